From an optimization exercise on the open Yosys and OpenROAD flow, aimed at small area, a short achievable clock period and few clock cycles; shortcuts taken in it are not production practice. RTL that was checked went through simulation tests only; none was proved equivalent to the original. The runs stand in the order in which they began. Some may have run side by side, so a run need not build on the results above it, and the first need not be the original design. The series may have gaps, and a smaller design here may also do less where the tests do not look. For runs 10, 22, 23 and 28 to 32, only the layout was checked, not whether the RTL still works. The flow treats the clock pin as an ideal source, which a real chip does not have. Power figures rest on the tool's default switching activity, not on a simulated workload.

$ cat flow/config.mk
export PLATFORM = sky130hd
export DESIGN_NAME = top
export DESIGN_NICKNAME = top
export VERILOG_FILES = /design/flow/design.v
export SDC_FILE = /design/flow/constraint.sdc
export NUM_CORES = 4
export LEC_CHECK = 0
export CAP_MARGIN = 20
export CORE_MARGIN = 2
export CORE_UTILIZATION = 40
export SLEW_MARGIN = 20
$ cat flow/constraint.sdc
create_clock -name core_clock -period 100.0 [get_ports {clk}]
set_input_delay 20.0000 -clock core_clock [delete_from_list [all_inputs] [get_ports {clk}]]
set_output_delay 20.0000 -clock core_clock [all_outputs]
set_load 0.01 [all_outputs]
$ cat flow/design.v
        module sqrt(
            input clk,
            input rst,
            input [31:0] in_data,
            input en,
            output out_valid,
            output [11:0] out_data
        );
reg [11:0] out_data_true;
reg [11:0] out_data_true_next;
reg out_valid_true;
reg out_valid_true_next;
reg [7:0] integer_parts;
reg [7:0] integer_parts_next;
reg [3:0] fraction_parts;
reg [3:0] fraction_parts_next;
reg integer_trigger;
reg [7:0] temp1;
reg [15:0] temp2;
reg [31:0] temp_result;
reg [31:0] difference;
reg [31:0] last_temp_result;
reg [7:0] last_integer_parts;
reg [3:0] last_fraction_parts;
always @(posedge clk or posedge rst)
begin
    if (rst)
    begin
        out_valid_true <= 0;
    end
    else if(en)
        out_valid_true <= out_valid_true_next;
    else
        out_valid_true <= 0;
end
always @(posedge clk or posedge rst)
begin
    if (rst)
    begin
        out_data_true <= 0;
    end
    else if(en)
        out_data_true <= out_data_true_next;
    else
        out_data_true <= 0;
end
always @(posedge clk or posedge rst)
begin
    if(rst)
        fraction_parts <= 0;
    else if(en)
        fraction_parts <= fraction_parts_next;
    else
        fraction_parts <= 0;
end
always @(*)
begin  
    if (fraction_parts < 15)
    begin
        fraction_parts_next = fraction_parts + 1;
        integer_trigger = 0;
    end
    else
    begin
        fraction_parts_next = 0;
        integer_trigger = 1;
    end
end
always @(posedge clk or posedge rst)
begin
    if(rst)
        integer_parts <= 0;
    else if(en == 1 && integer_trigger == 1)
        integer_parts <= integer_parts_next;
    else if(en == 1 && integer_trigger != 1)
        integer_parts <= integer_parts;
    else
        integer_parts <= 0;
end
always @(*)
begin  
    if (integer_parts < 256)
        integer_parts_next = integer_parts + 1;
    else
        integer_parts_next = 0;
end
always @(posedge clk) begin
    last_temp_result <= temp_result;
    last_fraction_parts <= fraction_parts;
    last_integer_parts  <= integer_parts;
end
always @(*) begin
    difference = in_data - last_temp_result;
end
always @(*)
begin
    temp1 = fraction_parts * fraction_parts;
    temp2 = integer_parts * integer_parts;
    temp_result = {temp2,8'b0} + temp1 +2*{integer_parts,4'b0}*fraction_parts;
    if (in_data == temp_result)
    begin
        out_data_true_next = {integer_parts,fraction_parts};
        out_valid_true_next = 1;
    end
    else if (in_data > temp_result )
    begin
        out_data_true_next = {integer_parts,fraction_parts};
        out_valid_true_next = 0;
    end
    else
    begin
        if(difference > temp_result - in_data)
        begin
            out_data_true_next = {integer_parts,fraction_parts};
            out_valid_true_next = 1;
        end
        else begin
            out_data_true_next = {last_integer_parts,last_fraction_parts};
            out_valid_true_next = 1;
        end
    end
end
assign out_data = out_data_true;    
assign out_valid = out_valid_true;
endmodule
module top(
           input clk,
           input rst,
           input [7:0] in_data,
           input in_valid,
           input storage_reset,
           output [11:0] out_data,
           output out_valid,
           output in_rdy,
           output [1:0] err_data,
           output err_valid
       );
reg [2:0] current_state,next_state;
reg [7:0] rdy_data;
reg [24:0] square_result;
reg [24:0] square_result_next;
reg [8:0] count;
reg [8:0] count_next;
reg [11:0] out_data_reg;
reg in_rdy_reg;
wire [31:0] divide_result;
reg [31:0] divide_result_reg;
wire [11:0] ROOT;
wire en;
wire out_valid_reg1;
reg out_valid_reg;
reg  en_reg;
reg  en_add_reg;
sqrt U0(.clk(clk),.rst(rst),.in_data(divide_result),.en(en),.out_valid(out_valid_reg1),.out_data(ROOT));
parameter RESET=0,READY=1, INPUT=2,CALCULATE=3,OUTPUT=4;
always@(posedge clk or posedge rst)
begin
    if(rst)
        current_state <= RESET;
    else
        current_state <= next_state;
end
always@(*)
begin
    case(current_state)
        RESET :
            next_state = (rst == 0)?READY:RESET;
        READY :
            next_state = (in_valid == 0)?READY:INPUT;
        INPUT :
            next_state = (in_valid == 1)?INPUT:CALCULATE;
        CALCULATE:
            next_state = (out_valid_reg1 == 1)?OUTPUT:CALCULATE;
        OUTPUT:
            next_state = READY;
        default:
            next_state = READY;
    endcase
end
always@(*)
begin
    case(current_state)
        RESET:
        begin
            in_rdy_reg = 0;
            en_add_reg = 0;
            out_valid_reg = 0;
            en_reg = 0;
        end
        READY:
        begin
            in_rdy_reg = 1;
            en_add_reg = 0;
            out_valid_reg = 0;
            en_reg = 0;
        end
        INPUT:
        begin
            in_rdy_reg = 0;
            out_valid_reg = 0;
            en_add_reg = 1;
            en_reg = 0;
        end
        CALCULATE:
        begin
            in_rdy_reg = 0;
            en_add_reg = 0;
            out_valid_reg = 0;
            en_reg = 1;
        end
        OUTPUT:
        begin
            in_rdy_reg = 0;
            en_add_reg = 0;
            out_valid_reg = 1;
            en_reg = 0;
        end
        default:
        begin
            in_rdy_reg = 0;
            en_add_reg = 0;
            out_valid_reg = 0;
            en_reg = 0;
        end
    endcase
end
always @(posedge clk or posedge rst)
begin
    if(rst)
        square_result <= 0;
    else if (storage_reset == 1)
        square_result <= (next_state == INPUT) ? rdy_data * rdy_data : 25'd0;
    else if(next_state == INPUT)
        square_result <= square_result_next;
    else
        square_result <= square_result;
end
always @(*)
begin  
    rdy_data = in_data;
    square_result_next = square_result + rdy_data * rdy_data;
end
always @(posedge clk or posedge rst)
begin
    if(rst)
        count <= 0;
    else if (storage_reset == 1)
        count <= (next_state == INPUT) ? 9'd1 : 9'd0;
    else if(next_state == INPUT)
        count <= count_next;
    else
        count <= count;
end
always @(*)
begin  
    count_next = count + 1;
end
always @(*)
begin
    divide_result_reg = ({square_result, 8'b0}) / count;
end
always @(posedge clk)
begin
    out_data_reg <= ROOT;
end
assign divide_result = divide_result_reg;
assign en = en_reg;
assign out_valid = out_valid_reg;
assign out_data = out_data_reg;
assign in_rdy = in_rdy_reg;
assign err_data = 0;
assign err_valid = 0;
endmodule
$ cat flow/run.sh
#!/bin/bash
# synth_recipe.tcl (not shown) runs the flow's synth.tcl, then flattens the netlist and writes it again
# the make line also repeats each setting of config.mk as NAME=value (left out here)
make -C /OpenROAD-flow-scripts/flow DESIGN_CONFIG=/design/flow/config.mk WORK_HOME=/design/flow/orfs CLKGATE_MAP_FILE= SYNTH_SCRIPT=/design/flow/synth_recipe.tcl finish
==> out/results.tsv, run 1 <==
stage	metric	value	unit
global_route	antenna_found_initial	0	
detailed_routing	wire_per_inst	18.24	um
detailed_routing	vias	33730	
clocking	cts_root_buf	clkbuf_16	
clocking	cts_tree	yes	
detailed_routing	drc	0	
logic_synthesis	yosysSeqAreaShare	7.418	%
global_route	grt_first_pass_wirelength	165400	um
worst_setup_path	crit_path_max_fanout	23	
timing	maxSlewHeadroom	27.20	%
final_layout	drive_above_1_share	8.128	%
global_route	track_usage	23.15	%
global_route	grt_max_degree	50	
timing	drv_slew	0	
final_layout	synthToLayoutAreaGrowth	6.912	%
clocking	clockBufferDepth	2	
final_layout	utilization	43.06	%
timing	period_share	92.81	%
logic_synthesis	syn_area	33600	um^2
detailed_routing	first_iter_violations	2568	
logic_synthesis	synth_cell_types	129	
detailed_routing	routed_wl	103200	um
logic_synthesis	yosysWarningCount	2	
worst_setup_path	crit_required	100.27	ns
worst_setup_path	cp_slowest_cell	or4_1	
global_route	grt-ovfl-total	0	
timing	max_freq	10.77	MHz
logic_synthesis	synth_async_sr_flop_share	56.88	%
worst_setup_path	critPathArrivalTime	93.08	ns
placed_design	place_congestion	0.9384	
final_layout	nFillCells	8604	
final_layout	largest_reg_flops	25	
floorplan	rows	106	
final_layout	final_cells	5659	
placed_design	portBuffers	25	
logic_synthesis	synthCells	4597	
placed_design	place_hpwl	82350	um
timing	hold_viol_final	0	
flow_run	cap_viol_max_count	0	
clocking	path_clk_slew	0.09	ns
detailed_routing	drt-pass1-iter-count	7	
worst_setup_path	timing.critical_path.mode_cell	o21a_1	
final_layout	regMostFlops	square_result	
logic_synthesis	avgSynthCellArea	7.309	um^2
logic_synthesis	ys_dominant_reg_cell	dfrtp_1	
timing	skew	0.01542	ns
timing	tightest_slew	1.064	ns
floorplan	initial_core_util	40.28	%
clocking	cts.sinks	109	
floorplan	num_io_pins	29	
logic_synthesis	ys_seq_elements	109	
clocking	htreeDepth	3	
min_path	hp-class	reg -> reg	
detailed_routing	vias_per_cell	5.961	
placed_design	place_inst	5595	
worst_setup_path	worst_setup_path_start_kind	register	
global_route	grt_pass1_vias	31360	
clocking	numCtsBuffers	9	
timing	period_needed	92.81	ns
logic_synthesis	synth-edff-count	0	
final_layout	top_regs	square_result x25, U0.last_temp_result x23	
placed_design	dpl_cell_area	34860	um^2
final_layout	layout.nets	5103	
run_status	outcome	finished clean	
clocking	clkLatencyLatePin	0.40	ns
worst_setup_path	worst_path_largest_cell_delay	0.64	ns
detailed_routing	antenna_left	0	
floorplan	core	83420	um^2
timing	setup_viol	0	
floorplan	die-width	293.8	um
floorplan	die_area	86330	um^2
worst_setup_path	crit_type	reg -> reg	
final_layout	fin_area	35920	um^2
timing	setup_tns	0	ns
floorplan	die_h	293.8	um
worst_setup_path	crit_path_end_kind	register	
==> cells by family (layout without fill, tap and decap cells) <==
group | count (synthesis) | count (layout) | synth area share [%]
simple gates | 1682 | 1682 | 25.65
compound gates | 1382 | 1382 | 28.17
fa+ha+maj | 521 | 521 | 20.84
buf+inv | 439 | 416 | 5.180
xor+xnor | 346 | 346 | 9.042
mux | 116 | 116 | 3.679
flops | 109 | 109 | 7.418
other cells | 2 | 7 | 0.02235
==> layout make-up <==
| class | count | area [um^2] | share of cell area [%] |
|---|---|---|---|
| clock buffers | 10 | 229.0 | 0.6374 |
| repair inverters | 1 | 5.005 | 0.01393 |
| diodes | 2 | 5.005 | 0.01393 |
| clock inverters | 6 | 56.30 | 0.1567 |
| flip-flops and latches | 109 | 2492 | 6.938 |
| multi-input cells | 4052 | 29770 | 82.88 |
| inverters | 294 | 1151 | 3.204 |
| well taps | 1080 | 1351 | 3.762 |
| repair buffers | 105 | 859.6 | 2.393 |
==> Yosys cell counts, drive strengths merged (71+ instances only) <==
| cell | instances | area share [%] |
|---|---|---|
| and2 | 97 | 1.8 |
| inv | 292 | 3.3 |
| xnor2 | 226 | 5.9 |
| nor2 | 418 | 4.7 |
| a21oi | 339 | 5.1 |
| nor3 | 199 | 3.1 |
| o21a | 147 | 3.3 |
| xor2 | 120 | 3.1 |
| o21ai | 228 | 3.4 |
| clkbuf | 89 | 0.99 |
| a21o | 136 | 3.0 |
| nand4 | 71 | 1.3 |
| o31ai | 90 | 2.1 |
| nand3 | 140 | 2.1 |
| nand2 | 365 | 4.1 |
| ha | 454 | 17 |
==> what timing repair did <==
item	CTS	global route
resized for setup	14	100
gates cloned	0	2
hold buffers	0	0
setup buffers	1	43
pin swaps	2	14
setup endpoints to repair	12	13
==> worst max-delay path, delay by kind of cell (launching register included) <==
| kind | cells | cell delay, ns |
|---|---|---|
| flops | 1 | 0.47 |
| mux | 6 | 1.69 |
| simple gates | 138 | 24.71 |
| buf+inv | 41 | 5.96 |
| fa+ha+maj | 35 | 10.23 |
| compound gates | 259 | 49.24 |
| xor+xnor | 1 | 0.14 |
==> metal layers <==
metal	GRT usage (%)	wire, um	part of all wire (%)	vias to the layer above
li1	-	-	-	16870
met1	33.05	50380	49	15880
met2	37.99	46710	45	864
met3	2.085	4583	4.4	110
met4	4.256	1552	1.5	0
met5	0	0	0	-
==> per-stage QoR <==
| step | worst slack (ns) | hold WS [ns] |
|---|---|---|
| after floorplan | 7.499 | 0.3242 |
| after global placement | 0.5733 | 0.3250 |
| after detailed placement | -1.730 | 0.3294 |
| after CTS | 0.02629 | 0.3398 |
| after global routing | -0.3196 | 0.3453 |
| final | 7.189 | 0.3392 |
==> worst paths after layout <==
kind | cells after the start | end | startpoint | slack [ns]
setup / recovery | 480 | U0.out_data_true[9] | count[8] | 7.19
hold / removal | 0 | out_data_reg[9] | U0.out_data_true[9] | 0.34
setup reg to reg | 480 | U0.out_data_true[9] | count[8] | 7.19
hold reg to reg | 0 | out_data_reg[9] | U0.out_data_true[9] | 0.34
max in group asynchronous | 3 | square_result[23] | rst | 78.99
min in group asynchronous | 2 | count[0] | rst | 19.94
==> layout by cell type, fill, tap and decap left out, drive strengths merged, types with 81 or more instances in the layout <==
| cell type | instances |
|---|---|
| nor2 | 418 |
| buf | 81 |
| and2 | 97 |
| ha | 454 |
| nand2 | 365 |
| nor3 | 199 |
| o31ai | 90 |
| o21ai | 228 |
| a21oi | 339 |
| xor2 | 120 |
| a21o | 136 |
| inv | 285 |
| xnor2 | 226 |
| nand3 | 140 |
| o21a | 147 |
Testbench counts, summed over its fixed seeds: cycles 359,509.
Power of run 1 is left out: the tool's default activity adds up to more than one toggle a clock period on the data nets, which glitch-free logic cannot reach.
==> inputs of run 2 (changes only) <==
==> flow/design.v (replaced) <==
module rsub #(parameter W = 8) (
    input  [W-1:0] a,
    input  [W-1:0] b,
    output [W-1:0] d,
    output         ge
);
wire [W:0] c;
assign c[0] = 1'b1;
genvar i;
generate
    for (i = 0; i < W; i = i + 1) begin : bit_
        wire nb = ~b[i];
        assign d[i]   = a[i] ^ nb ^ c[i];
        assign c[i+1] = (a[i] & nb) | (a[i] & c[i]) | (nb & c[i]);
    end
endgenerate
assign ge = c[W];
endmodule
module sqrt(
    input  [8:0]  rd_in,     
    input  [1:0]  yb,        
    input  [8:0]  divisor,   
    input         zero_q,    
    input  [12:0] rs_in,     
    input  [11:0] f_in,      
    output [8:0]  rd_out,
    output [12:0] rs_out,
    output        b          
);
wire [9:0] t1 = {rd_in, yb[1]};
wire [9:0] d1;
wire       q1;
rsub #(10) s1(.a(t1), .b({1'b0, divisor}), .d(d1), .ge(q1));
wire [8:0] r1 = q1 ? d1[8:0] : t1[8:0];
wire [9:0] t2 = {r1, yb[0]};
wire [9:0] d2;
wire       q2;
rsub #(10) s2(.a(t2), .b({1'b0, divisor}), .d(d2), .ge(q2));
assign rd_out = q2 ? d2[8:0] : t2[8:0];
wire [14:0] ts = {rs_in, q1 & ~zero_q, q2 & ~zero_q};
wire [14:0] ds;
rsub #(15) s3(.a(ts), .b({1'b0, f_in, 2'b01}), .d(ds), .ge(b));
assign rs_out = b ? ds[12:0] : ts[12:0];
endmodule
module top(
    input clk,
    input rst,
    input [7:0] in_data,
    input in_valid,
    input storage_reset,
    output [11:0] out_data,
    output out_valid,
    output in_rdy,
    output [1:0] err_data,
    output err_valid
);
reg  [7:0]  xq;
reg         vq, srq;
reg  [24:0] S;
reg  [8:0]  N;
reg  [3:0]  st;         
reg         ov, rdy;
reg  [8:0]  Rd;
reg  [12:0] Rs;
reg  [11:0] F;
always @(posedge clk)
    xq <= in_data;
wire [24:0] Sn;
sqacc U1(.s(srq ? 25'd0 : S), .x(vq ? xq : 8'd0), .sn(Sn));
wire [8:0]  Nn = (srq ? 9'd0 : N) + {8'd0, vq};
wire idle  = (st == 4'd0);
wire rnd   = (st == 4'd13);
wire start = idle & vq & ~in_valid;
wire [3:0] st_next = idle ? {3'd0, start} : (rnd ? 4'd0 : st + 4'd1);
always @(posedge clk or posedge rst) begin
    if (rst) begin
        vq  <= 1'b0;
        srq <= 1'b0;
        S   <= 25'd0;
        N   <= 9'd0;
        st  <= 4'd0;
        ov  <= 1'b0;
        rdy <= 1'b1;
    end else begin
        vq  <= in_valid;
        srq <= storage_reset;
        S   <= Sn;
        N   <= Nn;
        st  <= st_next;
        ov  <= rnd;
        rdy <= (st_next == 4'd0) & ~in_valid;
    end
end
reg [1:0] yb;
always @(*) begin
    case (st)
        4'd1: yb = S[15:14];
        4'd2: yb = S[13:12];
        4'd3: yb = S[11:10];
        4'd4: yb = S[9:8];
        4'd5: yb = S[7:6];
        4'd6: yb = S[5:4];
        4'd7: yb = S[3:2];
        4'd8: yb = S[1:0];
        default: yb = 2'b00;
    endcase
end
wire [8:0]  rd_out;
wire [12:0] rs_out;
wire        b;
sqrt U0(
    .rd_in  (Rd),
    .yb     (yb),
    .divisor(N),
    .zero_q (rnd),
    .rs_in  (Rs),
    .f_in   (F),
    .rd_out (rd_out),
    .rs_out (rs_out),
    .b      (b)
);
always @(posedge clk) begin
    Rd <= idle ? Sn[24:16] : rd_out;
    Rs <= idle ? 13'd0 : rs_out;
    F  <= idle ? 12'd0 : (rnd ? F + {11'd0, b} : {F[10:0], b});
end
assign out_data  = F;
assign out_valid = ov;
assign in_rdy    = rdy;
assign err_data  = 2'b00;
assign err_valid = 1'b0;
endmodule
module sqacc(input [24:0] s, input [7:0] x, output [24:0] sn);
wire p1 = x[0] & x[1];
wire p2 = x[0] & x[2];
wire p3 = x[0] & x[3];
wire p4 = x[0] & x[4];
wire p5 = x[0] & x[5];
wire p6 = x[0] & x[6];
wire p7 = x[0] & x[7];
wire p8 = x[1] & x[2];
wire p9 = x[1] & x[3];
wire p10 = x[1] & x[4];
wire p11 = x[1] & x[5];
wire p12 = x[1] & x[6];
wire p13 = x[1] & x[7];
wire p14 = x[2] & x[3];
wire p15 = x[2] & x[4];
wire p16 = x[2] & x[5];
wire p17 = x[2] & x[6];
wire p18 = x[2] & x[7];
wire p19 = x[3] & x[4];
wire p20 = x[3] & x[5];
wire p21 = x[3] & x[6];
wire p22 = x[3] & x[7];
wire p23 = x[4] & x[5];
wire p24 = x[4] & x[6];
wire p25 = x[4] & x[7];
wire p26 = x[5] & x[6];
wire p27 = x[5] & x[7];
wire p28 = x[6] & x[7];
wire s29 = s[0] ^ x[0];
wire c30 = s[0] & x[0];
wire s31 = s[1] ^ c30;
wire c32 = s[1] & c30;
wire s33 = s[2] ^ x[1] ^ p1;
wire c34 = (s[2] & x[1]) | (s[2] & p1) | (x[1] & p1);
wire s35 = c32 ^ s33;
wire c36 = c32 & s33;
wire s37 = s[3] ^ p2 ^ c34;
wire c38 = (s[3] & p2) | (s[3] & c34) | (p2 & c34);
wire s39 = c36 ^ s37;
wire c40 = c36 & s37;
wire s41 = s[4] ^ x[2] ^ p3;
wire c42 = (s[4] & x[2]) | (s[4] & p3) | (x[2] & p3);
wire s43 = p8 ^ s41 ^ c38;
wire c44 = (p8 & s41) | (p8 & c38) | (s41 & c38);
wire s45 = c40 ^ s43;
wire c46 = c40 & s43;
wire s47 = s[5] ^ p4 ^ p9;
wire c48 = (s[5] & p4) | (s[5] & p9) | (p4 & p9);
wire s49 = c42 ^ s47 ^ c44;
wire c50 = (c42 & s47) | (c42 & c44) | (s47 & c44);
wire s51 = c46 ^ s49;
wire c52 = c46 & s49;
wire s53 = s[6] ^ x[3] ^ p5;
wire c54 = (s[6] & x[3]) | (s[6] & p5) | (x[3] & p5);
wire s55 = p10 ^ p14 ^ c48;
wire c56 = (p10 & p14) | (p10 & c48) | (p14 & c48);
wire s57 = s53 ^ s55 ^ c50;
wire c58 = (s53 & s55) | (s53 & c50) | (s55 & c50);
wire s59 = c52 ^ s57;
wire c60 = c52 & s57;
wire s61 = s[7] ^ p6 ^ p11;
wire c62 = (s[7] & p6) | (s[7] & p11) | (p6 & p11);
wire s63 = p15 ^ c54 ^ s61;
wire c64 = (p15 & c54) | (p15 & s61) | (c54 & s61);
wire s65 = c56 ^ s63 ^ c58;
wire c66 = (c56 & s63) | (c56 & c58) | (s63 & c58);
wire s67 = c60 ^ s65;
wire c68 = c60 & s65;
wire s69 = s[8] ^ x[4] ^ p7;
wire c70 = (s[8] & x[4]) | (s[8] & p7) | (x[4] & p7);
wire s71 = p12 ^ p16 ^ p19;
wire c72 = (p12 & p16) | (p12 & p19) | (p16 & p19);
wire s73 = c62 ^ s69 ^ s71;
wire c74 = (c62 & s69) | (c62 & s71) | (s69 & s71);
wire s75 = c64 ^ s73 ^ c66;
wire c76 = (c64 & s73) | (c64 & c66) | (s73 & c66);
wire s77 = c68 ^ s75;
wire c78 = c68 & s75;
wire s79 = s[9] ^ p13 ^ p17;
wire c80 = (s[9] & p13) | (s[9] & p17) | (p13 & p17);
wire s81 = p20 ^ c70 ^ c72;
wire c82 = (p20 & c70) | (p20 & c72) | (c70 & c72);
wire s83 = s79 ^ c74 ^ s81;
wire c84 = (s79 & c74) | (s79 & s81) | (c74 & s81);
wire s85 = s83 ^ c76 ^ c78;
wire c86 = (s83 & c76) | (s83 & c78) | (c76 & c78);
wire s87 = s[10] ^ x[5] ^ p18;
wire c88 = (s[10] & x[5]) | (s[10] & p18) | (x[5] & p18);
wire s89 = p21 ^ p23 ^ c80;
wire c90 = (p21 & p23) | (p21 & c80) | (p23 & c80);
wire s91 = s87 ^ c82 ^ s89;
wire c92 = (s87 & c82) | (s87 & s89) | (c82 & s89);
wire s93 = c84 ^ s91 ^ c86;
wire c94 = (c84 & s91) | (c84 & c86) | (s91 & c86);
wire s95 = s[11] ^ p22 ^ p24;
wire c96 = (s[11] & p22) | (s[11] & p24) | (p22 & p24);
wire s97 = c88 ^ s95 ^ c90;
wire c98 = (c88 & s95) | (c88 & c90) | (s95 & c90);
wire s99 = c92 ^ s97 ^ c94;
wire c100 = (c92 & s97) | (c92 & c94) | (s97 & c94);
wire s101 = s[12] ^ x[6] ^ p25;
wire c102 = (s[12] & x[6]) | (s[12] & p25) | (x[6] & p25);
wire s103 = p26 ^ c96 ^ s101;
wire c104 = (p26 & c96) | (p26 & s101) | (c96 & s101);
wire s105 = s103 ^ c98 ^ c100;
wire c106 = (s103 & c98) | (s103 & c100) | (c98 & c100);
wire s107 = s[13] ^ p27 ^ c102;
wire c108 = (s[13] & p27) | (s[13] & c102) | (p27 & c102);
wire s109 = c104 ^ s107 ^ c106;
wire c110 = (c104 & s107) | (c104 & c106) | (s107 & c106);
wire s111 = s[14] ^ x[7] ^ p28;
wire c112 = (s[14] & x[7]) | (s[14] & p28) | (x[7] & p28);
wire s113 = s111 ^ c108 ^ c110;
wire c114 = (s111 & c108) | (s111 & c110) | (c108 & c110);
wire s115 = s[15] ^ c112 ^ c114;
wire c116 = (s[15] & c112) | (s[15] & c114) | (c112 & c114);
wire s117 = s[16] ^ c116;
wire c118 = s[16] & c116;
wire s119 = s[17] ^ c118;
wire c120 = s[17] & c118;
wire s121 = s[18] ^ c120;
wire c122 = s[18] & c120;
wire s123 = s[19] ^ c122;
wire c124 = s[19] & c122;
wire s125 = s[20] ^ c124;
wire c126 = s[20] & c124;
wire s127 = s[21] ^ c126;
wire c128 = s[21] & c126;
wire s129 = s[22] ^ c128;
wire c130 = s[22] & c128;
wire s131 = s[23] ^ c130;
wire c132 = s[23] & c130;
wire s133 = s[24] ^ c132;
wire c134 = s[24] & c132;
assign sn[0] = s29;
assign sn[1] = s31;
assign sn[2] = s35;
assign sn[3] = s39;
assign sn[4] = s45;
assign sn[5] = s51;
assign sn[6] = s59;
assign sn[7] = s67;
assign sn[8] = s77;
assign sn[9] = s85;
assign sn[10] = s93;
assign sn[11] = s99;
assign sn[12] = s105;
assign sn[13] = s109;
assign sn[14] = s113;
assign sn[15] = s115;
assign sn[16] = s117;
assign sn[17] = s119;
assign sn[18] = s121;
assign sn[19] = s123;
assign sn[20] = s125;
assign sn[21] = s127;
assign sn[22] = s129;
assign sn[23] = s131;
assign sn[24] = s133;
endmodule
==> run 2 against run 1 <==
Against the previous run: final area shrank 83%; critical path depth shrank 479; core utilization grew 2.7 points; non-clock buffer count shrank 76; sequential share of layout area grew 24 points; routed wire length shrank 90%; synthesized cell count shrank 88%; via count shrank 89%; area after synthesis shrank 84%; sequential cell count shrank 25; register-to-register slack gained 78 ns.
==> out/results.tsv, run 2 <==
stage	metric	value	unit	change
clocking	ctsResizeCount	0		-14
min_path	min-delay-start	Rs[9]		
clocking	clockBufferDepth	2		unchanged
global_route	grt_max_degree	45		-10%
logic_synthesis	post_synth_xor_area_fraction	2.265	%	-6.8 points
final_layout	layout.nets	651		-87%
final_layout	utilization	45.79	%	+2.7 points
timing	setup_tns	0	ns	unchanged
logic_synthesis	synth_area_leaders	fa_1, dfrtp_1, dfxtp_1		
final_layout	final_cells	734		-87%
logic_synthesis	avgSynthCellArea	10.06	um^2	+38%
worst_setup_path	crit_path_end_kind	output port		
timing	maxSlewHeadroom	38.52	%	+11 points
logic_synthesis	synth_common_cells	inv_1, fa_1, nand2_1, dfxtp_1, dfrtp_1		
logic_synthesis	synth.top_cell.area_share	21.82	%	+4.9 points
worst_setup_path	crit_type	reg -> out		
timing	drv_slew	0		unchanged
worst_setup_path	reg2reg_from	st[0]		
final_layout	nFillCells	1295		-85%
flow_run	cap_viol_max_count	0		unchanged
timing	period_share	21.43	%	-71 points
worst_setup_path	cp_slowest_cell	clkdlybuf4s50_1		
clocking	cts_tree	yes		
placed_design	place_inst	718		-87%
detailed_routing	routed_wl	10220	um	-90%
clocking	numCtsBuffers	9		unchanged
logic_synthesis	synth_cell_types	49		-62%
placed_design	dpl_cell_area	5784	um^2	-83%
logic_synthesis	ys_seq_elements	84		-23%
logic_synthesis	synth-edff-count	0		unchanged
logic_synthesis	synth-compound-area-share	7.189	%	-21 points
floorplan	core	13240	um^2	-84%
final_layout	synthToLayoutAreaGrowth	12.02	%	
logic_synthesis	synthCells	538		-88%
floorplan	rows	42		-60%
floorplan	die_h	120.3	um	-59%
timing	max_freq	46.67	MHz	+330%
placed_design	place_hpwl	7673	um	-91%
floorplan	die_area	14480	um^2	-83%
final_layout	multi_input_area	3166	um^2	-89%
detailed_routing	vias	3642		-89%
worst_setup_path	critical_path.top_delay_family	buffers and inverters		
final_layout	largest_reg_flops	25		unchanged
final_layout	final_cell_mix	inv_1, fa_1, nand2_1, dfxtp_1, dfrtp_1		
worst_setup_path	worst_path_largest_cell_delay	0.60	ns	-0.04 ns
worst_setup_path	crit_required	80.00	ns	-20.27 ns
logic_synthesis	yosys.cell_count.top_type	inv_1		
global_route	grt_pass1_vias	3698		-88%
detailed_routing	vias_per_cell	4.962		-17%
final_layout	diodes	0		-2
logic_synthesis	synth-simple-area-share	18.89	%	-6.8 points
logic_synthesis	ys_dominant_reg_cell	dfxtp_1		
clocking	postCtsSetupRepairBufs	0		-1
global_route	grt-ovfl-total	0		unchanged
final_layout	seq_area	1893	um^2	-24%
global_route	track_usage	15.72	%	-7.4 points
logic_synthesis	yosysWarningCount	1		-1
run_status	outcome	finished clean		
logic_synthesis	muxShareOfSynthArea	1.872	%	-1.8 points
detailed_routing	antenna_left	0		unchanged
timing	skew	0.005571	ns	-0.009852 ns
power_and_ir_drop	power.density	27.43	nW/um^2	
min_path	hp-class	reg -> reg		
worst_setup_path	worst_setup_path_start_kind	register		
detailed_routing	first_iter_violations	156		-94%
clocking	clkLatencyLatePin	0.35	ns	-0.05 ns
final_layout	fin_area	6063	um^2	-83%
final_layout	top_regs	S x25, Rs x13, F x12		
timing	setup_viol	0		unchanged
timing	period_needed	21.43	ns	-71.38 ns
logic_synthesis	synth_async_sr_flop_share	50.00	%	-6.9 points
worst_setup_path	crit_path_max_fanout	8		-65%
floorplan	initial_core_util	40.87	%	+0.60 points
placed_design	portBuffers	25		unchanged
logic_synthesis	synth_fa_ha_area_share	28.06	%	+7.2 points
worst_setup_path	path_buf_inv	1		-98%
worst_setup_path	critPathLaunch	F[3]		
floorplan	die-width	120.3	um	-59%
timing	hold_ws	0.4966	ns	+0.1575 ns
logic_synthesis	syn_area	5413	um^2	-84%
timing	tightest_slew	0.9222	ns	-0.1423 ns
clocking	path_clk_slew	0.06	ns	-0.03 ns
clocking	cts_root_buf	clkbuf_16		
timing	hold_viol_final	0		unchanged
placed_design	place_congestion	0.7948		-15%
worst_setup_path	cp_cell_sequence	clkdlybuf4s50_1		
logic_synthesis	synth_top_family_by_area	adder cells		
detailed_routing	drt-pass1-iter-count	5		-2
clocking	cts.sinks	84		-23%
timing	rsz0062_at_grt	false		
global_route	antenna_found_initial	0		unchanged
global_route	grt_first_pass_wirelength	17860	um	-89%
logic_synthesis	yosysSeqAreaShare	34.97	%	+28 points
detailed_routing	drc	0		unchanged
worst_setup_path	critPathArrivalTime	1.43	ns	-91.65 ns
clocking	ctsHoldBuffers	0		unchanged
power_and_ir_drop	peakVddDrop	0.000009254	V	
clocking	htreeDepth	3		unchanged
final_layout	regMostFlops	S		
power_and_ir_drop	p_leak	2.809	nW	
detailed_routing	wire_per_inst	13.92	um	-24%
floorplan	num_io_pins	29		unchanged
final_layout	drive_above_1_share	4.839	%	-3.3 points
logic_synthesis	synth_top_area_cell	fa_1		
run 2: per-stage QoR:
step,total power [W],worst slack [ns]
finish,0.0001663,78.57
global route,0.0001835,78.50
CTS,0.0001692,78.56
detailed placement,0.0001372,78.70
global placement,0.0001344,78.78
floorplan,0.0001158,79.03
run 2: area by class of cell:
cell class              instances  area share (%)
flip-flops and latches         84           31.22
well taps                     176           3.632
inverters                      60           3.714
repair buffers                 29           4.622
clock buffers                  11           4.003
multi-input cells             369           52.21
clock inverters                 5          0.5984
run 2: cell families (layout without fill, tap and decap cells):
kind of cell	count (synthesis)	in the layout
and+or+nand+nor	193	193
buffers and inverters	87	105
adders and majority gates	86	86
DFF	84	84
AOI/OAI and AO/OA	63	63
xor gates and xnor gates	14	14
muxes	10	10
other	1	3
run 2: power breakdown:
group	switching, W	total (W)	internal, W
clock network	0.0000138	0.0000313	0.0000175
registers	0.0000133	0.0000595	0.0000461
logic	0.0000393	0.0000755	0.0000362
total	0.0000664	0.000166	0.0000999
run 2: final timing paths:
| check | to | slack, ns | cells past startpoint |
|---|---|---|---|
| max | out_data[3] | 78.57 | 1 |
| max in group asynchronous | rdy | 79.52 | 3 |
| min | Rs[11] | 0.50 | 2 |
| min in group asynchronous | srq | 20.10 | 3 |
| min reg2reg | Rs[11] | 0.50 | 2 |
| max reg2reg | F[11] | 84.74 | 50 |
run 2: metal layers:
| metal | routed length, um | GRT usage, % |
|---|---|---|
| met1 | 4500 | 19.99 |
| met3 | 284 | 3.255 |
| met5 | 0 | 0 |
| met4 | 132 | 5.669 |
| met2 | 5299 | 26.60 |
Testbench counts for the RTL of run 2, summed over its fixed seeds: cycles 9,702.
==> inputs of run 3 (changes only) <==
--- a/flow/config.mk
+++ b/flow/config.mk
@@ -8,4 +8,7 @@
 export CAP_MARGIN = 20
 export CORE_MARGIN = 2
 export CORE_UTILIZATION = 40
+export CTS_BUF_LIST = sky130_fd_sc_hd__clkbuf_8
+export CTS_CLUSTER_DIAMETER = 200
+export CTS_CLUSTER_SIZE = 50
 export SLEW_MARGIN = 20
==> run 3 against run 2 <==
Against the previous run: still clean on timing, DRC and antenna; die area unchanged; area after synthesis is the same; clock skew increased by 0.0065 ns; routed wire length is 0.31% lower; core utilization is 0.77 points lower; via count rose by 0.11%; cell count stayed put; worst setup slack got worse by 0.051 ns; largest cell class unchanged.
==> out/results.tsv, run 3 <==
stage	metric	value	unit	change
run_status	outcome	finished clean		
timing	period_needed	21.48	ns	+0.05080 ns
worst_setup_path	worst_path_largest_cell_delay	0.60	ns	about the same
placed_design	place_hpwl	7673	um	unchanged
worst_setup_path	critPathArrivalTime	1.48	ns	+0.05 ns
clocking	postCtsSetupRepairBufs	0		unchanged
power_and_ir_drop	peakVddDrop	0.000007790	V	-16%
final_layout	largest_reg_flops	25		unchanged
clocking	cts_tree	yes		
min_path	min-delay-start	Rs[8]		
clocking	ctsHoldBuffers	0		unchanged
logic_synthesis	synth.top_cell.area_share	21.82	%	unchanged
logic_synthesis	yosys.cell_count.top_type	inv_1		
worst_setup_path	critical_path.top_delay_family	buffers and inverters		
global_route	grt_max_degree	45		unchanged
final_layout	nFillCells	1307		+0.93%
logic_synthesis	synth_cell_types	49		unchanged
final_layout	final_cell_mix	inv_1, fa_1, nand2_1, dfxtp_1, dfrtp_1		
floorplan	num_io_pins	29		unchanged
logic_synthesis	yosysWarningCount	1		unchanged
floorplan	die-width	120.3	um	unchanged
logic_synthesis	synth_async_sr_flop_share	50.00	%	unchanged
worst_setup_path	reg2reg_from	st[0]		
detailed_routing	wire_per_inst	13.88	um	-0.31%
clocking	cts.sinks	84		unchanged
detailed_routing	routed_wl	10190	um	-0.31%
final_layout	multi_input_area	3166	um^2	unchanged
global_route	track_usage	15.67	%	-0.054 points
worst_setup_path	cp_cell_sequence	clkdlybuf4s50_1		
detailed_routing	drt-pass1-iter-count	4		-1
final_layout	regMostFlops	S		
floorplan	rows	42		unchanged
worst_setup_path	crit_path_max_fanout	8		unchanged
placed_design	place_congestion	0.7948		unchanged
timing	hold_viol_final	0		unchanged
flow_run	cap_viol_max_count	0		unchanged
final_layout	diodes	0		unchanged
timing	maxSlewHeadroom	38.29	%	-0.23 points
final_layout	drive_above_1_share	4.839	%	unchanged
min_path	hold_depth	2		unchanged
logic_synthesis	synth_common_cells	inv_1, fa_1, nand2_1, dfxtp_1, dfrtp_1		
clocking	htreeDepth	3		unchanged
timing	max_freq	46.56	MHz	-0.24%
global_route	grt-ovfl-total	0		unchanged
worst_setup_path	crit_type	reg -> out		
logic_synthesis	ys_seq_elements	84		unchanged
power_and_ir_drop	p_leak	2.767	nW	-1.5%
worst_setup_path	ff2ff_path_depth	50		unchanged
clocking	path_clk_slew	0.09	ns	+0.03 ns
detailed_routing	vias	3646		+0.11%
worst_setup_path	reg2reg_to	F[11]		
floorplan	die_h	120.3	um	unchanged
timing	rsz0062_at_grt	false		
final_layout	final_common_cell	inv_1		
final_layout	synthToLayoutAreaGrowth	10.15	%	
global_route	grt_first_pass_wirelength	17850	um	about the same
timing	tightest_slew	0.9256	ns	+0.003391 ns
logic_synthesis	synth_area_leaders	fa_1, dfrtp_1, dfxtp_1		
worst_setup_path	worst_setup_path_start_kind	register		
timing	drv_slew	0		unchanged
global_route	grt_pass1_vias	3708		+0.27%
worst_setup_path	cp_slowest_cell	clkdlybuf4s50_1		
timing	setup_viol	0		unchanged
worst_setup_path	path_buf_inv	1		unchanged
worst_setup_path	ff2ff_setup_slack	84.72	ns	-0.02 ns
detailed_routing	drc	0		unchanged
logic_synthesis	synthCells	538		unchanged
global_route	antenna_found_initial	0		unchanged
clocking	clkLatencyLatePin	0.38	ns	+0.03 ns
worst_setup_path	crit_path_end_kind	output port		
floorplan	initial_core_util	40.87	%	unchanged
floorplan	core	13240	um^2	unchanged
placed_design	portBuffers	25		unchanged
logic_synthesis	avgSynthCellArea	10.06	um^2	unchanged
detailed_routing	vias_per_cell	4.967		+0.11%
final_layout	layout.nets	651		unchanged
min_path	min_to	Rs[10]		
detailed_routing	antenna_left	0		unchanged
logic_synthesis	synth-edff-count	0		unchanged
final_layout	top_regs	S x25, Rs x13, F x12		
clocking	ctsResizeCount	0		unchanged
final_layout	seq_area	1893	um^2	unchanged
detailed_routing	first_iter_violations	145		-7.1%
timing	hold_ws	0.5006	ns	+0.003929 ns
clocking	clockBufferDepth	2		unchanged
logic_synthesis	ys_dominant_reg_cell	dfxtp_1		
worst_setup_path	crit_required	80.00	ns	about the same
timing	period_share	21.48	%	+0.051 points
floorplan	die_area	14480	um^2	unchanged
timing	skew	0.01208	ns	+0.006509 ns
logic_synthesis	syn_area	5413	um^2	unchanged
clocking	cts_root_buf	clkbuf_8		
min_path	hp-class	reg -> reg		
logic_synthesis	synth_top_area_cell	fa_1		
clocking	numCtsBuffers	9		unchanged
power_and_ir_drop	power.density	26.42	nW/um^2	-3.7%
logic_synthesis	yosysSeqAreaShare	34.97	%	unchanged
timing	setup_tns	0	ns	unchanged
run 3: cell counts after synthesis:
Identical to the previous run, type by type.
run 3: worst max-delay path by stage:
stage | from | to | slack [ns] | depth (start not counted)
6_report | F[3] | out_data[3] | 78.52 | 1
2_1_floorplan | rst | N[0] | 79.03 | 1
5_1_grt | F[3] | out_data[3] | 78.46 | 1
3_3_place_gp | in_valid | rdy | 78.78 | 5
4_1_cts | F[3] | out_data[3] | 78.51 | 1
3_5_place_dp | in_valid | rdy | 78.70 | 5
run 3: cells by family after synthesis:
family	count (synthesis)	synth area share [%]
other	1	0.06928
muxes	10	1.872
AOI/OAI and AO/OA	63	7.190
and+or+nand+nor	193	18.89
buffers and inverters	87	6.681
xor gates and xnor gates	14	2.265
DFF	84	34.97
adders and majority gates	86	28.06
run 3: area by class of cell:
type | count | share of cell area, %
Tap cell | 176 | 3.694
Inverter | 60 | 3.778
Timing Repair Buffer | 29 | 4.701
Multi-Input combinational cell | 369 | 53.10
Clock buffer | 10 | 2.308
Clock inverter | 6 | 0.6716
Sequential cell | 84 | 31.75
run 3: per-stage QoR:
| stage | total power, W | instances | area, um^2 | utilization (%) | setup slack, ns |
|---|---|---|---|---|---|
| floorplan | 0.0001158 | 540 | 5420 | - | 79.03 |
| global placement | 0.0001344 | 718 | 5784 | 43.68 | 78.78 |
| detailed placement | 0.0001372 | 718 | 5784 | 43.68 | 78.70 |
| CTS | 0.0001602 | 734 | 5962 | 45.02 | 78.51 |
| global route | 0.0001743 | 734 | 5962 | 45.02 | 78.46 |
| finish | 0.0001575 | 734 | 5962 | 45.02 | 78.52 |
run 3: report_power, final:
part	total [W]	switching (W)	internal, W
Sequential	0.0000594	0.0000134	0.0000460
Combinational	0.0000755	0.0000393	0.0000362
Clock	0.0000226	0.0000129	0.00000964
run 3: routing by layer:
metal | part of all wire, % | GRT usage [%]
met1 | 45 | 19.89
met2 | 51 | 26.63
met3 | 2.3 | 2.547
met4 | 1.9 | 6.541
met5 | 0 | 0
==> inputs of run 4 (changes only) <==
==> flow/flow/run.sh (new file) <==
#!/bin/bash
# Standard layout, with plain buffers (buf_1) on the ports.
bash standard.sh BUFFER_PORTS_ARGS="-buffer_cell sky130_fd_sc_hd__buf_1" finish > standard.log 2>&1
==> flow/standard.sh (new file) <==
#!/bin/bash
# synth_recipe.tcl (not shown) runs the flow's synth.tcl, then flattens the netlist and writes it again
# the make line also repeats each setting of config.mk as NAME=value (left out here)
make -C /OpenROAD-flow-scripts/flow DESIGN_CONFIG=/design/flow/config.mk WORK_HOME=/design/flow/orfs CLKGATE_MAP_FILE= SYNTH_SCRIPT=/design/flow/synth_recipe.tcl "${@:-finish}"
removed: flow/run.sh
==> run 4 against run 3 <==
Against the previous run: critical path type unchanged; total power increased by 0.61%; still clean on timing, DRC and antenna; area after synthesis stayed put; final area is 2.0% lower.
==> out/results.tsv, run 4 <==
stage	metric	value	unit	change
logic_synthesis	synth-compound-area-share	7.189	%	unchanged
detailed_routing	vias	3622		-0.66%
worst_setup_path	reg2reg_from	st[0]		
final_layout	final_common_cell	inv_1		
floorplan	num_io_pins	29		unchanged
clocking	clkLatencyLatePin	0.38	ns	about the same
worst_setup_path	critical_path_depth	1		unchanged
placed_design	place_congestion	0.8142		+2.4%
logic_synthesis	synth_top_area_cell	fa_1		
detailed_routing	drt-pass1-iter-count	4		unchanged
logic_synthesis	ys_seq_elements	84		unchanged
clocking	numCtsBuffers	9		unchanged
timing	setup_ws	78.91	ns	+0.3906 ns
clocking	htreeDepth	3		unchanged
timing	period_needed	21.09	ns	-0.3906 ns
logic_synthesis	muxShareOfSynthArea	1.872	%	unchanged
logic_synthesis	synth_async_sr_flop_share	50.00	%	unchanged
timing	hold_viol_final	0		unchanged
worst_setup_path	path_buf_inv	1		unchanged
floorplan	initial_core_util	40.87	%	unchanged
global_route	grt_pass1_vias	3827		+3.2%
final_layout	final_cells	734		unchanged
clocking	clockBufferDepth	2		unchanged
worst_setup_path	worst_setup_path_start_kind	register		
detailed_routing	first_iter_violations	140		-3.4%
final_layout	nFillCells	1304		-0.23%
timing	skew	0.01414	ns	+0.002056 ns
placed_design	dp_slack	79.09	ns	+0.3893 ns
timing	drv_slew	0		unchanged
logic_synthesis	synthCells	538		unchanged
logic_synthesis	synth_area_leaders	fa_1, dfrtp_1, dfxtp_1		
final_layout	largest_reg_flops	25		unchanged
final_layout	synthToLayoutAreaGrowth	7.975	%	
detailed_routing	routed_wl	10160	um	-0.21%
clocking	cts_root_buf	clkbuf_8		
logic_synthesis	synth-simple-area-share	18.89	%	unchanged
power_and_ir_drop	peakVddDrop	0.000009031	V	+16%
floorplan	rows	42		unchanged
logic_synthesis	synth_cell_types	49		unchanged
detailed_routing	wire_per_inst	13.85	um	-0.21%
logic_synthesis	avgSynthCellArea	10.06	um^2	unchanged
final_layout	final_cell_mix	inv_1, fa_1, nand2_1, dfxtp_1, dfrtp_1		
timing	setup_tns	0	ns	unchanged
worst_setup_path	crit_required	80.00	ns	about the same
min_path	min-delay-start	Rs[4]		
logic_synthesis	yosysSeqAreaShare	34.97	%	unchanged
logic_synthesis	ys_dominant_reg_cell	dfxtp_1		
worst_setup_path	ff2ff_path_depth	50		unchanged
worst_setup_path	worst_path_largest_cell_delay	0.50	ns	-0.10 ns
logic_synthesis	syn_area	5413	um^2	unchanged
worst_setup_path	crit_path_end_kind	output port		
power_and_ir_drop	p_leak	2.727	nW	-1.4%
placed_design	dpl_cell_area	5628	um^2	-2.7%
global_route	grt-ovfl-total	0		unchanged
clocking	postCtsSetupRepairBufs	0		unchanged
clocking	cts.sinks	84		unchanged
logic_synthesis	synth_top_family_by_area	adder cells		
timing	rsz0062_at_grt	false		
detailed_routing	antenna_left	0		unchanged
global_route	track_usage	15.78	%	+0.11 points
run_status	outcome	finished clean		
timing	tightest_slew	0.9216	ns	-0.003944 ns
power_and_ir_drop	power.density	27.11	nW/um^2	+2.6%
floorplan	die_h	120.3	um	unchanged
logic_synthesis	synth_common_cells	inv_1, fa_1, nand2_1, dfxtp_1, dfrtp_1		
worst_setup_path	critical_path.top_delay_family	flip-flops		
detailed_routing	vias_per_cell	4.935		-0.66%
floorplan	die-width	120.3	um	unchanged
worst_setup_path	cp_slowest_cell	dfxtp_1		
clocking	ctsResizeCount	0		unchanged
logic_synthesis	yosys.cell_count.top_type	inv_1		
timing	max_freq	47.42	MHz	+1.9%
logic_synthesis	synth_fa_ha_area_share	28.06	%	unchanged
placed_design	portBuffers	25		unchanged
power_and_ir_drop	power	0.0001584	W	+0.61%
logic_synthesis	post_synth_xor_area_fraction	2.265	%	unchanged
logic_synthesis	yosysWarningCount	1		unchanged
final_layout	layout.nets	651		unchanged
final_layout	drive_above_1_share	4.659	%	-0.18 points
final_layout	top_regs	S x25, Rs x13, F x12		
floorplan	core	13240	um^2	unchanged
placed_design	place_hpwl	7588	um	-1.1%
worst_setup_path	critPathArrivalTime	1.09	ns	-0.39 ns
clocking	path_clk_slew	0.09	ns	about the same
worst_setup_path	crit_path_max_fanout	8		unchanged
clocking	ctsHoldBuffers	0		unchanged
global_route	grt_first_pass_wirelength	18140	um	+1.6%
final_layout	diodes	0		unchanged
final_layout	fin_area	5844	um^2	-2.0%
logic_synthesis	synth-edff-count	0		unchanged
timing	maxSlewHeadroom	38.56	%	+0.26 points
clocking	cts_tree	yes		
worst_setup_path	cp_cell_sequence	buf_1		
worst_setup_path	critPathLaunch	F[9]		
timing	period_share	21.09	%	-0.39 points
detailed_routing	drc	0		unchanged
min_path	hp-class	reg -> reg		
logic_synthesis	synth.top_cell.area_share	21.82	%	unchanged
global_route	grt_max_degree	45		unchanged
placed_design	place_inst	718		unchanged
flow_run	cap_viol_max_count	0		unchanged
global_route	antenna_found_initial	0		unchanged
final_layout	regMostFlops	S		
min_path	hold_depth	2		unchanged
timing	setup_viol	0		unchanged
worst_setup_path	crit_type	reg -> out		
floorplan	die_area	14480	um^2	unchanged
==> run 4: report_power, final <==
| group | internal (W) | switching [W] |
|---|---|---|
| sequential | 0.0000460 | 0.0000133 |
| clock | 0.0000140 | 0.0000131 |
| combinational | 0.0000328 | 0.0000392 |
==> run 4: final timing paths <==
check,end,slack [ns]
hold / removal,Rs[6],0.50
setup reg to reg,F[11],84.71
min in group asynchronous,srq,19.72
hold reg to reg,Rs[6],0.50
setup / recovery,out_data[9],78.91
max in group asynchronous,N[7],79.89
==> run 4: through the flow <==
step	util, %	hold WS [ns]
floorplan	-	0.4714
global placement	42.50	0.4841
detailed placement	42.50	0.4888
CTS	44.13	0.5057
global route	44.13	0.5216
finish	44.13	0.5048
==> run 4: layer usage <==
layer / global-route usage [%] / part of all wire (%) / vias up
met1: 20.46 / 46 / 1790
met2: 26.49 / 50 / 40
met4: 6.177 / 1.8 / 0
met3: 2.642 / 2.3 / 14
li1: - / - / 1778
met5: 0 / 0 / -
==> run 4: logic make-up after synthesis <==
kind of cell	Yosys count
AOI/OAI and AO/OA	63
xor gates and xnor gates	14
adders and majority gates	86
buffers and inverters	87
DFF	84
muxes	10
other	1
and+or+nand+nor	193
==> run 4: area by class of cell <==
cell class	count	area, um^2	area share (%)
clock inverters	7	92.59	1.584
inverters	60	225.2	3.854
multi-input cells	369	3166	54.16
well taps	176	220.2	3.768
repair buffers	29	123.9	2.119
flip-flops and latches	84	1893	32.39
clock buffers	9	123.9	2.119
==> inputs of run 5 (changes only) <==
==> flow/flow/run.sh (replaced) <==
#!/bin/bash
# Standard layout, with plain buffers (buf_2) on the ports.
bash standard.sh BUFFER_PORTS_ARGS="-buffer_cell sky130_fd_sc_hd__buf_2" finish > standard.log 2>&1
==> run 5 against run 4 <==
Against the previous run: global-route usage decreased by 0.48 points; sequential share of layout area decreased by 0.097 points; clock skew rose by 0.0023 ns; area after synthesis is the same; still clean; core utilization is 0.13 points higher; critical path depth unchanged; total power down 0.83%; largest cell class unchanged; sequential power is essentially flat; worst setup slack better by 0.016 ns.
==> out/results.tsv, run 5 <==
stage	metric	value	unit	change
final_layout	largest_reg_flops	25		unchanged
worst_setup_path	critPathArrivalTime	1.07	ns	-0.02 ns
clocking	ctsHoldBuffers	0		unchanged
final_layout	final_cell_mix	inv_1, fa_1, nand2_1, dfxtp_1, dfrtp_1		
timing	max_freq	47.46	MHz	about the same
detailed_routing	vias_per_cell	4.921		-0.28%
timing	tightest_slew	0.9112	ns	-0.01042 ns
final_layout	drive_above_1_share	9.319	%	+4.7 points
worst_setup_path	crit_type	reg -> out		
clocking	postCtsSetupRepairBufs	0		unchanged
logic_synthesis	yosysSeqAreaShare	34.97	%	unchanged
global_route	grt_max_degree	45		unchanged
flow_run	cap_viol_max_count	0		unchanged
global_route	grt_pass1_vias	3779		-1.3%
logic_synthesis	synth_cell_types	49		unchanged
global_route	track_usage	15.30	%	-0.48 points
timing	drv_slew	0		unchanged
timing	rsz0062_at_grt	false		
timing	period_share	21.07	%	about the same
worst_setup_path	worst_path_largest_cell_delay	0.50	ns	about the same
worst_setup_path	crit_path_max_fanout	8		unchanged
run_status	outcome	finished clean		
detailed_routing	drt-pass1-iter-count	4		unchanged
logic_synthesis	synth.top_cell.area_share	21.82	%	unchanged
timing	setup_tns	0	ns	unchanged
clocking	cts_root_buf	clkbuf_8		
logic_synthesis	synth-edff-count	0		unchanged
final_layout	final_common_cell	inv_1		
final_layout	layout.nets	651		unchanged
worst_setup_path	cp_slowest_cell	dfxtp_1		
placed_design	place_congestion	0.7876		-3.3%
floorplan	die_area	14480	um^2	unchanged
logic_synthesis	avgSynthCellArea	10.06	um^2	unchanged
worst_setup_path	crit_required	80.00	ns	about the same
logic_synthesis	ys_seq_elements	84		unchanged
timing	hold_viol_final	0		unchanged
clocking	path_clk_slew	0.09	ns	about the same
detailed_routing	drc	0		unchanged
final_layout	synthToLayoutAreaGrowth	8.299	%	
worst_setup_path	cp_cell_sequence	buf_2		
timing	period_needed	21.07	ns	-0.01550 ns
floorplan	die_h	120.3	um	unchanged
clocking	numCtsBuffers	9		unchanged
final_layout	nFillCells	1320		+1.2%
power_and_ir_drop	power	0.0001571	W	-0.83%
detailed_routing	first_iter_violations	97		-31%
floorplan	core	13240	um^2	unchanged
global_route	grt_first_pass_wirelength	17600	um	-3.0%
detailed_routing	wire_per_inst	13.73	um	-0.83%
timing	skew	0.01639	ns	+0.002258 ns
detailed_routing	antenna_left	0		unchanged
clocking	clkLatencyLatePin	0.38	ns	about the same
logic_synthesis	synthCells	538		unchanged
power_and_ir_drop	peakVddDrop	0.000009736	V	+7.8%
clocking	cts_tree	yes		
timing	maxSlewHeadroom	39.25	%	+0.69 points
worst_setup_path	path_buf_inv	1		unchanged
placed_design	portBuffers	25		unchanged
logic_synthesis	synth_common_cells	inv_1, fa_1, nand2_1, dfxtp_1, dfrtp_1		
clocking	htreeDepth	3		unchanged
worst_setup_path	critical_path_depth	1		unchanged
clocking	clockBufferDepth	2		unchanged
clocking	cts.sinks	84		unchanged
floorplan	num_io_pins	29		unchanged
detailed_routing	vias	3612		-0.28%
final_layout	top_regs	S x25, Rs x13, F x12		
logic_synthesis	yosys.cell_count.top_type	inv_1		
floorplan	die-width	120.3	um	unchanged
logic_synthesis	synth_async_sr_flop_share	50.00	%	unchanged
floorplan	initial_core_util	40.87	%	unchanged
worst_setup_path	critical_path.top_delay_family	flip-flops		
power_and_ir_drop	p_leak	2.798	nW	+2.6%
final_layout	regMostFlops	S		
clocking	ctsResizeCount	0		unchanged
logic_synthesis	ys_dominant_reg_cell	dfxtp_1		
min_path	hold_depth	2		unchanged
global_route	antenna_found_initial	0		unchanged
min_path	hp-class	reg -> reg		
placed_design	place_hpwl	7638	um	+0.65%
worst_setup_path	worst_setup_path_start_kind	register		
logic_synthesis	synth_top_area_cell	fa_1		
detailed_routing	routed_wl	10080	um	-0.83%
global_route	grt-ovfl-total	0		unchanged
timing	setup_viol	0		unchanged
worst_setup_path	crit_path_end_kind	output port		
floorplan	rows	42		unchanged
final_layout	diodes	0		unchanged
worst_setup_path	ff2ff_path_depth	50		unchanged
logic_synthesis	synth_area_leaders	fa_1, dfrtp_1, dfxtp_1		
logic_synthesis	yosysWarningCount	1		unchanged
logic_synthesis	syn_area	5413	um^2	unchanged
power_and_ir_drop	power.density	26.81	nW/um^2	-1.1%
[run 5: cell counts after synthesis]
Identical to the previous run, type by type.
[run 5: layout make-up]
cell class | instances | area (um^2) | share of cell area, %
clock inverters | 6 | 65.06 | 1.110
clock buffers | 10 | 137.6 | 2.348
inverters | 60 | 225.2 | 3.842
multi-input cells | 369 | 3166 | 54.00
well taps | 176 | 220.2 | 3.757
repair buffers | 29 | 155.1 | 2.647
flip-flops and latches | 84 | 1893 | 32.29
[run 5: routing by layer]
| layer | wire (um) | vias up | track usage [%] |
|---|---|---|---|
| li1 | - | 1771 | - |
| met1 | 4520 | 1792 | 19.15 |
| met2 | 5157 | 37 | 26.53 |
| met3 | 219 | 12 | 2.406 |
| met4 | 183 | 0 | 6.105 |
| met5 | 0 | - | 0 |
[run 5: worst paths after layout]
path	startpoint	to	slack, ns
setup / recovery	F[3]	out_data[3]	78.93
hold / removal	Rs[9]	Rs[11]	0.50
setup reg to reg	st[0]	F[11]	84.74
hold reg to reg	Rs[9]	Rs[11]	0.50
max in group asynchronous	rst	rdy	79.88
min in group asynchronous	rst	S[4]	19.74
[run 5: logic make-up after synthesis]
| kind of cell | after synthesis | synth area share [%] |
|---|---|---|
| AO/OA/AOI/OAI | 63 | 7.190 |
| XOR/XNOR | 14 | 2.265 |
| adder cells (fa/ha/maj) | 86 | 28.06 |
| buffers and inverters | 87 | 6.681 |
| flip-flops | 84 | 34.97 |
| multiplexers | 10 | 1.872 |
| other | 1 | 0.06928 |
| AND/OR/NAND/NOR | 193 | 18.89 |
[run 5: stage by stage]
| stage | setup slack [ns] | util [%] | instance area, um^2 | cells | hold slack (ns) |
|---|---|---|---|---|---|
| after floorplan | 79.03 | - | 5420 | 540 | 0.4714 |
| after global placement | 79.18 | 42.73 | 5659 | 718 | 0.4875 |
| after detailed placement | 79.14 | 42.73 | 5659 | 718 | 0.4867 |
| after CTS | 78.91 | 44.26 | 5862 | 734 | 0.5076 |
| after global routing | 78.88 | 44.26 | 5862 | 734 | 0.5285 |
| final | 78.93 | 44.26 | 5862 | 734 | 0.5033 |
[run 5: where the power goes]
| part | internal [W] | switching, W |
|---|---|---|
| registers | 0.0000460 | 0.0000131 |
| clock network | 0.0000122 | 0.0000130 |
| logic | 0.0000336 | 0.0000392 |
==> inputs of run 6 (changes only) <==
==> flow/flow/run.sh (replaced) <==
#!/bin/bash
# Standard layout with plain port buffers and a small clock tree without dummy loads.
bash standard.sh BUFFER_PORTS_ARGS="-buffer_cell sky130_fd_sc_hd__buf_1" \
  CTS_ARGS="-sink_clustering_enable -repair_clock_nets -dont_use_dummy_load -sink_clustering_size 100 -sink_clustering_max_diameter 1000 -buf_list sky130_fd_sc_hd__clkbuf_16 -root_buf sky130_fd_sc_hd__clkbuf_16" \
  finish > standard.log 2>&1
--- a/flow/config.mk
+++ b/flow/config.mk
@@ -8,7 +8,4 @@
 export CAP_MARGIN = 20
 export CORE_MARGIN = 2
 export CORE_UTILIZATION = 40
-export CTS_BUF_LIST = sky130_fd_sc_hd__clkbuf_8
-export CTS_CLUSTER_DIAMETER = 200
-export CTS_CLUSTER_SIZE = 50
 export SLEW_MARGIN = 20
==> run 6 against run 5 <==
Against the previous run: clock power increased by 11%; cell count decreased by 0.95%; clock skew about the same; die area unchanged; clock-buffer cell count decreased by 1; still clean; critical endpoint unchanged; sequential power increased by 0.7%; critical path type unchanged; core utilization decreased by 0.066 points.
==> out/results.tsv, run 6 <==
stage	metric	value	unit	change
timing	max_freq	47.55	MHz	+0.19%
clocking	path_clk_slew	0.06	ns	-0.03 ns
final_layout	nFillCells	1293		-2.0%
final_layout	regMostFlops	S		
worst_setup_path	crit_type	reg -> out		
logic_synthesis	yosysSeqAreaShare	34.97	%	unchanged
floorplan	rows	42		unchanged
worst_setup_path	critPathLaunch	F[3]		
placed_design	dp_slack	79.09	ns	-0.04990 ns
clocking	cts_tree	yes		
min_path	hp-class	reg -> reg		
logic_synthesis	synth_top_area_cell	fa_1		
timing	setup_tns	0	ns	unchanged
power_and_ir_drop	peakVddDrop	0.00001078	V	+11%
worst_setup_path	critPathArrivalTime	1.03	ns	-0.04 ns
worst_setup_path	critical_path_depth	1		unchanged
clocking	cts_root_buf	clkbuf_16		
logic_synthesis	yosys.cell_count.top_type	inv_1		
logic_synthesis	synth_async_sr_flop_share	50.00	%	unchanged
placed_design	place_congestion	0.8142		+3.4%
detailed_routing	routed_wl	10190	um	+1.0%
final_layout	layout.nets	651		unchanged
worst_setup_path	crit_required	80.00	ns	about the same
logic_synthesis	yosysWarningCount	1		unchanged
logic_synthesis	ys_dominant_reg_cell	dfxtp_1		
final_layout	top_regs	S x25, Rs x13, F x12		
logic_synthesis	synth-edff-count	0		unchanged
worst_setup_path	reg2reg_from	st[0]		
clocking	postCtsSetupRepairBufs	0		unchanged
floorplan	die_area	14480	um^2	unchanged
clocking	htreeDepth	3		unchanged
floorplan	initial_core_util	40.87	%	unchanged
global_route	grt_max_degree	45		unchanged
timing	period_needed	21.03	ns	-0.04030 ns
timing	hold_viol_final	0		unchanged
clocking	clkLatencyLatePin	0.34	ns	-0.04 ns
detailed_routing	drc	0		unchanged
logic_synthesis	synthCells	538		unchanged
logic_synthesis	synth.top_cell.area_share	21.82	%	unchanged
timing	setup_viol	0		unchanged
clocking	numCtsBuffers	9		unchanged
final_layout	drive_above_1_share	3.811	%	-5.5 points
floorplan	num_io_pins	29		unchanged
timing	tightest_slew	0.9158	ns	+0.004617 ns
worst_setup_path	cp_cell_sequence	buf_1		
worst_setup_path	worst_path_largest_cell_delay	0.49	ns	about the same
timing	skew	0.01642	ns	+0.00002970 ns
worst_setup_path	crit_path_max_fanout	8		unchanged
logic_synthesis	avgSynthCellArea	10.06	um^2	unchanged
global_route	grt-ovfl-total	0		unchanged
run_status	outcome	finished clean		
global_route	grt_first_pass_wirelength	18220	um	+3.5%
final_layout	diodes	0		unchanged
placed_design	portBuffers	25		unchanged
floorplan	die_h	120.3	um	unchanged
global_route	grt_pass1_vias	3844		+1.7%
logic_synthesis	synth_area_leaders	fa_1, dfrtp_1, dfxtp_1		
final_layout	final_cell_mix	inv_1, fa_1, nand2_1, dfxtp_1, dfrtp_1		
flow_run	cap_viol_max_count	0		unchanged
final_layout	multi_input_area	3166	um^2	unchanged
clocking	clockBufferDepth	2		unchanged
worst_setup_path	crit_path_end_kind	output port		
detailed_routing	antenna_left	0		unchanged
final_layout	seq_area	1893	um^2	unchanged
final_layout	synthToLayoutAreaGrowth	8.137	%	
floorplan	die-width	120.3	um	unchanged
power_and_ir_drop	p_leak	2.726	nW	-2.6%
clocking	ctsResizeCount	0		unchanged
worst_setup_path	cp_slowest_cell	dfxtp_1		
logic_synthesis	syn_area	5413	um^2	unchanged
floorplan	core	13240	um^2	unchanged
detailed_routing	vias	3633		+0.58%
final_layout	largest_reg_flops	25		unchanged
timing	period_share	21.03	%	-0.040 points
worst_setup_path	worst_setup_path_start_kind	register		
detailed_routing	vias_per_cell	4.997		+1.5%
global_route	track_usage	15.79	%	+0.49 points
timing	setup_ws	78.97	ns	+0.04030 ns
detailed_routing	drt-pass1-iter-count	4		unchanged
timing	drv_slew	0		unchanged
detailed_routing	wire_per_inst	14.01	um	+2.0%
clocking	cts.sinks	84		unchanged
logic_synthesis	synth_cell_types	49		unchanged
logic_synthesis	ys_seq_elements	84		unchanged
power_and_ir_drop	power.density	27.24	nW/um^2	+1.6%
clocking	ctsHoldBuffers	0		unchanged
min_path	hold_depth	2		unchanged
min_path	min-delay-start	Rs[9]		
timing	rsz0062_at_grt	false		
worst_setup_path	path_buf_inv	1		unchanged
worst_setup_path	ff2ff_path_depth	50		unchanged
logic_synthesis	synth_common_cells	inv_1, fa_1, nand2_1, dfxtp_1, dfrtp_1		
global_route	antenna_found_initial	0		unchanged
timing	maxSlewHeadroom	38.94	%	-0.31 points
detailed_routing	first_iter_violations	139		+43%
worst_setup_path	critical_path.top_delay_family	flip-flops		
placed_design	place_hpwl	7588	um	-0.65%
-- run 6: cell counts after synthesis --
No cell type changed its count.
-- run 6: cell families (layout without fill, tap and decap cells) --
kind of cell	count (synthesis)	after routing	synth area share, %
multiplexers	10	10	1.872
buffers and inverters	87	98	6.681
adder cells (fa/ha/maj)	86	86	28.06
other	1	3	0.06928
XOR/XNOR	14	14	2.265
AND/OR/NAND/NOR	193	193	18.89
flip-flops	84	84	34.97
AO/OA/AOI/OAI	63	63	7.190
-- run 6: layout make-up --
class / count / share of cell area, %
well taps: 176 / 3.762
multi-input cells: 369 / 54.08
repair buffers: 29 / 2.116
clock buffers: 9 / 3.848
flip-flops and latches: 84 / 32.34
inverters: 60 / 3.848
-- run 6: power breakdown --
| part | internal, W | total (W) | switching [W] |
|---|---|---|---|
| combinational | 0.0000328 | 0.0000720 | 0.0000392 |
| clock | 0.0000158 | 0.0000280 | 0.0000122 |
| sequential | 0.0000461 | 0.0000595 | 0.0000133 |
| total | 0.0000948 | 0.000159 | 0.0000647 |
-- run 6: per-stage QoR --
stage | utilization, % | hold WS, ns | power, W | cell area (um^2) | instances
4_1_cts | 44.20 | 0.4946 | 0.0001624 | 5853 | 727
2_1_floorplan | - | 0.4714 | 0.0001158 | 5420 | 540
3_3_place_gp | 42.50 | 0.4841 | 0.0001311 | 5628 | 718
6_report | 44.20 | 0.4907 | 0.0001594 | 5853 | 727
3_5_place_dp | 42.50 | 0.4888 | 0.0001342 | 5628 | 718
5_1_grt | 44.20 | 0.5140 | 0.0001767 | 5853 | 727
-- run 6: path summary, 6_finish.rpt --
check	to	slack [ns]
max	out_data[3]	78.97
min	Rs[11]	0.49
max reg2reg	F[11]	84.75
min reg2reg	Rs[11]	0.49
max in group asynchronous	N[7]	79.84
min in group asynchronous	srq	19.76
-- run 6: metal layers --
layer  vias to the layer above  global-route usage (%)  part of all wire, %
met1                      1798                   20.40                   45
met4                         0                   4.433                  1.4
met3                        14                   3.491                  3.1
met2                        52                   26.81                   50
met5                         -                       0                    0
li1                       1769                       -                    -
==> inputs of run 7 (changes only) <==
==> flow/flow/run.sh (replaced) <==
#!/bin/bash
# Standard layout with plain port buffers and a small clock tree without dummy loads.
bash standard.sh BUFFER_PORTS_ARGS="-buffer_cell sky130_fd_sc_hd__buf_1" \
  CTS_ARGS="-sink_clustering_enable -repair_clock_nets -dont_use_dummy_load -sink_clustering_size 100 -sink_clustering_max_diameter 1000 -buf_list sky130_fd_sc_hd__clkbuf_8 -root_buf sky130_fd_sc_hd__clkbuf_16" \
  finish > standard.log 2>&1
==> run 7 against run 6 <==
Against the previous run: final area is the same; total power unchanged; die area is the same; worst setup slack stayed put; via count stayed put; sequential cell count unchanged; combinational power about the same; core utilization did not move; clock-buffer cell count stayed put; fmax unchanged; cell count did not move; clock skew unchanged.
==> out/results.tsv, run 7 <==
stage	metric	value	unit	change
timing	hold_viol_final	0		unchanged
final_layout	synthToLayoutAreaGrowth	8.137	%	unchanged
power_and_ir_drop	peakVddDrop	0.00001078	V	unchanged
final_layout	seq_area	1893	um^2	unchanged
clocking	clkLatencyLatePin	0.34	ns	about the same
placed_design	place_hpwl	7588	um	unchanged
clocking	cts_root_buf	clkbuf_16		
clocking	clockBufferDepth	2		unchanged
detailed_routing	drc	0		unchanged
worst_setup_path	critPathArrivalTime	1.03	ns	about the same
worst_setup_path	worst_path_largest_cell_delay	0.49	ns	about the same
run_status	outcome	finished clean		
timing	setup_viol	0		unchanged
placed_design	place_inst	718		unchanged
logic_synthesis	yosysWarningCount	1		unchanged
logic_synthesis	synth_top_area_cell	fa_1		
timing	period_share	21.03	%	unchanged
clocking	postCtsSetupRepairBufs	0		unchanged
worst_setup_path	worst_setup_path_start_kind	register		
floorplan	initial_core_util	40.87	%	unchanged
floorplan	die-width	120.3	um	unchanged
timing	tightest_slew	0.9158	ns	unchanged
detailed_routing	antenna_left	0		unchanged
placed_design	place_congestion	0.8142		unchanged
logic_synthesis	synthCells	538		unchanged
final_layout	final_cell_mix	inv_1, fa_1, nand2_1, dfxtp_1, dfrtp_1		
detailed_routing	first_iter_violations	139		unchanged
detailed_routing	wire_per_inst	14.01	um	unchanged
worst_setup_path	critical_path.top_delay_family	flip-flops		
final_layout	final_cells	727		unchanged
logic_synthesis	synth_cell_types	49		unchanged
logic_synthesis	synth_common_cells	inv_1, fa_1, nand2_1, dfxtp_1, dfrtp_1		
global_route	grt_first_pass_wirelength	18220	um	unchanged
detailed_routing	routed_wl	10190	um	unchanged
timing	drv_slew	0		unchanged
power_and_ir_drop	power.density	27.24	nW/um^2	unchanged
power_and_ir_drop	internal_power	0.00009475	W	unchanged
final_layout	regMostFlops	S		
timing	hold_ws	0.4907	ns	unchanged
final_layout	utilization	44.20	%	unchanged
timing	maxSlewHeadroom	38.94	%	unchanged
global_route	grt-ovfl-total	0		unchanged
floorplan	die_area	14480	um^2	unchanged
power_and_ir_drop	p_leak	2.726	nW	unchanged
final_layout	multi_input_area	3166	um^2	unchanged
floorplan	rows	42		unchanged
logic_synthesis	syn_area	5413	um^2	unchanged
logic_synthesis	ys_seq_elements	84		unchanged
power_and_ir_drop	p_seq_share	37.3	%	about the same
clocking	cts_tree	yes		
clocking	numCtsBuffers	9		unchanged
power_and_ir_drop	p_comb_share	45.2	%	about the same
logic_synthesis	synth_area_leaders	fa_1, dfrtp_1, dfxtp_1		
power_and_ir_drop	p_sw_share	40.57	%	unchanged
floorplan	core	13240	um^2	unchanged
placed_design	dpl_cell_area	5628	um^2	unchanged
final_layout	nFillCells	1293		unchanged
power_and_ir_drop	clockPowerShare	17.6	%	about the same
global_route	antenna_found_initial	0		unchanged
detailed_routing	vias	3633		unchanged
worst_setup_path	path_buf_inv	1		unchanged
timing	max_freq	47.55	MHz	unchanged
logic_synthesis	synth-edff-count	0		unchanged
timing	period_needed	21.03	ns	unchanged
worst_setup_path	cp_slowest_cell	dfxtp_1		
clocking	htreeDepth	3		unchanged
logic_synthesis	yosys.cell_count.top_type	inv_1		
logic_synthesis	synth_async_sr_flop_share	50.00	%	unchanged
logic_synthesis	avgSynthCellArea	10.06	um^2	unchanged
flow_run	cap_viol_max_count	0		unchanged
global_route	grt_max_degree	45		unchanged
global_route	track_usage	15.79	%	unchanged
clocking	ctsResizeCount	0		unchanged
final_layout	fin_area	5853	um^2	unchanged
worst_setup_path	crit_path_max_fanout	8		unchanged
timing	setup_tns	0	ns	unchanged
final_layout	layout.nets	651		unchanged
final_layout	drive_above_1_share	3.811	%	unchanged
min_path	hp-class	reg -> reg		
logic_synthesis	yosysSeqAreaShare	34.97	%	unchanged
detailed_routing	drt-pass1-iter-count	4		unchanged
worst_setup_path	crit_required	80.00	ns	about the same
worst_setup_path	crit_path_end_kind	output port		
final_layout	diodes	0		unchanged
logic_synthesis	ys_dominant_reg_cell	dfxtp_1		
global_route	grt_pass1_vias	3844		unchanged
final_layout	top_regs	S x25, Rs x13, F x12		
timing	skew	0.01642	ns	unchanged
clocking	path_clk_slew	0.06	ns	about the same
detailed_routing	vias_per_cell	4.997		unchanged
floorplan	die_h	120.3	um	unchanged
clocking	ctsHoldBuffers	0		unchanged
placed_design	portBuffers	25		unchanged
floorplan	num_io_pins	29		unchanged
power_and_ir_drop	power_switching	0.00006468	W	unchanged
worst_setup_path	cp_cell_sequence	buf_1		
timing	rsz0062_at_grt	false		
logic_synthesis	synth.top_cell.area_share	21.82	%	unchanged
worst_setup_path	crit_type	reg -> out		
clocking	cts.sinks	84		unchanged
final_layout	largest_reg_flops	25		unchanged
## run 7: metrics by stage
stage | setup WS, ns | total power (W)
final | 78.97 | 0.0001594
after floorplan | 79.03 | 0.0001158
after detailed placement | 79.09 | 0.0001342
after global routing | 78.91 | 0.0001767
after CTS | 78.96 | 0.0001624
after global placement | 79.16 | 0.0001311
## run 7: power by group through the flow
stage | logic, W | registers (W) | clock network (W)
6_report | 0.0000720 | 0.0000595 | 0.0000280
4_1_cts | 0.0000739 | 0.0000596 | 0.0000289
2_1_floorplan | 0.0000603 | 0.0000554 | 0
5_1_grt | 0.0000849 | 0.0000617 | 0.0000301
3_3_place_gp | 0.0000715 | 0.0000595 | 0
3_5_place_dp | 0.0000741 | 0.0000601 | 0
## run 7: cells by family after synthesis
| kind of cell | after synthesis | synth area share, % |
|---|---|---|
| AOI/OAI and AO/OA | 63 | 7.190 |
| adders and majority gates | 86 | 28.06 |
| muxes | 10 | 1.872 |
| DFF | 84 | 34.97 |
| xor gates and xnor gates | 14 | 2.265 |
| buffers and inverters | 87 | 6.681 |
| other | 1 | 0.06928 |
| and+or+nand+nor | 193 | 18.89 |
## run 7: final timing paths
check,start,endpoint,slack (ns),cells past startpoint
max,F[3],out_data[3],78.97,1
min,Rs[9],Rs[11],0.49,2
max reg2reg,st[0],F[11],84.75,50
min reg2reg,Rs[9],Rs[11],0.49,2
max in group asynchronous,rst,N[7],79.84,3
min in group asynchronous,rst,srq,19.76,3
## run 7: cell type report
cell class	instances	share of cell area [%]
inverters	60	3.848
flip-flops and latches	84	32.34
repair buffers	29	2.116
well taps	176	3.762
multi-input cells	369	54.08
clock buffers	9	3.848
## run 7: per-layer routing
metal / wire length [um] / global-route usage, % / up-vias
met5: 0 / 0 / -
met4: 144 / 4.433 / 0
met3: 312 / 3.491 / 14
met2: 5099 / 26.81 / 52
met1: 4627 / 20.40 / 1798
li1: - / - / 1769
## run 7: worst min-delay path: stages (launching register included)
cell      delay (ns)
dfxtp_1         0.31
nor2_1          0.10
a211oi_1        0.05
==> inputs of run 8 (changes only) <==
==> flow/flow/run.sh (replaced) <==
#!/bin/bash
# The standard layout (standard.sh, standard synthesis) with two
# changes: plain buf_1 cells as the port buffers, and a one-level clock tree
# built by flow/clock_tree.tcl before CTS (2 clkbuf_16 driving the
# flip-flops) instead of TritonCTS's H-tree.
export FLOW_CLK_BUFS=2
export FLOW_CLK_CELL=sky130_fd_sc_hd__clkbuf_16
bash standard.sh BUFFER_PORTS_ARGS="-buffer_cell sky130_fd_sc_hd__buf_1" \
  PRE_CTS_TCL="$PWD/flow/clock_tree.tcl" finish > standard.log 2>&1
==> flow/flow/clock_tree.tcl (new file) <==
# PRE_CTS hook: a one-level clock tree. The clock port drives a few clock
# buffers, each driving the flip-flops of one cluster (k-means on the
# flip-flop positions). TritonCTS then finds the clock net already buffered
# and leaves it alone.
proc my_clock_tree {nbuf cell} {
  set net [$block findNet clk]
  set pts {}
  foreach it [$net getITerms] {
    set b [[$it getInst] getBBox]
    lappend pts [list $it [expr {([$b xMin]+[$b xMax])/2.0}] [expr {([$b yMin]+[$b yMax])/2.0}]]
  }
  set pts [lsort -real -index 1 $pts]
  set n [llength $pts]
  # initial centres spread along x
  set cs {}
  for {set k 0} {$k < $nbuf} {incr k} {
    set p [lindex $pts [expr {int(($k + 0.5) * $n / $nbuf)}]]
    lappend cs [list [lindex $p 1] [lindex $p 2]]
  }
  for {set iter 0} {$iter < 30} {incr iter} {
    set groups {}
    for {set k 0} {$k < $nbuf} {incr k} { lappend groups {} }
    foreach p $pts {
      set best 0; set bd 1e30
      for {set k 0} {$k < $nbuf} {incr k} {
        set c [lindex $cs $k]
        set d [expr {abs([lindex $p 1]-[lindex $c 0]) + abs([lindex $p 2]-[lindex $c 1])}]
        if {$d < $bd} { set bd $d; set best $k }
      }
      lset groups $best [concat [lindex $groups $best] [list $p]]
    }
    set cs {}
    foreach g $groups {
      set sx 0; set sy 0
      foreach p $g { set sx [expr {$sx + [lindex $p 1]}]; set sy [expr {$sy + [lindex $p 2]}] }
      set m [expr {max(1, [llength $g])}]
      lappend cs [list [expr {$sx / $m}] [expr {$sy / $m}]]
    }
  }
  set dbu [$block getDbUnitsPerMicron]
  for {set k 0} {$k < $nbuf} {incr k} {
    set g [lindex $groups $k]
    if {[llength $g] == 0} continue
    set pins {}
    foreach p $g {
      set it [lindex $p 0]
      lappend pins [get_pins "[[$it getInst] getName]/[[$it getMTerm] getName]"]
    }
    set c [lindex $cs $k]
    insert_buffer -buffer_cell $cell -net clk -load_pins $pins \
      -location [list [expr {[lindex $c 0] / $dbu}] [expr {[lindex $c 1] / $dbu}]]
    puts "clock buffer $k: [llength $g] flip-flops"
  }
}
my_clock_tree $::env(FLOW_CLK_BUFS) $::env(FLOW_CLK_CELL)
==> run 8 against run 7 <==
Against the previous run: the run now fails in clock tree synthesis; synthesized cell count is the same; area after synthesis unchanged.
==> out/results.tsv, run 8 <==
stage	metric	value	unit	change
floorplan	num_io_pins	29		unchanged
floorplan	die_h	120.3	um	unchanged
logic_synthesis	synth.top_cell.area_share	21.82	%	unchanged
placed_design	place_congestion	0.8142		unchanged
logic_synthesis	yosys.cell_count.top_type	inv_1		
run_status	error_line	"Error: cts.tcl, 6 can't read ""block"": no such variable"		
logic_synthesis	ys_seq_elements	84		unchanged
logic_synthesis	yosysWarningCount	1		unchanged
run_status	outcome	aborted with a tool error		
floorplan	rows	42		unchanged
floorplan	initial_core_util	40.87	%	unchanged
logic_synthesis	synth_common_cells	inv_1, fa_1, nand2_1, dfxtp_1, dfrtp_1		
floorplan	die-width	120.3	um	unchanged
logic_synthesis	ys_dominant_reg_cell	dfxtp_1		
logic_synthesis	synth_cell_types	49		unchanged
logic_synthesis	synth_async_sr_flop_share	50.00	%	unchanged
logic_synthesis	synthCells	538		unchanged
logic_synthesis	syn_area	5413	um^2	unchanged
placed_design	portBuffers	25		unchanged
run_status	haltStage	clock tree synthesis		
logic_synthesis	synth_top_area_cell	fa_1		
logic_synthesis	synth_area_leaders	fa_1, dfrtp_1, dfxtp_1		
logic_synthesis	avgSynthCellArea	10.06	um^2	unchanged
logic_synthesis	yosysSeqAreaShare	34.97	%	unchanged
placed_design	place_hpwl	7588	um	unchanged
logic_synthesis	synth-edff-count	0		unchanged
## run 8: cell counts after synthesis
No cell type changed its count.
## run 8: kinds of logic after synthesis
kind of cell,share of synthesized area [%]
buf+inv,6.681
other cells,0.06928
mux,1.872
flops,34.97
compound gates,7.190
xor+xnor,2.265
fa+ha+maj,28.06
simple gates,18.89
## run 8: worst max path at each step
stage                end  slack [ns]  depth (start not counted)  startpoint
floorplan           N[0]       79.03                          1         rst
global placement     rdy       79.16                          5    in_valid
detailed placement   rdy       79.09                          5    in_valid
## run 8: through the flow
| stage | instances | cell area (um^2) | setup WS (ns) | util, % | hold WS (ns) |
|---|---|---|---|---|---|
| 3_5_place_dp | 718 | 5628 | 79.09 | 42.50 | 0.4888 |
| 3_3_place_gp | 718 | 5628 | 79.16 | 42.50 | 0.4841 |
| 2_1_floorplan | 540 | 5420 | 79.03 | - | 0.4714 |
==> inputs of run 9 (changes only) <==
==> flow/flow/run.sh (replaced) <==
#!/bin/bash
# The standard layout (standard.sh, standard synthesis) with two
# changes: plain buf_1 cells as the port buffers, and a one-level clock tree
# built by flow/clock_tree.tcl before CTS (4 clkbuf_16 driving the
# flip-flops) instead of TritonCTS's H-tree.
export FLOW_CLK_BUFS=4
export FLOW_CLK_CELL=sky130_fd_sc_hd__clkbuf_16
bash standard.sh BUFFER_PORTS_ARGS="-buffer_cell sky130_fd_sc_hd__buf_1" \
  PRE_CTS_TCL="$PWD/flow/clock_tree.tcl" finish > standard.log 2>&1
--- a/flow/flow/clock_tree.tcl
+++ b/flow/flow/clock_tree.tcl
@@ -3,6 +3,7 @@
 # flip-flop positions). TritonCTS then finds the clock net already buffered
 # and leaves it alone.
 proc my_clock_tree {nbuf cell} {
+  set block [ord::get_db_block]
   set net [$block findNet clk]
   set pts {}
   foreach it [$net getITerms] {
==> run 9 against run 8 <==
Against the previous run: now clean on timing, DRC and antenna; area after synthesis unchanged; synthesized cell count unchanged.
==> out/results.tsv, run 9 <==
stage	metric	value	unit	change
global_route	gr-usage-met1	20.28	%	
detailed_routing	drt-pass1-iter-count	6		
power_and_ir_drop	power_switching	0.00006129	W	
global_route	antenna_found_initial	0		
detailed_routing	routed_wl	10010	um	
final_layout	synthToLayoutAreaGrowth	5.825	%	
global_route	grtUsageMet3	0.9434	%	
logic_synthesis	synth_cell_types	49		unchanged
power_and_ir_drop	p_comb_share	48.9	%	
global_route	grt_max_degree	45		
global_route	grt_first_pass_wirelength	17930	um	
logic_synthesis	synthCells	538		unchanged
timing	period_needed	20.87	ns	
floorplan	die_h	120.3	um	unchanged
final_layout	fin_area	5728	um^2	
worst_setup_path	crit_path_end_kind	output port		
detailed_routing	vias	3586		
power_and_ir_drop	p_leak	2.664	nW	
logic_synthesis	ys_dominant_reg_cell	dfxtp_1		
detailed_routing	vias_per_cell	4.967		
final_layout	regMostFlops	S		
flow_run	cap_viol_max_count	0		
logic_synthesis	syn_area	5413	um^2	unchanged
clocking	clkLatencyLatePin	0.17	ns	
power_and_ir_drop	clockPowerShare	10.8	%	
min_path	hold_depth	2		
logic_synthesis	yosys.cell_count.top_type	inv_1		
run_status	outcome	finished clean		
worst_setup_path	worst_setup_path_start_kind	register		
placed_design	place_hpwl	7588	um	unchanged
power_and_ir_drop	power.density	25.74	nW/um^2	
final_layout	utilization	43.25	%	
timing	hold_ws	0.4985	ns	
final_layout	largest_reg_flops	25		
floorplan	num_io_pins	29		unchanged
detailed_routing	wire_per_inst	13.87	um	
logic_synthesis	yosysWarningCount	1		unchanged
logic_synthesis	synth_area_leaders	fa_1, dfrtp_1, dfxtp_1		
placed_design	portBuffers	25		unchanged
worst_setup_path	path_buf_inv	1		
timing	hold_viol_final	0		
logic_synthesis	synth_async_sr_flop_share	50.00	%	unchanged
min_path	min-delay-start	Rs[8]		
logic_synthesis	yosysSeqAreaShare	34.97	%	unchanged
power_and_ir_drop	p_sw_share	41.56	%	
global_route	grt-ovfl-total	0		
global_route	grt.busiest_layer	met2		
floorplan	die_area	14480	um^2	
global_route	grt_pass1_vias	3787		
timing	setup_tns	0	ns	
logic_synthesis	avgSynthCellArea	10.06	um^2	unchanged
worst_setup_path	cp_cell_sequence	buf_1		
floorplan	die-width	120.3	um	unchanged
power_and_ir_drop	internal_power	0.00008616	W	
clocking	ctsHoldBuffers	0		
power_and_ir_drop	power	0.0001475	W	
final_layout	layout.nets	646		
worst_setup_path	reg2reg_from	st[0]		
min_path	hp-class	reg -> reg		
detailed_routing	antenna_left	0		
logic_synthesis	synth.top_cell.area_share	21.82	%	unchanged
clocking	ctsResizeCount	0		
clocking	path_clk_slew	0.11	ns	
timing	max_freq	47.91	MHz	
clocking	postCtsSetupRepairBufs	0		
final_layout	diodes	0		
placed_design	place_congestion	0.8142		unchanged
floorplan	rows	42		unchanged
detailed_routing	drc	0		
timing	setup_viol	0		
global_route	use_met2	26.46	%	
worst_setup_path	cp_slowest_cell	dfxtp_1		
final_layout	final_cell_mix	inv_1, fa_1, nand2_1, dfxtp_1, dfrtp_1		
logic_synthesis	ys_seq_elements	84		unchanged
logic_synthesis	synth_common_cells	inv_1, fa_1, nand2_1, dfxtp_1, dfrtp_1		
worst_setup_path	critical_path.top_delay_family	flip-flops		
final_layout	drive_above_1_share	2.930	%	
logic_synthesis	synth-edff-count	0		unchanged
detailed_routing	first_iter_violations	131		
placed_design	dpl_cell_area	5628	um^2	unchanged
min_path	min_to	Rs[10]		
power_and_ir_drop	peakVddDrop	0.00001127	V	
final_layout	top_regs	S x25, Rs x13, F x12		
worst_setup_path	crit_path_max_fanout	8		
global_route	track_usage	14.67	%	
floorplan	core	13240	um^2	
worst_setup_path	ff2ff_path_depth	50		
worst_setup_path	reg2reg_to	F[11]		
power_and_ir_drop	p_seq_share	40.2	%	
worst_setup_path	crit_required	80.00	ns	
timing	drv_slew	0		
worst_setup_path	ff2ff_setup_slack	84.73	ns	
timing	maxSlewHeadroom	37.50	%	
timing	skew	0.03699	ns	
timing	rsz0062_at_grt	false		
logic_synthesis	synth_top_area_cell	fa_1		
timing	period_share	20.87	%	
worst_setup_path	worst_path_largest_cell_delay	0.51	ns	
floorplan	initial_core_util	40.87	%	unchanged
worst_setup_path	critPathArrivalTime	0.87	ns	
timing	tightest_slew	0.9374	ns	
worst_setup_path	crit_type	reg -> out		
[run 9: cell counts after synthesis]
Identical to the previous run, type by type.
[run 9: cells by family (layout without fill, tap and decap cells)]
kind of cell / Yosys count / in the layout / share of synthesized area [%]
simple gates: 193 / 193 / 18.89
buf+inv: 87 / 93 / 6.681
fa+ha+maj: 86 / 86 / 28.06
flops: 84 / 84 / 34.97
compound gates: 63 / 63 / 7.190
xor+xnor: 14 / 14 / 2.265
mux: 10 / 10 / 1.872
other cells: 1 / 3 / 0.06928
[run 9: worst max path at each step]
stage | startpoint | endpoint | slack [ns] | cells after the start
final | F[3] | out_data[3] | 79.13 | 1
after global placement | in_valid | rdy | 79.16 | 5
after global routing | F[2] | out_data[2] | 79.07 | 1
after floorplan | rst | N[0] | 79.03 | 1
after detailed placement | in_valid | rdy | 79.09 | 5
after CTS | in_valid | rdy | 79.09 | 5
[run 9: power groups by stage]
stage | clock network [W] | logic, W | registers [W]
global route | 0.0000179 | 0.0000848 | 0.0000616
detailed placement | 0 | 0.0000741 | 0.0000601
CTS | 0.0000122 | 0.0000738 | 0.0000603
finish | 0.0000160 | 0.0000721 | 0.0000593
global placement | 0 | 0.0000715 | 0.0000595
floorplan | 0 | 0.0000603 | 0.0000554
[run 9: routing by layer]
layer  up-vias  share of wire, %
met3         7               2.0
met1      1780                46
li1       1765                 -
met5         -                 0
met4         0              0.85
met2        34                52
[run 9: area by class of cell, without the clock buffers]
| class | instances | area (um^2) |
|---|---|---|
| tap | 176 | 220.2 |
| fill | 1305 | 7515 |
| inverter | 60 | 225.2 |
| timing repair buffer | 29 | 123.9 |
| multi-input combinational | 369 | 3166 |
| sequential | 84 | 1893 |
[run 9: per-stage QoR]
step	worst slack (ns)	std cells
after floorplan	79.03	540
after global placement	79.16	718
after detailed placement	79.09	718
after CTS	79.09	722
after global routing	79.07	722
final	79.13	722
==> inputs of run 10 (changes only) <==
--- a/flow/design.v
+++ b/flow/design.v
@@ -54,28 +54,26 @@
     output [1:0] err_data,
     output err_valid
 );
-reg  [7:0]  xq;
-reg         vq, srq;
+reg  [7:0]  xq;         
+reg         vq;
 reg  [24:0] S;
 reg  [8:0]  N;
 reg  [3:0]  st;         
 reg         ov, rdy;
 reg  [8:0]  Rd;
 reg  [12:0] Rs;
-reg  [11:0] F;
-always @(posedge clk)
-    xq <= in_data;
-wire [24:0] Sn;
-sqacc U1(.s(srq ? 25'd0 : S), .x(vq ? xq : 8'd0), .sn(Sn));
-wire [8:0]  Nn = (srq ? 9'd0 : N) + {8'd0, vq};
+reg  [3:0]  Fh;         
 wire idle  = (st == 4'd0);
+wire first = (st == 4'd1);
 wire rnd   = (st == 4'd13);
 wire start = idle & vq & ~in_valid;
 wire [3:0] st_next = idle ? {3'd0, start} : (rnd ? 4'd0 : st + 4'd1);
+wire [24:0] Sn;
+sqacc U1(.s(S), .x(vq ? xq : 8'd0), .sn(Sn));
+wire [8:0]  Nn = N + {8'd0, vq};
 always @(posedge clk or posedge rst) begin
     if (rst) begin
         vq  <= 1'b0;
-        srq <= 1'b0;
         S   <= 25'd0;
         N   <= 9'd0;
         st  <= 4'd0;
@@ -83,9 +81,8 @@
         rdy <= 1'b1;
     end else begin
         vq  <= in_valid;
-        srq <= storage_reset;
-        S   <= Sn;
-        N   <= Nn;
+        S   <= storage_reset ? 25'd0 : Sn;
+        N   <= storage_reset ? 9'd0 : Nn;
         st  <= st_next;
         ov  <= rnd;
         rdy <= (st_next == 4'd0) & ~in_valid;
@@ -105,6 +102,7 @@
         default: yb = 2'b00;
     endcase
 end
+wire [11:0] F = {Fh, first ? 8'd0 : xq};
 wire [8:0]  rd_out;
 wire [12:0] rs_out;
 wire        b;
@@ -119,12 +117,14 @@
     .rs_out (rs_out),
     .b      (b)
 );
+wire [11:0] f_next = rnd ? F + {11'd0, b} : {F[10:0], b};
 always @(posedge clk) begin
+    xq <= idle ? in_data : f_next[7:0];
+    Fh <= idle ? 4'd0 : f_next[11:8];
     Rd <= idle ? Sn[24:16] : rd_out;
     Rs <= idle ? 13'd0 : rs_out;
-    F  <= idle ? 12'd0 : (rnd ? F + {11'd0, b} : {F[10:0], b});
 end
-assign out_data  = F;
+assign out_data  = {Fh, xq};
 assign out_valid = ov;
 assign in_rdy    = rdy;
 assign err_data  = 2'b00;
==> run 10 against run 9 <==
Against the previous run: routed wire length rose by 11%; combinational power up 43%; sequential cell count shrank 9; worst setup slack worse by 0.18 ns; core utilization decreased by 0.20 points; via count rose by 3.2%; critical path type unchanged; largest power group unchanged; highest routed layer unchanged.
==> out/results.tsv, run 10 <==
stage	metric	value	unit	change
run_status	outcome	finished clean		
timing	setup_tns	0	ns	unchanged
timing	period_share	21.06	%	+0.18 points
timing	setup_ws	78.94	ns	-0.1843 ns
power_and_ir_drop	peakVddDrop	0.000009616	V	-15%
power_and_ir_drop	power.density	30.72	nW/um^2	+19%
clocking	ctsResizeCount	0		unchanged
power_and_ir_drop	p_comb_share	58.6	%	+9.7 points
worst_setup_path	reg2reg_from	st[1]		
power_and_ir_drop	p_seq_share	32.8	%	-7.4 points
timing	setup_viol	0		unchanged
final_layout	drive_above_1_share	4.052	%	+1.1 points
worst_setup_path	crit_type	reg -> out		
timing	skew	0.02914	ns	-0.007853 ns
worst_setup_path	worst_path_largest_cell_delay	0.69	ns	+0.18 ns
final_layout	largest_reg_flops	25		unchanged
floorplan	core	13240	um^2	unchanged
final_layout	nFillCells	1296		-0.69%
logic_synthesis	synth_cell_types	51		+4.1%
worst_setup_path	critPathLaunch	xq[3]		
worst_setup_path	ff2ff_setup_slack	84.36	ns	-0.37 ns
worst_setup_path	worst_setup_path_start_kind	register		
logic_synthesis	yosys.cell_count.top_type	inv_1		
logic_synthesis	synth_area_leaders	fa_1, dfrtp_1, dfxtp_1		
power_and_ir_drop	clockPowerShare	8.6	%	-2.2 points
worst_setup_path	path_buf_inv	1		unchanged
min_path	min-delay-start	Rs[0]		
logic_synthesis	synth_common_cells	inv_1, fa_1, dfrtp_1, nand2_1, nor2_1		
flow_run	cap_viol_max_count	0		unchanged
placed_design	place_congestion	0.8248		+1.3%
detailed_routing	vias	3701		+3.2%
clocking	path_clk_slew	0.09	ns	-0.02 ns
global_route	grt_first_pass_wirelength	19550	um	+9.0%
min_path	hold_depth	2		unchanged
worst_setup_path	crit_path_end_kind	output port		
detailed_routing	antenna_left	0		unchanged
timing	period_needed	21.06	ns	+0.1843 ns
logic_synthesis	synth-edff-count	0		unchanged
floorplan	num_io_pins	29		unchanged
logic_synthesis	synth_async_sr_flop_share	54.67	%	+4.7 points
logic_synthesis	yosysSeqAreaShare	31.43	%	-3.5 points
placed_design	dp_slack	79.16	ns	+0.07100 ns
global_route	grt_pass1_vias	3951		+4.3%
final_layout	regMostFlops	S		
floorplan	die_h	120.6	um	+0.19%
logic_synthesis	ys_dominant_reg_cell	dfrtp_1		
timing	max_freq	47.49	MHz	-0.88%
clocking	clkLatencyLatePin	0.16	ns	about the same
min_path	hp-class	reg -> reg		
worst_setup_path	crit_path_max_fanout	14		+6
final_layout	diodes	0		unchanged
global_route	grt_max_degree	46		+2.2%
global_route	track_usage	16.25	%	+1.6 points
final_layout	top_regs	S x25, Rs x13		
detailed_routing	vias_per_cell	5.147		+3.6%
floorplan	rows	42		unchanged
detailed_routing	drt-pass1-iter-count	4		-2
logic_synthesis	yosysWarningCount	1		unchanged
logic_synthesis	synthCells	542		+0.74%
worst_setup_path	crit_required	80.00	ns	about the same
clocking	ctsHoldBuffers	0		unchanged
timing	hold_viol_final	0		unchanged
min_path	min_to	Rs[2]		
timing	rsz0062_at_grt	false		
global_route	antenna_found_initial	0		unchanged
logic_synthesis	synth.top_cell.area_share	21.74	%	-0.085 points
clocking	postCtsSetupRepairBufs	0		unchanged
power_and_ir_drop	p_leak	2.650	nW	-0.52%
floorplan	die-width	120.6	um	+0.19%
timing	maxSlewHeadroom	33.88	%	-3.6 points
detailed_routing	first_iter_violations	247		+89%
logic_synthesis	syn_area	5434	um^2	+0.39%
logic_synthesis	ys_seq_elements	75		-11%
detailed_routing	routed_wl	11150	um	+11%
floorplan	die_area	14530	um^2	+0.38%
worst_setup_path	critPathArrivalTime	1.06	ns	+0.19 ns
placed_design	portBuffers	25		unchanged
worst_setup_path	ff2ff_path_depth	53		+6.0%
worst_setup_path	cp_slowest_cell	dfxtp_1		
final_layout	synthToLayoutAreaGrowth	4.927	%	
logic_synthesis	synth_top_area_cell	fa_1		
floorplan	initial_core_util	41.03	%	+0.16 points
final_layout	layout.nets	643		-0.46%
final_layout	final_cell_mix	inv_1, fa_1, dfrtp_1, nand2_1, nor2_1		
power_and_ir_drop	p_sw_share	44.58	%	+3.0 points
logic_synthesis	avgSynthCellArea	10.03	um^2	-0.35%
worst_setup_path	critical_path.top_delay_family	flip-flops		
worst_setup_path	reg2reg_to	xq[5]		
power_and_ir_drop	power_switching	0.00007809	W	+27%
detailed_routing	wire_per_inst	15.51	um	+12%
power_and_ir_drop	internal_power	0.00009707	W	+13%
detailed_routing	drc	0		unchanged
global_route	grt-ovfl-total	0		unchanged
placed_design	place_hpwl	8401	um	+11%
worst_setup_path	cp_cell_sequence	buf_1		
timing	tightest_slew	0.9918	ns	+0.05442 ns
timing	drv_slew	0		unchanged
run 10: cells by family after synthesis:
logic type | count (synthesis) | synth area share [%]
simple gates | 175 | 17.68
buf+inv | 93 | 7.391
fa+ha+maj | 86 | 27.95
compound gates | 77 | 9.142
flops | 75 | 31.43
mux | 22 | 4.237
xor+xnor | 13 | 2.095
other cells | 1 | 0.06901
run 10: final cells by class, without the clock buffers:
class	instances	area [um^2]	area share, %
inverter	60	225.2	3.950
sequential	75	1708	29.95
timing repair buffer	28	116.4	2.041
tap	176	220.2	3.862
multi-input combinational	376	3332	58.44
run 10: per-layer routing:
metal	part of all wire [%]	routed length, um	global-route usage, %
met1	46	5148	22.50
met5	0	0	0
met4	1.2	138	1.890
met2	50	5549	28.88
met3	2.8	317	1.132
run 10: worst max-delay path by stage:
stage	end	slack, ns	cells past startpoint
4_1_cts	out_data[1]	79.15	1
5_1_grt	out_data[1]	78.88	1
2_1_floorplan	N[0]	79.06	1
6_report	out_data[3]	78.94	1
3_3_place_gp	out_data[1]	79.18	1
3_5_place_dp	out_data[1]	79.16	1
run 10: metrics by stage:
step,hold slack (ns),cell area (um^2),cells,util (%),total power (W)
5_1_grt,0.5390,5702,719,43.06,0.0001956
3_3_place_gp,0.4919,5602,715,42.30,0.0001576
6_report,0.5044,5702,719,43.06,0.0001752
2_1_floorplan,0.4781,5441,544,-,0.0001364
4_1_cts,0.5000,5702,719,43.06,0.0001754
3_5_place_dp,0.4996,5602,715,42.30,0.0001625
run 10: power groups by stage:
| stage | Combinational (W) | Sequential, W | Clock, W |
|---|---|---|---|
| CTS | 0.000105 | 0.0000582 | 0.0000117 |
| global route | 0.000119 | 0.0000595 | 0.0000167 |
| floorplan | 0.0000869 | 0.0000495 | 0 |
| detailed placement | 0.000105 | 0.0000579 | 0 |
| global placement | 0.000100 | 0.0000574 | 0 |
| finish | 0.000103 | 0.0000574 | 0.0000151 |
==> inputs of run 11 (changes only) <==
--- a/flow/design.v
+++ b/flow/design.v
@@ -54,26 +54,28 @@
     output [1:0] err_data,
     output err_valid
 );
-reg  [7:0]  xq;         
-reg         vq;
+reg  [7:0]  xq;
+reg         vq, srq;
 reg  [24:0] S;
 reg  [8:0]  N;
 reg  [3:0]  st;         
 reg         ov, rdy;
 reg  [8:0]  Rd;
 reg  [12:0] Rs;
-reg  [3:0]  Fh;         
+reg  [11:0] F;
+always @(posedge clk)
+    xq <= in_data;
+wire [24:0] Sn;
+sqacc U1(.s(srq ? 25'd0 : S), .x(vq ? xq : 8'd0), .sn(Sn));
+wire [8:0]  Nn = (srq ? 9'd0 : N) + {8'd0, vq};
 wire idle  = (st == 4'd0);
-wire first = (st == 4'd1);
 wire rnd   = (st == 4'd13);
 wire start = idle & vq & ~in_valid;
 wire [3:0] st_next = idle ? {3'd0, start} : (rnd ? 4'd0 : st + 4'd1);
-wire [24:0] Sn;
-sqacc U1(.s(S), .x(vq ? xq : 8'd0), .sn(Sn));
-wire [8:0]  Nn = N + {8'd0, vq};
 always @(posedge clk or posedge rst) begin
     if (rst) begin
         vq  <= 1'b0;
+        srq <= 1'b0;
         S   <= 25'd0;
         N   <= 9'd0;
         st  <= 4'd0;
@@ -81,8 +83,9 @@
         rdy <= 1'b1;
     end else begin
         vq  <= in_valid;
-        S   <= storage_reset ? 25'd0 : Sn;
-        N   <= storage_reset ? 9'd0 : Nn;
+        srq <= storage_reset;
+        S   <= Sn;
+        N   <= Nn;
         st  <= st_next;
         ov  <= rnd;
         rdy <= (st_next == 4'd0) & ~in_valid;
@@ -102,7 +105,6 @@
         default: yb = 2'b00;
     endcase
 end
-wire [11:0] F = {Fh, first ? 8'd0 : xq};
 wire [8:0]  rd_out;
 wire [12:0] rs_out;
 wire        b;
@@ -117,14 +119,12 @@
     .rs_out (rs_out),
     .b      (b)
 );
-wire [11:0] f_next = rnd ? F + {11'd0, b} : {F[10:0], b};
 always @(posedge clk) begin
-    xq <= idle ? in_data : f_next[7:0];
-    Fh <= idle ? 4'd0 : f_next[11:8];
     Rd <= idle ? Sn[24:16] : rd_out;
     Rs <= idle ? 13'd0 : rs_out;
+    F  <= idle ? 12'd0 : (rnd ? F + {11'd0, b} : {F[10:0], b});
 end
-assign out_data  = {Fh, xq};
+assign out_data  = F;
 assign out_valid = ov;
 assign in_rdy    = rdy;
 assign err_data  = 2'b00;
==> flow/flow/run.sh (replaced) <==
#!/bin/bash
# The standard layout (standard.sh) with three changes:
#  1. after the standard synthesis, flow/fa_polarity.py flips full-adder
#     cells (all inputs and outputs complemented, same function) to remove
#     inverters; the result is used only if Yosys proves it equivalent to
#     the standard netlist (flow/fa_equiv.ys);
#  2. plain buf_1 cells as the port buffers;
#  3. a one-level clock tree built by flow/clock_tree.tcl before CTS
#     (4 clkbuf_16 driving the flip-flops) instead of TritonCTS's H-tree.
# Each tool's output goes to its own log file in this folder.
set -u
export FLOW_CLK_BUFS=4
export FLOW_CLK_CELL=sky130_fd_sc_hd__clkbuf_16
RES=orfs/results/sky130hd/top/base
bash standard.sh synth > synth.log 2>&1 || exit 1
cp $RES/1_2_yosys.v 1_2_yosys.std.v
if python3 flow/fa_polarity.py 1_2_yosys.std.v 1_2_yosys.fa.v > fa_polarity.log 2>&1 &&
   yosys -l fa_equiv.log -q flow/fa_equiv.ys > /dev/null 2>&1 &&
   grep -q "Equivalence successfully proven" fa_equiv.log; then
  echo "using the full-adder polarity netlist" >> fa_polarity.log
  cp 1_2_yosys.fa.v $RES/1_2_yosys.v
  rm -f $RES/1_synth.odb $RES/1_synth.sdc
else
  echo "keeping the standard netlist" >> fa_polarity.log
fi
bash standard.sh BUFFER_PORTS_ARGS="-buffer_cell sky130_fd_sc_hd__buf_1" \
  PRE_CTS_TCL="$PWD/flow/clock_tree.tcl" finish > standard.log 2>&1
==> flow/flow/fa_equiv.ys (new file) <==
# Prove the full-adder polarity netlist equivalent to the standard netlist.
read_liberty -ignore_miss_func /OpenROAD-flow-scripts/flow/platforms/sky130hd/lib/sky130_fd_sc_hd__tt_025C_1v80.lib
read_verilog 1_2_yosys.std.v
rename top gold
read_verilog 1_2_yosys.fa.v
rename top gate
flatten
async2sync
rename -hide w:*.*
opt_clean -purge
equiv_make gold gate eq
hierarchy -top eq
equiv_simple -seq 2
equiv_induct
equiv_status -assert
==> flow/flow/fa_polarity.py (new file) <==
#!/usr/bin/env python3
"""Remove inverters around full-adder cells in a flat gate-level netlist.

A full adder is self-dual: FA(~a,~b,~c) = (~sum, ~cout). Each fa cell may so
be "flipped" (all its inputs and outputs complemented) without changing the
circuit's function. This script chooses flips that minimise the number of
inverters needed and rewrites the netlist. Only inv_1/clkinv_1 cells whose
nets are internal are rebuilt; every other cell keeps its function.

usage: fa_polarity.py IN.v OUT.v
"""
import re, sys, random

OUTPINS = {"X", "Y", "Q", "Q_N", "SUM", "COUT", "HI", "LO"}
INV = {"sky130_fd_sc_hd__inv_1", "sky130_fd_sc_hd__clkinv_1"}
FA = {"sky130_fd_sc_hd__fa_1", "sky130_fd_sc_hd__fa_2", "sky130_fd_sc_hd__fa_4"}

src = open(sys.argv[1]).read()
inst_re = re.compile(r"^(\s*)(sky130_fd_sc_hd__\w+)\s+(\S+)\s*\((.*?)\);\n", re.S | re.M)
pin_re = re.compile(r"\.(\w+)\(\s*(.*?)\s*\)\s*(?:,|$)", re.S)

insts = []
for m in inst_re.finditer(src):
    pins = [(p, n.strip()) for p, n in pin_re.findall(m.group(4))]
    insts.append({"span": m.span(), "ind": m.group(1), "type": m.group(2),
                  "name": m.group(3), "pins": pins})

hdr = re.search(r"module\s+\w+\s*\((.*?)\);", src, re.S).group(1)
special = set()
for d in re.findall(r"^\s*(?:input|output|inout)\b([^;]*);", src, re.M):
    d = re.sub(r"\[[^\]]*\]", " ", d)
    for t in d.replace(",", " ").split():
        special.add(t)
assign_txt = " ".join(re.findall(r"^\s*assign\s+(.*?);", src, re.M | re.S))

def base(n):
    return re.sub(r"\s*\[\d+\]$", "", n.lstrip("\\").strip())

def is_special(n):
    b = base(n)
    return b in special or (n.strip() in assign_txt) or b in assign_txt

driver = {}
for i, c in enumerate(insts):
    for p, n in c["pins"]:
        if p in OUTPINS:
            driver[n] = (i, p)

# inverters we may rebuild
rebuild = set()
for i, c in enumerate(insts):
    if c["type"] in INV:
        d = dict(c["pins"])
        if not is_special(d["Y"]) and not is_special(d["A"]):
            rebuild.add(i)

def root(n):
    pol = 0
    seen = 0
    while n in driver and driver[n][0] in rebuild and seen < 100:
        i = driver[n][0]
        n = dict(insts[i]["pins"])["A"]
        pol ^= 1
        seen += 1
    return n, pol

fas = [i for i, c in enumerate(insts) if c["type"] in FA]
fa_index = {i: k for k, i in enumerate(fas)}

# consumers: (root, needed polarity, fa index or None)
cons = {}   # root -> list of (pol, fa or None)
for i, c in enumerate(insts):
    if i in rebuild:
        continue
    for p, n in c["pins"]:
        if p in OUTPINS:
            continue
        r, pol = root(n)
        cons.setdefault(r, []).append((pol, fa_index.get(i)))
# nets referenced by ports / assigns with rebuilt-inverter drivers
for n in list(driver):
    if is_special(n) and driver[n][0] in rebuild:
        r, pol = root(n)
        cons.setdefault(r, []).append((pol, None))

# source of each root: fa output?
src_fa = {}
for i in fas:
    for p, n in insts[i]["pins"]:
        if p in ("SUM", "COUT"):
            src_fa[n] = fa_index[i]

def cost(flip):
    tot = 0
    for r, lst in cons.items():
        sp = flip[src_fa[r]] if r in src_fa else 0
        need = set(pol ^ (flip[f] if f is not None else 0) for pol, f in lst)
        if any(q != sp for q in need):
            tot += 1
    return tot

# roots touched by each fa
touch = {k: set() for k in range(len(fas))}
for r, lst in cons.items():
    for pol, f in lst:
        if f is not None:
            touch[f].add(r)
for r, f in src_fa.items():
    touch[f].add(r)

def local_cost(flip, roots):
    tot = 0
    for r in roots:
        lst = cons.get(r, [])
        sp = flip[src_fa[r]] if r in src_fa else 0
        if any((pol ^ (flip[f] if f is not None else 0)) != sp for pol, f in lst):
            tot += 1
    return tot

best = [0] * len(fas)
bestc = cost(best)
start_cost = bestc
rng = random.Random(1)
for restart in range(30):
    flip = best[:] if restart == 0 else [rng.randint(0, 1) for _ in fas]
    improved = True
    while improved:
        improved = False
        for k in range(len(fas)):
            before = local_cost(flip, touch[k])
            flip[k] ^= 1
            after = local_cost(flip, touch[k])
            if after < before:
                improved = True
            else:
                flip[k] ^= 1
    c = cost(flip)
    if c < bestc:
        best, bestc = flip, c
print(f"fa cells {len(fas)}, rebuildable inverters {len(rebuild)}, "
      f"inverters needed: before {start_cost}, after {bestc}", file=sys.stderr)

# rebuild netlist
flip = best
newwires = []
newinsts = []
cnt = [0]
def fmt(n):
    return n + " " if n.startswith("\\") else n

def fresh(prefix):
    cnt[0] += 1
    return f"{prefix}{cnt[0]}_"

pol_net = {}  # (root, pol) -> net name
for r in cons:
    sp = flip[src_fa[r]] if r in src_fa else 0
    pol_net[(r, sp)] = r if sp == 0 else None  # filled below for flipped fa
for r, f in src_fa.items():
    if flip[f]:
        n = fresh("fapn_")
        newwires.append(n)
        pol_net[(r, 1)] = n
        pol_net[(r, 0)] = None

def net_for(r, pol):
    k = (r, pol)
    if pol_net.get(k):
        return pol_net[k]
    other = pol_net.get((r, pol ^ 1))
    if other is None:
        other = r
        pol_net[(r, pol ^ 1)] = r
    if pol == 0 and r in src_fa and flip[src_fa[r]]:
        n = r   # keep the original name for the true polarity
    else:
        n = fresh("fapi_")
        newwires.append(n)
    newinsts.append(("sky130_fd_sc_hd__inv_1", fresh("fapinv_"), [("A", other), ("Y", n)]))
    pol_net[k] = n
    return n

out = []
last = 0
for i, c in enumerate(insts):
    s, e = c["span"]
    out.append(src[last:s])
    last = e
    if i in rebuild:
        d = dict(c["pins"])
        if is_special(d["Y"]):
            r, pol = root(d["Y"])
            out.append(f"{c['ind']}{c['type']} {c['name']} (\n    .A({fmt(net_for(r, pol ^ 1))}),\n    .Y({fmt(d['Y'])})\n  );\n")
            # note: keeps the port-facing inverter, input rebuilt
        continue
    f = fa_index.get(i)
    fl = flip[f] if f is not None else 0
    pins = []
    for p, n in c["pins"]:
        if p in OUTPINS:
            if fl and p in ("SUM", "COUT"):
                n = pol_net[(n, 1)]
            pins.append((p, n))
        else:
            r, pol = root(n)
            pins.append((p, net_for(r, pol ^ fl)))
    body = ",\n".join(f"    .{p}({fmt(n)})" for p, n in pins)
    out.append(f"{c['ind']}{c['type']} {c['name']} (\n{body}\n  );\n")
out.append(src[last:])
txt = "".join(out)
decl = "".join(f"  wire {w};\n" for w in newwires)
body = "".join(f"  {t} {nm} (\n" + ",\n".join(f"    .{p}({fmt(n)})" for p, n in pins) + "\n  );\n"
               for t, nm, pins in newinsts)
k = txt.rfind("endmodule")
txt = txt[:k] + decl + body + txt[k:]
open(sys.argv[2], "w").write(txt)
==> run 11 against run 10 <==
Against the previous run: routed wire length is 11% lower; sequential cell count is 9 higher; total power is 16% lower; combinational power is about 30% lower; critical endpoint is now out_data[2]; clock power is 7% higher; still clean on timing, DRC and antenna; die area is 1.5% lower; final area is 0.79% lower; hold slack worse by 0.020 ns; register-to-register slack better by 0.45 ns; area after synthesis is 1.6% lower.
==> out/results.tsv, run 11 <==
stage	metric	value	unit	change
timing	skew	0.02666	ns	-0.002480 ns
clocking	path_clk_slew	0.10	ns	about the same
detailed_routing	vias_per_cell	4.977		-3.3%
final_layout	largest_reg_flops	25		unchanged
detailed_routing	drc	0		unchanged
power_and_ir_drop	p_leak	2.644	nW	-0.22%
floorplan	initial_core_util	40.71	%	-0.32 points
final_layout	final_common_cell	fa_1		
final_layout	nFillCells	1307		+0.85%
timing	maxSlewHeadroom	39.23	%	+5.4 points
worst_setup_path	crit_type	reg -> out		
worst_setup_path	crit_path_max_fanout	7		-7
global_route	grt_max_degree	45		-2.2%
final_layout	regMostFlops	S		
global_route	grt_pass1_vias	3655		-7.5%
logic_synthesis	syn_area	5349	um^2	-1.6%
timing	hold_viol_final	0		unchanged
floorplan	die_h	119.6	um	-0.76%
worst_setup_path	crit_path_end_kind	output port		
floorplan	rows	42		unchanged
clocking	ctsHoldBuffers	0		unchanged
timing	setup_tns	0	ns	unchanged
final_layout	top_regs	S x25, Rs x13, F x12		
worst_setup_path	critPathArrivalTime	0.86	ns	-0.20 ns
detailed_routing	antenna_left	0		unchanged
detailed_routing	first_iter_violations	112		-55%
timing	period_needed	20.86	ns	-0.2027 ns
global_route	grt_first_pass_wirelength	17530	um	-10%
worst_setup_path	path_buf_inv	1		unchanged
placed_design	place_hpwl	7564	um	-10%
floorplan	die-width	119.6	um	-0.76%
timing	drv_slew	0		unchanged
worst_setup_path	critical_path.top_delay_family	flip-flops		
worst_setup_path	cp_cell_sequence	buf_1		
floorplan	die_area	14310	um^2	-1.5%
detailed_routing	vias	3504		-5.3%
timing	setup_viol	0		unchanged
detailed_routing	routed_wl	9926	um	-11%
run_status	outcome	finished clean		
timing	rsz0062_at_grt	false		
clocking	postCtsSetupRepairBufs	0		unchanged
global_route	track_usage	14.45	%	-1.8 points
global_route	antenna_found_initial	0		unchanged
final_layout	drive_above_1_share	3.030	%	-1.0 points
flow_run	cap_viol_max_count	0		unchanged
logic_synthesis	synthCells	521		-3.9%
final_layout	utilization	43.06	%	about the same
global_route	grt-ovfl-total	0		unchanged
clocking	ctsResizeCount	0		unchanged
worst_setup_path	cp_slowest_cell	dfxtp_1		
placed_design	place_congestion	0.7961		-3.5%
worst_setup_path	crit_required	80.00	ns	about the same
detailed_routing	wire_per_inst	14.10	um	-9.1%
final_layout	diodes	0		unchanged
final_layout	multi_input_area	3166	um^2	-5.0%
worst_setup_path	worst_setup_path_start_kind	register		
timing	period_share	20.86	%	-0.20 points
final_layout	final_cell_mix	fa_1, nand2_1, dfxtp_1, inv_1, dfrtp_1		
power_and_ir_drop	power.density	26.08	nW/um^2	-15%
min_path	hp-class	reg -> reg		
power_and_ir_drop	peakVddDrop	0.000008976	V	-6.7%
logic_synthesis	avgSynthCellArea	10.27	um^2	+2.4%
final_layout	layout.nets	628		-2.3%
detailed_routing	drt-pass1-iter-count	4		unchanged
worst_setup_path	worst_path_largest_cell_delay	0.48	ns	-0.21 ns
final_layout	synthToLayoutAreaGrowth	5.754	%	
timing	max_freq	47.95	MHz	+0.97%
floorplan	num_io_pins	29		unchanged
final_layout	seq_area	1893	um^2	+11%
timing	tightest_slew	0.9102	ns	-0.08164 ns
floorplan	core	13140	um^2	-0.79%
logic_synthesis	yosysWarningCount	1		unchanged
placed_design	portBuffers	25		unchanged
clocking	clkLatencyLatePin	0.17	ns	about the same
==> run 11: layout make-up, without the clock buffers <==
| class | count | area share (%) |
|---|---|---|
| Timing Repair Buffer | 28 | 2.057 |
| Inverter | 43 | 2.853 |
| Multi-Input combinational cell | 369 | 55.96 |
| Tap cell | 176 | 3.893 |
| Sequential cell | 84 | 33.47 |
==> run 11: final timing paths <==
path                        from     endpoint  slack, ns  depth (start not counted)
max reg2reg                st[0]        F[11]      84.81                         50
max in group asynchronous    rst         S[9]      79.40                          2
max                         F[2]  out_data[2]      79.14                          1
min                        Rs[5]        Rs[7]       0.48                          2
min reg2reg                Rs[5]        Rs[7]       0.48                          2
min in group asynchronous    rst        S[20]      20.01                          2
==> run 11: metal layers <==
metal / vias to the layer above / track usage (%) / routed length [um]
met1: 1733 / 19.37 / 4394
met4: 0 / 1.471 / 123
met2: 33 / 26.93 / 5199
met3: 8 / 0.5703 / 208
li1: 1730 / - / -
met5: - / 0 / 0
==> run 11: per-stage QoR <==
step	instance area [um^2]	hold slack, ns	worst slack, ns	instances	power [W]
final	5657	0.4839	79.14	704	0.0001475
after CTS	5657	0.4901	79.09	704	0.0001461
after global routing	5657	0.5109	79.09	704	0.0001644
after global placement	5557	0.4833	79.16	700	0.0001309
after detailed placement	5557	0.4878	79.09	700	0.0001336
after floorplan	5356	0.4714	79.03	523	0.0001155
==> run 11: power breakdown <==
group	switching [W]	total [W]	internal, W
clock network	0.00000878	0.0000161	0.00000731
registers	0.0000129	0.0000590	0.0000460
logic	0.0000394	0.0000725	0.0000330
Testbench counts for the RTL of run 11, summed over its fixed seeds: cycles 9,702.
==> inputs of run 12 (changes only) <==
--- a/flow/design.v
+++ b/flow/design.v
@@ -55,7 +55,7 @@
     output err_valid
 );
 reg  [7:0]  xq;
-reg         vq, srq;
+reg         vq;
 reg  [24:0] S;
 reg  [8:0]  N;
 reg  [3:0]  st;         
@@ -66,8 +66,8 @@
 always @(posedge clk)
     xq <= in_data;
 wire [24:0] Sn;
-sqacc U1(.s(srq ? 25'd0 : S), .x(vq ? xq : 8'd0), .sn(Sn));
-wire [8:0]  Nn = (srq ? 9'd0 : N) + {8'd0, vq};
+sqacc U1(.s(S), .x(vq ? xq : 8'd0), .sn(Sn));
+wire [8:0]  Nn = N + {8'd0, vq};
 wire idle  = (st == 4'd0);
 wire rnd   = (st == 4'd13);
 wire start = idle & vq & ~in_valid;
@@ -75,20 +75,18 @@
 always @(posedge clk or posedge rst) begin
     if (rst) begin
         vq  <= 1'b0;
-        srq <= 1'b0;
         S   <= 25'd0;
         N   <= 9'd0;
         st  <= 4'd0;
         ov  <= 1'b0;
-        rdy <= 1'b1;
+        rdy <= 1'b0;
     end else begin
         vq  <= in_valid;
-        srq <= storage_reset;
-        S   <= Sn;
-        N   <= Nn;
+        S   <= storage_reset ? 25'd0 : Sn;
+        N   <= storage_reset ? 9'd0 : Nn;
         st  <= st_next;
         ov  <= rnd;
-        rdy <= (st_next == 4'd0) & ~in_valid;
+        rdy <= ~in_valid & (idle ? ~vq : rnd);    
     end
 end
 reg [1:0] yb;
==> run 12 against run 11 <==
Against the previous run: still clean; routed wire length is 3.9% lower; total power fell by 5.3%; die area decreased by 1.5%; cell count is 4.1% lower; final area down 1.4%; highest routed layer unchanged.
==> out/results.tsv, run 12 <==
stage	metric	value	unit	change
global_route	grt_first_pass_wirelength	17050	um	-2.7%
worst_setup_path	path_buf_inv	1		unchanged
placed_design	dpl_cell_area	5478	um^2	-1.4%
placed_design	place_congestion	0.8116		+1.9%
detailed_routing	met1Wirelength	4668	um	+6.2%
final_layout	largest_reg_flops	25		unchanged
clocking	ctsHoldBuffers	0		unchanged
detailed_routing	drt-pass1-iter-count	4		unchanged
power_and_ir_drop	power.density	25.04	nW/um^2	-4.0%
final_layout	diodes	0		unchanged
placed_design	dp_slack	79.20	ns	+0.1055 ns
timing	skew	0.05381	ns	+0.02716 ns
worst_setup_path	worst_setup_path_start_kind	register		
floorplan	rows	41		-2.4%
clocking	ctsResizeCount	0		unchanged
final_layout	layout.nets	603		-4.0%
logic_synthesis	avgSynthCellArea	10.68	um^2	+4.0%
flow_run	cap_viol_max_count	0		unchanged
final_layout	regMostFlops	S		
final_layout	top_regs	S x25, Rs x13, F x12		
detailed_routing	drc	0		unchanged
placed_design	place_hpwl	7326	um	-3.2%
worst_setup_path	crit_path_end_kind	output port		
power_and_ir_drop	power	0.0001397	W	-5.3%
worst_setup_path	crit_type	reg -> out		
timing	hold_viol_final	0		unchanged
placed_design	portBuffers	25		unchanged
clocking	path_clk_slew	0.12	ns	+0.02 ns
floorplan	die_h	118.7	um	-0.75%
worst_setup_path	cp_slowest_cell	dfxtp_1		
timing	setup_ws	79.13	ns	-0.01200 ns
timing	maxSlewHeadroom	37.64	%	-1.6 points
worst_setup_path	critPathArrivalTime	0.87	ns	about the same
timing	drv_slew	0		unchanged
logic_synthesis	yosysWarningCount	1		unchanged
floorplan	num_io_pins	29		unchanged
floorplan	core	12720	um^2	-3.2%
global_route	grt_max_degree	42		-6.7%
detailed_routing	wire_per_inst	14.13	um	+0.25%
floorplan	initial_core_util	41.39	%	+0.68 points
detailed_routing	top_layer	met4		
floorplan	die-width	118.7	um	-0.75%
timing	hold_ws	0.5053	ns	+0.02131 ns
global_route	antenna_found_initial	0		unchanged
logic_synthesis	syn_area	5266	um^2	-1.5%
global_route	track_usage	14.26	%	-0.19 points
floorplan	die_area	14100	um^2	-1.5%
timing	setup_viol	0		unchanged
logic_synthesis	synthCells	493		-5.4%
min_path	hp-class	reg -> reg		
worst_setup_path	critical_path.top_delay_family	flip-flops		
detailed_routing	antenna_left	0		unchanged
timing	period_share	20.87	%	about the same
worst_setup_path	crit_path_max_fanout	8		+1
detailed_routing	first_iter_violations	177		+58%
final_layout	final_common_cell	fa_1		
worst_setup_path	worst_path_largest_cell_delay	0.50	ns	+0.02 ns
detailed_routing	vias_per_cell	4.982		about the same
clocking	postCtsSetupRepairBufs	0		unchanged
timing	period_needed	20.87	ns	+0.01200 ns
detailed_routing	dr_wl_met2	4593	um	-12%
detailed_routing	wl_met3	173	um	-17%
timing	tightest_slew	0.9355	ns	+0.02526 ns
worst_setup_path	crit_required	80.00	ns	about the same
detailed_routing	routed_wl	9541	um	-3.9%
timing	setup_tns	0	ns	unchanged
final_layout	drive_above_1_share	4.374	%	+1.3 points
power_and_ir_drop	peakVddDrop	0.00001381	V	+54%
power_and_ir_drop	p_leak	2.586	nW	-2.2%
run_status	outcome	finished clean		
global_route	grt-ovfl-total	0		unchanged
timing	max_freq	47.92	MHz	about the same
clocking	clkLatencyLatePin	0.18	ns	about the same
final_layout	synthToLayoutAreaGrowth	5.916	%	
global_route	grt_pass1_vias	3427		-6.2%
timing	rsz0062_at_grt	false		
worst_setup_path	cp_cell_sequence	buf_1		
detailed_routing	vias	3363		-4.0%
final_layout	fin_area	5578	um^2	-1.4%
final_layout	final_cell_mix	fa_1, dfxtp_1, nand2_1, dfrtp_1, inv_1		
[run 12: cell type report, without the clock buffers]
type | count | area, um^2
Sequential cell | 83 | 1867
Tap cell | 172 | 215.2
Fill cell | 1284 | 7144
Timing Repair Buffer | 27 | 108.9
Inverter | 39 | 146.4
Multi-Input combinational cell | 350 | 3141
[run 12: where the power goes]
group          switching [W]  internal [W]
Clock             0.00000843    0.00000729
Sequential         0.0000122     0.0000442
Combinational      0.0000353     0.0000323
[run 12: final timing paths]
check	slack [ns]	depth (start not counted)	end	from
setup / recovery	79.13	1	out_data[2]	F[2]
hold / removal	0.51	2	Rs[6]	Rs[4]
setup reg to reg	84.71	49	F[11]	st[0]
hold reg to reg	0.51	2	Rs[6]	Rs[4]
max in group asynchronous	79.43	2	S[5]	rst
min in group asynchronous	19.98	2	rdy	rst
[run 12: per-stage QoR]
| stage | std cells | util (%) |
|---|---|---|
| 2_1_floorplan | 495 | - |
| 3_3_place_gp | 671 | 43.06 |
| 3_5_place_dp | 671 | 43.06 |
| 4_1_cts | 675 | 43.84 |
| 5_1_grt | 675 | 43.84 |
| 6_report | 675 | 43.84 |
[run 12: routing by layer]
metal,GRT usage (%),vias to the layer above
li1,-,1652
met4,1.190,0
met5,0,-
met3,0.4826,6
met2,23.67,28
met1,21.68,1677
Testbench counts for the RTL of run 12, summed over its fixed seeds: cycles 9,702.
==> inputs of run 13 (changes only) <==
--- a/flow/flow/run.sh
+++ b/flow/flow/run.sh
@@ -6,10 +6,10 @@
 #     the standard netlist (flow/fa_equiv.ys);
 #  2. plain buf_1 cells as the port buffers;
 #  3. a one-level clock tree built by flow/clock_tree.tcl before CTS
-#     (4 clkbuf_16 driving the flip-flops) instead of TritonCTS's H-tree.
+#     (4 clkbuf_16, each driving a quarter of the flip-flops) instead of TritonCTS's H-tree.
 # Each tool's output goes to its own log file in this folder.
 set -u
-export FLOW_CLK_BUFS=4
+
 export FLOW_CLK_CELL=sky130_fd_sc_hd__clkbuf_16
 RES=orfs/results/sky130hd/top/base
 bash standard.sh synth > synth.log 2>&1 || exit 1
==> flow/flow/clock_tree.tcl (replaced) <==
# PRE_CTS hook: a one-level clock tree. The clock port drives four clock
# buffers; each drives one quarter of the flip-flops (split at the median x,
# then each half at its median y), placed at the quarter's centre. TritonCTS
# then finds the clock net already buffered and leaves it alone.
proc my_clock_tree {cell} {
  set block [ord::get_db_block]
  set net [$block findNet clk]
  set pts {}
  foreach it [$net getITerms] {
    set b [[$it getInst] getBBox]
    lappend pts [list $it [expr {([$b xMin]+[$b xMax])/2.0}] [expr {([$b yMin]+[$b yMax])/2.0}]]
  }
  set pts [lsort -real -index 1 $pts]
  set h [expr {[llength $pts] / 2}]
  set groups {}
  foreach half [list [lrange $pts 0 [expr {$h - 1}]] [lrange $pts $h end]] {
    set half [lsort -real -index 2 $half]
    set q [expr {[llength $half] / 2}]
    lappend groups [lrange $half 0 [expr {$q - 1}]] [lrange $half $q end]
  }
  set dbu [$block getDbUnitsPerMicron]
  set k 0
  foreach g $groups {
    set pins {}
    set sx 0; set sy 0
    foreach p $g {
      set it [lindex $p 0]
      lappend pins [get_pins "[[$it getInst] getName]/[[$it getMTerm] getName]"]
      set sx [expr {$sx + [lindex $p 1]}]; set sy [expr {$sy + [lindex $p 2]}]
    }
    set n [llength $g]
    insert_buffer -buffer_cell $cell -net clk -load_pins $pins \
      -location [list [expr {$sx / $n / $dbu}] [expr {$sy / $n / $dbu}]]
    puts "clock buffer $k: $n flip-flops"
    incr k
  }
}
my_clock_tree $::env(FLOW_CLK_CELL)
==> run 13 against run 12 <==
Against the previous run: routed wire length barely moved; global-route usage increased by 0.15 points; total power hardly changed; die area unchanged; final area is the same; core utilization stayed put; sequential share of layout area unchanged; sequential cell count unchanged; fmax up 0.18%; sequential power is essentially flat; critical path type unchanged.
==> out/results.tsv, run 13 <==
stage	metric	value	unit	change
timing	rsz0062_at_grt	false		
worst_setup_path	crit_required	80.00	ns	about the same
logic_synthesis	syn_area	5266	um^2	unchanged
detailed_routing	antenna_left	0		unchanged
detailed_routing	vias	3352		-0.33%
worst_setup_path	critPathArrivalTime	0.83	ns	-0.04 ns
worst_setup_path	critical_path.top_delay_family	flip-flops		
floorplan	die_area	14100	um^2	unchanged
run_status	outcome	finished clean		
final_layout	largest_reg_flops	25		unchanged
worst_setup_path	crit_path_max_fanout	8		unchanged
worst_setup_path	crit_type	reg -> out		
power_and_ir_drop	p_leak	2.586	nW	unchanged
detailed_routing	drc	0		unchanged
global_route	grt-ovfl-total	0		unchanged
clocking	postCtsSetupRepairBufs	0		unchanged
worst_setup_path	path_buf_inv	1		unchanged
worst_setup_path	ff2ff_setup_slack	84.74	ns	+0.03 ns
final_layout	utilization	43.84	%	unchanged
final_layout	top_regs	S x25, Rs x13, F x12		
global_route	track_usage	14.42	%	+0.15 points
worst_setup_path	worst_setup_path_start_kind	register		
timing	skew	0.01028	ns	-0.04353 ns
timing	drv_slew	0		unchanged
final_layout	synthToLayoutAreaGrowth	5.916	%	unchanged
worst_setup_path	cp_cell_sequence	buf_1		
flow_run	cap_viol_max_count	0		unchanged
placed_design	portBuffers	25		unchanged
floorplan	die_h	118.7	um	unchanged
placed_design	place_congestion	0.8116		unchanged
final_layout	diodes	0		unchanged
timing	max_freq	48.01	MHz	+0.18%
final_layout	final_cells	675		unchanged
detailed_routing	routed_wl	9549	um	about the same
timing	setup_tns	0	ns	unchanged
timing	setup_viol	0		unchanged
global_route	grt_first_pass_wirelength	17170	um	+0.69%
clocking	ctsResizeCount	0		unchanged
floorplan	core	12720	um^2	unchanged
global_route	grt_pass1_vias	3443		+0.47%
detailed_routing	first_iter_violations	190		+7.3%
power_and_ir_drop	power	0.0001397	W	about the same
final_layout	regMostFlops	S		
clocking	clkLatencyLatePin	0.15	ns	-0.03 ns
final_layout	layout.nets	603		unchanged
clocking	path_clk_slew	0.08	ns	-0.04 ns
detailed_routing	vias_per_cell	4.966		-0.33%
logic_synthesis	yosysWarningCount	1		unchanged
timing	maxSlewHeadroom	37.65	%	about the same
min_path	hp-class	reg -> reg		
timing	hold_viol_final	0		unchanged
worst_setup_path	worst_path_largest_cell_delay	0.49	ns	about the same
worst_setup_path	cp_slowest_cell	dfxtp_1		
global_route	antenna_found_initial	0		unchanged
floorplan	initial_core_util	41.39	%	unchanged
placed_design	place_inst	671		unchanged
clocking	ctsHoldBuffers	0		unchanged
global_route	grt_max_degree	42		unchanged
logic_synthesis	avgSynthCellArea	10.68	um^2	unchanged
floorplan	num_io_pins	29		unchanged
detailed_routing	wire_per_inst	14.15	um	about the same
power_and_ir_drop	peakVddDrop	0.00001339	V	-3.0%
power_and_ir_drop	power.density	25.05	nW/um^2	about the same
timing	period_needed	20.83	ns	-0.03660 ns
final_layout	fin_area	5578	um^2	unchanged
timing	period_share	20.83	%	-0.037 points
placed_design	dpl_cell_area	5478	um^2	unchanged
floorplan	die-width	118.7	um	unchanged
final_layout	final_common_cell	fa_1		
floorplan	rows	41		unchanged
placed_design	place_hpwl	7326	um	unchanged
final_layout	final_cell_mix	fa_1, dfxtp_1, nand2_1, dfrtp_1, inv_1		
timing	tightest_slew	0.9352	ns	-0.0002435 ns
worst_setup_path	crit_path_end_kind	output port		
logic_synthesis	synthCells	493		unchanged
final_layout	drive_above_1_share	4.374	%	unchanged
detailed_routing	drt-pass1-iter-count	4		unchanged
[run 13: routing by layer]
layer | GRT usage, % | share of wire (%) | vias up
met5 | 0 | 0 | -
met4 | 1.339 | 1.2 | 0
met3 | 0.4344 | 1.5 | 5
met2 | 23.60 | 48 | 26
met1 | 22.17 | 49 | 1671
li1 | - | - | 1650
[run 13: stage by stage]
stage               hold slack (ns)  worst slack, ns
floorplan                    0.4714            79.05
finish                       0.5037            79.17
CTS                          0.4905            79.20
global placement             0.4792            79.22
global route                 0.5356            79.12
detailed placement           0.4884            79.20
[run 13: area by class of cell, without the clock buffers]
| type | count | area (um^2) |
|---|---|---|
| fillers | 1284 | 7144 |
| inverters | 39 | 146.4 |
| multi-input cells | 350 | 3141 |
| flip-flops and latches | 83 | 1867 |
| well taps | 172 | 215.2 |
| repair buffers | 27 | 108.9 |
[run 13: power breakdown]
group | leakage, nW | internal [W] | switching (W) | total [W]
clock | 0.0493 | 0.00000729 | 0.00000854 | 0.0000158
combinational | 1.64 | 0.0000323 | 0.0000353 | 0.0000676
sequential | 0.901 | 0.0000442 | 0.0000121 | 0.0000563
[run 13: path summary, 6_finish.rpt]
check	from	cells past startpoint	end
max	F[2]	1	out_data[2]
min	Rs[7]	2	Rs[9]
max reg2reg	st[1]	49	F[11]
min reg2reg	Rs[7]	2	Rs[9]
max in group asynchronous	rst	2	vq
min in group asynchronous	rst	2	N[3]
==> inputs of run 14 (changes only) <==
--- a/flow/config.mk
+++ b/flow/config.mk
@@ -7,5 +7,5 @@
 export LEC_CHECK = 0
 export CAP_MARGIN = 20
 export CORE_MARGIN = 2
-export CORE_UTILIZATION = 40
+export CORE_UTILIZATION = 65
 export SLEW_MARGIN = 20
==> run 14 against run 13 <==
Against the previous run: still clean on timing, DRC and antenna; sequential cell count stayed put; area after synthesis is the same; synthesized cell count stayed put; fmax is essentially flat; die area fell by 37%; register-to-register slack improved by 0.33 ns; sequential power hardly changed; worst setup slack got worse by 0.0013 ns; combinational power is 0.9% higher; clock skew down 0.0029 ns; routed wire length down 0.92%; largest power group unchanged.
==> out/results.tsv, run 14 <==
stage	metric	value	unit	change
worst_setup_path	crit_path_max_fanout	8		unchanged
final_layout	regMostFlops	S		
floorplan	rows	32		-22%
logic_synthesis	avgSynthCellArea	10.68	um^2	unchanged
logic_synthesis	yosysWarningCount	1		unchanged
placed_design	place_inst	603		-10%
worst_setup_path	worst_path_largest_cell_delay	0.49	ns	about the same
power_and_ir_drop	internal_power	0.00008419	W	+0.47%
floorplan	die_h	94.01	um	-21%
final_layout	synthToLayoutAreaGrowth	4.538	%	
worst_setup_path	path_buf_inv	1		unchanged
floorplan	initial_core_util	67.45	%	+26 points
timing	setup_ws	79.17	ns	-0.001300 ns
timing	setup_tns	0	ns	unchanged
final_layout	seq_area	1867	um^2	unchanged
global_route	track_usage	22.75	%	+8.3 points
power_and_ir_drop	power_switching	0.00005635	W	+0.76%
detailed_routing	wire_per_inst	15.59	um	+10%
detailed_routing	antenna_left	0		unchanged
final_layout	largest_reg_flops	25		unchanged
clocking	postCtsSetupRepairBufs	0		unchanged
worst_setup_path	crit_path_end_kind	output port		
timing	hold_viol_final	0		unchanged
power_and_ir_drop	p_sw_share	40.10	%	+0.069 points
power_and_ir_drop	peakVddDrop	0.00001970	V	+47%
worst_setup_path	critical_path.top_delay_family	flip-flops		
global_route	grt_first_pass_wirelength	16100	um	-6.2%
timing	skew	0.007337	ns	-0.002944 ns
placed_design	place_congestion	0.8114		about the same
final_layout	nFillCells	616		-52%
final_layout	final_cell_mix	fa_1, dfxtp_1, nand2_1, dfrtp_1, inv_1		
worst_setup_path	crit_type	reg -> out		
flow_run	cap_viol_max_count	0		unchanged
final_layout	drive_above_1_share	4.554	%	+0.18 points
final_layout	diodes	0		unchanged
detailed_routing	vias_per_cell	5.619		+13%
worst_setup_path	cp_slowest_cell	dfxtp_1		
clocking	ctsHoldBuffers	0		unchanged
power_and_ir_drop	p_comb_share	48.5	%	about the same
worst_setup_path	crit_required	80.00	ns	about the same
power_and_ir_drop	power.density	25.53	nW/um^2	+1.9%
timing	rsz0062_at_grt	false		
floorplan	core	7807	um^2	-39%
clocking	path_clk_slew	0.09	ns	about the same
global_route	grt-ovfl-total	0		unchanged
logic_synthesis	syn_area	5266	um^2	unchanged
placed_design	portBuffers	25		unchanged
final_layout	multi_input_area	3141	um^2	unchanged
floorplan	die_area	8838	um^2	-37%
global_route	grt_pass1_vias	3342		-2.9%
power_and_ir_drop	p_seq_share	40.0	%	-0.3 points
clocking	clkLatencyLatePin	0.15	ns	about the same
global_route	antenna_found_initial	0		unchanged
timing	drv_slew	0		unchanged
global_route	grt_max_degree	42		unchanged
detailed_routing	routed_wl	9461	um	-0.92%
final_layout	top_regs	S x25, Rs x13, F x12		
placed_design	place_hpwl	7159	um	-2.3%
logic_synthesis	synthCells	493		unchanged
worst_setup_path	worst_setup_path_start_kind	register		
timing	max_freq	48.00	MHz	about the same
final_layout	final_common_cell	fa_1		
floorplan	die-width	94.01	um	-21%
placed_design	dp_slack	79.35	ns	+0.1509 ns
final_layout	final_cells	607		-10%
timing	period_needed	20.83	ns	+0.001300 ns
detailed_routing	first_iter_violations	93		-51%
run_status	outcome	finished clean		
timing	maxSlewHeadroom	51.16	%	+14 points
final_layout	utilization	70.51	%	+27 points
detailed_routing	drc	0		unchanged
worst_setup_path	critPathArrivalTime	0.83	ns	about the same
worst_setup_path	cp_cell_sequence	buf_1		
timing	period_share	20.83	%	about the same
power_and_ir_drop	p_leak	2.592	nW	+0.25%
detailed_routing	vias	3411		+1.8%
final_layout	layout.nets	605		+0.33%
timing	tightest_slew	0.7325	ns	-0.2027 ns
detailed_routing	drt-pass1-iter-count	6		+2
power_and_ir_drop	power	0.0001405	W	+0.59%
power_and_ir_drop	clockPowerShare	11.5	%	+0.2 points
min_path	hp-class	reg -> reg		
clocking	ctsResizeCount	0		unchanged
timing	setup_viol	0		unchanged
floorplan	num_io_pins	29		unchanged
[run 14: changes by cell type in the layout (fill, tap and decap cells not counted), sizes merged]
cell / delta
clkinv: +1
buf: +2
inv: -1
[run 14: final cells by class, without the clock buffers]
class | instances | share of cell area [%]
inverters | 39 | 2.659
multi-input cells | 350 | 57.05
flip-flops and latches | 83 | 33.91
well taps | 102 | 2.318
repair buffers | 29 | 2.250
[run 14: per-layer routing]
metal | vias to the layer above | track usage, % | share of wire, %
met5 | - | 0 | 0
met4 | 0 | 0.9662 | 0.66
met2 | 75 | 37.20 | 45
li1 | 1648 | - | -
met1 | 1683 | 34.95 | 49
met3 | 5 | 2.568 | 5.1
[run 14: through the flow]
stage	hold WS, ns	area [um^2]
after floorplan	0.4714	5274
after global placement	0.4858	5405
after detailed placement	0.4863	5405
after CTS	0.4905	5505
after global routing	0.5248	5505
final	0.4946	5505
[run 14: path summary, 6_finish.rpt]
| path | startpoint | endpoint | slack [ns] | cells after the start |
|---|---|---|---|---|
| max in group asynchronous | rst | S[20] | 79.72 | 3 |
| setup reg to reg | st[1] | F[10] | 85.07 | 51 |
| hold / removal | Rs[7] | Rs[9] | 0.49 | 2 |
| hold reg to reg | Rs[7] | Rs[9] | 0.49 | 2 |
| min in group asynchronous | rst | S[2] | 19.93 | 3 |
| setup / recovery | F[3] | out_data[3] | 79.17 | 1 |
[run 14: power by group through the flow]
stage               clock [W]  sequential [W]  combinational (W)
CTS                 0.0000122       0.0000570          0.0000694
floorplan                   0       0.0000531          0.0000565
global placement            0       0.0000566          0.0000662
global route        0.0000176       0.0000582          0.0000792
finish              0.0000161       0.0000562          0.0000682
detailed placement          0       0.0000569          0.0000690
==> inputs of run 15 (changes only) <==
--- a/flow/flow/run.sh
+++ b/flow/flow/run.sh
@@ -7,6 +7,7 @@
 #  2. plain buf_1 cells as the port buffers;
 #  3. a one-level clock tree built by flow/clock_tree.tcl before CTS
 #     (4 clkbuf_16, each driving a quarter of the flip-flops) instead of TritonCTS's H-tree.
+#  4. flip-flops that drive output ports get drive strength 2.
 # Each tool's output goes to its own log file in this folder.
 set -u
 
--- a/flow/flow/clock_tree.tcl
+++ b/flow/flow/clock_tree.tcl
@@ -1,7 +1,29 @@
-# PRE_CTS hook: a one-level clock tree. The clock port drives four clock
-# buffers; each drives one quarter of the flip-flops (split at the median x,
-# then each half at its median y), placed at the quarter's centre. TritonCTS
-# then finds the clock net already buffered and leaves it alone.
+# PRE_CTS hook.
+# 1. Flip-flops that drive an output port (through its port buffer) get the
+#    next drive strength (the output stage only; same cell function).
+# 2. A one-level clock tree: the clock port drives four clock buffers; each
+#    drives one quarter of the flip-flops (split at the median x, then each
+#    half at its median y), placed at the quarter's centre. TritonCTS then
+#    finds the clock net already buffered and leaves it alone.
+proc my_size_output_flops {} {
+  set block [ord::get_db_block]
+  foreach bt [$block getBTerms] {
+    if {[$bt getIoType] ne "OUTPUT"} continue
+    foreach it [[$bt getNet] getITerms] {
+      if {![$it isOutputSignal]} continue
+      set buf [$it getInst]
+      set a [$buf findITerm A]
+      if {$a eq "NULL" || [$a getNet] eq "NULL"} continue
+      foreach d [[$a getNet] getITerms] {
+        if {![$d isOutputSignal]} continue
+        set ff [$d getInst]
+        if {[regexp {^(sky130_fd_sc_hd__df[a-z]+)_1$} [[$ff getMaster] getName] -> base]} {
+          replace_cell [$ff getName] ${base}_2
+        }
+      }
+    }
+  }
+}
 proc my_clock_tree {cell} {
   set block [ord::get_db_block]
   set net [$block findNet clk]
@@ -35,4 +57,5 @@
     incr k
   }
 }
+my_size_output_flops
 my_clock_tree $::env(FLOW_CLK_CELL)
--- a/flow/config.mk
+++ b/flow/config.mk
@@ -7,5 +7,5 @@
 export LEC_CHECK = 0
 export CAP_MARGIN = 20
 export CORE_MARGIN = 2
-export CORE_UTILIZATION = 65
+export CORE_UTILIZATION = 40
 export SLEW_MARGIN = 20
==> run 15 against run 14 <==
Against the previous run: still clean; sequential share of layout area fell by 0.23 points; combinational power fell by 0.9%; synthesized cell count did not move; global-route usage fell by 8.4 points; clock skew rose by 0.0015 ns; worst setup slack improved by 0.092 ns; die area rose by 60%; critical endpoint is now out_data[2].
==> out/results.tsv, run 15 <==
stage	metric	value	unit	change
worst_setup_path	path_buf_inv	1		unchanged
detailed_routing	drc	0		unchanged
final_layout	top_regs	S x25, Rs x13, F x12		
floorplan	num_io_pins	29		unchanged
placed_design	portBuffers	25		unchanged
floorplan	initial_core_util	41.39	%	-26 points
final_layout	drive_above_1_share	7.157	%	+2.6 points
timing	setup_tns	0	ns	unchanged
worst_setup_path	critPathArrivalTime	0.74	ns	-0.09 ns
global_route	grt_first_pass_wirelength	17150	um	+6.5%
final_layout	final_cell_mix	fa_1, nand2_1, dfrtp_1, inv_1		
floorplan	die_area	14100	um^2	+60%
logic_synthesis	avgSynthCellArea	10.68	um^2	unchanged
detailed_routing	first_iter_violations	195		+110%
timing	max_freq	48.22	MHz	+0.45%
clocking	path_clk_slew	0.08	ns	about the same
final_layout	largest_reg_flops	25		unchanged
worst_setup_path	crit_path_max_fanout	8		unchanged
floorplan	die_h	118.7	um	+26%
floorplan	die-width	118.7	um	+26%
power_and_ir_drop	peakVddDrop	0.00001351	V	-31%
detailed_routing	wire_per_inst	14.19	um	-9.0%
global_route	antenna_found_initial	0		unchanged
logic_synthesis	synthCells	493		unchanged
timing	setup_viol	0		unchanged
timing	hold_viol_final	0		unchanged
timing	period_needed	20.74	ns	-0.09240 ns
run_status	outcome	finished clean		
placed_design	place_congestion	0.8116		about the same
clocking	postCtsSetupRepairBufs	0		unchanged
timing	period_share	20.74	%	-0.092 points
global_route	grt_pass1_vias	3438		+2.9%
detailed_routing	antenna_left	0		unchanged
floorplan	core	12720	um^2	+63%
timing	tightest_slew	0.9359	ns	+0.2033 ns
final_layout	seq_area	1884	um^2	+0.94%
flow_run	cap_viol_max_count	0		unchanged
floorplan	rows	41		+28%
worst_setup_path	cp_slowest_cell	dfxtp_2		
power_and_ir_drop	p_leak	2.584	nW	-0.29%
detailed_routing	routed_wl	9578	um	+1.2%
global_route	grt-ovfl-total	0		unchanged
timing	maxSlewHeadroom	37.61	%	-14 points
logic_synthesis	syn_area	5266	um^2	unchanged
global_route	track_usage	14.40	%	-8.4 points
worst_setup_path	critical_path.top_delay_family	flip-flops		
clocking	clkLatencyLatePin	0.15	ns	about the same
final_layout	nFillCells	1284		+110%
clocking	ctsResizeCount	0		unchanged
detailed_routing	vias_per_cell	4.960		-12%
detailed_routing	vias	3348		-1.8%
final_layout	synthToLayoutAreaGrowth	6.249	%	
placed_design	place_inst	671		+11%
worst_setup_path	crit_path_end_kind	output port		
global_route	grt_max_degree	42		unchanged
logic_synthesis	yosysWarningCount	1		unchanged
final_layout	regMostFlops	S		
final_layout	utilization	43.98	%	-27 points
power_and_ir_drop	power	0.0001404	W	-0.12%
final_layout	layout.nets	603		-0.33%
worst_setup_path	cp_cell_sequence	buf_1		
final_layout	final_cells	675		+11%
final_layout	final_common_cell	fa_1		
worst_setup_path	crit_type	reg -> out		
power_and_ir_drop	power.density	25.09	nW/um^2	-1.7%
timing	drv_slew	0		unchanged
timing	rsz0062_at_grt	false		
timing	skew	0.008825	ns	+0.001487 ns
detailed_routing	drt-pass1-iter-count	4		-2
clocking	ctsHoldBuffers	0		unchanged
worst_setup_path	worst_path_largest_cell_delay	0.42	ns	-0.07 ns
worst_setup_path	worst_setup_path_start_kind	register		
min_path	hp-class	reg -> reg		
worst_setup_path	crit_required	80.00	ns	about the same
final_layout	diodes	0		unchanged
placed_design	place_hpwl	7326	um	+2.3%
final_layout	multi_input_area	3141	um^2	unchanged
-- run 15: cell types whose count changed in the layout (fill, tap and decap cells not counted) --
cell	change
buf_4	-2
clkinv_1	-1
dfrtp_1	-2
dfrtp_2	+2
dfxtp_1	-12
dfxtp_2	+12
inv_2	+1
-- run 15: layout make-up, without the clock buffers --
type	count	area share [%]
multi-input cells	350	56.13
flip-flops and latches	83	33.68
well taps	172	3.846
inverters	39	2.616
repair buffers	27	1.945
-- run 15: path summary, 6_finish.rpt --
check,from,to,slack [ns],cells after the start
min in group asynchronous,rst,N[3],20.00,2
setup reg to reg,st[1],F[11],84.76,49
hold / removal,Rs[7],Rs[9],0.50,2
hold reg to reg,Rs[7],Rs[9],0.50,2
setup / recovery,F[2],out_data[2],79.26,1
max in group asynchronous,rst,rdy,79.40,2
-- run 15: worst register-to-register path: cells and delay by family, from the launching register on --
family / cells / cell delay (ns)
flops: 1 / 0.70
simple gates: 10 / 2.68
fa+ha+maj: 30 / 10.56
compound gates: 6 / 1.01
buf+inv: 3 / 0.20
-- run 15: metal layers --
| layer | track usage [%] | wire, um | vias to the layer above |
|---|---|---|---|
| met5 | 0 | 0 | - |
| li1 | - | - | 1649 |
| met4 | 1.339 | 117 | 0 |
| met3 | 0.4344 | 185 | 5 |
| met1 | 22.14 | 4710 | 1667 |
| met2 | 23.56 | 4565 | 27 |
-- run 15: per-stage QoR --
stage	hold slack [ns]	cell area, um^2	setup WS (ns)
floorplan	0.4714	5274	79.05
global placement	0.4792	5478	79.22
detailed placement	0.4884	5478	79.20
CTS	0.4905	5595	79.13
global route	0.5356	5595	79.19
finish	0.5033	5595	79.26
-- run 15: power by group --
group,total [W],switching [W],internal (W),leakage [nW]
Clock,0.0000159,0.00000863,0.00000730,0.0493
Sequential,0.0000569,0.0000121,0.0000447,0.900
Combinational,0.0000676,0.0000352,0.0000323,1.64
Total,0.000140,0.0000560,0.0000844,2.58
==> inputs of run 16 (changes only) <==
--- a/flow/design.v
+++ b/flow/design.v
@@ -75,19 +75,19 @@
 always @(posedge clk or posedge rst) begin
     if (rst) begin
         vq  <= 1'b0;
-        S   <= 25'd0;
-        N   <= 9'd0;
         st  <= 4'd0;
         ov  <= 1'b0;
         rdy <= 1'b0;
     end else begin
         vq  <= in_valid;
-        S   <= storage_reset ? 25'd0 : Sn;
-        N   <= storage_reset ? 9'd0 : Nn;
         st  <= st_next;
         ov  <= rnd;
         rdy <= ~in_valid & (idle ? ~vq : rnd);    
     end
+end
+always @(posedge clk) begin
+    S <= (rst | storage_reset) ? 25'd0 : Sn;
+    N <= (rst | storage_reset) ? 9'd0 : Nn;
 end
 reg [1:0] yb;
 always @(*) begin
--- a/flow/flow/run.sh
+++ b/flow/flow/run.sh
@@ -7,7 +7,6 @@
 #  2. plain buf_1 cells as the port buffers;
 #  3. a one-level clock tree built by flow/clock_tree.tcl before CTS
 #     (4 clkbuf_16, each driving a quarter of the flip-flops) instead of TritonCTS's H-tree.
-#  4. flip-flops that drive output ports get drive strength 2.
 # Each tool's output goes to its own log file in this folder.
 set -u
 
==> flow/flow/clock_tree.tcl (replaced) <==
# PRE_CTS hook: a one-level clock tree. The clock port drives four clock
# buffers; each drives one quarter of the flip-flops (split at the median x,
# then each half at its median y), placed at the quarter's centre. TritonCTS
# then finds the clock net already buffered and leaves it alone.
proc my_clock_tree {cell} {
  set block [ord::get_db_block]
  set net [$block findNet clk]
  set pts {}
  foreach it [$net getITerms] {
    set b [[$it getInst] getBBox]
    lappend pts [list $it [expr {([$b xMin]+[$b xMax])/2.0}] [expr {([$b yMin]+[$b yMax])/2.0}]]
  }
  set pts [lsort -real -index 1 $pts]
  set h [expr {[llength $pts] / 2}]
  set groups {}
  foreach half [list [lrange $pts 0 [expr {$h - 1}]] [lrange $pts $h end]] {
    set half [lsort -real -index 2 $half]
    set q [expr {[llength $half] / 2}]
    lappend groups [lrange $half 0 [expr {$q - 1}]] [lrange $half $q end]
  }
  set dbu [$block getDbUnitsPerMicron]
  set k 0
  foreach g $groups {
    set pins {}
    set sx 0; set sy 0
    foreach p $g {
      set it [lindex $p 0]
      lappend pins [get_pins "[[$it getInst] getName]/[[$it getMTerm] getName]"]
      set sx [expr {$sx + [lindex $p 1]}]; set sy [expr {$sy + [lindex $p 2]}]
    }
    set n [llength $g]
    insert_buffer -buffer_cell $cell -net clk -load_pins $pins \
      -location [list [expr {$sx / $n / $dbu}] [expr {$sy / $n / $dbu}]]
    puts "clock buffer $k: $n flip-flops"
    incr k
  }
}
my_clock_tree $::env(FLOW_CLK_CELL)
==> run 16 against run 15 <==
Against the previous run: largest power group unchanged; still clean on timing, DRC and antenna; sequential power decreased by 4.4%; synthesized cell count up 7.1%; hold slack worse by 0.0073 ns; fmax down 0.47%; cell count increased by 4.9%; sequential cell count stayed put; worst setup slack got worse by 0.099 ns; sequential share of layout area decreased by 2.8 points.
==> out/results.tsv, run 16 <==
stage	metric	value	unit	change
run_status	outcome	finished clean		
clocking	ctsHoldBuffers	0		unchanged
logic_synthesis	avgSynthCellArea	9.832	um^2	-8.0%
power_and_ir_drop	clockPowerShare	12.5	%	+1.1 points
min_path	min-delay-start	N[7]		
final_layout	multi_input_area	3197	um^2	+1.8%
global_route	antenna_found_initial	0		unchanged
logic_synthesis	synthCells	528		+7.1%
placed_design	place_congestion	0.7824		-3.6%
final_layout	diodes	0		unchanged
worst_setup_path	cp_cell_sequence	buf_1		
logic_synthesis	yosysWarningCount	1		unchanged
detailed_routing	antenna_left	0		unchanged
worst_setup_path	path_buf_inv	1		unchanged
min_path	hp-class	reg -> reg		
worst_setup_path	crit_required	80.00	ns	about the same
timing	setup_viol	0		unchanged
power_and_ir_drop	power	0.0001259	W	-10%
worst_setup_path	reg2reg_from	st[1]		
detailed_routing	drt-pass1-iter-count	4		unchanged
worst_setup_path	crit_path_max_fanout	9		+1
global_route	grt-ovfl-total	0		unchanged
floorplan	die_area	13910	um^2	-1.4%
final_layout	top_regs	S x25, Rs x13, F x12		
clocking	postCtsSetupRepairBufs	0		unchanged
power_and_ir_drop	p_comb_share	44.3	%	-3.8 points
flow_run	cap_viol_max_count	0		unchanged
final_layout	drive_above_1_share	3.358	%	-3.8 points
power_and_ir_drop	p_leak	2.528	nW	-2.2%
global_route	track_usage	14.75	%	+0.36 points
logic_synthesis	syn_area	5191	um^2	-1.4%
final_layout	nFillCells	1261		-1.8%
timing	tightest_slew	0.7429	ns	-0.1930 ns
floorplan	num_io_pins	29		unchanged
global_route	grt_pass1_vias	3622		+5.4%
placed_design	place_hpwl	7796	um	+6.4%
timing	skew	0.01022	ns	+0.001393 ns
clocking	path_clk_slew	0.08	ns	about the same
floorplan	core	12670	um^2	-0.40%
power_and_ir_drop	peakVddDrop	0.000009519	V	-30%
placed_design	portBuffers	25		unchanged
power_and_ir_drop	power_switching	0.00005052	W	-9.8%
final_layout	largest_reg_flops	25		unchanged
detailed_routing	first_iter_violations	111		-43%
power_and_ir_drop	internal_power	0.00007535	W	-11%
timing	setup_tns	0	ns	unchanged
worst_setup_path	cp_slowest_cell	dfxtp_1		
timing	period_needed	20.84	ns	+0.09870 ns
detailed_routing	vias	3521		+5.2%
clocking	clkLatencyLatePin	0.15	ns	about the same
worst_setup_path	critPathArrivalTime	0.84	ns	+0.10 ns
final_layout	final_cell_mix	dfxtp_1, nand2_1, fa_1, inv_1, nor2_1		
timing	hold_viol_final	0		unchanged
global_route	grt_first_pass_wirelength	17310	um	+0.93%
detailed_routing	routed_wl	10020	um	+4.6%
clocking	ctsResizeCount	0		unchanged
floorplan	rows	41		unchanged
worst_setup_path	crit_path_end_kind	output port		
global_route	grt_max_degree	34		-19%
final_layout	layout.nets	636		+5.5%
power_and_ir_drop	power.density	22.88	nW/um^2	-8.8%
worst_setup_path	worst_setup_path_start_kind	register		
worst_setup_path	crit_type	reg -> out		
power_and_ir_drop	p_seq_share	43.2	%	+2.7 points
worst_setup_path	critPathLaunch	F[8]		
detailed_routing	drc	0		unchanged
detailed_routing	vias_per_cell	4.973		+0.27%
timing	rsz0062_at_grt	false		
timing	drv_slew	0		unchanged
floorplan	die_h	117.9	um	-0.69%
timing	period_share	20.84	%	+0.099 points
worst_setup_path	critical_path.top_delay_family	flip-flops		
power_and_ir_drop	p_sw_share	40.13	%	+0.24 points
final_layout	regMostFlops	S		
final_layout	synthToLayoutAreaGrowth	5.977	%	
detailed_routing	wire_per_inst	14.16	um	-0.23%
worst_setup_path	worst_path_largest_cell_delay	0.50	ns	+0.08 ns
final_layout	final_common_cell	dfxtp_1		
final_layout	seq_area	1697	um^2	-10%
timing	maxSlewHeadroom	50.47	%	+13 points
timing	max_freq	47.99	MHz	-0.47%
floorplan	initial_core_util	40.97	%	-0.42 points
floorplan	die-width	117.9	um	-0.69%
## run 16: through the flow
step	hold WS [ns]	cell area, um^2	utilization, %	setup WS (ns)	cells
after global placement	0.4736	5401	42.63	79.33	704
after detailed placement	0.4889	5401	42.63	79.30	704
after floorplan	0.4581	5199	-	79.38	530
final	0.4960	5502	43.42	79.16	708
after CTS	0.4889	5502	43.42	79.30	708
after global routing	0.5246	5502	43.42	79.09	708
## run 16: worst paths after layout
path                            cells past startpoint  slack (ns)     endpoint
worst max-delay path                                1       79.16  out_data[8]
max in group asynchronous                           2       79.96           ov
worst min-delay path                                2        0.50         N[7]
worst max register to register                     55       85.38        F[10]
min in group asynchronous                           2       19.79        st[2]
worst min register to register                      2        0.50         N[7]
## run 16: layer usage
metal	GRT usage [%]	vias up	wire, um
met2	25.98	43	4782
met3	0.6783	12	215
met4	2.033	0	159
li1	-	1743	-
met5	0	-	0
met1	20.64	1723	4866
## run 16: layout make-up, without the clock buffers
type / instances / share of cell area, %
Tap cell: 172 / 3.912
Sequential cell: 83 / 30.84
Inverter: 43 / 2.934
Timing Repair Buffer: 30 / 2.388
Multi-Input combinational cell: 376 / 58.11
## run 16: worst min-delay path, stage by stage (launching register included)
cell,delay [ns]
dfxtp_1,0.32
o21ai_0,0.07
a21oi_1,0.06
## run 16: power groups by stage
stage | combinational [W] | clock [W] | sequential [W]
2_1_floorplan | 0.0000464 | 0 | 0.0000509
3_3_place_gp | 0.0000547 | 0 | 0.0000547
3_5_place_dp | 0.0000556 | 0 | 0.0000553
4_1_cts | 0.0000567 | 0.0000122 | 0.0000554
5_1_grt | 0.0000653 | 0.0000174 | 0.0000563
6_report | 0.0000558 | 0.0000157 | 0.0000544
Testbench counts for the RTL of run 16, summed over its fixed seeds: cycles 9,702.
==> inputs of run 17 (changes only) <==
==> flow/flow/run.sh (replaced) <==
#!/bin/bash
# The standard layout (standard.sh) with these changes:
#  1. after the standard synthesis, flow/fa_polarity.py flips full-adder
#     cells (all inputs and outputs complemented, same function) to remove
#     inverters, and flow/remap.tcl re-maps the remaining combinational
#     logic for area with ABC's area mapper (flip-flops and adders kept).
#     A netlist is used only if Yosys proves it equivalent to the standard
#     netlist (flow/equiv.ys); otherwise the previous one is kept;
#  2. plain buf_1 cells as the port buffers;
#  3. a one-level clock tree built by flow/clock_tree.tcl before CTS
#     (4 clkbuf_16, each driving a quarter of the flip-flops) instead of
#     TritonCTS's H-tree.
# Each tool's output goes to its own log file in this folder.
set -u
export FLOW_CLK_CELL=sky130_fd_sc_hd__clkbuf_16
RES=orfs/results/sky130hd/top/base
bash standard.sh synth > synth.log 2>&1 || exit 1
cp $RES/1_2_yosys.v 1_2_yosys.std.v
use=1_2_yosys.std.v
proven() {  # proven NETLIST LOG
  cp "$1" gate.v
  yosys -l "$2" -q flow/equiv.ys > /dev/null 2>&1 && grep -q "Equivalence successfully proven" "$2"
}
if python3 flow/fa_polarity.py 1_2_yosys.std.v 1_2_yosys.fa.v > fa_polarity.log 2>&1 &&
   proven 1_2_yosys.fa.v equiv_fa.log; then
  use=1_2_yosys.fa.v
  if yosys -l remap.log -q -c flow/remap.tcl > /dev/null 2>&1 &&
     proven 1_2_yosys.remap.v equiv_remap.log; then
    use=1_2_yosys.remap.v
  fi
fi
echo "netlist used: $use" > netlist_used.log
if [ "$use" != 1_2_yosys.std.v ]; then
  cp $use $RES/1_2_yosys.v
  rm -f $RES/1_synth.odb $RES/1_synth.sdc
fi
bash standard.sh BUFFER_PORTS_ARGS="-buffer_cell sky130_fd_sc_hd__buf_1" \
  PRE_CTS_TCL="$PWD/flow/clock_tree.tcl" finish > standard.log 2>&1
==> flow/flow/equiv.ys (new file) <==
# Prove the netlist in gate.v equivalent to the standard netlist 1_2_yosys.std.v
# (registers paired by name).
read_liberty -ignore_miss_func /OpenROAD-flow-scripts/flow/platforms/sky130hd/lib/sky130_fd_sc_hd__tt_025C_1v80.lib
read_verilog 1_2_yosys.std.v
rename top gold
read_verilog gate.v
rename top gate
hierarchy -check
check -assert gate
flatten
async2sync
setundef -undriven -anyseq
rename -hide w:*.*
opt_clean -purge
equiv_make gold gate eq
hierarchy -top eq
equiv_simple -seq 2
equiv_induct
equiv_status -assert
==> flow/flow/remap.tcl (new file) <==
# Yosys: re-map the combinational logic of the (full-adder polarity) netlist
# 1_2_yosys.fa.v for area with ABC's area mapper. Flip-flops, full and half
# adders stay as they are (same instances and names); every other cell is
# expanded to its function and mapped again. Writes 1_2_yosys.remap.v.
set lib $::env(FLOW_HOME)/platforms/sky130hd/lib/sky130_fd_sc_hd__tt_025C_1v80.lib
set dont_use {}
set f [open $lib r]
set txt [read $f]
close $f
foreach {m c} [regexp -all -inline {cell\s*\(\s*"?(sky130_fd_sc_hd__\w+)"?\s*\)} $txt] {
  if {[string match *lpflow* $c] || [string match *probe* $c] ||
      [string match sky130_fd_sc_hd__clk* $c] || [string match sky130_fd_sc_hd__dly* $c]} {
    lappend dont_use -dont_use $c
  }
}
yosys read_liberty -ignore_miss_func $lib
yosys read_verilog 1_2_yosys.fa.v
yosys hierarchy -top top
yosys setattr -mod -set keep_hierarchy 1 sky130_fd_sc_hd__fa_1 sky130_fd_sc_hd__ha_1 sky130_fd_sc_hd__df*
yosys flatten
yosys rename -hide w:*.*
yosys opt_clean -purge
yosys abc -liberty $lib {*}$dont_use -script "+strash;dc2;dch,-f;amap;topo"
yosys opt_clean -purge
yosys hilomap -hicell sky130_fd_sc_hd__conb_1 HI -locell sky130_fd_sc_hd__conb_1 LO
yosys splitnets
yosys opt_clean -purge
yosys stat -liberty $lib
yosys select top
yosys write_verilog -noattr -noexpr -nohex -nodec -selected 1_2_yosys.remap.v
removed: flow/flow/fa_equiv.ys
==> run 17 against run 16 <==
Against the previous run: sequential power fell by 7.5%; combinational power rose by 3%; hold slack improved by 0.0065 ns; die area fell by 8.6%; global-route usage rose by 0.51 points; total power fell by 1.5%; register-to-register slack got worse by 0.50 ns; sequential cell count did not move; critical path depth rose by 2; critical endpoint is now N[7]; largest cell class unchanged.
==> out/results.tsv, run 17 <==
stage	metric	value	unit	change
floorplan	num_io_pins	29		unchanged
logic_synthesis	syn_area	4730	um^2	-8.9%
final_layout	utilization	44.63	%	+1.2 points
final_layout	layout.nets	600		-5.7%
clocking	postCtsSetupRepairBufs	0		unchanged
placed_design	dpl_cell_area	5017	um^2	-7.1%
placed_design	portBuffers	25		unchanged
timing	hold_viol_final	0		unchanged
final_layout	largest_reg_flops	25		unchanged
global_route	grt-ovfl-total	0		unchanged
detailed_routing	vias	3337		-5.2%
floorplan	initial_core_util	41.24	%	+0.27 points
floorplan	die-width	112.7	um	-4.4%
global_route	grt_pass1_vias	3430		-5.3%
power_and_ir_drop	power.density	24.23	nW/um^2	+5.9%
logic_synthesis	yosysWarningCount	1		unchanged
clocking	ctsHoldBuffers	0		unchanged
timing	setup_viol	0		unchanged
global_route	grt_first_pass_wirelength	16310	um	-5.7%
floorplan	die_area	12710	um^2	-8.6%
timing	maxSlewHeadroom	34.83	%	-16 points
timing	setup_tns	0	ns	unchanged
timing	tightest_slew	0.9764	ns	+0.2335 ns
worst_setup_path	crit_path_end_kind	register		
flow_run	cap_viol_max_count	0		unchanged
power_and_ir_drop	internal_power	0.00007529	W	about the same
floorplan	die_h	112.7	um	-4.4%
timing	period_needed	20.91	ns	+0.07450 ns
detailed_routing	antenna_left	0		unchanged
final_layout	final_common_cell	nor2_1		
worst_setup_path	worst_setup_path_start_kind	input pin		
final_layout	drive_above_1_share	1.400	%	-2.0 points
worst_setup_path	crit_required	100.06	ns	+20.06 ns
final_layout	diodes	0		unchanged
power_and_ir_drop	p_leak	2.271	nW	-10%
worst_setup_path	cp_slowest_cell	or2_2		
power_and_ir_drop	clockPowerShare	13.0	%	+0.5 points
run_status	outcome	finished clean		
detailed_routing	routed_wl	9505	um	-5.2%
clocking	clkLatencyLatePin	0.15	ns	about the same
final_layout	synthToLayoutAreaGrowth	8.201	%	
min_path	hp-class	reg -> reg		
logic_synthesis	avgSynthCellArea	10.08	um^2	+2.6%
detailed_routing	drt-pass1-iter-count	4		unchanged
timing	max_freq	47.82	MHz	-0.36%
floorplan	rows	39		-4.9%
worst_setup_path	crit_type	in -> reg		
final_layout	nFillCells	1111		-12%
global_route	grt_max_degree	35		+2.9%
worst_setup_path	crit_path_max_fanout	34		+25
power_and_ir_drop	p_comb_share	46.4	%	+2.1 points
global_route	antenna_found_initial	0		unchanged
worst_setup_path	cp_cell_sequence	buf_1 > or2_2 > a311oi_1		
timing	period_share	20.91	%	+0.074 points
timing	drv_slew	0		unchanged
power_and_ir_drop	p_sw_share	39.28	%	-0.85 points
timing	skew	0.005114	ns	-0.005104 ns
power_and_ir_drop	peakVddDrop	0.00001922	V	+100%
timing	hold_ws	0.5025	ns	+0.006496 ns
logic_synthesis	synthCells	469		-11%
worst_setup_path	worst_path_largest_cell_delay	0.55	ns	+0.05 ns
worst_setup_path	critPathArrivalTime	20.97	ns	+20.13 ns
timing	rsz0062_at_grt	false		
power_and_ir_drop	power	0.0001240	W	-1.5%
final_layout	top_regs	S x25, Rs x13, F x12		
final_layout	fin_area	5117	um^2	-7.0%
detailed_routing	drc	0		unchanged
global_route	track_usage	15.27	%	+0.51 points
placed_design	place_congestion	0.7996		+2.2%
power_and_ir_drop	p_seq_share	40.6	%	-2.6 points
detailed_routing	vias_per_cell	5.190		+4.4%
final_layout	regMostFlops	S		
clocking	ctsResizeCount	0		unchanged
detailed_routing	wire_per_inst	14.78	um	+4.4%
detailed_routing	first_iter_violations	153		+38%
power_and_ir_drop	power_switching	0.00004871	W	-3.6%
final_layout	final_cell_mix	nor2_1, dfxtp_1, inv_1, fa_1, ha_1		
placed_design	place_hpwl	7307	um	-6.3%
clocking	path_clk_slew	0.08	ns	about the same
floorplan	core	11470	um^2	-9.5%
[run 17: path summary, 6_finish.rpt]
path,startpoint,end,slack [ns],cells after the start
hold reg to reg,N[7],N[7],0.50,1
setup reg to reg,st[1],F[11],84.88,61
setup / recovery,rst,N[7],79.09,3
min in group asynchronous,rst,vq,19.75,2
hold / removal,N[7],N[7],0.50,1
max in group asynchronous,rst,st[3],80.02,2
[run 17: stage by stage]
step / setup WS (ns) / cells
detailed placement: 78.91 / 639
CTS: 78.90 / 643
global route: 79.03 / 643
finish: 79.09 / 643
global placement: 78.72 / 639
floorplan: 78.79 / 469
[run 17: area by class of cell, without the clock buffers]
class / count / area (um^2) / share of cell area [%]
sequential: 83 / 1697 / 33.15
timing repair buffer: 27 / 108.9 / 2.127
inverter: 69 / 259.0 / 5.061
multi-input combinational: 317 / 2774 / 54.21
tap: 143 / 178.9 / 3.496
[run 17: power by group through the flow]
stage          Sequential [W]  Combinational, W   Clock, W
2_1_floorplan       0.0000502         0.0000425          0
3_3_place_gp        0.0000509         0.0000553          0
3_5_place_dp        0.0000513         0.0000576          0
4_1_cts             0.0000514         0.0000579  0.0000122
5_1_grt             0.0000519         0.0000670  0.0000174
6_report            0.0000503         0.0000576  0.0000161
[run 17: routing by layer]
metal  track usage, %  wire, um
met5                0         0
met3            1.071       308
met1            21.63      4581
met2            27.03      4559
met4            1.138        55
[run 17: worst max-delay path: cells and delay by family]
family                 cells  cell delay, ns
AOI/OAI and AO/OA          1            0.34
buffers and inverters      1            0.08
and+or+nand+nor            1            0.55
==> inputs of run 18 (changes only) <==
--- a/flow/design.v
+++ b/flow/design.v
@@ -75,19 +75,19 @@
 always @(posedge clk or posedge rst) begin
     if (rst) begin
         vq  <= 1'b0;
+        S   <= 25'd0;
+        N   <= 9'd0;
         st  <= 4'd0;
         ov  <= 1'b0;
         rdy <= 1'b0;
     end else begin
         vq  <= in_valid;
+        S   <= storage_reset ? 25'd0 : Sn;
+        N   <= storage_reset ? 9'd0 : Nn;
         st  <= st_next;
         ov  <= rnd;
         rdy <= ~in_valid & (idle ? ~vq : rnd);    
     end
-end
-always @(posedge clk) begin
-    S <= (rst | storage_reset) ? 25'd0 : Sn;
-    N <= (rst | storage_reset) ? 9'd0 : Nn;
 end
 reg [1:0] yb;
 always @(*) begin
==> run 18 against run 17 <==
Against the previous run: clock skew increased by 0.0019 ns; via count up 1.5%; sequential share of layout area up 2.0 points; first-iteration DRC count fell by 0.65%; cell count rose by 0.31%; combinational power up about 20%; critical path depth fell by 2; routed wire length rose by 1.7%; core utilization decreased by 0.25 points; fmax grew 0.53%.
==> out/results.tsv, run 18 <==
stage	metric	value	unit	change
run_status	outcome	finished clean		
worst_setup_path	crit_type	reg -> out		
final_layout	top_regs	S x25, Rs x13, F x12		
final_layout	drive_above_1_share	1.807	%	+0.41 points
power_and_ir_drop	power	0.0001388	W	+12%
floorplan	rows	40		+2.6%
final_layout	diodes	0		unchanged
worst_setup_path	crit_path_max_fanout	7		-79%
detailed_routing	top_layer	met4		
floorplan	core	11960	um^2	+4.3%
global_route	track_usage	15.75	%	+0.48 points
detailed_routing	first_iter_violations	152		-0.65%
placed_design	dp_slack	79.17	ns	+0.2582 ns
placed_design	place_hpwl	7373	um	+0.90%
final_layout	layout.nets	598		-0.33%
global_route	grt_first_pass_wirelength	17040	um	+4.4%
power_and_ir_drop	peakVddDrop	0.000008844	V	-54%
timing	setup_tns	0	ns	unchanged
floorplan	num_io_pins	29		unchanged
detailed_routing	met1Wirelength	4748	um	+3.6%
detailed_routing	drc	0		unchanged
timing	setup_ws	79.20	ns	+0.1097 ns
timing	hold_viol_final	0		unchanged
timing	period_share	20.80	%	-0.11 points
timing	tightest_slew	0.7318	ns	-0.2446 ns
timing	drv_slew	0		unchanged
worst_setup_path	critical_path.top_delay_family	flip-flops		
detailed_routing	drt-pass1-iter-count	4		unchanged
worst_setup_path	worst_setup_path_start_kind	register		
detailed_routing	vias_per_cell	5.250		+1.2%
placed_design	place_congestion	0.8320		+4.1%
detailed_routing	vias	3386		+1.5%
clocking	ctsResizeCount	0		unchanged
placed_design	place_inst	641		+0.31%
global_route	grt-ovfl-total	0		unchanged
detailed_routing	routed_wl	9664	um	+1.7%
worst_setup_path	path_buf_inv	1		unchanged
clocking	postCtsSetupRepairBufs	0		unchanged
global_route	grt_max_degree	41		+17%
timing	max_freq	48.07	MHz	+0.53%
global_route	antenna_found_initial	0		unchanged
flow_run	cap_viol_max_count	0		unchanged
timing	setup_viol	0		unchanged
worst_setup_path	worst_path_largest_cell_delay	0.47	ns	-0.08 ns
timing	skew	0.007059	ns	+0.001945 ns
logic_synthesis	avgSynthCellArea	10.54	um^2	+4.6%
clocking	path_clk_slew	0.09	ns	about the same
logic_synthesis	synthCells	464		-1.1%
detailed_routing	antenna_left	0		unchanged
floorplan	die-width	114.6	um	+1.6%
floorplan	die_area	13130	um^2	+3.3%
detailed_routing	wire_per_inst	14.98	um	+1.4%
final_layout	regMostFlops	S		
floorplan	die_h	114.6	um	+1.6%
floorplan	initial_core_util	40.90	%	-0.34 points
detailed_routing	dr_wl_met2	4569	um	+0.22%
worst_setup_path	critPathArrivalTime	0.80	ns	-20.17 ns
global_route	grt_pass1_vias	3481		+1.5%
power_and_ir_drop	power.density	26.15	nW/um^2	+7.9%
final_layout	final_cell_mix	inv_1, nor2_1, fa_1, dfxtp_1, dfrtp_1		
timing	rsz0062_at_grt	false		
clocking	clkLatencyLatePin	0.15	ns	about the same
worst_setup_path	crit_path_end_kind	output port		
final_layout	final_common_cell	inv_1		
final_layout	largest_reg_flops	25		unchanged
timing	maxSlewHeadroom	51.11	%	+16 points
worst_setup_path	cp_cell_sequence	buf_1		
min_path	hp-class	reg -> reg		
timing	period_needed	20.80	ns	-0.1097 ns
clocking	ctsHoldBuffers	0		unchanged
logic_synthesis	yosysWarningCount	1		unchanged
final_layout	synthToLayoutAreaGrowth	8.491	%	
power_and_ir_drop	p_leak	2.467	nW	+8.6%
worst_setup_path	crit_required	80.00	ns	-20.06 ns
final_layout	final_cells	645		+0.31%
worst_setup_path	cp_slowest_cell	dfxtp_1		
logic_synthesis	syn_area	4892	um^2	+3.4%
detailed_routing	wl_met3	243	um	-21%
placed_design	portBuffers	25		unchanged
==> run 18: final cells by class, without the clock buffers <==
cell class	count	area, um^2
Fill cell	1163	6654
Multi-Input combinational cell	310	2759
Sequential cell	83	1867
Inverter	71	266.5
Tap cell	147	183.9
Timing Repair Buffer	30	131.4
==> run 18: path summary, 6_finish.rpt <==
path,endpoint,startpoint,depth (start not counted),slack (ns)
max,out_data[9],F[9],1,79.20
min,N[8],N[7],1,0.49
max reg2reg,F[11],st[1],59,84.36
min reg2reg,N[8],N[7],1,0.49
max in group asynchronous,S[10],rst,3,79.64
min in group asynchronous,ov,rst,2,19.65
==> run 18: report_power, final <==
| part | switching [W] | internal (W) | total [W] |
|---|---|---|---|
| sequential | 0.00000889 | 0.0000444 | 0.0000533 |
| clock | 0.00000880 | 0.00000730 | 0.0000161 |
| combinational | 0.0000376 | 0.0000318 | 0.0000694 |
==> run 18: per-stage QoR <==
step           hold slack [ns]  utilization [%]  cell area (um^2)
6_report                0.4925            44.37              5308
5_1_grt                 0.5313            44.37              5308
4_1_cts                 0.4830            44.37              5308
3_5_place_dp            0.4838            43.54              5207
3_3_place_gp            0.4640            43.54              5207
2_1_floorplan           0.4557                -              4892
==> run 18: layer usage <==
layer | vias up | track usage, %
li1 | 1624 | -
met1 | 1702 | 23.80
met2 | 54 | 26.27
met3 | 6 | 0.6353
met4 | 0 | 1.463
met5 | - | 0
Testbench counts for the RTL of run 18, summed over its fixed seeds: cycles 9,702.
==> inputs of run 19 (changes only) <==
--- a/flow/flow/run.sh
+++ b/flow/flow/run.sh
@@ -3,7 +3,7 @@
 #  1. after the standard synthesis, flow/fa_polarity.py flips full-adder
 #     cells (all inputs and outputs complemented, same function) to remove
 #     inverters, and flow/remap.tcl re-maps the remaining combinational
-#     logic for area with ABC's area mapper (flip-flops and adders kept).
+#     logic for area with ABC's area mapper (flip-flops and full adders kept).
 #     A netlist is used only if Yosys proves it equivalent to the standard
 #     netlist (flow/equiv.ys); otherwise the previous one is kept;
 #  2. plain buf_1 cells as the port buffers;
@@ -21,7 +21,7 @@
   cp "$1" gate.v
   yosys -l "$2" -q flow/equiv.ys > /dev/null 2>&1 && grep -q "Equivalence successfully proven" "$2"
 }
-if python3 flow/fa_polarity.py 1_2_yosys.std.v 1_2_yosys.fa.v > fa_polarity.log 2>&1 &&
+if python3 flow/fa_polarity.py --free-logic 1_2_yosys.std.v 1_2_yosys.fa.v > fa_polarity.log 2>&1 &&
    proven 1_2_yosys.fa.v equiv_fa.log; then
   use=1_2_yosys.fa.v
   if yosys -l remap.log -q -c flow/remap.tcl > /dev/null 2>&1 &&
--- a/flow/flow/fa_polarity.py
+++ b/flow/flow/fa_polarity.py
@@ -7,7 +7,11 @@
 inverters needed and rewrites the netlist. Only inv_1/clkinv_1 cells whose
 nets are internal are rebuilt; every other cell keeps its function.
 
-usage: fa_polarity.py IN.v OUT.v
+With --free-logic, plain logic cells count as taking and giving either
+polarity (the netlist is re-mapped afterwards), so only the polarities at
+full adders, flip-flops, half adders and ports are costed.
+
+usage: fa_polarity.py [--free-logic] IN.v OUT.v
 """
 import re, sys, random
 
@@ -15,6 +19,9 @@
 INV = {"sky130_fd_sc_hd__inv_1", "sky130_fd_sc_hd__clkinv_1"}
 FA = {"sky130_fd_sc_hd__fa_1", "sky130_fd_sc_hd__fa_2", "sky130_fd_sc_hd__fa_4"}
 
+FREE = "--free-logic" in sys.argv
+args = [a for a in sys.argv[1:] if not a.startswith("--")]
+sys.argv = [sys.argv[0]] + args
 src = open(sys.argv[1]).read()
 inst_re = re.compile(r"^(\s*)(sky130_fd_sc_hd__\w+)\s+(\S+)\s*\((.*?)\);\n", re.S | re.M)
 pin_re = re.compile(r"\.(\w+)\(\s*(.*?)\s*\)\s*(?:,|$)", re.S)
@@ -69,6 +76,7 @@
 
 # consumers: (root, needed polarity, fa index or None)
 cons = {}   # root -> list of (pol, fa or None)
+free_cons = {}
 for i, c in enumerate(insts):
     if i in rebuild:
         continue
@@ -76,6 +84,10 @@
         if p in OUTPINS:
             continue
         r, pol = root(n)
+        t = c["type"]
+        if FREE and i not in fa_index and not t.startswith("sky130_fd_sc_hd__df") and not t.startswith("sky130_fd_sc_hd__ha"):
+            free_cons[(r, pol)] = True
+            continue
         cons.setdefault(r, []).append((pol, fa_index.get(i)))
 # nets referenced by ports / assigns with rebuilt-inverter drivers
 for n in list(driver):
@@ -90,14 +102,14 @@
         if p in ("SUM", "COUT"):
             src_fa[n] = fa_index[i]
 
+def is_free_src(r):
+    return FREE and r in driver and driver[r][0] not in rebuild and insts[driver[r][0]]["type"] not in FA \
+        and not insts[driver[r][0]]["type"].startswith("sky130_fd_sc_hd__df") \
+        and not insts[driver[r][0]]["type"].startswith("sky130_fd_sc_hd__ha") \
+        and not insts[driver[r][0]]["type"].startswith("sky130_fd_sc_hd__conb")
+
 def cost(flip):
-    tot = 0
-    for r, lst in cons.items():
-        sp = flip[src_fa[r]] if r in src_fa else 0
-        need = set(pol ^ (flip[f] if f is not None else 0) for pol, f in lst)
-        if any(q != sp for q in need):
-            tot += 1
-    return tot
+    return local_cost(flip, cons.keys())
 
 # roots touched by each fa
 touch = {k: set() for k in range(len(fas))}
@@ -113,6 +125,13 @@
     for r in roots:
         lst = cons.get(r, [])
         sp = flip[src_fa[r]] if r in src_fa else 0
+        if FREE:
+            lst = [(pol, f) for pol, f in lst if f is not None or not free_cons.get((r, pol), False)]
+            if is_free_src(r):
+                need = set(pol ^ (flip[f] if f is not None else 0) for pol, f in lst)
+                if len(need) > 1:
+                    tot += 1
+                continue
         if any((pol ^ (flip[f] if f is not None else 0)) != sp for pol, f in lst):
             tot += 1
     return tot
@@ -165,6 +184,8 @@
 
 def net_for(r, pol):
     k = (r, pol)
+    if (r, 0) not in pol_net and (r, 1) not in pol_net:
+        pol_net[(r, 0)] = r      # a root net carries its own (true) value
     if pol_net.get(k):
         return pol_net[k]
     other = pol_net.get((r, pol ^ 1))
--- a/flow/flow/remap.tcl
+++ b/flow/flow/remap.tcl
@@ -1,6 +1,6 @@
 # Yosys: re-map the combinational logic of the (full-adder polarity) netlist
-# 1_2_yosys.fa.v for area with ABC's area mapper. Flip-flops, full and half
-# adders stay as they are (same instances and names); every other cell is
+# 1_2_yosys.fa.v for area with ABC's area mapper. Flip-flops and full adders
+# stay as they are (same instances and names); every other cell is
 # expanded to its function and mapped again. Writes 1_2_yosys.remap.v.
 set lib $::env(FLOW_HOME)/platforms/sky130hd/lib/sky130_fd_sc_hd__tt_025C_1v80.lib
 set dont_use {}
@@ -16,7 +16,7 @@
 yosys read_liberty -ignore_miss_func $lib
 yosys read_verilog 1_2_yosys.fa.v
 yosys hierarchy -top top
-yosys setattr -mod -set keep_hierarchy 1 sky130_fd_sc_hd__fa_1 sky130_fd_sc_hd__ha_1 sky130_fd_sc_hd__df*
+yosys setattr -mod -set keep_hierarchy 1 sky130_fd_sc_hd__fa_1 sky130_fd_sc_hd__df*
 yosys flatten
 yosys rename -hide w:*.*
 yosys opt_clean -purge
==> run 19 against run 18 <==
Against the previous run: total power decreased by 3.1%; critical path type unchanged; fmax increased by 0.20%; still clean; highest routed layer unchanged; sequential cell count unchanged; final area decreased by 4.0%; sequential share of layout area increased by 1.5 points; sequential power decreased by 2%; core utilization increased by 0.24 points; hold slack got worse by 0.024 ns.
==> out/results.tsv, run 19 <==
stage	metric	value	unit	change
min_path	hold_depth	1		unchanged
power_and_ir_drop	p_leak	2.306	nW	-6.5%
clocking	ctsResizeCount	0		unchanged
timing	tightest_slew	0.9939	ns	+0.2621 ns
timing	setup_ws	79.24	ns	+0.04240 ns
global_route	track_usage	15.46	%	-0.29 points
placed_design	dp_slack	79.32	ns	+0.1491 ns
timing	period_needed	20.76	ns	-0.04240 ns
detailed_routing	vias	3389		+0.089%
power_and_ir_drop	p_seq_share	39.0	%	+0.6 points
detailed_routing	drt-pass1-iter-count	5		+1
min_path	hp-class	reg -> reg		
worst_setup_path	crit_type	reg -> out		
final_layout	nFillCells	1122		-3.5%
worst_setup_path	worst_setup_path_start_kind	register		
power_and_ir_drop	p_comb_share	49.0	%	-1.0 points
global_route	grt_max_degree	42		+2.4%
worst_setup_path	critPathArrivalTime	0.76	ns	-0.04 ns
detailed_routing	routed_wl	9224	um	-4.6%
worst_setup_path	reg2reg_from	st[1]		
final_layout	synthToLayoutAreaGrowth	8.763	%	
timing	drv_slew	0		unchanged
worst_setup_path	ff2ff_path_depth	57		-3.4%
power_and_ir_drop	peakVddDrop	0.00001917	V	+120%
worst_setup_path	crit_path_end_kind	output port		
placed_design	place_inst	647		+0.94%
logic_synthesis	yosysWarningCount	1		unchanged
final_layout	final_common_cell	nor2_1		
floorplan	die_h	112.2	um	-2.1%
clocking	postCtsSetupRepairBufs	0		unchanged
final_layout	largest_reg_flops	25		unchanged
final_layout	top_regs	S x25, Rs x13, F x12		
worst_setup_path	cp_slowest_cell	dfxtp_1		
timing	setup_viol	0		unchanged
floorplan	num_io_pins	29		unchanged
clocking	ctsHoldBuffers	0		unchanged
power_and_ir_drop	internal_power	0.00008113	W	-2.8%
global_route	antenna_found_initial	0		unchanged
final_layout	diodes	0		unchanged
final_layout	drive_above_1_share	1.772	%	-0.036 points
worst_setup_path	critPathLaunch	F[9]		
detailed_routing	vias_per_cell	5.206		-0.83%
global_route	grt-ovfl-total	0		unchanged
timing	maxSlewHeadroom	33.45	%	-18 points
worst_setup_path	critical_path.top_delay_family	flip-flops		
placed_design	place_hpwl	7142	um	-3.1%
final_layout	regMostFlops	S		
timing	rsz0062_at_grt	false		
detailed_routing	wire_per_inst	14.17	um	-5.4%
final_layout	utilization	44.61	%	+0.24 points
placed_design	portBuffers	25		unchanged
timing	setup_tns	0	ns	unchanged
logic_synthesis	syn_area	4683	um^2	-4.3%
final_layout	final_cells	651		+0.93%
global_route	grt_first_pass_wirelength	16530	um	-3.0%
detailed_routing	drc	0		unchanged
detailed_routing	antenna_left	0		unchanged
min_path	min-delay-start	N[8]		
logic_synthesis	synthCells	474		+2.2%
timing	period_share	20.76	%	-0.042 points
timing	max_freq	48.17	MHz	+0.20%
clocking	path_clk_slew	0.09	ns	about the same
final_layout	layout.nets	581		-2.8%
worst_setup_path	crit_required	80.00	ns	about the same
power_and_ir_drop	power_switching	0.00005340	W	-3.4%
floorplan	initial_core_util	41.01	%	+0.12 points
placed_design	place_congestion	0.8743		+5.1%
worst_setup_path	cp_cell_sequence	buf_1		
run_status	outcome	finished clean		
floorplan	rows	39		-2.5%
timing	hold_viol_final	0		unchanged
final_layout	final_cell_mix	nor2_1, inv_1, fa_1, dfxtp_1, dfrtp_1		
power_and_ir_drop	p_sw_share	39.69	%	-0.14 points
logic_synthesis	avgSynthCellArea	9.880	um^2	-6.3%
global_route	grt_pass1_vias	3527		+1.3%
worst_setup_path	critical_path_depth	1		unchanged
flow_run	cap_viol_max_count	0		unchanged
worst_setup_path	crit_path_max_fanout	5		-2
power_and_ir_drop	clockPowerShare	12.0	%	+0.4 points
floorplan	die-width	112.2	um	-2.1%
detailed_routing	first_iter_violations	182		+20%
floorplan	core	11420	um^2	-4.5%
power_and_ir_drop	power.density	26.41	nW/um^2	+1.0%
worst_setup_path	worst_path_largest_cell_delay	0.42	ns	-0.05 ns
floorplan	die_area	12590	um^2	-4.1%
worst_setup_path	path_buf_inv	1		unchanged
clocking	clkLatencyLatePin	0.15	ns	about the same
timing	skew	0.008248	ns	+0.001189 ns
==> run 19: path summary, 6_finish.rpt <==
| kind | end | slack [ns] |
|---|---|---|
| max | out_data[9] | 79.24 |
| min | N[8] | 0.47 |
| max reg2reg | F[10] | 83.28 |
| min reg2reg | N[8] | 0.47 |
| max in group asynchronous | S[0] | 79.70 |
| min in group asynchronous | S[22] | 19.92 |
==> run 19: area by class of cell, without the clock buffers <==
class / count / area, um^2 / area share [%]
tap: 143 / 178.9 / 3.513
inverter: 70 / 262.8 / 5.158
timing repair buffer: 30 / 131.4 / 2.579
multi-input combinational: 321 / 2554 / 50.14
sequential: 83 / 1867 / 36.65
==> run 19: metrics by stage <==
step                hold slack [ns]   power, W  instance area (um^2)
floorplan                    0.4277  0.0001030                  4683
global placement             0.4516  0.0001169                  4994
detailed placement           0.4633  0.0001197                  4994
CTS                          0.4634  0.0001323                  5094
global route                 0.5032  0.0001494                  5094
finish                       0.4688  0.0001345                  5094
==> run 19: layer usage <==
| metal | wire [um] | up-vias | part of all wire, % | global-route usage (%) |
|---|---|---|---|---|
| met4 | 177 | 0 | 1.9 | 2.358 |
| met2 | 4293 | 89 | 47 | 26.14 |
| li1 | - | 1662 | - | - |
| met1 | 4246 | 1620 | 46 | 22.10 |
| met5 | 0 | - | 0 | 0 |
| met3 | 505 | 18 | 5.5 | 1.836 |
==> run 19: power groups by stage <==
stage	clock (W)	sequential (W)	combinational [W]
global placement	0	0.0000532	0.0000637
finish	0.0000161	0.0000524	0.0000659
global route	0.0000176	0.0000540	0.0000777
CTS	0.0000122	0.0000534	0.0000667
floorplan	0	0.0000520	0.0000510
detailed placement	0	0.0000531	0.0000666
==> inputs of run 20 (changes only) <==
--- a/flow/design.v
+++ b/flow/design.v
@@ -75,19 +75,19 @@
 always @(posedge clk or posedge rst) begin
     if (rst) begin
         vq  <= 1'b0;
-        S   <= 25'd0;
-        N   <= 9'd0;
         st  <= 4'd0;
         ov  <= 1'b0;
         rdy <= 1'b0;
     end else begin
         vq  <= in_valid;
-        S   <= storage_reset ? 25'd0 : Sn;
-        N   <= storage_reset ? 9'd0 : Nn;
         st  <= st_next;
         ov  <= rnd;
         rdy <= ~in_valid & (idle ? ~vq : rnd);    
     end
+end
+always @(posedge clk) begin
+    S <= (rst | storage_reset) ? 25'd0 : Sn;
+    N <= (rst | storage_reset) ? 9'd0 : Nn;
 end
 reg [1:0] yb;
 always @(*) begin
==> run 20 against run 19 <==
Against the previous run: core utilization is 0.58 points higher; still clean; hold slack better by 0.0011 ns; worst setup slack worse by 0.34 ns; clock power hardly changed; routed wire length is 1.9% higher; via count is 2.2% lower; area after synthesis is 4.1% lower.
==> out/results.tsv, run 20 <==
stage	metric	value	unit	change
global_route	track_usage	16.68	%	+1.2 points
floorplan	core	10890	um^2	-4.6%
floorplan	num_io_pins	29		unchanged
worst_setup_path	worst_path_largest_cell_delay	0.33	ns	-0.09 ns
final_layout	utilization	45.18	%	+0.58 points
power_and_ir_drop	p_leak	2.132	nW	-7.6%
min_path	hp-class	reg -> reg		
detailed_routing	wire_per_inst	14.50	um	+2.3%
worst_setup_path	crit_type	in -> reg		
final_layout	diodes	0		unchanged
timing	period_needed	21.10	ns	+0.3439 ns
final_layout	final_cells	648		-0.46%
detailed_routing	routed_wl	9397	um	+1.9%
final_layout	regMostFlops	S		
global_route	grt_first_pass_wirelength	16250	um	-1.7%
placed_design	place_congestion	0.8122		-7.1%
detailed_routing	drc	0		unchanged
logic_synthesis	yosysWarningCount	1		unchanged
placed_design	place_hpwl	7241	um	+1.4%
clocking	clkLatencyLatePin	0.15	ns	about the same
timing	max_freq	47.38	MHz	-1.6%
logic_synthesis	syn_area	4491	um^2	-4.1%
clocking	ctsHoldBuffers	0		unchanged
worst_setup_path	crit_required	100.06	ns	+20.06 ns
final_layout	largest_reg_flops	25		unchanged
final_layout	layout.nets	581		unchanged
min_path	min_to	N[8]		
worst_setup_path	reg2reg_from	st[0]		
worst_setup_path	reg2reg_to	F[11]		
floorplan	die_area	12090	um^2	-4.0%
timing	setup_ws	78.90	ns	-0.3439 ns
run_status	outcome	finished clean		
worst_setup_path	crit_path_max_fanout	18		+13
worst_setup_path	ff2ff_path_depth	59		+3.5%
detailed_routing	drt-pass1-iter-count	4		-1
final_layout	synthToLayoutAreaGrowth	9.557	%	
worst_setup_path	critPathArrivalTime	21.17	ns	+20.41 ns
global_route	grt_pass1_vias	3452		-2.1%
power_and_ir_drop	power.density	24.82	nW/um^2	-6.0%
min_path	min-delay-start	N[8]		
flow_run	cap_viol_max_count	0		unchanged
placed_design	place_inst	643		-0.62%
floorplan	rows	38		-2.6%
timing	tightest_slew	0.5288	ns	-0.4651 ns
timing	skew	0.009192	ns	+0.0009436 ns
floorplan	die_h	110.0	um	-2.0%
final_layout	nFillCells	1068		-4.8%
timing	drv_slew	0		unchanged
timing	setup_viol	0		unchanged
worst_setup_path	cp_cell_sequence	buf_1 > nor2_1 > inv_1 > buf_16 > a221oi_1		
detailed_routing	antenna_left	0		unchanged
global_route	grt-ovfl-total	0		unchanged
worst_setup_path	path_buf_inv	3		+2
timing	rsz0062_at_grt	false		
clocking	ctsResizeCount	0		unchanged
logic_synthesis	avgSynthCellArea	9.474	um^2	-4.1%
final_layout	final_common_cell	nor2_1		
timing	maxSlewHeadroom	64.71	%	+31 points
worst_setup_path	cp_slowest_cell	inv_1		
global_route	grt_max_degree	33		-21%
final_layout	fin_area	4920	um^2	-3.4%
worst_setup_path	ff2ff_setup_slack	85.27	ns	+1.99 ns
placed_design	dpl_cell_area	4792	um^2	-4.0%
power_and_ir_drop	peakVddDrop	0.00001850	V	-3.5%
clocking	postCtsSetupRepairBufs	0		unchanged
min_path	hold_depth	1		unchanged
global_route	antenna_found_initial	0		unchanged
worst_setup_path	crit_path_end_kind	register		
logic_synthesis	synthCells	474		unchanged
worst_setup_path	worst_setup_path_start_kind	input pin		
detailed_routing	first_iter_violations	167		-8.2%
placed_design	dp_slack	78.59	ns	-0.7228 ns
timing	setup_tns	0	ns	unchanged
final_layout	drive_above_1_share	1.969	%	+0.20 points
clocking	path_clk_slew	0.09	ns	about the same
placed_design	portBuffers	25		unchanged
timing	period_share	21.10	%	+0.34 points
timing	hold_viol_final	0		unchanged
floorplan	initial_core_util	41.24	%	+0.23 points
detailed_routing	vias	3314		-2.2%
final_layout	top_regs	S x25, Rs x13, F x12		
final_layout	final_cell_mix	nor2_1, dfxtp_1, inv_1, fa_1, nand2_1		
worst_setup_path	critical_path.top_delay_family	buffers and inverters		
floorplan	die-width	110.0	um	-2.0%
detailed_routing	vias_per_cell	5.114		-1.8%
run 20: cell type report, without the clock buffers:
cell class	instances	area, um^2	share of cell area [%]
multi-input cells	319	2526	51.35
flip-flops and latches	83	1697	34.49
inverters	72	270.3	5.493
well taps	140	175.2	3.561
repair buffers	30	151.4	3.077
run 20: worst max path at each step:
| stage | from | endpoint | slack, ns | cells after the start |
|---|---|---|---|---|
| after floorplan | rst | N[8] | 79.16 | 3 |
| after global placement | rst | N[8] | 78.67 | 4 |
| after detailed placement | rst | N[8] | 78.59 | 4 |
| after CTS | rst | N[8] | 78.59 | 4 |
| after global routing | rst | N[8] | 78.76 | 5 |
| final | rst | N[8] | 78.90 | 5 |
run 20: worst reg2reg max path, delay by kind of cell (launching register included):
kind,cells,cell delay (ns)
DFF,1,0.44
adders and majority gates,26,9.15
and+or+nand+nor,16,2.46
buffers and inverters,10,1.55
AOI/OAI and AO/OA,7,1.01
run 20: metal layers:
| layer | track usage [%] | vias up | share of wire [%] |
|---|---|---|---|
| met2 | 27.83 | 51 | 46 |
| li1 | - | 1648 | - |
| met3 | 1.423 | 6 | 3.3 |
| met1 | 24.31 | 1609 | 50 |
| met4 | 1.989 | 0 | 1.3 |
| met5 | 0 | - | 0 |
run 20: stage by stage:
stage / hold WS [ns] / power, W
global route: 0.5041 / 0.0001340
finish: 0.4698 / 0.0001221
CTS: 0.4621 / 0.0001198
detailed placement: 0.4637 / 0.0001074
floorplan: 0.4290 / 0.00009164
global placement: 0.4394 / 0.0001043
run 20: power by group:
group	leakage (nW)	total, W	switching, W	internal [W]
Sequential	0.715	0.0000502	0.00000738	0.0000428
Combinational	1.37	0.0000560	0.0000314	0.0000246
Clock	0.0493	0.0000159	0.00000862	0.00000730
Testbench counts for the RTL of run 20, summed over its fixed seeds: cycles 9,702.
==> inputs of run 21 (changes only) <==
--- a/flow/design.v
+++ b/flow/design.v
@@ -1,46 +1,48 @@
-module rsub #(parameter W = 8) (
+module radd #(parameter W = 8) (
     input  [W-1:0] a,
     input  [W-1:0] b,
-    output [W-1:0] d,
-    output         ge
+    input          ci,
+    output [W-1:0] s,
+    output         co
 );
 wire [W:0] c;
-assign c[0] = 1'b1;
+assign c[0] = ci;
 genvar i;
 generate
     for (i = 0; i < W; i = i + 1) begin : bit_
-        wire nb = ~b[i];
-        assign d[i]   = a[i] ^ nb ^ c[i];
-        assign c[i+1] = (a[i] & nb) | (a[i] & c[i]) | (nb & c[i]);
+        assign s[i]   = a[i] ^ b[i] ^ c[i];
+        assign c[i+1] = (a[i] & b[i]) | (a[i] & c[i]) | (b[i] & c[i]);
     end
 endgenerate
-assign ge = c[W];
+assign co = c[W];
 endmodule
 module sqrt(
     input  [8:0]  rd_in,     
     input  [1:0]  yb,        
-    input  [8:0]  divisor,   
+    input  [8:0]  ndiv,      
     input         zero_q,    
-    input  [12:0] rs_in,     
+    input  [12:0] nrs_in,    
     input  [11:0] f_in,      
     output [8:0]  rd_out,
-    output [12:0] rs_out,
+    output [12:0] nrs_out,
     output        b          
 );
 wire [9:0] t1 = {rd_in, yb[1]};
 wire [9:0] d1;
 wire       q1;
-rsub #(10) s1(.a(t1), .b({1'b0, divisor}), .d(d1), .ge(q1));
+radd #(10) s1(.a(t1), .b({1'b1, ndiv}), .ci(1'b1), .s(d1), .co(q1));
 wire [8:0] r1 = q1 ? d1[8:0] : t1[8:0];
 wire [9:0] t2 = {r1, yb[0]};
 wire [9:0] d2;
 wire       q2;
-rsub #(10) s2(.a(t2), .b({1'b0, divisor}), .d(d2), .ge(q2));
+radd #(10) s2(.a(t2), .b({1'b1, ndiv}), .ci(1'b1), .s(d2), .co(q2));
 assign rd_out = q2 ? d2[8:0] : t2[8:0];
-wire [14:0] ts = {rs_in, q1 & ~zero_q, q2 & ~zero_q};
-wire [14:0] ds;
-rsub #(15) s3(.a(ts), .b({1'b0, f_in, 2'b01}), .d(ds), .ge(b));
-assign rs_out = b ? ds[12:0] : ts[12:0];
+wire [14:0] nts = {nrs_in, ~(q1 & ~zero_q), ~(q2 & ~zero_q)};
+wire [14:0] nds;
+wire        lt;
+radd #(15) s3(.a(nts), .b({1'b0, f_in, 2'b01}), .ci(1'b0), .s(nds), .co(lt));
+assign b = ~lt;
+assign nrs_out = lt ? nts[12:0] : nds[12:0];
 endmodule
 module top(
     input clk,
@@ -57,17 +59,17 @@
 reg  [7:0]  xq;
 reg         vq;
 reg  [24:0] S;
-reg  [8:0]  N;
+reg  [8:0]  Nb;        
 reg  [3:0]  st;         
 reg         ov, rdy;
 reg  [8:0]  Rd;
-reg  [12:0] Rs;
+reg  [12:0] Rsb;       
 reg  [11:0] F;
 always @(posedge clk)
     xq <= in_data;
 wire [24:0] Sn;
 sqacc U1(.s(S), .x(vq ? xq : 8'd0), .sn(Sn));
-wire [8:0]  Nn = N + {8'd0, vq};
+wire [8:0]  Nbn = Nb - {8'd0, vq};
 wire idle  = (st == 4'd0);
 wire rnd   = (st == 4'd13);
 wire start = idle & vq & ~in_valid;
@@ -75,19 +77,19 @@
 always @(posedge clk or posedge rst) begin
     if (rst) begin
         vq  <= 1'b0;
+        S   <= 25'd0;
+        Nb  <= 9'h1ff;
         st  <= 4'd0;
         ov  <= 1'b0;
         rdy <= 1'b0;
     end else begin
         vq  <= in_valid;
+        S   <= storage_reset ? 25'd0 : Sn;
+        Nb  <= storage_reset ? 9'h1ff : Nbn;
         st  <= st_next;
         ov  <= rnd;
         rdy <= ~in_valid & (idle ? ~vq : rnd);    
     end
-end
-always @(posedge clk) begin
-    S <= (rst | storage_reset) ? 25'd0 : Sn;
-    N <= (rst | storage_reset) ? 9'd0 : Nn;
 end
 reg [1:0] yb;
 always @(*) begin
@@ -104,22 +106,22 @@
     endcase
 end
 wire [8:0]  rd_out;
-wire [12:0] rs_out;
+wire [12:0] nrs_out;
 wire        b;
 sqrt U0(
     .rd_in  (Rd),
     .yb     (yb),
-    .divisor(N),
+    .ndiv   (Nb),
     .zero_q (rnd),
-    .rs_in  (Rs),
+    .nrs_in (Rsb),
     .f_in   (F),
     .rd_out (rd_out),
-    .rs_out (rs_out),
+    .nrs_out(nrs_out),
     .b      (b)
 );
 always @(posedge clk) begin
     Rd <= idle ? Sn[24:16] : rd_out;
-    Rs <= idle ? 13'd0 : rs_out;
+    Rsb <= idle ? 13'h1fff : nrs_out;
     F  <= idle ? 12'd0 : (rnd ? F + {11'd0, b} : {F[10:0], b});
 end
 assign out_data  = F;
--- a/flow/flow/run.sh
+++ b/flow/flow/run.sh
@@ -10,6 +10,7 @@
 #  3. a one-level clock tree built by flow/clock_tree.tcl before CTS
 #     (4 clkbuf_16, each driving a quarter of the flip-flops) instead of
 #     TritonCTS's H-tree.
+#  4. before CTS, drivers of nets with 12 or more loads get drive strength 4.
 # Each tool's output goes to its own log file in this folder.
 set -u
 export FLOW_CLK_CELL=sky130_fd_sc_hd__clkbuf_16
--- a/flow/flow/clock_tree.tcl
+++ b/flow/flow/clock_tree.tcl
@@ -1,7 +1,33 @@
-# PRE_CTS hook: a one-level clock tree. The clock port drives four clock
-# buffers; each drives one quarter of the flip-flops (split at the median x,
-# then each half at its median y), placed at the quarter's centre. TritonCTS
-# then finds the clock net already buffered and leaves it alone.
+# PRE_CTS hook.
+# 1. Nets with many loads get a stronger driver: a cell with drive strength
+#    0, 1 or 2 that drives 12 or more pins is swapped for the same function
+#    with drive strength 4 (clock nets and flip-flops left alone).
+# 2. A one-level clock tree: the clock port drives four clock buffers; each
+#    drives one quarter of the flip-flops (split at the median x, then each
+#    half at its median y), placed at the quarter's centre. TritonCTS then
+#    finds the clock net already buffered and leaves it alone.
+proc my_size_fanout_drivers {min_loads} {
+  set block [ord::get_db_block]
+  foreach net [$block getNets] {
+    if {[$net getSigType] ne "SIGNAL"} continue
+    set loads 0
+    set drv ""
+    foreach it [$net getITerms] {
+      if {[$it isOutputSignal]} { set drv $it } else { incr loads }
+    }
+    if {$drv eq "" || $loads < $min_loads} continue
+    set inst [$drv getInst]
+    set m [[$inst getMaster] getName]
+    if {[string match "sky130_fd_sc_hd__df*" $m] || [string match "sky130_fd_sc_hd__clk*" $m]} continue
+    if {[regexp {^(sky130_fd_sc_hd__\w+)_[012]$} $m -> base]} {
+      if {[get_lib_cells -quiet ${base}_4] ne ""} {
+        replace_cell [$inst getName] ${base}_4
+        puts "sized [$inst getName] $m -> ${base}_4 ($loads loads)"
+      }
+    }
+  }
+}
+my_size_fanout_drivers 12
 proc my_clock_tree {cell} {
   set block [ord::get_db_block]
   set net [$block findNet clk]
==> run 21 against run 20 <==
Against the previous run: critical path depth shrank 4; combinational power grew 26%; clock skew grew 0.0023 ns; final area rose by 3.0%; critical path type is now reg -> out.
==> out/results.tsv, run 21 <==
stage	metric	value	unit	change
run_status	outcome	finished clean		
worst_setup_path	worst_path_largest_cell_delay	0.43	ns	+0.10 ns
placed_design	portBuffers	25		unchanged
final_layout	synthToLayoutAreaGrowth	9.044	%	
timing	tightest_slew	0.7513	ns	+0.2225 ns
logic_synthesis	syn_area	4648	um^2	+3.5%
detailed_routing	antenna_left	0		unchanged
timing	setup_tns	0	ns	unchanged
floorplan	die-width	111.8	um	+1.7%
timing	hold_viol_final	0		unchanged
placed_design	place_congestion	0.8152		+0.37%
floorplan	initial_core_util	40.88	%	-0.36 points
floorplan	die_area	12500	um^2	+3.4%
final_layout	regMostFlops	S		
detailed_routing	vias	3392		+2.4%
timing	rsz0062_at_grt	false		
worst_setup_path	reg2reg_from	st[1]		
worst_setup_path	reg2reg_to	F[11]		
floorplan	num_io_pins	29		unchanged
logic_synthesis	avgSynthCellArea	9.911	um^2	+4.6%
final_layout	top_regs	S x25, Rsb x13, F x12		
global_route	grt_pass1_vias	3534		+2.4%
worst_setup_path	ff2ff_path_depth	57		-3.4%
final_layout	final_common_cell	nor2_1		
final_layout	layout.nets	576		-0.86%
clocking	path_clk_slew	0.09	ns	about the same
worst_setup_path	crit_type	reg -> out		
detailed_routing	drc	0		unchanged
final_layout	utilization	44.58	%	-0.60 points
detailed_routing	vias_per_cell	5.259		+2.8%
final_layout	diodes	0		unchanged
final_layout	largest_reg_flops	25		unchanged
timing	max_freq	48.17	MHz	+1.7%
clocking	ctsResizeCount	0		unchanged
min_path	min_to	st[0]		
worst_setup_path	critPathArrivalTime	0.76	ns	-20.41 ns
global_route	track_usage	16.37	%	-0.31 points
detailed_routing	routed_wl	9709	um	+3.3%
timing	setup_viol	0		unchanged
worst_setup_path	crit_path_end_kind	output port		
worst_setup_path	crit_path_max_fanout	5		-13
global_route	grt-ovfl-total	0		unchanged
timing	period_share	20.76	%	-0.35 points
floorplan	die_h	111.8	um	+1.7%
placed_design	place_hpwl	7369	um	+1.8%
placed_design	dp_slack	79.22	ns	+0.6263 ns
global_route	grt_max_degree	42		+27%
worst_setup_path	cp_slowest_cell	dfxtp_1		
detailed_routing	drt-pass1-iter-count	4		unchanged
logic_synthesis	yosysWarningCount	1		unchanged
detailed_routing	wire_per_inst	15.05	um	+3.8%
clocking	clkLatencyLatePin	0.16	ns	about the same
final_layout	final_cell_mix	nor2_1, fa_1, inv_1, dfxtp_1, nand2_1		
final_layout	nFillCells	1134		+6.2%
final_layout	drive_above_1_share	3.984	%	+2.0 points
worst_setup_path	cp_cell_sequence	buf_1		
timing	drv_slew	0		unchanged
flow_run	cap_viol_max_count	0		unchanged
worst_setup_path	crit_required	80.00	ns	-20.06 ns
global_route	antenna_found_initial	0		unchanged
logic_synthesis	synthCells	469		-1.1%
timing	period_needed	20.76	ns	-0.3462 ns
floorplan	core	11370	um^2	+4.4%
worst_setup_path	critical_path.top_delay_family	flip-flops		
power_and_ir_drop	p_leak	2.259	nW	+5.9%
worst_setup_path	path_buf_inv	1		-2
global_route	grt_first_pass_wirelength	17020	um	+4.8%
min_path	hold_depth	1		unchanged
detailed_routing	first_iter_violations	237		+42%
clocking	postCtsSetupRepairBufs	0		unchanged
floorplan	rows	39		+2.6%
timing	setup_ws	79.24	ns	+0.3462 ns
worst_setup_path	ff2ff_setup_slack	83.39	ns	-1.88 ns
power_and_ir_drop	peakVddDrop	0.00001954	V	+5.6%
worst_setup_path	worst_setup_path_start_kind	register		
min_path	hp-class	reg -> reg		
power_and_ir_drop	power.density	27.71	nW/um^2	+12%
timing	skew	0.01154	ns	+0.002345 ns
timing	maxSlewHeadroom	49.73	%	-15 points
clocking	ctsHoldBuffers	0		unchanged
min_path	min-delay-start	st[0]		
==> run 21: per-layer routing <==
| metal | global-route usage [%] | up-vias | wire (um) |
|---|---|---|---|
| met3 | 1.415 | 6 | 328 |
| met2 | 28.57 | 54 | 4797 |
| li1 | - | 1637 | - |
| met4 | 1.481 | 0 | 83 |
| met1 | 23.36 | 1695 | 4500 |
| met5 | 0 | - | 0 |
==> run 21: cell type report, without the clock buffers <==
type,instances,area [um^2],share of cell area (%)
well taps,143,178.9,3.530
inverters,54,207.7,4.098
flip-flops and latches,83,1878,37.05
multi-input cells,332,2580,50.90
repair buffers,29,123.9,2.444
==> run 21: report_power, final <==
part	switching [W]	internal, W
clock	0.00000875	0.00000730
combinational	0.0000391	0.0000315
sequential	0.00000920	0.0000446
total	0.0000570	0.0000834
==> run 21: how the worst max path moves through the flow <==
stage                              from           to  depth (start not counted)
after floorplan                     rst         S[0]                          1
after global placement    storage_reset        Nb[4]                          3
after detailed placement  storage_reset         S[2]                          3
after CTS                 storage_reset         S[2]                          3
after global routing               F[4]  out_data[4]                          1
final                              F[6]  out_data[6]                          1
==> run 21: through the flow <==
step	power, W	hold slack (ns)	instances	area, um^2
5_1_grt	0.0001561	0.5259	645	5069
2_1_floorplan	0.0001067	0.4456	469	4648
3_5_place_dp	0.0001251	0.4764	641	4951
3_3_place_gp	0.0001224	0.4714	641	4951
6_report	0.0001404	0.4846	645	5069
4_1_cts	0.0001389	0.4757	645	5069
Testbench counts for the RTL of run 21, summed over its fixed seeds: cycles 9,702.
==> inputs of run 22 (changes only) <==
--- a/flow/design.v
+++ b/flow/design.v
@@ -77,19 +77,19 @@
 always @(posedge clk or posedge rst) begin
     if (rst) begin
         vq  <= 1'b0;
-        S   <= 25'd0;
-        Nb  <= 9'h1ff;
         st  <= 4'd0;
         ov  <= 1'b0;
         rdy <= 1'b0;
     end else begin
         vq  <= in_valid;
-        S   <= storage_reset ? 25'd0 : Sn;
-        Nb  <= storage_reset ? 9'h1ff : Nbn;
         st  <= st_next;
         ov  <= rnd;
         rdy <= ~in_valid & (idle ? ~vq : rnd);    
     end
+end
+always @(posedge clk) begin
+    S <= (rst | storage_reset) ? 25'd0 : Sn;
+    Nb <= (rst | storage_reset) ? 9'h1ff : Nbn;
 end
 reg [1:0] yb;
 always @(*) begin
==> run 22 against run 21 <==
Against the previous run: still clean; register-to-register slack improved by 0.60 ns; clock power about the same; core utilization increased by 0.40 points; area after synthesis decreased by 4.3%; critical path depth increased by 3; cell count decreased by 1.9%; total power decreased by 9.9%; sequential share of layout area decreased by 2.3 points; synthesized cell count decreased by 1.5%; hold slack got worse by 0.0050 ns; sequential power decreased by 4.3%; routed wire length decreased by 10%; critical path type is now in -> reg.
==> out/results.tsv, run 22 <==
stage	metric	value	unit	change
worst_setup_path	crit_path_end_kind	register		
floorplan	core	10840	um^2	-4.7%
floorplan	initial_core_util	41.05	%	+0.17 points
placed_design	place_congestion	0.8225		+0.90%
final_layout	regMostFlops	S		
final_layout	final_common_cell	nor2_1		
worst_setup_path	reg2reg_to	F[11]		
logic_synthesis	yosysWarningCount	1		unchanged
floorplan	die_h	109.5	um	-2.1%
worst_setup_path	reg2reg_from	st[0]		
power_and_ir_drop	power.density	25.96	nW/um^2	-6.3%
final_layout	layout.nets	567		-1.6%
timing	maxSlewHeadroom	51.64	%	+1.9 points
detailed_routing	drc	0		unchanged
clocking	ctsHoldBuffers	0		unchanged
flow_run	cap_viol_max_count	0		unchanged
worst_setup_path	critPathArrivalTime	21.24	ns	+20.48 ns
global_route	grt-ovfl-total	0		unchanged
clocking	path_clk_slew	0.08	ns	about the same
logic_synthesis	syn_area	4451	um^2	-4.3%
worst_setup_path	ff2ff_path_depth	59		+3.5%
detailed_routing	vias_per_cell	5.177		-1.6%
logic_synthesis	avgSynthCellArea	9.633	um^2	-2.8%
min_path	hp-class	reg -> reg		
final_layout	drive_above_1_share	2.434	%	-1.5 points
timing	period_share	21.19	%	+0.44 points
detailed_routing	antenna_left	0		unchanged
worst_setup_path	crit_type	in -> reg		
worst_setup_path	cp_cell_sequence	buf_1 > nor2_1 > inv_4 > a211o_1		
detailed_routing	wire_per_inst	13.75	um	-8.6%
worst_setup_path	crit_required	100.05	ns	+20.05 ns
placed_design	place_hpwl	6800	um	-7.7%
global_route	antenna_found_initial	0		unchanged
detailed_routing	first_iter_violations	175		-26%
run_status	outcome	finished clean		
global_route	track_usage	15.35	%	-1.0 points
timing	skew	0.007078	ns	-0.004459 ns
placed_design	place_inst	629		-1.9%
detailed_routing	drt-pass1-iter-count	5		+1
power_and_ir_drop	p_leak	2.065	nW	-8.6%
floorplan	num_io_pins	29		unchanged
clocking	postCtsSetupRepairBufs	0		unchanged
global_route	grt_max_degree	28		-33%
clocking	clkLatencyLatePin	0.15	ns	about the same
timing	tightest_slew	0.7227	ns	-0.02860 ns
timing	rsz0062_at_grt	false		
final_layout	top_regs	S x25, Rsb x13, F x12		
timing	max_freq	47.18	MHz	-2.1%
final_layout	nFillCells	1039		-8.4%
floorplan	rows	38		-2.6%
timing	drv_slew	0		unchanged
worst_setup_path	cp_slowest_cell	nor2_1		
global_route	grt_pass1_vias	3391		-4.0%
power_and_ir_drop	peakVddDrop	0.00001615	V	-17%
detailed_routing	routed_wl	8706	um	-10%
floorplan	die-width	109.5	um	-2.1%
worst_setup_path	critPathLaunch	storage_reset		
worst_setup_path	ff2ff_setup_slack	83.99	ns	+0.60 ns
detailed_routing	vias	3277		-3.4%
timing	period_needed	21.19	ns	+0.4365 ns
final_layout	synthToLayoutAreaGrowth	9.559	%	
timing	setup_tns	0	ns	unchanged
worst_setup_path	crit_path_max_fanout	27		+22
global_route	grt_first_pass_wirelength	15010	um	-12%
final_layout	final_cells	633		-1.9%
logic_synthesis	synthCells	462		-1.5%
worst_setup_path	worst_setup_path_start_kind	input pin		
worst_setup_path	setup.worst_path.end	Nb[6]		
final_layout	diodes	0		unchanged
clocking	ctsResizeCount	0		unchanged
floorplan	die_area	11990	um^2	-4.1%
final_layout	largest_reg_flops	25		unchanged
timing	setup_viol	0		unchanged
final_layout	final_cell_mix	nor2_1, dfxtp_1, fa_1, inv_1, nand2_1		
timing	hold_viol_final	0		unchanged
placed_design	portBuffers	25		unchanged
worst_setup_path	worst_path_largest_cell_delay	0.56	ns	+0.13 ns
-- run 22: cell types whose count changed in the layout (fill, tap and decap cells not counted), moves of 3 or more --
cell	before	now
dfrtp_1	32	7
a222oi_1	3	0
and3_1	6	3
a21oi_1	19	12
o211ai_1	1	6
dfxtp_1	42	76
dfstp_2	9	0
nor3_1	12	9
nor2_1	92	87
o21ai_0	24	21
o22ai_1	20	25
-- run 22: power breakdown --
group / internal (W) / total [W] / switching (W)
registers: 0.0000427 / 0.0000515 / 0.00000878
clock network: 0.00000729 / 0.0000158 / 0.00000852
logic: 0.0000267 / 0.0000593 / 0.0000326
total: 0.0000767 / 0.000127 / 0.0000499
-- run 22: cell type report, without the clock buffers --
cell class	instances	area (um^2)	area share, %
Sequential cell	83	1697	34.80
Timing Repair Buffer	27	108.9	2.232
Multi-Input combinational cell	325	2585	53.02
Tap cell	140	175.2	3.593
Inverter	54	210.2	4.311
-- run 22: critical path: cells and delay by family --
kind                   cells  cell delay, ns
AND/OR/NAND/NOR            1            0.56
buffers and inverters      2            0.34
AO/OA/AOI/OAI              1            0.33
-- run 22: through the flow --
stage          setup WS, ns  utilization (%)  hold slack, ns  total power, W  instance area [um^2]
2_1_floorplan         78.91                -          0.4434      0.00009534                  4451
6_report              78.81            44.98          0.4796       0.0001266                  4876
4_1_cts               78.63            44.98          0.4754       0.0001249                  4876
3_5_place_dp          78.31            43.68          0.4647       0.0001102                  4735
5_1_grt               78.68            44.98          0.5288       0.0001402                  4876
3_3_place_gp          78.40            43.68          0.4620       0.0001086                  4735
-- run 22: worst min-delay path by stage --
stage               startpoint  endpoint  slack (ns)  depth (start not counted)
floorplan                 S[1]      S[1]        0.44                          1
global placement          S[1]      S[1]        0.46                          1
detailed placement        S[1]      S[1]        0.46                          1
CTS                       S[1]      S[1]        0.48                          1
global route              S[1]      S[1]        0.53                          1
finish                    S[1]      S[1]        0.48                          1
-- run 22: layer usage --
metal	vias to the layer above	track usage, %	wire (um)	part of all wire, %
li1	1610	-	-	-
met1	1615	20.31	4131	47
met2	46	28.35	4216	48
met3	6	1.541	289	3.3
met4	0	1.085	69	0.79
met5	-	0	0	0
==> inputs of run 23 (changes only) <==
--- a/flow/design.v
+++ b/flow/design.v
@@ -58,6 +58,7 @@
 );
 reg  [7:0]  xq;
 reg         vq;
+reg         clr;        
 reg  [24:0] S;
 reg  [8:0]  Nb;        
 reg  [3:0]  st;         
@@ -68,8 +69,8 @@
 always @(posedge clk)
     xq <= in_data;
 wire [24:0] Sn;
-sqacc U1(.s(S), .x(vq ? xq : 8'd0), .sn(Sn));
-wire [8:0]  Nbn = Nb - {8'd0, vq};
+sqacc U1(.s(clr ? 25'd0 : S), .x(vq ? xq : 8'd0), .sn(Sn));
+wire [8:0]  Nbn = (clr ? 9'h1ff : Nb) - {8'd0, vq};
 wire idle  = (st == 4'd0);
 wire rnd   = (st == 4'd13);
 wire start = idle & vq & ~in_valid;
@@ -88,8 +89,9 @@
     end
 end
 always @(posedge clk) begin
-    S <= (rst | storage_reset) ? 25'd0 : Sn;
-    Nb <= (rst | storage_reset) ? 9'h1ff : Nbn;
+    clr <= rst | storage_reset;
+    S   <= Sn;
+    Nb  <= Nbn;
 end
 reg [1:0] yb;
 always @(*) begin
--- a/flow/flow/run.sh
+++ b/flow/flow/run.sh
@@ -10,7 +10,6 @@
 #  3. a one-level clock tree built by flow/clock_tree.tcl before CTS
 #     (4 clkbuf_16, each driving a quarter of the flip-flops) instead of
 #     TritonCTS's H-tree.
-#  4. before CTS, drivers of nets with 12 or more loads get drive strength 4.
 # Each tool's output goes to its own log file in this folder.
 set -u
 export FLOW_CLK_CELL=sky130_fd_sc_hd__clkbuf_16
==> flow/flow/clock_tree.tcl (replaced) <==
# PRE_CTS hook: a one-level clock tree. The clock port drives four clock
# buffers; each drives one quarter of the flip-flops (split at the median x,
# then each half at its median y), placed at the quarter's centre. TritonCTS
# then finds the clock net already buffered and leaves it alone.
proc my_clock_tree {cell} {
  set block [ord::get_db_block]
  set net [$block findNet clk]
  set pts {}
  foreach it [$net getITerms] {
    set b [[$it getInst] getBBox]
    lappend pts [list $it [expr {([$b xMin]+[$b xMax])/2.0}] [expr {([$b yMin]+[$b yMax])/2.0}]]
  }
  set pts [lsort -real -index 1 $pts]
  set h [expr {[llength $pts] / 2}]
  set groups {}
  foreach half [list [lrange $pts 0 [expr {$h - 1}]] [lrange $pts $h end]] {
    set half [lsort -real -index 2 $half]
    set q [expr {[llength $half] / 2}]
    lappend groups [lrange $half 0 [expr {$q - 1}]] [lrange $half $q end]
  }
  set dbu [$block getDbUnitsPerMicron]
  set k 0
  foreach g $groups {
    set pins {}
    set sx 0; set sy 0
    foreach p $g {
      set it [lindex $p 0]
      lappend pins [get_pins "[[$it getInst] getName]/[[$it getMTerm] getName]"]
      set sx [expr {$sx + [lindex $p 1]}]; set sy [expr {$sy + [lindex $p 2]}]
    }
    set n [llength $g]
    insert_buffer -buffer_cell $cell -net clk -load_pins $pins \
      -location [list [expr {$sx / $n / $dbu}] [expr {$sy / $n / $dbu}]]
    puts "clock buffer $k: $n flip-flops"
    incr k
  }
}
my_clock_tree $::env(FLOW_CLK_CELL)
==> run 23 against run 22 <==
Against the previous run: via count up 3.6%; combinational power grew 14%; hold slack improved by 0.013 ns; sequential share of layout area shrank 0.41 points; clock power barely moved; critical path type is now reg -> out; critical endpoint is now out_data[1]; largest cell class unchanged.
==> out/results.tsv, run 23 <==
stage	metric	value	unit	change
global_route	grt_pass1_vias	3508		+3.5%
logic_synthesis	synthCells	485		+5.0%
detailed_routing	first_iter_violations	190		+8.6%
final_layout	fin_area	4992	um^2	+2.4%
global_route	grt_max_degree	32		+14%
final_layout	top_regs	S x25, Rsb x13, F x12		
timing	max_freq	48.18	MHz	+2.1%
floorplan	initial_core_util	40.47	%	-0.58 points
detailed_routing	wire_per_inst	13.99	um	+1.7%
detailed_routing	vias_per_cell	5.128		-0.94%
floorplan	die_area	12330	um^2	+2.8%
timing	rsz0062_at_grt	false		
global_route	antenna_found_initial	0		unchanged
timing	hold_viol_final	0		unchanged
power_and_ir_drop	peakVddDrop	0.00001673	V	+3.6%
detailed_routing	drt-pass1-iter-count	4		-1
detailed_routing	dr_wl_met2	4327	um	+2.6%
final_layout	drive_above_1_share	1.734	%	-0.70 points
timing	setup_tns	0	ns	unchanged
worst_setup_path	critPathArrivalTime	0.75	ns	-20.49 ns
global_route	grt-ovfl-total	0		unchanged
global_route	track_usage	15.66	%	+0.31 points
power_and_ir_drop	power	0.0001367	W	+8.0%
logic_synthesis	syn_area	4582	um^2	+3.0%
power_and_ir_drop	power.density	27.39	nW/um^2	+5.5%
final_layout	regMostFlops	S		
worst_setup_path	crit_type	reg -> out		
detailed_routing	routed_wl	9264	um	+6.4%
timing	setup_viol	0		unchanged
clocking	clkLatencyLatePin	0.15	ns	about the same
worst_setup_path	worst_path_largest_cell_delay	0.42	ns	-0.14 ns
placed_design	place_inst	658		+4.6%
floorplan	die_h	111.0	um	+1.4%
final_layout	final_cells	662		+4.6%
detailed_routing	vias	3395		+3.6%
min_path	hp-class	reg -> reg		
floorplan	core	11320	um^2	+4.4%
worst_setup_path	cp_slowest_cell	dfxtp_1		
final_layout	diodes	0		unchanged
worst_setup_path	crit_path_max_fanout	5		-81%
global_route	grt_first_pass_wirelength	16480	um	+9.7%
worst_setup_path	worst_setup_path_start_kind	register		
timing	period_share	20.75	%	-0.44 points
worst_setup_path	path_buf_inv	1		-1
timing	tightest_slew	1.000	ns	+0.2776 ns
final_layout	layout.nets	593		+4.6%
detailed_routing	drc	0		unchanged
final_layout	largest_reg_flops	25		unchanged
clocking	ctsResizeCount	0		unchanged
worst_setup_path	cp_cell_sequence	buf_1		
clocking	ctsHoldBuffers	0		unchanged
logic_synthesis	avgSynthCellArea	9.447	um^2	-1.9%
timing	skew	0.01170	ns	+0.004622 ns
floorplan	die-width	111.0	um	+1.4%
floorplan	num_io_pins	29		unchanged
floorplan	rows	39		+2.6%
detailed_routing	antenna_left	0		unchanged
timing	maxSlewHeadroom	33.02	%	-19 points
placed_design	place_hpwl	7179	um	+5.6%
timing	drv_slew	0		unchanged
flow_run	cap_viol_max_count	0		unchanged
final_layout	nFillCells	1145		+10%
run_status	outcome	finished clean		
clocking	path_clk_slew	0.08	ns	about the same
timing	period_needed	20.75	ns	-0.4414 ns
final_layout	final_common_cell	nor2_1		
worst_setup_path	critical_path.top_delay_family	flip-flops		
final_layout	final_cell_mix	nor2_1, dfxtp_1, fa_1, inv_1, nand2_1		
power_and_ir_drop	p_leak	2.110	nW	+2.2%
worst_setup_path	crit_required	80.00	ns	-20.05 ns
placed_design	dpl_cell_area	4892	um^2	+3.3%
logic_synthesis	yosysWarningCount	1		unchanged
clocking	postCtsSetupRepairBufs	0		unchanged
detailed_routing	met1Wirelength	4469	um	+8.2%
final_layout	synthToLayoutAreaGrowth	8.957	%	
detailed_routing	wl_met3	384	um	+33%
detailed_routing	top_layer	met4		
final_layout	utilization	44.10	%	-0.88 points
worst_setup_path	crit_path_end_kind	output port		
placed_design	place_congestion	0.8357		+1.6%
placed_design	portBuffers	25		unchanged
[run 23: report_power, final]
group / switching [W] / internal (W) / total, W
registers: 0.00000797 / 0.0000449 / 0.0000528
clock network: 0.00000881 / 0.00000731 / 0.0000161
logic: 0.0000370 / 0.0000308 / 0.0000678
total: 0.0000538 / 0.0000830 / 0.000137
[run 23: layout make-up, without the clock buffers]
cell class / instances / area [um^2] / share of cell area [%]
Timing Repair Buffer: 30 / 131.4 / 2.632
Inverter: 52 / 195.2 / 3.910
Sequential cell: 84 / 1717 / 34.39
Tap cell: 143 / 178.9 / 3.584
Multi-Input combinational cell: 349 / 2670 / 53.48
[run 23: worst paths after layout]
check / start / to / slack [ns] / cells past startpoint
worst min-delay path: S[24] / S[24] / 0.49 / 1
min in group asynchronous: rst / st[2] / 19.75 / 2
worst max-delay path: F[1] / out_data[1] / 79.25 / 1
worst min register to register: S[24] / S[24] / 0.49 / 1
worst max register to register: st[0] / F[11] / 83.86 / 54
max in group asynchronous: rst / ov / 80.03 / 2
[run 23: stage by stage]
step	setup slack (ns)	hold slack [ns]
detailed placement	79.42	0.4810
floorplan	79.58	0.4447
CTS	79.41	0.4836
global placement	79.42	0.4565
finish	79.25	0.4928
global route	79.19	0.5274
[run 23: routing by layer]
layer | GRT usage [%] | up-vias
li1 | - | 1685
met1 | 22.65 | 1652
met2 | 27.03 | 52
met3 | 1.422 | 6
met4 | 1.152 | 0
met5 | 0 | -
==> inputs of run 24 (changes only) <==
--- a/flow/design.v
+++ b/flow/design.v
@@ -58,7 +58,6 @@
 );
 reg  [7:0]  xq;
 reg         vq;
-reg         clr;        
 reg  [24:0] S;
 reg  [8:0]  Nb;        
 reg  [3:0]  st;         
@@ -69,8 +68,8 @@
 always @(posedge clk)
     xq <= in_data;
 wire [24:0] Sn;
-sqacc U1(.s(clr ? 25'd0 : S), .x(vq ? xq : 8'd0), .sn(Sn));
-wire [8:0]  Nbn = (clr ? 9'h1ff : Nb) - {8'd0, vq};
+sqacc U1(.s(S), .x(vq ? xq : 8'd0), .sn(Sn));
+wire [8:0]  Nbn = Nb - {8'd0, vq};
 wire idle  = (st == 4'd0);
 wire rnd   = (st == 4'd13);
 wire start = idle & vq & ~in_valid;
@@ -78,20 +77,19 @@
 always @(posedge clk or posedge rst) begin
     if (rst) begin
         vq  <= 1'b0;
+        S   <= 25'd0;
+        Nb  <= 9'h1ff;
         st  <= 4'd0;
         ov  <= 1'b0;
         rdy <= 1'b0;
     end else begin
         vq  <= in_valid;
+        S   <= storage_reset ? 25'd0 : Sn;
+        Nb  <= storage_reset ? 9'h1ff : Nbn;
         st  <= st_next;
         ov  <= rnd;
         rdy <= ~in_valid & (idle ? ~vq : rnd);    
     end
-end
-always @(posedge clk) begin
-    clr <= rst | storage_reset;
-    S   <= Sn;
-    Nb  <= Nbn;
 end
 reg [1:0] yb;
 always @(*) begin
==> run 24 against run 23 <==
Against the previous run: routed wire length grew 4.4%; final area is 1.2% higher; combinational power increased by 3%; first-iteration DRC count grew 27%; clock skew is essentially flat; register-to-register slack worse by 0.69 ns; highest routed layer unchanged.
==> out/results.tsv, run 24 <==
stage	metric	value	unit	change
run_status	outcome	finished clean		
timing	tightest_slew	0.8057	ns	-0.1946 ns
global_route	grt_first_pass_wirelength	17000	um	+3.2%
floorplan	rows	39		unchanged
floorplan	die_area	12500	um^2	+1.4%
placed_design	place_inst	641		-2.6%
power_and_ir_drop	peakVddDrop	0.00001955	V	+17%
worst_setup_path	critPathLaunch	F[6]		
placed_design	portBuffers	25		unchanged
worst_setup_path	setup.worst_path.end	out_data[6]		
global_route	track_usage	16.35	%	+0.69 points
worst_setup_path	critPathArrivalTime	0.76	ns	about the same
worst_setup_path	ff2ff_path_depth	57		+5.6%
detailed_routing	drc	0		unchanged
floorplan	initial_core_util	40.88	%	+0.41 points
global_route	grt_pass1_vias	3524		+0.46%
timing	maxSlewHeadroom	46.13	%	+13 points
power_and_ir_drop	power	0.0001396	W	+2.1%
worst_setup_path	crit_path_end_kind	output port		
placed_design	place_hpwl	7369	um	+2.6%
detailed_routing	antenna_left	0		unchanged
worst_setup_path	worst_path_largest_cell_delay	0.43	ns	about the same
logic_synthesis	synthCells	469		-3.3%
detailed_routing	first_iter_violations	241		+27%
placed_design	dpl_cell_area	4951	um^2	+1.2%
logic_synthesis	avgSynthCellArea	9.911	um^2	+4.9%
final_layout	diodes	0		unchanged
detailed_routing	vias_per_cell	5.223		+1.8%
timing	max_freq	48.17	MHz	about the same
worst_setup_path	reg2reg_to	F[11]		
final_layout	final_common_cell	nor2_1		
final_layout	largest_reg_flops	25		unchanged
clocking	postCtsSetupRepairBufs	0		unchanged
worst_setup_path	crit_path_max_fanout	5		unchanged
flow_run	cap_viol_max_count	0		unchanged
clocking	ctsHoldBuffers	0		unchanged
worst_setup_path	critical_path_depth	1		unchanged
final_layout	fin_area	5051	um^2	+1.2%
final_layout	drive_above_1_share	3.386	%	+1.7 points
worst_setup_path	crit_required	80.00	ns	about the same
power_and_ir_drop	p_leak	2.263	nW	+7.2%
worst_setup_path	crit_type	reg -> out		
timing	period_share	20.76	%	about the same
global_route	antenna_found_initial	0		unchanged
placed_design	dp_slack	79.22	ns	-0.1953 ns
floorplan	die_h	111.8	um	+0.70%
floorplan	die-width	111.8	um	+0.70%
timing	hold_viol_final	0		unchanged
logic_synthesis	syn_area	4648	um^2	+1.4%
detailed_routing	vias	3369		-0.77%
detailed_routing	routed_wl	9672	um	+4.4%
clocking	ctsResizeCount	0		unchanged
placed_design	place_congestion	0.8152		-2.5%
clocking	path_clk_slew	0.09	ns	about the same
timing	skew	0.01188	ns	+0.0001842 ns
worst_setup_path	worst_setup_path_start_kind	register		
final_layout	top_regs	S x25, Rsb x13, F x12		
worst_setup_path	cp_slowest_cell	dfxtp_1		
floorplan	num_io_pins	29		unchanged
worst_setup_path	critical_path.top_delay_family	flip-flops		
timing	rsz0062_at_grt	false		
timing	period_needed	20.76	ns	+0.004800 ns
clocking	clkLatencyLatePin	0.16	ns	about the same
timing	drv_slew	0		unchanged
final_layout	final_cell_mix	nor2_1, fa_1, inv_1, dfxtp_1, nand2_1		
worst_setup_path	cp_cell_sequence	buf_1		
detailed_routing	drt-pass1-iter-count	4		unchanged
worst_setup_path	path_buf_inv	1		unchanged
final_layout	layout.nets	576		-2.9%
floorplan	core	11370	um^2	+0.43%
global_route	grt_max_degree	42		+31%
power_and_ir_drop	power.density	27.63	nW/um^2	+0.89%
logic_synthesis	yosysWarningCount	1		unchanged
final_layout	final_cells	645		-2.6%
worst_setup_path	ff2ff_setup_slack	83.17	ns	-0.69 ns
timing	setup_ws	79.24	ns	-0.004800 ns
final_layout	regMostFlops	S		
worst_setup_path	reg2reg_from	st[1]		
detailed_routing	wire_per_inst	15.00	um	+7.2%
final_layout	synthToLayoutAreaGrowth	8.667	%	
global_route	grt-ovfl-total	0		unchanged
timing	setup_tns	0	ns	unchanged
min_path	hp-class	reg -> reg		
timing	setup_viol	0		unchanged
-- run 24: layer usage --
| metal | up-vias | track usage [%] | wire length, um |
|---|---|---|---|
| met5 | - | 0 | 0 |
| li1 | 1632 | - | - |
| met3 | 6 | 1.415 | 429 |
| met2 | 62 | 28.48 | 4737 |
| met1 | 1669 | 23.36 | 4422 |
| met4 | 0 | 1.481 | 83 |
-- run 24: final cells by class, without the clock buffers --
cell class	instances	area (um^2)
multi-input cells	332	2567
repair buffers	29	123.9
flip-flops and latches	83	1878
inverters	54	202.7
well taps	143	178.9
fillers	1135	6319
-- run 24: worst min-delay path by stage --
stage / start / endpoint / slack, ns / depth (start not counted)
after floorplan: st[0] / st[0] / 0.45 / 1
after global placement: st[0] / st[0] / 0.47 / 1
after detailed placement: st[0] / st[0] / 0.48 / 1
after CTS: st[0] / st[0] / 0.48 / 1
after global routing: st[0] / st[0] / 0.53 / 1
final: st[0] / st[0] / 0.48 / 1
-- run 24: power breakdown --
part           switching (W)  total [W]  internal [W]
clock network     0.00000877  0.0000161    0.00000730
logic              0.0000384  0.0000697     0.0000313
registers         0.00000920  0.0000538     0.0000446
total              0.0000563   0.000140     0.0000832
-- run 24: stage by stage --
step,util [%],hold WS (ns)
floorplan,-,0.4456
global placement,43.55,0.4714
detailed placement,43.55,0.4764
CTS,44.43,0.4757
global route,44.43,0.5259
finish,44.43,0.4846
Testbench counts for the RTL of run 24, summed over its fixed seeds: cycles 9,702.
==> inputs of run 25 (changes only) <==
--- a/flow/design.v
+++ b/flow/design.v
@@ -58,6 +58,7 @@
 );
 reg  [7:0]  xq;
 reg         vq;
+reg         W;          
 reg  [24:0] S;
 reg  [8:0]  Nb;        
 reg  [3:0]  st;         
@@ -68,8 +69,8 @@
 always @(posedge clk)
     xq <= in_data;
 wire [24:0] Sn;
-sqacc U1(.s(S), .x(vq ? xq : 8'd0), .sn(Sn));
-wire [8:0]  Nbn = Nb - {8'd0, vq};
+sqacc U1(.s(W ? S : 25'd0), .x(vq ? xq : 8'd0), .sn(Sn));
+wire [8:0]  Nbn = (W ? Nb : 9'h1ff) - {8'd0, vq};
 wire idle  = (st == 4'd0);
 wire rnd   = (st == 4'd13);
 wire start = idle & vq & ~in_valid;
@@ -77,15 +78,13 @@
 always @(posedge clk or posedge rst) begin
     if (rst) begin
         vq  <= 1'b0;
-        S   <= 25'd0;
-        Nb  <= 9'h1ff;
+        W   <= 1'b0;
         st  <= 4'd0;
         ov  <= 1'b0;
         rdy <= 1'b0;
     end else begin
         vq  <= in_valid;
-        S   <= storage_reset ? 25'd0 : Sn;
-        Nb  <= storage_reset ? 9'h1ff : Nbn;
+        W   <= ~storage_reset;
         st  <= st_next;
         ov  <= rnd;
         rdy <= ~in_valid & (idle ? ~vq : rnd);    
@@ -120,6 +119,8 @@
     .b      (b)
 );
 always @(posedge clk) begin
+    S  <= Sn;
+    Nb <= Nbn;
     Rd <= idle ? Sn[24:16] : rd_out;
     Rsb <= idle ? 13'h1fff : nrs_out;
     F  <= idle ? 12'd0 : (rnd ? F + {11'd0, b} : {F[10:0], b});
==> run 25 against run 24 <==
Against the previous run: fmax down 0.11%; cell count up 4.7%; highest routed layer unchanged; sequential share of layout area decreased by 2.8 points; clock power about the same.
==> out/results.tsv, run 25 <==
stage	metric	value	unit	change
run_status	outcome	finished clean		
global_route	grt_pass1_vias	3424		-2.8%
placed_design	dpl_cell_area	4906	um^2	-0.91%
floorplan	rows	39		unchanged
worst_setup_path	crit_required	80.00	ns	about the same
worst_setup_path	worst_path_largest_cell_delay	0.45	ns	+0.02 ns
worst_setup_path	ff2ff_path_depth	53		-7.0%
min_path	hp-class	reg -> reg		
final_layout	utilization	44.22	%	-0.21 points
power_and_ir_drop	p_sw_share	41.05	%	+0.68 points
final_layout	largest_reg_flops	25		unchanged
floorplan	die_area	12380	um^2	-0.94%
flow_run	cap_viol_max_count	0		unchanged
detailed_routing	drc	0		unchanged
timing	tightest_slew	0.8001	ns	-0.005629 ns
detailed_routing	first_iter_violations	213		-12%
worst_setup_path	reg2reg_to	F[11]		
placed_design	place_congestion	0.7897		-3.1%
timing	hold_ws	0.4759	ns	-0.008703 ns
detailed_routing	routed_wl	9175	um	-5.1%
final_layout	seq_area	1722	um^2	-8.3%
worst_setup_path	ff2ff_setup_slack	83.98	ns	+0.81 ns
final_layout	top_regs	S x25, Rsb x13, F x12		
global_route	grt.busiest_layer	met2		
worst_setup_path	crit_path_end_kind	output port		
global_route	gr-usage-met1	20.96	%	-2.4 points
timing	period_needed	20.78	ns	+0.02220 ns
final_layout	final_common_cell	nor2_1		
power_and_ir_drop	p_leak	2.138	nW	-5.5%
power_and_ir_drop	power_switching	0.00006088	W	+8.1%
logic_synthesis	avgSynthCellArea	9.225	um^2	-6.9%
worst_setup_path	crit_type	reg -> out		
min_path	min_to	S[24]		
placed_design	place_hpwl	7057	um	-4.2%
floorplan	initial_core_util	40.66	%	-0.22 points
clocking	ctsHoldBuffers	0		unchanged
global_route	grt_max_degree	31		-26%
timing	setup_tns	0	ns	unchanged
final_layout	drive_above_1_share	1.504	%	-1.9 points
floorplan	num_io_pins	29		unchanged
timing	skew	0.01102	ns	-0.0008664 ns
worst_setup_path	critical_path_depth	1		unchanged
timing	maxSlewHeadroom	46.46	%	+0.33 points
detailed_routing	vias	3380		+0.33%
detailed_routing	vias_per_cell	5.007		-4.1%
clocking	clkLatencyLatePin	0.16	ns	about the same
final_layout	nFillCells	1092		-3.8%
timing	drv_slew	0		unchanged
min_path	hold_depth	1		unchanged
global_route	antenna_found_initial	0		unchanged
clocking	postCtsSetupRepairBufs	0		unchanged
placed_design	portBuffers	25		unchanged
global_route	grt_first_pass_wirelength	15930	um	-6.3%
floorplan	die-width	111.3	um	-0.47%
global_route	use_met2	26.59	%	-1.9 points
power_and_ir_drop	power.density	29.63	nW/um^2	+7.2%
detailed_routing	wire_per_inst	13.59	um	-9.4%
final_layout	fin_area	5006	um^2	-0.89%
timing	max_freq	48.12	MHz	-0.11%
timing	rsz0062_at_grt	false		
worst_setup_path	critPathArrivalTime	0.78	ns	+0.02 ns
detailed_routing	drt-pass1-iter-count	6		+2
floorplan	die_h	111.3	um	-0.47%
power_and_ir_drop	internal_power	0.00008745	W	+5.1%
final_layout	regMostFlops	S		
global_route	grt-ovfl-total	0		unchanged
detailed_routing	antenna_left	0		unchanged
worst_setup_path	cp_cell_sequence	buf_1		
logic_synthesis	synthCells	499		+6.4%
global_route	grtUsageMet3	1.367	%	-0.048 points
timing	period_share	20.78	%	+0.022 points
final_layout	final_cell_mix	nor2_1, dfxtp_1, fa_1, inv_1, nand2_1		
clocking	ctsResizeCount	0		unchanged
logic_synthesis	yosysWarningCount	1		unchanged
power_and_ir_drop	p_comb_share	52.6	%	+2.7 points
final_layout	synthToLayoutAreaGrowth	8.752	%	about the same
worst_setup_path	cp_slowest_cell	dfxtp_1		
min_path	min-delay-start	S[24]		
global_route	track_usage	15.14	%	-1.2 points
clocking	path_clk_slew	0.09	ns	about the same
worst_setup_path	path_buf_inv	1		unchanged
logic_synthesis	syn_area	4603	um^2	-0.97%
power_and_ir_drop	clockPowerShare	10.8	%	-0.7 points
power_and_ir_drop	p_seq_share	36.6	%	-2.0 points
final_layout	layout.nets	606		+5.2%
worst_setup_path	critical_path.top_delay_family	flip-flops		
worst_setup_path	worst_setup_path_start_kind	register		
floorplan	core	11320	um^2	-0.43%
final_layout	diodes	0		unchanged
worst_setup_path	crit_path_max_fanout	7		+2
final_layout	multi_input_area	2679	um^2	+4.3%
worst_setup_path	reg2reg_from	st[1]		
timing	setup_viol	0		unchanged
timing	hold_viol_final	0		unchanged
power_and_ir_drop	peakVddDrop	0.00001450	V	-26%
==> run 25: final cells by class, without the clock buffers <==
type	count	area share [%]
timing repair buffer	29	2.474
tap	143	3.574
inverter	54	4.049
multi-input combinational	361	53.51
sequential	84	34.39
==> run 25: metal layers <==
metal,wire (um),part of all wire [%]
met1,4308,47
met4,111,1.2
met2,4354,47
met3,401,4.4
met5,0,0
==> run 25: worst max-delay path by stage <==
stage          startpoint     endpoint  slack (ns)
5_1_grt              F[7]  out_data[7]       79.15
2_1_floorplan        F[7]  out_data[7]       79.56
6_report             F[7]  out_data[7]       79.22
3_5_place_dp         F[7]  out_data[7]       79.39
3_3_place_gp         F[7]  out_data[7]       79.41
4_1_cts              F[7]  out_data[7]       79.39
==> run 25: metrics by stage <==
stage	worst slack (ns)	total power [W]	cells
2_1_floorplan	79.56	0.0001131	499
3_3_place_gp	79.41	0.0001316	671
3_5_place_dp	79.39	0.0001330	671
4_1_cts	79.39	0.0001464	675
5_1_grt	79.15	0.0001632	675
6_report	79.22	0.0001483	675
==> run 25: power by group through the flow <==
stage | combinational, W | sequential, W | clock (W)
4_1_cts | 0.0000788 | 0.0000553 | 0.0000122
3_5_place_dp | 0.0000779 | 0.0000551 | 0
3_3_place_gp | 0.0000770 | 0.0000546 | 0
6_report | 0.0000780 | 0.0000543 | 0.0000161
5_1_grt | 0.0000894 | 0.0000560 | 0.0000178
2_1_floorplan | 0.0000586 | 0.0000545 | 0
Testbench counts for the RTL of run 25, summed over its fixed seeds: cycles 9,702.
==> inputs of run 26 (changes only) <==
--- a/flow/flow/run.sh
+++ b/flow/flow/run.sh
@@ -8,7 +8,7 @@
 #     netlist (flow/equiv.ys); otherwise the previous one is kept;
 #  2. plain buf_1 cells as the port buffers;
 #  3. a one-level clock tree built by flow/clock_tree.tcl before CTS
-#     (4 clkbuf_16, each driving a quarter of the flip-flops) instead of
+#     (3 clkbuf_16, each driving a third of the flip-flops) instead of
 #     TritonCTS's H-tree.
 # Each tool's output goes to its own log file in this folder.
 set -u
==> flow/flow/clock_tree.tcl (replaced) <==
# PRE_CTS hook: a one-level clock tree. The clock port drives three clock
# buffers; each drives one third of the flip-flops (cut by x position),
# placed at the centre of its third. TritonCTS then finds the clock net
# already buffered and leaves it alone.
proc my_clock_tree {cell nbuf} {
  set block [ord::get_db_block]
  set net [$block findNet clk]
  set pts {}
  foreach it [$net getITerms] {
    set b [[$it getInst] getBBox]
    lappend pts [list $it [expr {([$b xMin]+[$b xMax])/2.0}] [expr {([$b yMin]+[$b yMax])/2.0}]]
  }
  set pts [lsort -real -index 1 $pts]
  set n [llength $pts]
  set dbu [$block getDbUnitsPerMicron]
  for {set k 0} {$k < $nbuf} {incr k} {
    set g [lrange $pts [expr {$k * $n / $nbuf}] [expr {($k + 1) * $n / $nbuf - 1}]]
    set pins {}
    set sx 0; set sy 0
    foreach p $g {
      set it [lindex $p 0]
      lappend pins [get_pins "[[$it getInst] getName]/[[$it getMTerm] getName]"]
      set sx [expr {$sx + [lindex $p 1]}]; set sy [expr {$sy + [lindex $p 2]}]
    }
    set m [llength $g]
    insert_buffer -buffer_cell $cell -net clk -load_pins $pins \
      -location [list [expr {$sx / $m / $dbu}] [expr {$sy / $m / $dbu}]]
    puts "clock buffer $k: $m flip-flops"
  }
}
my_clock_tree $::env(FLOW_CLK_CELL) 3
==> run 26 against run 25 <==
Against the previous run: sequential share of layout area grew 0.17 points; die area unchanged; highest routed layer unchanged; critical path depth unchanged; combinational power decreased by 0.8%; sequential cell count stayed put; still clean on timing, DRC and antenna.
==> out/results.tsv, run 26 <==
stage	metric	value	unit	change
placed_design	portBuffers	25		unchanged
logic_synthesis	yosysWarningCount	1		unchanged
floorplan	rows	39		unchanged
detailed_routing	vias	3374		-0.18%
power_and_ir_drop	peakVddDrop	0.00001885	V	+30%
final_layout	regMostFlops	S		
flow_run	cap_viol_max_count	0		unchanged
placed_design	dp_slack	79.39	ns	unchanged
floorplan	die-width	111.3	um	unchanged
clocking	path_clk_slew	0.11	ns	+0.02 ns
timing	skew	0.008081	ns	-0.002936 ns
detailed_routing	routed_wl	9034	um	-1.5%
floorplan	die_area	12380	um^2	unchanged
logic_synthesis	synthCells	499		unchanged
timing	hold_viol_final	0		unchanged
final_layout	final_cell_mix	nor2_1, dfxtp_1, fa_1, inv_1, nand2_1		
final_layout	synthToLayoutAreaGrowth	8.209	%	
worst_setup_path	ff2ff_setup_slack	84.01	ns	+0.03 ns
timing	rsz0062_at_grt	false		
global_route	grt_first_pass_wirelength	15730	um	-1.3%
worst_setup_path	crit_path_end_kind	output port		
detailed_routing	vias_per_cell	5.006		about the same
timing	drv_slew	0		unchanged
timing	tightest_slew	0.7832	ns	-0.01688 ns
timing	setup_viol	0		unchanged
worst_setup_path	cp_slowest_cell	dfxtp_1		
clocking	ctsResizeCount	0		unchanged
detailed_routing	drc	0		unchanged
timing	period_share	20.80	%	+0.023 points
global_route	antenna_found_initial	0		unchanged
floorplan	initial_core_util	40.66	%	unchanged
global_route	track_usage	14.87	%	-0.27 points
final_layout	top_regs	S x25, Rsb x13, F x12		
worst_setup_path	worst_setup_path_start_kind	register		
floorplan	num_io_pins	29		unchanged
worst_setup_path	worst_path_largest_cell_delay	0.46	ns	about the same
timing	max_freq	48.07	MHz	-0.11%
final_layout	final_common_cell	nor2_1		
final_layout	nFillCells	1097		+0.46%
placed_design	place_hpwl	7057	um	unchanged
clocking	postCtsSetupRepairBufs	0		unchanged
global_route	grt_pass1_vias	3395		-0.85%
worst_setup_path	cp_cell_sequence	buf_1		
power_and_ir_drop	power.density	29.29	nW/um^2	-1.1%
worst_setup_path	crit_type	reg -> out		
worst_setup_path	critPathArrivalTime	0.80	ns	+0.02 ns
logic_synthesis	avgSynthCellArea	9.225	um^2	unchanged
global_route	grt-ovfl-total	0		unchanged
final_layout	multi_input_area	2679	um^2	unchanged
floorplan	core	11320	um^2	unchanged
run_status	outcome	finished clean		
worst_setup_path	crit_path_max_fanout	7		unchanged
worst_setup_path	crit_required	80.00	ns	about the same
final_layout	largest_reg_flops	25		unchanged
logic_synthesis	syn_area	4603	um^2	unchanged
detailed_routing	drt-pass1-iter-count	4		-2
global_route	grt_max_degree	31		unchanged
timing	maxSlewHeadroom	47.59	%	+1.1 points
timing	setup_ws	79.20	ns	-0.02310 ns
detailed_routing	wire_per_inst	13.40	um	-1.4%
worst_setup_path	path_buf_inv	1		unchanged
detailed_routing	first_iter_violations	173		-19%
final_layout	diodes	0		unchanged
final_layout	drive_above_1_share	1.318	%	-0.19 points
power_and_ir_drop	p_leak	2.125	nW	-0.58%
worst_setup_path	critical_path.top_delay_family	flip-flops		
clocking	ctsHoldBuffers	0		unchanged
final_layout	layout.nets	605		-0.17%
min_path	hp-class	reg -> reg		
timing	period_needed	20.80	ns	+0.02310 ns
floorplan	die_h	111.3	um	unchanged
placed_design	place_congestion	0.7897		unchanged
clocking	clkLatencyLatePin	0.17	ns	about the same
final_layout	seq_area	1722	um^2	unchanged
timing	setup_tns	0	ns	unchanged
detailed_routing	antenna_left	0		unchanged
-- run 26: changes by cell type in the layout (fill, tap and decap cells not counted) --
cell / previous run / this run
clkbuf_16: 4 / 3
-- run 26: path summary, 6_finish.rpt --
check,start,end,cells past startpoint
worst min register to register,S[24],S[24],1
worst min-delay path,S[24],S[24],1
worst max register to register,st[1],F[11],53
min in group asynchronous,rst,W,2
max in group asynchronous,rst,rdy,2
worst max-delay path,F[7],out_data[7],1
-- run 26: through the flow --
stage               std cells  cell area, um^2  hold WS, ns  power [W]  utilization (%)
global route              674             4981       0.5252  0.0001609            44.00
global placement          671             4906       0.4630  0.0001316            43.34
floorplan                 499             4603       0.4441  0.0001131                -
finish                    674             4981       0.4792  0.0001459            44.00
detailed placement        671             4906       0.4624  0.0001330            43.34
CTS                       674             4981       0.4647  0.0001440            44.00
-- run 26: power by group --
part / leakage (nW) / internal, W / switching (W)
clock network: 0.0370 / 0.00000558 / 0.00000874
registers: 0.733 / 0.0000458 / 0.00000844
logic: 1.36 / 0.0000341 / 0.0000432
total: 2.13 / 0.0000855 / 0.0000604
-- run 26: layout make-up, without the clock buffers --
type	instances	area share, %
multi-input cells	361	53.78
well taps	143	3.592
flip-flops and latches	84	34.56
inverters	54	4.069
repair buffers	29	2.487
-- run 26: routing by layer --
layer  part of all wire (%)  GRT usage (%)  vias up
met5                      0              0        -
met4                    1.0          1.728        0
met3                    3.8          1.039       11
met2                     48          26.50       65
met1                     47          20.61     1607
li1                       -              -     1691
==> inputs of run 27 (changes only) <==
--- a/flow/config.mk
+++ b/flow/config.mk
@@ -7,5 +7,5 @@
 export LEC_CHECK = 0
 export CAP_MARGIN = 20
 export CORE_MARGIN = 2
-export CORE_UTILIZATION = 40
+export CORE_UTILIZATION = 55
 export SLEW_MARGIN = 20
==> run 27 against run 26 <==
Against the previous run: still clean on timing, DRC and antenna; final area shrank 0.95%; routed wire length hardly changed; clock skew shrank 0.0022 ns; fmax about the same; cell count is 5.6% lower; core utilization increased by 16 points; synthesized cell count unchanged; sequential cell count is the same; hold slack gained 0.0092 ns; sequential share of layout area increased by 0.33 points; clock power about the same; highest routed layer unchanged.
==> out/results.tsv, run 27 <==
stage	metric	value	unit	change
detailed_routing	wire_per_inst	14.20	um	+5.9%
global_route	antenna_found_initial	0		unchanged
detailed_routing	antenna_left	0		unchanged
floorplan	num_io_pins	29		unchanged
global_route	gr-usage-met1	31.92	%	+11 points
timing	drv_slew	0		unchanged
worst_setup_path	cp_cell_sequence	buf_1		
final_layout	synthToLayoutAreaGrowth	7.176	%	
final_layout	largest_reg_flops	25		unchanged
timing	hold_ws	0.4883	ns	+0.009165 ns
global_route	grt_first_pass_wirelength	15300	um	-2.7%
placed_design	place_inst	633		-5.7%
worst_setup_path	reg2reg_to	F[11]		
floorplan	die_area	9117	um^2	-26%
final_layout	final_cell_mix	nor2_1, dfxtp_1, fa_1, inv_1, nand2_1		
timing	skew	0.005861	ns	-0.002221 ns
worst_setup_path	critical_path_depth	1		unchanged
detailed_routing	drt-pass1-iter-count	4		unchanged
worst_setup_path	crit_required	80.00	ns	about the same
global_route	grt.busiest_layer	met2		
timing	max_freq	48.08	MHz	about the same
power_and_ir_drop	power.density	29.65	nW/um^2	+1.2%
placed_design	portBuffers	25		unchanged
power_and_ir_drop	peakVddDrop	0.00001493	V	-21%
global_route	use_met2	35.15	%	+8.6 points
timing	maxSlewHeadroom	45.44	%	-2.2 points
final_layout	regMostFlops	S		
timing	period_share	20.80	%	about the same
worst_setup_path	crit_type	reg -> out		
timing	setup_viol	0		unchanged
worst_setup_path	critPathLaunch	F[7]		
timing	rsz0062_at_grt	false		
logic_synthesis	yosysWarningCount	1		unchanged
final_layout	diodes	0		unchanged
logic_synthesis	syn_area	4603	um^2	unchanged
worst_setup_path	setup.worst_path.end	out_data[7]		
clocking	clkLatencyLatePin	0.17	ns	about the same
clocking	postCtsSetupRepairBufs	0		unchanged
clocking	path_clk_slew	0.11	ns	about the same
floorplan	die_h	95.49	um	-14%
detailed_routing	vias	3365		-0.27%
run_status	outcome	finished clean		
detailed_routing	routed_wl	9030	um	about the same
worst_setup_path	critPathArrivalTime	0.80	ns	about the same
clocking	ctsResizeCount	0		unchanged
timing	tightest_slew	0.8154	ns	+0.03216 ns
timing	hold_viol_final	0		unchanged
floorplan	initial_core_util	56.31	%	+16 points
clocking	ctsHoldBuffers	0		unchanged
global_route	grtUsageMet3	0.8696	%	-0.17 points
worst_setup_path	crit_path_end_kind	output port		
detailed_routing	drc	0		unchanged
placed_design	place_hpwl	6950	um	-1.5%
final_layout	drive_above_1_share	1.318	%	unchanged
floorplan	die-width	95.49	um	-14%
global_route	grt_pass1_vias	3271		-3.7%
worst_setup_path	cp_slowest_cell	dfxtp_1		
worst_setup_path	worst_setup_path_start_kind	register		
power_and_ir_drop	p_leak	2.125	nW	unchanged
timing	setup_tns	0	ns	unchanged
detailed_routing	vias_per_cell	5.291		+5.7%
global_route	track_usage	20.84	%	+6.0 points
final_layout	layout.nets	605		unchanged
timing	period_needed	20.80	ns	-0.005700 ns
floorplan	rows	33		-15%
worst_setup_path	path_buf_inv	1		unchanged
placed_design	place_congestion	0.7848		-0.62%
detailed_routing	first_iter_violations	182		+5.2%
final_layout	final_common_cell	nor2_1		
worst_setup_path	critical_path.top_delay_family	flip-flops		
logic_synthesis	synthCells	499		unchanged
worst_setup_path	crit_path_max_fanout	7		unchanged
final_layout	utilization	60.35	%	+16 points
final_layout	top_regs	S x25, Rsb x13, F x12		
worst_setup_path	ff2ff_setup_slack	84.15	ns	+0.14 ns
global_route	grt-ovfl-total	0		unchanged
min_path	hp-class	reg -> reg		
global_route	grt_max_degree	31		unchanged
flow_run	cap_viol_max_count	0		unchanged
worst_setup_path	ff2ff_path_depth	53		unchanged
worst_setup_path	reg2reg_from	st[1]		
floorplan	core	8175	um^2	-28%
logic_synthesis	avgSynthCellArea	9.225	um^2	unchanged
final_layout	final_cells	636		-5.6%
worst_setup_path	worst_path_largest_cell_delay	0.45	ns	about the same
==> run 27: per-stage QoR <==
| stage | cell area (um^2) | setup slack, ns | total power [W] |
|---|---|---|---|
| floorplan | 4603 | 79.56 | 0.0001131 |
| global placement | 4858 | 79.41 | 0.0001316 |
| detailed placement | 4858 | 79.40 | 0.0001322 |
| CTS | 4933 | 79.40 | 0.0001442 |
| global route | 4933 | 79.13 | 0.0001620 |
| finish | 4933 | 79.20 | 0.0001463 |
==> run 27: worst min path at each step <==
stage           from     to  slack (ns)  depth (start not counted)
3_5_place_dp   S[24]  S[24]        0.47                          1
3_3_place_gp   S[24]  S[24]        0.46                          1
4_1_cts        S[24]  S[24]        0.48                          1
5_1_grt        S[24]  S[24]        0.52                          1
6_report       S[24]  S[24]        0.49                          1
2_1_floorplan  S[24]  S[24]        0.44                          1
==> run 27: final cells by class, without the clock buffers <==
class / instances / area, um^2
repair buffers: 29 / 123.9
well taps: 105 / 131.4
fillers: 754 / 3242
flip-flops and latches: 84 / 1722
inverters: 54 / 202.7
multi-input cells: 361 / 2679
==> run 27: power breakdown <==
part,switching [W],total (W),internal [W]
logic,0.0000432,0.0000776,0.0000344
clock network,0.00000856,0.0000141,0.00000557
registers,0.00000871,0.0000545,0.0000458
total,0.0000605,0.000146,0.0000858
==> run 27: metal layers <==
layer / vias up / routed length (um)
met3: 4 / 324
met5: - / 0
li1: 1687 / -
met4: 0 / 44
met2: 56 / 4141
met1: 1618 / 4520
==> inputs of run 28 (changes only) <==
--- a/flow/design.v
+++ b/flow/design.v
@@ -25,6 +25,7 @@
     input  [11:0] f_in,      
     output [8:0]  rd_out,
     output [12:0] nrs_out,
+    output [1:0]  q,         
     output        b          
 );
 wire [9:0] t1 = {rd_in, yb[1]};
@@ -37,6 +38,7 @@
 wire       q2;
 radd #(10) s2(.a(t2), .b({1'b1, ndiv}), .ci(1'b1), .s(d2), .co(q2));
 assign rd_out = q2 ? d2[8:0] : t2[8:0];
+assign q = {q1, q2};
 wire [14:0] nts = {nrs_in, ~(q1 & ~zero_q), ~(q2 & ~zero_q)};
 wire [14:0] nds;
 wire        lt;
@@ -72,7 +74,7 @@
 sqacc U1(.s(W ? S : 25'd0), .x(vq ? xq : 8'd0), .sn(Sn));
 wire [8:0]  Nbn = (W ? Nb : 9'h1ff) - {8'd0, vq};
 wire idle  = (st == 4'd0);
-wire rnd   = (st == 4'd13);
+wire rnd   = (st == 4'd12);
 wire start = idle & vq & ~in_valid;
 wire [3:0] st_next = idle ? {3'd0, start} : (rnd ? 4'd0 : st + 4'd1);
 always @(posedge clk or posedge rst) begin
@@ -93,37 +95,41 @@
 reg [1:0] yb;
 always @(*) begin
     case (st)
-        4'd1: yb = S[15:14];
-        4'd2: yb = S[13:12];
-        4'd3: yb = S[11:10];
-        4'd4: yb = S[9:8];
-        4'd5: yb = S[7:6];
-        4'd6: yb = S[5:4];
-        4'd7: yb = S[3:2];
-        4'd8: yb = S[1:0];
+        4'd0: yb = Sn[15:14];
+        4'd1: yb = S[13:12];
+        4'd2: yb = S[11:10];
+        4'd3: yb = S[9:8];
+        4'd4: yb = S[7:6];
+        4'd5: yb = S[5:4];
+        4'd6: yb = S[3:2];
+        4'd7: yb = S[1:0];
         default: yb = 2'b00;
     endcase
 end
 wire [8:0]  rd_out;
 wire [12:0] nrs_out;
+wire [1:0]  q;
 wire        b;
 sqrt U0(
-    .rd_in  (Rd),
+    .rd_in  (idle ? Sn[24:16] : Rd),
     .yb     (yb),
-    .ndiv   (Nb),
+    .ndiv   (Nbn),       
     .zero_q (rnd),
     .nrs_in (Rsb),
     .f_in   (F),
     .rd_out (rd_out),
     .nrs_out(nrs_out),
+    .q      (q),
     .b      (b)
 );
+wire       b0  = q[1] | q[0];
+wire [1:0] rs0 = {q[1] & q[0], q[1] & ~q[0]};    
 always @(posedge clk) begin
     S  <= Sn;
     Nb <= Nbn;
-    Rd <= idle ? Sn[24:16] : rd_out;
-    Rsb <= idle ? 13'h1fff : nrs_out;
-    F  <= idle ? 12'd0 : (rnd ? F + {11'd0, b} : {F[10:0], b});
+    Rd <= rd_out;
+    Rsb <= idle ? {11'h7ff, ~rs0} : nrs_out;
+    F  <= idle ? {11'd0, b0} : (rnd ? F + {11'd0, b} : {F[10:0], b});
 end
 assign out_data  = F;
 assign out_valid = ov;
--- a/flow/flow/run.sh
+++ b/flow/flow/run.sh
@@ -8,7 +8,7 @@
 #     netlist (flow/equiv.ys); otherwise the previous one is kept;
 #  2. plain buf_1 cells as the port buffers;
 #  3. a one-level clock tree built by flow/clock_tree.tcl before CTS
-#     (3 clkbuf_16, each driving a third of the flip-flops) instead of
+#     (4 clkbuf_16, each driving a quarter of the flip-flops) instead of
 #     TritonCTS's H-tree.
 # Each tool's output goes to its own log file in this folder.
 set -u
==> flow/flow/clock_tree.tcl (replaced) <==
# PRE_CTS hook: a one-level clock tree. The clock port drives four clock
# buffers; each drives one quarter of the flip-flops (split at the median x,
# then each half at its median y), placed at the quarter's centre. TritonCTS
# then finds the clock net already buffered and leaves it alone.
proc my_clock_tree {cell} {
  set block [ord::get_db_block]
  set net [$block findNet clk]
  set pts {}
  foreach it [$net getITerms] {
    set b [[$it getInst] getBBox]
    lappend pts [list $it [expr {([$b xMin]+[$b xMax])/2.0}] [expr {([$b yMin]+[$b yMax])/2.0}]]
  }
  set pts [lsort -real -index 1 $pts]
  set h [expr {[llength $pts] / 2}]
  set groups {}
  foreach half [list [lrange $pts 0 [expr {$h - 1}]] [lrange $pts $h end]] {
    set half [lsort -real -index 2 $half]
    set q [expr {[llength $half] / 2}]
    lappend groups [lrange $half 0 [expr {$q - 1}]] [lrange $half $q end]
  }
  set dbu [$block getDbUnitsPerMicron]
  set k 0
  foreach g $groups {
    set pins {}
    set sx 0; set sy 0
    foreach p $g {
      set it [lindex $p 0]
      lappend pins [get_pins "[[$it getInst] getName]/[[$it getMTerm] getName]"]
      set sx [expr {$sx + [lindex $p 1]}]; set sy [expr {$sy + [lindex $p 2]}]
    }
    set n [llength $g]
    insert_buffer -buffer_cell $cell -net clk -load_pins $pins \
      -location [list [expr {$sx / $n / $dbu}] [expr {$sy / $n / $dbu}]]
    puts "clock buffer $k: $n flip-flops"
    incr k
  }
}
my_clock_tree $::env(FLOW_CLK_CELL)
--- a/flow/config.mk
+++ b/flow/config.mk
@@ -7,5 +7,5 @@
 export LEC_CHECK = 0
 export CAP_MARGIN = 20
 export CORE_MARGIN = 2
-export CORE_UTILIZATION = 55
+export CORE_UTILIZATION = 40
 export SLEW_MARGIN = 20
==> run 28 against run 27 <==
Against the previous run: still clean; routed wire length is 6.8% higher; worst setup slack improved by 0.034 ns; synthesized cell count down 2.4%; final area up 2.6%; core utilization decreased by 16 points; area after synthesis grew 0.98%; first-iteration DRC count down 23%; sequential cell count did not move; combinational power is 4.4% higher; via count rose by 1.2%; critical path type unchanged; largest cell class unchanged.
==> out/results.tsv, run 28 <==
stage	metric	value	unit	change
power_and_ir_drop	p_sw_share	40.15	%	-1.2 points
worst_setup_path	ff2ff_setup_slack	79.28	ns	-4.87 ns
final_layout	regMostFlops	S		
worst_setup_path	crit_path_end_kind	output port		
timing	rsz0062_at_grt	false		
power_and_ir_drop	peakVddDrop	0.00001989	V	+33%
logic_synthesis	avgSynthCellArea	9.545	um^2	+3.5%
timing	period_share	20.76	%	-0.034 points
final_layout	final_cell_mix	nor2_1, dfxtp_1, inv_1, fa_1, nand2_1		
detailed_routing	wire_per_inst	14.55	um	+2.5%
global_route	antenna_found_initial	0		unchanged
final_layout	drive_above_1_share	1.923	%	+0.60 points
global_route	track_usage	16.08	%	-4.8 points
global_route	grt-ovfl-total	0		unchanged
final_layout	final_common_cell	nor2_1		
placed_design	portBuffers	25		unchanged
detailed_routing	vias_per_cell	5.134		-3.0%
final_layout	nFillCells	1095		+45%
power_and_ir_drop	p_leak	2.175	nW	+2.3%
global_route	grt_first_pass_wirelength	17010	um	+11%
run_status	outcome	finished clean		
power_and_ir_drop	p_seq_share	35.5	%	-1.8 points
worst_setup_path	crit_required	80.00	ns	about the same
floorplan	die_area	12500	um^2	+37%
clocking	ctsResizeCount	0		unchanged
detailed_routing	drt-pass1-iter-count	4		unchanged
timing	setup_tns	0	ns	unchanged
worst_setup_path	worst_setup_path_start_kind	register		
floorplan	core	11370	um^2	+39%
final_layout	largest_reg_flops	25		unchanged
timing	drv_slew	0		unchanged
clocking	ctsHoldBuffers	0		unchanged
timing	skew	0.01006	ns	+0.004200 ns
timing	hold_viol_final	0		unchanged
worst_setup_path	crit_type	reg -> out		
logic_synthesis	yosysWarningCount	1		unchanged
floorplan	die_h	111.8	um	+17%
placed_design	place_congestion	0.7971		+1.6%
power_and_ir_drop	p_comb_share	53.7	%	+0.6 points
detailed_routing	routed_wl	9648	um	+6.8%
power_and_ir_drop	clockPowerShare	10.8	%	+1.1 points
clocking	clkLatencyLatePin	0.16	ns	about the same
worst_setup_path	path_buf_inv	1		unchanged
global_route	grt_max_degree	28		-9.7%
worst_setup_path	cp_slowest_cell	dfxtp_1		
placed_design	place_hpwl	7390	um	+6.3%
final_layout	synthToLayoutAreaGrowth	8.856	%	
timing	period_needed	20.76	ns	-0.03450 ns
worst_setup_path	cp_cell_sequence	buf_1		
floorplan	num_io_pins	29		unchanged
clocking	postCtsSetupRepairBufs	0		unchanged
floorplan	rows	39		+18%
detailed_routing	vias	3404		+1.2%
timing	maxSlewHeadroom	52.53	%	+7.1 points
worst_setup_path	critPathArrivalTime	0.76	ns	-0.04 ns
final_layout	layout.nets	593		-2.0%
flow_run	cap_viol_max_count	0		unchanged
timing	setup_viol	0		unchanged
detailed_routing	drc	0		unchanged
logic_synthesis	syn_area	4648	um^2	+0.98%
power_and_ir_drop	power_switching	0.00006063	W	+0.27%
power_and_ir_drop	power.density	29.85	nW/um^2	+0.66%
floorplan	initial_core_util	40.88	%	-15 points
detailed_routing	antenna_left	0		unchanged
final_layout	utilization	44.50	%	-16 points
clocking	path_clk_slew	0.09	ns	-0.02 ns
global_route	grt_pass1_vias	3586		+9.6%
final_layout	diodes	0		unchanged
timing	max_freq	48.16	MHz	+0.17%
floorplan	die-width	111.8	um	+17%
worst_setup_path	crit_path_max_fanout	5		-2
worst_setup_path	critical_path.top_delay_family	flip-flops		
worst_setup_path	worst_path_largest_cell_delay	0.42	ns	-0.03 ns
final_layout	seq_area	1722	um^2	unchanged
final_layout	multi_input_area	2699	um^2	+0.75%
min_path	hp-class	reg -> reg		
final_layout	top_regs	S x25, Rsb x13, F x12		
power_and_ir_drop	internal_power	0.00009039	W	+5.3%
timing	tightest_slew	0.7121	ns	-0.1033 ns
detailed_routing	first_iter_violations	141		-23%
logic_synthesis	synthCells	487		-2.4%
run 28: cell types whose count changed in the layout (fill, tap and decap cells not counted), sizes merged, moves of 3 or more:
cell / previous run / this run
a221o: 1 / 11
nand2: 38 / 32
o22ai: 16 / 5
a2111oi: 0 / 3
inv: 54 / 63
o21ai: 14 / 25
a211o: 0 / 3
nor3: 16 / 10
nor2: 124 / 101
o22a: 7 / 16
o32ai: 1 / 7
a21oi: 22 / 16
run 28: metal layers:
layer	vias up	part of all wire, %	track usage (%)
li1	1684	-	-
met1	1658	47	22.75
met2	58	49	28.12
met3	4	3.1	1.143
met4	0	0.83	1.893
met5	-	0	0
run 28: final timing paths:
| kind | from | to | cells past startpoint |
|---|---|---|---|
| worst max-delay path | F[8] | out_data[8] | 1 |
| worst min-delay path | S[24] | S[24] | 1 |
| worst max register to register | vq | F[11] | 70 |
| worst min register to register | S[24] | S[24] | 1 |
| max in group asynchronous | rst | ov | 2 |
| min in group asynchronous | rst | st[1] | 2 |
run 28: cell type report, without the clock buffers:
type	count	share of cell area (%)
sequential	84	34.03
multi-input combinational	340	53.34
timing repair buffer	29	2.448
tap	143	3.536
inverter	63	4.674
run 28: metrics by stage:
stage	total power (W)	setup slack, ns	std cells	instance area (um^2)	hold WS, ns
2_1_floorplan	0.0001150	79.58	487	4648	0.4229
3_3_place_gp	0.0001329	79.42	659	4956	0.4393
3_5_place_dp	0.0001354	79.32	659	4960	0.4536
4_1_cts	0.0001486	79.25	663	5060	0.4524
5_1_grt	0.0001678	78.04	663	5060	0.4984
6_report	0.0001510	79.24	663	5060	0.4605
run 28: power by group through the flow:
| stage | registers (W) | clock network, W | logic (W) |
|---|---|---|---|
| final | 0.0000536 | 0.0000164 | 0.0000810 |
| after global routing | 0.0000555 | 0.0000181 | 0.0000941 |
| after CTS | 0.0000546 | 0.0000122 | 0.0000818 |
| after detailed placement | 0.0000544 | 0 | 0.0000810 |
| after global placement | 0.0000541 | 0 | 0.0000788 |
| after floorplan | 0.0000537 | 0 | 0.0000613 |
==> inputs of run 29 (changes only) <==
--- a/flow/flow/run.sh
+++ b/flow/flow/run.sh
@@ -8,7 +8,7 @@
 #     netlist (flow/equiv.ys); otherwise the previous one is kept;
 #  2. plain buf_1 cells as the port buffers;
 #  3. a one-level clock tree built by flow/clock_tree.tcl before CTS
-#     (4 clkbuf_16, each driving a quarter of the flip-flops) instead of
+#     (3 clkbuf_16, each driving a third of the flip-flops) instead of
 #     TritonCTS's H-tree.
 # Each tool's output goes to its own log file in this folder.
 set -u
==> flow/flow/clock_tree.tcl (replaced) <==
# PRE_CTS hook: a one-level clock tree. The clock port drives three clock
# buffers; each drives one third of the flip-flops (cut by x position),
# placed at the centre of its third. TritonCTS then finds the clock net
# already buffered and leaves it alone.
proc my_clock_tree {cell nbuf} {
  set block [ord::get_db_block]
  set net [$block findNet clk]
  set pts {}
  foreach it [$net getITerms] {
    set b [[$it getInst] getBBox]
    lappend pts [list $it [expr {([$b xMin]+[$b xMax])/2.0}] [expr {([$b yMin]+[$b yMax])/2.0}]]
  }
  set pts [lsort -real -index 1 $pts]
  set n [llength $pts]
  set dbu [$block getDbUnitsPerMicron]
  for {set k 0} {$k < $nbuf} {incr k} {
    set g [lrange $pts [expr {$k * $n / $nbuf}] [expr {($k + 1) * $n / $nbuf - 1}]]
    set pins {}
    set sx 0; set sy 0
    foreach p $g {
      set it [lindex $p 0]
      lappend pins [get_pins "[[$it getInst] getName]/[[$it getMTerm] getName]"]
      set sx [expr {$sx + [lindex $p 1]}]; set sy [expr {$sy + [lindex $p 2]}]
    }
    set m [llength $g]
    insert_buffer -buffer_cell $cell -net clk -load_pins $pins \
      -location [list [expr {$sx / $m / $dbu}] [expr {$sy / $m / $dbu}]]
    puts "clock buffer $k: $m flip-flops"
  }
}
my_clock_tree $::env(FLOW_CLK_CELL) 3
==> run 29 against run 28 <==
Against the previous run: still clean on timing, DRC and antenna; fmax decreased by 0.13%; critical path depth unchanged; area after synthesis unchanged; hold slack improved by 0.0018 ns; sequential power about the same; sequential share of layout area increased by 0.17 points; core utilization decreased by 0.22 points; global-route usage decreased by 0.093 points; first-iteration DRC count increased by 12%; clock skew decreased by 0.0015 ns; routed wire length decreased by 0.97%; largest cell class unchanged.
==> out/results.tsv, run 29 <==
stage	metric	value	unit	change
placed_design	place_congestion	0.7971		unchanged
min_path	hold_depth	1		unchanged
global_route	grtUsageMet3	0.7621	%	-0.38 points
floorplan	core	11370	um^2	unchanged
global_route	grt_first_pass_wirelength	16970	um	-0.24%
global_route	grt_max_degree	29		+3.6%
final_layout	final_common_cell	nor2_1		
final_layout	regMostFlops	S		
detailed_routing	first_iter_violations	158		+12%
flow_run	cap_viol_max_count	0		unchanged
worst_setup_path	worst_path_largest_cell_delay	0.43	ns	about the same
final_layout	nFillCells	1097		+0.18%
final_layout	top_regs	S x25, Rsb x13, F x12		
timing	setup_ws	79.21	ns	-0.02660 ns
detailed_routing	vias	3374		-0.88%
final_layout	synthToLayoutAreaGrowth	8.318	%	
timing	maxSlewHeadroom	53.38	%	+0.85 points
placed_design	portBuffers	25		unchanged
timing	hold_viol_final	0		unchanged
worst_setup_path	cp_cell_sequence	buf_1		
clocking	ctsHoldBuffers	0		unchanged
worst_setup_path	reg2reg_from	vq		
final_layout	layout.nets	592		-0.17%
floorplan	die-width	111.8	um	unchanged
global_route	grt.busiest_layer	met2		
clocking	clkLatencyLatePin	0.17	ns	about the same
worst_setup_path	crit_path_end_kind	output port		
detailed_routing	drt-pass1-iter-count	4		unchanged
worst_setup_path	reg2reg_to	F[11]		
global_route	grt-ovfl-total	0		unchanged
worst_setup_path	cp_slowest_cell	dfxtp_1		
timing	hold_ws	0.4623	ns	+0.001824 ns
run_status	outcome	finished clean		
detailed_routing	wire_per_inst	14.43	um	-0.82%
logic_synthesis	synthCells	487		unchanged
logic_synthesis	syn_area	4648	um^2	unchanged
floorplan	num_io_pins	29		unchanged
floorplan	die_area	12500	um^2	unchanged
final_layout	final_cells	662		-0.15%
timing	setup_tns	0	ns	unchanged
power_and_ir_drop	p_leak	2.163	nW	-0.57%
power_and_ir_drop	power.density	29.55	nW/um^2	-0.99%
timing	period_share	20.79	%	+0.027 points
timing	skew	0.008540	ns	-0.001521 ns
floorplan	initial_core_util	40.88	%	unchanged
timing	period_needed	20.79	ns	+0.02660 ns
clocking	postCtsSetupRepairBufs	0		unchanged
detailed_routing	antenna_left	0		unchanged
worst_setup_path	critPathArrivalTime	0.79	ns	+0.03 ns
worst_setup_path	crit_required	80.00	ns	about the same
timing	tightest_slew	0.6994	ns	-0.01273 ns
logic_synthesis	avgSynthCellArea	9.545	um^2	unchanged
placed_design	place_inst	659		unchanged
global_route	antenna_found_initial	0		unchanged
worst_setup_path	worst_setup_path_start_kind	register		
floorplan	rows	39		unchanged
final_layout	diodes	0		unchanged
detailed_routing	vias_per_cell	5.097		-0.73%
worst_setup_path	crit_type	reg -> out		
worst_setup_path	path_buf_inv	1		unchanged
logic_synthesis	yosysWarningCount	1		unchanged
detailed_routing	drc	0		unchanged
worst_setup_path	critical_path.top_delay_family	flip-flops		
final_layout	fin_area	5035	um^2	-0.49%
placed_design	place_hpwl	7390	um	unchanged
worst_setup_path	ff2ff_path_depth	70		unchanged
final_layout	largest_reg_flops	25		unchanged
final_layout	drive_above_1_share	1.734	%	-0.19 points
worst_setup_path	crit_path_max_fanout	5		unchanged
placed_design	dp_slack	79.32	ns	unchanged
timing	drv_slew	0		unchanged
min_path	hp-class	reg -> reg		
global_route	track_usage	15.99	%	-0.093 points
worst_setup_path	ff2ff_setup_slack	79.25	ns	-0.03 ns
global_route	gr-usage-met1	22.36	%	-0.39 points
timing	rsz0062_at_grt	false		
floorplan	die_h	111.8	um	unchanged
clocking	path_clk_slew	0.11	ns	+0.02 ns
timing	setup_viol	0		unchanged
timing	max_freq	48.10	MHz	-0.13%
global_route	use_met2	28.65	%	+0.53 points
clocking	ctsResizeCount	0		unchanged
power_and_ir_drop	peakVddDrop	0.00001763	V	-11%
min_path	min-delay-start	S[24]		
global_route	grt_pass1_vias	3595		+0.25%
detailed_routing	routed_wl	9554	um	-0.97%
final_layout	final_cell_mix	nor2_1, dfxtp_1, inv_1, fa_1, nand2_1		
placed_design	dpl_cell_area	4960	um^2	unchanged
min_path	min_to	S[24]		
==> run 29: stage by stage <==
stage / util [%] / power [W]
after floorplan: - / 0.0001150
after global placement: 43.59 / 0.0001329
after detailed placement: 43.62 / 0.0001354
final: 44.28 / 0.0001488
after global routing: 44.28 / 0.0001658
after CTS: 44.28 / 0.0001469
==> run 29: routing by layer <==
metal / part of all wire, % / wire [um]
met1: 48 / 4570
met2: 49 / 4686
met3: 2.5 / 235
met4: 0.64 / 61
met5: 0 / 0
==> run 29: how the worst max path moves through the flow <==
stage	startpoint	end	slack, ns	depth (start not counted)
after floorplan	F[6]	out_data[6]	79.58	0
after global placement	F[8]	out_data[8]	79.42	1
after detailed placement	vq	F[11]	79.32	70
after CTS	vq	F[11]	79.25	70
after global routing	vq	F[11]	78.02	70
final	F[8]	out_data[8]	79.21	1
==> run 29: area by class of cell, without the clock buffers <==
| type | count | area [um^2] | share of cell area (%) |
|---|---|---|---|
| Inverter | 63 | 236.5 | 4.697 |
| Multi-Input combinational cell | 340 | 2699 | 53.60 |
| Sequential cell | 84 | 1722 | 34.19 |
| Tap cell | 143 | 178.9 | 3.554 |
| Timing Repair Buffer | 29 | 123.9 | 2.460 |
==> run 29: power breakdown <==
group	switching, W	total, W	internal (W)	leakage [nW]
combinational	0.0000436	0.0000809	0.0000373	1.39
sequential	0.00000785	0.0000536	0.0000457	0.733
clock	0.00000874	0.0000143	0.00000558	0.0370
==> inputs of run 30 (changes only) <==
--- a/flow/design.v
+++ b/flow/design.v
@@ -124,12 +124,20 @@
 );
 wire       b0  = q[1] | q[0];
 wire [1:0] rs0 = {q[1] & q[0], q[1] & ~q[0]};    
+wire [11:0] fones;
+assign fones[0] = 1'b1;
+genvar gi;
+generate
+    for (gi = 1; gi < 12; gi = gi + 1) begin : fo
+        assign fones[gi] = fones[gi-1] & F[gi-1];
+    end
+endgenerate
 always @(posedge clk) begin
     S  <= Sn;
     Nb <= Nbn;
     Rd <= rd_out;
     Rsb <= idle ? {11'h7ff, ~rs0} : nrs_out;
-    F  <= idle ? {11'd0, b0} : (rnd ? F + {11'd0, b} : {F[10:0], b});
+    F  <= idle ? {11'd0, b0} : (rnd ? F ^ ({12{b}} & fones) : {F[10:0], b});
 end
 assign out_data  = F;
 assign out_valid = ov;
==> run 30 against run 29 <==
Against the previous run: still clean; critical path depth unchanged; routed wire length grew 5.4%; clock power about the same; clock skew grew 0.0041 ns; combinational power rose by 4.7%; fmax is essentially flat; sequential power barely moved; sequential share of layout area is the same; worst setup slack lost 0.014 ns; global-route usage up 0.42 points; largest power group unchanged.
==> out/results.tsv, run 30 <==
stage	metric	value	unit	change
floorplan	num_io_pins	29		unchanged
final_layout	top_regs	S x25, Rsb x13, F x12		
worst_setup_path	reg2reg_from	vq		
worst_setup_path	worst_path_largest_cell_delay	0.46	ns	+0.03 ns
detailed_routing	drt-pass1-iter-count	4		unchanged
detailed_routing	first_iter_violations	268		+70%
final_layout	final_common_cell	nor2_1		
timing	maxSlewHeadroom	46.00	%	-7.4 points
power_and_ir_drop	power.density	30.38	nW/um^2	+2.8%
logic_synthesis	yosysWarningCount	1		unchanged
detailed_routing	routed_wl	10070	um	+5.4%
flow_run	cap_viol_max_count	0		unchanged
worst_setup_path	reg2reg_to	F[10]		
global_route	grt-ovfl-total	0		unchanged
floorplan	die_area	12460	um^2	-0.31%
timing	skew	0.01262	ns	+0.004083 ns
clocking	ctsHoldBuffers	0		unchanged
min_path	hold_depth	1		unchanged
detailed_routing	drc	0		unchanged
worst_setup_path	path_buf_inv	1		unchanged
worst_setup_path	crit_path_end_kind	output port		
worst_setup_path	critPathArrivalTime	0.80	ns	about the same
global_route	grt_pass1_vias	3635		+1.1%
global_route	grt_first_pass_wirelength	17420	um	+2.6%
timing	hold_viol_final	0		unchanged
final_layout	drive_above_1_share	2.079	%	+0.35 points
worst_setup_path	cp_cell_sequence	buf_1		
logic_synthesis	avgSynthCellArea	9.360	um^2	-1.9%
floorplan	rows	39		unchanged
timing	setup_tns	0	ns	unchanged
timing	setup_viol	0		unchanged
placed_design	place_hpwl	7739	um	+4.7%
global_route	grt_max_degree	29		unchanged
floorplan	die-width	111.6	um	-0.16%
logic_synthesis	synthCells	495		+1.6%
power_and_ir_drop	p_sw_share	42.21	%	+1.8 points
clocking	postCtsSetupRepairBufs	0		unchanged
worst_setup_path	worst_setup_path_start_kind	register		
clocking	path_clk_slew	0.11	ns	about the same
floorplan	initial_core_util	40.75	%	-0.13 points
final_layout	layout.nets	602		+1.7%
global_route	antenna_found_initial	0		unchanged
worst_setup_path	crit_path_max_fanout	6		+1
worst_setup_path	cp_slowest_cell	dfxtp_1		
power_and_ir_drop	p_leak	2.173	nW	+0.46%
floorplan	die_h	111.6	um	-0.16%
final_layout	regMostFlops	S		
final_layout	nFillCells	1132		+3.2%
detailed_routing	vias_per_cell	5.204		+2.1%
logic_synthesis	syn_area	4633	um^2	-0.32%
timing	period_needed	20.80	ns	+0.01390 ns
power_and_ir_drop	p_seq_share	35.2	%	-0.8 points
min_path	min_to	S[24]		
timing	hold_ws	0.4796	ns	+0.01733 ns
clocking	ctsResizeCount	0		unchanged
min_path	min-delay-start	S[24]		
worst_setup_path	crit_required	80.00	ns	about the same
worst_setup_path	ff2ff_path_depth	72		+2.9%
min_path	hp-class	reg -> reg		
timing	rsz0062_at_grt	false		
final_layout	synthToLayoutAreaGrowth	8.669	%	
timing	tightest_slew	0.8069	ns	+0.1076 ns
worst_setup_path	ff2ff_setup_slack	79.42	ns	+0.17 ns
run_status	outcome	finished clean		
power_and_ir_drop	p_comb_share	55.4	%	+1.0 points
worst_setup_path	crit_type	reg -> out		
timing	drv_slew	0		unchanged
timing	period_share	20.80	%	about the same
final_layout	final_cell_mix	nor2_1, dfxtp_1, inv_1, fa_1, nand2_1		
power_and_ir_drop	power_switching	0.00006455	W	+7.3%
power_and_ir_drop	clockPowerShare	9.4	%	-0.2 points
power_and_ir_drop	peakVddDrop	0.00002380	V	+35%
detailed_routing	wire_per_inst	14.98	um	+3.8%
floorplan	core	11370	um^2	unchanged
timing	max_freq	48.07	MHz	about the same
worst_setup_path	critical_path.top_delay_family	flip-flops		
power_and_ir_drop	internal_power	0.00008839	W	-0.26%
global_route	track_usage	16.41	%	+0.42 points
detailed_routing	antenna_left	0		unchanged
placed_design	place_congestion	0.8499		+6.6%
final_layout	diodes	0		unchanged
clocking	clkLatencyLatePin	0.17	ns	about the same
final_layout	largest_reg_flops	25		unchanged
placed_design	portBuffers	25		unchanged
detailed_routing	vias	3497		+3.6%
run 30: worst max-delay path by stage:
stage	start	end	slack [ns]	cells after the start
after floorplan	F[10]	out_data[10]	79.56	0
after global placement	F[10]	out_data[10]	79.41	1
after detailed placement	F[10]	out_data[10]	79.39	1
after CTS	vq	F[10]	79.39	72
after global routing	vq	F[11]	78.15	73
final	F[10]	out_data[10]	79.20	1
run 30: per-layer routing:
layer  global-route usage [%]  share of wire, %  vias to the layer above
met2                    29.62                51                       52
met5                        0                 0                        -
met1                    22.98                45                     1728
met4                   0.9053              0.65                        0
li1                         -                 -                     1712
met3                   0.9799               2.9                        5
run 30: metrics by stage:
stage / utilization [%] / area [um^2] / setup slack (ns) / instances / total power (W)
floorplan: - / 4633 / 79.56 / 495 / 0.0001162
global route: 44.28 / 5035 / 78.15 / 672 / 0.0001693
CTS: 44.28 / 5035 / 79.39 / 672 / 0.0001510
finish: 44.28 / 5035 / 79.20 / 672 / 0.0001529
detailed placement: 43.62 / 4960 / 79.39 / 669 / 0.0001398
global placement: 43.62 / 4960 / 79.41 / 669 / 0.0001364
run 30: area by class of cell, without the clock buffers:
| type | count | area (um^2) | share of cell area, % |
|---|---|---|---|
| inverter | 64 | 240.2 | 4.771 |
| sequential | 84 | 1722 | 34.19 |
| timing repair buffer | 32 | 146.4 | 2.908 |
| tap | 143 | 178.9 | 3.554 |
| multi-input combinational | 346 | 2673 | 53.08 |
run 30: power by group through the flow:
stage	clock network [W]	registers (W)	logic, W
floorplan	0	0.0000539	0.0000623
global placement	0	0.0000544	0.0000820
detailed placement	0	0.0000546	0.0000852
CTS	0.0000105	0.0000549	0.0000856
global route	0.0000162	0.0000555	0.0000976
finish	0.0000144	0.0000538	0.0000847
==> inputs of run 31 (changes only) <==
--- a/flow/design.v
+++ b/flow/design.v
@@ -69,9 +69,9 @@
 reg  [12:0] Rsb;       
 reg  [11:0] F;
 always @(posedge clk)
-    xq <= in_data;
+    xq <= in_valid ? in_data : 8'd0;
 wire [24:0] Sn;
-sqacc U1(.s(W ? S : 25'd0), .x(vq ? xq : 8'd0), .sn(Sn));
+sqacc U1(.s(W ? S : 25'd0), .x(xq), .sn(Sn));
 wire [8:0]  Nbn = (W ? Nb : 9'h1ff) - {8'd0, vq};
 wire idle  = (st == 4'd0);
 wire rnd   = (st == 4'd12);
==> run 31 against run 30 <==
Against the previous run: still clean; fmax about the same; combinational power decreased by 8.5%; die area increased by 0.73%; hold slack got worse by 0.0065 ns; clock skew decreased by 0.0068 ns; sequential share of layout area decreased by 0.10 points; first-iteration DRC count decreased by 26%; final area increased by 0.30%; cell count increased by 0.60%.
==> out/results.tsv, run 31 <==
stage	metric	value	unit	change
worst_setup_path	cp_slowest_cell	dfxtp_1		
floorplan	die_h	112.0	um	+0.36%
final_layout	largest_reg_flops	25		unchanged
final_layout	top_regs	S x25, Rsb x13, F x12		
worst_setup_path	crit_required	80.00	ns	about the same
global_route	use_met2	28.53	%	-1.1 points
placed_design	portBuffers	25		unchanged
detailed_routing	first_iter_violations	198		-26%
clocking	clkLatencyLatePin	0.17	ns	about the same
global_route	gr-usage-met1	23.41	%	+0.43 points
final_layout	drive_above_1_share	1.501	%	-0.58 points
worst_setup_path	worst_path_largest_cell_delay	0.45	ns	about the same
timing	max_freq	48.09	MHz	about the same
clocking	ctsHoldBuffers	0		unchanged
worst_setup_path	crit_path_max_fanout	5		-1
power_and_ir_drop	power.density	28.50	nW/um^2	-6.2%
final_layout	multi_input_area	2691	um^2	+0.70%
flow_run	cap_viol_max_count	0		unchanged
floorplan	die-width	112.0	um	+0.36%
power_and_ir_drop	p_leak	2.178	nW	+0.25%
detailed_routing	routed_wl	9646	um	-4.2%
clocking	path_clk_slew	0.11	ns	about the same
global_route	grt_first_pass_wirelength	17300	um	-0.67%
floorplan	rows	39		unchanged
timing	skew	0.005852	ns	-0.006770 ns
placed_design	place_congestion	0.7800		-8.2%
placed_design	dpl_cell_area	4975	um^2	+0.30%
global_route	grt.busiest_layer	met2		
detailed_routing	drt-pass1-iter-count	4		unchanged
final_layout	diodes	0		unchanged
placed_design	dp_slack	79.19	ns	-0.1988 ns
timing	setup_viol	0		unchanged
worst_setup_path	critical_path.top_delay_family	flip-flops		
logic_synthesis	synthCells	501		+1.2%
logic_synthesis	yosysWarningCount	1		unchanged
global_route	grtUsageMet3	0.9719	%	-0.0079 points
detailed_routing	vias	3521		+0.69%
global_route	grt_max_degree	29		unchanged
power_and_ir_drop	peakVddDrop	0.00002142	V	-10%
detailed_routing	wire_per_inst	14.27	um	-4.8%
worst_setup_path	cp_cell_sequence	buf_1		
final_layout	final_cell_mix	nor2_1, dfxtp_1, inv_1, fa_1, nand2_1		
min_path	hp-class	reg -> reg		
clocking	ctsResizeCount	0		unchanged
worst_setup_path	critical_path_depth	1		unchanged
clocking	postCtsSetupRepairBufs	0		unchanged
run_status	outcome	finished clean		
floorplan	die_area	12550	um^2	+0.73%
timing	setup_ws	79.21	ns	+0.01000 ns
placed_design	place_hpwl	7459	um	-3.6%
min_path	hold_depth	1		unchanged
final_layout	regMostFlops	S		
detailed_routing	drc	0		unchanged
logic_synthesis	syn_area	4668	um^2	+0.76%
worst_setup_path	worst_setup_path_start_kind	register		
timing	drv_slew	0		unchanged
timing	tightest_slew	1.045	ns	+0.2383 ns
worst_setup_path	path_buf_inv	1		unchanged
detailed_routing	vias_per_cell	5.209		about the same
timing	period_needed	20.79	ns	-0.01000 ns
worst_setup_path	critPathArrivalTime	0.79	ns	about the same
floorplan	core	11420	um^2	+0.43%
final_layout	layout.nets	606		+0.66%
worst_setup_path	ff2ff_path_depth	68		-5.6%
floorplan	initial_core_util	40.88	%	+0.13 points
final_layout	nFillCells	1135		+0.27%
final_layout	seq_area	1722	um^2	unchanged
final_layout	final_common_cell	nor2_1		
final_layout	synthToLayoutAreaGrowth	8.175	%	
timing	period_share	20.79	%	about the same
global_route	antenna_found_initial	0		unchanged
final_layout	fin_area	5050	um^2	+0.30%
worst_setup_path	crit_path_end_kind	output port		
global_route	grt_pass1_vias	3619		-0.44%
worst_setup_path	crit_type	reg -> out		
floorplan	num_io_pins	29		unchanged
logic_synthesis	avgSynthCellArea	9.318	um^2	-0.45%
detailed_routing	antenna_left	0		unchanged
global_route	grt-ovfl-total	0		unchanged
timing	setup_tns	0	ns	unchanged
global_route	track_usage	16.21	%	-0.19 points
timing	hold_viol_final	0		unchanged
timing	rsz0062_at_grt	false		
timing	maxSlewHeadroom	29.99	%	-16 points
[run 31: per-layer routing]
metal / wire length [um] / share of wire, %
met1: 4560 / 47
met2: 4704 / 49
met4: 66 / 0.68
met5: 0 / 0
met3: 314 / 3.3
[run 31: worst paths after layout]
check,startpoint,endpoint,slack (ns)
worst max-delay path,F[8],out_data[8],79.21
worst min-delay path,S[24],S[24],0.47
max in group asynchronous,rst,rdy,80.04
min in group asynchronous,rst,st[3],19.73
worst max register to register,W,F[11],79.63
worst min register to register,S[24],S[24],0.47
[run 31: area by class of cell, without the clock buffers]
| cell class | instances | area share, % |
|---|---|---|
| Multi-Input combinational cell | 349 | 53.30 |
| Sequential cell | 84 | 34.09 |
| Inverter | 67 | 4.980 |
| Tap cell | 143 | 3.543 |
| Timing Repair Buffer | 30 | 2.602 |
[run 31: power by group]
part | internal (W) | switching (W) | total, W
clock network | 0.00000557 | 0.00000871 | 0.0000143
registers | 0.0000450 | 0.00000706 | 0.0000521
logic | 0.0000339 | 0.0000436 | 0.0000775
[run 31: metrics by stage]
stage | total power [W] | utilization, % | hold WS, ns | std cells
after global routing | 0.0001598 | 44.23 | 0.5065 | 676
after floorplan | 0.0001113 | - | 0.4231 | 501
after global placement | 0.0001285 | 43.57 | 0.4525 | 673
after detailed placement | 0.0001311 | 43.57 | 0.4619 | 673
final | 0.0001439 | 44.23 | 0.4731 | 676
after CTS | 0.0001420 | 44.23 | 0.4611 | 676
==> inputs of run 32 (changes only) <==
--- a/flow/design.v
+++ b/flow/design.v
@@ -69,7 +69,7 @@
 reg  [12:0] Rsb;       
 reg  [11:0] F;
 always @(posedge clk)
-    xq <= in_valid ? in_data : 8'd0;
+    xq <= (in_valid & ~rst) ? in_data : 8'd0;
 wire [24:0] Sn;
 sqacc U1(.s(W ? S : 25'd0), .x(xq), .sn(Sn));
 wire [8:0]  Nbn = (W ? Nb : 9'h1ff) - {8'd0, vq};
==> run 32 against run 31 <==
Against the previous run: still clean; clock power about the same; sequential power decreased by 2%; cell count increased by 0.15%; worst setup slack got worse by 0.45 ns; via count decreased by 0.97%; global-route usage decreased by 0.73 points; sequential cell count unchanged; synthesized cell count increased by 0.20%; die area increased by 0.34%; largest power group unchanged.
==> out/results.tsv, run 32 <==
stage	metric	value	unit	change
final_layout	drive_above_1_share	1.685	%	+0.18 points
min_path	hp-class	reg -> reg		
final_layout	layout.nets	607		+0.17%
clocking	ctsHoldBuffers	0		unchanged
worst_setup_path	crit_path_end_kind	register		
worst_setup_path	crit_required	100.06	ns	+20.06 ns
worst_setup_path	crit_path_max_fanout	25		+20
power_and_ir_drop	power.density	25.78	nW/um^2	-9.5%
detailed_routing	wire_per_inst	14.00	um	-1.9%
power_and_ir_drop	p_leak	2.155	nW	-1.1%
clocking	path_clk_slew	0.11	ns	about the same
logic_synthesis	syn_area	4684	um^2	+0.35%
timing	setup_ws	78.76	ns	-0.4455 ns
global_route	grt_first_pass_wirelength	16560	um	-4.3%
floorplan	num_io_pins	29		unchanged
clocking	clkLatencyLatePin	0.17	ns	about the same
final_layout	regMostFlops	S		
global_route	grt-ovfl-total	0		unchanged
final_layout	top_regs	S x25, Rsb x13, F x12		
final_layout	diodes	0		unchanged
logic_synthesis	synthCells	502		+0.20%
final_layout	synthToLayoutAreaGrowth	8.253	%	about the same
flow_run	cap_viol_max_count	0		unchanged
final_layout	largest_reg_flops	25		unchanged
worst_setup_path	cp_slowest_cell	inv_1		
worst_setup_path	worst_setup_path_start_kind	register		
timing	setup_tns	0	ns	unchanged
clocking	ctsResizeCount	0		unchanged
placed_design	dp_slack	78.73	ns	-0.4603 ns
detailed_routing	drt-pass1-iter-count	4		unchanged
logic_synthesis	yosysWarningCount	1		unchanged
timing	max_freq	47.08	MHz	-2.1%
clocking	postCtsSetupRepairBufs	0		unchanged
final_layout	final_cell_mix	nor2_1, dfxtp_1, inv_1, fa_1, nand2_1		
timing	drv_slew	0		unchanged
timing	setup_viol	0		unchanged
global_route	track_usage	15.48	%	-0.73 points
timing	period_share	21.24	%	+0.45 points
timing	maxSlewHeadroom	48.74	%	+19 points
placed_design	portBuffers	25		unchanged
timing	rsz0062_at_grt	false		
floorplan	die-width	112.2	um	+0.17%
floorplan	initial_core_util	41.03	%	+0.14 points
detailed_routing	vias_per_cell	5.151		-1.1%
global_route	grt_max_degree	29		unchanged
floorplan	core	11420	um^2	unchanged
placed_design	place_hpwl	7683	um	+3.0%
worst_setup_path	worst_path_largest_cell_delay	0.58	ns	+0.13 ns
run_status	outcome	finished clean		
timing	tightest_slew	0.7680	ns	-0.2772 ns
final_layout	final_common_cell	nor2_1		
worst_setup_path	timing.critical_path.mode_cell	fa_1		
placed_design	place_congestion	0.8268		+6.0%
timing	hold_viol_final	0		unchanged
timing	skew	0.006048	ns	+0.0001952 ns
worst_setup_path	crit_type	reg -> reg		
detailed_routing	vias	3487		-0.97%
floorplan	die_area	12590	um^2	+0.34%
final_layout	nFillCells	1101		-3.0%
detailed_routing	drc	0		unchanged
power_and_ir_drop	power	0.0001307	W	-9.2%
detailed_routing	first_iter_violations	171		-14%
floorplan	rows	39		unchanged
placed_design	place_inst	674		+0.15%
logic_synthesis	avgSynthCellArea	9.332	um^2	+0.15%
worst_setup_path	critPathArrivalTime	21.30	ns	+20.51 ns
global_route	antenna_found_initial	0		unchanged
detailed_routing	routed_wl	9479	um	-1.7%
floorplan	die_h	112.2	um	+0.17%
detailed_routing	antenna_left	0		unchanged
power_and_ir_drop	peakVddDrop	0.00002516	V	+17%
final_layout	final_cells	677		+0.15%
timing	period_needed	21.24	ns	+0.4455 ns
global_route	grt_pass1_vias	3506		-3.1%
[run 32: worst paths after layout]
| path | startpoint | end | slack, ns | cells after the start |
|---|---|---|---|---|
| min in group asynchronous | rst | W | 19.75 | 2 |
| worst min-delay path | S[24] | S[24] | 0.46 | 1 |
| worst min register to register | S[24] | S[24] | 0.46 | 1 |
| worst max register to register | W | F[10] | 78.76 | 72 |
| worst max-delay path | W | F[10] | 78.76 | 72 |
| max in group asynchronous | rst | rdy | 79.99 | 2 |
[run 32: area by class of cell, without the clock buffers]
class                      count  area, um^2  share of cell area [%]
timing repair buffer          30       131.4                   2.591
multi-input combinational    343        2686                   52.97
sequential                    84        1722                   33.95
tap                          143       178.9                   3.528
inverter                      74       277.8                   5.477
[run 32: power by group]
group	switching, W	internal (W)	total [W]
registers	0.00000723	0.0000436	0.0000508
logic	0.0000357	0.0000300	0.0000657
clock network	0.00000861	0.00000557	0.0000142
total	0.0000516	0.0000791	0.000131
[run 32: per-stage QoR]
step | hold WS, ns | util [%] | cell area [um^2]
detailed placement | 0.4353 | 43.75 | 4996
floorplan | 0.4174 | - | 4684
global placement | 0.4323 | 43.75 | 4996
finish | 0.4575 | 44.41 | 5071
global route | 0.4888 | 44.41 | 5071
CTS | 0.4396 | 44.41 | 5071
[run 32: critical path, delay by kind of cell (launching register included)]
family | cells | cell delay (ns)
fa+ha+maj | 39 | 14.35
compound gates | 9 | 1.53
flops | 1 | 0.37
simple gates | 17 | 3.34
buf+inv | 7 | 1.55
[run 32: layer usage]
layer | part of all wire (%) | track usage (%)
met5 | 0 | 0
met2 | 47 | 26.63
met4 | 1.1 | 2.276
met1 | 48 | 22.29
met3 | 3.3 | 0.9179
==> inputs of run 33 (changes only) <==
==> flow/design.v: back to that of run 25 <==
--- a/flow/config.mk
+++ b/flow/config.mk
@@ -5,7 +5,7 @@
 export SDC_FILE = /design/flow/constraint.sdc
 export NUM_CORES = 4
 export LEC_CHECK = 0
-export CAP_MARGIN = 20
+export CAP_MARGIN = 0
 export CORE_MARGIN = 2
 export CORE_UTILIZATION = 40
-export SLEW_MARGIN = 20
+export SLEW_MARGIN = 0
==> run 33 against run 32 <==
Against the previous run: largest power group unchanged; fmax rose by 2.1%; final area fell by 1.8%; clock skew rose by 0.0020 ns; hold slack improved by 0.022 ns; die area fell by 1.7%; synthesized cell count fell by 0.60%; still clean; combinational power rose by 18%; worst setup slack improved by 0.44 ns; global-route usage fell by 0.61 points; cell count fell by 0.44%.
==> out/results.tsv, run 33 <==
stage	metric	value	unit	change
min_path	hold_depth	1		unchanged
final_layout	utilization	44.00	%	-0.41 points
logic_synthesis	synthCells	499		-0.60%
detailed_routing	drt-pass1-iter-count	4		unchanged
final_layout	largest_reg_flops	25		unchanged
timing	hold_viol_final	0		unchanged
min_path	min_to	S[24]		
floorplan	core	11320	um^2	-0.85%
floorplan	die_area	12380	um^2	-1.7%
global_route	grt_first_pass_wirelength	15730	um	-5.0%
placed_design	place_inst	671		-0.45%
power_and_ir_drop	clockPowerShare	9.8	%	-1.0 points
power_and_ir_drop	power.density	29.29	nW/um^2	+14%
timing	rsz0062_at_grt	false		
detailed_routing	antenna_left	0		unchanged
worst_setup_path	crit_required	80.00	ns	-20.06 ns
worst_setup_path	cp_cell_sequence	buf_1		
power_and_ir_drop	peakVddDrop	0.00001885	V	-25%
floorplan	num_io_pins	29		unchanged
placed_design	portBuffers	25		unchanged
run_status	outcome	finished clean		
clocking	clkLatencyLatePin	0.17	ns	about the same
worst_setup_path	path_buf_inv	1		-6
timing	setup_viol	0		unchanged
clocking	postCtsSetupRepairBufs	0		unchanged
global_route	antenna_found_initial	0		unchanged
timing	skew	0.008081	ns	+0.002034 ns
detailed_routing	drc	0		unchanged
logic_synthesis	avgSynthCellArea	9.225	um^2	-1.1%
detailed_routing	routed_wl	9034	um	-4.7%
power_and_ir_drop	p_comb_share	53.0	%	+2.7 points
worst_setup_path	reg2reg_to	F[11]		
logic_synthesis	yosysWarningCount	1		unchanged
detailed_routing	wire_per_inst	13.40	um	-4.3%
detailed_routing	vias	3374		-3.2%
final_layout	layout.nets	605		-0.33%
timing	hold_ws	0.4792	ns	+0.02163 ns
timing	period_share	20.80	%	-0.44 points
timing	tightest_slew	0.7832	ns	+0.01519 ns
power_and_ir_drop	p_sw_share	41.40	%	+1.9 points
final_layout	diodes	0		unchanged
placed_design	place_congestion	0.7897		-4.5%
worst_setup_path	ff2ff_path_depth	53		-26%
worst_setup_path	worst_setup_path_start_kind	register		
final_layout	synthToLayoutAreaGrowth	8.209	%	about the same
final_layout	final_cells	674		-0.44%
final_layout	final_common_cell	nor2_1		
logic_synthesis	syn_area	4603	um^2	-1.7%
global_route	track_usage	14.87	%	-0.61 points
power_and_ir_drop	internal_power	0.00008551	W	+8.0%
floorplan	initial_core_util	40.66	%	-0.36 points
worst_setup_path	crit_path_end_kind	output port		
worst_setup_path	crit_path_max_fanout	7		-72%
flow_run	cap_viol_max_count	0		unchanged
power_and_ir_drop	power_switching	0.00006040	W	+17%
timing	drv_slew	0		unchanged
floorplan	die-width	111.3	um	-0.84%
worst_setup_path	critical_path.top_delay_family	flip-flops		
worst_setup_path	reg2reg_from	st[1]		
placed_design	place_hpwl	7057	um	-8.1%
clocking	path_clk_slew	0.11	ns	about the same
timing	max_freq	48.07	MHz	+2.1%
global_route	grt_pass1_vias	3395		-3.2%
global_route	grt_max_degree	31		+6.9%
timing	setup_tns	0	ns	unchanged
worst_setup_path	worst_path_largest_cell_delay	0.46	ns	-0.12 ns
detailed_routing	vias_per_cell	5.006		-2.8%
clocking	ctsResizeCount	0		unchanged
worst_setup_path	critPathArrivalTime	0.80	ns	-20.50 ns
clocking	ctsHoldBuffers	0		unchanged
worst_setup_path	ff2ff_setup_slack	84.01	ns	+5.25 ns
power_and_ir_drop	p_seq_share	37.2	%	-1.7 points
final_layout	regMostFlops	S		
power_and_ir_drop	p_leak	2.125	nW	-1.4%
worst_setup_path	cp_slowest_cell	dfxtp_1		
timing	period_needed	20.80	ns	-0.4358 ns
final_layout	final_cell_mix	nor2_1, dfxtp_1, fa_1, inv_1, nand2_1		
final_layout	top_regs	S x25, Rsb x13, F x12		
floorplan	die_h	111.3	um	-0.84%
timing	maxSlewHeadroom	47.59	%	-1.1 points
worst_setup_path	crit_type	reg -> out		
min_path	min-delay-start	S[24]		
min_path	hp-class	reg -> reg		
detailed_routing	first_iter_violations	173		+1.2%
final_layout	drive_above_1_share	1.318	%	-0.37 points
global_route	grt-ovfl-total	0		unchanged
floorplan	rows	39		unchanged
run 33: worst max-delay path by stage:
| stage | to | slack (ns) | cells past startpoint | start |
|---|---|---|---|---|
| global placement | out_data[7] | 79.41 | 1 | F[7] |
| finish | out_data[7] | 79.20 | 1 | F[7] |
| detailed placement | out_data[7] | 79.39 | 1 | F[7] |
| global route | out_data[7] | 79.12 | 1 | F[7] |
| CTS | out_data[7] | 79.39 | 1 | F[7] |
| floorplan | out_data[7] | 79.56 | 0 | F[7] |
run 33: metal layers:
| layer | global-route usage, % | up-vias | share of wire (%) |
|---|---|---|---|
| met5 | 0 | - | 0 |
| met4 | 1.728 | 0 | 1.0 |
| met3 | 1.039 | 11 | 3.8 |
| met2 | 26.50 | 65 | 48 |
| met1 | 20.61 | 1607 | 47 |
| li1 | - | 1691 | - |
run 33: final cells by class, without the clock buffers:
cell class / count / area [um^2]
well taps: 143 / 178.9
repair buffers: 29 / 123.9
flip-flops and latches: 84 / 1722
multi-input cells: 361 / 2679
inverters: 54 / 202.7
fillers: 1097 / 6340
run 33: metrics by stage:
stage           power, W  worst slack (ns)  instance area (um^2)
2_1_floorplan  0.0001131             79.56                  4603
3_3_place_gp   0.0001316             79.41                  4906
3_5_place_dp   0.0001330             79.39                  4906
4_1_cts        0.0001440             79.39                  4981
5_1_grt        0.0001609             79.12                  4981
6_report       0.0001459             79.20                  4981
run 33: power groups by stage:
stage          logic [W]  clock network, W  registers [W]
2_1_floorplan  0.0000586                 0      0.0000545
3_3_place_gp   0.0000770                 0      0.0000546
3_5_place_dp   0.0000779                 0      0.0000551
4_1_cts        0.0000782         0.0000105      0.0000552
5_1_grt        0.0000890         0.0000160      0.0000559
6_report       0.0000774         0.0000143      0.0000542
Testbench counts for the RTL of run 33, summed over its fixed seeds: cycles 9,702.
==> inputs of run 34 (changes only) <==
--- a/flow/flow/remap.tcl
+++ b/flow/flow/remap.tcl
@@ -20,7 +20,7 @@
 yosys flatten
 yosys rename -hide w:*.*
 yosys opt_clean -purge
-yosys abc -liberty $lib {*}$dont_use -script "+strash;dc2;dch,-f;amap;topo"
+yosys abc -liberty $lib {*}$dont_use -script "+strash;dch,-f;amap,-m;topo"
 yosys opt_clean -purge
 yosys hilomap -hicell sky130_fd_sc_hd__conb_1 HI -locell sky130_fd_sc_hd__conb_1 LO
 yosys splitnets
--- a/flow/config.mk
+++ b/flow/config.mk
@@ -5,7 +5,7 @@
 export SDC_FILE = /design/flow/constraint.sdc
 export NUM_CORES = 4
 export LEC_CHECK = 0
-export CAP_MARGIN = 0
+export CAP_MARGIN = 20
 export CORE_MARGIN = 2
 export CORE_UTILIZATION = 40
-export SLEW_MARGIN = 0
+export SLEW_MARGIN = 20
==> run 34 against run 33 <==
Against the previous run: via count shrank 0.44%; area after synthesis shrank 0.22%; worst setup slack improved by 0.0056 ns; clock power about the same; cell count up 0.45%; sequential cell count unchanged; total power up 0.48%; hold slack improved by 0.0041 ns; synthesized cell count rose by 0.60%; die area decreased by 0.21%; largest cell class unchanged.
==> out/results.tsv, run 34 <==
stage	metric	value	unit	change
flow_run	cap_viol_max_count	0		unchanged
timing	period_share	20.80	%	about the same
final_layout	layout.nets	608		+0.50%
clocking	ctsHoldBuffers	0		unchanged
placed_design	dp_slack	79.40	ns	+0.008900 ns
detailed_routing	dr_wl_met2	4383	um	+1.1%
floorplan	die_h	111.2	um	-0.10%
worst_setup_path	cp_slowest_cell	dfxtp_1		
placed_design	place_congestion	0.7935		+0.48%
timing	hold_viol_final	0		unchanged
worst_setup_path	critPathArrivalTime	0.80	ns	about the same
worst_setup_path	worst_setup_path_start_kind	register		
final_layout	utilization	43.95	%	-0.044 points
floorplan	num_io_pins	29		unchanged
final_layout	largest_reg_flops	25		unchanged
timing	maxSlewHeadroom	44.33	%	-3.3 points
placed_design	place_hpwl	7157	um	+1.4%
power_and_ir_drop	power.density	29.47	nW/um^2	+0.58%
floorplan	initial_core_util	40.57	%	-0.088 points
worst_setup_path	cp_cell_sequence	buf_1		
global_route	grt_pass1_vias	3496		+3.0%
final_layout	top_regs	S x25, Rsb x13, F x12		
clocking	clkLatencyLatePin	0.17	ns	about the same
worst_setup_path	crit_type	reg -> out		
timing	setup_ws	79.20	ns	+0.005600 ns
final_layout	final_common_cell	nor2_1		
placed_design	portBuffers	25		unchanged
global_route	grt-ovfl-total	0		unchanged
global_route	track_usage	15.32	%	+0.45 points
final_layout	regMostFlops	S		
detailed_routing	met1Wirelength	4546	um	+6.7%
detailed_routing	vias_per_cell	4.962		-0.89%
worst_setup_path	path_buf_inv	1		unchanged
clocking	postCtsSetupRepairBufs	0		unchanged
floorplan	rows	39		unchanged
final_layout	drive_above_1_share	1.498	%	+0.18 points
timing	setup_tns	0	ns	unchanged
run_status	outcome	finished clean		
final_layout	synthToLayoutAreaGrowth	8.336	%	
floorplan	die-width	111.2	um	-0.10%
detailed_routing	top_layer	met4		
global_route	grt_max_degree	29		-6.5%
detailed_routing	wl_met3	215	um	-38%
final_layout	final_cell_mix	nor2_1, dfxtp_1, fa_1, inv_1, nand2_1		
clocking	ctsResizeCount	0		unchanged
worst_setup_path	worst_path_largest_cell_delay	0.45	ns	about the same
worst_setup_path	crit_required	80.00	ns	about the same
power_and_ir_drop	peakVddDrop	0.00002241	V	+19%
detailed_routing	antenna_left	0		unchanged
detailed_routing	routed_wl	9259	um	+2.5%
timing	max_freq	48.08	MHz	about the same
timing	tightest_slew	0.8350	ns	+0.05180 ns
timing	setup_viol	0		unchanged
timing	hold_ws	0.4833	ns	+0.004095 ns
floorplan	core	11320	um^2	unchanged
logic_synthesis	synthCells	502		+0.60%
logic_synthesis	avgSynthCellArea	9.150	um^2	-0.81%
logic_synthesis	syn_area	4593	um^2	-0.22%
clocking	path_clk_slew	0.11	ns	about the same
floorplan	die_area	12360	um^2	-0.21%
global_route	antenna_found_initial	0		unchanged
timing	drv_slew	0		unchanged
final_layout	diodes	0		unchanged
detailed_routing	first_iter_violations	223		+29%
worst_setup_path	crit_path_max_fanout	6		-1
power_and_ir_drop	p_leak	2.211	nW	+4.0%
detailed_routing	vias	3359		-0.44%
global_route	grt_first_pass_wirelength	16280	um	+3.6%
detailed_routing	drt-pass1-iter-count	4		unchanged
worst_setup_path	critical_path.top_delay_family	flip-flops		
detailed_routing	drc	0		unchanged
timing	period_needed	20.80	ns	-0.005600 ns
detailed_routing	wire_per_inst	13.68	um	+2.0%
worst_setup_path	crit_path_end_kind	output port		
min_path	hp-class	reg -> reg		
logic_synthesis	yosysWarningCount	1		unchanged
timing	rsz0062_at_grt	false		
timing	skew	0.008575	ns	+0.0004934 ns
run 34: path summary, 6_finish.rpt:
| path | from | endpoint | slack [ns] | cells past startpoint |
|---|---|---|---|---|
| setup / recovery | F[3] | out_data[3] | 79.20 | 1 |
| setup reg to reg | st[0] | F[11] | 83.74 | 54 |
| min in group asynchronous | rst | st[1] | 19.74 | 2 |
| max in group asynchronous | rst | st[0] | 80.02 | 2 |
| hold reg to reg | S[23] | S[23] | 0.48 | 1 |
| hold / removal | S[23] | S[23] | 0.48 | 1 |
run 34: stage by stage:
stage	power, W	std cells	instance area (um^2)
after floorplan	0.0001132	502	4593
after global placement	0.0001316	674	4901
after detailed placement	0.0001332	674	4901
after CTS	0.0001447	677	4976
after global routing	0.0001621	677	4976
final	0.0001466	677	4976
run 34: routing by layer:
metal | global-route usage (%) | vias up
met5 | 0 | -
met3 | 1.148 | 10
li1 | - | 1692
met1 | 21.79 | 1611
met2 | 26.26 | 46
met4 | 2.469 | 0
run 34: report_power, final:
group          switching (W)  internal, W
clock network     0.00000888   0.00000558
registers         0.00000911    0.0000461
logic              0.0000432    0.0000338
run 34: cell type report, without the clock buffers:
cell class / count / area, um^2
Fill cell: 1121 / 6345
Inverter: 59 / 221.5
Multi-Input combinational cell: 359 / 2655
Sequential cell: 84 / 1722
Tap cell: 143 / 178.9
Timing Repair Buffer: 29 / 123.9
==> inputs of run 35 (changes only) <==
--- a/flow/flow/remap.tcl
+++ b/flow/flow/remap.tcl
@@ -20,7 +20,7 @@
 yosys flatten
 yosys rename -hide w:*.*
 yosys opt_clean -purge
-yosys abc -liberty $lib {*}$dont_use -script "+strash;dch,-f;amap,-m;topo"
+yosys abc -liberty $lib {*}$dont_use -script "+strash;ifraig;dch,-f;amap;topo"
 yosys opt_clean -purge
 yosys hilomap -hicell sky130_fd_sc_hd__conb_1 HI -locell sky130_fd_sc_hd__conb_1 LO
 yosys splitnets
==> run 35 against run 34 <==
Against the previous run: register-to-register slack lost 0.15 ns; sequential power shrank 1%; core utilization is essentially flat; sequential share of layout area is essentially flat; final area shrank 0.10%; routed wire length shrank 2.8%; hold slack gained 0.018 ns; die area is the same; first-iteration DRC count grew 5.8%; synthesized cell count shrank 1.8%; critical path depth is the same; largest cell class unchanged.
==> out/results.tsv, run 35 <==
stage	metric	value	unit	change
placed_design	place_inst	665		-1.3%
worst_setup_path	cp_cell_sequence	buf_1		
logic_synthesis	yosysWarningCount	1		unchanged
final_layout	final_cell_mix	nor2_1, dfxtp_1, fa_1, inv_1, nand2_1		
placed_design	place_congestion	0.8290		+4.5%
worst_setup_path	path_buf_inv	1		unchanged
worst_setup_path	crit_path_end_kind	output port		
flow_run	cap_viol_max_count	0		unchanged
floorplan	core	11320	um^2	unchanged
timing	hold_ws	0.5014	ns	+0.01817 ns
timing	tightest_slew	0.8775	ns	+0.04245 ns
final_layout	diodes	0		unchanged
logic_synthesis	synthCells	493		-1.8%
global_route	grt-ovfl-total	0		unchanged
floorplan	initial_core_util	40.57	%	unchanged
global_route	track_usage	15.07	%	-0.26 points
timing	hold_viol_final	0		unchanged
worst_setup_path	cp_slowest_cell	dfxtp_1		
detailed_routing	vias	3377		+0.54%
worst_setup_path	crit_path_max_fanout	6		unchanged
final_layout	final_cells	668		-1.3%
power_and_ir_drop	power.density	29.12	nW/um^2	-1.2%
worst_setup_path	worst_path_largest_cell_delay	0.46	ns	about the same
timing	rsz0062_at_grt	false		
logic_synthesis	avgSynthCellArea	9.317	um^2	+1.8%
detailed_routing	wire_per_inst	13.48	um	-1.5%
detailed_routing	routed_wl	9003	um	-2.8%
detailed_routing	drt-pass1-iter-count	5		+1
worst_setup_path	crit_required	80.00	ns	about the same
worst_setup_path	critPathArrivalTime	0.81	ns	about the same
detailed_routing	first_iter_violations	236		+5.8%
clocking	ctsResizeCount	0		unchanged
timing	maxSlewHeadroom	41.44	%	-2.9 points
clocking	postCtsSetupRepairBufs	0		unchanged
timing	setup_tns	0	ns	unchanged
placed_design	place_hpwl	6945	um	-3.0%
logic_synthesis	syn_area	4593	um^2	unchanged
clocking	ctsHoldBuffers	0		unchanged
final_layout	regMostFlops	S		
timing	drv_slew	0		unchanged
timing	setup_viol	0		unchanged
global_route	grt_first_pass_wirelength	16130	um	-0.93%
final_layout	drive_above_1_share	1.333	%	-0.16 points
run_status	outcome	finished clean		
floorplan	rows	39		unchanged
clocking	clkLatencyLatePin	0.17	ns	about the same
final_layout	synthToLayoutAreaGrowth	8.227	%	
detailed_routing	drc	0		unchanged
timing	max_freq	48.05	MHz	about the same
detailed_routing	antenna_left	0		unchanged
final_layout	top_regs	S x25, Rsb x13, F x12		
final_layout	final_common_cell	nor2_1		
floorplan	die-width	111.2	um	unchanged
clocking	path_clk_slew	0.11	ns	about the same
global_route	grt_max_degree	29		unchanged
floorplan	die_h	111.2	um	unchanged
final_layout	layout.nets	599		-1.5%
min_path	hp-class	reg -> reg		
power_and_ir_drop	power	0.0001448	W	-1.3%
detailed_routing	vias_per_cell	5.055		+1.9%
worst_setup_path	worst_setup_path_start_kind	register		
timing	skew	0.006766	ns	-0.001808 ns
placed_design	dpl_cell_area	4896	um^2	-0.10%
floorplan	num_io_pins	29		unchanged
worst_setup_path	critical_path.top_delay_family	flip-flops		
timing	period_share	20.81	%	about the same
power_and_ir_drop	peakVddDrop	0.00002406	V	+7.4%
timing	period_needed	20.81	ns	+0.01270 ns
worst_setup_path	crit_type	reg -> out		
global_route	grt_pass1_vias	3497		+0.029%
global_route	antenna_found_initial	0		unchanged
floorplan	die_area	12360	um^2	unchanged
placed_design	portBuffers	25		unchanged
final_layout	largest_reg_flops	25		unchanged
final_layout	fin_area	4971	um^2	-0.10%
power_and_ir_drop	p_leak	2.167	nW	-2.0%
-- run 35: layer usage --
| layer | global-route usage [%] | vias up | share of wire [%] |
|---|---|---|---|
| li1 | - | 1683 | - |
| met1 | 21.04 | 1628 | 48 |
| met2 | 26.63 | 61 | 48 |
| met3 | 1.203 | 5 | 2.9 |
| met4 | 1.564 | 0 | 0.92 |
| met5 | 0 | - | 0 |
-- run 35: where the power goes --
part	internal (W)	switching, W	total, W	leakage, nW
Sequential	0.0000460	0.00000857	0.0000546	0.732
Combinational	0.0000335	0.0000422	0.0000757	1.40
Clock	0.00000559	0.00000895	0.0000145	0.0370
-- run 35: area by class of cell, without the clock buffers --
class | count | area, um^2
fillers | 1117 | 6350
inverters | 53 | 198.9
multi-input cells | 356 | 2673
flip-flops and latches | 84 | 1722
well taps | 143 | 178.9
repair buffers | 29 | 123.9
-- run 35: worst paths after layout --
| kind | start | endpoint | slack (ns) | cells after the start |
|---|---|---|---|---|
| min in group asynchronous | rst | vq | 19.73 | 2 |
| max in group asynchronous | rst | W | 80.03 | 2 |
| min reg2reg | S[20] | S[20] | 0.50 | 2 |
| max reg2reg | st[0] | F[10] | 83.59 | 55 |
| max | F[6] | out_data[6] | 79.19 | 1 |
| min | S[20] | S[20] | 0.50 | 2 |
-- run 35: metrics by stage --
| step | setup slack (ns) | utilization [%] |
|---|---|---|
| 2_1_floorplan | 79.57 | - |
| 3_3_place_gp | 79.41 | 43.25 |
| 3_5_place_dp | 79.40 | 43.25 |
| 4_1_cts | 79.39 | 43.91 |
| 5_1_grt | 79.15 | 43.91 |
| 6_report | 79.19 | 43.91 |
==> inputs of run 36 (changes only) <==
--- a/flow/design.v
+++ b/flow/design.v
@@ -56,18 +56,16 @@
     output [1:0] err_data,
     output err_valid
 );
-reg  [7:0]  xq;
+reg  [7:0]  xq;         
 reg         vq;
 reg         W;          
 reg  [24:0] S;
 reg  [8:0]  Nb;        
 reg  [3:0]  st;         
 reg         ov, rdy;
-reg  [8:0]  Rd;
+reg         Rd8;        
 reg  [12:0] Rsb;       
 reg  [11:0] F;
-always @(posedge clk)
-    xq <= in_data;
 wire [24:0] Sn;
 sqacc U1(.s(W ? S : 25'd0), .x(vq ? xq : 8'd0), .sn(Sn));
 wire [8:0]  Nbn = (W ? Nb : 9'h1ff) - {8'd0, vq};
@@ -108,7 +106,7 @@
 wire [12:0] nrs_out;
 wire        b;
 sqrt U0(
-    .rd_in  (Rd),
+    .rd_in  ({Rd8, xq}),
     .yb     (yb),
     .ndiv   (Nb),
     .zero_q (rnd),
@@ -121,7 +119,8 @@
 always @(posedge clk) begin
     S  <= Sn;
     Nb <= Nbn;
-    Rd <= idle ? Sn[24:16] : rd_out;
+    Rd8 <= idle ? Sn[24] : rd_out[8];
+    xq  <= in_valid ? in_data : (idle ? Sn[23:16] : rd_out[7:0]);
     Rsb <= idle ? 13'h1fff : nrs_out;
     F  <= idle ? 12'd0 : (rnd ? F + {11'd0, b} : {F[10:0], b});
 end
--- a/flow/flow/remap.tcl
+++ b/flow/flow/remap.tcl
@@ -20,7 +20,7 @@
 yosys flatten
 yosys rename -hide w:*.*
 yosys opt_clean -purge
-yosys abc -liberty $lib {*}$dont_use -script "+strash;ifraig;dch,-f;amap;topo"
+yosys abc -liberty $lib {*}$dont_use -script "+strash;dc2;dch,-f;amap;topo"
 yosys opt_clean -purge
 yosys hilomap -hicell sky130_fd_sc_hd__conb_1 HI -locell sky130_fd_sc_hd__conb_1 LO
 yosys splitnets
==> run 36 against run 35 <==
Against the previous run: sequential share of layout area decreased by 2.4 points; sequential power decreased by 4.8%; largest cell class unchanged; worst setup slack got worse by 0.056 ns; critical path type is now in -> reg.
==> out/results.tsv, run 36 <==
stage	metric	value	unit	change
floorplan	die_h	109.6	um	-1.4%
timing	max_freq	47.92	MHz	-0.27%
placed_design	dp_slack	78.97	ns	-0.4284 ns
worst_setup_path	worst_path_largest_cell_delay	0.44	ns	-0.02 ns
worst_setup_path	crit_path_max_fanout	14		+8
logic_synthesis	yosysWarningCount	1		unchanged
placed_design	portBuffers	25		unchanged
floorplan	rows	38		-2.6%
clocking	postCtsSetupRepairBufs	0		unchanged
floorplan	num_io_pins	29		unchanged
flow_run	cap_viol_max_count	0		unchanged
final_layout	drive_above_1_share	1.721	%	+0.39 points
clocking	clkLatencyLatePin	0.17	ns	about the same
timing	maxSlewHeadroom	51.74	%	+10 points
worst_setup_path	crit_required	100.07	ns	+20.07 ns
final_layout	largest_reg_flops	25		unchanged
final_layout	synthToLayoutAreaGrowth	8.668	%	
final_layout	seq_area	1562	um^2	-9.3%
floorplan	initial_core_util	41.15	%	+0.57 points
worst_setup_path	cp_slowest_cell	buf_1		
detailed_routing	wire_per_inst	14.67	um	+8.9%
timing	setup_ws	79.13	ns	-0.05550 ns
final_layout	regMostFlops	S		
worst_setup_path	critical_path_depth	3		+2
final_layout	final_common_cell	nor2_1		
placed_design	place_hpwl	7606	um	+9.5%
final_layout	diodes	0		unchanged
clocking	ctsHoldBuffers	0		unchanged
floorplan	die-width	109.6	um	-1.4%
detailed_routing	vias	3458		+2.4%
timing	rsz0062_at_grt	false		
final_layout	layout.nets	597		-0.33%
power_and_ir_drop	p_leak	2.087	nW	-3.7%
global_route	track_usage	17.31	%	+2.2 points
worst_setup_path	worst_setup_path_start_kind	input pin		
worst_setup_path	crit_path_end_kind	register		
timing	drv_slew	0		unchanged
final_layout	multi_input_area	2686	um^2	+0.52%
timing	hold_viol_final	0		unchanged
min_path	min_to	st[0]		
floorplan	die_area	12010	um^2	-2.8%
worst_setup_path	cp_cell_sequence	buf_1 > inv_1 > o22a_1		
worst_setup_path	ff2ff_setup_slack	84.20	ns	+0.61 ns
worst_setup_path	critical_path.top_delay_family	buffers and inverters		
worst_setup_path	critPathArrivalTime	20.94	ns	+20.13 ns
global_route	grt_max_degree	27		-6.9%
detailed_routing	first_iter_violations	233		-1.3%
final_layout	nFillCells	1054		-5.6%
global_route	grt-ovfl-total	0		unchanged
timing	setup_tns	0	ns	unchanged
worst_setup_path	ff2ff_path_depth	55		unchanged
worst_setup_path	reg2reg_from	st[1]		
global_route	grt_pass1_vias	3360		-3.9%
min_path	min-delay-start	st[0]		
final_layout	final_cell_mix	nor2_1, dfxtp_1, fa_1, inv_1, nand2_1		
detailed_routing	drt-pass1-iter-count	5		unchanged
timing	tightest_slew	0.7238	ns	-0.1536 ns
power_and_ir_drop	power.density	32.92	nW/um^2	+13%
detailed_routing	vias_per_cell	5.216		+3.2%
power_and_ir_drop	peakVddDrop	0.00001797	V	-25%
timing	period_share	20.87	%	+0.056 points
detailed_routing	drc	0		unchanged
min_path	hp-class	reg -> reg		
placed_design	place_congestion	0.8423		+1.6%
worst_setup_path	crit_type	in -> reg		
timing	skew	0.01393	ns	+0.007166 ns
logic_synthesis	avgSynthCellArea	9.103	um^2	-2.3%
timing	setup_viol	0		unchanged
detailed_routing	routed_wl	9727	um	+8.0%
clocking	path_clk_slew	0.11	ns	about the same
detailed_routing	antenna_left	0		unchanged
floorplan	core	10840	um^2	-4.2%
final_layout	top_regs	S x25, Rsb x13, F x12		
min_path	hold_depth	1		-1
logic_synthesis	syn_area	4461	um^2	-2.9%
worst_setup_path	path_buf_inv	2		+1
clocking	ctsResizeCount	0		unchanged
run_status	outcome	finished clean		
global_route	grt_first_pass_wirelength	16570	um	+2.7%
worst_setup_path	reg2reg_to	F[10]		
logic_synthesis	synthCells	490		-0.61%
global_route	antenna_found_initial	0		unchanged
timing	period_needed	20.87	ns	+0.05550 ns
-- run 36: worst reg2reg max path, delay by kind of cell, from the launching register on --
kind / cells / cell delay [ns]
AO/OA/AOI/OAI: 10 / 1.78
buffers and inverters: 4 / 0.78
adder cells (fa/ha/maj): 26 / 10.34
AND/OR/NAND/NOR: 15 / 2.35
flip-flops: 1 / 0.41
-- run 36: cell type report, without the clock buffers --
cell class,count,area share [%]
Inverter,58,4.491
Sequential cell,76,32.21
Multi-Input combinational cell,356,55.42
Timing Repair Buffer,30,2.710
Tap cell,140,3.614
-- run 36: worst max-delay path by stage --
stage,from,to,slack (ns)
finish,in_valid,xq[0],79.13
global route,in_valid,xq[0],79.06
CTS,in_valid,xq[0],78.97
detailed placement,in_valid,xq[0],78.97
global placement,in_valid,xq[0],79.01
floorplan,in_valid,xq[0],79.52
-- run 36: per-stage QoR --
| step | cells | instance area (um^2) | utilization, % | hold WS [ns] | power [W] |
|---|---|---|---|---|---|
| 4_1_cts | 662 | 4840 | 44.64 | 0.4781 | 0.0001577 |
| 5_1_grt | 663 | 4847 | 44.71 | 0.5180 | 0.0001784 |
| 6_report | 663 | 4847 | 44.71 | 0.4884 | 0.0001596 |
| 3_5_place_dp | 659 | 4765 | 43.95 | 0.4791 | 0.0001464 |
| 2_1_floorplan | 490 | 4461 | - | 0.4445 | 0.0001235 |
| 3_3_place_gp | 659 | 4765 | 43.95 | 0.4770 | 0.0001443 |
-- run 36: layer usage --
| metal | vias to the layer above | global-route usage [%] | wire [um] |
|---|---|---|---|
| met3 | 9 | 0.8299 | 401 |
| met4 | 0 | 1.899 | 133 |
| met2 | 82 | 30.16 | 4737 |
| li1 | 1681 | - | - |
| met5 | - | 0 | 0 |
| met1 | 1686 | 24.78 | 4454 |
-- run 36: power by group --
part | leakage, nW | internal, W | total [W] | switching (W)
logic | 1.39 | 0.0000403 | 0.0000938 | 0.0000536
clock network | 0.0370 | 0.00000555 | 0.0000137 | 0.00000813
registers | 0.665 | 0.0000430 | 0.0000520 | 0.00000904
Testbench counts for the RTL of run 36, summed over its fixed seeds: cycles 9,702.

static timing again, ports no longer ideal:
Ports are ideal in the flow. The routed layouts listed here were re-timed in OpenROAD. Step 1, drivers: a clkbuf_16 drives clk and a buf_2 each remaining input, both assumed. Step 2 adds t to the input delays and takes it off the output delays; t is the mean of the earliest and latest rising clock arrival at the registers after step 1. Input paths then give back, and output paths get back, about the clock's delay inside the block. a / b / c = ideal / step 1 / step 2; a / b = the first two.
run	t, ns	setup slack, ns	worst hold slack (ns)	clock arrival spread, ns	worst slew at a driven data input, ns
run 1	0.452	7.189 / 7.189 / 7.189	0.339 / 0.339 / 0.339	0.018 / 0.018	0.07
run 2	0.380	78.573 / 78.536 / 78.694	0.497 / 0.497 / 0.497	0.006 / 0.006	0.03
run 3	0.407	78.523 / 78.490 / 78.692	0.501 / 0.501 / 0.501	0.012 / 0.012	0.03
run 4	0.402	78.913 / 78.881 / 79.090	0.505 / 0.505 / 0.505	0.014 / 0.014	0.03
run 5	0.402	78.929 / 78.897 / 79.139	0.503 / 0.503 / 0.503	0.017 / 0.017	0.03
run 6	0.369	78.969 / 78.934 / 79.085	0.491 / 0.491 / 0.491	0.016 / 0.016	0.03
run 7	0.369	78.969 / 78.934 / 79.085	0.491 / 0.491 / 0.491	0.016 / 0.016	0.03
run 9	0.230	79.126 / 79.047 / 79.083	0.499 / 0.499 / 0.499	0.037 / 0.037	0.03
run 10	0.225	78.942 / 78.860 / 79.085	0.504 / 0.504 / 0.504	0.029 / 0.029	0.03
run 11	0.238	79.145 / 79.059 / 79.076	0.484 / 0.484 / 0.484	0.027 / 0.026	0.03
run 12	0.228	79.133 / 79.055 / 79.255	0.505 / 0.505 / 0.505	0.053 / 0.053	0.03
run 13	0.226	79.169 / 79.090 / 79.287	0.504 / 0.504 / 0.504	0.010 / 0.010	0.03
run 14	0.228	79.168 / 79.089 / 79.317	0.495 / 0.495 / 0.495	0.007 / 0.007	0.03
run 15	0.227	79.260 / 79.182 / 79.234	0.503 / 0.503 / 0.503	0.009 / 0.009	0.03
run 16	0.228	79.162 / 79.081 / 79.296	0.496 / 0.496 / 0.496	0.011 / 0.010	0.03
run 17	0.232	79.087 / 79.086 / 78.916	0.502 / 0.502 / 0.502	0.005 / 0.005	0.05
run 18	0.231	79.197 / 79.117 / 79.176	0.492 / 0.492 / 0.492	0.007 / 0.007	0.03
run 19	0.235	79.239 / 79.153 / 79.314	0.469 / 0.469 / 0.469	0.009 / 0.009	0.06
run 20	0.236	78.895 / 78.958 / 78.722	0.470 / 0.470 / 0.470	0.009 / 0.009	0.04
run 21	0.230	79.242 / 79.162 / 79.261	0.485 / 0.485 / 0.485	0.012 / 0.012	0.03
run 22	0.231	78.805 / 78.864 / 78.633	0.480 / 0.480 / 0.480	0.007 / 0.007	0.03
run 23	0.227	79.247 / 79.169 / 79.396	0.493 / 0.493 / 0.493	0.012 / 0.012	0.04
run 24	0.230	79.242 / 79.162 / 79.260	0.485 / 0.485 / 0.485	0.012 / 0.012	0.03
run 25	0.237	79.220 / 79.136 / 79.373	0.476 / 0.476 / 0.476	0.011 / 0.012	0.03
run 26	0.230	79.196 / 79.132 / 79.363	0.479 / 0.479 / 0.479	0.009 / 0.009	0.03
run 27	0.226	79.202 / 79.140 / 79.366	0.488 / 0.488 / 0.488	0.006 / 0.006	0.04
run 28	0.233	79.237 / 79.155 / 79.276	0.460 / 0.460 / 0.460	0.010 / 0.010	0.04
run 29	0.229	79.210 / 79.147 / 79.253	0.462 / 0.462 / 0.462	0.009 / 0.009	0.04
run 30	0.228	79.196 / 79.133 / 79.361	0.480 / 0.480 / 0.480	0.013 / 0.013	0.04
run 31	0.227	79.206 / 79.145 / 79.230	0.473 / 0.473 / 0.473	0.006 / 0.006	0.03
run 32	0.227	78.761 / 78.761 / 78.761	0.458 / 0.458 / 0.458	0.006 / 0.006	0.05
run 33	0.230	79.196 / 79.132 / 79.363	0.479 / 0.479 / 0.479	0.009 / 0.009	0.03
run 34	0.229	79.202 / 79.139 / 79.368	0.483 / 0.483 / 0.483	0.008 / 0.008	0.04
run 35	0.231	79.189 / 79.127 / 79.358	0.501 / 0.501 / 0.501	0.007 / 0.007	0.03
run 36	0.234	79.134 / 79.143 / 78.948	0.488 / 0.488 / 0.488	0.014 / 0.014	0.03
After both steps every run listed still meets setup and hold. The setup slack of run 36, which loses most, moves by +0.009 ns with the drivers and by -0.186 ns with both steps. Setup slack includes reset recovery checks.
